From an optimization exercise on the open Yosys and OpenROAD flow, aimed at small area; shortcuts taken in it are not production practice.
At most, simulation tests tie the RTL to the original design; equivalence was not proved.
Order is by start time. A run may have started before the one above it ended, and the first run may already hold edits.
The series may have gaps, and a smaller design here may also do less where the tests do not look.
Function not checked in runs 4, 5, 8 and 9: the RTL went through the layout flow alone.

==> flow/design.v <==
`timescale 1ns / 1ps
module DFF(
    input [10:0] D,  
    input clk,
    input en,
    output reg [10:0] Q
);
always @(posedge clk) 
    if (en) begin
        Q <= D; 
    end 
endmodule 
`timescale 1ns / 1ps
module complement(
    input sys_clk,
    input en,
    input [10:0] inp,
    output reg [10:0] outp
    );
always @ (posedge sys_clk) begin
    if (en) begin
        if (inp[10] == 1'b1) begin
            outp <= {1'b1, ~inp[9:0] + 10'd1};  
        end
        else outp <= inp;
    end
end
endmodule
`timescale 1ns / 1ps
module comp5(
    input sys_clk,
    input en,
    input [10:0] inp1,
    input [10:0] inp2,
    input [10:0] inp3,
    input [10:0] inp4,
    input [10:0] inp5,
    output [10:0] outp1,
    output [10:0] outp2,
    output [10:0] outp3,
    output [10:0] outp4,
    output [10:0] outp5
    );
complement comp1 (.sys_clk(sys_clk), .en(en), .inp(inp1), .outp(outp1));
complement comp2 (.sys_clk(sys_clk), .en(en), .inp(inp2), .outp(outp2));
complement comp3 (.sys_clk(sys_clk), .en(en), .inp(inp3), .outp(outp3));
complement comp4 (.sys_clk(sys_clk), .en(en), .inp(inp4), .outp(outp4));
complement comp5 (.sys_clk(sys_clk), .en(en), .inp(inp5), .outp(outp5));
endmodule
`timescale 1ns / 1ps
module accum5(
    input sys_clk,
    input clr,
    input [10:0] D1, D2, D3, D4, D5,
    output reg [10:0] Q
    );
localparam SF = 2.0**-7.0;   
always @(posedge sys_clk) begin 
  if (clr) 
    Q <= 11'b0000; 
  else begin
    Q <= D1+D2+D3+D4+D5;
  end 
end 
endmodule
`timescale 1ns / 1ps
module WS_PE(
    input [10:0] xin,
    input [10:0] win,
    input [10:0] psum,
    input load_w,
    input sys_clk,
    input enable,
    output reg [10:0] outp,
    output reg [10:0] f_inp
    );
reg [10:0] weights;
reg [20:0] pout;
localparam SF = 2.0**-7.0;   
always @ (posedge sys_clk) begin
if (load_w) begin
    weights <= win;
end
else if (enable) begin
    if (xin == 11'b0) begin
        outp <= psum;
    end
    else if (weights == 11'b0) begin
        outp <= psum;
    end
    else begin
        pout = weights[9:0] * xin[9:0];
        if (pout[16:7] == 10'b0)  
            outp <= psum;
        else begin
        if (weights[10] ^ xin[10])
            pout = ~pout + 1;  
        outp <= {pout[20], pout[16:7]} + psum;  
        end
    end
    f_inp <= xin;
end
end
endmodule
`timescale 1ns / 1ps
module pe25(
    input [10:0] x1,
    input [10:0] x2,
    input [10:0] x3,
    input [10:0] x4,
    input [10:0] x5,
    input [10:0] w11,
    input [10:0] w12,
    input [10:0] w13,
    input [10:0] w14,
    input [10:0] w15,
    input [10:0] w21,
    input [10:0] w22,
    input [10:0] w23,
    input [10:0] w24,
    input [10:0] w25,
    input [10:0] w31,
    input [10:0] w32,
    input [10:0] w33,
    input [10:0] w34,
    input [10:0] w35,
    input [10:0] w41,
    input [10:0] w42,
    input [10:0] w43,
    input [10:0] w44,
    input [10:0] w45,
    input [10:0] w51,
    input [10:0] w52,
    input [10:0] w53,
    input [10:0] w54,
    input [10:0] w55,
    input sys_clk,
    input load_w,
    input en,
    input [10:0] bias,
    input clr,
    output [10:0] acc_out
);
wire [10:0] zero_bias = 11'b0;
wire [10:0] o11, o12, o13, o14, o15, o21,o22,o23,o24,o25,o31,o32,o33,o34,o35,o41,o42,o43,o44, o45,o51,o52,o53,o54,o55;
wire [10:0] fx11, fx12, fx13, fx14, fx21,fx22,fx23, fx24,fx31,fx32, fx33, fx34, fx41,fx42,fx43,fx44,fx51,fx52, fx53,fx54;
WS_PE pe11(.psum(bias), .enable(en), .sys_clk(sys_clk), .load_w(load_w), .win(w11), .xin(x1), .outp(o11), .f_inp(fx11));
WS_PE pe12(.psum(zero_bias), .enable(en), .sys_clk(sys_clk), .load_w(load_w), .win(w12), .xin(fx11), .outp(o12), .f_inp(fx12));
WS_PE pe13(.psum(zero_bias), .enable(en), .sys_clk(sys_clk), .load_w(load_w), .win(w13), .xin(fx12), .outp(o13), .f_inp(fx13));
WS_PE pe14(.psum(zero_bias), .enable(en), .sys_clk(sys_clk), .load_w(load_w), .win(w14), .xin(fx13), .outp(o14), .f_inp(fx14));
WS_PE pe15(.psum(zero_bias), .enable(en), .sys_clk(sys_clk), .load_w(load_w), .win(w15), .xin(fx14), .outp(o15));
WS_PE pe21(.psum(o11), .enable(en), .sys_clk(sys_clk), .load_w(load_w), .win(w21), .xin(x2), .outp(o21), .f_inp(fx21));
WS_PE pe22(.psum(o12), .enable(en), .sys_clk(sys_clk), .load_w(load_w), .win(w22), .xin(fx21), .outp(o22), .f_inp(fx22));
WS_PE pe23(.psum(o13), .enable(en), .sys_clk(sys_clk), .load_w(load_w), .win(w23), .xin(fx22), .outp(o23), .f_inp(fx23));
WS_PE pe24(.psum(o14), .enable(en), .sys_clk(sys_clk), .load_w(load_w), .win(w24), .xin(fx23), .outp(o24), .f_inp(fx24));
WS_PE pe25(.psum(o15), .enable(en), .sys_clk(sys_clk), .load_w(load_w), .win(w25), .xin(fx24), .outp(o25));
WS_PE pe31(.psum(o21), .enable(en), .sys_clk(sys_clk), .load_w(load_w), .win(w31), .xin(x3), .outp(o31), .f_inp(fx31));
WS_PE pe32(.psum(o22), .enable(en), .sys_clk(sys_clk), .load_w(load_w), .win(w32), .xin(fx31), .outp(o32), .f_inp(fx32));
WS_PE pe33(.psum(o23), .enable(en), .sys_clk(sys_clk), .load_w(load_w), .win(w33), .xin(fx32), .outp(o33), .f_inp(fx33));
WS_PE pe34(.psum(o24), .enable(en), .sys_clk(sys_clk), .load_w(load_w), .win(w34), .xin(fx33), .outp(o34), .f_inp(fx34));
WS_PE pe35(.psum(o25), .enable(en), .sys_clk(sys_clk), .load_w(load_w), .win(w35), .xin(fx34), .outp(o35));
WS_PE pe41(.psum(o31), .enable(en), .sys_clk(sys_clk), .load_w(load_w), .win(w41), .xin(x4), .outp(o41), .f_inp(fx41));
WS_PE pe42(.psum(o32), .enable(en), .sys_clk(sys_clk), .load_w(load_w), .win(w42), .xin(fx41), .outp(o42), .f_inp(fx42));
WS_PE pe43(.psum(o33), .enable(en), .sys_clk(sys_clk), .load_w(load_w), .win(w43), .xin(fx42), .outp(o43), .f_inp(fx43));
WS_PE pe44(.psum(o34), .enable(en), .sys_clk(sys_clk), .load_w(load_w), .win(w44), .xin(fx43), .outp(o44), .f_inp(fx44));
WS_PE pe45(.psum(o35), .enable(en), .sys_clk(sys_clk), .load_w(load_w), .win(w45), .xin(fx44), .outp(o45));
 WS_PE pe51(.psum(o41), .enable(en), .sys_clk(sys_clk), .load_w(load_w), .win(w51), .xin(x5), .outp(o51), .f_inp(fx51));
 WS_PE pe52(.psum(o42), .enable(en), .sys_clk(sys_clk), .load_w(load_w), .win(w52), .xin(fx51), .outp(o52), .f_inp(fx52));
 WS_PE pe53(.psum(o43), .enable(en), .sys_clk(sys_clk), .load_w(load_w), .win(w53), .xin(fx52), .outp(o53), .f_inp(fx53));
 WS_PE pe54(.psum(o44), .enable(en), .sys_clk(sys_clk), .load_w(load_w), .win(w54), .xin(fx53), .outp(o54), .f_inp(fx54));
 WS_PE pe55(.psum(o45), .enable(en), .sys_clk(sys_clk), .load_w(load_w), .win(w55), .xin(fx54), .outp(o55));
accum5 acc5(.sys_clk(sys_clk), .clr(clr), .D1(o51), .D2(o52), .D3(o53), .D4(o54), .D5(o55), .Q(acc_out)); 
endmodule
`timescale 1ns / 1ps
module ws_conv5(
    input sys_clk,
    input en,
    input load_w,
    input clr,
    input [10:0] w11, w12, w13, w14, w15,
    input [10:0] w21, w22, w23, w24, w25,
    input [10:0] w31, w32, w33, w34, w35,
    input [10:0] w41, w42, w43, w44, w45,
    input [10:0] w51, w52, w53, w54, w55,
    input [10:0] bias,
    input [10:0] x1, x2, x3, x4, x5,
    output [10:0] acc_out
    );
    wire [10:0] w11a, w12a, w13a, w14a, w15a, w21a, w22a, w23a, w24a, w25a, w31a, w32a, w33a, w34a, w35a, w41a, w42a, w43a, w44a, w45a, w51a, w52a, w53a, w54a, w55a;
    wire [10:0] bias_reg;
    DFF bias_FF(.clk(sys_clk), .en(en), .D(bias), .Q(bias_reg));
    comp5 compblk2(.sys_clk(sys_clk), .en(en), .inp1(w11), .inp2(w12), .inp3(w13), .inp4(w14), .inp5(w15), .outp1(w11a), .outp2(w12a), .outp3(w13a), .outp4(w14a), .outp5(w15a));
    comp5 compblk3(.sys_clk(sys_clk), .en(en), .inp1(w21), .inp2(w22), .inp3(w23), .inp4(w24), .inp5(w25), .outp1(w21a), .outp2(w22a), .outp3(w23a), .outp4(w24a), .outp5(w25a));
    comp5 compblk4(.sys_clk(sys_clk), .en(en), .inp1(w31), .inp2(w32), .inp3(w33), .inp4(w34), .inp5(w35), .outp1(w31a), .outp2(w32a), .outp3(w33a), .outp4(w34a), .outp5(w35a));
    comp5 compblk5(.sys_clk(sys_clk), .en(en), .inp1(w41), .inp2(w42), .inp3(w43), .inp4(w44), .inp5(w45), .outp1(w41a), .outp2(w42a), .outp3(w43a), .outp4(w44a), .outp5(w45a));
    comp5 compblk6(.sys_clk(sys_clk), .en(en), .inp1(w51), .inp2(w52), .inp3(w53), .inp4(w54), .inp5(w55), .outp1(w51a), .outp2(w52a), .outp3(w53a), .outp4(w54a), .outp5(w55a));
    pe25 pe_arr(.bias(bias_reg), .clr(clr), .en(en), .acc_out(acc_out), .load_w(load_w), .sys_clk(sys_clk),
        .w11(w11a), .w12(w12a), .w13(w13a), .w14(w14a), .w15(w15a), .w21(w21a), .w22(w22a), .w23(w23a), .w24(w24a), .w25(w25a), .w31(w31a), .w32(w32a), .w33(w33a), .w34(w34a), .w35(w35a), .w41(w41a), .w42(w42a), .w43(w43a), .w44(w44a), .w45(w45a), .w51(w51a), .w52(w52a), .w53(w53a), .w54(w54a), .w55(w55a),
        .x1(x1), .x2(x2), .x3(x3), .x4(x4), .x5(x5));
endmodule
==> flow/run.sh <==
#!/bin/bash
# synth_recipe.tcl (not shown) runs the flow's synth.tcl, then flattens the netlist and writes it again
# the make line also repeats each setting of config.mk as NAME=value (left out here)
make -C /OpenROAD-flow-scripts/flow DESIGN_CONFIG=/design/flow/config.mk WORK_HOME=/design/flow/orfs CLKGATE_MAP_FILE= SYNTH_SCRIPT=/design/flow/synth_recipe.tcl finish
==> flow/config.mk <==
export PLATFORM = sky130hd
export DESIGN_NAME = ws_conv5
export DESIGN_NICKNAME = ws_conv5
export VERILOG_FILES = /design/flow/design.v
export SDC_FILE = /design/flow/constraint.sdc
export NUM_CORES = 4
export LEC_CHECK = 0
export CAP_MARGIN = 20
export CORE_MARGIN = 2
export CORE_UTILIZATION = 40
export PLACE_DENSITY = 0.6
export SLEW_MARGIN = 20
==> flow/constraint.sdc <==
create_clock -name core_clock -period 9.5 [get_ports {sys_clk}]
set_input_delay 1.9000 -clock core_clock [delete_from_list [all_inputs] [get_ports {sys_clk}]]
set_output_delay 1.9000 -clock core_clock [all_outputs]
set_load 0.01 [all_outputs]
==> results.ini, run 1 <==
[run_status]
status=no timing/DRC/antenna violations

[die]
initial_core_util_pct=40.1
io_pins=356
coreArea_um2=342000
design.die.area_um2=348000
chipHeight_um=590
die_w_um=590
rows=215

[cells_and_area]
drive_above_1_share_pct=3.94
design_area_um2=149000
final_common_cell=inv_1
stdcell_count=18600
most-common-layout-cells=inv_1, fa_1, nand2_1
n_fill_cell=32900
synthToLayoutAreaGrowth_pct=8.97
nets=17400

[global_route]
grt_max_degree=146
track_usage_pct=19.4
grt_pass1_wl_um=545000
overflow=0
antenna_found_initial=26
grt_pass1_vias=100000

[yosys]
synthMuxAreaShare_pct=1.48
synthXorXnorAreaFrac_pct=6.28
synth.top_cell.area_share_pct=23.2
ys_ff_latch=1067
synth-edff-count=1056
async_reset_ff_share_pct=0
dominantRegCellSynth=edfxtp_1
synth_top_family_by_area=adder cells
ys_types=97
ys_seq_area_share_pct=23.3
synth_compound_area_share_pct=9.33
yosysTopAreaCell=fa_1
synthAdderAreaFrac_pct=37.5
yosys_warnings=4
synthTopCellsByArea=fa_1, edfxtp_1, ha_1, and2_1, inv_1
syn_area_um2=137000
yosys.area_share.simple_pct=15.6
syn_avg_cell_area_um2=9.86
syn_inst=13900

[timing]
rsz0062_at_grt=no
setup-violations-final=0
hold_viol_final=0
slew_headroom_pct=32.4
max_freq_mhz=116
finalCritPeriodShare_pct=90.5
worst_pin_slew_ns=1.01
skew_ns=0.0359
period_minus_slack_ns=8.60
final_max_slew_viol_count=0
holdWs_ns=0.400
setup_ws_ns=0.902

[worst_setup_path]
r2r_start=pe_arr.pe31.f_inp[1]
crit_type=input port to flop
cp_max_fo=6
worstPathBufferInverterCount=6
slowest_delay_ns=0.55
slowest_stage=fa_1
cp-startpoint=x2[1]
critPathTopFamily=adder cells
crit_path_start_kind=input port
cp.arrival_ns=9.17
cp_data_required_time_ns=10.08
endpoint_kind=flop

[clocking]
cts_root_buffer=clkbuf_16
clk_latency_ns=0.86
clk_pin_slew_ns=0.07
cts.repair.resized=0
hold_buffers=0
cts_sinks=1067
h-tree-depth=4
cts_tree=done
cts_buffer_depth=4
cts_buffers=142
cts_setup_buffers=0

[place]
gp_congestion=0.868
place.port_buffers=355
dp_hpwl_um=259000
placed_area_um2=145000
dp.cells=18300
dp_slack_ns=0.118

[routing]
wl_per_cell_um=17.8
ant_nets=0
drt_wl_total_um=331000
drc=0
drtPass1Iterations=5
avgViaCountPerCell=5.19
drt-initial-drc-count=5093
vias=96300

[min_path]
min_from=compblk6.comp1.outp[0]
hold_path.class=flop to flop

[job]
cap_violations=0

[final timing paths]
check | endpoint | slack (ns) | depth (start not counted)
setup / recovery | pe_arr.pe21.outp[10] | 0.90 | 29
hold / removal | pe_arr.pe51.weights[0] | 0.40 | 0
setup reg to reg | pe_arr.pe32.outp[10] | 1.40 | 29
hold reg to reg | pe_arr.pe51.weights[0] | 0.40 | 0
[stage by stage]
step,setup TNS (ns),utilization [%]
floorplan,-110.76,-
global placement,0,42.3
detailed placement,0,42.3
CTS,0,43.7
global route,0,43.7
finish,0,43.7
[area by class of cell]
cell class / instances / area [µm²] / area share (%)
Clock buffer: 158 / 3710 / 2.48
Antenna cell: 11 / 27.5 / 0.0184
Multi-Input combinational cell: 10500 / 96300 / 64.4
Inverter: 1788 / 6710 / 4.49
Clock inverter: 98 / 963 / 0.645
Timing Repair Buffer: 427 / 4140 / 2.77
Sequential cell: 1067 / 31900 / 21.4
Tap cell: 4557 / 5700 / 3.82
[worst reg2reg max path, delay by kind of cell, from the launching register on]
family          cells  cell delay, ns
fa+ha+maj           7            3.02
xor+xnor            2            0.22
buf+inv             6            0.31
flops               1            0.85
compound gates      6            1.43
simple gates        8            2.03
[cells by family (layout without fill, tap and decap cells)]
kind of cell             count (synthesis)  after routing
AO/OA/AOI/OAI                         1914           1914
XOR/XNOR                               982            982
adder cells (fa/ha/maj)               3152           3152
buffers and inverters                 2388           2471
flip-flops                            1067           1067
multiplexers                           182            182
other                                    0             11
AND/OR/NAND/NOR                       4224           4224
[synthesized netlist by cell type, drive strengths merged (16+ instances only)]
| master | count |
|---|---|
| nor2 | 381 |
| a2111oi | 48 |
| inv | 1788 |
| a211o | 24 |
| a21oi | 463 |
| a311oi | 16 |
| fa | 1591 |
| a21boi | 17 |
| nor3b | 19 |
| or4 | 23 |
| nand3 | 135 |
| nor4 | 157 |
| or2 | 38 |
| a21o | 181 |
| o41ai | 64 |
| nor2b | 39 |
| a211oi | 63 |
| edfxtp | 1056 |
| o2111ai | 20 |
| nand4 | 45 |
| mux2i | 17 |
| o211ai | 46 |
| nand2b | 68 |
| or3 | 58 |
| and2 | 1411 |
| o21ai | 393 |
| clkbuf | 578 |
| a41oi | 19 |
| xor2 | 293 |
| nor3 | 170 |
| ha | 1561 |
| o31ai | 106 |
| buf | 22 |
| xnor2 | 688 |
| o21bai | 161 |
| a31oi | 61 |
| nand2 | 1565 |
| o21a | 69 |
| mux2 | 165 |
| and3 | 50 |
[routing by layer]
metal | vias up | global-route usage, % | share of wire, %
li1 | 46200 | - | -
met1 | 47900 | 26.3 | 46
met2 | 1760 | 32.3 | 47
met3 | 428 | 2.42 | 4.5
met4 | 18 | 5.54 | 2.9
met5 | - | 0 | 0.032
Power of run 1 is left out: the tool's default activity adds up to more than one toggle a clock period on the data nets, which glitch-free logic cannot reach.
==> inputs of run 2 (changes only) <==
==> flow/design.v (replaced) <==
module ws_conv5(
    input sys_clk,
    input en,
    input load_w,
    input clr,
    input [10:0] w11, w12, w13, w14, w15,
    input [10:0] w21, w22, w23, w24, w25,
    input [10:0] w31, w32, w33, w34, w35,
    input [10:0] w41, w42, w43, w44, w45,
    input [10:0] w51, w52, w53, w54, w55,
    input [10:0] bias,
    input [10:0] x1, x2, x3, x4, x5,
    output reg [10:0] acc_out
    );
    wire [10:0] win [0:24];
    assign win[0] = w11; assign win[1] = w12; assign win[2] = w13; assign win[3] = w14; assign win[4] = w15;
    assign win[5] = w21; assign win[6] = w22; assign win[7] = w23; assign win[8] = w24; assign win[9] = w25;
    assign win[10] = w31; assign win[11] = w32; assign win[12] = w33; assign win[13] = w34; assign win[14] = w35;
    assign win[15] = w41; assign win[16] = w42; assign win[17] = w43; assign win[18] = w44; assign win[19] = w45;
    assign win[20] = w51; assign win[21] = w52; assign win[22] = w53; assign win[23] = w54; assign win[24] = w55;
    wire [10:0] xin [0:4];
    assign xin[0] = x1; assign xin[1] = x2; assign xin[2] = x3; assign xin[3] = x4; assign xin[4] = x5;
    wire step = en & ~load_w;
    reg [10:0] wc [0:24];    
    reg [10:0] wt [0:24];    
    reg [10:0] b;
    reg [10:0] f [0:4][0:3];  
    reg [10:0] s [0:4];       
    function [10:0] contrib(input [10:0] wv, input [10:0] xv);
        reg [16:0] p;
        reg sg, cin;
        begin
            p = wv[9:0] * xv[9:0];
            sg = wv[10] ^ xv[10];
            cin = sg & ((p[6:0] == 7'd0) | (p[16:7] == 10'd0));
            contrib = {sg, p[16:7] ^ {10{sg}}} + {10'd0, cin};
        end
    endfunction
    integer i, r, c;
    always @(posedge sys_clk) begin
        if (en) begin
            b <= bias;
            for (i = 0; i < 25; i = i + 1)
                wc[i] <= win[i][10] ? {1'b1, ~win[i][9:0] + 10'd1} : win[i];
        end
        if (load_w)
            for (i = 0; i < 25; i = i + 1)
                wt[i] <= wc[i];
    end
    reg [10:0] rowsum [0:4];
    reg [10:0] xv;
    always @(*) begin
        for (r = 0; r < 5; r = r + 1) begin
            rowsum[r] = (r == 0) ? b : s[r-1];
            for (c = 0; c < 5; c = c + 1) begin
                xv = (c == 0) ? xin[r] : f[r][c-1];
                rowsum[r] = rowsum[r] + contrib(wt[r*5+c], xv);
            end
        end
    end
    always @(posedge sys_clk) begin
        if (step) begin
            for (r = 0; r < 5; r = r + 1) begin
                s[r] <= rowsum[r];
                f[r][0] <= xin[r];
                for (c = 1; c < 4; c = c + 1)
                    f[r][c] <= f[r][c-1];
            end
        end
        acc_out <= clr ? 11'd0 : s[4];
    end
endmodule
==> results.ini, run 2 <==
[cells_and_area]
final_common_cell=inv_1
most-common-layout-cells=inv_1, fa_1, nand2_1
n_fill_cell=26300  ; -20%
design_area_um2=131000  ; -13%
multi_input_area_um2=81100  ; -16%
largestRegisters=wc: 275 flops, wt: 275 flops, f: 220 flops
drive_above_1_share_pct=9.04  ; +5.1 points
nets=15200  ; -13%
synthToLayoutAreaGrowth_pct=14.6
final_util_pct=46.2  ; +2.5 points
regArea_um2=25300  ; -21%

[worst_setup_path]
cp.arrival_ns=10.17  ; +1.00 ns
r2r_slack_ns=-0.03  ; -1.43 ns
cp_common_cell=fa_1
cp_data_required_time_ns=10.12  ; +0.04 ns
reg2regPathDepth=34  ; +17%
r2r_start=wt[24][3]
r2r_end=s[4][10]
worstPathBufferInverterCount=10  ; +4
slowest_delay_ns=0.54  ; about the same
slowest_stage=fa_1
critPathTopFamily=adder cells
cp_max_fo=4  ; -2
endpoint_kind=flop
crit_type=input port to flop
crit_path_start_kind=input port

[yosys]
dominantRegCellSynth=edfxtp_1
synthMuxAreaShare_pct=0.0472  ; -1.4 points
syn_area_um2=114000  ; -17%
synth.top_cell.area_share_pct=30.0  ; +6.8 points
async_reset_ff_share_pct=0  ; unchanged
synthAdderAreaFrac_pct=42.1  ; +4.6 points
synthTopCellsByCount=inv_1, fa_1, nand2_1
ys_ff_latch=847  ; -21%
synth-edff-count=836  ; -21%
ys_types=82  ; -15%
ys_seq_area_share_pct=22.2  ; -1.1 points
syn_avg_cell_area_um2=10.1  ; +1.9%
yosys.area_share.simple_pct=14.3  ; -1.3 points
yosysTopAreaCell=fa_1
yosys_warnings=6  ; +2
synthXorXnorAreaFrac_pct=7.68  ; +1.4 points
synth_top_family_by_area=adder cells
synthTopCellsByArea=fa_1, edfxtp_1, ha_1, inv_1, and2_1
synth_most_common_cell=inv_1
synth_compound_area_share_pct=5.91  ; -3.4 points
syn_inst=11300  ; -18%

[clocking]
clk_latency_ns=0.86  ; about the same
h-tree-depth=3  ; -1
cts_root_buffer=clkbuf_16
hold_buffers=0  ; unchanged
cts_buffer_depth=4  ; unchanged
cts_tree=done
clk_pin_slew_ns=0.07  ; about the same
cts_buffers=112  ; -21%
cts_sinks=847  ; -21%

[global_route]
grt_pass1_vias=87100  ; -13%
track_usage_pct=20.3  ; +0.99 points
overflow=0  ; unchanged
grt_max_degree=133  ; -8.9%
grt_pass1_wl_um=470000  ; -14%
antenna_found_initial=24  ; -7.7%

[timing]
skew_ns=0.0900  ; +0.0541 ns
rsz0062_at_grt=yes
max_freq_mhz=105  ; -10%
setup_ws_ns=-0.0523  ; -0.955 ns
setup-violations-final=4  ; +4
finalCritPeriodShare_pct=101  ; +10 points
worst_pin_slew_ns=1.06  ; +0.0474 ns
hold_viol_final=0  ; unchanged
slew_headroom_pct=28.9  ; -3.5 points
period_minus_slack_ns=9.55  ; +0.955 ns
final_max_slew_viol_count=0  ; unchanged

[routing]
ant_nets=0  ; unchanged
wl_per_cell_um=18.1  ; +1.5%
avgViaCountPerCell=5.03  ; -3.1%
drt-initial-drc-count=4057  ; -20%
drtPass1Iterations=5  ; unchanged
vias=79900  ; -17%
drt_wl_total_um=287000  ; -13%
drc=0  ; unchanged

[place]
place.port_buffers=355  ; unchanged
dp_hpwl_um=233000  ; -10%
gp_congestion=0.896  ; +3.3%
dp_slack_ns=-1.49  ; -1.61 ns
placed_area_um2=125000  ; -13%

[die]
die_w_um=538  ; -8.8%
initial_core_util_pct=40.3  ; +0.22 points
coreArea_um2=283000  ; -17%
rows=195  ; -9.3%
design.die.area_um2=289000  ; -17%
io_pins=356  ; unchanged
chipHeight_um=538  ; -8.8%

[min_path]
hold_path_end=wt[0][1]
min_from=wc[0][1]
hold_depth=0  ; unchanged
hold_path.class=flop to flop

[job]
cap_violations=0  ; unchanged

[run_status]
status=complete, but fails checks
failed_checks=negative setup slack

[run 2: layer usage]
layer | global-route usage, % | vias up | part of all wire, %
li1 | - | 37200 | -
met1 | 26.4 | 40700 | 43
met2 | 35.5 | 1648 | 50
met3 | 2.58 | 380 | 4.5
met4 | 5.71 | 26 | 2.7
met5 | 0 | - | 0.057
[run 2: how the worst max path moves through the flow]
stage | startpoint | slack (ns) | cells past startpoint | endpoint
final | x4[3] | -0.05 | 36 | s[3][8]
after global routing | f[19][5] | -0.31 | 35 | s[4][10]
after CTS | x4[1] | -0.20 | 37 | s[3][10]
after detailed placement | x4[1] | -1.49 | 37 | s[3][10]
after global placement | x4[1] | -1.41 | 37 | s[3][10]
after floorplan | x4[1] | -0.50 | 34 | s[3][10]
[run 2: stage by stage]
step                TNS [ns]  instances  hold WS, ns
finish                -0.102      15900        0.354
global route           -2.45      15900        0.369
CTS                   -0.367      15800        0.359
detailed placement    -48.68      15600        0.405
global placement      -43.04      15600        0.400
floorplan              -3.02      11300        0.400
[run 2: worst register-to-register path: cells and delay by family, from the launching register on]
kind	cells	cell delay, ns
and+or+nand+nor	5	1.91
AOI/OAI and AO/OA	9	1.52
adders and majority gates	11	4.86
xor gates and xnor gates	2	0.18
DFF	1	0.50
buffers and inverters	7	0.32
[run 2: cell type report]
cell class / count / area share (%)
inverters: 2011 / 5.78
clock buffers: 121 / 2.17
clock inverters: 80 / 0.649
well taps: 3743 / 3.59
repair buffers: 951 / 6.33
diodes: 8 / 0.0153
multi-input cells: 8131 / 62.1
flip-flops and latches: 847 / 19.4
[run 2: kinds of logic (layout without fill, tap and decap cells)]
group           Yosys count  in the layout
other cells               0              8
compound gates         1019           1019
mux                       5              5
flops                   847            847
xor+xnor                998            998
fa+ha+maj              2805           2805
simple gates           3304           3304
buf+inv                2359           3163
[run 2: repair_timing]
| action | in CTS | in global routing |
|---|---|---|
| buffers inserted | 50 | 60 |
| endpoints found under the setup margin | 29 | 33 |
| pin swaps | 109 | 150 |
| cloned | 1 | 0 |
| resized for setup | 173 | 212 |
Power of run 2 is left out for the same reason.
==> inputs of run 3 (changes only) <==
==> flow/design.v (replaced) <==
`timescale 1ns / 1ps
module ws_conv5(
    input sys_clk,
    input en,
    input load_w,
    input clr,
    input [10:0] w11, w12, w13, w14, w15,
    input [10:0] w21, w22, w23, w24, w25,
    input [10:0] w31, w32, w33, w34, w35,
    input [10:0] w41, w42, w43, w44, w45,
    input [10:0] w51, w52, w53, w54, w55,
    input [10:0] bias,
    input [10:0] x1, x2, x3, x4, x5,
    output reg [10:0] acc_out
    );
    wire [10:0] win [0:24];
    assign win[0] = w11; assign win[1] = w12; assign win[2] = w13; assign win[3] = w14; assign win[4] = w15;
    assign win[5] = w21; assign win[6] = w22; assign win[7] = w23; assign win[8] = w24; assign win[9] = w25;
    assign win[10] = w31; assign win[11] = w32; assign win[12] = w33; assign win[13] = w34; assign win[14] = w35;
    assign win[15] = w41; assign win[16] = w42; assign win[17] = w43; assign win[18] = w44; assign win[19] = w45;
    assign win[20] = w51; assign win[21] = w52; assign win[22] = w53; assign win[23] = w54; assign win[24] = w55;
    wire [10:0] xin [0:4];
    assign xin[0] = x1; assign xin[1] = x2; assign xin[2] = x3; assign xin[3] = x4; assign xin[4] = x5;
    wire step = en & ~load_w;
    reg [10:0] wc [0:24];     
    reg [10:0] wt [0:24];     
    reg [10:0] b;             
    reg [10:0] f [0:4][0:3];  
    reg [10:0] sa [0:4];      
    reg [10:0] sb [0:4];      
    integer i, r, c;
    always @(posedge sys_clk) begin
        if (en) begin
            b <= bias;
            for (i = 0; i < 25; i = i + 1)
                wc[i] <= win[i][10] ? {1'b1, ~win[i][9:0] + 10'd1} : win[i];
        end
        if (load_w)
            for (i = 0; i < 25; i = i + 1)
                wt[i] <= wc[i];
    end
    wire [10:0] rsa [0:4];
    wire [10:0] rsb [0:4];
    genvar gr, gc;
    generate
        for (gr = 0; gr < 5; gr = gr + 1) begin : row
            wire [10:0] pc [0:4];    
            wire [4:0] pci;          
            for (gc = 0; gc < 5; gc = gc + 1) begin : col
                wire [10:0] wv = wt[gr*5+gc];
                wire [10:0] xv;
                wire [10:0] c;
                wire cin;
                assign pc[gc] = c;
                assign pci[gc] = cin;
                if (gc == 0) begin : p
                    assign xv = xin[gr];
                wire t1 = ~(wv[0] & xv[0]);
                wire t2 = ~(wv[0] & xv[1]);
                wire t3 = ~(wv[0] & xv[2]);
                wire t4 = ~(wv[0] & xv[3]);
                wire t5 = ~(wv[0] & xv[4]);
                wire t6 = ~(wv[0] & xv[5]);
                wire t7 = ~(wv[0] & xv[6]);
                wire t8 = ~(wv[0] & xv[7]);
                wire t9 = ~(wv[0] & xv[8]);
                wire t10 = ~(wv[0] & xv[9]);
                wire t11 = ~(wv[1] & xv[0]);
                wire t12 = ~(wv[1] & xv[1]);
                wire t13 = ~(wv[1] & xv[2]);
                wire t14 = ~(wv[1] & xv[3]);
                wire t15 = ~(wv[1] & xv[4]);
                wire t16 = ~(wv[1] & xv[5]);
                wire t17 = ~(wv[1] & xv[6]);
                wire t18 = ~(wv[1] & xv[7]);
                wire t19 = ~(wv[1] & xv[8]);
                wire t20 = ~(wv[1] & xv[9]);
                wire t21 = ~(wv[2] & xv[0]);
                wire t22 = ~(wv[2] & xv[1]);
                wire t23 = ~(wv[2] & xv[2]);
                wire t24 = ~(wv[2] & xv[3]);
                wire t25 = ~(wv[2] & xv[4]);
                wire t26 = ~(wv[2] & xv[5]);
                wire t27 = ~(wv[2] & xv[6]);
                wire t28 = ~(wv[2] & xv[7]);
                wire t29 = ~(wv[2] & xv[8]);
                wire t30 = ~(wv[2] & xv[9]);
                wire t31 = ~(wv[3] & xv[0]);
                wire t32 = ~(wv[3] & xv[1]);
                wire t33 = ~(wv[3] & xv[2]);
                wire t34 = ~(wv[3] & xv[3]);
                wire t35 = ~(wv[3] & xv[4]);
                wire t36 = ~(wv[3] & xv[5]);
                wire t37 = ~(wv[3] & xv[6]);
                wire t38 = ~(wv[3] & xv[7]);
                wire t39 = ~(wv[3] & xv[8]);
                wire t40 = ~(wv[3] & xv[9]);
                wire t41 = ~(wv[4] & xv[0]);
                wire t42 = ~(wv[4] & xv[1]);
                wire t43 = ~(wv[4] & xv[2]);
                wire t44 = ~(wv[4] & xv[3]);
                wire t45 = ~(wv[4] & xv[4]);
                wire t46 = ~(wv[4] & xv[5]);
                wire t47 = ~(wv[4] & xv[6]);
                wire t48 = ~(wv[4] & xv[7]);
                wire t49 = ~(wv[4] & xv[8]);
                wire t50 = ~(wv[4] & xv[9]);
                wire t51 = ~(wv[5] & xv[0]);
                wire t52 = ~(wv[5] & xv[1]);
                wire t53 = ~(wv[5] & xv[2]);
                wire t54 = ~(wv[5] & xv[3]);
                wire t55 = ~(wv[5] & xv[4]);
                wire t56 = ~(wv[5] & xv[5]);
                wire t57 = ~(wv[5] & xv[6]);
                wire t58 = ~(wv[5] & xv[7]);
                wire t59 = ~(wv[5] & xv[8]);
                wire t60 = ~(wv[5] & xv[9]);
                wire t61 = ~(wv[6] & xv[0]);
                wire t62 = ~(wv[6] & xv[1]);
                wire t63 = ~(wv[6] & xv[2]);
                wire t64 = ~(wv[6] & xv[3]);
                wire t65 = ~(wv[6] & xv[4]);
                wire t66 = ~(wv[6] & xv[5]);
                wire t67 = ~(wv[6] & xv[6]);
                wire t68 = ~(wv[6] & xv[7]);
                wire t69 = ~(wv[6] & xv[8]);
                wire t70 = ~(wv[6] & xv[9]);
                wire t71 = ~(wv[7] & xv[0]);
                wire t72 = ~(wv[7] & xv[1]);
                wire t73 = ~(wv[7] & xv[2]);
                wire t74 = ~(wv[7] & xv[3]);
                wire t75 = ~(wv[7] & xv[4]);
                wire t76 = ~(wv[7] & xv[5]);
                wire t77 = ~(wv[7] & xv[6]);
                wire t78 = ~(wv[7] & xv[7]);
                wire t79 = ~(wv[7] & xv[8]);
                wire t80 = ~(wv[7] & xv[9]);
                wire t81 = ~(wv[8] & xv[0]);
                wire t82 = ~(wv[8] & xv[1]);
                wire t83 = ~(wv[8] & xv[2]);
                wire t84 = ~(wv[8] & xv[3]);
                wire t85 = ~(wv[8] & xv[4]);
                wire t86 = ~(wv[8] & xv[5]);
                wire t87 = ~(wv[8] & xv[6]);
                wire t88 = ~(wv[8] & xv[7]);
                wire t89 = ~(wv[8] & xv[8]);
                wire t90 = ~(wv[9] & xv[0]);
                wire t91 = ~(wv[9] & xv[1]);
                wire t92 = ~(wv[9] & xv[2]);
                wire t93 = ~(wv[9] & xv[3]);
                wire t94 = ~(wv[9] & xv[4]);
                wire t95 = ~(wv[9] & xv[5]);
                wire t96 = ~(wv[9] & xv[6]);
                wire t97 = ~(wv[9] & xv[7]);
                wire t98, t99;
                fa ut98(.a(1'b1), .b(t3), .c(t12), .s(t98), .co(t99));
                wire t100, t101;
                fa ut100(.a(t4), .b(t13), .c(t22), .s(t100), .co(t101));
                wire t102, t103;
                fa ut102(.a(1'b1), .b(t31), .c(t99), .s(t102), .co(t103));
                wire t104, t105;
                fa ut104(.a(t5), .b(t14), .c(t23), .s(t104), .co(t105));
                wire t106, t107;
                fa ut106(.a(t32), .b(t41), .c(t101), .s(t106), .co(t107));
                wire t108, t109;
                fa ut108(.a(1'b1), .b(t104), .c(t103), .s(t108), .co(t109));
                wire t110, t111;
                fa ut110(.a(t6), .b(t15), .c(t24), .s(t110), .co(t111));
                wire t112, t113;
                fa ut112(.a(t33), .b(t42), .c(t51), .s(t112), .co(t113));
                wire t114, t115;
                fa ut114(.a(t105), .b(t110), .c(t112), .s(t114), .co(t115));
                wire t116, t117;
                fa ut116(.a(1'b1), .b(t107), .c(t114), .s(t116), .co(t117));
                wire t118, t119;
                fa ut118(.a(t7), .b(t16), .c(t25), .s(t118), .co(t119));
                wire t120, t121;
                fa ut120(.a(t34), .b(t43), .c(t52), .s(t120), .co(t121));
                wire t122, t123;
                fa ut122(.a(t61), .b(t111), .c(t113), .s(t122), .co(t123));
                wire t124, t125;
                fa ut124(.a(t118), .b(t120), .c(t115), .s(t124), .co(t125));
                wire t126, t127;
                fa ut126(.a(1'b1), .b(t122), .c(t117), .s(t126), .co(t127));
                wire t128, t129;
                fa ut128(.a(t8), .b(t17), .c(t26), .s(t128), .co(t129));
                wire t130, t131;
                fa ut130(.a(t35), .b(t44), .c(t53), .s(t130), .co(t131));
                wire t132, t133;
                fa ut132(.a(t62), .b(t71), .c(t119), .s(t132), .co(t133));
                wire t134, t135;
                fa ut134(.a(t121), .b(t128), .c(t130), .s(t134), .co(t135));
                wire t136, t137;
                fa ut136(.a(t123), .b(t132), .c(t134), .s(t136), .co(t137));
                wire t138, t139;
                fa ut138(.a(1'b1), .b(t125), .c(t136), .s(t138), .co(t139));
                wire t140, t141;
                fa ut140(.a(t9), .b(t18), .c(t27), .s(t140), .co(t141));
                wire t142, t143;
                fa ut142(.a(t36), .b(t45), .c(t54), .s(t142), .co(t143));
                wire t144, t145;
                fa ut144(.a(t63), .b(t72), .c(t81), .s(t144), .co(t145));
                wire t146, t147;
                fa ut146(.a(t129), .b(t131), .c(t140), .s(t146), .co(t147));
                wire t148, t149;
                fa ut148(.a(t142), .b(t144), .c(t133), .s(t148), .co(t149));
                wire t150, t151;
                fa ut150(.a(t135), .b(t146), .c(t148), .s(t150), .co(t151));
                wire t152, t153;
                fa ut152(.a(1'b1), .b(t137), .c(t150), .s(t152), .co(t153));
                wire t154, t155;
                fa ut154(.a(t10), .b(t19), .c(t28), .s(t154), .co(t155));
                wire t156, t157;
                fa ut156(.a(t37), .b(t46), .c(t55), .s(t156), .co(t157));
                wire t158, t159;
                fa ut158(.a(t64), .b(t73), .c(t82), .s(t158), .co(t159));
                wire t160, t161;
                fa ut160(.a(t90), .b(t141), .c(t143), .s(t160), .co(t161));
                wire t162, t163;
                fa ut162(.a(t145), .b(t154), .c(t156), .s(t162), .co(t163));
                wire t164, t165;
                fa ut164(.a(t158), .b(t147), .c(t160), .s(t164), .co(t165));
                wire t166, t167;
                fa ut166(.a(t162), .b(t149), .c(t164), .s(t166), .co(t167));
                wire t168, t169;
                fa ut168(.a(1'b1), .b(t151), .c(t166), .s(t168), .co(t169));
                wire t170, t171;
                fa ut170(.a(t20), .b(t29), .c(t38), .s(t170), .co(t171));
                wire t172, t173;
                fa ut172(.a(t47), .b(t56), .c(t65), .s(t172), .co(t173));
                wire t174, t175;
                fa ut174(.a(t74), .b(t83), .c(t91), .s(t174), .co(t175));
                wire t176, t177;
                fa ut176(.a(t155), .b(t157), .c(t159), .s(t176), .co(t177));
                wire t178, t179;
                fa ut178(.a(t170), .b(t172), .c(t174), .s(t178), .co(t179));
                wire t180, t181;
                fa ut180(.a(t161), .b(t163), .c(t176), .s(t180), .co(t181));
                wire t182, t183;
                fa ut182(.a(t178), .b(t165), .c(t180), .s(t182), .co(t183));
                wire t184, t185;
                fa ut184(.a(1'b1), .b(t167), .c(t182), .s(t184), .co(t185));
                wire t186, t187;
                fa ut186(.a(t30), .b(t39), .c(t48), .s(t186), .co(t187));
                wire t188, t189;
                fa ut188(.a(t57), .b(t66), .c(t75), .s(t188), .co(t189));
                wire t190, t191;
                fa ut190(.a(t84), .b(t92), .c(t171), .s(t190), .co(t191));
                wire t192, t193;
                fa ut192(.a(t173), .b(t175), .c(t186), .s(t192), .co(t193));
                wire t194, t195;
                fa ut194(.a(t188), .b(t177), .c(t179), .s(t194), .co(t195));
                wire t196, t197;
                fa ut196(.a(t190), .b(t192), .c(t181), .s(t196), .co(t197));
                wire t198, t199;
                fa ut198(.a(t194), .b(t183), .c(t196), .s(t198), .co(t199));
                wire t200, t201;
                fa ut200(.a(t40), .b(t49), .c(t58), .s(t200), .co(t201));
                wire t202, t203;
                fa ut202(.a(t67), .b(t76), .c(t85), .s(t202), .co(t203));
                wire t204, t205;
                fa ut204(.a(t93), .b(t187), .c(t189), .s(t204), .co(t205));
                wire t206, t207;
                fa ut206(.a(t200), .b(t202), .c(t191), .s(t206), .co(t207));
                wire t208, t209;
                fa ut208(.a(t193), .b(t204), .c(t195), .s(t208), .co(t209));
                wire t210, t211;
                fa ut210(.a(t206), .b(t197), .c(t208), .s(t210), .co(t211));
                wire t212, t213;
                fa ut212(.a(t50), .b(t59), .c(t68), .s(t212), .co(t213));
                wire t214, t215;
                fa ut214(.a(t77), .b(t86), .c(t94), .s(t214), .co(t215));
                wire t216, t217;
                fa ut216(.a(t201), .b(t203), .c(t212), .s(t216), .co(t217));
                wire t218, t219;
                fa ut218(.a(t214), .b(t205), .c(t216), .s(t218), .co(t219));
                wire t220, t221;
                fa ut220(.a(t207), .b(t218), .c(t209), .s(t220), .co(t221));
                wire t222, t223;
                fa ut222(.a(t60), .b(t69), .c(t78), .s(t222), .co(t223));
                wire t224, t225;
                fa ut224(.a(t87), .b(t95), .c(t213), .s(t224), .co(t225));
                wire t226, t227;
                fa ut226(.a(t215), .b(t222), .c(t217), .s(t226), .co(t227));
                wire t228, t229;
                fa ut228(.a(t224), .b(t219), .c(t226), .s(t228), .co(t229));
                wire t230, t231;
                fa ut230(.a(t70), .b(t79), .c(t88), .s(t230), .co(t231));
                wire t232, t233;
                fa ut232(.a(t96), .b(t223), .c(t230), .s(t232), .co(t233));
                wire t234, t235;
                fa ut234(.a(t225), .b(t232), .c(t227), .s(t234), .co(t235));
                wire t236, t237;
                fa ut236(.a(t80), .b(t89), .c(t97), .s(t236), .co(t237));
                wire t238, t239;
                fa ut238(.a(t231), .b(t236), .c(t233), .s(t238), .co(t239));
                wire t240, t241;
                fa ut240(.a(1'b1), .b(t2), .c(t11), .s(t240), .co(t241));
                wire t242, t243;
                fa ut242(.a(t21), .b(t241), .c(t98), .s(t242), .co(t243));
                wire t244, t245;
                fa ut244(.a(t100), .b(t102), .c(t243), .s(t244), .co(t245));
                wire t246, t247;
                fa ut246(.a(t106), .b(t108), .c(t245), .s(t246), .co(t247));
                wire t248, t249;
                fa ut248(.a(t109), .b(t116), .c(t247), .s(t248), .co(t249));
                wire t250, t251;
                fa ut250(.a(t124), .b(t126), .c(t249), .s(t250), .co(t251));
                wire t252, t253;
                fa ut252(.a(t127), .b(t138), .c(t251), .s(t252), .co(t253));
                wire t254, t255;
                fa ut254(.a(t139), .b(t152), .c(t253), .s(t254), .co(t255));
                wire t256, t257;
                fa ut256(.a(t153), .b(t168), .c(t255), .s(t256), .co(t257));
                wire t258, t259;
                fa ut258(.a(t169), .b(t184), .c(t257), .s(t258), .co(t259));
                wire t260, t261;
                fa ut260(.a(t185), .b(t198), .c(t259), .s(t260), .co(t261));
                wire t262, t263;
                fa ut262(.a(1'b1), .b(t199), .c(t210), .s(t262), .co(t263));
                wire t264, t265;
                fa ut264(.a(t211), .b(t220), .c(t263), .s(t264), .co(t265));
                wire t266, t267;
                fa ut266(.a(t228), .b(t221), .c(t265), .s(t266), .co(t267));
                wire t268, t269;
                fa ut268(.a(t229), .b(t234), .c(t267), .s(t268), .co(t269));
                wire t270 = t235 ^ t238 ^ t269;
                wire t271, t272;
                fa ut271(.a(1'b0), .b(t199), .c(t210), .s(t271), .co(t272));
                wire t273, t274;
                fa ut273(.a(t211), .b(t220), .c(t272), .s(t273), .co(t274));
                wire t275, t276;
                fa ut275(.a(t228), .b(t221), .c(t274), .s(t275), .co(t276));
                wire t277, t278;
                fa ut277(.a(t229), .b(t234), .c(t276), .s(t277), .co(t278));
                wire t279 = t235 ^ t238 ^ t278;
                wire t280 = t261 ? t262 : t271;
                wire t281 = t261 ? t264 : t273;
                wire t282 = t261 ? t266 : t275;
                wire t283 = t261 ? t268 : t277;
                wire t284 = t261 ? t270 : t279;
                wire [9:0] t = {~t284, ~t283, ~t282, ~t281, ~t280, ~t260, ~t258, ~t256, ~t254, ~t252};
                wire sg = wv[10] ^ xv[10];
                wire lowz = t1 & t240 & t242 & t244 & t246 & t248 & t250;
                assign cin = sg & (lowz | ~|t);
                assign c = {sg, t ^ {10{sg}}};
                end else begin : q
                    assign xv = f[gr][gc-1];
                wire t1 = ~(wv[0] & xv[0]);
                wire t2 = ~(wv[0] & xv[1]);
                wire t3 = ~(wv[0] & xv[2]);
                wire t4 = ~(wv[0] & xv[3]);
                wire t5 = ~(wv[0] & xv[4]);
                wire t6 = ~(wv[0] & xv[5]);
                wire t7 = ~(wv[0] & xv[6]);
                wire t8 = ~(wv[0] & xv[7]);
                wire t9 = ~(wv[0] & xv[8]);
                wire t10 = ~(wv[0] & xv[9]);
                wire t11 = ~(wv[1] & xv[0]);
                wire t12 = ~(wv[1] & xv[1]);
                wire t13 = ~(wv[1] & xv[2]);
                wire t14 = ~(wv[1] & xv[3]);
                wire t15 = ~(wv[1] & xv[4]);
                wire t16 = ~(wv[1] & xv[5]);
                wire t17 = ~(wv[1] & xv[6]);
                wire t18 = ~(wv[1] & xv[7]);
                wire t19 = ~(wv[1] & xv[8]);
                wire t20 = ~(wv[1] & xv[9]);
                wire t21 = ~(wv[2] & xv[0]);
                wire t22 = ~(wv[2] & xv[1]);
                wire t23 = ~(wv[2] & xv[2]);
                wire t24 = ~(wv[2] & xv[3]);
                wire t25 = ~(wv[2] & xv[4]);
                wire t26 = ~(wv[2] & xv[5]);
                wire t27 = ~(wv[2] & xv[6]);
                wire t28 = ~(wv[2] & xv[7]);
                wire t29 = ~(wv[2] & xv[8]);
                wire t30 = ~(wv[2] & xv[9]);
                wire t31 = ~(wv[3] & xv[0]);
                wire t32 = ~(wv[3] & xv[1]);
                wire t33 = ~(wv[3] & xv[2]);
                wire t34 = ~(wv[3] & xv[3]);
                wire t35 = ~(wv[3] & xv[4]);
                wire t36 = ~(wv[3] & xv[5]);
                wire t37 = ~(wv[3] & xv[6]);
                wire t38 = ~(wv[3] & xv[7]);
                wire t39 = ~(wv[3] & xv[8]);
                wire t40 = ~(wv[3] & xv[9]);
                wire t41 = ~(wv[4] & xv[0]);
                wire t42 = ~(wv[4] & xv[1]);
                wire t43 = ~(wv[4] & xv[2]);
                wire t44 = ~(wv[4] & xv[3]);
                wire t45 = ~(wv[4] & xv[4]);
                wire t46 = ~(wv[4] & xv[5]);
                wire t47 = ~(wv[4] & xv[6]);
                wire t48 = ~(wv[4] & xv[7]);
                wire t49 = ~(wv[4] & xv[8]);
                wire t50 = ~(wv[4] & xv[9]);
                wire t51 = ~(wv[5] & xv[0]);
                wire t52 = ~(wv[5] & xv[1]);
                wire t53 = ~(wv[5] & xv[2]);
                wire t54 = ~(wv[5] & xv[3]);
                wire t55 = ~(wv[5] & xv[4]);
                wire t56 = ~(wv[5] & xv[5]);
                wire t57 = ~(wv[5] & xv[6]);
                wire t58 = ~(wv[5] & xv[7]);
                wire t59 = ~(wv[5] & xv[8]);
                wire t60 = ~(wv[5] & xv[9]);
                wire t61 = ~(wv[6] & xv[0]);
                wire t62 = ~(wv[6] & xv[1]);
                wire t63 = ~(wv[6] & xv[2]);
                wire t64 = ~(wv[6] & xv[3]);
                wire t65 = ~(wv[6] & xv[4]);
                wire t66 = ~(wv[6] & xv[5]);
                wire t67 = ~(wv[6] & xv[6]);
                wire t68 = ~(wv[6] & xv[7]);
                wire t69 = ~(wv[6] & xv[8]);
                wire t70 = ~(wv[6] & xv[9]);
                wire t71 = ~(wv[7] & xv[0]);
                wire t72 = ~(wv[7] & xv[1]);
                wire t73 = ~(wv[7] & xv[2]);
                wire t74 = ~(wv[7] & xv[3]);
                wire t75 = ~(wv[7] & xv[4]);
                wire t76 = ~(wv[7] & xv[5]);
                wire t77 = ~(wv[7] & xv[6]);
                wire t78 = ~(wv[7] & xv[7]);
                wire t79 = ~(wv[7] & xv[8]);
                wire t80 = ~(wv[7] & xv[9]);
                wire t81 = ~(wv[8] & xv[0]);
                wire t82 = ~(wv[8] & xv[1]);
                wire t83 = ~(wv[8] & xv[2]);
                wire t84 = ~(wv[8] & xv[3]);
                wire t85 = ~(wv[8] & xv[4]);
                wire t86 = ~(wv[8] & xv[5]);
                wire t87 = ~(wv[8] & xv[6]);
                wire t88 = ~(wv[8] & xv[7]);
                wire t89 = ~(wv[8] & xv[8]);
                wire t90 = ~(wv[9] & xv[0]);
                wire t91 = ~(wv[9] & xv[1]);
                wire t92 = ~(wv[9] & xv[2]);
                wire t93 = ~(wv[9] & xv[3]);
                wire t94 = ~(wv[9] & xv[4]);
                wire t95 = ~(wv[9] & xv[5]);
                wire t96 = ~(wv[9] & xv[6]);
                wire t97 = ~(wv[9] & xv[7]);
                wire t98, t99;
                fa ut98(.a(1'b1), .b(t2), .c(t11), .s(t98), .co(t99));
                wire t100, t101;
                fa ut100(.a(t3), .b(t12), .c(t21), .s(t100), .co(t101));
                wire t102, t103;
                fa ut102(.a(1'b1), .b(t99), .c(t100), .s(t102), .co(t103));
                wire t104, t105;
                fa ut104(.a(t4), .b(t13), .c(t22), .s(t104), .co(t105));
                wire t106, t107;
                fa ut106(.a(t31), .b(t101), .c(t104), .s(t106), .co(t107));
                wire t108, t109;
                fa ut108(.a(1'b1), .b(t103), .c(t106), .s(t108), .co(t109));
                wire t110, t111;
                fa ut110(.a(t5), .b(t14), .c(t23), .s(t110), .co(t111));
                wire t112, t113;
                fa ut112(.a(t32), .b(t41), .c(t105), .s(t112), .co(t113));
                wire t114, t115;
                fa ut114(.a(t110), .b(t112), .c(t107), .s(t114), .co(t115));
                wire t116, t117;
                fa ut116(.a(1'b1), .b(t109), .c(t114), .s(t116), .co(t117));
                wire t118, t119;
                fa ut118(.a(t6), .b(t15), .c(t24), .s(t118), .co(t119));
                wire t120, t121;
                fa ut120(.a(t33), .b(t42), .c(t51), .s(t120), .co(t121));
                wire t122, t123;
                fa ut122(.a(t111), .b(t118), .c(t120), .s(t122), .co(t123));
                wire t124, t125;
                fa ut124(.a(t113), .b(t122), .c(t115), .s(t124), .co(t125));
                wire t126, t127;
                fa ut126(.a(1'b1), .b(t117), .c(t124), .s(t126), .co(t127));
                wire t128, t129;
                fa ut128(.a(t7), .b(t16), .c(t25), .s(t128), .co(t129));
                wire t130, t131;
                fa ut130(.a(t34), .b(t43), .c(t52), .s(t130), .co(t131));
                wire t132, t133;
                fa ut132(.a(t61), .b(t119), .c(t121), .s(t132), .co(t133));
                wire t134, t135;
                fa ut134(.a(t128), .b(t130), .c(t132), .s(t134), .co(t135));
                wire t136, t137;
                fa ut136(.a(t123), .b(t134), .c(t125), .s(t136), .co(t137));
                wire t138, t139;
                fa ut138(.a(1'b1), .b(t127), .c(t136), .s(t138), .co(t139));
                wire t140, t141;
                fa ut140(.a(t8), .b(t17), .c(t26), .s(t140), .co(t141));
                wire t142, t143;
                fa ut142(.a(t35), .b(t44), .c(t53), .s(t142), .co(t143));
                wire t144, t145;
                fa ut144(.a(t62), .b(t71), .c(t129), .s(t144), .co(t145));
                wire t146, t147;
                fa ut146(.a(t131), .b(t140), .c(t142), .s(t146), .co(t147));
                wire t148, t149;
                fa ut148(.a(t133), .b(t144), .c(t146), .s(t148), .co(t149));
                wire t150, t151;
                fa ut150(.a(t135), .b(t148), .c(t137), .s(t150), .co(t151));
                wire t152, t153;
                fa ut152(.a(1'b1), .b(t139), .c(t150), .s(t152), .co(t153));
                wire t154, t155;
                fa ut154(.a(t9), .b(t18), .c(t27), .s(t154), .co(t155));
                wire t156, t157;
                fa ut156(.a(t36), .b(t45), .c(t54), .s(t156), .co(t157));
                wire t158, t159;
                fa ut158(.a(t63), .b(t72), .c(t81), .s(t158), .co(t159));
                wire t160, t161;
                fa ut160(.a(t141), .b(t143), .c(t154), .s(t160), .co(t161));
                wire t162, t163;
                fa ut162(.a(t156), .b(t158), .c(t145), .s(t162), .co(t163));
                wire t164, t165;
                fa ut164(.a(t147), .b(t160), .c(t162), .s(t164), .co(t165));
                wire t166, t167;
                fa ut166(.a(t149), .b(t164), .c(t151), .s(t166), .co(t167));
                wire t168, t169;
                fa ut168(.a(1'b1), .b(t153), .c(t166), .s(t168), .co(t169));
                wire t170, t171;
                fa ut170(.a(t10), .b(t19), .c(t28), .s(t170), .co(t171));
                wire t172, t173;
                fa ut172(.a(t37), .b(t46), .c(t55), .s(t172), .co(t173));
                wire t174, t175;
                fa ut174(.a(t64), .b(t73), .c(t82), .s(t174), .co(t175));
                wire t176, t177;
                fa ut176(.a(t90), .b(t155), .c(t157), .s(t176), .co(t177));
                wire t178, t179;
                fa ut178(.a(t159), .b(t170), .c(t172), .s(t178), .co(t179));
                wire t180, t181;
                fa ut180(.a(t174), .b(t176), .c(t161), .s(t180), .co(t181));
                wire t182, t183;
                fa ut182(.a(t178), .b(t163), .c(t180), .s(t182), .co(t183));
                wire t184, t185;
                fa ut184(.a(t165), .b(t182), .c(t167), .s(t184), .co(t185));
                wire t186, t187;
                fa ut186(.a(1'b1), .b(t169), .c(t184), .s(t186), .co(t187));
                wire t188, t189;
                fa ut188(.a(t20), .b(t29), .c(t38), .s(t188), .co(t189));
                wire t190, t191;
                fa ut190(.a(t47), .b(t56), .c(t65), .s(t190), .co(t191));
                wire t192, t193;
                fa ut192(.a(t74), .b(t83), .c(t91), .s(t192), .co(t193));
                wire t194, t195;
                fa ut194(.a(t171), .b(t173), .c(t175), .s(t194), .co(t195));
                wire t196, t197;
                fa ut196(.a(t188), .b(t190), .c(t192), .s(t196), .co(t197));
                wire t198, t199;
                fa ut198(.a(t177), .b(t194), .c(t179), .s(t198), .co(t199));
                wire t200, t201;
                fa ut200(.a(t196), .b(t181), .c(t198), .s(t200), .co(t201));
                wire t202, t203;
                fa ut202(.a(t183), .b(t200), .c(t185), .s(t202), .co(t203));
                wire t204, t205;
                fa ut204(.a(1'b1), .b(t187), .c(t202), .s(t204), .co(t205));
                wire t206, t207;
                fa ut206(.a(t30), .b(t39), .c(t48), .s(t206), .co(t207));
                wire t208, t209;
                fa ut208(.a(t57), .b(t66), .c(t75), .s(t208), .co(t209));
                wire t210, t211;
                fa ut210(.a(t84), .b(t92), .c(t189), .s(t210), .co(t211));
                wire t212, t213;
                fa ut212(.a(t191), .b(t193), .c(t206), .s(t212), .co(t213));
                wire t214, t215;
                fa ut214(.a(t208), .b(t195), .c(t210), .s(t214), .co(t215));
                wire t216, t217;
                fa ut216(.a(t197), .b(t212), .c(t199), .s(t216), .co(t217));
                wire t218, t219;
                fa ut218(.a(t214), .b(t201), .c(t216), .s(t218), .co(t219));
                wire t220, t221;
                fa ut220(.a(t218), .b(t203), .c(t205), .s(t220), .co(t221));
                wire t222, t223;
                fa ut222(.a(t40), .b(t49), .c(t58), .s(t222), .co(t223));
                wire t224, t225;
                fa ut224(.a(t67), .b(t76), .c(t85), .s(t224), .co(t225));
                wire t226, t227;
                fa ut226(.a(t93), .b(t207), .c(t209), .s(t226), .co(t227));
                wire t228, t229;
                fa ut228(.a(t222), .b(t224), .c(t211), .s(t228), .co(t229));
                wire t230, t231;
                fa ut230(.a(t226), .b(t213), .c(t215), .s(t230), .co(t231));
                wire t232, t233;
                fa ut232(.a(t228), .b(t217), .c(t230), .s(t232), .co(t233));
                wire t234, t235;
                fa ut234(.a(t219), .b(t232), .c(t221), .s(t234), .co(t235));
                wire t236, t237;
                fa ut236(.a(t50), .b(t59), .c(t68), .s(t236), .co(t237));
                wire t238, t239;
                fa ut238(.a(t77), .b(t86), .c(t94), .s(t238), .co(t239));
                wire t240, t241;
                fa ut240(.a(t223), .b(t225), .c(t236), .s(t240), .co(t241));
                wire t242, t243;
                fa ut242(.a(t238), .b(t227), .c(t240), .s(t242), .co(t243));
                wire t244, t245;
                fa ut244(.a(t229), .b(t242), .c(t231), .s(t244), .co(t245));
                wire t246, t247;
                fa ut246(.a(t233), .b(t244), .c(t235), .s(t246), .co(t247));
                wire t248, t249;
                fa ut248(.a(t60), .b(t69), .c(t78), .s(t248), .co(t249));
                wire t250, t251;
                fa ut250(.a(t87), .b(t95), .c(t237), .s(t250), .co(t251));
                wire t252, t253;
                fa ut252(.a(t239), .b(t248), .c(t250), .s(t252), .co(t253));
                wire t254, t255;
                fa ut254(.a(t241), .b(t243), .c(t252), .s(t254), .co(t255));
                wire t256, t257;
                fa ut256(.a(t254), .b(t245), .c(t247), .s(t256), .co(t257));
                wire t258, t259;
                fa ut258(.a(t70), .b(t79), .c(t88), .s(t258), .co(t259));
                wire t260, t261;
                fa ut260(.a(t96), .b(t249), .c(t258), .s(t260), .co(t261));
                wire t262, t263;
                fa ut262(.a(t251), .b(t260), .c(t253), .s(t262), .co(t263));
                wire t264, t265;
                fa ut264(.a(t255), .b(t262), .c(t257), .s(t264), .co(t265));
                wire t266, t267;
                fa ut266(.a(t80), .b(t89), .c(t97), .s(t266), .co(t267));
                wire t268, t269;
                fa ut268(.a(t259), .b(t266), .c(t261), .s(t268), .co(t269));
                wire t270, t271;
                fa ut270(.a(t268), .b(t263), .c(t265), .s(t270), .co(t271));
                wire [9:0] t = {~t270, ~t264, ~t256, ~t246, ~t234, ~t220, ~t204, ~t186, ~t168, ~t152};
                wire sg = wv[10] ^ xv[10];
                wire lowz = t1 & t98 & t102 & t108 & t116 & t126 & t138;
                assign cin = sg & (lowz | ~|t);
                assign c = {sg, t ^ {10{sg}}};
                end
            end
            if (gr == 0) begin : r0
            wire t1, t2;
            fa ut1(.a(b[0]), .b(pc[0][0]), .c(pci[0]), .s(t1), .co(t2));
            wire t3, t4;
            fa ut3(.a(pc[1][0]), .b(pc[2][0]), .c(pc[3][0]), .s(t3), .co(t4));
            wire t5, t6;
            fa ut5(.a(pc[4][0]), .b(pci[1]), .c(pci[2]), .s(t5), .co(t6));
            wire t7, t8;
            fa ut7(.a(pci[3]), .b(pci[4]), .c(t1), .s(t7), .co(t8));
            wire t9, t10;
            ha ut9(.a(t3), .b(t5), .s(t9), .co(t10));
            wire t11, t12;
            fa ut11(.a(b[1]), .b(pc[0][1]), .c(pc[1][1]), .s(t11), .co(t12));
            wire t13, t14;
            fa ut13(.a(pc[2][1]), .b(pc[3][1]), .c(pc[4][1]), .s(t13), .co(t14));
            wire t15, t16;
            fa ut15(.a(t2), .b(t4), .c(t11), .s(t15), .co(t16));
            wire t17, t18;
            fa ut17(.a(t13), .b(t6), .c(t8), .s(t17), .co(t18));
            wire t19, t20;
            ha ut19(.a(t10), .b(t15), .s(t19), .co(t20));
            wire t21, t22;
            fa ut21(.a(b[2]), .b(pc[0][2]), .c(pc[1][2]), .s(t21), .co(t22));
            wire t23, t24;
            fa ut23(.a(pc[2][2]), .b(pc[3][2]), .c(pc[4][2]), .s(t23), .co(t24));
            wire t25, t26;
            fa ut25(.a(t12), .b(t14), .c(t21), .s(t25), .co(t26));
            wire t27, t28;
            fa ut27(.a(t23), .b(t16), .c(t25), .s(t27), .co(t28));
            wire t29, t30;
            ha ut29(.a(t20), .b(t18), .s(t29), .co(t30));
            wire t31, t32;
            fa ut31(.a(b[3]), .b(pc[0][3]), .c(pc[1][3]), .s(t31), .co(t32));
            wire t33, t34;
            fa ut33(.a(pc[2][3]), .b(pc[3][3]), .c(pc[4][3]), .s(t33), .co(t34));
            wire t35, t36;
            fa ut35(.a(t22), .b(t24), .c(t31), .s(t35), .co(t36));
            wire t37, t38;
            fa ut37(.a(t33), .b(t26), .c(t35), .s(t37), .co(t38));
            wire t39, t40;
            ha ut39(.a(t28), .b(t37), .s(t39), .co(t40));
            wire t41, t42;
            fa ut41(.a(b[4]), .b(pc[0][4]), .c(pc[1][4]), .s(t41), .co(t42));
            wire t43, t44;
            fa ut43(.a(pc[2][4]), .b(pc[3][4]), .c(pc[4][4]), .s(t43), .co(t44));
            wire t45, t46;
            fa ut45(.a(t32), .b(t34), .c(t41), .s(t45), .co(t46));
            wire t47, t48;
            fa ut47(.a(t43), .b(t36), .c(t45), .s(t47), .co(t48));
            wire t49, t50;
            ha ut49(.a(t38), .b(t47), .s(t49), .co(t50));
            wire t51, t52;
            fa ut51(.a(b[5]), .b(pc[0][5]), .c(pc[1][5]), .s(t51), .co(t52));
            wire t53, t54;
            fa ut53(.a(pc[2][5]), .b(pc[3][5]), .c(pc[4][5]), .s(t53), .co(t54));
            wire t55, t56;
            fa ut55(.a(t42), .b(t44), .c(t51), .s(t55), .co(t56));
            wire t57, t58;
            fa ut57(.a(t53), .b(t46), .c(t55), .s(t57), .co(t58));
            wire t59, t60;
            ha ut59(.a(t48), .b(t57), .s(t59), .co(t60));
            wire t61, t62;
            fa ut61(.a(b[6]), .b(pc[0][6]), .c(pc[1][6]), .s(t61), .co(t62));
            wire t63, t64;
            fa ut63(.a(pc[2][6]), .b(pc[3][6]), .c(pc[4][6]), .s(t63), .co(t64));
            wire t65, t66;
            fa ut65(.a(t52), .b(t54), .c(t61), .s(t65), .co(t66));
            wire t67, t68;
            fa ut67(.a(t63), .b(t56), .c(t65), .s(t67), .co(t68));
            wire t69, t70;
            ha ut69(.a(t58), .b(t67), .s(t69), .co(t70));
            wire t71, t72;
            fa ut71(.a(b[7]), .b(pc[0][7]), .c(pc[1][7]), .s(t71), .co(t72));
            wire t73, t74;
            fa ut73(.a(pc[2][7]), .b(pc[3][7]), .c(pc[4][7]), .s(t73), .co(t74));
            wire t75, t76;
            fa ut75(.a(t62), .b(t64), .c(t71), .s(t75), .co(t76));
            wire t77, t78;
            fa ut77(.a(t73), .b(t66), .c(t75), .s(t77), .co(t78));
            wire t79, t80;
            ha ut79(.a(t68), .b(t77), .s(t79), .co(t80));
            wire t81, t82;
            fa ut81(.a(b[8]), .b(pc[0][8]), .c(pc[1][8]), .s(t81), .co(t82));
            wire t83, t84;
            fa ut83(.a(pc[2][8]), .b(pc[3][8]), .c(pc[4][8]), .s(t83), .co(t84));
            wire t85, t86;
            fa ut85(.a(t72), .b(t74), .c(t81), .s(t85), .co(t86));
            wire t87, t88;
            fa ut87(.a(t83), .b(t76), .c(t85), .s(t87), .co(t88));
            wire t89, t90;
            ha ut89(.a(t78), .b(t87), .s(t89), .co(t90));
            wire t91, t92;
            fa ut91(.a(b[9]), .b(pc[0][9]), .c(pc[1][9]), .s(t91), .co(t92));
            wire t93, t94;
            fa ut93(.a(pc[2][9]), .b(pc[3][9]), .c(pc[4][9]), .s(t93), .co(t94));
            wire t95, t96;
            fa ut95(.a(t82), .b(t84), .c(t91), .s(t95), .co(t96));
            wire t97, t98;
            fa ut97(.a(t93), .b(t86), .c(t95), .s(t97), .co(t98));
            wire t99, t100;
            ha ut99(.a(t88), .b(t97), .s(t99), .co(t100));
            wire t101, t102;
            fa ut101(.a(b[10]), .b(pc[0][10]), .c(pc[1][10]), .s(t101), .co(t102));
            wire t103, t104;
            fa ut103(.a(pc[2][10]), .b(pc[3][10]), .c(pc[4][10]), .s(t103), .co(t104));
            wire t105, t106;
            fa ut105(.a(t92), .b(t94), .c(t101), .s(t105), .co(t106));
            wire t107, t108;
            fa ut107(.a(t103), .b(t96), .c(t105), .s(t107), .co(t108));
            wire t109, t110;
            ha ut109(.a(t98), .b(t107), .s(t109), .co(t110));
            assign rsa[gr] = {t100, t90, t80, t70, t60, t50, t40, t30, t27, t17, t7};
            assign rsb[gr] = {t109, t99, t89, t79, t69, t59, t49, t39, t29, t19, t9};
            end else begin : rn
            wire t1, t2;
            fa ut1(.a(sa[gr-1][0]), .b(sb[gr-1][0]), .c(pc[0][0]), .s(t1), .co(t2));
            wire t3, t4;
            fa ut3(.a(pci[0]), .b(pc[1][0]), .c(pc[2][0]), .s(t3), .co(t4));
            wire t5, t6;
            fa ut5(.a(pc[3][0]), .b(pc[4][0]), .c(t1), .s(t5), .co(t6));
            wire t7, t8;
            fa ut7(.a(pci[1]), .b(pci[2]), .c(pci[3]), .s(t7), .co(t8));
            wire t9, t10;
            fa ut9(.a(pci[4]), .b(t3), .c(t5), .s(t9), .co(t10));
            wire t11, t12;
            fa ut11(.a(sa[gr-1][1]), .b(sb[gr-1][1]), .c(pc[0][1]), .s(t11), .co(t12));
            wire t13, t14;
            fa ut13(.a(pc[1][1]), .b(pc[2][1]), .c(pc[3][1]), .s(t13), .co(t14));
            wire t15, t16;
            fa ut15(.a(pc[4][1]), .b(t2), .c(t11), .s(t15), .co(t16));
            wire t17, t18;
            fa ut17(.a(t4), .b(t13), .c(t6), .s(t17), .co(t18));
            wire t19, t20;
            fa ut19(.a(t15), .b(t8), .c(t10), .s(t19), .co(t20));
            wire t21, t22;
            fa ut21(.a(sa[gr-1][2]), .b(sb[gr-1][2]), .c(pc[0][2]), .s(t21), .co(t22));
            wire t23, t24;
            fa ut23(.a(pc[1][2]), .b(pc[2][2]), .c(pc[3][2]), .s(t23), .co(t24));
            wire t25, t26;
            fa ut25(.a(pc[4][2]), .b(t12), .c(t21), .s(t25), .co(t26));
            wire t27, t28;
            fa ut27(.a(t14), .b(t23), .c(t16), .s(t27), .co(t28));
            wire t29, t30;
            fa ut29(.a(t25), .b(t18), .c(t27), .s(t29), .co(t30));
            wire t31, t32;
            fa ut31(.a(sa[gr-1][3]), .b(sb[gr-1][3]), .c(pc[0][3]), .s(t31), .co(t32));
            wire t33, t34;
            fa ut33(.a(pc[1][3]), .b(pc[2][3]), .c(pc[3][3]), .s(t33), .co(t34));
            wire t35, t36;
            fa ut35(.a(pc[4][3]), .b(t22), .c(t31), .s(t35), .co(t36));
            wire t37, t38;
            fa ut37(.a(t24), .b(t33), .c(t26), .s(t37), .co(t38));
            wire t39, t40;
            fa ut39(.a(t35), .b(t28), .c(t37), .s(t39), .co(t40));
            wire t41, t42;
            fa ut41(.a(sa[gr-1][4]), .b(sb[gr-1][4]), .c(pc[0][4]), .s(t41), .co(t42));
            wire t43, t44;
            fa ut43(.a(pc[1][4]), .b(pc[2][4]), .c(pc[3][4]), .s(t43), .co(t44));
            wire t45, t46;
            fa ut45(.a(pc[4][4]), .b(t32), .c(t41), .s(t45), .co(t46));
            wire t47, t48;
            fa ut47(.a(t34), .b(t43), .c(t36), .s(t47), .co(t48));
            wire t49, t50;
            fa ut49(.a(t45), .b(t38), .c(t47), .s(t49), .co(t50));
            wire t51, t52;
            fa ut51(.a(sa[gr-1][5]), .b(sb[gr-1][5]), .c(pc[0][5]), .s(t51), .co(t52));
            wire t53, t54;
            fa ut53(.a(pc[1][5]), .b(pc[2][5]), .c(pc[3][5]), .s(t53), .co(t54));
            wire t55, t56;
            fa ut55(.a(pc[4][5]), .b(t42), .c(t51), .s(t55), .co(t56));
            wire t57, t58;
            fa ut57(.a(t44), .b(t53), .c(t46), .s(t57), .co(t58));
            wire t59, t60;
            fa ut59(.a(t55), .b(t48), .c(t57), .s(t59), .co(t60));
            wire t61, t62;
            fa ut61(.a(sa[gr-1][6]), .b(sb[gr-1][6]), .c(pc[0][6]), .s(t61), .co(t62));
            wire t63, t64;
            fa ut63(.a(pc[1][6]), .b(pc[2][6]), .c(pc[3][6]), .s(t63), .co(t64));
            wire t65, t66;
            fa ut65(.a(pc[4][6]), .b(t52), .c(t61), .s(t65), .co(t66));
            wire t67, t68;
            fa ut67(.a(t54), .b(t63), .c(t56), .s(t67), .co(t68));
            wire t69, t70;
            fa ut69(.a(t65), .b(t58), .c(t67), .s(t69), .co(t70));
            wire t71, t72;
            fa ut71(.a(sa[gr-1][7]), .b(sb[gr-1][7]), .c(pc[0][7]), .s(t71), .co(t72));
            wire t73, t74;
            fa ut73(.a(pc[1][7]), .b(pc[2][7]), .c(pc[3][7]), .s(t73), .co(t74));
            wire t75, t76;
            fa ut75(.a(pc[4][7]), .b(t62), .c(t71), .s(t75), .co(t76));
            wire t77, t78;
            fa ut77(.a(t64), .b(t73), .c(t66), .s(t77), .co(t78));
            wire t79, t80;
            fa ut79(.a(t75), .b(t68), .c(t77), .s(t79), .co(t80));
            wire t81, t82;
            fa ut81(.a(sa[gr-1][8]), .b(sb[gr-1][8]), .c(pc[0][8]), .s(t81), .co(t82));
            wire t83, t84;
            fa ut83(.a(pc[1][8]), .b(pc[2][8]), .c(pc[3][8]), .s(t83), .co(t84));
            wire t85, t86;
            fa ut85(.a(pc[4][8]), .b(t72), .c(t81), .s(t85), .co(t86));
            wire t87, t88;
            fa ut87(.a(t74), .b(t83), .c(t76), .s(t87), .co(t88));
            wire t89, t90;
            fa ut89(.a(t85), .b(t78), .c(t87), .s(t89), .co(t90));
            wire t91, t92;
            fa ut91(.a(sa[gr-1][9]), .b(sb[gr-1][9]), .c(pc[0][9]), .s(t91), .co(t92));
            wire t93, t94;
            fa ut93(.a(pc[1][9]), .b(pc[2][9]), .c(pc[3][9]), .s(t93), .co(t94));
            wire t95, t96;
            fa ut95(.a(pc[4][9]), .b(t82), .c(t91), .s(t95), .co(t96));
            wire t97, t98;
            fa ut97(.a(t84), .b(t93), .c(t86), .s(t97), .co(t98));
            wire t99, t100;
            fa ut99(.a(t95), .b(t88), .c(t97), .s(t99), .co(t100));
            wire t101, t102;
            fa ut101(.a(sa[gr-1][10]), .b(sb[gr-1][10]), .c(pc[0][10]), .s(t101), .co(t102));
            wire t103, t104;
            fa ut103(.a(pc[1][10]), .b(pc[2][10]), .c(pc[3][10]), .s(t103), .co(t104));
            wire t105, t106;
            fa ut105(.a(pc[4][10]), .b(t92), .c(t101), .s(t105), .co(t106));
            wire t107, t108;
            fa ut107(.a(t94), .b(t103), .c(t96), .s(t107), .co(t108));
            wire t109, t110;
            fa ut109(.a(t105), .b(t98), .c(t107), .s(t109), .co(t110));
            assign rsa[gr] = {t100, t90, t80, t70, t60, t50, t40, t30, t20, t17, t7};
            assign rsb[gr] = {t109, t99, t89, t79, t69, t59, t49, t39, t29, t19, t9};
            end
        end
    endgenerate
    wire [10:0] acc_d;
    wire t1, t2;
    ha ut1(.a(sa[4][0]), .b(sb[4][0]), .s(t1), .co(t2));
    wire t3, t4;
    fa ut3(.a(sa[4][1]), .b(sb[4][1]), .c(t2), .s(t3), .co(t4));
    wire t5, t6;
    fa ut5(.a(sa[4][2]), .b(sb[4][2]), .c(t4), .s(t5), .co(t6));
    wire t7, t8;
    fa ut7(.a(sa[4][3]), .b(sb[4][3]), .c(t6), .s(t7), .co(t8));
    wire t9, t10;
    fa ut9(.a(sa[4][4]), .b(sb[4][4]), .c(t8), .s(t9), .co(t10));
    wire t11, t12;
    fa ut11(.a(sa[4][5]), .b(sb[4][5]), .c(t10), .s(t11), .co(t12));
    wire t13, t14;
    fa ut13(.a(sa[4][6]), .b(sb[4][6]), .c(t12), .s(t13), .co(t14));
    wire t15, t16;
    fa ut15(.a(sa[4][7]), .b(sb[4][7]), .c(t14), .s(t15), .co(t16));
    wire t17, t18;
    fa ut17(.a(sa[4][8]), .b(sb[4][8]), .c(t16), .s(t17), .co(t18));
    wire t19, t20;
    fa ut19(.a(sa[4][9]), .b(sb[4][9]), .c(t18), .s(t19), .co(t20));
    wire t21, t22;
    fa ut21(.a(sa[4][10]), .b(sb[4][10]), .c(t20), .s(t21), .co(t22));
    assign acc_d = {t21, t19, t17, t15, t13, t11, t9, t7, t5, t3, t1};
    always @(posedge sys_clk) begin
        if (step) begin
            for (r = 0; r < 5; r = r + 1) begin
                sa[r] <= rsa[r];
                sb[r] <= rsb[r];
                f[r][0] <= xin[r];
                for (c = 1; c < 4; c = c + 1)
                    f[r][c] <= f[r][c-1];
            end
        end
        acc_out <= clr ? 11'd0 : acc_d;
    end
endmodule
module fa(input a, input b, input c, output s, output co);
    assign s = a ^ b ^ c;
    assign co = (a & b) | (a & c) | (b & c);
endmodule
module ha(input a, input b, output s, output co);
    assign s = a ^ b;
    assign co = a & b;
endmodule
--- a/flow/config.mk
+++ b/flow/config.mk
@@ -11,2 +11,3 @@
 export PLACE_DENSITY = 0.6
 export SLEW_MARGIN = 20
+export SYNTH_HIERARCHICAL = 1
==> results.ini, run 3 <==
[worst_setup_path]
cp_data_required_time_ns=10.03  ; -0.09 ns
critPathTopFamily=adder cells
crit_type=flop to flop
slowest_stage=fa_2
cp_common_cell=fa_1
cp.arrival_ns=9.80  ; -0.37 ns
endpoint_kind=flop
worstPathBufferInverterCount=0  ; -10
slowest_delay_ns=0.61  ; +0.07 ns
cp_max_fo=5  ; +1
crit_chain=nand2_2, fa_2, fa_1, fa_1, fa_2, fa_1, fa_1, fa_1, fa_1, fa_2, fa_2, fa_1, fa_1, fa_1, fa_1, fa_1, fa_2, xnor2_2, fa_1, fa_1, fa_1, ha_1
crit_path_start_kind=flop

[timing]
finalCritPeriodShare_pct=97.5  ; -3.0 points
max_freq_mhz=108  ; +3.1%
setup-violations-final=0  ; -4
worst_pin_slew_ns=1.05  ; -0.0123 ns
period_minus_slack_ns=9.27  ; -0.287 ns
setup_ws_ns=0.235  ; +0.287 ns
skew_ns=0.0582  ; -0.0319 ns
slew_headroom_pct=30.0  ; +1.1 points
final_max_slew_viol_count=0  ; unchanged
hold_viol_final=0  ; unchanged

[cells_and_area]
largestRegisters=wc: 275 flops, wt: 275 flops, f: 220 flops
drive_above_1_share_pct=9.73  ; +0.69 points
final_util_pct=46.0  ; -0.23 points
synthToLayoutAreaGrowth_pct=14.3
stdcell_count=11500  ; -28%
most-common-layout-cells=nand2_1, fa_1, edfxtp_1
n_fill_cell=21400  ; -19%
final_common_cell=nand2_1
design_area_um2=110000  ; -15%
nets=11000  ; -28%

[die]
rows=180  ; -7.7%
coreArea_um2=240000  ; -15%
die_w_um=496  ; -7.9%
chipHeight_um=496  ; -7.9%
initial_core_util_pct=40.2  ; -0.085 points
design.die.area_um2=246000  ; -15%
io_pins=356  ; unchanged

[place]
place.port_buffers=355  ; unchanged
placed_area_um2=106000  ; -15%
dp.cells=11200  ; -28%
gp_congestion=0.902  ; +0.67%
dp_hpwl_um=195000  ; -16%
dp_slack_ns=-0.339  ; +1.16 ns

[routing]
drc=0  ; unchanged
wl_per_cell_um=20.8  ; +15%
drt_wl_total_um=239000  ; -17%
top_layer=met5
vias=58500  ; -27%
drt-initial-drc-count=4122  ; +1.6%
avgViaCountPerCell=5.11  ; +1.6%
dr_wl_met2_um=122000  ; -15%
wl_met1_um=93900  ; -24%
met3_length_um=13800  ; +6.9%
drtPass1Iterations=6  ; +1
ant_nets=0  ; unchanged

[yosys]
syn_area_um2=96600  ; -15%
async_reset_ff_share_pct=0  ; unchanged
ys_seq_area_share_pct=27.9  ; +5.7 points
synth.top_cell.area_share_pct=51.0  ; +21 points
yosys_warnings=17  ; +11
synthTopCellsByCount=nand2_1, fa_1, edfxtp_1
synth_most_common_cell=nand2_1
syn_inst=7555  ; -33%
ys_types=34  ; -59%
synth-edff-count=891  ; +6.6%
yosysTopAreaCell=fa_1
syn_avg_cell_area_um2=12.8  ; +27%
ys_ff_latch=902  ; +6.5%
synthTopCellsByArea=fa_1, edfxtp_1, nand2_1, xnor2_1, clkbuf_1
dominantRegCellSynth=edfxtp_1

[clocking]
h-tree-depth=3  ; unchanged
cts_tree=done
clk_pin_slew_ns=0.06  ; about the same
hold_buffers=0  ; unchanged
clk_latency_ns=0.79  ; -0.07 ns
cts_sinks=902  ; +6.5%
cts_buffer_depth=3  ; -1
cts_root_buffer=clkbuf_16
cts_buffers=111  ; -0.89%

[global_route]
overflow=0  ; unchanged
grt_pass1_wl_um=380000  ; -19%
track_usage_pct=20.1  ; -0.26 points
antenna_found_initial=16  ; -33%
grt_max_degree=135  ; +1.5%
grt_pass1_vias=66800  ; -23%

[min_path]
hold_path.class=flop to flop

[job]
cap_violations=0  ; unchanged

[run_status]
status=no timing/DRC/antenna violations

-- run 3: through the flow --
stage                     setup TNS (ns)  hold slack (ns)
after floorplan                        0            0.400
final                                  0            0.403
after CTS                              0            0.404
after global routing            -0.00722            0.394
after detailed placement          -12.46            0.405
after global placement             -7.36            0.400
-- run 3: cell families after synthesis --
family | Yosys count | synth area share [%]
simple gates | 2824 | 11.6
fa+ha+maj | 2501 | 51.5
flops | 902 | 27.9
buf+inv | 606 | 2.56
xor+xnor | 485 | 4.40
compound gates | 215 | 1.80
mux | 20 | 0.207
other cells | 2 | 0.00777
-- run 3: final cells by class --
cell class	count	area, µm²	share of cell area [%]
diodes	7	17.5	0.0159
flip-flops and latches	902	27000	24.4
clock inverters	72	791	0.716
inverters	55	206	0.187
well taps	3185	3990	3.61
multi-input cells	6305	68600	62.1
repair buffers	797	6930	6.27
clock buffers	133	2970	2.69
-- run 3: routing by layer --
layer	up-vias	global-route usage, %
met5	-	0
met4	16	7.36
met3	420	2.77
met2	2047	34.4
met1	31400	26.1
li1	24700	-
-- run 3: worst reg2reg max path: cells and delay by family, from the launching register on --
family	cells	cell delay, ns
DFF	1	0.55
and+or+nand+nor	1	0.13
xor gates and xnor gates	1	0.13
adders and majority gates	20	8.18
-- run 3: final timing paths --
path             start         to  slack (ns)  cells past startpoint
max            f[0][1]   sb[0][9]        0.23                     22
min reg2reg  wc[16][9]  wt[16][9]        0.40                      0
min          wc[16][9]  wt[16][9]        0.40                      0
max reg2reg    f[0][1]   sb[0][9]        0.23                     22
-- run 3: Yosys stat by module, one instance, submodules excluded --
module	area [µm²]	flip-flops and latches	copies in the design	cells inside
ws_conv5	47200	902	1	5079
fa	20.0	0	2464	1
ha	12.5	0	12	1
-- run 3: what timing repair did --
| item | in CTS | in global routing |
|---|---|---|
| endpoints found under the setup margin | 14 | 19 |
| gates cloned | 0 | 0 |
| pin swaps | 6 | 26 |
| resized for setup | 17 | 112 |
| endpoints found under the hold margin | 0 | 0 |
| buffers inserted | 12 | 28 |
Power of run 3 is left out for the same reason.
==> inputs of run 4 (changes only) <==
--- a/flow/design.v
+++ b/flow/design.v
@@ -627,93 +627,93 @@
             if (gr == 0) begin : r0
             wire t1, t2;
-            fa ut1(.a(b[0]), .b(pc[0][0]), .c(pci[0]), .s(t1), .co(t2));
+            fa ut1(.a(b[0]), .b(pc[1][0]), .c(pc[2][0]), .s(t1), .co(t2));
             wire t3, t4;
-            fa ut3(.a(pc[1][0]), .b(pc[2][0]), .c(pc[3][0]), .s(t3), .co(t4));
+            fa ut3(.a(pc[3][0]), .b(pc[4][0]), .c(t1), .s(t3), .co(t4));
             wire t5, t6;
-            fa ut5(.a(pc[4][0]), .b(pci[1]), .c(pci[2]), .s(t5), .co(t6));
+            fa ut5(.a(t3), .b(pc[0][0]), .c(pci[0]), .s(t5), .co(t6));
             wire t7, t8;
-            fa ut7(.a(pci[3]), .b(pci[4]), .c(t1), .s(t7), .co(t8));
+            fa ut7(.a(pci[1]), .b(pci[2]), .c(pci[3]), .s(t7), .co(t8));
             wire t9, t10;
-            ha ut9(.a(t3), .b(t5), .s(t9), .co(t10));
+            ha ut9(.a(pci[4]), .b(t5), .s(t9), .co(t10));
             wire t11, t12;
-            fa ut11(.a(b[1]), .b(pc[0][1]), .c(pc[1][1]), .s(t11), .co(t12));
+            fa ut11(.a(b[1]), .b(pc[1][1]), .c(pc[2][1]), .s(t11), .co(t12));
             wire t13, t14;
-            fa ut13(.a(pc[2][1]), .b(pc[3][1]), .c(pc[4][1]), .s(t13), .co(t14));
+            fa ut13(.a(pc[3][1]), .b(pc[4][1]), .c(t2), .s(t13), .co(t14));
             wire t15, t16;
-            fa ut15(.a(t2), .b(t4), .c(t11), .s(t15), .co(t16));
+            fa ut15(.a(t11), .b(t4), .c(t13), .s(t15), .co(t16));
             wire t17, t18;
-            fa ut17(.a(t13), .b(t6), .c(t8), .s(t17), .co(t18));
+            fa ut17(.a(t15), .b(pc[0][1]), .c(t6), .s(t17), .co(t18));
             wire t19, t20;
-            ha ut19(.a(t10), .b(t15), .s(t19), .co(t20));
+            ha ut19(.a(t10), .b(t8), .s(t19), .co(t20));
             wire t21, t22;
-            fa ut21(.a(b[2]), .b(pc[0][2]), .c(pc[1][2]), .s(t21), .co(t22));
+            fa ut21(.a(b[2]), .b(pc[1][2]), .c(pc[2][2]), .s(t21), .co(t22));
             wire t23, t24;
-            fa ut23(.a(pc[2][2]), .b(pc[3][2]), .c(pc[4][2]), .s(t23), .co(t24));
+            fa ut23(.a(pc[3][2]), .b(pc[4][2]), .c(t12), .s(t23), .co(t24));
             wire t25, t26;
-            fa ut25(.a(t12), .b(t14), .c(t21), .s(t25), .co(t26));
+            fa ut25(.a(t14), .b(t21), .c(t23), .s(t25), .co(t26));
             wire t27, t28;
-            fa ut27(.a(t23), .b(t16), .c(t25), .s(t27), .co(t28));
+            fa ut27(.a(t16), .b(t25), .c(pc[0][2]), .s(t27), .co(t28));
             wire t29, t30;
-            ha ut29(.a(t20), .b(t18), .s(t29), .co(t30));
+            ha ut29(.a(t27), .b(t18), .s(t29), .co(t30));
             wire t31, t32;
-            fa ut31(.a(b[3]), .b(pc[0][3]), .c(pc[1][3]), .s(t31), .co(t32));
+            fa ut31(.a(b[3]), .b(pc[1][3]), .c(pc[2][3]), .s(t31), .co(t32));
             wire t33, t34;
-            fa ut33(.a(pc[2][3]), .b(pc[3][3]), .c(pc[4][3]), .s(t33), .co(t34));
+            fa ut33(.a(pc[3][3]), .b(pc[4][3]), .c(t22), .s(t33), .co(t34));
             wire t35, t36;
-            fa ut35(.a(t22), .b(t24), .c(t31), .s(t35), .co(t36));
+            fa ut35(.a(t24), .b(t26), .c(t31), .s(t35), .co(t36));
             wire t37, t38;
-            fa ut37(.a(t33), .b(t26), .c(t35), .s(t37), .co(t38));
+            fa ut37(.a(t33), .b(t35), .c(pc[0][3]), .s(t37), .co(t38));
             wire t39, t40;
             ha ut39(.a(t28), .b(t37), .s(t39), .co(t40));
             wire t41, t42;
-            fa ut41(.a(b[4]), .b(pc[0][4]), .c(pc[1][4]), .s(t41), .co(t42));
+            fa ut41(.a(b[4]), .b(pc[1][4]), .c(pc[2][4]), .s(t41), .co(t42));
             wire t43, t44;
-            fa ut43(.a(pc[2][4]), .b(pc[3][4]), .c(pc[4][4]), .s(t43), .co(t44));
+            fa ut43(.a(pc[3][4]), .b(pc[4][4]), .c(t32), .s(t43), .co(t44));
             wire t45, t46;
-            fa ut45(.a(t32), .b(t34), .c(t41), .s(t45), .co(t46));
+            fa ut45(.a(t34), .b(t36), .c(t41), .s(t45), .co(t46));
             wire t47, t48;
-            fa ut47(.a(t43), .b(t36), .c(t45), .s(t47), .co(t48));
+            fa ut47(.a(t43), .b(t45), .c(pc[0][4]), .s(t47), .co(t48));
             wire t49, t50;
-            ha ut49(.a(t38), .b(t47), .s(t49), .co(t50));
+            ha ut49(.a(t38), .b(t40), .s(t49), .co(t50));
             wire t51, t52;
-            fa ut51(.a(b[5]), .b(pc[0][5]), .c(pc[1][5]), .s(t51), .co(t52));
+            fa ut51(.a(b[5]), .b(pc[1][5]), .c(pc[2][5]), .s(t51), .co(t52));
             wire t53, t54;
-            fa ut53(.a(pc[2][5]), .b(pc[3][5]), .c(pc[4][5]), .s(t53), .co(t54));
+            fa ut53(.a(pc[3][5]), .b(pc[4][5]), .c(t42), .s(t53), .co(t54));
             wire t55, t56;
-            fa ut55(.a(t42), .b(t44), .c(t51), .s(t55), .co(t56));
+            fa ut55(.a(t44), .b(t46), .c(t51), .s(t55), .co(t56));
             wire t57, t58;
-            fa ut57(.a(t53), .b(t46), .c(t55), .s(t57), .co(t58));
+            fa ut57(.a(t53), .b(t55), .c(pc[0][5]), .s(t57), .co(t58));
             wire t59, t60;
-            ha ut59(.a(t48), .b(t57), .s(t59), .co(t60));
+            ha ut59(.a(t48), .b(t50), .s(t59), .co(t60));
             wire t61, t62;
-            fa ut61(.a(b[6]), .b(pc[0][6]), .c(pc[1][6]), .s(t61), .co(t62));
+            fa ut61(.a(b[6]), .b(pc[1][6]), .c(pc[2][6]), .s(t61), .co(t62));
             wire t63, t64;
-            fa ut63(.a(pc[2][6]), .b(pc[3][6]), .c(pc[4][6]), .s(t63), .co(t64));
+            fa ut63(.a(pc[3][6]), .b(pc[4][6]), .c(t52), .s(t63), .co(t64));
             wire t65, t66;
-            fa ut65(.a(t52), .b(t54), .c(t61), .s(t65), .co(t66));
+            fa ut65(.a(t54), .b(t56), .c(t61), .s(t65), .co(t66));
             wire t67, t68;
-            fa ut67(.a(t63), .b(t56), .c(t65), .s(t67), .co(t68));
+            fa ut67(.a(t63), .b(t65), .c(pc[0][6]), .s(t67), .co(t68));
             wire t69, t70;
-            ha ut69(.a(t58), .b(t67), .s(t69), .co(t70));
+            ha ut69(.a(t58), .b(t60), .s(t69), .co(t70));
             wire t71, t72;
-            fa ut71(.a(b[7]), .b(pc[0][7]), .c(pc[1][7]), .s(t71), .co(t72));
+            fa ut71(.a(b[7]), .b(pc[1][7]), .c(pc[2][7]), .s(t71), .co(t72));
             wire t73, t74;
-            fa ut73(.a(pc[2][7]), .b(pc[3][7]), .c(pc[4][7]), .s(t73), .co(t74));
+            fa ut73(.a(pc[3][7]), .b(pc[4][7]), .c(t62), .s(t73), .co(t74));
             wire t75, t76;
-            fa ut75(.a(t62), .b(t64), .c(t71), .s(t75), .co(t76));
+            fa ut75(.a(t64), .b(t66), .c(t71), .s(t75), .co(t76));
             wire t77, t78;
-            fa ut77(.a(t73), .b(t66), .c(t75), .s(t77), .co(t78));
+            fa ut77(.a(t73), .b(pc[0][7]), .c(t75), .s(t77), .co(t78));
             wire t79, t80;
-            ha ut79(.a(t68), .b(t77), .s(t79), .co(t80));
+            ha ut79(.a(t68), .b(t70), .s(t79), .co(t80));
             wire t81, t82;
-            fa ut81(.a(b[8]), .b(pc[0][8]), .c(pc[1][8]), .s(t81), .co(t82));
+            fa ut81(.a(b[8]), .b(pc[1][8]), .c(pc[2][8]), .s(t81), .co(t82));
             wire t83, t84;
-            fa ut83(.a(pc[2][8]), .b(pc[3][8]), .c(pc[4][8]), .s(t83), .co(t84));
+            fa ut83(.a(pc[3][8]), .b(pc[4][8]), .c(t72), .s(t83), .co(t84));
             wire t85, t86;
-            fa ut85(.a(t72), .b(t74), .c(t81), .s(t85), .co(t86));
+            fa ut85(.a(t74), .b(pc[0][8]), .c(t76), .s(t85), .co(t86));
             wire t87, t88;
-            fa ut87(.a(t83), .b(t76), .c(t85), .s(t87), .co(t88));
+            fa ut87(.a(t81), .b(t83), .c(t78), .s(t87), .co(t88));
             wire t89, t90;
-            ha ut89(.a(t78), .b(t87), .s(t89), .co(t90));
+            ha ut89(.a(t80), .b(t85), .s(t89), .co(t90));
             wire t91, t92;
             fa ut91(.a(b[9]), .b(pc[0][9]), .c(pc[1][9]), .s(t91), .co(t92));
@@ -721,9 +721,9 @@
             fa ut93(.a(pc[2][9]), .b(pc[3][9]), .c(pc[4][9]), .s(t93), .co(t94));
             wire t95, t96;
-            fa ut95(.a(t82), .b(t84), .c(t91), .s(t95), .co(t96));
+            fa ut95(.a(t82), .b(t84), .c(t86), .s(t95), .co(t96));
             wire t97, t98;
-            fa ut97(.a(t93), .b(t86), .c(t95), .s(t97), .co(t98));
+            fa ut97(.a(t91), .b(t93), .c(t90), .s(t97), .co(t98));
             wire t99, t100;
-            ha ut99(.a(t88), .b(t97), .s(t99), .co(t100));
+            ha ut99(.a(t95), .b(t88), .s(t99), .co(t100));
             wire t101, t102;
             fa ut101(.a(b[10]), .b(pc[0][10]), .c(pc[1][10]), .s(t101), .co(t102));
@@ -731,102 +731,102 @@
             fa ut103(.a(pc[2][10]), .b(pc[3][10]), .c(pc[4][10]), .s(t103), .co(t104));
             wire t105, t106;
-            fa ut105(.a(t92), .b(t94), .c(t101), .s(t105), .co(t106));
+            fa ut105(.a(t101), .b(t103), .c(t92), .s(t105), .co(t106));
             wire t107, t108;
-            fa ut107(.a(t103), .b(t96), .c(t105), .s(t107), .co(t108));
+            fa ut107(.a(t94), .b(t96), .c(t105), .s(t107), .co(t108));
             wire t109, t110;
-            ha ut109(.a(t98), .b(t107), .s(t109), .co(t110));
-            assign rsa[gr] = {t100, t90, t80, t70, t60, t50, t40, t30, t27, t17, t7};
+            ha ut109(.a(t98), .b(t100), .s(t109), .co(t110));
+            assign rsa[gr] = {t107, t97, t87, t77, t67, t57, t47, t30, t20, t17, t7};
             assign rsb[gr] = {t109, t99, t89, t79, t69, t59, t49, t39, t29, t19, t9};
             end else begin : rn
             wire t1, t2;
-            fa ut1(.a(sa[gr-1][0]), .b(sb[gr-1][0]), .c(pc[0][0]), .s(t1), .co(t2));
+            fa ut1(.a(sa[gr-1][0]), .b(sb[gr-1][0]), .c(pc[1][0]), .s(t1), .co(t2));
             wire t3, t4;
-            fa ut3(.a(pci[0]), .b(pc[1][0]), .c(pc[2][0]), .s(t3), .co(t4));
+            fa ut3(.a(pc[2][0]), .b(pc[3][0]), .c(pc[4][0]), .s(t3), .co(t4));
             wire t5, t6;
-            fa ut5(.a(pc[3][0]), .b(pc[4][0]), .c(t1), .s(t5), .co(t6));
+            fa ut5(.a(t1), .b(t3), .c(pc[0][0]), .s(t5), .co(t6));
             wire t7, t8;
-            fa ut7(.a(pci[1]), .b(pci[2]), .c(pci[3]), .s(t7), .co(t8));
+            fa ut7(.a(t5), .b(pci[0]), .c(pci[1]), .s(t7), .co(t8));
             wire t9, t10;
-            fa ut9(.a(pci[4]), .b(t3), .c(t5), .s(t9), .co(t10));
+            fa ut9(.a(pci[2]), .b(pci[3]), .c(pci[4]), .s(t9), .co(t10));
             wire t11, t12;
-            fa ut11(.a(sa[gr-1][1]), .b(sb[gr-1][1]), .c(pc[0][1]), .s(t11), .co(t12));
+            fa ut11(.a(sa[gr-1][1]), .b(sb[gr-1][1]), .c(pc[1][1]), .s(t11), .co(t12));
             wire t13, t14;
-            fa ut13(.a(pc[1][1]), .b(pc[2][1]), .c(pc[3][1]), .s(t13), .co(t14));
+            fa ut13(.a(pc[2][1]), .b(pc[3][1]), .c(pc[4][1]), .s(t13), .co(t14));
             wire t15, t16;
-            fa ut15(.a(pc[4][1]), .b(t2), .c(t11), .s(t15), .co(t16));
+            fa ut15(.a(t2), .b(t4), .c(t11), .s(t15), .co(t16));
             wire t17, t18;
-            fa ut17(.a(t4), .b(t13), .c(t6), .s(t17), .co(t18));
+            fa ut17(.a(t13), .b(t15), .c(pc[0][1]), .s(t17), .co(t18));
             wire t19, t20;
-            fa ut19(.a(t15), .b(t8), .c(t10), .s(t19), .co(t20));
+            fa ut19(.a(t6), .b(t17), .c(t8), .s(t19), .co(t20));
             wire t21, t22;
-            fa ut21(.a(sa[gr-1][2]), .b(sb[gr-1][2]), .c(pc[0][2]), .s(t21), .co(t22));
+            fa ut21(.a(sa[gr-1][2]), .b(sb[gr-1][2]), .c(pc[1][2]), .s(t21), .co(t22));
             wire t23, t24;
-            fa ut23(.a(pc[1][2]), .b(pc[2][2]), .c(pc[3][2]), .s(t23), .co(t24));
+            fa ut23(.a(pc[2][2]), .b(pc[3][2]), .c(pc[4][2]), .s(t23), .co(t24));
             wire t25, t26;
-            fa ut25(.a(pc[4][2]), .b(t12), .c(t21), .s(t25), .co(t26));
+            fa ut25(.a(t12), .b(t14), .c(t16), .s(t25), .co(t26));
             wire t27, t28;
-            fa ut27(.a(t14), .b(t23), .c(t16), .s(t27), .co(t28));
+            fa ut27(.a(t21), .b(t23), .c(t25), .s(t27), .co(t28));
             wire t29, t30;
-            fa ut29(.a(t25), .b(t18), .c(t27), .s(t29), .co(t30));
+            fa ut29(.a(t27), .b(pc[0][2]), .c(t18), .s(t29), .co(t30));
             wire t31, t32;
-            fa ut31(.a(sa[gr-1][3]), .b(sb[gr-1][3]), .c(pc[0][3]), .s(t31), .co(t32));
+            fa ut31(.a(sa[gr-1][3]), .b(sb[gr-1][3]), .c(pc[1][3]), .s(t31), .co(t32));
             wire t33, t34;
-            fa ut33(.a(pc[1][3]), .b(pc[2][3]), .c(pc[3][3]), .s(t33), .co(t34));
+            fa ut33(.a(pc[2][3]), .b(pc[3][3]), .c(pc[4][3]), .s(t33), .co(t34));
             wire t35, t36;
-            fa ut35(.a(pc[4][3]), .b(t22), .c(t31), .s(t35), .co(t36));
+            fa ut35(.a(t22), .b(t24), .c(t26), .s(t35), .co(t36));
             wire t37, t38;
-            fa ut37(.a(t24), .b(t33), .c(t26), .s(t37), .co(t38));
+            fa ut37(.a(t31), .b(t33), .c(t28), .s(t37), .co(t38));
             wire t39, t40;
-            fa ut39(.a(t35), .b(t28), .c(t37), .s(t39), .co(t40));
+            fa ut39(.a(t35), .b(t37), .c(pc[0][3]), .s(t39), .co(t40));
             wire t41, t42;
-            fa ut41(.a(sa[gr-1][4]), .b(sb[gr-1][4]), .c(pc[0][4]), .s(t41), .co(t42));
+            fa ut41(.a(sa[gr-1][4]), .b(sb[gr-1][4]), .c(pc[1][4]), .s(t41), .co(t42));
             wire t43, t44;
-            fa ut43(.a(pc[1][4]), .b(pc[2][4]), .c(pc[3][4]), .s(t43), .co(t44));
+            fa ut43(.a(pc[2][4]), .b(pc[3][4]), .c(pc[4][4]), .s(t43), .co(t44));
             wire t45, t46;
-            fa ut45(.a(pc[4][4]), .b(t32), .c(t41), .s(t45), .co(t46));
+            fa ut45(.a(t32), .b(t34), .c(t36), .s(t45), .co(t46));
             wire t47, t48;
-            fa ut47(.a(t34), .b(t43), .c(t36), .s(t47), .co(t48));
+            fa ut47(.a(t41), .b(t43), .c(t38), .s(t47), .co(t48));
             wire t49, t50;
-            fa ut49(.a(t45), .b(t38), .c(t47), .s(t49), .co(t50));
+            fa ut49(.a(t45), .b(t47), .c(pc[0][4]), .s(t49), .co(t50));
             wire t51, t52;
-            fa ut51(.a(sa[gr-1][5]), .b(sb[gr-1][5]), .c(pc[0][5]), .s(t51), .co(t52));
+            fa ut51(.a(sa[gr-1][5]), .b(sb[gr-1][5]), .c(pc[1][5]), .s(t51), .co(t52));
             wire t53, t54;
-            fa ut53(.a(pc[1][5]), .b(pc[2][5]), .c(pc[3][5]), .s(t53), .co(t54));
+            fa ut53(.a(pc[2][5]), .b(pc[3][5]), .c(pc[4][5]), .s(t53), .co(t54));
             wire t55, t56;
-            fa ut55(.a(pc[4][5]), .b(t42), .c(t51), .s(t55), .co(t56));
+            fa ut55(.a(t42), .b(t44), .c(t46), .s(t55), .co(t56));
             wire t57, t58;
-            fa ut57(.a(t44), .b(t53), .c(t46), .s(t57), .co(t58));
+            fa ut57(.a(t51), .b(t53), .c(t48), .s(t57), .co(t58));
             wire t59, t60;
-            fa ut59(.a(t55), .b(t48), .c(t57), .s(t59), .co(t60));
+            fa ut59(.a(t55), .b(pc[0][5]), .c(t57), .s(t59), .co(t60));
             wire t61, t62;
-            fa ut61(.a(sa[gr-1][6]), .b(sb[gr-1][6]), .c(pc[0][6]), .s(t61), .co(t62));
+            fa ut61(.a(sa[gr-1][6]), .b(sb[gr-1][6]), .c(pc[1][6]), .s(t61), .co(t62));
             wire t63, t64;
-            fa ut63(.a(pc[1][6]), .b(pc[2][6]), .c(pc[3][6]), .s(t63), .co(t64));
+            fa ut63(.a(pc[2][6]), .b(pc[3][6]), .c(pc[4][6]), .s(t63), .co(t64));
             wire t65, t66;
-            fa ut65(.a(pc[4][6]), .b(t52), .c(t61), .s(t65), .co(t66));
+            fa ut65(.a(t52), .b(t54), .c(t56), .s(t65), .co(t66));
             wire t67, t68;
-            fa ut67(.a(t54), .b(t63), .c(t56), .s(t67), .co(t68));
+            fa ut67(.a(t61), .b(t63), .c(t58), .s(t67), .co(t68));
             wire t69, t70;
-            fa ut69(.a(t65), .b(t58), .c(t67), .s(t69), .co(t70));
+            fa ut69(.a(t65), .b(pc[0][6]), .c(t60), .s(t69), .co(t70));
             wire t71, t72;
-            fa ut71(.a(sa[gr-1][7]), .b(sb[gr-1][7]), .c(pc[0][7]), .s(t71), .co(t72));
+            fa ut71(.a(sa[gr-1][7]), .b(sb[gr-1][7]), .c(pc[1][7]), .s(t71), .co(t72));
             wire t73, t74;
-            fa ut73(.a(pc[1][7]), .b(pc[2][7]), .c(pc[3][7]), .s(t73), .co(t74));
+            fa ut73(.a(pc[2][7]), .b(pc[3][7]), .c(pc[4][7]), .s(t73), .co(t74));
             wire t75, t76;
-            fa ut75(.a(pc[4][7]), .b(t62), .c(t71), .s(t75), .co(t76));
+            fa ut75(.a(t62), .b(t64), .c(t66), .s(t75), .co(t76));
             wire t77, t78;
-            fa ut77(.a(t64), .b(t73), .c(t66), .s(t77), .co(t78));
+            fa ut77(.a(t71), .b(t73), .c(pc[0][7]), .s(t77), .co(t78));
             wire t79, t80;
-            fa ut79(.a(t75), .b(t68), .c(t77), .s(t79), .co(t80));
+            fa ut79(.a(t68), .b(t75), .c(t77), .s(t79), .co(t80));
             wire t81, t82;
-            fa ut81(.a(sa[gr-1][8]), .b(sb[gr-1][8]), .c(pc[0][8]), .s(t81), .co(t82));
+            fa ut81(.a(sa[gr-1][8]), .b(sb[gr-1][8]), .c(pc[1][8]), .s(t81), .co(t82));
             wire t83, t84;
-            fa ut83(.a(pc[1][8]), .b(pc[2][8]), .c(pc[3][8]), .s(t83), .co(t84));
+            fa ut83(.a(pc[2][8]), .b(pc[3][8]), .c(pc[4][8]), .s(t83), .co(t84));
             wire t85, t86;
-            fa ut85(.a(pc[4][8]), .b(t72), .c(t81), .s(t85), .co(t86));
+            fa ut85(.a(t72), .b(t74), .c(pc[0][8]), .s(t85), .co(t86));
             wire t87, t88;
-            fa ut87(.a(t74), .b(t83), .c(t76), .s(t87), .co(t88));
+            fa ut87(.a(t76), .b(t81), .c(t83), .s(t87), .co(t88));
             wire t89, t90;
-            fa ut89(.a(t85), .b(t78), .c(t87), .s(t89), .co(t90));
+            fa ut89(.a(t78), .b(t85), .c(t87), .s(t89), .co(t90));
             wire t91, t92;
             fa ut91(.a(sa[gr-1][9]), .b(sb[gr-1][9]), .c(pc[0][9]), .s(t91), .co(t92));
@@ -834,9 +834,9 @@
             fa ut93(.a(pc[1][9]), .b(pc[2][9]), .c(pc[3][9]), .s(t93), .co(t94));
             wire t95, t96;
-            fa ut95(.a(pc[4][9]), .b(t82), .c(t91), .s(t95), .co(t96));
+            fa ut95(.a(pc[4][9]), .b(t82), .c(t84), .s(t95), .co(t96));
             wire t97, t98;
-            fa ut97(.a(t84), .b(t93), .c(t86), .s(t97), .co(t98));
+            fa ut97(.a(t86), .b(t91), .c(t88), .s(t97), .co(t98));
             wire t99, t100;
-            fa ut99(.a(t95), .b(t88), .c(t97), .s(t99), .co(t100));
+            fa ut99(.a(t93), .b(t95), .c(t97), .s(t99), .co(t100));
             wire t101, t102;
             fa ut101(.a(sa[gr-1][10]), .b(sb[gr-1][10]), .c(pc[0][10]), .s(t101), .co(t102));
@@ -844,10 +844,10 @@
             fa ut103(.a(pc[1][10]), .b(pc[2][10]), .c(pc[3][10]), .s(t103), .co(t104));
             wire t105, t106;
-            fa ut105(.a(pc[4][10]), .b(t92), .c(t101), .s(t105), .co(t106));
+            fa ut105(.a(pc[4][10]), .b(t101), .c(t103), .s(t105), .co(t106));
             wire t107, t108;
-            fa ut107(.a(t94), .b(t103), .c(t96), .s(t107), .co(t108));
+            fa ut107(.a(t105), .b(t92), .c(t94), .s(t107), .co(t108));
             wire t109, t110;
-            fa ut109(.a(t105), .b(t98), .c(t107), .s(t109), .co(t110));
-            assign rsa[gr] = {t100, t90, t80, t70, t60, t50, t40, t30, t20, t17, t7};
+            fa ut109(.a(t96), .b(t98), .c(t107), .s(t109), .co(t110));
+            assign rsa[gr] = {t100, t90, t80, t70, t67, t50, t40, t30, t20, t10, t7};
             assign rsb[gr] = {t109, t99, t89, t79, t69, t59, t49, t39, t29, t19, t9};
             end
--- a/flow/config.mk
+++ b/flow/config.mk
@@ -8,6 +8,9 @@
 export CAP_MARGIN = 20
 export CORE_MARGIN = 2
-export CORE_UTILIZATION = 40
-export PLACE_DENSITY = 0.6
+export CORE_UTILIZATION = 60
+export CTS_BUF_LIST = sky130_fd_sc_hd__clkbuf_16
+export CTS_CLUSTER_DIAMETER = 100
+export CTS_CLUSTER_SIZE = 20
+export PLACE_DENSITY = 0.72
 export SLEW_MARGIN = 20
 export SYNTH_HIERARCHICAL = 1
==> results.ini, run 4 <==
[cells_and_area]
final_common_cell=nand2_1
final_util_pct=66.7  ; +21 points
most-common-layout-cells=nand2_1, fa_1, edfxtp_1
largestRegisters=wc: 275 flops, wt: 275 flops, f: 220 flops
drive_above_1_share_pct=8.05  ; -1.7 points
synthToLayoutAreaGrowth_pct=10.6
nets=10900  ; -0.87%

[min_path]
min_from=wc[19][1]
hold_path.class=flop to flop

[global_route]
track_usage_pct=29.8  ; +9.7 points
grt_use_met3_pct=5.56  ; +2.8 points
overflow=0  ; unchanged
busiest_layer=met2
antenna_found_initial=26  ; +10
grt_pass1_wl_um=372000  ; -2.1%
grt_pass1_vias=66600  ; -0.40%
use_met1_pct=39.7  ; +14 points
met2_usage_pct=48.7  ; +14 points
grt_max_degree=149  ; +10%

[yosys]
synthTopCellsByArea=fa_1, edfxtp_1, nand2_1, xnor2_1, clkbuf_1
syn_area_um2=96600  ; unchanged
synth.top_cell.area_share_pct=51.0  ; unchanged
async_reset_ff_share_pct=0  ; unchanged
dominantRegCellSynth=edfxtp_1
yosysTopAreaCell=fa_1
ys_seq_area_share_pct=27.9  ; unchanged
synth_most_common_cell=nand2_1
yosys_warnings=17  ; unchanged
syn_avg_cell_area_um2=12.8  ; unchanged
ys_types=34  ; unchanged
synth-edff-count=891  ; unchanged
synthTopCellsByCount=nand2_1, fa_1, edfxtp_1
ys_ff_latch=902  ; unchanged
syn_inst=7555  ; unchanged

[worst_setup_path]
cp_max_fo=4  ; -1
crit_path_start_kind=flop
r2r_start=wt[3][0]
cp.arrival_ns=9.77  ; -0.03 ns
cp-startpoint=wt[3][0]
endpoint_kind=flop
cp_data_required_time_ns=10.01  ; -0.02 ns
crit_type=flop to flop

[clocking]
h-tree-depth=2  ; -1
hold_buffers=0  ; unchanged
cts_sinks=902  ; unchanged
clk_latency_ns=0.75  ; -0.04 ns
cts_root_buffer=clkbuf_16
cts_buffer_depth=3  ; unchanged
clk_pin_slew_ns=0.10  ; +0.04 ns
cts_buffers=57  ; -49%
cts_tree=done

[routing]
avgViaCountPerCell=5.77  ; +13%
ant_nets=0  ; unchanged
drc=0  ; unchanged
drt_wl_total_um=234000  ; -2.0%
drtPass1Iterations=10  ; +4
vias=59300  ; +1.3%
wl_per_cell_um=22.7  ; +9.2%
drt-initial-drc-count=5700  ; +38%

[place]
gp_congestion=0.959  ; +6.4%
dp_hpwl_um=190000  ; -2.7%
place.port_buffers=355  ; unchanged

[timing]
max_freq_mhz=108  ; about the same
final_max_slew_viol_count=0  ; unchanged
period_minus_slack_ns=9.27  ; +0.00133 ns
skew_ns=0.0506  ; -0.00762 ns
slew_headroom_pct=39.8  ; +9.8 points
worst_pin_slew_ns=0.903  ; -0.146 ns
finalCritPeriodShare_pct=97.5  ; about the same
setup-violations-final=0  ; unchanged
hold_viol_final=0  ; unchanged

[die]
die_w_um=405  ; -18%
io_pins=356  ; unchanged
rows=147  ; -18%
coreArea_um2=160000  ; -33%
initial_core_util_pct=60.3  ; +20 points
design.die.area_um2=164000  ; -33%
chipHeight_um=405  ; -18%

[run_status]
status=no timing/DRC/antenna violations

[job]
cap_violations=0  ; unchanged

[run 4: critical path, cell delays in order, from the launching register on]
cell,delay [ns]
edfxtp_1,0.40
nand2_1,0.09
fa_1,0.45
fa_1,0.48
fa_1,0.43
fa_1,0.49
fa_2,0.39
fa_2,0.38
fa_1,0.43
fa_2,0.38
fa_2,0.63
xnor2_2,0.11
fa_1,0.51
fa_2,0.36
fa_1,0.42
fa_1,0.44
fa_1,0.43
fa_1,0.43
fa_1,0.43
fa_1,0.39
fa_1,0.46
ha_1,0.23
ha_1,0.28
[run 4: cell type report]
type	instances	area, µm²
clock buffers	59	1480
multi-input cells	6305	68600
clock inverters	32	295
fillers	11500	53300
well taps	2160	2700
diodes	14	35.0
repair buffers	755	6600
flip-flops and latches	902	27000
inverters	55	206
[run 4: cell families after synthesis]
logic type               Yosys count  synth area share (%)
adder cells (fa/ha/maj)         2501                  51.5
other                              2               0.00777
AND/OR/NAND/NOR                 2824                  11.6
multiplexers                      20                 0.207
XOR/XNOR                         485                  4.40
buffers and inverters            606                  2.56
flip-flops                       902                  27.9
AO/OA/AOI/OAI                    215                  1.80
[run 4: worst paths after layout]
| check | end | slack (ns) | depth (start not counted) |
|---|---|---|---|
| max | sb[0][10] | 0.23 | 22 |
| min | wt[19][1] | 0.40 | 0 |
| max reg2reg | sb[0][10] | 0.23 | 22 |
| min reg2reg | wt[19][1] | 0.40 | 0 |
[run 4: layer usage]
metal | wire [µm] | part of all wire, %
met5 | 150 | 0.064
met4 | 11800 | 5.0
met3 | 19700 | 8.4
met2 | 115000 | 49
met1 | 87400 | 37
[run 4: per-stage QoR]
step / cell area, µm² / setup slack, ns / std cells / setup TNS (ns) / hold slack [ns]
CTS: 106000 / -0.00782 / 10200 / -0.00782 / 0.395
detailed placement: 104000 / -0.133 / 10100 / -0.210 / 0.405
floorplan: 97600 / 0.144 / 7813 / 0 / 0.400
global route: 107000 / -0.0183 / 10300 / -0.0248 / 0.413
global placement: 104000 / 0.00147 / 10100 / 0 / 0.401
finish: 107000 / 0.234 / 10300 / 0 / 0.395
[run 4: Yosys stat by module (local to each module, per instance)]
| module | cells inside | area (µm²) |
|---|---|---|
| ws_conv5 | 5079 | 47200 |
| ha | 1 | 12.5 |
| fa | 1 | 20.0 |
[run 4: timing repair]
item	4_1_cts	5_1_grt
gates cloned	0	0
buffers inserted	4	27
setup endpoints to repair	5	16
pin swaps	4	30
resized for setup	11	110
Power of run 4 is left out for the same reason.
==> inputs of run 5 (changes only) <==
--- a/flow/design.v
+++ b/flow/design.v
@@ -154,193 +154,190 @@
                 wire t97 = ~(wv[9] & xv[7]);
                 wire t98, t99;
-                fa ut98(.a(1'b1), .b(t3), .c(t12), .s(t98), .co(t99));
+                xnor2m ut98(.a(t2), .b(t11), .y(t98));
+                or2m ut99(.a(t2), .b(t11), .y(t99));
                 wire t100, t101;
-                fa ut100(.a(t4), .b(t13), .c(t22), .s(t100), .co(t101));
+                fa ut100(.a(t3), .b(t12), .c(t21), .s(t100), .co(t101));
                 wire t102, t103;
-                fa ut102(.a(1'b1), .b(t31), .c(t99), .s(t102), .co(t103));
+                xnor2m ut102(.a(t99), .b(t100), .y(t102));
+                or2m ut103(.a(t99), .b(t100), .y(t103));
                 wire t104, t105;
-                fa ut104(.a(t5), .b(t14), .c(t23), .s(t104), .co(t105));
+                fa ut104(.a(t4), .b(t13), .c(t22), .s(t104), .co(t105));
                 wire t106, t107;
-                fa ut106(.a(t32), .b(t41), .c(t101), .s(t106), .co(t107));
+                fa ut106(.a(t31), .b(t101), .c(t104), .s(t106), .co(t107));
                 wire t108, t109;
-                fa ut108(.a(1'b1), .b(t104), .c(t103), .s(t108), .co(t109));
+                xnor2m ut108(.a(t103), .b(t106), .y(t108));
+                or2m ut109(.a(t103), .b(t106), .y(t109));
                 wire t110, t111;
-                fa ut110(.a(t6), .b(t15), .c(t24), .s(t110), .co(t111));
+                fa ut110(.a(t5), .b(t14), .c(t23), .s(t110), .co(t111));
                 wire t112, t113;
-                fa ut112(.a(t33), .b(t42), .c(t51), .s(t112), .co(t113));
+                fa ut112(.a(t32), .b(t41), .c(t105), .s(t112), .co(t113));
                 wire t114, t115;
-                fa ut114(.a(t105), .b(t110), .c(t112), .s(t114), .co(t115));
+                fa ut114(.a(t110), .b(t107), .c(t112), .s(t114), .co(t115));
                 wire t116, t117;
-                fa ut116(.a(1'b1), .b(t107), .c(t114), .s(t116), .co(t117));
+                xnor2m ut116(.a(t109), .b(t114), .y(t116));
+                or2m ut117(.a(t109), .b(t114), .y(t117));
                 wire t118, t119;
-                fa ut118(.a(t7), .b(t16), .c(t25), .s(t118), .co(t119));
+                fa ut118(.a(t6), .b(t15), .c(t24), .s(t118), .co(t119));
                 wire t120, t121;
-                fa ut120(.a(t34), .b(t43), .c(t52), .s(t120), .co(t121));
+                fa ut120(.a(t33), .b(t42), .c(t51), .s(t120), .co(t121));
                 wire t122, t123;
-                fa ut122(.a(t61), .b(t111), .c(t113), .s(t122), .co(t123));
+                fa ut122(.a(t111), .b(t118), .c(t120), .s(t122), .co(t123));
                 wire t124, t125;
-                fa ut124(.a(t118), .b(t120), .c(t115), .s(t124), .co(t125));
+                fa ut124(.a(t113), .b(t122), .c(t115), .s(t124), .co(t125));
                 wire t126, t127;
-                fa ut126(.a(1'b1), .b(t122), .c(t117), .s(t126), .co(t127));
+                xnor2m ut126(.a(t117), .b(t124), .y(t126));
+                or2m ut127(.a(t117), .b(t124), .y(t127));
                 wire t128, t129;
-                fa ut128(.a(t8), .b(t17), .c(t26), .s(t128), .co(t129));
+                fa ut128(.a(t7), .b(t16), .c(t25), .s(t128), .co(t129));
                 wire t130, t131;
-                fa ut130(.a(t35), .b(t44), .c(t53), .s(t130), .co(t131));
+                fa ut130(.a(t34), .b(t43), .c(t52), .s(t130), .co(t131));
                 wire t132, t133;
-                fa ut132(.a(t62), .b(t71), .c(t119), .s(t132), .co(t133));
+                fa ut132(.a(t61), .b(t119), .c(t121), .s(t132), .co(t133));
                 wire t134, t135;
-                fa ut134(.a(t121), .b(t128), .c(t130), .s(t134), .co(t135));
+                fa ut134(.a(t128), .b(t130), .c(t123), .s(t134), .co(t135));
                 wire t136, t137;
-                fa ut136(.a(t123), .b(t132), .c(t134), .s(t136), .co(t137));
+                fa ut136(.a(t132), .b(t134), .c(t125), .s(t136), .co(t137));
                 wire t138, t139;
-                fa ut138(.a(1'b1), .b(t125), .c(t136), .s(t138), .co(t139));
+                xnor2m ut138(.a(t127), .b(t136), .y(t138));
+                or2m ut139(.a(t127), .b(t136), .y(t139));
                 wire t140, t141;
-                fa ut140(.a(t9), .b(t18), .c(t27), .s(t140), .co(t141));
+                fa ut140(.a(t8), .b(t17), .c(t26), .s(t140), .co(t141));
                 wire t142, t143;
-                fa ut142(.a(t36), .b(t45), .c(t54), .s(t142), .co(t143));
+                fa ut142(.a(t35), .b(t44), .c(t53), .s(t142), .co(t143));
                 wire t144, t145;
-                fa ut144(.a(t63), .b(t72), .c(t81), .s(t144), .co(t145));
+                fa ut144(.a(t62), .b(t71), .c(t129), .s(t144), .co(t145));
                 wire t146, t147;
-                fa ut146(.a(t129), .b(t131), .c(t140), .s(t146), .co(t147));
+                fa ut146(.a(t131), .b(t140), .c(t142), .s(t146), .co(t147));
                 wire t148, t149;
-                fa ut148(.a(t142), .b(t144), .c(t133), .s(t148), .co(t149));
+                fa ut148(.a(t133), .b(t144), .c(t146), .s(t148), .co(t149));
                 wire t150, t151;
-                fa ut150(.a(t135), .b(t146), .c(t148), .s(t150), .co(t151));
+                fa ut150(.a(t135), .b(t148), .c(t137), .s(t150), .co(t151));
                 wire t152, t153;
-                fa ut152(.a(1'b1), .b(t137), .c(t150), .s(t152), .co(t153));
+                xnor2m ut152(.a(t139), .b(t150), .y(t152));
+                or2m ut153(.a(t139), .b(t150), .y(t153));
                 wire t154, t155;
-                fa ut154(.a(t10), .b(t19), .c(t28), .s(t154), .co(t155));
+                fa ut154(.a(t9), .b(t18), .c(t27), .s(t154), .co(t155));
                 wire t156, t157;
-                fa ut156(.a(t37), .b(t46), .c(t55), .s(t156), .co(t157));
+                fa ut156(.a(t36), .b(t45), .c(t54), .s(t156), .co(t157));
                 wire t158, t159;
-                fa ut158(.a(t64), .b(t73), .c(t82), .s(t158), .co(t159));
+                fa ut158(.a(t63), .b(t72), .c(t81), .s(t158), .co(t159));
                 wire t160, t161;
-                fa ut160(.a(t90), .b(t141), .c(t143), .s(t160), .co(t161));
+                fa ut160(.a(t141), .b(t143), .c(t154), .s(t160), .co(t161));
                 wire t162, t163;
-                fa ut162(.a(t145), .b(t154), .c(t156), .s(t162), .co(t163));
+                fa ut162(.a(t156), .b(t158), .c(t145), .s(t162), .co(t163));
                 wire t164, t165;
-                fa ut164(.a(t158), .b(t147), .c(t160), .s(t164), .co(t165));
+                fa ut164(.a(t147), .b(t160), .c(t162), .s(t164), .co(t165));
                 wire t166, t167;
-                fa ut166(.a(t162), .b(t149), .c(t164), .s(t166), .co(t167));
+                fa ut166(.a(t149), .b(t164), .c(t151), .s(t166), .co(t167));
                 wire t168, t169;
-                fa ut168(.a(1'b1), .b(t151), .c(t166), .s(t168), .co(t169));
+                xnor2m ut168(.a(t153), .b(t166), .y(t168));
+                or2m ut169(.a(t153), .b(t166), .y(t169));
                 wire t170, t171;
-                fa ut170(.a(t20), .b(t29), .c(t38), .s(t170), .co(t171));
+                fa ut170(.a(t10), .b(t19), .c(t28), .s(t170), .co(t171));
                 wire t172, t173;
-                fa ut172(.a(t47), .b(t56), .c(t65), .s(t172), .co(t173));
+                fa ut172(.a(t37), .b(t46), .c(t55), .s(t172), .co(t173));
                 wire t174, t175;
-                fa ut174(.a(t74), .b(t83), .c(t91), .s(t174), .co(t175));
+                fa ut174(.a(t64), .b(t73), .c(t82), .s(t174), .co(t175));
                 wire t176, t177;
-                fa ut176(.a(t155), .b(t157), .c(t159), .s(t176), .co(t177));
+                fa ut176(.a(t90), .b(t155), .c(t157), .s(t176), .co(t177));
                 wire t178, t179;
-                fa ut178(.a(t170), .b(t172), .c(t174), .s(t178), .co(t179));
+                fa ut178(.a(t159), .b(t170), .c(t172), .s(t178), .co(t179));
                 wire t180, t181;
-                fa ut180(.a(t161), .b(t163), .c(t176), .s(t180), .co(t181));
+                fa ut180(.a(t174), .b(t161), .c(t176), .s(t180), .co(t181));
                 wire t182, t183;
-                fa ut182(.a(t178), .b(t165), .c(t180), .s(t182), .co(t183));
+                fa ut182(.a(t178), .b(t163), .c(t180), .s(t182), .co(t183));
                 wire t184, t185;
-                fa ut184(.a(1'b1), .b(t167), .c(t182), .s(t184), .co(t185));
+                fa ut184(.a(t165), .b(t182), .c(t167), .s(t184), .co(t185));
                 wire t186, t187;
-                fa ut186(.a(t30), .b(t39), .c(t48), .s(t186), .co(t187));
+                xnor2m ut186(.a(t169), .b(t184), .y(t186));
+                or2m ut187(.a(t169), .b(t184), .y(t187));
                 wire t188, t189;
-                fa ut188(.a(t57), .b(t66), .c(t75), .s(t188), .co(t189));
+                fa ut188(.a(t20), .b(t29), .c(t38), .s(t188), .co(t189));
                 wire t190, t191;
-                fa ut190(.a(t84), .b(t92), .c(t171), .s(t190), .co(t191));
+                fa ut190(.a(t47), .b(t56), .c(t65), .s(t190), .co(t191));
                 wire t192, t193;
-                fa ut192(.a(t173), .b(t175), .c(t186), .s(t192), .co(t193));
+                fa ut192(.a(t74), .b(t83), .c(t91), .s(t192), .co(t193));
                 wire t194, t195;
-                fa ut194(.a(t188), .b(t177), .c(t179), .s(t194), .co(t195));
+                fa ut194(.a(t171), .b(t173), .c(t175), .s(t194), .co(t195));
                 wire t196, t197;
-                fa ut196(.a(t190), .b(t192), .c(t181), .s(t196), .co(t197));
+                fa ut196(.a(t188), .b(t190), .c(t192), .s(t196), .co(t197));
                 wire t198, t199;
-                fa ut198(.a(t194), .b(t183), .c(t196), .s(t198), .co(t199));
+                fa ut198(.a(t177), .b(t179), .c(t194), .s(t198), .co(t199));
                 wire t200, t201;
-                fa ut200(.a(t40), .b(t49), .c(t58), .s(t200), .co(t201));
+                fa ut200(.a(t196), .b(t181), .c(t198), .s(t200), .co(t201));
                 wire t202, t203;
-                fa ut202(.a(t67), .b(t76), .c(t85), .s(t202), .co(t203));
+                fa ut202(.a(t183), .b(t200), .c(t185), .s(t202), .co(t203));
                 wire t204, t205;
-                fa ut204(.a(t93), .b(t187), .c(t189), .s(t204), .co(t205));
+                xnor2m ut204(.a(t187), .b(t202), .y(t204));
+                or2m ut205(.a(t187), .b(t202), .y(t205));
                 wire t206, t207;
-                fa ut206(.a(t200), .b(t202), .c(t191), .s(t206), .co(t207));
+                fa ut206(.a(t30), .b(t39), .c(t48), .s(t206), .co(t207));
                 wire t208, t209;
-                fa ut208(.a(t193), .b(t204), .c(t195), .s(t208), .co(t209));
+                fa ut208(.a(t57), .b(t66), .c(t75), .s(t208), .co(t209));
                 wire t210, t211;
-                fa ut210(.a(t206), .b(t197), .c(t208), .s(t210), .co(t211));
+                fa ut210(.a(t84), .b(t92), .c(t189), .s(t210), .co(t211));
                 wire t212, t213;
-                fa ut212(.a(t50), .b(t59), .c(t68), .s(t212), .co(t213));
+                fa ut212(.a(t191), .b(t193), .c(t206), .s(t212), .co(t213));
                 wire t214, t215;
-                fa ut214(.a(t77), .b(t86), .c(t94), .s(t214), .co(t215));
+                fa ut214(.a(t208), .b(t195), .c(t197), .s(t214), .co(t215));
                 wire t216, t217;
-                fa ut216(.a(t201), .b(t203), .c(t212), .s(t216), .co(t217));
+                fa ut216(.a(t210), .b(t212), .c(t199), .s(t216), .co(t217));
                 wire t218, t219;
-                fa ut218(.a(t214), .b(t205), .c(t216), .s(t218), .co(t219));
+                fa ut218(.a(t214), .b(t201), .c(t216), .s(t218), .co(t219));
                 wire t220, t221;
-                fa ut220(.a(t207), .b(t218), .c(t209), .s(t220), .co(t221));
+                fa ut220(.a(t218), .b(t203), .c(t205), .s(t220), .co(t221));
                 wire t222, t223;
-                fa ut222(.a(t60), .b(t69), .c(t78), .s(t222), .co(t223));
+                fa ut222(.a(t40), .b(t49), .c(t58), .s(t222), .co(t223));
                 wire t224, t225;
-                fa ut224(.a(t87), .b(t95), .c(t213), .s(t224), .co(t225));
+                fa ut224(.a(t67), .b(t76), .c(t85), .s(t224), .co(t225));
                 wire t226, t227;
-                fa ut226(.a(t215), .b(t222), .c(t217), .s(t226), .co(t227));
+                fa ut226(.a(t93), .b(t207), .c(t209), .s(t226), .co(t227));
                 wire t228, t229;
-                fa ut228(.a(t224), .b(t219), .c(t226), .s(t228), .co(t229));
+                fa ut228(.a(t222), .b(t224), .c(t211), .s(t228), .co(t229));
                 wire t230, t231;
-                fa ut230(.a(t70), .b(t79), .c(t88), .s(t230), .co(t231));
+                fa ut230(.a(t213), .b(t226), .c(t215), .s(t230), .co(t231));
                 wire t232, t233;
-                fa ut232(.a(t96), .b(t223), .c(t230), .s(t232), .co(t233));
+                fa ut232(.a(t228), .b(t217), .c(t230), .s(t232), .co(t233));
                 wire t234, t235;
-                fa ut234(.a(t225), .b(t232), .c(t227), .s(t234), .co(t235));
+                fa ut234(.a(t219), .b(t232), .c(t221), .s(t234), .co(t235));
                 wire t236, t237;
-                fa ut236(.a(t80), .b(t89), .c(t97), .s(t236), .co(t237));
+                fa ut236(.a(t50), .b(t59), .c(t68), .s(t236), .co(t237));
                 wire t238, t239;
-                fa ut238(.a(t231), .b(t236), .c(t233), .s(t238), .co(t239));
+                fa ut238(.a(t77), .b(t86), .c(t94), .s(t238), .co(t239));
                 wire t240, t241;
-                fa ut240(.a(1'b1), .b(t2), .c(t11), .s(t240), .co(t241));
+                fa ut240(.a(t223), .b(t225), .c(t236), .s(t240), .co(t241));
                 wire t242, t243;
-                fa ut242(.a(t21), .b(t241), .c(t98), .s(t242), .co(t243));
+                fa ut242(.a(t238), .b(t227), .c(t240), .s(t242), .co(t243));
                 wire t244, t245;
-                fa ut244(.a(t100), .b(t102), .c(t243), .s(t244), .co(t245));
+                fa ut244(.a(t229), .b(t242), .c(t231), .s(t244), .co(t245));
                 wire t246, t247;
-                fa ut246(.a(t106), .b(t108), .c(t245), .s(t246), .co(t247));
+                fa ut246(.a(t233), .b(t244), .c(t235), .s(t246), .co(t247));
                 wire t248, t249;
-                fa ut248(.a(t109), .b(t116), .c(t247), .s(t248), .co(t249));
+                fa ut248(.a(t60), .b(t69), .c(t78), .s(t248), .co(t249));
                 wire t250, t251;
-                fa ut250(.a(t124), .b(t126), .c(t249), .s(t250), .co(t251));
+                fa ut250(.a(t87), .b(t95), .c(t237), .s(t250), .co(t251));
                 wire t252, t253;
-                fa ut252(.a(t127), .b(t138), .c(t251), .s(t252), .co(t253));
+                fa ut252(.a(t239), .b(t248), .c(t241), .s(t252), .co(t253));
                 wire t254, t255;
-                fa ut254(.a(t139), .b(t152), .c(t253), .s(t254), .co(t255));
+                fa ut254(.a(t250), .b(t243), .c(t252), .s(t254), .co(t255));
                 wire t256, t257;
-                fa ut256(.a(t153), .b(t168), .c(t255), .s(t256), .co(t257));
+                fa ut256(.a(t254), .b(t245), .c(t247), .s(t256), .co(t257));
                 wire t258, t259;
-                fa ut258(.a(t169), .b(t184), .c(t257), .s(t258), .co(t259));
+                fa ut258(.a(t70), .b(t79), .c(t88), .s(t258), .co(t259));
                 wire t260, t261;
-                fa ut260(.a(t185), .b(t198), .c(t259), .s(t260), .co(t261));
+                fa ut260(.a(t96), .b(t249), .c(t258), .s(t260), .co(t261));
                 wire t262, t263;
-                fa ut262(.a(1'b1), .b(t199), .c(t210), .s(t262), .co(t263));
+                fa ut262(.a(t251), .b(t260), .c(t253), .s(t262), .co(t263));
                 wire t264, t265;
-                fa ut264(.a(t211), .b(t220), .c(t263), .s(t264), .co(t265));
+                fa ut264(.a(t255), .b(t262), .c(t257), .s(t264), .co(t265));
                 wire t266, t267;
-                fa ut266(.a(t228), .b(t221), .c(t265), .s(t266), .co(t267));
+                fa ut266(.a(t80), .b(t89), .c(t97), .s(t266), .co(t267));
                 wire t268, t269;
-                fa ut268(.a(t229), .b(t234), .c(t267), .s(t268), .co(t269));
-                wire t270 = t235 ^ t238 ^ t269;
-                wire t271, t272;
-                fa ut271(.a(1'b0), .b(t199), .c(t210), .s(t271), .co(t272));
-                wire t273, t274;
-                fa ut273(.a(t211), .b(t220), .c(t272), .s(t273), .co(t274));
-                wire t275, t276;
-                fa ut275(.a(t228), .b(t221), .c(t274), .s(t275), .co(t276));
-                wire t277, t278;
-                fa ut277(.a(t229), .b(t234), .c(t276), .s(t277), .co(t278));
-                wire t279 = t235 ^ t238 ^ t278;
-                wire t280 = t261 ? t262 : t271;
-                wire t281 = t261 ? t264 : t273;
-                wire t282 = t261 ? t266 : t275;
-                wire t283 = t261 ? t268 : t277;
-                wire t284 = t261 ? t270 : t279;
-                wire [9:0] t = {~t284, ~t283, ~t282, ~t281, ~t280, ~t260, ~t258, ~t256, ~t254, ~t252};
+                fa ut268(.a(t259), .b(t266), .c(t261), .s(t268), .co(t269));
+                wire t270, t271;
+                fa ut270(.a(t268), .b(t263), .c(t265), .s(t270), .co(t271));
+                wire [9:0] t = {~t270, ~t264, ~t256, ~t246, ~t234, ~t220, ~t204, ~t186, ~t168, ~t152};
                 wire sg = wv[10] ^ xv[10];
-                wire lowz = t1 & t240 & t242 & t244 & t246 & t248 & t250;
+                wire lowz = t1 & t98 & t102 & t108 & t116 & t126 & t138;
                 assign cin = sg & (lowz | ~|t);
                 assign c = {sg, t ^ {10{sg}}};
@@ -445,9 +442,11 @@
                 wire t97 = ~(wv[9] & xv[7]);
                 wire t98, t99;
-                fa ut98(.a(1'b1), .b(t2), .c(t11), .s(t98), .co(t99));
+                xnor2m ut98(.a(t2), .b(t11), .y(t98));
+                or2m ut99(.a(t2), .b(t11), .y(t99));
                 wire t100, t101;
                 fa ut100(.a(t3), .b(t12), .c(t21), .s(t100), .co(t101));
                 wire t102, t103;
-                fa ut102(.a(1'b1), .b(t99), .c(t100), .s(t102), .co(t103));
+                xnor2m ut102(.a(t99), .b(t100), .y(t102));
+                or2m ut103(.a(t99), .b(t100), .y(t103));
                 wire t104, t105;
                 fa ut104(.a(t4), .b(t13), .c(t22), .s(t104), .co(t105));
@@ -455,5 +454,6 @@
                 fa ut106(.a(t31), .b(t101), .c(t104), .s(t106), .co(t107));
                 wire t108, t109;
-                fa ut108(.a(1'b1), .b(t103), .c(t106), .s(t108), .co(t109));
+                xnor2m ut108(.a(t103), .b(t106), .y(t108));
+                or2m ut109(.a(t103), .b(t106), .y(t109));
                 wire t110, t111;
                 fa ut110(.a(t5), .b(t14), .c(t23), .s(t110), .co(t111));
@@ -463,5 +463,6 @@
                 fa ut114(.a(t110), .b(t112), .c(t107), .s(t114), .co(t115));
                 wire t116, t117;
-                fa ut116(.a(1'b1), .b(t109), .c(t114), .s(t116), .co(t117));
+                xnor2m ut116(.a(t109), .b(t114), .y(t116));
+                or2m ut117(.a(t109), .b(t114), .y(t117));
                 wire t118, t119;
                 fa ut118(.a(t6), .b(t15), .c(t24), .s(t118), .co(t119));
@@ -473,5 +474,6 @@
                 fa ut124(.a(t113), .b(t122), .c(t115), .s(t124), .co(t125));
                 wire t126, t127;
-                fa ut126(.a(1'b1), .b(t117), .c(t124), .s(t126), .co(t127));
+                xnor2m ut126(.a(t117), .b(t124), .y(t126));
+                or2m ut127(.a(t117), .b(t124), .y(t127));
                 wire t128, t129;
                 fa ut128(.a(t7), .b(t16), .c(t25), .s(t128), .co(t129));
@@ -485,5 +487,6 @@
                 fa ut136(.a(t123), .b(t134), .c(t125), .s(t136), .co(t137));
                 wire t138, t139;
-                fa ut138(.a(1'b1), .b(t127), .c(t136), .s(t138), .co(t139));
+                xnor2m ut138(.a(t127), .b(t136), .y(t138));
+                or2m ut139(.a(t127), .b(t136), .y(t139));
                 wire t140, t141;
                 fa ut140(.a(t8), .b(t17), .c(t26), .s(t140), .co(t141));
@@ -499,5 +502,6 @@
                 fa ut150(.a(t135), .b(t148), .c(t137), .s(t150), .co(t151));
                 wire t152, t153;
-                fa ut152(.a(1'b1), .b(t139), .c(t150), .s(t152), .co(t153));
+                xnor2m ut152(.a(t139), .b(t150), .y(t152));
+                or2m ut153(.a(t139), .b(t150), .y(t153));
                 wire t154, t155;
                 fa ut154(.a(t9), .b(t18), .c(t27), .s(t154), .co(t155));
@@ -515,5 +519,6 @@
                 fa ut166(.a(t149), .b(t164), .c(t151), .s(t166), .co(t167));
                 wire t168, t169;
-                fa ut168(.a(1'b1), .b(t153), .c(t166), .s(t168), .co(t169));
+                xnor2m ut168(.a(t153), .b(t166), .y(t168));
+                or2m ut169(.a(t153), .b(t166), .y(t169));
                 wire t170, t171;
                 fa ut170(.a(t10), .b(t19), .c(t28), .s(t170), .co(t171));
@@ -533,5 +538,6 @@
                 fa ut184(.a(t165), .b(t182), .c(t167), .s(t184), .co(t185));
                 wire t186, t187;
-                fa ut186(.a(1'b1), .b(t169), .c(t184), .s(t186), .co(t187));
+                xnor2m ut186(.a(t169), .b(t184), .y(t186));
+                or2m ut187(.a(t169), .b(t184), .y(t187));
                 wire t188, t189;
                 fa ut188(.a(t20), .b(t29), .c(t38), .s(t188), .co(t189));
@@ -551,5 +557,6 @@
                 fa ut202(.a(t183), .b(t200), .c(t185), .s(t202), .co(t203));
                 wire t204, t205;
-                fa ut204(.a(1'b1), .b(t187), .c(t202), .s(t204), .co(t205));
+                xnor2m ut204(.a(t187), .b(t202), .y(t204));
+                or2m ut205(.a(t187), .b(t202), .y(t205));
                 wire t206, t207;
                 fa ut206(.a(t30), .b(t39), .c(t48), .s(t206), .co(t207));
@@ -631,9 +638,9 @@
             fa ut3(.a(pc[3][0]), .b(pc[4][0]), .c(t1), .s(t3), .co(t4));
             wire t5, t6;
-            fa ut5(.a(t3), .b(pc[0][0]), .c(pci[0]), .s(t5), .co(t6));
+            fa ut5(.a(t3), .b(pc[0][0]), .c(pci[1]), .s(t5), .co(t6));
             wire t7, t8;
-            fa ut7(.a(pci[1]), .b(pci[2]), .c(pci[3]), .s(t7), .co(t8));
+            fa ut7(.a(pci[2]), .b(pci[3]), .c(pci[4]), .s(t7), .co(t8));
             wire t9, t10;
-            ha ut9(.a(pci[4]), .b(t5), .s(t9), .co(t10));
+            ha ut9(.a(t5), .b(t7), .s(t9), .co(t10));
             wire t11, t12;
             fa ut11(.a(b[1]), .b(pc[1][1]), .c(pc[2][1]), .s(t11), .co(t12));
@@ -645,5 +652,5 @@
             fa ut17(.a(t15), .b(pc[0][1]), .c(t6), .s(t17), .co(t18));
             wire t19, t20;
-            ha ut19(.a(t10), .b(t8), .s(t19), .co(t20));
+            ha ut19(.a(t8), .b(t10), .s(t19), .co(t20));
             wire t21, t22;
             fa ut21(.a(b[2]), .b(pc[1][2]), .c(pc[2][2]), .s(t21), .co(t22));
@@ -693,7 +700,7 @@
             fa ut65(.a(t54), .b(t56), .c(t61), .s(t65), .co(t66));
             wire t67, t68;
-            fa ut67(.a(t63), .b(t65), .c(pc[0][6]), .s(t67), .co(t68));
+            fa ut67(.a(t63), .b(t65), .c(t60), .s(t67), .co(t68));
             wire t69, t70;
-            ha ut69(.a(t58), .b(t60), .s(t69), .co(t70));
+            ha ut69(.a(pc[0][6]), .b(t58), .s(t69), .co(t70));
             wire t71, t72;
             fa ut71(.a(b[7]), .b(pc[1][7]), .c(pc[2][7]), .s(t71), .co(t72));
@@ -703,7 +710,7 @@
             fa ut75(.a(t64), .b(t66), .c(t71), .s(t75), .co(t76));
             wire t77, t78;
-            fa ut77(.a(t73), .b(pc[0][7]), .c(t75), .s(t77), .co(t78));
+            fa ut77(.a(t73), .b(t75), .c(t70), .s(t77), .co(t78));
             wire t79, t80;
-            ha ut79(.a(t68), .b(t70), .s(t79), .co(t80));
+            ha ut79(.a(t68), .b(pc[0][7]), .s(t79), .co(t80));
             wire t81, t82;
             fa ut81(.a(b[8]), .b(pc[1][8]), .c(pc[2][8]), .s(t81), .co(t82));
@@ -711,19 +718,19 @@
             fa ut83(.a(pc[3][8]), .b(pc[4][8]), .c(t72), .s(t83), .co(t84));
             wire t85, t86;
-            fa ut85(.a(t74), .b(pc[0][8]), .c(t76), .s(t85), .co(t86));
+            fa ut85(.a(t74), .b(t76), .c(t81), .s(t85), .co(t86));
             wire t87, t88;
-            fa ut87(.a(t81), .b(t83), .c(t78), .s(t87), .co(t88));
+            fa ut87(.a(t83), .b(t85), .c(t78), .s(t87), .co(t88));
             wire t89, t90;
-            ha ut89(.a(t80), .b(t85), .s(t89), .co(t90));
+            ha ut89(.a(t80), .b(pc[0][8]), .s(t89), .co(t90));
             wire t91, t92;
-            fa ut91(.a(b[9]), .b(pc[0][9]), .c(pc[1][9]), .s(t91), .co(t92));
+            fa ut91(.a(b[9]), .b(pc[1][9]), .c(pc[2][9]), .s(t91), .co(t92));
             wire t93, t94;
-            fa ut93(.a(pc[2][9]), .b(pc[3][9]), .c(pc[4][9]), .s(t93), .co(t94));
+            fa ut93(.a(pc[3][9]), .b(pc[4][9]), .c(t82), .s(t93), .co(t94));
             wire t95, t96;
-            fa ut95(.a(t82), .b(t84), .c(t86), .s(t95), .co(t96));
+            fa ut95(.a(t84), .b(t86), .c(t91), .s(t95), .co(t96));
             wire t97, t98;
-            fa ut97(.a(t91), .b(t93), .c(t90), .s(t97), .co(t98));
+            fa ut97(.a(t93), .b(t95), .c(t88), .s(t97), .co(t98));
             wire t99, t100;
-            ha ut99(.a(t95), .b(t88), .s(t99), .co(t100));
+            ha ut99(.a(t90), .b(pc[0][9]), .s(t99), .co(t100));
             wire t101, t102;
             fa ut101(.a(b[10]), .b(pc[0][10]), .c(pc[1][10]), .s(t101), .co(t102));
@@ -735,6 +742,6 @@
             fa ut107(.a(t94), .b(t96), .c(t105), .s(t107), .co(t108));
             wire t109, t110;
-            ha ut109(.a(t98), .b(t100), .s(t109), .co(t110));
-            assign rsa[gr] = {t107, t97, t87, t77, t67, t57, t47, t30, t20, t17, t7};
+            ha ut109(.a(t107), .b(t100), .s(t109), .co(t110));
+            assign rsa[gr] = {t98, t97, t87, t77, t67, t57, t47, t30, t20, t17, pci[0]};
             assign rsb[gr] = {t109, t99, t89, t79, t69, t59, t49, t39, t29, t19, t9};
             end else begin : rn
@@ -746,7 +753,7 @@
             fa ut5(.a(t1), .b(t3), .c(pc[0][0]), .s(t5), .co(t6));
             wire t7, t8;
-            fa ut7(.a(t5), .b(pci[0]), .c(pci[1]), .s(t7), .co(t8));
+            fa ut7(.a(t5), .b(pci[1]), .c(pci[2]), .s(t7), .co(t8));
             wire t9, t10;
-            fa ut9(.a(pci[2]), .b(pci[3]), .c(pci[4]), .s(t9), .co(t10));
+            fa ut9(.a(pci[3]), .b(pci[4]), .c(t7), .s(t9), .co(t10));
             wire t11, t12;
             fa ut11(.a(sa[gr-1][1]), .b(sb[gr-1][1]), .c(pc[1][1]), .s(t11), .co(t12));
@@ -798,5 +805,5 @@
             fa ut57(.a(t51), .b(t53), .c(t48), .s(t57), .co(t58));
             wire t59, t60;
-            fa ut59(.a(t55), .b(pc[0][5]), .c(t57), .s(t59), .co(t60));
+            fa ut59(.a(t55), .b(t57), .c(pc[0][5]), .s(t59), .co(t60));
             wire t61, t62;
             fa ut61(.a(sa[gr-1][6]), .b(sb[gr-1][6]), .c(pc[1][6]), .s(t61), .co(t62));
@@ -808,5 +815,5 @@
             fa ut67(.a(t61), .b(t63), .c(t58), .s(t67), .co(t68));
             wire t69, t70;
-            fa ut69(.a(t65), .b(pc[0][6]), .c(t60), .s(t69), .co(t70));
+            fa ut69(.a(t65), .b(t67), .c(pc[0][6]), .s(t69), .co(t70));
             wire t71, t72;
             fa ut71(.a(sa[gr-1][7]), .b(sb[gr-1][7]), .c(pc[1][7]), .s(t71), .co(t72));
@@ -816,7 +823,7 @@
             fa ut75(.a(t62), .b(t64), .c(t66), .s(t75), .co(t76));
             wire t77, t78;
-            fa ut77(.a(t71), .b(t73), .c(pc[0][7]), .s(t77), .co(t78));
+            fa ut77(.a(t71), .b(t73), .c(t68), .s(t77), .co(t78));
             wire t79, t80;
-            fa ut79(.a(t68), .b(t75), .c(t77), .s(t79), .co(t80));
+            fa ut79(.a(t75), .b(t77), .c(t70), .s(t79), .co(t80));
             wire t81, t82;
             fa ut81(.a(sa[gr-1][8]), .b(sb[gr-1][8]), .c(pc[1][8]), .s(t81), .co(t82));
@@ -824,19 +831,19 @@
             fa ut83(.a(pc[2][8]), .b(pc[3][8]), .c(pc[4][8]), .s(t83), .co(t84));
             wire t85, t86;
-            fa ut85(.a(t72), .b(t74), .c(pc[0][8]), .s(t85), .co(t86));
+            fa ut85(.a(t72), .b(t74), .c(t76), .s(t85), .co(t86));
             wire t87, t88;
-            fa ut87(.a(t76), .b(t81), .c(t83), .s(t87), .co(t88));
+            fa ut87(.a(t81), .b(t83), .c(t78), .s(t87), .co(t88));
             wire t89, t90;
-            fa ut89(.a(t78), .b(t85), .c(t87), .s(t89), .co(t90));
+            fa ut89(.a(t85), .b(t87), .c(t80), .s(t89), .co(t90));
             wire t91, t92;
-            fa ut91(.a(sa[gr-1][9]), .b(sb[gr-1][9]), .c(pc[0][9]), .s(t91), .co(t92));
+            fa ut91(.a(sa[gr-1][9]), .b(sb[gr-1][9]), .c(pc[1][9]), .s(t91), .co(t92));
             wire t93, t94;
-            fa ut93(.a(pc[1][9]), .b(pc[2][9]), .c(pc[3][9]), .s(t93), .co(t94));
+            fa ut93(.a(pc[2][9]), .b(pc[3][9]), .c(pc[4][9]), .s(t93), .co(t94));
             wire t95, t96;
-            fa ut95(.a(pc[4][9]), .b(t82), .c(t84), .s(t95), .co(t96));
+            fa ut95(.a(t82), .b(t84), .c(t86), .s(t95), .co(t96));
             wire t97, t98;
-            fa ut97(.a(t86), .b(t91), .c(t88), .s(t97), .co(t98));
+            fa ut97(.a(t91), .b(t93), .c(t88), .s(t97), .co(t98));
             wire t99, t100;
-            fa ut99(.a(t93), .b(t95), .c(t97), .s(t99), .co(t100));
+            fa ut99(.a(t95), .b(t97), .c(pc[0][9]), .s(t99), .co(t100));
             wire t101, t102;
             fa ut101(.a(sa[gr-1][10]), .b(sb[gr-1][10]), .c(pc[0][10]), .s(t101), .co(t102));
@@ -848,6 +855,6 @@
             fa ut107(.a(t105), .b(t92), .c(t94), .s(t107), .co(t108));
             wire t109, t110;
-            fa ut109(.a(t96), .b(t98), .c(t107), .s(t109), .co(t110));
-            assign rsa[gr] = {t100, t90, t80, t70, t67, t50, t40, t30, t20, t10, t7};
+            fa ut109(.a(t96), .b(t107), .c(t98), .s(t109), .co(t110));
+            assign rsa[gr] = {t100, t90, pc[0][8], pc[0][7], t60, t50, t40, t30, t20, t10, pci[0]};
             assign rsb[gr] = {t109, t99, t89, t79, t69, t59, t49, t39, t29, t19, t9};
             end
@@ -895,4 +902,10 @@
     assign co = (a & b) | (a & c) | (b & c);
 endmodule
+module xnor2m(input a, input b, output y);
+    assign y = ~(a ^ b);
+endmodule
+module or2m(input a, input b, output y);
+    assign y = a | b;
+endmodule
 module ha(input a, input b, output s, output co);
     assign s = a ^ b;
==> flow/flow/run.sh (new file) <==
#!/bin/bash
# Layout: the standard flow (standard.sh), except that the buffer put on
# every input and output port is the smallest buffer cell. The whole output of
# the flow goes to standard.log; ORFS keeps each step's log under orfs/logs/.
set -euo pipefail
cd "$(dirname "$0")/.."
export BUFFER_PORTS_ARGS="-buffer_cell sky130_fd_sc_hd__buf_1"
bash standard.sh > standard.log 2>&1
==> flow/standard.sh (new file) <==
#!/bin/bash
# synth_recipe.tcl (not shown) runs the flow's synth.tcl, then flattens the netlist and writes it again
# the make line also repeats each setting of config.mk as NAME=value (left out here)
make -C /OpenROAD-flow-scripts/flow DESIGN_CONFIG=/design/flow/config.mk WORK_HOME=/design/flow/orfs CLKGATE_MAP_FILE= SYNTH_SCRIPT=/design/flow/synth_recipe.tcl "${@:-finish}"
--- a/flow/config.mk
+++ b/flow/config.mk
@@ -6,5 +6,5 @@
 export NUM_CORES = 4
 export LEC_CHECK = 0
-export CAP_MARGIN = 20
+export CAP_MARGIN = 0
 export CORE_MARGIN = 2
 export CORE_UTILIZATION = 60
@@ -13,4 +13,4 @@
 export CTS_CLUSTER_SIZE = 20
 export PLACE_DENSITY = 0.72
-export SLEW_MARGIN = 20
+export SLEW_MARGIN = 0
 export SYNTH_HIERARCHICAL = 1
removed: flow/run.sh
==> results.ini, run 5 <==
[place]
gp_congestion=0.945  ; -1.5%
place.port_buffers=355  ; unchanged
dp_hpwl_um=178000  ; -5.9%

[timing]
skew_ns=0.0339  ; -0.0167 ns
setup-violations-final=0  ; unchanged
max_freq_mhz=107  ; -0.54%
holdWs_ns=0.404  ; +0.00906 ns
finalSetupTns_ns=0  ; unchanged
worst_pin_slew_ns=1.14  ; +0.238 ns
hold_viol_final=0  ; unchanged
final_max_slew_viol_count=0  ; unchanged
finalCritPeriodShare_pct=98.1  ; +0.53 points
slew_headroom_pct=23.9  ; -16 points
period_minus_slack_ns=9.32  ; +0.0507 ns

[worst_setup_path]
crit_chain=nand2_1, fa_1, fa_1, fa_1, fa_1, fa_1, fa_1, fa_1, xnor2_2, xnor2_1, fa_1, fa_1, fa_1, fa_1, fa_1, fa_1, fa_1, fa_1, fa_1, fa_1, fa_1, fa_1
cp.arrival_ns=9.80  ; +0.03 ns
r2r_slack_ns=0.18  ; -0.05 ns
slowest_stage=fa_1
endpoint_kind=flop
critPathTopFamily=adder cells
worstPathBufferInverterCount=0  ; unchanged
cp_common_cell=fa_1
crit_path_start_kind=flop
cp_data_required_time_ns=9.98  ; -0.03 ns
slowest_delay_ns=0.57  ; -0.06 ns
crit_type=flop to flop
cp_max_fo=3  ; -1

[global_route]
met2_usage_pct=46.4  ; -2.4 points
grt_use_met3_pct=4.53  ; -1.0 points
busiest_layer=met2
track_usage_pct=28.6  ; -1.2 points
use_met1_pct=40.0  ; +0.27 points
antenna_found_initial=10  ; -62%
grt_pass1_vias=64000  ; -3.8%
overflow=0  ; unchanged
grt_pass1_wl_um=352000  ; -5.2%
grt_max_degree=168  ; +13%

[die]
coreArea_um2=156000  ; -2.6%
rows=145  ; -1.4%
design.die.area_um2=160000  ; -2.6%
io_pins=356  ; unchanged
die_w_um=400  ; -1.3%
chipHeight_um=400  ; -1.3%
initial_core_util_pct=60.3  ; about the same

[clocking]
cts_sinks=902  ; unchanged
h-tree-depth=2  ; unchanged
cts_buffer_depth=3  ; unchanged
clk_pin_slew_ns=0.09  ; about the same
cts_buffers=57  ; unchanged
cts_tree=done
clk_latency_ns=0.73  ; -0.02 ns
cts_root_buffer=clkbuf_16

[routing]
drc=0  ; unchanged
avgViaCountPerCell=5.86  ; +1.6%
drt-initial-drc-count=5572  ; -2.2%
drtPass1Iterations=6  ; -4
drt_wl_total_um=221000  ; -5.5%
wl_per_cell_um=21.9  ; -3.6%
ant_nets=0  ; unchanged
vias=59000  ; -0.41%

[cells_and_area]
drive_above_1_share_pct=6.34  ; -1.7 points
nets=10600  ; -3.2%
most-common-layout-cells=nand2_1, fa_1, edfxtp_1
synthToLayoutAreaGrowth_pct=7.33
largestRegisters=wc: 275 flops, wt: 275 flops, f: 220 flops
regArea_um2=27000  ; unchanged
n_fill_cell=11600  ; +1.0%
final_common_cell=nand2_1
multi_input_area_um2=65100  ; -5.1%

[yosys]
ys_seq_area_share_pct=28.7  ; +0.74 points
yosys_warnings=17  ; unchanged
yosysTopAreaCell=fa_1
async_reset_ff_share_pct=0  ; unchanged
synth_most_common_cell=nand2_1
synthTopCellsByCount=nand2_1, fa_1, edfxtp_1
ys_types=32  ; -5.9%
syn_inst=7719  ; +2.2%
synth.top_cell.area_share_pct=46.8  ; -4.3 points
synth-edff-count=891  ; unchanged
syn_area_um2=94100  ; -2.6%
dominantRegCellSynth=edfxtp_1
ys_ff_latch=902  ; unchanged
synthTopCellsByArea=fa_1, edfxtp_1, nand2_1, xnor2_1, clkbuf_1
syn_avg_cell_area_um2=12.2  ; -4.7%

[min_path]
hold_path.class=flop to flop

[run_status]
status=no timing/DRC/antenna violations

[job]
cap_violations=0  ; unchanged

-- run 5: cell types whose count changed after synthesis, moves of 23 or more --
cell / change
o31ai_4: -23
xnor2_1: +200
or3b_4: -23
nor3_1: +47
xor2_1: +40
a21oi_1: +37
fa_1: -265
inv_1: +23
o31ai_1: -24
a31oi_1: +39
nand2_1: -96
buf_6: -23
nand3_1: -35
or2_1: +250
-- run 5: Yosys stat by module (local to each module, per instance) --
module	flops+latches	cell area (µm²)	cells
ws_conv5	902	46200	5008
fa	0	20.0	1
xnor2m	0	8.76	1
or2m	0	6.26	1
ha	0	12.5	1
-- run 5: area by class of cell --
cell class / instances / share of cell area, %
Multi-Input combinational cell: 6215 / 64.5
Sequential cell: 902 / 26.7
Timing Repair Buffer: 738 / 4.21
Tap cell: 2058 / 2.55
Clock buffer: 57 / 1.41
Clock inverter: 32 / 0.395
Inverter: 73 / 0.271
Antenna cell: 6 / 0.0149
-- run 5: path summary, 6_finish.rpt --
kind / start / endpoint / cells past startpoint
worst max-delay path: wt[16][0] / sb[3][9] / 22
worst min-delay path: wc[21][3] / wt[21][3] / 0
worst max register to register: wt[16][0] / sb[3][9] / 22
worst min register to register: wc[21][3] / wt[21][3] / 0
-- run 5: worst register-to-register path, cell delays in order (launching register included) --
cell      delay [ns]
edfxtp_1        0.38
nand2_1         0.09
fa_1            0.45
fa_1            0.47
fa_1            0.42
fa_1            0.41
fa_1            0.41
fa_1            0.39
fa_1            0.52
xnor2_2         0.24
xnor2_1         0.18
fa_1            0.48
fa_1            0.40
fa_1            0.46
fa_1            0.40
fa_1            0.39
fa_1            0.39
fa_1            0.39
fa_1            0.39
fa_1            0.40
fa_1            0.40
fa_1            0.57
fa_1            0.44
-- run 5: per-stage QoR --
stage          cell area (µm²)  std cells  setup slack [ns]  util, %
2_1_floorplan            94100       7719             0.106        -
3_3_place_gp             98700       9954            -0.128     63.3
3_5_place_dp             98700       9954            -0.170     63.3
4_1_cts                 101000      10000            0.0654     64.5
5_1_grt                 101000      10100           -0.0223     64.8
6_report                101000      10100             0.183     64.8
-- run 5: cell families (layout without fill, tap and decap cells) --
| kind of cell | Yosys count | in the layout | share of synthesized area (%) |
|---|---|---|---|
| other | 0 | 6 | 0 |
| xor gates and xnor gates | 725 | 725 | 6.75 |
| AOI/OAI and AO/OA | 248 | 248 | 1.69 |
| buffers and inverters | 602 | 900 | 2.43 |
| adders and majority gates | 2236 | 2236 | 47.3 |
| and+or+nand+nor | 3006 | 3006 | 13.2 |
| DFF | 902 | 902 | 28.7 |
-- run 5: repair_timing --
item                                    4_1_cts  5_1_grt
gates resized for setup                       0       37
buffers inserted                              1       31
endpoints found under the setup margin        1       14
pin swaps                                     0       18
hold buffers                                  0        0
-- run 5: layer usage --
metal	wire, µm	up-vias
met1	86100	30900
met5	25	-
li1	-	24700
met4	8740	6
met3	17900	500
met2	108000	2880
Power of run 5 is left out for the same reason.
==> inputs of run 6 (changes only) <==
--- a/flow/design.v
+++ b/flow/design.v
@@ -154,190 +154,204 @@
                 wire t97 = ~(wv[9] & xv[7]);
                 wire t98, t99;
-                xnor2m ut98(.a(t2), .b(t11), .y(t98));
-                or2m ut99(.a(t2), .b(t11), .y(t99));
+                xnor2m ut98(.a(t3), .b(t12), .y(t98));
+                or2m ut99(.a(t3), .b(t12), .y(t99));
                 wire t100, t101;
-                fa ut100(.a(t3), .b(t12), .c(t21), .s(t100), .co(t101));
+                fa ut100(.a(t4), .b(t13), .c(t22), .s(t100), .co(t101));
                 wire t102, t103;
-                xnor2m ut102(.a(t99), .b(t100), .y(t102));
-                or2m ut103(.a(t99), .b(t100), .y(t103));
+                xnor2m ut102(.a(t31), .b(t99), .y(t102));
+                or2m ut103(.a(t31), .b(t99), .y(t103));
                 wire t104, t105;
-                fa ut104(.a(t4), .b(t13), .c(t22), .s(t104), .co(t105));
+                fa ut104(.a(t5), .b(t14), .c(t23), .s(t104), .co(t105));
                 wire t106, t107;
-                fa ut106(.a(t31), .b(t101), .c(t104), .s(t106), .co(t107));
+                fa ut106(.a(t32), .b(t41), .c(t101), .s(t106), .co(t107));
                 wire t108, t109;
-                xnor2m ut108(.a(t103), .b(t106), .y(t108));
-                or2m ut109(.a(t103), .b(t106), .y(t109));
+                xnor2m ut108(.a(t103), .b(t104), .y(t108));
+                or2m ut109(.a(t103), .b(t104), .y(t109));
                 wire t110, t111;
-                fa ut110(.a(t5), .b(t14), .c(t23), .s(t110), .co(t111));
+                fa ut110(.a(t6), .b(t15), .c(t24), .s(t110), .co(t111));
                 wire t112, t113;
-                fa ut112(.a(t32), .b(t41), .c(t105), .s(t112), .co(t113));
+                fa ut112(.a(t33), .b(t42), .c(t51), .s(t112), .co(t113));
                 wire t114, t115;
-                fa ut114(.a(t110), .b(t107), .c(t112), .s(t114), .co(t115));
+                fa ut114(.a(t105), .b(t110), .c(t112), .s(t114), .co(t115));
                 wire t116, t117;
-                xnor2m ut116(.a(t109), .b(t114), .y(t116));
-                or2m ut117(.a(t109), .b(t114), .y(t117));
+                xnor2m ut116(.a(t109), .b(t107), .y(t116));
+                or2m ut117(.a(t109), .b(t107), .y(t117));
                 wire t118, t119;
-                fa ut118(.a(t6), .b(t15), .c(t24), .s(t118), .co(t119));
+                fa ut118(.a(t7), .b(t16), .c(t25), .s(t118), .co(t119));
                 wire t120, t121;
-                fa ut120(.a(t33), .b(t42), .c(t51), .s(t120), .co(t121));
+                fa ut120(.a(t34), .b(t43), .c(t52), .s(t120), .co(t121));
                 wire t122, t123;
-                fa ut122(.a(t111), .b(t118), .c(t120), .s(t122), .co(t123));
+                fa ut122(.a(t61), .b(t111), .c(t113), .s(t122), .co(t123));
                 wire t124, t125;
-                fa ut124(.a(t113), .b(t122), .c(t115), .s(t124), .co(t125));
+                fa ut124(.a(t118), .b(t120), .c(t115), .s(t124), .co(t125));
                 wire t126, t127;
-                xnor2m ut126(.a(t117), .b(t124), .y(t126));
-                or2m ut127(.a(t117), .b(t124), .y(t127));
+                xnor2m ut126(.a(t122), .b(t117), .y(t126));
+                or2m ut127(.a(t122), .b(t117), .y(t127));
                 wire t128, t129;
-                fa ut128(.a(t7), .b(t16), .c(t25), .s(t128), .co(t129));
+                fa ut128(.a(t8), .b(t17), .c(t26), .s(t128), .co(t129));
                 wire t130, t131;
-                fa ut130(.a(t34), .b(t43), .c(t52), .s(t130), .co(t131));
+                fa ut130(.a(t35), .b(t44), .c(t53), .s(t130), .co(t131));
                 wire t132, t133;
-                fa ut132(.a(t61), .b(t119), .c(t121), .s(t132), .co(t133));
+                fa ut132(.a(t62), .b(t71), .c(t119), .s(t132), .co(t133));
                 wire t134, t135;
-                fa ut134(.a(t128), .b(t130), .c(t123), .s(t134), .co(t135));
+                fa ut134(.a(t121), .b(t128), .c(t130), .s(t134), .co(t135));
                 wire t136, t137;
-                fa ut136(.a(t132), .b(t134), .c(t125), .s(t136), .co(t137));
+                fa ut136(.a(t123), .b(t132), .c(t134), .s(t136), .co(t137));
                 wire t138, t139;
-                xnor2m ut138(.a(t127), .b(t136), .y(t138));
-                or2m ut139(.a(t127), .b(t136), .y(t139));
+                xnor2m ut138(.a(t127), .b(t125), .y(t138));
+                or2m ut139(.a(t127), .b(t125), .y(t139));
                 wire t140, t141;
-                fa ut140(.a(t8), .b(t17), .c(t26), .s(t140), .co(t141));
+                fa ut140(.a(t9), .b(t18), .c(t27), .s(t140), .co(t141));
                 wire t142, t143;
-                fa ut142(.a(t35), .b(t44), .c(t53), .s(t142), .co(t143));
+                fa ut142(.a(t36), .b(t45), .c(t54), .s(t142), .co(t143));
                 wire t144, t145;
-                fa ut144(.a(t62), .b(t71), .c(t129), .s(t144), .co(t145));
+                fa ut144(.a(t63), .b(t72), .c(t81), .s(t144), .co(t145));
                 wire t146, t147;
-                fa ut146(.a(t131), .b(t140), .c(t142), .s(t146), .co(t147));
+                fa ut146(.a(t129), .b(t131), .c(t140), .s(t146), .co(t147));
                 wire t148, t149;
-                fa ut148(.a(t133), .b(t144), .c(t146), .s(t148), .co(t149));
+                fa ut148(.a(t142), .b(t144), .c(t133), .s(t148), .co(t149));
                 wire t150, t151;
-                fa ut150(.a(t135), .b(t148), .c(t137), .s(t150), .co(t151));
+                fa ut150(.a(t135), .b(t146), .c(t148), .s(t150), .co(t151));
                 wire t152, t153;
-                xnor2m ut152(.a(t139), .b(t150), .y(t152));
-                or2m ut153(.a(t139), .b(t150), .y(t153));
+                xnor2m ut152(.a(t137), .b(t139), .y(t152));
+                or2m ut153(.a(t137), .b(t139), .y(t153));
                 wire t154, t155;
-                fa ut154(.a(t9), .b(t18), .c(t27), .s(t154), .co(t155));
+                fa ut154(.a(t10), .b(t19), .c(t28), .s(t154), .co(t155));
                 wire t156, t157;
-                fa ut156(.a(t36), .b(t45), .c(t54), .s(t156), .co(t157));
+                fa ut156(.a(t37), .b(t46), .c(t55), .s(t156), .co(t157));
                 wire t158, t159;
-                fa ut158(.a(t63), .b(t72), .c(t81), .s(t158), .co(t159));
+                fa ut158(.a(t64), .b(t73), .c(t82), .s(t158), .co(t159));
                 wire t160, t161;
-                fa ut160(.a(t141), .b(t143), .c(t154), .s(t160), .co(t161));
+                fa ut160(.a(t90), .b(t141), .c(t143), .s(t160), .co(t161));
                 wire t162, t163;
-                fa ut162(.a(t156), .b(t158), .c(t145), .s(t162), .co(t163));
+                fa ut162(.a(t145), .b(t154), .c(t156), .s(t162), .co(t163));
                 wire t164, t165;
-                fa ut164(.a(t147), .b(t160), .c(t162), .s(t164), .co(t165));
+                fa ut164(.a(t158), .b(t147), .c(t160), .s(t164), .co(t165));
                 wire t166, t167;
-                fa ut166(.a(t149), .b(t164), .c(t151), .s(t166), .co(t167));
+                fa ut166(.a(t162), .b(t149), .c(t164), .s(t166), .co(t167));
                 wire t168, t169;
-                xnor2m ut168(.a(t153), .b(t166), .y(t168));
-                or2m ut169(.a(t153), .b(t166), .y(t169));
+                xnor2m ut168(.a(t151), .b(t153), .y(t168));
+                or2m ut169(.a(t151), .b(t153), .y(t169));
                 wire t170, t171;
-                fa ut170(.a(t10), .b(t19), .c(t28), .s(t170), .co(t171));
+                fa ut170(.a(t20), .b(t29), .c(t38), .s(t170), .co(t171));
                 wire t172, t173;
-                fa ut172(.a(t37), .b(t46), .c(t55), .s(t172), .co(t173));
+                fa ut172(.a(t47), .b(t56), .c(t65), .s(t172), .co(t173));
                 wire t174, t175;
-                fa ut174(.a(t64), .b(t73), .c(t82), .s(t174), .co(t175));
+                fa ut174(.a(t74), .b(t83), .c(t91), .s(t174), .co(t175));
                 wire t176, t177;
-                fa ut176(.a(t90), .b(t155), .c(t157), .s(t176), .co(t177));
+                fa ut176(.a(t155), .b(t157), .c(t159), .s(t176), .co(t177));
                 wire t178, t179;
-                fa ut178(.a(t159), .b(t170), .c(t172), .s(t178), .co(t179));
+                fa ut178(.a(t170), .b(t172), .c(t174), .s(t178), .co(t179));
                 wire t180, t181;
-                fa ut180(.a(t174), .b(t161), .c(t176), .s(t180), .co(t181));
+                fa ut180(.a(t161), .b(t163), .c(t176), .s(t180), .co(t181));
                 wire t182, t183;
-                fa ut182(.a(t178), .b(t163), .c(t180), .s(t182), .co(t183));
+                fa ut182(.a(t178), .b(t165), .c(t180), .s(t182), .co(t183));
                 wire t184, t185;
-                fa ut184(.a(t165), .b(t182), .c(t167), .s(t184), .co(t185));
+                xnor2m ut184(.a(t167), .b(t182), .y(t184));
+                or2m ut185(.a(t167), .b(t182), .y(t185));
                 wire t186, t187;
-                xnor2m ut186(.a(t169), .b(t184), .y(t186));
-                or2m ut187(.a(t169), .b(t184), .y(t187));
+                fa ut186(.a(t30), .b(t39), .c(t48), .s(t186), .co(t187));
                 wire t188, t189;
-                fa ut188(.a(t20), .b(t29), .c(t38), .s(t188), .co(t189));
+                fa ut188(.a(t57), .b(t66), .c(t75), .s(t188), .co(t189));
                 wire t190, t191;
-                fa ut190(.a(t47), .b(t56), .c(t65), .s(t190), .co(t191));
+                fa ut190(.a(t84), .b(t92), .c(t171), .s(t190), .co(t191));
                 wire t192, t193;
-                fa ut192(.a(t74), .b(t83), .c(t91), .s(t192), .co(t193));
+                fa ut192(.a(t173), .b(t175), .c(t186), .s(t192), .co(t193));
                 wire t194, t195;
-                fa ut194(.a(t171), .b(t173), .c(t175), .s(t194), .co(t195));
+                fa ut194(.a(t188), .b(t177), .c(t179), .s(t194), .co(t195));
                 wire t196, t197;
-                fa ut196(.a(t188), .b(t190), .c(t192), .s(t196), .co(t197));
+                fa ut196(.a(t190), .b(t192), .c(t181), .s(t196), .co(t197));
                 wire t198, t199;
-                fa ut198(.a(t177), .b(t179), .c(t194), .s(t198), .co(t199));
+                fa ut198(.a(t194), .b(t183), .c(t196), .s(t198), .co(t199));
                 wire t200, t201;
-                fa ut200(.a(t196), .b(t181), .c(t198), .s(t200), .co(t201));
+                fa ut200(.a(t40), .b(t49), .c(t58), .s(t200), .co(t201));
                 wire t202, t203;
-                fa ut202(.a(t183), .b(t200), .c(t185), .s(t202), .co(t203));
+                fa ut202(.a(t67), .b(t76), .c(t85), .s(t202), .co(t203));
                 wire t204, t205;
-                xnor2m ut204(.a(t187), .b(t202), .y(t204));
-                or2m ut205(.a(t187), .b(t202), .y(t205));
+                fa ut204(.a(t93), .b(t187), .c(t189), .s(t204), .co(t205));
                 wire t206, t207;
-                fa ut206(.a(t30), .b(t39), .c(t48), .s(t206), .co(t207));
+                fa ut206(.a(t200), .b(t202), .c(t191), .s(t206), .co(t207));
                 wire t208, t209;
-                fa ut208(.a(t57), .b(t66), .c(t75), .s(t208), .co(t209));
+                fa ut208(.a(t193), .b(t204), .c(t195), .s(t208), .co(t209));
                 wire t210, t211;
-                fa ut210(.a(t84), .b(t92), .c(t189), .s(t210), .co(t211));
+                fa ut210(.a(t206), .b(t197), .c(t208), .s(t210), .co(t211));
                 wire t212, t213;
-                fa ut212(.a(t191), .b(t193), .c(t206), .s(t212), .co(t213));
+                fa ut212(.a(t50), .b(t59), .c(t68), .s(t212), .co(t213));
                 wire t214, t215;
-                fa ut214(.a(t208), .b(t195), .c(t197), .s(t214), .co(t215));
+                fa ut214(.a(t77), .b(t86), .c(t94), .s(t214), .co(t215));
                 wire t216, t217;
-                fa ut216(.a(t210), .b(t212), .c(t199), .s(t216), .co(t217));
+                fa ut216(.a(t201), .b(t203), .c(t212), .s(t216), .co(t217));
                 wire t218, t219;
-                fa ut218(.a(t214), .b(t201), .c(t216), .s(t218), .co(t219));
+                fa ut218(.a(t214), .b(t205), .c(t216), .s(t218), .co(t219));
                 wire t220, t221;
-                fa ut220(.a(t218), .b(t203), .c(t205), .s(t220), .co(t221));
+                fa ut220(.a(t207), .b(t218), .c(t209), .s(t220), .co(t221));
                 wire t222, t223;
-                fa ut222(.a(t40), .b(t49), .c(t58), .s(t222), .co(t223));
+                fa ut222(.a(t60), .b(t69), .c(t78), .s(t222), .co(t223));
                 wire t224, t225;
-                fa ut224(.a(t67), .b(t76), .c(t85), .s(t224), .co(t225));
+                fa ut224(.a(t87), .b(t95), .c(t213), .s(t224), .co(t225));
                 wire t226, t227;
-                fa ut226(.a(t93), .b(t207), .c(t209), .s(t226), .co(t227));
+                fa ut226(.a(t215), .b(t222), .c(t217), .s(t226), .co(t227));
                 wire t228, t229;
-                fa ut228(.a(t222), .b(t224), .c(t211), .s(t228), .co(t229));
+                fa ut228(.a(t224), .b(t219), .c(t226), .s(t228), .co(t229));
                 wire t230, t231;
-                fa ut230(.a(t213), .b(t226), .c(t215), .s(t230), .co(t231));
+                fa ut230(.a(t70), .b(t79), .c(t88), .s(t230), .co(t231));
                 wire t232, t233;
-                fa ut232(.a(t228), .b(t217), .c(t230), .s(t232), .co(t233));
+                fa ut232(.a(t96), .b(t223), .c(t230), .s(t232), .co(t233));
                 wire t234, t235;
-                fa ut234(.a(t219), .b(t232), .c(t221), .s(t234), .co(t235));
+                fa ut234(.a(t225), .b(t232), .c(t227), .s(t234), .co(t235));
                 wire t236, t237;
-                fa ut236(.a(t50), .b(t59), .c(t68), .s(t236), .co(t237));
+                fa ut236(.a(t80), .b(t89), .c(t97), .s(t236), .co(t237));
                 wire t238, t239;
-                fa ut238(.a(t77), .b(t86), .c(t94), .s(t238), .co(t239));
+                fa ut238(.a(t231), .b(t236), .c(t233), .s(t238), .co(t239));
                 wire t240, t241;
-                fa ut240(.a(t223), .b(t225), .c(t236), .s(t240), .co(t241));
+                xnor2m ut240(.a(t2), .b(t11), .y(t240));
+                or2m ut241(.a(t2), .b(t11), .y(t241));
                 wire t242, t243;
-                fa ut242(.a(t238), .b(t227), .c(t240), .s(t242), .co(t243));
+                fa ut242(.a(t21), .b(t241), .c(t98), .s(t242), .co(t243));
                 wire t244, t245;
-                fa ut244(.a(t229), .b(t242), .c(t231), .s(t244), .co(t245));
+                fa ut244(.a(t100), .b(t102), .c(t243), .s(t244), .co(t245));
                 wire t246, t247;
-                fa ut246(.a(t233), .b(t244), .c(t235), .s(t246), .co(t247));
+                fa ut246(.a(t108), .b(t106), .c(t245), .s(t246), .co(t247));
                 wire t248, t249;
-                fa ut248(.a(t60), .b(t69), .c(t78), .s(t248), .co(t249));
+                fa ut248(.a(t114), .b(t116), .c(t247), .s(t248), .co(t249));
                 wire t250, t251;
-                fa ut250(.a(t87), .b(t95), .c(t237), .s(t250), .co(t251));
+                fa ut250(.a(t126), .b(t124), .c(t249), .s(t250), .co(t251));
                 wire t252, t253;
-                fa ut252(.a(t239), .b(t248), .c(t241), .s(t252), .co(t253));
+                fa ut252(.a(t136), .b(t138), .c(t251), .s(t252), .co(t253));
                 wire t254, t255;
-                fa ut254(.a(t250), .b(t243), .c(t252), .s(t254), .co(t255));
+                fa ut254(.a(t150), .b(t152), .c(t253), .s(t254), .co(t255));
                 wire t256, t257;
-                fa ut256(.a(t254), .b(t245), .c(t247), .s(t256), .co(t257));
+                fa ut256(.a(t166), .b(t168), .c(t255), .s(t256), .co(t257));
                 wire t258, t259;
-                fa ut258(.a(t70), .b(t79), .c(t88), .s(t258), .co(t259));
+                fa ut258(.a(t169), .b(t184), .c(t257), .s(t258), .co(t259));
                 wire t260, t261;
-                fa ut260(.a(t96), .b(t249), .c(t258), .s(t260), .co(t261));
+                fa ut260(.a(t185), .b(t198), .c(t259), .s(t260), .co(t261));
                 wire t262, t263;
-                fa ut262(.a(t251), .b(t260), .c(t253), .s(t262), .co(t263));
+                xnor2m ut262(.a(t199), .b(t210), .y(t262));
+                or2m ut263(.a(t199), .b(t210), .y(t263));
                 wire t264, t265;
-                fa ut264(.a(t255), .b(t262), .c(t257), .s(t264), .co(t265));
+                fa ut264(.a(t211), .b(t220), .c(t263), .s(t264), .co(t265));
                 wire t266, t267;
-                fa ut266(.a(t80), .b(t89), .c(t97), .s(t266), .co(t267));
+                fa ut266(.a(t228), .b(t221), .c(t265), .s(t266), .co(t267));
                 wire t268, t269;
-                fa ut268(.a(t259), .b(t266), .c(t261), .s(t268), .co(t269));
-                wire t270, t271;
-                fa ut270(.a(t268), .b(t263), .c(t265), .s(t270), .co(t271));
-                wire [9:0] t = {~t270, ~t264, ~t256, ~t246, ~t234, ~t220, ~t204, ~t186, ~t168, ~t152};
+                fa ut268(.a(t229), .b(t234), .c(t267), .s(t268), .co(t269));
+                wire t270 = t235 ^ t238 ^ t269;
+                wire t271, t272;
+                ha ut271(.a(t199), .b(t210), .s(t271), .co(t272));
+                wire t273, t274;
+                fa ut273(.a(t211), .b(t220), .c(t272), .s(t273), .co(t274));
+                wire t275, t276;
+                fa ut275(.a(t228), .b(t221), .c(t274), .s(t275), .co(t276));
+                wire t277, t278;
+                fa ut277(.a(t229), .b(t234), .c(t276), .s(t277), .co(t278));
+                wire t279 = t235 ^ t238 ^ t278;
+                wire t280 = t261 ? t262 : t271;
+                wire t281 = t261 ? t264 : t273;
+                wire t282 = t261 ? t266 : t275;
+                wire t283 = t261 ? t268 : t277;
+                wire t284 = t261 ? t270 : t279;
+                wire [9:0] t = {~t284, ~t283, ~t282, ~t281, ~t280, ~t260, ~t258, ~t256, ~t254, ~t252};
                 wire sg = wv[10] ^ xv[10];
-                wire lowz = t1 & t98 & t102 & t108 & t116 & t126 & t138;
+                wire lowz = t1 & t240 & t242 & t244 & t246 & t248 & t250;
                 assign cin = sg & (lowz | ~|t);
                 assign c = {sg, t ^ {10{sg}}};
@@ -638,9 +652,9 @@
             fa ut3(.a(pc[3][0]), .b(pc[4][0]), .c(t1), .s(t3), .co(t4));
             wire t5, t6;
-            fa ut5(.a(t3), .b(pc[0][0]), .c(pci[1]), .s(t5), .co(t6));
+            fa ut5(.a(t3), .b(pc[0][0]), .c(pci[0]), .s(t5), .co(t6));
             wire t7, t8;
-            fa ut7(.a(pci[2]), .b(pci[3]), .c(pci[4]), .s(t7), .co(t8));
+            fa ut7(.a(pci[1]), .b(pci[2]), .c(pci[3]), .s(t7), .co(t8));
             wire t9, t10;
-            ha ut9(.a(t5), .b(t7), .s(t9), .co(t10));
+            ha ut9(.a(pci[4]), .b(t5), .s(t9), .co(t10));
             wire t11, t12;
             fa ut11(.a(b[1]), .b(pc[1][1]), .c(pc[2][1]), .s(t11), .co(t12));
@@ -652,5 +666,5 @@
             fa ut17(.a(t15), .b(pc[0][1]), .c(t6), .s(t17), .co(t18));
             wire t19, t20;
-            ha ut19(.a(t8), .b(t10), .s(t19), .co(t20));
+            ha ut19(.a(t10), .b(t8), .s(t19), .co(t20));
             wire t21, t22;
             fa ut21(.a(b[2]), .b(pc[1][2]), .c(pc[2][2]), .s(t21), .co(t22));
@@ -700,7 +714,7 @@
             fa ut65(.a(t54), .b(t56), .c(t61), .s(t65), .co(t66));
             wire t67, t68;
-            fa ut67(.a(t63), .b(t65), .c(t60), .s(t67), .co(t68));
+            fa ut67(.a(t63), .b(pc[0][6]), .c(t65), .s(t67), .co(t68));
             wire t69, t70;
-            ha ut69(.a(pc[0][6]), .b(t58), .s(t69), .co(t70));
+            ha ut69(.a(t58), .b(t60), .s(t69), .co(t70));
             wire t71, t72;
             fa ut71(.a(b[7]), .b(pc[1][7]), .c(pc[2][7]), .s(t71), .co(t72));
@@ -710,7 +724,7 @@
             fa ut75(.a(t64), .b(t66), .c(t71), .s(t75), .co(t76));
             wire t77, t78;
-            fa ut77(.a(t73), .b(t75), .c(t70), .s(t77), .co(t78));
+            fa ut77(.a(t73), .b(pc[0][7]), .c(t68), .s(t77), .co(t78));
             wire t79, t80;
-            ha ut79(.a(t68), .b(pc[0][7]), .s(t79), .co(t80));
+            ha ut79(.a(t75), .b(t70), .s(t79), .co(t80));
             wire t81, t82;
             fa ut81(.a(b[8]), .b(pc[1][8]), .c(pc[2][8]), .s(t81), .co(t82));
@@ -718,19 +732,19 @@
             fa ut83(.a(pc[3][8]), .b(pc[4][8]), .c(t72), .s(t83), .co(t84));
             wire t85, t86;
-            fa ut85(.a(t74), .b(t76), .c(t81), .s(t85), .co(t86));
+            fa ut85(.a(t74), .b(pc[0][8]), .c(t76), .s(t85), .co(t86));
             wire t87, t88;
-            fa ut87(.a(t83), .b(t85), .c(t78), .s(t87), .co(t88));
+            fa ut87(.a(t81), .b(t83), .c(t78), .s(t87), .co(t88));
             wire t89, t90;
-            ha ut89(.a(t80), .b(pc[0][8]), .s(t89), .co(t90));
+            ha ut89(.a(t80), .b(t85), .s(t89), .co(t90));
             wire t91, t92;
-            fa ut91(.a(b[9]), .b(pc[1][9]), .c(pc[2][9]), .s(t91), .co(t92));
+            fa ut91(.a(b[9]), .b(pc[0][9]), .c(pc[1][9]), .s(t91), .co(t92));
             wire t93, t94;
-            fa ut93(.a(pc[3][9]), .b(pc[4][9]), .c(t82), .s(t93), .co(t94));
+            fa ut93(.a(pc[2][9]), .b(pc[3][9]), .c(pc[4][9]), .s(t93), .co(t94));
             wire t95, t96;
-            fa ut95(.a(t84), .b(t86), .c(t91), .s(t95), .co(t96));
+            fa ut95(.a(t82), .b(t84), .c(t86), .s(t95), .co(t96));
             wire t97, t98;
-            fa ut97(.a(t93), .b(t95), .c(t88), .s(t97), .co(t98));
+            fa ut97(.a(t91), .b(t93), .c(t90), .s(t97), .co(t98));
             wire t99, t100;
-            ha ut99(.a(t90), .b(pc[0][9]), .s(t99), .co(t100));
+            ha ut99(.a(t88), .b(t95), .s(t99), .co(t100));
             wire t101, t102;
             fa ut101(.a(b[10]), .b(pc[0][10]), .c(pc[1][10]), .s(t101), .co(t102));
@@ -742,6 +756,6 @@
             fa ut107(.a(t94), .b(t96), .c(t105), .s(t107), .co(t108));
             wire t109, t110;
-            ha ut109(.a(t107), .b(t100), .s(t109), .co(t110));
-            assign rsa[gr] = {t98, t97, t87, t77, t67, t57, t47, t30, t20, t17, pci[0]};
+            ha ut109(.a(t100), .b(t98), .s(t109), .co(t110));
+            assign rsa[gr] = {t107, t97, t87, t77, t67, t57, t47, t30, t20, t17, t7};
             assign rsb[gr] = {t109, t99, t89, t79, t69, t59, t49, t39, t29, t19, t9};
             end else begin : rn
@@ -753,7 +767,7 @@
             fa ut5(.a(t1), .b(t3), .c(pc[0][0]), .s(t5), .co(t6));
             wire t7, t8;
-            fa ut7(.a(t5), .b(pci[1]), .c(pci[2]), .s(t7), .co(t8));
+            fa ut7(.a(t5), .b(pci[0]), .c(pci[1]), .s(t7), .co(t8));
             wire t9, t10;
-            fa ut9(.a(pci[3]), .b(pci[4]), .c(t7), .s(t9), .co(t10));
+            fa ut9(.a(pci[2]), .b(pci[3]), .c(pci[4]), .s(t9), .co(t10));
             wire t11, t12;
             fa ut11(.a(sa[gr-1][1]), .b(sb[gr-1][1]), .c(pc[1][1]), .s(t11), .co(t12));
@@ -805,5 +819,5 @@
             fa ut57(.a(t51), .b(t53), .c(t48), .s(t57), .co(t58));
             wire t59, t60;
-            fa ut59(.a(t55), .b(t57), .c(pc[0][5]), .s(t59), .co(t60));
+            fa ut59(.a(t55), .b(pc[0][5]), .c(t57), .s(t59), .co(t60));
             wire t61, t62;
             fa ut61(.a(sa[gr-1][6]), .b(sb[gr-1][6]), .c(pc[1][6]), .s(t61), .co(t62));
@@ -813,7 +827,7 @@
             fa ut65(.a(t52), .b(t54), .c(t56), .s(t65), .co(t66));
             wire t67, t68;
-            fa ut67(.a(t61), .b(t63), .c(t58), .s(t67), .co(t68));
+            fa ut67(.a(t61), .b(t63), .c(pc[0][6]), .s(t67), .co(t68));
             wire t69, t70;
-            fa ut69(.a(t65), .b(t67), .c(pc[0][6]), .s(t69), .co(t70));
+            fa ut69(.a(t58), .b(t65), .c(t60), .s(t69), .co(t70));
             wire t71, t72;
             fa ut71(.a(sa[gr-1][7]), .b(sb[gr-1][7]), .c(pc[1][7]), .s(t71), .co(t72));
@@ -823,7 +837,7 @@
             fa ut75(.a(t62), .b(t64), .c(t66), .s(t75), .co(t76));
             wire t77, t78;
-            fa ut77(.a(t71), .b(t73), .c(t68), .s(t77), .co(t78));
+            fa ut77(.a(t71), .b(t73), .c(pc[0][7]), .s(t77), .co(t78));
             wire t79, t80;
-            fa ut79(.a(t75), .b(t77), .c(t70), .s(t79), .co(t80));
+            fa ut79(.a(t68), .b(t75), .c(t77), .s(t79), .co(t80));
             wire t81, t82;
             fa ut81(.a(sa[gr-1][8]), .b(sb[gr-1][8]), .c(pc[1][8]), .s(t81), .co(t82));
@@ -831,19 +845,19 @@
             fa ut83(.a(pc[2][8]), .b(pc[3][8]), .c(pc[4][8]), .s(t83), .co(t84));
             wire t85, t86;
-            fa ut85(.a(t72), .b(t74), .c(t76), .s(t85), .co(t86));
+            fa ut85(.a(t72), .b(t74), .c(pc[0][8]), .s(t85), .co(t86));
             wire t87, t88;
-            fa ut87(.a(t81), .b(t83), .c(t78), .s(t87), .co(t88));
+            fa ut87(.a(t76), .b(t81), .c(t83), .s(t87), .co(t88));
             wire t89, t90;
-            fa ut89(.a(t85), .b(t87), .c(t80), .s(t89), .co(t90));
+            fa ut89(.a(t78), .b(t85), .c(t87), .s(t89), .co(t90));
             wire t91, t92;
-            fa ut91(.a(sa[gr-1][9]), .b(sb[gr-1][9]), .c(pc[1][9]), .s(t91), .co(t92));
+            fa ut91(.a(sa[gr-1][9]), .b(sb[gr-1][9]), .c(pc[0][9]), .s(t91), .co(t92));
             wire t93, t94;
-            fa ut93(.a(pc[2][9]), .b(pc[3][9]), .c(pc[4][9]), .s(t93), .co(t94));
+            fa ut93(.a(pc[1][9]), .b(pc[2][9]), .c(pc[3][9]), .s(t93), .co(t94));
             wire t95, t96;
-            fa ut95(.a(t82), .b(t84), .c(t86), .s(t95), .co(t96));
+            fa ut95(.a(pc[4][9]), .b(t82), .c(t84), .s(t95), .co(t96));
             wire t97, t98;
-            fa ut97(.a(t91), .b(t93), .c(t88), .s(t97), .co(t98));
+            fa ut97(.a(t86), .b(t91), .c(t88), .s(t97), .co(t98));
             wire t99, t100;
-            fa ut99(.a(t95), .b(t97), .c(pc[0][9]), .s(t99), .co(t100));
+            fa ut99(.a(t93), .b(t95), .c(t90), .s(t99), .co(t100));
             wire t101, t102;
             fa ut101(.a(sa[gr-1][10]), .b(sb[gr-1][10]), .c(pc[0][10]), .s(t101), .co(t102));
@@ -855,6 +869,6 @@
             fa ut107(.a(t105), .b(t92), .c(t94), .s(t107), .co(t108));
             wire t109, t110;
-            fa ut109(.a(t96), .b(t107), .c(t98), .s(t109), .co(t110));
-            assign rsa[gr] = {t100, t90, pc[0][8], pc[0][7], t60, t50, t40, t30, t20, t10, pci[0]};
+            fa ut109(.a(t96), .b(t98), .c(t107), .s(t109), .co(t110));
+            assign rsa[gr] = {t100, t97, t80, t70, t67, t50, t40, t30, t20, t10, t7};
             assign rsb[gr] = {t109, t99, t89, t79, t69, t59, t49, t39, t29, t19, t9};
             end
==> results.ini, run 6 <==
[clocking]
h-tree-depth=2  ; unchanged
cts_root_buffer=clkbuf_16
clk_latency_ns=0.74  ; about the same
cts_buffers=58  ; +1.8%
cts_sinks=902  ; unchanged
cts_buffer_depth=3  ; unchanged
clk_pin_slew_ns=0.08  ; about the same
cts_tree=done

[worst_setup_path]
worstPathBufferInverterCount=0  ; unchanged
cp.arrival_ns=9.74  ; -0.06 ns
slowest_stage=edfxtp_1
crit_type=flop to flop
crit_chain=nand2_1, fa_1, fa_1, fa_1, fa_1, fa_1, fa_1, fa_1, fa_1, fa_1, or2_1, fa_1, xnor2_2, fa_1, fa_1, fa_1, fa_1, fa_1, fa_1, ha_1, fa_1, ha_1
endpoint_kind=flop
cp_common_cell=fa_1
crit_path_start_kind=flop
slowest_delay_ns=0.56  ; about the same
critPathTopFamily=adder cells
cp_data_required_time_ns=9.98  ; about the same
cp_max_fo=10  ; +7

[die]
io_pins=356  ; unchanged
chipHeight_um=403  ; +0.62%
design.die.area_um2=162000  ; +1.2%
die_w_um=403  ; +0.62%
initial_core_util_pct=60.3  ; about the same
coreArea_um2=158000  ; +1.3%
rows=146  ; +0.69%

[global_route]
grt_pass1_vias=64900  ; +1.4%
track_usage_pct=29.6  ; +1.0 points
grt_max_degree=147  ; -13%
grt_pass1_wl_um=366000  ; +4.0%
overflow=0  ; unchanged
antenna_found_initial=34  ; +24

[cells_and_area]
design_area_um2=101000  ; -0.30%
most-common-layout-cells=nand2_1, fa_1, edfxtp_1
nets=10500  ; -0.56%
final_common_cell=nand2_1
synthToLayoutAreaGrowth_pct=5.69
n_fill_cell=11800  ; +1.7%
largestRegisters=wc: 275 flops, wt: 275 flops, f: 220 flops
drive_above_1_share_pct=4.78  ; -1.6 points

[place]
place.port_buffers=355  ; unchanged
placed_area_um2=98900  ; +0.13%
dp_hpwl_um=187000  ; +4.8%
gp_congestion=0.959  ; +1.5%

[yosys]
synth-edff-count=891  ; unchanged
dominantRegCellSynth=edfxtp_1
synthTopCellsByCount=nand2_1, fa_1, edfxtp_1
synth.top_cell.area_share_pct=46.3  ; -0.47 points
ys_types=34  ; +6.3%
ys_seq_area_share_pct=28.3  ; -0.35 points
syn_area_um2=95300  ; +1.2%
ys_ff_latch=902  ; unchanged
syn_avg_cell_area_um2=12.2  ; about the same
yosysTopAreaCell=fa_1
async_reset_ff_share_pct=0  ; unchanged
synth_most_common_cell=nand2_1
yosys_warnings=17  ; unchanged
syn_inst=7808  ; +1.2%
synthTopCellsByArea=fa_1, edfxtp_1, nand2_1, xnor2_1, clkbuf_1

[timing]
skew_ns=0.0598  ; +0.0259 ns
slew_headroom_pct=27.3  ; +3.4 points
rsz0062_at_grt=yes
final_max_slew_viol_count=0  ; unchanged
max_freq_mhz=108  ; +0.61%
period_minus_slack_ns=9.26  ; -0.0569 ns
finalCritPeriodShare_pct=97.5  ; -0.60 points
worst_pin_slew_ns=1.09  ; -0.0506 ns
hold_viol_final=0  ; unchanged
setup-violations-final=0  ; unchanged

[routing]
vias=58900  ; -0.19%
avgViaCountPerCell=5.87  ; +0.25%
drt_wl_total_um=231000  ; +4.4%
drtPass1Iterations=6  ; unchanged
drt-initial-drc-count=5181  ; -7.0%
wl_per_cell_um=23.0  ; +4.9%
drc=0  ; unchanged
ant_nets=0  ; unchanged

[job]
cap_violations=0  ; unchanged

[min_path]
hold_path.class=flop to flop

[run_status]
status=no timing/DRC/antenna violations

run 6: cell count changes after synthesis, moves of 24 or more:
cell and delta:
a31oi_1 -39, nor3_1 -47, xor2_1 -40, a21oi_1 -37, xnor2_1 +55, nand3_1 +35, nand2_1 +96, o31ai_1 +24
run 6: kinds of logic after synthesis:
| logic type | count (synthesis) | share of synthesized area [%] |
|---|---|---|
| AO/OA/AOI/OAI | 215 | 1.83 |
| XOR/XNOR | 740 | 6.80 |
| adder cells (fa/ha/maj) | 2246 | 46.8 |
| buffers and inverters | 606 | 2.60 |
| flip-flops | 902 | 28.3 |
| multiplexers | 20 | 0.210 |
| AND/OR/NAND/NOR | 3079 | 13.4 |
run 6: final cells by class:
cell class	count	area [µm²]	share of cell area, %
diodes	14	35.0	0.0348
clock buffers	59	1480	1.47
clock inverters	33	350	0.348
inverters	55	206	0.205
multi-input cells	6300	65900	65.4
flip-flops and latches	902	27000	26.8
well taps	2072	2590	2.57
repair buffers	601	3220	3.20
run 6: path summary, 6_finish.rpt:
kind,start,end,slack (ns),cells after the start
max,wt[1][0],sb[0][10],0.24,22
max reg2reg,wt[1][0],sb[0][10],0.24,22
min,wc[15][7],wt[15][7],0.39,0
min reg2reg,wc[15][7],wt[15][7],0.39,0
run 6: layer usage:
layer	vias to the layer above	track usage (%)	routed length (µm)
met4	32	11.7	10800
met5	-	0	221
met3	540	6.66	20500
li1	24600	-	-
met2	2779	48.2	113000
met1	31000	39.1	86300
run 6: worst register-to-register path, cell delays in order (launching register included):
cell,delay [ns]
edfxtp_1,0.56
nand2_1,0.15
fa_1,0.46
fa_1,0.47
fa_1,0.44
fa_1,0.40
fa_1,0.40
fa_1,0.41
fa_1,0.41
fa_1,0.40
fa_1,0.47
or2_1,0.26
fa_1,0.50
xnor2_2,0.20
fa_1,0.47
fa_1,0.40
fa_1,0.42
fa_1,0.42
fa_1,0.42
fa_1,0.46
ha_1,0.21
fa_1,0.39
ha_1,0.28
run 6: timing repair:
| item | 4_1_cts | 5_1_grt |
|---|---|---|
| hold buffers | 0 | 0 |
| resized for setup | 0 | 1 |
| buffers inserted | 0 | 2 |
| setup endpoints to repair | 0 | 4 |
run 6: modules after synthesis (local to each module, per instance):
| module | cells | cell area [µm²] | times used | flops+latches |
|---|---|---|---|---|
| ws_conv5 | 5077 | 47200 | 1 | 902 |
| xnor2m | 1 | 8.76 | 255 | 0 |
| or2m | 1 | 6.26 | 255 | 0 |
| ha | 1 | 12.5 | 17 | 0 |
| fa | 1 | 20.0 | 2204 | 0 |
run 6: stage by stage:
step,setup slack (ns),hold WS (ns),utilization [%],std cells,setup TNS (ns)
2_1_floorplan,0.601,0.400,-,7808,0
3_3_place_gp,0.257,0.400,62.6,9928,0
3_5_place_dp,0.199,0.405,62.6,9928,0
4_1_cts,0.196,0.393,63.7,10000,0
5_1_grt,-0.0497,0.394,63.7,10000,-0.0497
6_report,0.240,0.391,63.8,10000,0
Power of run 6 is not shown: the default activity estimate is doubtful for this run.
==> inputs of run 7 (changes only) <==
==> flow/flow/run.sh (replaced) <==
#!/bin/bash
# Layout: the standard flow (standard.sh), except that the buffer put on
# every input and output port is the smallest buffer cell, and the buffers
# synthesis inserted are removed at floorplan (placement is not timing-driven;
# timing is repaired after clock tree synthesis and global routing).
# The whole output of the flow goes to standard.log; ORFS keeps each step's
# log under orfs/logs/.
set -euo pipefail
cd "$(dirname "$0")/.."
export BUFFER_PORTS_ARGS="-buffer_cell sky130_fd_sc_hd__buf_1"
export REMOVE_ABC_BUFFERS=1
bash standard.sh > standard.log 2>&1
--- a/flow/config.mk
+++ b/flow/config.mk
@@ -12,4 +12,5 @@
 export CTS_CLUSTER_DIAMETER = 100
 export CTS_CLUSTER_SIZE = 20
+export GPL_TIMING_DRIVEN = 0
 export PLACE_DENSITY = 0.72
 export SLEW_MARGIN = 0
==> results.ini, run 7 <==
[global_route]
grt_use_met3_pct=3.33  ; -3.3 points
use_met1_pct=33.8  ; -5.3 points
grt_max_degree=43  ; -71%
grt_pass1_wl_um=344000  ; -6.0%
antenna_found_initial=21  ; -38%
track_usage_pct=27.3  ; -2.3 points
met2_usage_pct=48.3  ; +0.11 points
overflow=0  ; unchanged
busiest_layer=met2
grt_pass1_vias=64100  ; -1.3%

[routing]
vias=58000  ; -1.6%
drc=0  ; unchanged
drtPass1Iterations=6  ; unchanged
ant_nets=0  ; unchanged
drt_wl_total_um=215000  ; -6.9%
wl_per_cell_um=21.6  ; -5.9%
avgViaCountPerCell=5.84  ; -0.62%
drt-initial-drc-count=4604  ; -11%

[yosys]
synthTopCellsByCount=nand2_1, fa_1, edfxtp_1
synthTopCellsByArea=fa_1, edfxtp_1, nand2_1, xnor2_1, clkbuf_1
yosysTopAreaCell=fa_1
ys_ff_latch=902  ; unchanged
async_reset_ff_share_pct=0  ; unchanged
synth.top_cell.area_share_pct=46.3  ; unchanged
ys_types=34  ; unchanged
syn_avg_cell_area_um2=12.2  ; unchanged
synth_most_common_cell=nand2_1
synth-edff-count=891  ; unchanged
syn_inst=7808  ; unchanged
ys_seq_area_share_pct=28.3  ; unchanged
dominantRegCellSynth=edfxtp_1
yosys_warnings=17  ; unchanged
syn_area_um2=95300  ; unchanged

[worst_setup_path]
crit_type=flop to flop
cp.arrival_ns=9.73  ; about the same
slowest_delay_ns=0.64  ; +0.08 ns
crit_path_start_kind=flop
cp_data_required_time_ns=9.94  ; -0.04 ns
slowest_stage=fa_1
cp_max_fo=8  ; -2
endpoint_kind=flop
cp_common_cell=fa_1
crit_chain=nand2_1, fa_1, fa_1, fa_1, fa_1, fa_1, fa_1, fa_1, fa_1, fa_1, or2_1, fa_1, fa_1, fa_1, fa_1, fa_1, xnor2_1, fa_1, fa_1, fa_1, fa_1
critPathTopFamily=adder cells
worstPathBufferInverterCount=0  ; unchanged

[die]
design.die.area_um2=162000  ; unchanged
die_w_um=403  ; unchanged
initial_core_util_pct=60.3  ; unchanged
chipHeight_um=403  ; unchanged
coreArea_um2=158000  ; unchanged
io_pins=356  ; unchanged
rows=146  ; unchanged

[timing]
final_max_slew_viol_count=0  ; unchanged
max_freq_mhz=108  ; -0.31%
slew_headroom_pct=8.26  ; -19 points
hold_viol_final=0  ; unchanged
setup_ws_ns=0.211  ; -0.0289 ns
worst_pin_slew_ns=1.37  ; +0.281 ns
period_minus_slack_ns=9.29  ; +0.0289 ns
skew_ns=0.0456  ; -0.0141 ns
finalCritPeriodShare_pct=97.8  ; +0.30 points
setup-violations-final=0  ; unchanged

[clocking]
cts_buffers=56  ; -3.4%
cts_root_buffer=clkbuf_16
cts_sinks=902  ; unchanged
h-tree-depth=2  ; unchanged
cts_buffer_depth=3  ; unchanged
clk_latency_ns=0.71  ; -0.03 ns
hold_buffers=0  ; unchanged
clk_pin_slew_ns=0.09  ; about the same
cts_tree=done

[run_status]
status=no timing/DRC/antenna violations

[cells_and_area]
nets=10400  ; -0.89%
n_fill_cell=11700  ; -1.3%
final_common_cell=nand2_1
synthToLayoutAreaGrowth_pct=5.27
largestRegisters=wc: 275 flops, wt: 275 flops, f: 220 flops
drive_above_1_share_pct=3.81  ; -0.97 points
most-common-layout-cells=nand2_1, fa_1, edfxtp_1

[place]
place.port_buffers=355  ; unchanged
dp_slack_ns=-0.0600  ; -0.259 ns
dp_hpwl_um=171000  ; -8.3%
gp_congestion=0.907  ; -5.4%

[job]
cap_violations=0  ; unchanged

[min_path]
hold_path.class=flop to flop

run 7: cell counts after synthesis:
Identical to the previous run, type by type.
run 7: worst register-to-register path, stage by stage, from the launching register on:
cell and delay (ns):
edfxtp_1 0.56, nand2_1 0.14, fa_1 0.46, fa_1 0.47
fa_1 0.42, fa_1 0.41, fa_1 0.40, fa_1 0.39
fa_1 0.39, fa_1 0.39, fa_1 0.47, or2_1 0.25
fa_1 0.40, fa_1 0.39, fa_1 0.39, fa_1 0.39
fa_1 0.51, xnor2_1 0.18, fa_1 0.64, fa_1 0.44
fa_1 0.42, fa_1 0.52
run 7: metrics by stage:
step                      instances  cell area, µm²  utilization, %  TNS (ns)  hold slack (ns)
after floorplan                7257           93000               -  -2657.11            0.400
after detailed placement       9710           97500            61.7   -0.0600            0.405
final                          9937          100000            63.5         0            0.413
after global placement         9684           97000            61.4         -            0.400
after global routing           9931          100000            63.5   -0.0124            0.425
after CTS                      9795           99200            62.8         0            0.412
run 7: worst paths after layout:
| kind | start | to | slack [ns] | depth (start not counted) |
|---|---|---|---|---|
| setup / recovery | f[13][3] | sb[3][9] | 0.21 | 21 |
| hold / removal | wc[2][4] | wt[2][4] | 0.41 | 0 |
| setup reg to reg | f[13][3] | sb[3][9] | 0.21 | 21 |
| hold reg to reg | wc[2][4] | wt[2][4] | 0.41 | 0 |
run 7: kinds of logic after synthesis:
group / share of synthesized area [%]
AND/OR/NAND/NOR: 13.4
adder cells (fa/ha/maj): 46.8
flip-flops: 28.3
XOR/XNOR: 6.80
buffers and inverters: 2.60
AO/OA/AOI/OAI: 1.83
multiplexers: 0.210
run 7: final cells by class:
class / count / area (µm²) / area share [%]
Multi-Input combinational cell: 6300 / 66000 / 65.8
Timing Repair Buffer: 509 / 2870 / 2.86
Clock inverter: 27 / 226 / 0.226
Sequential cell: 902 / 27000 / 26.9
Clock buffer: 58 / 1450 / 1.45
Inverter: 55 / 206 / 0.206
Tap cell: 2072 / 2590 / 2.58
Antenna cell: 14 / 35.0 / 0.0349
run 7: repair_timing:
| action | 4_1_cts | 5_1_grt |
|---|---|---|
| endpoints found under the setup margin | 0 | 12 |
| setup buffers | 0 | 125 |
| resized for setup | 0 | 3 |
run 7: per-module statistics from Yosys (local to each module, per instance):
| module | times used | cells |
|---|---|---|
| or2m | 255 | 1 |
| ws_conv5 | 1 | 5077 |
| ha | 17 | 1 |
| xnor2m | 255 | 1 |
| fa | 2204 | 1 |
run 7: layer usage:
layer / wire length [µm] / up-vias
li1: - / 24400
met2: 114000 / 2557
met5: 87 / -
met1: 75700 / 30500
met3: 14500 / 514
met4: 10900 / 12
Power of run 7 is not shown: default switching activity piles up to over one toggle a cycle in this logic, so the estimate is an artifact.
==> inputs of run 8 (changes only) <==
--- a/flow/design.v
+++ b/flow/design.v
@@ -328,6 +328,5 @@
                 fa ut260(.a(t185), .b(t198), .c(t259), .s(t260), .co(t261));
                 wire t262, t263;
-                xnor2m ut262(.a(t199), .b(t210), .y(t262));
-                or2m ut263(.a(t199), .b(t210), .y(t263));
+                fa ut262(.a(t199), .b(t210), .c(t261), .s(t262), .co(t263));
                 wire t264, t265;
                 fa ut264(.a(t211), .b(t220), .c(t263), .s(t264), .co(t265));
@@ -335,21 +334,13 @@
                 fa ut266(.a(t228), .b(t221), .c(t265), .s(t266), .co(t267));
                 wire t268, t269;
-                fa ut268(.a(t229), .b(t234), .c(t267), .s(t268), .co(t269));
+                xnor2m ut268(.a(t229), .b(t234), .y(t268));
+                or2m ut269(.a(t229), .b(t234), .y(t269));
                 wire t270 = t235 ^ t238 ^ t269;
                 wire t271, t272;
-                ha ut271(.a(t199), .b(t210), .s(t271), .co(t272));
-                wire t273, t274;
-                fa ut273(.a(t211), .b(t220), .c(t272), .s(t273), .co(t274));
-                wire t275, t276;
-                fa ut275(.a(t228), .b(t221), .c(t274), .s(t275), .co(t276));
-                wire t277, t278;
-                fa ut277(.a(t229), .b(t234), .c(t276), .s(t277), .co(t278));
-                wire t279 = t235 ^ t238 ^ t278;
-                wire t280 = t261 ? t262 : t271;
-                wire t281 = t261 ? t264 : t273;
-                wire t282 = t261 ? t266 : t275;
-                wire t283 = t261 ? t268 : t277;
-                wire t284 = t261 ? t270 : t279;
-                wire [9:0] t = {~t284, ~t283, ~t282, ~t281, ~t280, ~t260, ~t258, ~t256, ~t254, ~t252};
+                ha ut271(.a(t229), .b(t234), .s(t271), .co(t272));
+                wire t273 = t235 ^ t238 ^ t272;
+                wire t274 = t267 ? t268 : t271;
+                wire t275 = t267 ? t270 : t273;
+                wire [9:0] t = {~t275, ~t274, ~t266, ~t264, ~t262, ~t260, ~t258, ~t256, ~t254, ~t252};
                 wire sg = wv[10] ^ xv[10];
                 wire lowz = t1 & t240 & t242 & t244 & t246 & t248 & t250;
@@ -652,9 +643,9 @@
             fa ut3(.a(pc[3][0]), .b(pc[4][0]), .c(t1), .s(t3), .co(t4));
             wire t5, t6;
-            fa ut5(.a(t3), .b(pc[0][0]), .c(pci[0]), .s(t5), .co(t6));
+            fa ut5(.a(t3), .b(pc[0][0]), .c(pci[1]), .s(t5), .co(t6));
             wire t7, t8;
-            fa ut7(.a(pci[1]), .b(pci[2]), .c(pci[3]), .s(t7), .co(t8));
+            fa ut7(.a(pci[2]), .b(pci[3]), .c(pci[4]), .s(t7), .co(t8));
             wire t9, t10;
-            ha ut9(.a(pci[4]), .b(t5), .s(t9), .co(t10));
+            ha ut9(.a(t5), .b(t7), .s(t9), .co(t10));
             wire t11, t12;
             fa ut11(.a(b[1]), .b(pc[1][1]), .c(pc[2][1]), .s(t11), .co(t12));
@@ -666,5 +657,5 @@
             fa ut17(.a(t15), .b(pc[0][1]), .c(t6), .s(t17), .co(t18));
             wire t19, t20;
-            ha ut19(.a(t10), .b(t8), .s(t19), .co(t20));
+            ha ut19(.a(t8), .b(t10), .s(t19), .co(t20));
             wire t21, t22;
             fa ut21(.a(b[2]), .b(pc[1][2]), .c(pc[2][2]), .s(t21), .co(t22));
@@ -714,7 +705,7 @@
             fa ut65(.a(t54), .b(t56), .c(t61), .s(t65), .co(t66));
             wire t67, t68;
-            fa ut67(.a(t63), .b(pc[0][6]), .c(t65), .s(t67), .co(t68));
+            fa ut67(.a(t63), .b(t65), .c(t60), .s(t67), .co(t68));
             wire t69, t70;
-            ha ut69(.a(t58), .b(t60), .s(t69), .co(t70));
+            ha ut69(.a(pc[0][6]), .b(t58), .s(t69), .co(t70));
             wire t71, t72;
             fa ut71(.a(b[7]), .b(pc[1][7]), .c(pc[2][7]), .s(t71), .co(t72));
@@ -724,7 +715,7 @@
             fa ut75(.a(t64), .b(t66), .c(t71), .s(t75), .co(t76));
             wire t77, t78;
-            fa ut77(.a(t73), .b(pc[0][7]), .c(t68), .s(t77), .co(t78));
+            fa ut77(.a(t73), .b(t75), .c(t70), .s(t77), .co(t78));
             wire t79, t80;
-            ha ut79(.a(t75), .b(t70), .s(t79), .co(t80));
+            ha ut79(.a(t68), .b(pc[0][7]), .s(t79), .co(t80));
             wire t81, t82;
             fa ut81(.a(b[8]), .b(pc[1][8]), .c(pc[2][8]), .s(t81), .co(t82));
@@ -732,19 +723,19 @@
             fa ut83(.a(pc[3][8]), .b(pc[4][8]), .c(t72), .s(t83), .co(t84));
             wire t85, t86;
-            fa ut85(.a(t74), .b(pc[0][8]), .c(t76), .s(t85), .co(t86));
+            fa ut85(.a(t74), .b(t76), .c(t81), .s(t85), .co(t86));
             wire t87, t88;
-            fa ut87(.a(t81), .b(t83), .c(t78), .s(t87), .co(t88));
+            fa ut87(.a(t83), .b(t85), .c(t78), .s(t87), .co(t88));
             wire t89, t90;
-            ha ut89(.a(t80), .b(t85), .s(t89), .co(t90));
+            ha ut89(.a(t80), .b(pc[0][8]), .s(t89), .co(t90));
             wire t91, t92;
-            fa ut91(.a(b[9]), .b(pc[0][9]), .c(pc[1][9]), .s(t91), .co(t92));
+            fa ut91(.a(b[9]), .b(pc[1][9]), .c(pc[2][9]), .s(t91), .co(t92));
             wire t93, t94;
-            fa ut93(.a(pc[2][9]), .b(pc[3][9]), .c(pc[4][9]), .s(t93), .co(t94));
+            fa ut93(.a(pc[3][9]), .b(pc[4][9]), .c(t82), .s(t93), .co(t94));
             wire t95, t96;
-            fa ut95(.a(t82), .b(t84), .c(t86), .s(t95), .co(t96));
+            fa ut95(.a(t84), .b(t86), .c(t91), .s(t95), .co(t96));
             wire t97, t98;
-            fa ut97(.a(t91), .b(t93), .c(t90), .s(t97), .co(t98));
+            fa ut97(.a(t93), .b(t95), .c(pc[0][9]), .s(t97), .co(t98));
             wire t99, t100;
-            ha ut99(.a(t88), .b(t95), .s(t99), .co(t100));
+            ha ut99(.a(t90), .b(t88), .s(t99), .co(t100));
             wire t101, t102;
             fa ut101(.a(b[10]), .b(pc[0][10]), .c(pc[1][10]), .s(t101), .co(t102));
@@ -756,6 +747,6 @@
             fa ut107(.a(t94), .b(t96), .c(t105), .s(t107), .co(t108));
             wire t109, t110;
-            ha ut109(.a(t100), .b(t98), .s(t109), .co(t110));
-            assign rsa[gr] = {t107, t97, t87, t77, t67, t57, t47, t30, t20, t17, t7};
+            ha ut109(.a(t107), .b(t98), .s(t109), .co(t110));
+            assign rsa[gr] = {t100, t97, t87, t77, t67, t57, t47, t30, t20, t17, pci[0]};
             assign rsb[gr] = {t109, t99, t89, t79, t69, t59, t49, t39, t29, t19, t9};
             end else begin : rn
@@ -767,7 +758,7 @@
             fa ut5(.a(t1), .b(t3), .c(pc[0][0]), .s(t5), .co(t6));
             wire t7, t8;
-            fa ut7(.a(t5), .b(pci[0]), .c(pci[1]), .s(t7), .co(t8));
+            fa ut7(.a(t5), .b(pci[1]), .c(pci[2]), .s(t7), .co(t8));
             wire t9, t10;
-            fa ut9(.a(pci[2]), .b(pci[3]), .c(pci[4]), .s(t9), .co(t10));
+            fa ut9(.a(pci[3]), .b(pci[4]), .c(t7), .s(t9), .co(t10));
             wire t11, t12;
             fa ut11(.a(sa[gr-1][1]), .b(sb[gr-1][1]), .c(pc[1][1]), .s(t11), .co(t12));
@@ -819,5 +810,5 @@
             fa ut57(.a(t51), .b(t53), .c(t48), .s(t57), .co(t58));
             wire t59, t60;
-            fa ut59(.a(t55), .b(pc[0][5]), .c(t57), .s(t59), .co(t60));
+            fa ut59(.a(t55), .b(t57), .c(pc[0][5]), .s(t59), .co(t60));
             wire t61, t62;
             fa ut61(.a(sa[gr-1][6]), .b(sb[gr-1][6]), .c(pc[1][6]), .s(t61), .co(t62));
@@ -827,7 +818,7 @@
             fa ut65(.a(t52), .b(t54), .c(t56), .s(t65), .co(t66));
             wire t67, t68;
-            fa ut67(.a(t61), .b(t63), .c(pc[0][6]), .s(t67), .co(t68));
+            fa ut67(.a(t61), .b(t63), .c(t58), .s(t67), .co(t68));
             wire t69, t70;
-            fa ut69(.a(t58), .b(t65), .c(t60), .s(t69), .co(t70));
+            fa ut69(.a(t65), .b(t67), .c(pc[0][6]), .s(t69), .co(t70));
             wire t71, t72;
             fa ut71(.a(sa[gr-1][7]), .b(sb[gr-1][7]), .c(pc[1][7]), .s(t71), .co(t72));
@@ -837,7 +828,7 @@
             fa ut75(.a(t62), .b(t64), .c(t66), .s(t75), .co(t76));
             wire t77, t78;
-            fa ut77(.a(t71), .b(t73), .c(pc[0][7]), .s(t77), .co(t78));
+            fa ut77(.a(t71), .b(t73), .c(t68), .s(t77), .co(t78));
             wire t79, t80;
-            fa ut79(.a(t68), .b(t75), .c(t77), .s(t79), .co(t80));
+            fa ut79(.a(t75), .b(t77), .c(t70), .s(t79), .co(t80));
             wire t81, t82;
             fa ut81(.a(sa[gr-1][8]), .b(sb[gr-1][8]), .c(pc[1][8]), .s(t81), .co(t82));
@@ -845,19 +836,19 @@
             fa ut83(.a(pc[2][8]), .b(pc[3][8]), .c(pc[4][8]), .s(t83), .co(t84));
             wire t85, t86;
-            fa ut85(.a(t72), .b(t74), .c(pc[0][8]), .s(t85), .co(t86));
+            fa ut85(.a(t72), .b(t74), .c(t76), .s(t85), .co(t86));
             wire t87, t88;
-            fa ut87(.a(t76), .b(t81), .c(t83), .s(t87), .co(t88));
+            fa ut87(.a(t81), .b(t83), .c(t78), .s(t87), .co(t88));
             wire t89, t90;
-            fa ut89(.a(t78), .b(t85), .c(t87), .s(t89), .co(t90));
+            fa ut89(.a(t85), .b(pc[0][8]), .c(t87), .s(t89), .co(t90));
             wire t91, t92;
-            fa ut91(.a(sa[gr-1][9]), .b(sb[gr-1][9]), .c(pc[0][9]), .s(t91), .co(t92));
+            fa ut91(.a(sa[gr-1][9]), .b(sb[gr-1][9]), .c(pc[1][9]), .s(t91), .co(t92));
             wire t93, t94;
-            fa ut93(.a(pc[1][9]), .b(pc[2][9]), .c(pc[3][9]), .s(t93), .co(t94));
+            fa ut93(.a(pc[2][9]), .b(pc[3][9]), .c(pc[4][9]), .s(t93), .co(t94));
             wire t95, t96;
-            fa ut95(.a(pc[4][9]), .b(t82), .c(t84), .s(t95), .co(t96));
+            fa ut95(.a(t82), .b(t84), .c(t86), .s(t95), .co(t96));
             wire t97, t98;
-            fa ut97(.a(t86), .b(t91), .c(t88), .s(t97), .co(t98));
+            fa ut97(.a(t91), .b(t93), .c(t88), .s(t97), .co(t98));
             wire t99, t100;
-            fa ut99(.a(t93), .b(t95), .c(t90), .s(t99), .co(t100));
+            fa ut99(.a(t95), .b(pc[0][9]), .c(t97), .s(t99), .co(t100));
             wire t101, t102;
             fa ut101(.a(sa[gr-1][10]), .b(sb[gr-1][10]), .c(pc[0][10]), .s(t101), .co(t102));
@@ -869,6 +860,6 @@
             fa ut107(.a(t105), .b(t92), .c(t94), .s(t107), .co(t108));
             wire t109, t110;
-            fa ut109(.a(t96), .b(t98), .c(t107), .s(t109), .co(t110));
-            assign rsa[gr] = {t100, t97, t80, t70, t67, t50, t40, t30, t20, t10, t7};
+            fa ut109(.a(t96), .b(t107), .c(t98), .s(t109), .co(t110));
+            assign rsa[gr] = {t100, t90, t80, pc[0][7], t60, t50, t40, t30, t20, t10, pci[0]};
             assign rsb[gr] = {t109, t99, t89, t79, t69, t59, t49, t39, t29, t19, t9};
             end
==> flow/flow/run.sh (replaced) <==
#!/bin/bash
# Layout: the standard flow (standard.sh), except that the buffer put on
# every input and output port is the smallest buffer cell. The whole output of
# the flow goes to standard.log; ORFS keeps each step's log under orfs/logs/.
set -euo pipefail
cd "$(dirname "$0")/.."
export BUFFER_PORTS_ARGS="-buffer_cell sky130_fd_sc_hd__buf_1"
bash standard.sh > standard.log 2>&1
--- a/flow/config.mk
+++ b/flow/config.mk
@@ -10,7 +10,6 @@
 export CORE_UTILIZATION = 60
 export CTS_BUF_LIST = sky130_fd_sc_hd__clkbuf_16
-export CTS_CLUSTER_DIAMETER = 100
-export CTS_CLUSTER_SIZE = 20
-export GPL_TIMING_DRIVEN = 0
+export CTS_CLUSTER_DIAMETER = 120
+export CTS_CLUSTER_SIZE = 25
 export PLACE_DENSITY = 0.72
 export SLEW_MARGIN = 0
==> results.ini, run 8 <==
[worst_setup_path]
crit_path_start_kind=flop
cp_common_cell=fa_1
crit_type=flop to flop
worstPathBufferInverterCount=0  ; unchanged
cp_data_required_time_ns=9.93  ; about the same
cp_max_fo=5  ; -3
cp.arrival_ns=9.71  ; -0.02 ns
critPathTopFamily=adder cells
endpoint_kind=flop
slowest_stage=fa_1
crit_chain=nand2_1, fa_1, fa_1, fa_1, fa_1, fa_1, fa_1, fa_1, xnor2_2, xnor2_2, fa_1, fa_1, fa_1, fa_1, fa_1, fa_1, fa_1, fa_2, fa_1, fa_1, fa_1, fa_1
slowest_delay_ns=0.52  ; -0.12 ns

[yosys]
dominantRegCellSynth=edfxtp_1
synthTopCellsByArea=fa_1, edfxtp_1, nand2_1, xnor2_1, clkbuf_1
synth-edff-count=891  ; unchanged
yosys_warnings=17  ; unchanged
synth.top_cell.area_share_pct=46.4  ; +0.12 points
ys_seq_area_share_pct=28.6  ; +0.27 points
ys_ff_latch=902  ; unchanged
syn_avg_cell_area_um2=12.3  ; +0.77%
ys_types=31  ; -8.8%
synthTopCellsByCount=nand2_1, fa_1, edfxtp_1
yosysTopAreaCell=fa_1
synth_most_common_cell=nand2_1
syn_area_um2=94400  ; -0.93%
async_reset_ff_share_pct=0  ; unchanged
syn_inst=7676  ; -1.7%

[timing]
final_max_slew_viol_count=0  ; unchanged
finalCritPeriodShare_pct=97.7  ; about the same
slew_headroom_pct=29.7  ; +21 points
holdWs_ns=0.402  ; -0.0112 ns
hold_viol_final=0  ; unchanged
setup-violations-final=0  ; unchanged
worst_pin_slew_ns=1.05  ; -0.317 ns
max_freq_mhz=108  ; about the same
setup_ws_ns=0.215  ; +0.00375 ns
skew_ns=0.0269  ; -0.0187 ns
period_minus_slack_ns=9.29  ; -0.00375 ns

[cells_and_area]
final_util_pct=64.4  ; +0.89 points
synthToLayoutAreaGrowth_pct=6.51
final_common_cell=nand2_1
nets=10500  ; +0.36%
drive_above_1_share_pct=6.40  ; +2.6 points
most-common-layout-cells=nand2_1, fa_1, edfxtp_1
largestRegisters=wc: 275 flops, wt: 275 flops, f: 220 flops

[die]
die_w_um=401  ; -0.46%
chipHeight_um=401  ; -0.46%
rows=145  ; -0.68%
initial_core_util_pct=60.5  ; +0.13 points
io_pins=356  ; unchanged
coreArea_um2=156000  ; -1.1%
design.die.area_um2=161000  ; -0.92%

[routing]
wl_per_cell_um=22.2  ; +2.7%
drc=0  ; unchanged
drt_wl_total_um=222000  ; +3.1%
ant_nets=0  ; unchanged
drt-initial-drc-count=5022  ; +9.1%
drtPass1Iterations=9  ; +3
vias=58300  ; +0.50%
avgViaCountPerCell=5.84  ; +0.14%

[global_route]
track_usage_pct=28.7  ; +1.3 points
met2_usage_pct=47.3  ; -0.97 points
grt_max_degree=153  ; +260%
grt_pass1_wl_um=358000  ; +3.9%
use_met1_pct=38.9  ; +5.1 points
busiest_layer=met2
grt_use_met3_pct=5.56  ; +2.2 points
overflow=0  ; unchanged
antenna_found_initial=34  ; +62%
grt_pass1_vias=64400  ; +0.56%

[place]
gp_congestion=0.948  ; +4.4%
dp_slack_ns=0.00882  ; +0.0688 ns
place.port_buffers=355  ; unchanged
dp_hpwl_um=179000  ; +4.4%

[run_status]
status=no timing/DRC/antenna violations

[job]
cap_violations=0  ; unchanged

[clocking]
h-tree-depth=2  ; unchanged
clk_pin_slew_ns=0.11  ; +0.02 ns
cts_buffer_depth=3  ; unchanged
hold_buffers=0  ; unchanged
cts_root_buffer=clkbuf_16
clk_latency_ns=0.68  ; -0.03 ns
cts_tree=done
cts_buffers=47  ; -16%
cts_sinks=902  ; unchanged

[min_path]
hold_path.class=flop to flop

[run 8: Yosys stat by module, one instance, submodules excluded]
module	cells	times used
fa	1	2189
ha	1	17
or2m	1	255
ws_conv5	4960	1
xnor2m	1	255
[run 8: metrics by stage]
stage | area, µm² | std cells | TNS [ns]
2_1_floorplan | 94400 | 7676 | 0
3_3_place_gp | 98500 | 9836 | 0
3_5_place_dp | 98500 | 9836 | 0
4_1_cts | 100000 | 9911 | 0
5_1_grt | 101000 | 9964 | -0.0312
6_report | 101000 | 9973 | 0
[run 8: path summary, 6_finish.rpt]
check / endpoint / depth (start not counted) / slack [ns] / from
worst max register to register: sb[1][9] / 22 / 0.21 / wt[6][0]
worst min-delay path: wt[16][0] / 0 / 0.40 / wc[16][0]
worst min register to register: wt[16][0] / 0 / 0.40 / wc[16][0]
worst max-delay path: sb[1][9] / 22 / 0.21 / wt[6][0]
[run 8: area by class of cell]
type,instances,area [µm²]
Multi-Input combinational cell,6169,65300
Timing Repair Buffer,703,4010
Antenna cell,14,35.0
Fill cell,11700,55600
Tap cell,2058,2570
Sequential cell,902,27000
Clock buffer,49,1230
Inverter,54,203
Clock inverter,24,213
[run 8: worst reg2reg max path, stage by stage (launching register included)]
cell	delay, ns
edfxtp_1	0.46
nand2_1	0.11
fa_1	0.45
fa_1	0.47
fa_1	0.41
fa_1	0.38
fa_1	0.43
fa_1	0.42
fa_1	0.51
xnor2_2	0.25
xnor2_2	0.16
fa_1	0.45
fa_1	0.40
fa_1	0.45
fa_1	0.39
fa_1	0.39
fa_1	0.39
fa_1	0.39
fa_2	0.38
fa_1	0.40
fa_1	0.40
fa_1	0.52
fa_1	0.43
[run 8: per-layer routing]
layer | part of all wire, % | vias up
met5 | 0.080 | -
met4 | 3.7 | 28
met3 | 8.0 | 494
met2 | 50 | 2669
met1 | 39 | 30600
li1 | - | 24500
[run 8: cell families (layout without fill, tap and decap cells)]
group                    after synthesis  count (layout)  synth area share (%)
XOR/XNOR                             740             740                  6.86
flip-flops                           902             902                  28.6
AO/OA/AOI/OAI                        228             228                  1.92
multiplexers                          10              10                 0.106
adder cells (fa/ha/maj)             2231            2231                  47.0
AND/OR/NAND/NOR                     2960            2960                  13.1
other                                  0              14                     0
buffers and inverters                605             830                  2.44
[run 8: what timing repair did]
action | in CTS | in global routing
pin swaps | 0 | 5
hold endpoints to repair | 0 | 0
setup buffers | 2 | 48
endpoints found under the setup margin | 1 | 14
resized for setup | 0 | 28
Power of run 8 is left out for the same reason.
==> inputs of run 9 (changes only) <==
==> flow/flow/run.sh (replaced) <==
#!/bin/bash
# Layout: the standard flow (standard.sh), except that the buffer put on
# every input and output port is the smallest buffer cell, and the buffers
# synthesis inserted are removed at floorplan (placement is not timing-driven;
# timing is repaired after clock tree synthesis and global routing).
# The whole output of the flow goes to standard.log; ORFS keeps each step's
# log under orfs/logs/.
set -euo pipefail
cd "$(dirname "$0")/.."
export BUFFER_PORTS_ARGS="-buffer_cell sky130_fd_sc_hd__buf_1"
export REMOVE_ABC_BUFFERS=1
bash standard.sh > standard.log 2>&1
--- a/flow/config.mk
+++ b/flow/config.mk
@@ -12,4 +12,5 @@
 export CTS_CLUSTER_DIAMETER = 120
 export CTS_CLUSTER_SIZE = 25
+export GPL_TIMING_DRIVEN = 0
 export PLACE_DENSITY = 0.72
 export SLEW_MARGIN = 0
==> results.ini, run 9 <==
[worst_setup_path]
crit_path_start_kind=flop
worstPathBufferInverterCount=0  ; unchanged
cp_max_fo=10  ; +5
crit_type=flop to flop
cp_common_cell=fa_1
slowest_stage=edfxtp_1
critPathTopFamily=adder cells
cp.arrival_ns=9.74  ; +0.03 ns
endpoint_kind=flop
cp_data_required_time_ns=9.91  ; -0.02 ns
crit_chain=nand2_1, fa_1, fa_1, fa_1, fa_1, fa_1, fa_1, fa_1, fa_1, fa_1, or2_1, fa_1, fa_1, fa_1, fa_1, fa_1, xnor2_1, fa_1, fa_2, fa_1, fa_1
slowest_delay_ns=0.58  ; +0.06 ns

[routing]
vias=57600  ; -1.1%
drc=0  ; unchanged
ant_nets=0  ; unchanged
drt_wl_total_um=216000  ; -2.7%
drtPass1Iterations=9  ; unchanged
avgViaCountPerCell=5.85  ; about the same
wl_per_cell_um=21.9  ; -1.6%
drt-initial-drc-count=5018  ; -0.080%

[cells_and_area]
synthToLayoutAreaGrowth_pct=6.15
final_common_cell=nand2_1
most-common-layout-cells=nand2_1, fa_1, edfxtp_1
largestRegisters=wc: 275 flops, wt: 275 flops, f: 220 flops
stdcell_count=9856  ; -1.2%
drive_above_1_share_pct=5.51  ; -0.89 points
nets=10300  ; -1.1%

[clocking]
cts_root_buffer=clkbuf_16
cts_buffers=46  ; -2.1%
clk_latency_ns=0.69  ; about the same
h-tree-depth=2  ; unchanged
clk_pin_slew_ns=0.10  ; about the same
cts_sinks=902  ; unchanged
hold_buffers=0  ; unchanged
cts_tree=done
cts_buffer_depth=3  ; unchanged

[global_route]
track_usage_pct=27.5  ; -1.2 points
antenna_found_initial=37  ; +8.8%
grt_max_degree=42  ; -73%
overflow=0  ; unchanged
use_met1_pct=35.7  ; -3.2 points
grt_pass1_vias=63000  ; -2.2%
grt_use_met3_pct=5.20  ; -0.36 points
busiest_layer=met2
met2_usage_pct=46.7  ; -0.63 points
grt_pass1_wl_um=344000  ; -3.8%

[yosys]
ys_seq_area_share_pct=28.6  ; unchanged
synth-edff-count=891  ; unchanged
async_reset_ff_share_pct=0  ; unchanged
dominantRegCellSynth=edfxtp_1
synthTopCellsByCount=nand2_1, fa_1, edfxtp_1
synth_most_common_cell=nand2_1
ys_ff_latch=902  ; unchanged
yosys_warnings=17  ; unchanged
synth.top_cell.area_share_pct=46.4  ; unchanged
syn_inst=7676  ; unchanged
ys_types=31  ; unchanged
syn_avg_cell_area_um2=12.3  ; unchanged
syn_area_um2=94400  ; unchanged
yosysTopAreaCell=fa_1
synthTopCellsByArea=fa_1, edfxtp_1, nand2_1, xnor2_1, clkbuf_1

[run_status]
status=no timing/DRC/antenna violations

[place]
place.port_buffers=355  ; unchanged
dp.cells=9568  ; -2.7%
dp_hpwl_um=169000  ; -5.2%
gp_congestion=0.917  ; -3.2%

[min_path]
hold_path.class=flop to flop

[timing]
skew_ns=0.0348  ; +0.00788 ns
worst_pin_slew_ns=1.37  ; +0.318 ns
setup-violations-final=0  ; unchanged
finalCritPeriodShare_pct=98.2  ; +0.51 points
holdWs_ns=0.407  ; +0.00493 ns
slew_headroom_pct=8.22  ; -21 points
max_freq_mhz=107  ; -0.51%
period_minus_slack_ns=9.33  ; +0.0480 ns
hold_viol_final=0  ; unchanged
final_max_slew_viol_count=0  ; unchanged
finalSetupTns_ns=0  ; unchanged

[job]
cap_violations=0  ; unchanged

[die]
coreArea_um2=156000  ; unchanged
chipHeight_um=401  ; unchanged
initial_core_util_pct=60.5  ; unchanged
io_pins=356  ; unchanged
die_w_um=401  ; unchanged
design.die.area_um2=161000  ; unchanged
rows=145  ; unchanged

run 9: cell counts after synthesis:
No cell type changed its count.
run 9: layout make-up:
cell class	count	area, µm²
antenna	17	42.5
clock inverter	21	201
timing repair buffer	587	3480
sequential	902	27000
clock buffer	48	1200
multi-input combinational	6169	65600
tap	2058	2570
inverter	54	203
fill	11500	56000
run 9: per-module statistics from Yosys (local to each module, per instance):
module / cells / cell area [µm²] / times used
ha: 1 / 12.5 / 17
xnor2m: 1 / 8.76 / 255
fa: 1 / 20.0 / 2189
ws_conv5: 4960 / 46600 / 1
or2m: 1 / 6.26 / 255
run 9: stage by stage:
step / instance area, µm² / setup slack [ns] / utilization [%]
finish: 100000 / 0.167 / 64.2
global placement: 96200 / -86.28 / 61.6
detailed placement: 96900 / -0.358 / 62.0
global route: 100000 / -0.0358 / 64.2
CTS: 99000 / 0.000313 / 63.3
floorplan: 92300 / -8.05 / -
run 9: repair_timing:
item | CTS | global route
setup endpoints to repair | 12 | 13
gates resized for setup | 13 | 45
pin swaps | 9 | 30
buffers inserted | 75 | 127
run 9: metal layers:
metal / routed length (µm) / share of wire, %
met5: 266 / 0.12
met3: 18000 / 8.3
met2: 110000 / 51
met1: 78600 / 36
met4: 8620 / 4.0
run 9: final timing paths:
path / slack (ns) / end / startpoint / cells past startpoint
worst min-delay path: 0.41 / wt[15][4] / wc[15][4] / 0
worst min register to register: 0.41 / wt[15][4] / wc[15][4] / 0
worst max-delay path: 0.17 / sb[2][9] / wt[14][1] / 21
worst max register to register: 0.17 / sb[2][9] / wt[14][1] / 21
run 9: cell families after synthesis:
family | count (synthesis) | share of synthesized area (%)
multiplexers | 10 | 0.106
flip-flops | 902 | 28.6
XOR/XNOR | 740 | 6.86
AND/OR/NAND/NOR | 2960 | 13.1
adder cells (fa/ha/maj) | 2231 | 47.0
buffers and inverters | 605 | 2.44
AO/OA/AOI/OAI | 228 | 1.92
Power of run 9 is left out for the same reason.
==> inputs of run 10 (changes only) <==
--- a/flow/design.v
+++ b/flow/design.v
@@ -29,4 +29,48 @@
     reg [10:0] sa [0:4];      
     reg [10:0] sb [0:4];      
+    wire [10:0] wsm [0:24];
+    genvar gi;
+    generate
+        for (gi = 0; gi < 25; gi = gi + 1) begin : cv
+            wire [10:0] v = win[gi];
+            wire [9:1] tk;
+            nand2m n1(.a(v[10]), .b(v[0]), .y(tk[1]));
+            wire m2;
+            nand2m a2(.a(v[10]), .b(v[1]), .y(m2));
+            nand2m b2(.a(tk[1]), .b(m2), .y(tk[2]));
+            a21oim a3(.a(v[10]), .b(v[2]), .c(tk[2]), .y(tk[3]));
+            wire m4;
+            nand2m a4(.a(v[10]), .b(v[3]), .y(m4));
+            nand2m b4(.a(tk[3]), .b(m4), .y(tk[4]));
+            a21oim a5(.a(v[10]), .b(v[4]), .c(tk[4]), .y(tk[5]));
+            wire m6;
+            nand2m a6(.a(v[10]), .b(v[5]), .y(m6));
+            nand2m b6(.a(tk[5]), .b(m6), .y(tk[6]));
+            a21oim a7(.a(v[10]), .b(v[6]), .c(tk[6]), .y(tk[7]));
+            wire m8;
+            nand2m a8(.a(v[10]), .b(v[7]), .y(m8));
+            nand2m b8(.a(tk[7]), .b(m8), .y(tk[8]));
+            a21oim a9(.a(v[10]), .b(v[8]), .c(tk[8]), .y(tk[9]));
+            wire r1;
+            xnor2m x1(.a(v[1]), .b(tk[1]), .y(r1));
+            wire r2;
+            xor2m x2(.a(v[2]), .b(tk[2]), .y(r2));
+            wire r3;
+            xnor2m x3(.a(v[3]), .b(tk[3]), .y(r3));
+            wire r4;
+            xor2m x4(.a(v[4]), .b(tk[4]), .y(r4));
+            wire r5;
+            xnor2m x5(.a(v[5]), .b(tk[5]), .y(r5));
+            wire r6;
+            xor2m x6(.a(v[6]), .b(tk[6]), .y(r6));
+            wire r7;
+            xnor2m x7(.a(v[7]), .b(tk[7]), .y(r7));
+            wire r8;
+            xor2m x8(.a(v[8]), .b(tk[8]), .y(r8));
+            wire r9;
+            xnor2m x9(.a(v[9]), .b(tk[9]), .y(r9));
+            assign wsm[gi] = {v[10], r9, r8, r7, r6, r5, r4, r3, r2, r1, v[0]};
+        end
+    endgenerate
     integer i, r, c;
     always @(posedge sys_clk) begin
@@ -34,5 +78,5 @@
             b <= bias;
             for (i = 0; i < 25; i = i + 1)
-                wc[i] <= win[i][10] ? {1'b1, ~win[i][9:0] + 10'd1} : win[i];
+                wc[i] <= wsm[i];
         end
         if (load_w)
@@ -903,4 +947,13 @@
     end
 endmodule
+module nand2m(input a, input b, output y);
+    assign y = ~(a & b);
+endmodule
+module a21oim(input a, input b, input c, output y);
+    assign y = ~((a & b) | c);
+endmodule
+module xor2m(input a, input b, output y);
+    assign y = a ^ b;
+endmodule
 module fa(input a, input b, input c, output s, output co);
     assign s = a ^ b ^ c;
==> results.ini, run 10 <==
[cells_and_area]
drive_above_1_share_pct=6.54  ; +1.0 points
synthToLayoutAreaGrowth_pct=6.63
most-common-layout-cells=nand2_1, fa_1, edfxtp_1
stdcell_count=9830  ; -0.26%
nets=10300  ; -0.31%
largestRegisters=wc: 275 flops, wt: 275 flops, f: 220 flops
final_common_cell=nand2_1
design_area_um2=99600  ; -0.61%

[yosys]
synth.top_cell.area_share_pct=46.9  ; +0.50 points
dominantRegCellSynth=edfxtp_1
synthTopCellsByCount=nand2_1, fa_1, edfxtp_1
yosys_warnings=17  ; unchanged
ys_types=20  ; -35%
synthTopCellsByArea=fa_1, edfxtp_1, nand2_1, xnor2_1, clkbuf_1
async_reset_ff_share_pct=0  ; unchanged
synth-edff-count=891  ; unchanged
syn_inst=7596  ; -1.0%
syn_area_um2=93400  ; -1.1%
syn_avg_cell_area_um2=12.3  ; about the same
ys_seq_area_share_pct=28.9  ; +0.30 points
yosysTopAreaCell=fa_1
synth_most_common_cell=nand2_1
ys_ff_latch=902  ; unchanged

[worst_setup_path]
endpoint_kind=flop
cp.arrival_ns=9.75  ; about the same
cp_data_required_time_ns=9.92  ; about the same
crit_path_start_kind=flop
cp_max_fo=4  ; -6
crit_type=flop to flop

[routing]
vias=56600  ; -1.8%
drc=0  ; unchanged
drt_wl_total_um=213000  ; -1.3%
drtPass1Iterations=6  ; -3
ant_nets=0  ; unchanged
drt-initial-drc-count=5116  ; +2.0%
wl_per_cell_um=21.6  ; -1.0%
avgViaCountPerCell=5.76  ; -1.5%

[global_route]
grt_max_degree=44  ; +4.8%
antenna_found_initial=24  ; -35%
grt_pass1_vias=62300  ; -1.1%
grt_pass1_wl_um=338000  ; -1.7%
overflow=0  ; unchanged
track_usage_pct=27.7  ; +0.15 points

[timing]
worst_pin_slew_ns=1.34  ; -0.0330 ns
finalCritPeriodShare_pct=98.2  ; about the same
setup-violations-final=0  ; unchanged
period_minus_slack_ns=9.33  ; -0.00394 ns
skew_ns=0.0446  ; +0.00982 ns
holdWs_ns=0.408  ; +0.00112 ns
hold_viol_final=0  ; unchanged
final_max_slew_viol_count=0  ; unchanged
slew_headroom_pct=10.4  ; +2.2 points
setup_ws_ns=0.171  ; +0.00394 ns
max_freq_mhz=107  ; about the same

[die]
io_pins=356  ; unchanged
die_w_um=399  ; -0.52%
coreArea_um2=154000  ; -1.2%
rows=144  ; -0.69%
chipHeight_um=399  ; -0.52%
initial_core_util_pct=60.5  ; about the same
design.die.area_um2=159000  ; -1.0%

[clocking]
cts_tree=done
clk_pin_slew_ns=0.11  ; about the same
cts_sinks=902  ; unchanged
cts_buffers=46  ; unchanged
clk_latency_ns=0.70  ; about the same
cts_root_buffer=clkbuf_16
cts_buffer_depth=3  ; unchanged
h-tree-depth=2  ; unchanged

[place]
dp.cells=9500  ; -0.71%
placed_area_um2=95900  ; -1.0%
dp_slack_ns=-0.322  ; +0.0359 ns
place.port_buffers=355  ; unchanged
gp_congestion=0.919  ; +0.22%
dp_hpwl_um=166000  ; -1.8%

[min_path]
hold_path.class=flop to flop

[run_status]
status=no timing/DRC/antenna violations

[job]
cap_violations=0  ; unchanged

## run 10: cell families after synthesis
family	share of synthesized area (%)
multiplexers	0.107
flip-flops	28.9
buffers and inverters	2.21
AND/OR/NAND/NOR	13.2
AO/OA/AOI/OAI	1.34
XOR/XNOR	7.17
adder cells (fa/ha/maj)	47.1
## run 10: what timing repair did
item,CTS,global route
buffers inserted,80,168
pin swaps,0,20
setup endpoints to repair,10,14
resized for setup,8,44
hold buffers,0,0
gates cloned,0,0
hold endpoints to repair,0,0
## run 10: layout make-up
cell class,instances,area (µm²)
diodes,13,32.5
clock buffers,47,1180
clock inverters,21,203
fillers,11400,54800
multi-input cells,6168,64800
flip-flops and latches,902,27000
well taps,2044,2560
repair buffers,635,3920
## run 10: worst paths after layout
path	from	end	cells past startpoint	slack (ns)
max	wt[6][0]	sb[1][9]	22	0.17
min reg2reg	wc[7][8]	wt[7][8]	0	0.41
min	wc[7][8]	wt[7][8]	0	0.41
max reg2reg	wt[6][0]	sb[1][9]	22	0.17
## run 10: per-stage QoR
stage                     utilization [%]  setup TNS [ns]
after floorplan                         -        -2657.11
after global placement               61.7               -
after detailed placement             62.1           -1.46
after CTS                            63.4               0
after global routing                 64.5         -0.0454
final                                64.5               0
## run 10: critical path, stage by stage, from the launching register on
cell      delay, ns
edfxtp_1       0.52
nand2_2        0.11
fa_1           0.46
fa_1           0.49
fa_2           0.38
fa_1           0.40
fa_1           0.40
fa_1           0.40
fa_1           0.52
xnor2_2        0.22
xnor2_2        0.14
fa_1           0.45
fa_1           0.39
fa_1           0.47
fa_2           0.36
fa_1           0.39
fa_1           0.40
fa_1           0.40
fa_1           0.39
fa_1           0.40
fa_1           0.39
fa_1           0.53
fa_1           0.45
## run 10: per-layer routing
metal  global-route usage, %  vias to the layer above  wire (µm)
met5                       0                        -        163
met4                    10.4                       24       8950
met3                    4.35                      413      15900
met2                    46.6                     2484     108000
met1                    36.7                    29800      79700
li1                        -                    23900          -
## run 10: Yosys stat by module, one instance, submodules excluded
module    flip-flops and latches  times used
nand2m                         0         225
or2m                           0         255
fa                             0        2189
a21oim                         0         100
ws_conv5                     902           1
ha                             0          17
xor2m                          0         100
xnor2m                         0         380
Power of run 10 is left out for the same reason.
==> inputs of run 11 (changes only) <==
--- a/flow/design.v
+++ b/flow/design.v
@@ -491,190 +491,195 @@
                 wire t97 = ~(wv[9] & xv[7]);
                 wire t98, t99;
-                xnor2m ut98(.a(t2), .b(t11), .y(t98));
-                or2m ut99(.a(t2), .b(t11), .y(t99));
+                xnor2m ut98(.a(t3), .b(t12), .y(t98));
+                or2m ut99(.a(t3), .b(t12), .y(t99));
                 wire t100, t101;
-                fa ut100(.a(t3), .b(t12), .c(t21), .s(t100), .co(t101));
+                fa ut100(.a(t4), .b(t13), .c(t22), .s(t100), .co(t101));
                 wire t102, t103;
-                xnor2m ut102(.a(t99), .b(t100), .y(t102));
-                or2m ut103(.a(t99), .b(t100), .y(t103));
+                xnor2m ut102(.a(t31), .b(t99), .y(t102));
+                or2m ut103(.a(t31), .b(t99), .y(t103));
                 wire t104, t105;
-                fa ut104(.a(t4), .b(t13), .c(t22), .s(t104), .co(t105));
+                fa ut104(.a(t5), .b(t14), .c(t23), .s(t104), .co(t105));
                 wire t106, t107;
-                fa ut106(.a(t31), .b(t101), .c(t104), .s(t106), .co(t107));
+                fa ut106(.a(t32), .b(t41), .c(t101), .s(t106), .co(t107));
                 wire t108, t109;
-                xnor2m ut108(.a(t103), .b(t106), .y(t108));
-                or2m ut109(.a(t103), .b(t106), .y(t109));
+                xnor2m ut108(.a(t103), .b(t104), .y(t108));
+                or2m ut109(.a(t103), .b(t104), .y(t109));
                 wire t110, t111;
-                fa ut110(.a(t5), .b(t14), .c(t23), .s(t110), .co(t111));
+                fa ut110(.a(t6), .b(t15), .c(t24), .s(t110), .co(t111));
                 wire t112, t113;
-                fa ut112(.a(t32), .b(t41), .c(t105), .s(t112), .co(t113));
+                fa ut112(.a(t33), .b(t42), .c(t51), .s(t112), .co(t113));
                 wire t114, t115;
-                fa ut114(.a(t110), .b(t112), .c(t107), .s(t114), .co(t115));
+                fa ut114(.a(t105), .b(t110), .c(t112), .s(t114), .co(t115));
                 wire t116, t117;
-                xnor2m ut116(.a(t109), .b(t114), .y(t116));
-                or2m ut117(.a(t109), .b(t114), .y(t117));
+                xnor2m ut116(.a(t109), .b(t107), .y(t116));
+                or2m ut117(.a(t109), .b(t107), .y(t117));
                 wire t118, t119;
-                fa ut118(.a(t6), .b(t15), .c(t24), .s(t118), .co(t119));
+                fa ut118(.a(t7), .b(t16), .c(t25), .s(t118), .co(t119));
                 wire t120, t121;
-                fa ut120(.a(t33), .b(t42), .c(t51), .s(t120), .co(t121));
+                fa ut120(.a(t34), .b(t43), .c(t52), .s(t120), .co(t121));
                 wire t122, t123;
-                fa ut122(.a(t111), .b(t118), .c(t120), .s(t122), .co(t123));
+                fa ut122(.a(t61), .b(t111), .c(t113), .s(t122), .co(t123));
                 wire t124, t125;
-                fa ut124(.a(t113), .b(t122), .c(t115), .s(t124), .co(t125));
+                fa ut124(.a(t118), .b(t120), .c(t122), .s(t124), .co(t125));
                 wire t126, t127;
-                xnor2m ut126(.a(t117), .b(t124), .y(t126));
-                or2m ut127(.a(t117), .b(t124), .y(t127));
+                xnor2m ut126(.a(t115), .b(t117), .y(t126));
+                or2m ut127(.a(t115), .b(t117), .y(t127));
                 wire t128, t129;
-                fa ut128(.a(t7), .b(t16), .c(t25), .s(t128), .co(t129));
+                fa ut128(.a(t8), .b(t17), .c(t26), .s(t128), .co(t129));
                 wire t130, t131;
-                fa ut130(.a(t34), .b(t43), .c(t52), .s(t130), .co(t131));
+                fa ut130(.a(t35), .b(t44), .c(t53), .s(t130), .co(t131));
                 wire t132, t133;
-                fa ut132(.a(t61), .b(t119), .c(t121), .s(t132), .co(t133));
+                fa ut132(.a(t62), .b(t71), .c(t119), .s(t132), .co(t133));
                 wire t134, t135;
-                fa ut134(.a(t128), .b(t130), .c(t132), .s(t134), .co(t135));
+                fa ut134(.a(t121), .b(t128), .c(t130), .s(t134), .co(t135));
                 wire t136, t137;
-                fa ut136(.a(t123), .b(t134), .c(t125), .s(t136), .co(t137));
+                fa ut136(.a(t123), .b(t132), .c(t134), .s(t136), .co(t137));
                 wire t138, t139;
-                xnor2m ut138(.a(t127), .b(t136), .y(t138));
-                or2m ut139(.a(t127), .b(t136), .y(t139));
+                xnor2m ut138(.a(t127), .b(t125), .y(t138));
+                or2m ut139(.a(t127), .b(t125), .y(t139));
                 wire t140, t141;
-                fa ut140(.a(t8), .b(t17), .c(t26), .s(t140), .co(t141));
+                fa ut140(.a(t9), .b(t18), .c(t27), .s(t140), .co(t141));
                 wire t142, t143;
-                fa ut142(.a(t35), .b(t44), .c(t53), .s(t142), .co(t143));
+                fa ut142(.a(t36), .b(t45), .c(t54), .s(t142), .co(t143));
                 wire t144, t145;
-                fa ut144(.a(t62), .b(t71), .c(t129), .s(t144), .co(t145));
+                fa ut144(.a(t63), .b(t72), .c(t81), .s(t144), .co(t145));
                 wire t146, t147;
-                fa ut146(.a(t131), .b(t140), .c(t142), .s(t146), .co(t147));
+                fa ut146(.a(t129), .b(t131), .c(t140), .s(t146), .co(t147));
                 wire t148, t149;
-                fa ut148(.a(t133), .b(t144), .c(t146), .s(t148), .co(t149));
+                fa ut148(.a(t142), .b(t144), .c(t133), .s(t148), .co(t149));
                 wire t150, t151;
-                fa ut150(.a(t135), .b(t148), .c(t137), .s(t150), .co(t151));
+                fa ut150(.a(t135), .b(t146), .c(t148), .s(t150), .co(t151));
                 wire t152, t153;
-                xnor2m ut152(.a(t139), .b(t150), .y(t152));
-                or2m ut153(.a(t139), .b(t150), .y(t153));
+                xnor2m ut152(.a(t137), .b(t139), .y(t152));
+                or2m ut153(.a(t137), .b(t139), .y(t153));
                 wire t154, t155;
-                fa ut154(.a(t9), .b(t18), .c(t27), .s(t154), .co(t155));
+                fa ut154(.a(t10), .b(t19), .c(t28), .s(t154), .co(t155));
                 wire t156, t157;
-                fa ut156(.a(t36), .b(t45), .c(t54), .s(t156), .co(t157));
+                fa ut156(.a(t37), .b(t46), .c(t55), .s(t156), .co(t157));
                 wire t158, t159;
-                fa ut158(.a(t63), .b(t72), .c(t81), .s(t158), .co(t159));
+                fa ut158(.a(t64), .b(t73), .c(t82), .s(t158), .co(t159));
                 wire t160, t161;
-                fa ut160(.a(t141), .b(t143), .c(t154), .s(t160), .co(t161));
+                fa ut160(.a(t90), .b(t141), .c(t143), .s(t160), .co(t161));
                 wire t162, t163;
-                fa ut162(.a(t156), .b(t158), .c(t145), .s(t162), .co(t163));
+                fa ut162(.a(t145), .b(t154), .c(t156), .s(t162), .co(t163));
                 wire t164, t165;
-                fa ut164(.a(t147), .b(t160), .c(t162), .s(t164), .co(t165));
+                fa ut164(.a(t158), .b(t160), .c(t147), .s(t164), .co(t165));
                 wire t166, t167;
-                fa ut166(.a(t149), .b(t164), .c(t151), .s(t166), .co(t167));
+                fa ut166(.a(t162), .b(t149), .c(t164), .s(t166), .co(t167));
                 wire t168, t169;
-                xnor2m ut168(.a(t153), .b(t166), .y(t168));
-                or2m ut169(.a(t153), .b(t166), .y(t169));
+                xnor2m ut168(.a(t151), .b(t153), .y(t168));
+                or2m ut169(.a(t151), .b(t153), .y(t169));
                 wire t170, t171;
-                fa ut170(.a(t10), .b(t19), .c(t28), .s(t170), .co(t171));
+                fa ut170(.a(t20), .b(t29), .c(t38), .s(t170), .co(t171));
                 wire t172, t173;
-                fa ut172(.a(t37), .b(t46), .c(t55), .s(t172), .co(t173));
+                fa ut172(.a(t47), .b(t56), .c(t65), .s(t172), .co(t173));
                 wire t174, t175;
-                fa ut174(.a(t64), .b(t73), .c(t82), .s(t174), .co(t175));
+                fa ut174(.a(t74), .b(t83), .c(t91), .s(t174), .co(t175));
                 wire t176, t177;
-                fa ut176(.a(t90), .b(t155), .c(t157), .s(t176), .co(t177));
+                fa ut176(.a(t155), .b(t157), .c(t159), .s(t176), .co(t177));
                 wire t178, t179;
-                fa ut178(.a(t159), .b(t170), .c(t172), .s(t178), .co(t179));
+                fa ut178(.a(t170), .b(t172), .c(t174), .s(t178), .co(t179));
                 wire t180, t181;
-                fa ut180(.a(t174), .b(t176), .c(t161), .s(t180), .co(t181));
+                fa ut180(.a(t161), .b(t176), .c(t163), .s(t180), .co(t181));
                 wire t182, t183;
-                fa ut182(.a(t178), .b(t163), .c(t180), .s(t182), .co(t183));
+                fa ut182(.a(t178), .b(t165), .c(t180), .s(t182), .co(t183));
                 wire t184, t185;
-                fa ut184(.a(t165), .b(t182), .c(t167), .s(t184), .co(t185));
+                xnor2m ut184(.a(t167), .b(t182), .y(t184));
+                or2m ut185(.a(t167), .b(t182), .y(t185));
                 wire t186, t187;
-                xnor2m ut186(.a(t169), .b(t184), .y(t186));
-                or2m ut187(.a(t169), .b(t184), .y(t187));
+                fa ut186(.a(t30), .b(t39), .c(t48), .s(t186), .co(t187));
                 wire t188, t189;
-                fa ut188(.a(t20), .b(t29), .c(t38), .s(t188), .co(t189));
+                fa ut188(.a(t57), .b(t66), .c(t75), .s(t188), .co(t189));
                 wire t190, t191;
-                fa ut190(.a(t47), .b(t56), .c(t65), .s(t190), .co(t191));
+                fa ut190(.a(t84), .b(t92), .c(t171), .s(t190), .co(t191));
                 wire t192, t193;
-                fa ut192(.a(t74), .b(t83), .c(t91), .s(t192), .co(t193));
+                fa ut192(.a(t173), .b(t175), .c(t186), .s(t192), .co(t193));
                 wire t194, t195;
-                fa ut194(.a(t171), .b(t173), .c(t175), .s(t194), .co(t195));
+                fa ut194(.a(t188), .b(t177), .c(t190), .s(t194), .co(t195));
                 wire t196, t197;
-                fa ut196(.a(t188), .b(t190), .c(t192), .s(t196), .co(t197));
+                fa ut196(.a(t179), .b(t192), .c(t181), .s(t196), .co(t197));
                 wire t198, t199;
-                fa ut198(.a(t177), .b(t194), .c(t179), .s(t198), .co(t199));
+                fa ut198(.a(t194), .b(t183), .c(t196), .s(t198), .co(t199));
                 wire t200, t201;
-                fa ut200(.a(t196), .b(t181), .c(t198), .s(t200), .co(t201));
+                fa ut200(.a(t40), .b(t49), .c(t58), .s(t200), .co(t201));
                 wire t202, t203;
-                fa ut202(.a(t183), .b(t200), .c(t185), .s(t202), .co(t203));
+                fa ut202(.a(t67), .b(t76), .c(t85), .s(t202), .co(t203));
                 wire t204, t205;
-                xnor2m ut204(.a(t187), .b(t202), .y(t204));
-                or2m ut205(.a(t187), .b(t202), .y(t205));
+                fa ut204(.a(t93), .b(t187), .c(t189), .s(t204), .co(t205));
                 wire t206, t207;
-                fa ut206(.a(t30), .b(t39), .c(t48), .s(t206), .co(t207));
+                fa ut206(.a(t200), .b(t202), .c(t191), .s(t206), .co(t207));
                 wire t208, t209;
-                fa ut208(.a(t57), .b(t66), .c(t75), .s(t208), .co(t209));
+                fa ut208(.a(t204), .b(t193), .c(t195), .s(t208), .co(t209));
                 wire t210, t211;
-                fa ut210(.a(t84), .b(t92), .c(t189), .s(t210), .co(t211));
+                fa ut210(.a(t206), .b(t197), .c(t208), .s(t210), .co(t211));
                 wire t212, t213;
-                fa ut212(.a(t191), .b(t193), .c(t206), .s(t212), .co(t213));
+                fa ut212(.a(t50), .b(t59), .c(t68), .s(t212), .co(t213));
                 wire t214, t215;
-                fa ut214(.a(t208), .b(t195), .c(t210), .s(t214), .co(t215));
+                fa ut214(.a(t77), .b(t86), .c(t94), .s(t214), .co(t215));
                 wire t216, t217;
-                fa ut216(.a(t197), .b(t212), .c(t199), .s(t216), .co(t217));
+                fa ut216(.a(t201), .b(t203), .c(t212), .s(t216), .co(t217));
                 wire t218, t219;
-                fa ut218(.a(t214), .b(t201), .c(t216), .s(t218), .co(t219));
+                fa ut218(.a(t214), .b(t205), .c(t216), .s(t218), .co(t219));
                 wire t220, t221;
-                fa ut220(.a(t218), .b(t203), .c(t205), .s(t220), .co(t221));
+                fa ut220(.a(t207), .b(t218), .c(t209), .s(t220), .co(t221));
                 wire t222, t223;
-                fa ut222(.a(t40), .b(t49), .c(t58), .s(t222), .co(t223));
+                fa ut222(.a(t60), .b(t69), .c(t78), .s(t222), .co(t223));
                 wire t224, t225;
-                fa ut224(.a(t67), .b(t76), .c(t85), .s(t224), .co(t225));
+                fa ut224(.a(t87), .b(t95), .c(t213), .s(t224), .co(t225));
                 wire t226, t227;
-                fa ut226(.a(t93), .b(t207), .c(t209), .s(t226), .co(t227));
+                fa ut226(.a(t215), .b(t222), .c(t224), .s(t226), .co(t227));
                 wire t228, t229;
-                fa ut228(.a(t222), .b(t224), .c(t211), .s(t228), .co(t229));
+                fa ut228(.a(t217), .b(t219), .c(t226), .s(t228), .co(t229));
                 wire t230, t231;
-                fa ut230(.a(t226), .b(t213), .c(t215), .s(t230), .co(t231));
+                fa ut230(.a(t70), .b(t79), .c(t88), .s(t230), .co(t231));
                 wire t232, t233;
-                fa ut232(.a(t228), .b(t217), .c(t230), .s(t232), .co(t233));
+                fa ut232(.a(t96), .b(t223), .c(t230), .s(t232), .co(t233));
                 wire t234, t235;
-                fa ut234(.a(t219), .b(t232), .c(t221), .s(t234), .co(t235));
+                fa ut234(.a(t225), .b(t232), .c(t227), .s(t234), .co(t235));
                 wire t236, t237;
-                fa ut236(.a(t50), .b(t59), .c(t68), .s(t236), .co(t237));
+                fa ut236(.a(t80), .b(t89), .c(t97), .s(t236), .co(t237));
                 wire t238, t239;
-                fa ut238(.a(t77), .b(t86), .c(t94), .s(t238), .co(t239));
+                fa ut238(.a(t231), .b(t236), .c(t233), .s(t238), .co(t239));
                 wire t240, t241;
-                fa ut240(.a(t223), .b(t225), .c(t236), .s(t240), .co(t241));
+                xnor2m ut240(.a(t2), .b(t11), .y(t240));
+                or2m ut241(.a(t2), .b(t11), .y(t241));
                 wire t242, t243;
-                fa ut242(.a(t238), .b(t227), .c(t240), .s(t242), .co(t243));
+                fa ut242(.a(t21), .b(t241), .c(t98), .s(t242), .co(t243));
                 wire t244, t245;
-                fa ut244(.a(t229), .b(t242), .c(t231), .s(t244), .co(t245));
+                fa ut244(.a(t100), .b(t102), .c(t243), .s(t244), .co(t245));
                 wire t246, t247;
-                fa ut246(.a(t233), .b(t244), .c(t235), .s(t246), .co(t247));
+                fa ut246(.a(t108), .b(t106), .c(t245), .s(t246), .co(t247));
                 wire t248, t249;
-                fa ut248(.a(t60), .b(t69), .c(t78), .s(t248), .co(t249));
+                fa ut248(.a(t114), .b(t116), .c(t247), .s(t248), .co(t249));
                 wire t250, t251;
-                fa ut250(.a(t87), .b(t95), .c(t237), .s(t250), .co(t251));
+                fa ut250(.a(t126), .b(t124), .c(t249), .s(t250), .co(t251));
                 wire t252, t253;
-                fa ut252(.a(t239), .b(t248), .c(t250), .s(t252), .co(t253));
+                fa ut252(.a(t136), .b(t138), .c(t251), .s(t252), .co(t253));
                 wire t254, t255;
-                fa ut254(.a(t241), .b(t243), .c(t252), .s(t254), .co(t255));
+                fa ut254(.a(t150), .b(t152), .c(t253), .s(t254), .co(t255));
                 wire t256, t257;
-                fa ut256(.a(t254), .b(t245), .c(t247), .s(t256), .co(t257));
+                fa ut256(.a(t166), .b(t168), .c(t255), .s(t256), .co(t257));
                 wire t258, t259;
-                fa ut258(.a(t70), .b(t79), .c(t88), .s(t258), .co(t259));
+                fa ut258(.a(t169), .b(t184), .c(t257), .s(t258), .co(t259));
                 wire t260, t261;
-                fa ut260(.a(t96), .b(t249), .c(t258), .s(t260), .co(t261));
+                fa ut260(.a(t185), .b(t198), .c(t259), .s(t260), .co(t261));
                 wire t262, t263;
-                fa ut262(.a(t251), .b(t260), .c(t253), .s(t262), .co(t263));
+                fa ut262(.a(t199), .b(t210), .c(t261), .s(t262), .co(t263));
                 wire t264, t265;
-                fa ut264(.a(t255), .b(t262), .c(t257), .s(t264), .co(t265));
+                fa ut264(.a(t211), .b(t220), .c(t263), .s(t264), .co(t265));
                 wire t266, t267;
-                fa ut266(.a(t80), .b(t89), .c(t97), .s(t266), .co(t267));
+                fa ut266(.a(t228), .b(t221), .c(t265), .s(t266), .co(t267));
                 wire t268, t269;
-                fa ut268(.a(t259), .b(t266), .c(t261), .s(t268), .co(t269));
-                wire t270, t271;
-                fa ut270(.a(t268), .b(t263), .c(t265), .s(t270), .co(t271));
-                wire [9:0] t = {~t270, ~t264, ~t256, ~t246, ~t234, ~t220, ~t204, ~t186, ~t168, ~t152};
+                xnor2m ut268(.a(t229), .b(t234), .y(t268));
+                or2m ut269(.a(t229), .b(t234), .y(t269));
+                wire t270 = t235 ^ t238 ^ t269;
+                wire t271, t272;
+                ha ut271(.a(t229), .b(t234), .s(t271), .co(t272));
+                wire t273 = t235 ^ t238 ^ t272;
+                wire t274 = t267 ? t268 : t271;
+                wire t275 = t267 ? t270 : t273;
+                wire [9:0] t = {~t275, ~t274, ~t266, ~t264, ~t262, ~t260, ~t258, ~t256, ~t254, ~t252};
                 wire sg = wv[10] ^ xv[10];
-                wire lowz = t1 & t98 & t102 & t108 & t116 & t126 & t138;
+                wire lowz = t1 & t240 & t242 & t244 & t246 & t248 & t250;
                 assign cin = sg & (lowz | ~|t);
                 assign c = {sg, t ^ {10{sg}}};
@@ -717,7 +722,7 @@
             fa ut33(.a(pc[3][3]), .b(pc[4][3]), .c(t22), .s(t33), .co(t34));
             wire t35, t36;
-            fa ut35(.a(t24), .b(t26), .c(t31), .s(t35), .co(t36));
+            fa ut35(.a(t24), .b(t31), .c(t33), .s(t35), .co(t36));
             wire t37, t38;
-            fa ut37(.a(t33), .b(t35), .c(pc[0][3]), .s(t37), .co(t38));
+            fa ut37(.a(t26), .b(t35), .c(pc[0][3]), .s(t37), .co(t38));
             wire t39, t40;
             ha ut39(.a(t28), .b(t37), .s(t39), .co(t40));
@@ -767,5 +772,5 @@
             fa ut83(.a(pc[3][8]), .b(pc[4][8]), .c(t72), .s(t83), .co(t84));
             wire t85, t86;
-            fa ut85(.a(t74), .b(t76), .c(t81), .s(t85), .co(t86));
+            fa ut85(.a(t74), .b(t81), .c(t76), .s(t85), .co(t86));
             wire t87, t88;
             fa ut87(.a(t83), .b(t85), .c(t78), .s(t87), .co(t88));
@@ -777,7 +782,7 @@
             fa ut93(.a(pc[3][9]), .b(pc[4][9]), .c(t82), .s(t93), .co(t94));
             wire t95, t96;
-            fa ut95(.a(t84), .b(t86), .c(t91), .s(t95), .co(t96));
+            fa ut95(.a(t91), .b(t84), .c(t93), .s(t95), .co(t96));
             wire t97, t98;
-            fa ut97(.a(t93), .b(t95), .c(pc[0][9]), .s(t97), .co(t98));
+            fa ut97(.a(t86), .b(t95), .c(pc[0][9]), .s(t97), .co(t98));
             wire t99, t100;
             ha ut99(.a(t90), .b(t88), .s(t99), .co(t100));
@@ -789,5 +794,5 @@
             fa ut105(.a(t101), .b(t103), .c(t92), .s(t105), .co(t106));
             wire t107, t108;
-            fa ut107(.a(t94), .b(t96), .c(t105), .s(t107), .co(t108));
+            fa ut107(.a(t94), .b(t105), .c(t96), .s(t107), .co(t108));
             wire t109, t110;
             ha ut109(.a(t107), .b(t98), .s(t109), .co(t110));
@@ -820,7 +825,7 @@
             fa ut23(.a(pc[2][2]), .b(pc[3][2]), .c(pc[4][2]), .s(t23), .co(t24));
             wire t25, t26;
-            fa ut25(.a(t12), .b(t14), .c(t16), .s(t25), .co(t26));
+            fa ut25(.a(t12), .b(t14), .c(t21), .s(t25), .co(t26));
             wire t27, t28;
-            fa ut27(.a(t21), .b(t23), .c(t25), .s(t27), .co(t28));
+            fa ut27(.a(t23), .b(t16), .c(t25), .s(t27), .co(t28));
             wire t29, t30;
             fa ut29(.a(t27), .b(pc[0][2]), .c(t18), .s(t29), .co(t30));
@@ -880,9 +885,9 @@
             fa ut83(.a(pc[2][8]), .b(pc[3][8]), .c(pc[4][8]), .s(t83), .co(t84));
             wire t85, t86;
-            fa ut85(.a(t72), .b(t74), .c(t76), .s(t85), .co(t86));
+            fa ut85(.a(t72), .b(t74), .c(t81), .s(t85), .co(t86));
             wire t87, t88;
-            fa ut87(.a(t81), .b(t83), .c(t78), .s(t87), .co(t88));
+            fa ut87(.a(t83), .b(t76), .c(t85), .s(t87), .co(t88));
             wire t89, t90;
-            fa ut89(.a(t85), .b(pc[0][8]), .c(t87), .s(t89), .co(t90));
+            fa ut89(.a(t78), .b(t87), .c(pc[0][8]), .s(t89), .co(t90));
             wire t91, t92;
             fa ut91(.a(sa[gr-1][9]), .b(sb[gr-1][9]), .c(pc[1][9]), .s(t91), .co(t92));
@@ -890,9 +895,9 @@
             fa ut93(.a(pc[2][9]), .b(pc[3][9]), .c(pc[4][9]), .s(t93), .co(t94));
             wire t95, t96;
-            fa ut95(.a(t82), .b(t84), .c(t86), .s(t95), .co(t96));
+            fa ut95(.a(t82), .b(t84), .c(t91), .s(t95), .co(t96));
             wire t97, t98;
-            fa ut97(.a(t91), .b(t93), .c(t88), .s(t97), .co(t98));
+            fa ut97(.a(t93), .b(t86), .c(t95), .s(t97), .co(t98));
             wire t99, t100;
-            fa ut99(.a(t95), .b(pc[0][9]), .c(t97), .s(t99), .co(t100));
+            fa ut99(.a(t88), .b(t97), .c(pc[0][9]), .s(t99), .co(t100));
             wire t101, t102;
             fa ut101(.a(sa[gr-1][10]), .b(sb[gr-1][10]), .c(pc[0][10]), .s(t101), .co(t102));
--- a/flow/config.mk
+++ b/flow/config.mk
@@ -8,10 +8,10 @@
 export CAP_MARGIN = 0
 export CORE_MARGIN = 2
-export CORE_UTILIZATION = 60
+export CORE_UTILIZATION = 70
 export CTS_BUF_LIST = sky130_fd_sc_hd__clkbuf_16
 export CTS_CLUSTER_DIAMETER = 120
 export CTS_CLUSTER_SIZE = 25
 export GPL_TIMING_DRIVEN = 0
-export PLACE_DENSITY = 0.72
+export PLACE_DENSITY = 0.8
 export SLEW_MARGIN = 0
 export SYNTH_HIERARCHICAL = 1
==> results.ini, run 11 <==
[die]
design.die.area_um2=137000  ; -14%
rows=134  ; -6.9%
die_w_um=370  ; -7.1%
chipHeight_um=370  ; -7.1%
io_pins=356  ; unchanged
initial_core_util_pct=70.5  ; +10 points
coreArea_um2=133000  ; -14%

[global_route]
busiest_layer=met2
grt_use_met3_pct=5.56  ; +1.2 points
antenna_found_initial=26  ; +8.3%
met2_usage_pct=54.5  ; +7.9 points
overflow=0  ; unchanged
grt_max_degree=44  ; unchanged
grt_pass1_wl_um=342000  ; +1.3%
use_met1_pct=43.6  ; +6.9 points
grt_pass1_vias=63500  ; +1.9%
track_usage_pct=32.5  ; +4.9 points

[worst_setup_path]
worstPathBufferInverterCount=0  ; unchanged
cp_data_required_time_ns=9.94  ; +0.02 ns
crit_path_start_kind=flop
cp_max_fo=10  ; +6
cp_common_cell=fa_1
r2r_slack_ns=0.24  ; +0.07 ns
crit_chain=nand2_1, or2_1, fa_1, fa_1, fa_1, fa_1, fa_1, fa_1, fa_1, fa_1, fa_1, fa_1, fa_1, fa_1, fa_1, mux2i_1, xor2_1, fa_1, fa_1, fa_1, fa_1, ha_1
endpoint_kind=flop
slowest_delay_ns=0.61  ; +0.08 ns
r2r_start=wt[2][1]
crit_type=flop to flop
critPathTopFamily=adder cells
cp-startpoint=wt[2][1]
cp.arrival_ns=9.69  ; -0.06 ns
slowest_stage=edfxtp_1

[routing]
wl_per_cell_um=22.5  ; +4.2%
ant_nets=0  ; unchanged
vias=57500  ; +1.6%
drt_wl_total_um=212000  ; -0.48%
avgViaCountPerCell=6.13  ; +6.4%
drtPass1Iterations=6  ; unchanged
drc=0  ; unchanged
drt-initial-drc-count=5902  ; +15%

[cells_and_area]
design_area_um2=97500  ; -2.2%
drive_above_1_share_pct=2.72  ; -3.8 points
largestRegisters=wc: 275 flops, wt: 275 flops, f: 220 flops
stdcell_count=9389  ; -4.5%
most-common-layout-cells=nand2_1, fa_1, edfxtp_1
final_common_cell=nand2_1
nets=10100  ; -1.8%
synthToLayoutAreaGrowth_pct=3.76

[clocking]
clk_latency_ns=0.70  ; about the same
clk_pin_slew_ns=0.10  ; about the same
cts_root_buffer=clkbuf_16
hold_buffers=0  ; unchanged
cts_tree=done
cts_buffers=45  ; -2.2%
cts_sinks=902  ; unchanged
cts_buffer_depth=3  ; unchanged
h-tree-depth=2  ; unchanged

[run_status]
status=no timing/DRC/antenna violations

[yosys]
syn_inst=7676  ; +1.1%
dominantRegCellSynth=edfxtp_1
synth-edff-count=891  ; unchanged
syn_avg_cell_area_um2=12.2  ; -0.52%
ys_types=19  ; -5.0%
synth_most_common_cell=nand2_1
ys_seq_area_share_pct=28.7  ; -0.15 points
synth.top_cell.area_share_pct=45.8  ; -1.1 points
yosys_warnings=17  ; unchanged
yosysTopAreaCell=fa_1
async_reset_ff_share_pct=0  ; unchanged
ys_ff_latch=902  ; unchanged
synthTopCellsByArea=fa_1, edfxtp_1, nand2_1, xnor2_1, or2_1
synthTopCellsByCount=nand2_1, fa_1, edfxtp_1
syn_area_um2=93900  ; +0.53%

[timing]
worst_pin_slew_ns=1.37  ; +0.0288 ns
finalCritPeriodShare_pct=97.5  ; -0.75 points
final_max_slew_viol_count=0  ; unchanged
max_freq_mhz=108  ; +0.77%
slew_headroom_pct=8.50  ; -1.9 points
rsz0062_at_grt=no
finalSetupTns_ns=0  ; unchanged
setup-violations-final=0  ; unchanged
skew_ns=0.0360  ; -0.00860 ns
period_minus_slack_ns=9.26  ; -0.0711 ns
setup_ws_ns=0.242  ; +0.0711 ns
hold_viol_final=0  ; unchanged

[min_path]
min_from=wc[21][3]
hold_path.class=flop to flop

[job]
cap_violations=0  ; unchanged

[place]
dp.cells=9299  ; -2.1%
placed_area_um2=95900  ; about the same
dp_hpwl_um=168000  ; +0.67%
place.port_buffers=355  ; unchanged
dp_slack_ns=-0.0876  ; +0.235 ns
gp_congestion=0.928  ; +0.97%

-- run 11: cell count changes in the layout (fill, tap and decap cells not counted), moves of 18 or more --
cell / previous run / this run
mux2i_1: 10 / 49
xnor2_2: 21 / 0
fa_2: 22 / 0
buf_4: 240 / 13
xnor2_1: 608 / 650
nor3_1: 20 / 0
xor2_1: 120 / 168
fa_1: 2167 / 2149
or2_1: 255 / 275
ha_1: 16 / 37
-- run 11: layout make-up --
class | count | area, µm²
multi-input cells | 6248 | 64900
diodes | 11 | 27.5
flip-flops and latches | 902 | 27000
well taps | 1768 | 2210
clock buffers | 47 | 1180
clock inverters | 20 | 179
repair buffers | 393 | 1940
fillers | 8590 | 35800
-- run 11: what timing repair did --
item,CTS,global route
buffers inserted,0,11
setup endpoints to repair,0,2
resized for setup,0,1
-- run 11: Yosys stat by module, one instance, submodules excluded --
| module | flip-flops and latches | cells inside | cell area, µm² | copies in the design |
|---|---|---|---|---|
| ws_conv5 | 902 | 4390 | 42600 | 1 |
| or2m | 0 | 1 | 6.26 | 275 |
| xnor2m | 0 | 1 | 8.76 | 400 |
| xor2m | 0 | 1 | 8.76 | 100 |
| a21oim | 0 | 1 | 8.76 | 100 |
| fa | 0 | 1 | 20.0 | 2149 |
| nand2m | 0 | 1 | 3.75 | 225 |
| ha | 0 | 1 | 12.5 | 37 |
-- run 11: cell families after synthesis --
family	after synthesis	share of synthesized area, %
multiplexers	50	0.533
XOR/XNOR	825	7.69
AND/OR/NAND/NOR	3037	13.2
flip-flops	902	28.7
buffers and inverters	526	2.20
adder cells (fa/ha/maj)	2186	46.3
AO/OA/AOI/OAI	150	1.33
-- run 11: through the flow --
step                hold WS, ns  utilization (%)
finish                    0.407             73.1
global route              0.418             73.1
CTS                       0.412             73.0
detailed placement        0.405             72.0
global placement          0.401             71.6
floorplan                 0.400                -
-- run 11: metal layers --
metal / share of wire [%] / up-vias / wire, µm
met5: 0.12 / - / 259
met4: 4.3 / 34 / 9100
met3: 8.9 / 556 / 18800
met2: 51 / 3044 / 108000
met1: 36 / 30100 / 75600
li1: - / 23700 / -
-- run 11: worst paths after layout --
path / end / cells after the start
worst max register to register: sb[0][10] / 22
worst max-delay path: sb[0][10] / 22
worst min-delay path: wt[21][3] / 0
worst min register to register: wt[21][3] / 0
Power of run 11 is left out for the same reason.
==> inputs of run 12 (changes only) <==
--- a/flow/design.v
+++ b/flow/design.v
@@ -671,13 +671,9 @@
                 fa ut266(.a(t228), .b(t221), .c(t265), .s(t266), .co(t267));
                 wire t268, t269;
-                xnor2m ut268(.a(t229), .b(t234), .y(t268));
-                or2m ut269(.a(t229), .b(t234), .y(t269));
-                wire t270 = t235 ^ t238 ^ t269;
-                wire t271, t272;
-                ha ut271(.a(t229), .b(t234), .s(t271), .co(t272));
-                wire t273 = t235 ^ t238 ^ t272;
-                wire t274 = t267 ? t268 : t271;
-                wire t275 = t267 ? t270 : t273;
-                wire [9:0] t = {~t275, ~t274, ~t266, ~t264, ~t262, ~t260, ~t258, ~t256, ~t254, ~t252};
+                fa ut268(.a(t229), .b(t234), .c(t267), .s(t268), .co(t269));
+                wire t270 = t235 ^ t238 ^ 1'b1;
+                wire t271 = t235 ^ t238 ^ 1'b0;
+                wire t272 = t269 ? t270 : t271;
+                wire [9:0] t = {~t272, ~t268, ~t266, ~t264, ~t262, ~t260, ~t258, ~t256, ~t254, ~t252};
                 wire sg = wv[10] ^ xv[10];
                 wire lowz = t1 & t240 & t242 & t244 & t246 & t248 & t250;
@@ -772,5 +768,5 @@
             fa ut83(.a(pc[3][8]), .b(pc[4][8]), .c(t72), .s(t83), .co(t84));
             wire t85, t86;
-            fa ut85(.a(t74), .b(t81), .c(t76), .s(t85), .co(t86));
+            fa ut85(.a(t74), .b(t76), .c(t81), .s(t85), .co(t86));
             wire t87, t88;
             fa ut87(.a(t83), .b(t85), .c(t78), .s(t87), .co(t88));
@@ -782,7 +778,7 @@
             fa ut93(.a(pc[3][9]), .b(pc[4][9]), .c(t82), .s(t93), .co(t94));
             wire t95, t96;
-            fa ut95(.a(t91), .b(t84), .c(t93), .s(t95), .co(t96));
+            fa ut95(.a(t84), .b(t91), .c(t86), .s(t95), .co(t96));
             wire t97, t98;
-            fa ut97(.a(t86), .b(t95), .c(pc[0][9]), .s(t97), .co(t98));
+            fa ut97(.a(t93), .b(t95), .c(pc[0][9]), .s(t97), .co(t98));
             wire t99, t100;
             ha ut99(.a(t90), .b(t88), .s(t99), .co(t100));
@@ -885,9 +881,9 @@
             fa ut83(.a(pc[2][8]), .b(pc[3][8]), .c(pc[4][8]), .s(t83), .co(t84));
             wire t85, t86;
-            fa ut85(.a(t72), .b(t74), .c(t81), .s(t85), .co(t86));
+            fa ut85(.a(t72), .b(t74), .c(t76), .s(t85), .co(t86));
             wire t87, t88;
-            fa ut87(.a(t83), .b(t76), .c(t85), .s(t87), .co(t88));
+            fa ut87(.a(t81), .b(t83), .c(t78), .s(t87), .co(t88));
             wire t89, t90;
-            fa ut89(.a(t78), .b(t87), .c(pc[0][8]), .s(t89), .co(t90));
+            fa ut89(.a(t85), .b(t87), .c(pc[0][8]), .s(t89), .co(t90));
             wire t91, t92;
             fa ut91(.a(sa[gr-1][9]), .b(sb[gr-1][9]), .c(pc[1][9]), .s(t91), .co(t92));
@@ -899,5 +895,5 @@
             fa ut97(.a(t93), .b(t86), .c(t95), .s(t97), .co(t98));
             wire t99, t100;
-            fa ut99(.a(t88), .b(t97), .c(pc[0][9]), .s(t99), .co(t100));
+            fa ut99(.a(t88), .b(pc[0][9]), .c(t97), .s(t99), .co(t100));
             wire t101, t102;
             fa ut101(.a(sa[gr-1][10]), .b(sb[gr-1][10]), .c(pc[0][10]), .s(t101), .co(t102));
==> results.ini, run 12 <==
[timing]
setup-violations-final=0  ; unchanged
final_max_slew_viol_count=0  ; unchanged
finalSetupTns_ns=0  ; unchanged
hold_viol_final=0  ; unchanged
period_minus_slack_ns=9.34  ; +0.0843 ns
slew_headroom_pct=10.5  ; +2.0 points
skew_ns=0.0316  ; -0.00436 ns
worst_pin_slew_ns=1.34  ; -0.0296 ns
rsz0062_at_grt=yes
finalCritPeriodShare_pct=98.3  ; +0.89 points
max_freq_mhz=107  ; -0.90%

[global_route]
grt_pass1_vias=63300  ; -0.30%
overflow=0  ; unchanged
grt_pass1_wl_um=336000  ; -1.8%
antenna_found_initial=25  ; -3.8%
track_usage_pct=32.0  ; -0.54 points
grt_max_degree=42  ; -4.5%

[worst_setup_path]
cp_num_cells=23  ; +4.5%
crit_chain=nand2_1, or2_1, fa_1, fa_1, fa_1, fa_1, fa_2, fa_1, fa_1, fa_1, fa_1, fa_1, fa_1, fa_1, fa_1, fa_1, xnor2_2, xnor2_2, xnor2_2, fa_1, fa_1, fa_1, fa_1
critPathTopFamily=adder cells
cp_max_fo=7  ; -3
cp_data_required_time_ns=9.93  ; about the same
endpoint_kind=flop
reg2regPathDepth=23  ; +4.5%
slowest_stage=fa_1
cp.arrival_ns=9.77  ; +0.08 ns
cp_common_cell=fa_1
crit_path_start_kind=flop
crit_type=flop to flop
slowest_delay_ns=0.57  ; -0.04 ns
worstPathBufferInverterCount=0  ; unchanged

[yosys]
ys_seq_area_share_pct=28.9  ; +0.16 points
synth-edff-count=891  ; unchanged
synth_most_common_cell=nand2_1
async_reset_ff_share_pct=0  ; unchanged
synth.top_cell.area_share_pct=46.5  ; +0.69 points
synthTopCellsByCount=nand2_1, fa_1, edfxtp_1
ys_types=22  ; +3
dominantRegCellSynth=edfxtp_1
syn_area_um2=93400  ; -0.56%
syn_avg_cell_area_um2=12.3  ; +0.23%
yosysTopAreaCell=fa_1
syn_inst=7616  ; -0.78%
yosys_warnings=17  ; unchanged
synthTopCellsByArea=fa_1, edfxtp_1, nand2_1, xnor2_1, clkbuf_1
ys_ff_latch=902  ; unchanged

[cells_and_area]
drive_above_1_share_pct=4.44  ; +1.7 points
largestRegisters=wc: 275 flops, wt: 275 flops, f: 220 flops
synthToLayoutAreaGrowth_pct=4.82
final_common_cell=nand2_1
nets=10200  ; +0.43%
most-common-layout-cells=nand2_1, fa_1, edfxtp_1
stdcell_count=9438  ; +0.52%
final_util_pct=73.6  ; +0.52 points

[place]
gp_congestion=0.937  ; +0.93%
place.port_buffers=355  ; unchanged
dp_hpwl_um=165000  ; -1.4%
dp.cells=9240  ; -0.63%

[routing]
avgViaCountPerCell=6.11  ; -0.25%
wl_per_cell_um=22.3  ; -1.2%
drtPass1Iterations=6  ; unchanged
vias=57700  ; +0.27%
ant_nets=0  ; unchanged
drc=0  ; unchanged
drt-initial-drc-count=5668  ; -4.0%
drt_wl_total_um=210000  ; -0.66%

[run_status]
status=no timing/DRC/antenna violations

[clocking]
h-tree-depth=2  ; unchanged
cts_tree=done
clk_latency_ns=0.69  ; about the same
cts_buffer_depth=3  ; unchanged
cts_root_buffer=clkbuf_16
clk_pin_slew_ns=0.11  ; about the same
cts_buffers=45  ; unchanged
cts_sinks=902  ; unchanged

[die]
design.die.area_um2=136000  ; -0.55%
initial_core_util_pct=70.2  ; -0.22 points
rows=134  ; unchanged
coreArea_um2=133000  ; -0.25%
die_w_um=369  ; -0.28%
chipHeight_um=369  ; -0.28%
io_pins=356  ; unchanged

[min_path]
hold_path.class=flop to flop
hold_depth=0  ; unchanged

[job]
cap_violations=0  ; unchanged

==> run 12: changes by cell type after synthesis, sizes merged, moves of 12 or more <==
cell,change
a22o,+16
fa,+20
ha,-20
mux2i,-40
nand2,+20
nor3,+16
nor4b,-17
o21a,-16
or2,-20
xnor2,+12
xor2,-32
==> run 12: worst paths after layout <==
| kind | startpoint | to | slack (ns) |
|---|---|---|---|
| setup reg to reg | wt[21][1] | sb[4][9] | 0.16 |
| hold / removal | wc[16][4] | wt[16][4] | 0.41 |
| hold reg to reg | wc[16][4] | wt[16][4] | 0.41 |
| setup / recovery | wt[21][1] | sb[4][9] | 0.16 |
==> run 12: logic make-up after synthesis <==
logic type	synth area share (%)
adder cells (fa/ha/maj)	46.7
AND/OR/NAND/NOR	13.2
XOR/XNOR	7.55
AO/OA/AOI/OAI	1.36
multiplexers	0.107
buffers and inverters	2.21
flip-flops	28.9
==> run 12: modules after synthesis (local to each module, per instance) <==
module | cells inside | times used
fa | 1 | 2169
xnor2m | 1 | 380
xor2m | 1 | 100
or2m | 1 | 255
ha | 1 | 17
ws_conv5 | 4370 | 1
nand2m | 1 | 225
a21oim | 1 | 100
==> run 12: final cells by class <==
type | instances | area [µm²]
sequential | 902 | 27000
timing repair buffer | 497 | 2760
antenna | 16 | 40.0
clock inverter | 20 | 160
tap | 1768 | 2210
fill | 8390 | 35100
clock buffer | 47 | 1180
multi-input combinational | 6188 | 64600
==> run 12: timing repair <==
action,CTS,global route
resized for setup,3,20
hold buffers,0,0
setup buffers,33,79
pin swaps,0,11
setup endpoints to repair,8,15
==> run 12: metrics by stage <==
step           hold slack [ns]  instance area, µm²  worst slack, ns
6_report                 0.410               97900            0.157
4_1_cts                  0.415               97100          0.00174
2_1_floorplan            0.400               91300            -8.05
5_1_grt                  0.428               97900           -0.109
3_5_place_dp             0.405               95500           -0.257
3_3_place_gp             0.401               94900           -84.54
==> run 12: per-layer routing <==
metal  routed length (µm)  vias to the layer above  part of all wire, %  global-route usage [%]
met2               106000                     3310                   51                    53.6
met5                  118                        -                0.056                       0
met1                73300                    30000                   35                    41.6
met4                11000                       20                  5.2                    13.7
met3                19600                      693                  9.3                    6.05
li1                     -                    23700                    -                       -
Power of run 12 is left out for the same reason.
==> inputs of run 13 (changes only) <==
--- a/flow/design.v
+++ b/flow/design.v
@@ -378,13 +378,9 @@
                 fa ut266(.a(t228), .b(t221), .c(t265), .s(t266), .co(t267));
                 wire t268, t269;
-                xnor2m ut268(.a(t229), .b(t234), .y(t268));
-                or2m ut269(.a(t229), .b(t234), .y(t269));
-                wire t270 = t235 ^ t238 ^ t269;
-                wire t271, t272;
-                ha ut271(.a(t229), .b(t234), .s(t271), .co(t272));
-                wire t273 = t235 ^ t238 ^ t272;
-                wire t274 = t267 ? t268 : t271;
-                wire t275 = t267 ? t270 : t273;
-                wire [9:0] t = {~t275, ~t274, ~t266, ~t264, ~t262, ~t260, ~t258, ~t256, ~t254, ~t252};
+                fa ut268(.a(t229), .b(t234), .c(t267), .s(t268), .co(t269));
+                wire t270 = t235 ^ t238 ^ 1'b1;
+                wire t271 = t235 ^ t238 ^ 1'b0;
+                wire t272 = t269 ? t270 : t271;
+                wire [9:0] t = {~t272, ~t268, ~t266, ~t264, ~t262, ~t260, ~t258, ~t256, ~t254, ~t252};
                 wire sg = wv[10] ^ xv[10];
                 wire lowz = t1 & t240 & t242 & t244 & t246 & t248 & t250;
@@ -780,7 +776,7 @@
             fa ut95(.a(t84), .b(t91), .c(t86), .s(t95), .co(t96));
             wire t97, t98;
-            fa ut97(.a(t93), .b(t95), .c(pc[0][9]), .s(t97), .co(t98));
+            fa ut97(.a(t93), .b(t95), .c(t88), .s(t97), .co(t98));
             wire t99, t100;
-            ha ut99(.a(t90), .b(t88), .s(t99), .co(t100));
+            ha ut99(.a(t90), .b(pc[0][9]), .s(t99), .co(t100));
             wire t101, t102;
             fa ut101(.a(b[10]), .b(pc[0][10]), .c(pc[1][10]), .s(t101), .co(t102));
@@ -792,6 +788,6 @@
             fa ut107(.a(t94), .b(t105), .c(t96), .s(t107), .co(t108));
             wire t109, t110;
-            ha ut109(.a(t107), .b(t98), .s(t109), .co(t110));
-            assign rsa[gr] = {t100, t97, t87, t77, t67, t57, t47, t30, t20, t17, pci[0]};
+            ha ut109(.a(t107), .b(t100), .s(t109), .co(t110));
+            assign rsa[gr] = {t98, t97, t87, t77, t67, t57, t47, t30, t20, t17, pci[0]};
             assign rsb[gr] = {t109, t99, t89, t79, t69, t59, t49, t39, t29, t19, t9};
             end else begin : rn
@@ -885,5 +881,5 @@
             fa ut87(.a(t81), .b(t83), .c(t78), .s(t87), .co(t88));
             wire t89, t90;
-            fa ut89(.a(t85), .b(t87), .c(pc[0][8]), .s(t89), .co(t90));
+            fa ut89(.a(t85), .b(t87), .c(t80), .s(t89), .co(t90));
             wire t91, t92;
             fa ut91(.a(sa[gr-1][9]), .b(sb[gr-1][9]), .c(pc[1][9]), .s(t91), .co(t92));
@@ -895,5 +891,5 @@
             fa ut97(.a(t93), .b(t86), .c(t95), .s(t97), .co(t98));
             wire t99, t100;
-            fa ut99(.a(t88), .b(pc[0][9]), .c(t97), .s(t99), .co(t100));
+            fa ut99(.a(t88), .b(t97), .c(pc[0][9]), .s(t99), .co(t100));
             wire t101, t102;
             fa ut101(.a(sa[gr-1][10]), .b(sb[gr-1][10]), .c(pc[0][10]), .s(t101), .co(t102));
@@ -906,5 +902,5 @@
             wire t109, t110;
             fa ut109(.a(t96), .b(t107), .c(t98), .s(t109), .co(t110));
-            assign rsa[gr] = {t100, t90, t80, pc[0][7], t60, t50, t40, t30, t20, t10, pci[0]};
+            assign rsa[gr] = {t100, t90, pc[0][8], pc[0][7], t60, t50, t40, t30, t20, t10, pci[0]};
             assign rsb[gr] = {t109, t99, t89, t79, t69, t59, t49, t39, t29, t19, t9};
             end
==> results.ini, run 13 <==
[timing]
setup-violations-final=0  ; unchanged
worst_pin_slew_ns=1.37  ; +0.0305 ns
rsz0062_at_grt=yes
max_freq_mhz=106  ; -0.59%
finalSetupTns_ns=0  ; unchanged
final_max_slew_viol_count=0  ; unchanged
skew_ns=0.0283  ; -0.00333 ns
period_minus_slack_ns=9.40  ; +0.0558 ns
slew_headroom_pct=8.44  ; -2.0 points
finalCritPeriodShare_pct=98.9  ; +0.59 points
hold_viol_final=0  ; unchanged

[die]
rows=133  ; -0.75%
initial_core_util_pct=70.8  ; +0.53 points
io_pins=356  ; unchanged
design.die.area_um2=136000  ; -0.12%
coreArea_um2=132000  ; -0.87%
die_w_um=369  ; about the same
chipHeight_um=369  ; about the same

[worst_setup_path]
endpoint_kind=flop
reg2regPathDepth=21  ; -8.7%
slowest_delay_ns=0.61  ; +0.04 ns
crit_type=flop to flop
cp-startpoint=f[3][2]
r2r_slack_ns=0.10  ; -0.06 ns
cp_data_required_time_ns=9.96  ; +0.03 ns
critPathCapture=sb[0][10]
r2r_end=sb[0][10]
cp_max_fo=10  ; +3
crit_chain=nand2_1, fa_1, fa_1, fa_1, fa_1, fa_1, fa_1, fa_1, fa_1, fa_1, xnor2_1, fa_1, fa_1, fa_1, fa_1, fa_1, fa_1, fa_1, fa_1, fa_1, ha_1
slowest_stage=edfxtp_1
cp.arrival_ns=9.86  ; +0.09 ns
crit_path_start_kind=flop
cp_common_cell=fa_1
r2r_start=f[3][2]

[global_route]
grt_pass1_wl_um=333000  ; -1.1%
use_met1_pct=42.0  ; +0.48 points
grt_use_met3_pct=5.62  ; -0.44 points
met2_usage_pct=52.8  ; -0.80 points
grt_max_degree=44  ; +4.8%
grt_pass1_vias=62500  ; -1.2%
antenna_found_initial=20  ; -20%
track_usage_pct=31.6  ; -0.40 points
busiest_layer=met2
overflow=0  ; unchanged

[yosys]
dominantRegCellSynth=edfxtp_1
yosys_warnings=17  ; unchanged
synth_most_common_cell=nand2_1
syn_area_um2=93300  ; -0.12%
ys_seq_area_share_pct=28.9  ; +0.034 points
synth.top_cell.area_share_pct=46.7  ; +0.16 points
synthTopCellsByArea=fa_1, edfxtp_1, nand2_1, xnor2_1, clkbuf_1
synthTopCellsByCount=nand2_1, fa_1, edfxtp_1
synth-edff-count=891  ; unchanged
ys_types=24  ; +9.1%
async_reset_ff_share_pct=0  ; unchanged
ys_ff_latch=902  ; unchanged
yosysTopAreaCell=fa_1
syn_avg_cell_area_um2=12.3  ; +0.12%
syn_inst=7598  ; -0.24%

[routing]
drc=0  ; unchanged
drtPass1Iterations=8  ; +2
vias=57100  ; -0.98%
ant_nets=0  ; unchanged
avgViaCountPerCell=6.07  ; -0.66%
drt_wl_total_um=207000  ; -1.8%
drt-initial-drc-count=5551  ; -2.1%
wl_per_cell_um=22.0  ; -1.5%

[clocking]
cts_root_buffer=clkbuf_16
cts_buffers=43  ; -4.4%
cts_sinks=902  ; unchanged
clk_latency_ns=0.70  ; about the same
hold_buffers=0  ; unchanged
cts_buffer_depth=3  ; unchanged
clk_pin_slew_ns=0.10  ; about the same
cts_tree=done
h-tree-depth=2  ; unchanged

[job]
cap_violations=0  ; unchanged

[min_path]
hold_depth=0  ; unchanged
hold_path.class=flop to flop

[cells_and_area]
most-common-layout-cells=nand2_1, fa_1, edfxtp_1
synthToLayoutAreaGrowth_pct=4.83  ; about the same
n_fill_cell=8424  ; +0.41%
largestRegisters=wc: 275 flops, wt: 275 flops, f: 220 flops
final_common_cell=nand2_1
nets=10200  ; -0.069%
drive_above_1_share_pct=4.34  ; -0.097 points

[run_status]
status=no timing/DRC/antenna violations

[place]
dp_hpwl_um=162000  ; -1.9%
place.port_buffers=355  ; unchanged
gp_congestion=0.946  ; +1.0%

## run 13: cell types whose count changed after synthesis, moves of 6 or more
| cell | previous run | this run |
|---|---|---|
| buf_2 | 0 | 25 |
| buf_4 | 25 | 0 |
| nand4_1 | 71 | 50 |
| nand3_1 | 4 | 24 |
| nor4b_1 | 3 | 21 |
| nor3_1 | 16 | 0 |
| xor2_1 | 143 | 128 |
| mux2i_1 | 10 | 0 |
| o21a_1 | 9 | 0 |
| nor4_1 | 6 | 0 |
## run 13: routing by layer
| metal | vias to the layer above | wire, µm |
|---|---|---|
| li1 | 23600 | - |
| met1 | 29900 | 73600 |
| met2 | 3051 | 105000 |
| met3 | 555 | 18200 |
| met4 | 22 | 9440 |
| met5 | - | 145 |
## run 13: what timing repair did
item / 4_1_cts / 5_1_grt
cloned: 0 / 0
pin swaps: 0 / 3
endpoints found under the setup margin: 5 / 15
setup buffers: 15 / 109
gates resized for setup: 2 / 11
hold endpoints to repair: 0 / 0
## run 13: cell type report
| cell class | instances | area, µm² | share of cell area (%) |
|---|---|---|---|
| sequential | 902 | 27000 | 27.6 |
| tap | 1755 | 2200 | 2.25 |
| antenna | 11 | 27.5 | 0.0281 |
| timing repair buffer | 510 | 2900 | 2.96 |
| multi-input combinational | 6170 | 64500 | 65.9 |
| clock buffer | 43 | 1080 | 1.10 |
| clock inverter | 16 | 143 | 0.146 |
## run 13: logic make-up after synthesis
logic type,share of synthesized area (%)
flops,28.9
simple gates,13.2
xor+xnor,7.53
buf+inv,2.15
fa+ha+maj,46.8
compound gates,1.35
## run 13: through the flow
stage                     instances  area, µm²  setup WS [ns]  hold slack [ns]  util, %
after floorplan                7072      91300          -8.05            0.400        -
after global routing           9399      97800         -0.139            0.399     74.2
after detailed placement       9210      95400         -0.434            0.405     72.4
after global placement         9182      94800         -83.69            0.400     71.9
final                          9407      97800          0.101            0.399     74.2
after CTS                      9284      96800        0.00203            0.401     73.4
## run 13: Yosys stat by module, one instance, submodules excluded
module	flip-flops and latches	area, µm²	copies in the design	cells inside
ws_conv5	902	42200	1	4362
fa	0	20.0	2174	1
ha	0	12.5	12	1
a21oim	0	8.76	100	1
xnor2m	0	8.76	375	1
xor2m	0	8.76	100	1
or2m	0	6.26	250	1
nand2m	0	3.75	225	1
## run 13: critical path, delay by kind of cell, from the launching register on
family	cells	cell delay [ns]
xor gates and xnor gates	1	0.31
and+or+nand+nor	1	0.15
adders and majority gates	19	8.09
DFF	1	0.61
## run 13: worst min-delay path by stage
stage | startpoint | to
final | wc[1][2] | wt[1][2]
after floorplan | wc[0][0] | wt[0][0]
after CTS | wc[1][2] | wt[1][2]
after global placement | wc[1][6] | wt[1][6]
after global routing | wc[1][3] | wt[1][3]
after detailed placement | wc[0][3] | wt[0][3]
Power of run 13 is left out for the same reason.

port drivers added, routing unchanged:
In the flow no input, the clock included, has a driving cell. The finished layouts below were timed again as built, in two steps.
Step 1 (the two cells are an assumption about what drives the block):
set clk [get_ports {sys_clk}]
set_driving_cell -lib_cell sky130_fd_sc_hd__clkbuf_16 $clk
set_driving_cell -lib_cell sky130_fd_sc_hd__buf_2 [delete_from_list [all_inputs] $clk]
Step 2, shift: input delay + t, output delay - t, t = (earliest + latest rising clock arrival at the registers) / 2. This alone moves slack from input paths to output paths.
Slacks: ideal / step 1 / step 2; pairs: ideal / step 1.
run	t (ns)	setup WS [ns]	worst hold slack (ns)	worst setup path after step 2
run 1	0.941	0.902 / 0.913 / -0.028	0.400 / 0.400 / 0.400	input to register
run 2	0.913	-0.052 / -0.059 / -0.972	0.354 / 0.354 / 0.354	input to register
run 3	0.857	0.235 / 0.235 / -0.330	0.403 / 0.403 / 0.403	input to register
run 4	0.810	0.234 / 0.234 / -0.161	0.395 / 0.395 / 0.395	input to register
run 5	0.804	0.183 / 0.183 / -0.221	0.404 / 0.404 / 0.404	input to register
run 6	0.802	0.240 / 0.240 / 0.240	0.391 / 0.391 / 0.391	register to register
run 7	0.774	0.211 / 0.211 / -0.046	0.413 / 0.413 / 0.413	input to register
run 8	0.756	0.215 / 0.215 / 0.187	0.402 / 0.402 / 0.402	input to register
run 9	0.768	0.167 / 0.167 / -0.446	0.407 / 0.407 / 0.407	input to register
run 10	0.772	0.171 / 0.171 / -0.373	0.408 / 0.408 / 0.408	input to register
run 11	0.771	0.242 / 0.242 / -0.214	0.407 / 0.407 / 0.407	input to register
run 12	0.759	0.157 / 0.157 / -0.326	0.410 / 0.410 / 0.410	input to register
run 13	0.771	0.101 / 0.101 / -0.564	0.399 / 0.399 / 0.399	input to register
Met with ideal ports but missed after step 2: setup timing in 10 of these runs. For run 1, which loses most, drivers alone change the setup slack by +0.011 ns; drivers and shift together by -0.930 ns.
